What follows belongs to an exercise in optimizing a design on an open flow for small area, a short achievable clock period and few clock cycles per item; a production flow would make more cautious choices. Where RTL was checked, it was by simulation tests only, not by an equivalence proof against the original. Order is by start time. A run may have started before the one above it ended, and the first run may already hold edits. Not every run is shown, and edits may drop behaviour that the tests do not exercise. No functional check of the RTL was part of runs 5, 6, 19, 20, 35, 42 and 43. The clock port is modelled as an ideal driver; clocking choices that lean on that would not hold on a real chip.

[flow/config.mk]
export PLATFORM = sky130hd
export DESIGN_NAME = skinny_top
export DESIGN_NICKNAME = skinny_top
export VERILOG_FILES = /design/flow/design.v
export SDC_FILE = /design/flow/constraint.sdc
export NUM_CORES = 4
export LEC_CHECK = 0
export CAP_MARGIN = 20
export CORE_MARGIN = 2
export CORE_UTILIZATION = 40
export SLEW_MARGIN = 20
[flow/constraint.sdc]
create_clock -name core_clock -period 10.0 [get_ports {clock}]
set_input_delay 2.0000 -clock core_clock [delete_from_list [all_inputs] [get_ports {clock}]]
set_output_delay 2.0000 -clock core_clock [all_outputs]
set_load 0.01 [all_outputs]
[flow/design.v]
module skinny_top (
    input               clock,
    input               reset,
    input               start,
    input [7:0]         input_plaintext,
    input [23:0]        input_tweakey,
    output              ready,
    output              done,
    output [127:0]      ciphertext
);
    reg [127:0] st;      
    reg [383:0] tk;      
    reg         loading;
    reg [3:0]   lcnt;
    reg         busy;
    reg [5:0]   rc;
    reg         done_r;
    wire last = (rc == 6'h0A);    
    assign ready      = ~loading & ~busy;
    assign done       = done_r;
    assign ciphertext = st;
    always @(posedge clock or posedge reset) begin
        if (reset) begin
            loading <= 1'b0;
            lcnt    <= 4'd0;
            busy    <= 1'b0;
            rc      <= 6'd0;
            done_r  <= 1'b0;
        end else begin
            done_r <= busy & last;
            if (loading) begin
                lcnt <= lcnt + 4'd1;
                if (lcnt == 4'd15) begin
                    loading <= 1'b0;
                    busy    <= 1'b1;
                end
            end else if (busy) begin
                if (last)
                    busy <= 1'b0;
            end else if (start) begin
                loading <= 1'b1;
                lcnt    <= 4'd1;
            end
            rc <= busy ? {rc[4:0], rc[5] ^ rc[4] ^ 1'b1} : 6'h01;
        end
    end
    always @(posedge clock) begin
        if (busy) begin
            st <= round(st, tk, rc);
            tk <= {tk_sched1(tk[383:256]), tk_sched2(tk[255:128]), tk_sched3(tk[127:0])};
        end else begin
            st <= {st[119:0], input_plaintext};
            tk <= {tk[359:0], input_tweakey};
        end
    end
    function [7:0] sbox;
        input [7:0] a;
        reg x0, x1, x2, x3, x4, x5, x6, x7;
        begin
            {x7, x6, x5, x4, x3, x2, x1, x0} = a;
            x0 = x0 ^ ~(x2 | x3);
            x4 = x4 ^ ~(x6 | x7);
            x5 = x5 ^ ~(x0 | x4);
            x6 = x6 ^ ~(x1 | x2);
            x7 = x7 ^ ~(x5 | x6);
            x1 = x1 ^ ~(x3 | x0);
            x2 = x2 ^ ~(x7 | x1);
            x3 = x3 ^ ~(x4 | x5);
            sbox = {x5, x4, x0, x3, x1, x6, x7, x2};
        end
    endfunction
    function [127:0] round;
        input [127:0] s;
        input [383:0] k;
        input [5:0]   c;
        reg [7:0] b [0:15];
        reg [7:0] n [0:15];
        integer i;
        begin
            for (i = 0; i < 16; i = i + 1)
                b[i] = sbox(s[127 - 8*i -: 8]);
            b[0] = b[0] ^ {4'h0, c[3:0]};
            b[4] = b[4] ^ {6'h00, c[5:4]};
            b[8] = b[8] ^ 8'h02;
            for (i = 0; i < 8; i = i + 1)
                b[i] = b[i] ^ k[383 - 8*i -: 8] ^ k[255 - 8*i -: 8] ^ k[127 - 8*i -: 8];
            for (i = 0; i < 4; i = i + 1) begin
                n[i]      = b[i];
                n[4 + i]  = b[4  + ((i + 3) % 4)];
                n[8 + i]  = b[8  + ((i + 2) % 4)];
                n[12 + i] = b[12 + ((i + 1) % 4)];
            end
            for (i = 0; i < 4; i = i + 1) begin
                round[127 - 8*i -: 8]      = n[i] ^ n[8+i] ^ n[12+i];
                round[127 - 8*(4+i) -: 8]  = n[i];
                round[127 - 8*(8+i) -: 8]  = n[4+i] ^ n[8+i];
                round[127 - 8*(12+i) -: 8] = n[i] ^ n[8+i];
            end
        end
    endfunction
    function [127:0] tk_perm;
        input [127:0] t;
        begin
            tk_perm = {t[55:48], t[7:0], t[63:56], t[23:16],
                       t[47:40], t[15:8], t[31:24], t[39:32],
                       t[127:64]};
        end
    endfunction
    function [127:0] tk_sched1;
        input [127:0] t;
        begin
            tk_sched1 = tk_perm(t);
        end
    endfunction
    function [127:0] tk_sched2;
        input [127:0] t;
        reg [127:0] p;
        integer i;
        begin
            p = tk_perm(t);
            for (i = 0; i < 8; i = i + 1)
                p[127 - 8*i -: 8] = {p[126 - 8*i -: 7], p[127 - 8*i] ^ p[125 - 8*i]};
            tk_sched2 = p;
        end
    endfunction
    function [127:0] tk_sched3;
        input [127:0] t;
        reg [127:0] p;
        integer i;
        begin
            p = tk_perm(t);
            for (i = 0; i < 8; i = i + 1)
                p[127 - 8*i -: 8] = {p[120 - 8*i] ^ p[126 - 8*i], p[127 - 8*i -: 7]};
            tk_sched3 = p;
        end
    endfunction
endmodule
[flow/run.sh]
#!/bin/bash
# synth_recipe.tcl (not shown) runs the flow's synth.tcl, then flattens the netlist and writes it again
# the make line also repeats each setting of config.mk as NAME=value (left out here)
make -C /OpenROAD-flow-scripts/flow DESIGN_CONFIG=/design/flow/config.mk WORK_HOME=/design/flow/orfs CLKGATE_MAP_FILE= SYNTH_SCRIPT=/design/flow/synth_recipe.tcl finish
==> metrics.cfg, run 1 <==
[timing]
slew_headroom_pct=26.0
hold_viol=0
tightest_slew_ns=1.11
maxSlewViolCount=0
setup_tns_ns=0
finalSetupViolCount=0
fin_skew_ns=0.0166
fmax_ghz=0.232
fin_crit_ns=4.30
rsz0062_at_grt=no
fin_crit_sh_pct=43.0
fin_ws_ns=5.70

[hold_path]
hold_path.class=reg2reg
min_from=tk[184]

[placed_design]
place_congestion=0.923
detailed_place_hpwl_mm=53.5
portBuffers=164
post_dp_cell_area_um2=24600
pre_cts_ws_ns=5.69

[setup_path]
reg2reg_from=busy
path_class=reg2out
crit_start=busy
worst_path_max_delay_cell=dfrtp_4
crit_path_end_kind=primary output
critPathMaxStageDelay_ns=1.11
arrival_ns=2.30
worstPathMaxFanout=85
worstPathRequired_ns=8.00
start_kind=flip-flop
path_cells=nor2_1, clkdlybuf4s50_1

[logic_synthesis]
synth_edf_count=0
ys_ff_latch=525
synth_fp_nets=1963
syn_area_um2=22300
synth_async_sr_flop_share_pct=2.48
syn_inst=1926
synth_cell_type_count=52
synth_ff_type=dfxtp_1
synth_compound_area_share_pct=3.39
synth_xor_xnor_area_share_pct=16.8
synth-adder-area-share_pct=0.112
synth_simple_gate_area_share_pct=6.06
ys_warn_count=3
synthMuxAreaShare_pct=24.7
synth_top_family_by_area=multiplexers
syn-mean-instance-area_um2=11.6
synth_seq_area_share_pct=47.4

[routing]
drt_first_iter_violations=898
drc=0
dr.pass1.iters=5
vias=14509
wirelength_mm=68.4
post_drt_via_cell_ratio=5.08
antenna_left=0
wl_per_cell_um=24.0

[cells_and_area]
n_antenna_cell=0
fin_area_um2=26500
fin_nets=2100
drive_gt1_share_pct=27.3
layout_commonest_cell=dfxtp_1
area_growth_syn_to_layout_pct=18.7
layout_common_cells=dfxtp_1, mux2_2, xnor2_1

[cts]
clock_latency_ns=0.60
clock_sinks=525
holdBufCountCts=0
htreeDepth=2
cts.clk_slew.worst_paths_ns=0.06
clock_path_buffers=3
cts_root_buffer=clkbuf_16
cts_tree=done
numCtsBuffers=55
postCtsSetupBuffers=0
cts_resized=0

[die]
std_cell_rows=86
dieWidth_um=240
die-area_um2=57700
core_um2=55100
initial_utilization_pct=40.5
die_y_um=240
ioPinCount=165

[grt]
grt_pass1_vias=14421
grt_overflow_total=0
track_usage_pct=23.5
antenna_found_initial=1
grt_max_degree=206
grt_pass1_wl_mm=98.1

[run]
maxCapViolations=0

[status]
status=finished clean

final timing paths:
path | endpoint | slack [ns] | cells past startpoint
setup / recovery | ready | 5.70 | 2
hold / removal | tk[208] | 0.47 | 2
setup reg to reg | tk[96] | 5.70 | 4
hold reg to reg | tk[208] | 0.47 | 2
max in group asynchronous | busy | 7.91 | 2
min in group asynchronous | rc[5] | 1.72 | 2
final cells by class:
| class | instances | area, um2 |
|---|---|---|
| Fill cell | 5025 | 28600 |
| Multi-Input combinational cell | 1309 | 11400 |
| Sequential cell | 525 | 10600 |
| Timing Repair Buffer | 167 | 1690 |
| Clock buffer | 74 | 1530 |
| Tap cell | 748 | 936 |
| Clock inverter | 26 | 353 |
| Inverter | 5 | 18.8 |
registers in the layout (all words and copies together) (netlist names):
signal,cells
tk,384
st,128
rc,6
lcnt,4
busy,1
done_r,1
loading,1
layer usage:
layer  global-route usage [%]  part of all wire [%]  up-vias
met3                     2.95                   4.2      102
met5                        0                     0        -
li1                         -                     -     6898
met2                     40.4                    48      359
met4                     8.58                   3.5        0
met1                     30.3                    44     7150
Yosys cell counts (2+ instances only):
cell	instances	area share, %
a211oi_1	5	0.17
a21oi_1	40	0.90
a221o_1	2	0.090
a221oi_1	2	0.079
a31oi_1	3	0.084
and2_1	20	0.56
buf_1	9	0.15
clkbuf_1	77	1.3
dfrtp_1	13	1.5
dfxtp_1	512	46
ha_1	2	0.11
inv_1	5	0.084
mux2_2	475	24
mux2i_1	15	0.67
nand2_1	57	0.96
nand2b_1	5	0.14
nand3_1	22	0.49
nand3b_1	16	0.54
nand4_1	11	0.31
nor2_1	88	1.5
nor2b_1	2	0.056
nor3_1	10	0.22
nor4_1	3	0.084
o211ai_1	2	0.067
o21a_1	11	0.37
o21ai_0	46	1.0
o22ai_1	5	0.14
or3_1	32	0.90
xnor2_1	334	13
xor2_1	77	3.0
xor3_1	4	0.43
kinds of logic (layout without fill, tap and decap cells):
family,Yosys count,count (layout)
compound gates,127,127
fa+ha+maj,2,2
flops,525,525
mux,490,490
buf+inv,92,272
simple gates,273,273
xor+xnor,417,417
critical path, delay by kind of cell (launching register included):
family                 cells  cell delay (ns)
AND/OR/NAND/NOR            1             0.08
flip-flops                 1             1.11
buffers and inverters      1             0.52
stage by stage:
stage	instances	hold slack [ns]	util [%]
after detailed placement	2754	0.464	44.6
final	2854	0.471	48.1
after global routing	2854	0.491	48.1
after CTS	2854	0.476	48.1
after global placement	2754	0.459	44.6
after floorplan	1926	0.447	-
Testbench counts, summed over its fixed seeds: cycles 27,656, items 384.
Power of run 1 is not shown: default switching activity piles up to over one toggle a cycle in this logic, so the estimate is an artifact.
==> run 2, diff against run 1 <==
--- a/flow/config.mk
+++ b/flow/config.mk
@@ -10,2 +10,3 @@
 export CORE_UTILIZATION = 40
+export SETUP_SLACK_MARGIN = 5
 export SLEW_MARGIN = 20
==> run 2 against run 1 <==
Against the previous run: setup slack stayed put; fmax stayed put; wire length stayed put; sequential share of layout area stayed put; critical endpoint unchanged; largest cell class unchanged.
==> metrics.cfg, run 2 <==
[status]
status=finished clean

[cts]
holdBufCountCts=0  ; unchanged
postCtsSetupBuffers=0  ; unchanged
clock_latency_ns=0.60  ; about the same
cts_tree=done
cts_resized=0  ; unchanged
clock_sinks=525  ; unchanged
clock_path_buffers=3  ; unchanged
htreeDepth=2  ; unchanged
cts_root_buffer=clkbuf_16
cts.clk_slew.worst_paths_ns=0.06  ; about the same
numCtsBuffers=55  ; unchanged

[logic_synthesis]
ys_ff_latch=525  ; unchanged
synth_area_leaders=dfxtp_1, mux2_2, xnor2_1
yosysMostFrequentCell=dfxtp_1
ys_top_cells_by_count=dfxtp_1, mux2_2, xnor2_1
yosysTopAreaCellShare_pct=46.0  ; unchanged
ys_warn_count=3  ; unchanged
syn_area_um2=22300  ; unchanged
syn-mean-instance-area_um2=11.6  ; unchanged
synth_edf_count=0  ; unchanged
synth_async_sr_flop_share_pct=2.48  ; unchanged
synth_top_area_cell=dfxtp_1
synth_fp_nets=1963  ; unchanged
synth_ff_type=dfxtp_1
syn_inst=1926  ; unchanged
synth_cell_type_count=52  ; unchanged
synth_seq_area_share_pct=47.4  ; unchanged

[timing]
rsz0062_at_grt=no
tightest_slew_ns=1.11  ; unchanged
fin_crit_sh_pct=43.0  ; unchanged
setup_tns_ns=0  ; unchanged
fin_skew_ns=0.0166  ; unchanged
fmax_ghz=0.232  ; unchanged
fin_crit_ns=4.30  ; unchanged
hold_viol=0  ; unchanged
slew_headroom_pct=26.0  ; unchanged
finalSetupViolCount=0  ; unchanged
maxSlewViolCount=0  ; unchanged

[die]
initial_utilization_pct=40.5  ; unchanged
die-area_um2=57700  ; unchanged
std_cell_rows=86  ; unchanged
dieWidth_um=240  ; unchanged
core_um2=55100  ; unchanged
ioPinCount=165  ; unchanged
die_y_um=240  ; unchanged

[cells_and_area]
register_area_um2=10600  ; unchanged
n_antenna_cell=0  ; unchanged
area_growth_syn_to_layout_pct=18.7  ; unchanged
multi_input_area_um2=11400  ; unchanged
fin_nets=2100  ; unchanged
layout_common_cells=dfxtp_1, mux2_2, xnor2_1
largest-register=tk
layout_commonest_cell=dfxtp_1
reg_top3=tk (384), st (128), rc (6)
largest_reg_flops=384  ; unchanged
fill_cells=5025  ; unchanged
drive_gt1_share_pct=27.3  ; unchanged

[routing]
antenna_left=0  ; unchanged
dr.pass1.iters=5  ; unchanged
drc=0  ; unchanged
drt_first_iter_violations=898  ; unchanged
vias=14509  ; unchanged
post_drt_via_cell_ratio=5.08  ; unchanged
wirelength_mm=68.4  ; unchanged
wl_per_cell_um=24.0  ; unchanged

[placed_design]
detailed_place_hpwl_mm=53.5  ; unchanged
portBuffers=164  ; unchanged
place_congestion=0.923  ; unchanged

[setup_path]
worstPathRequired_ns=8.00  ; about the same
path_class=reg2out
arrival_ns=2.30  ; about the same
critPathMaxStageDelay_ns=1.11  ; about the same
start_kind=flip-flop
ff2ff_setup_slack_ns=5.70  ; about the same
path_cells=nor2_1, clkdlybuf4s50_1
crit_path_end_kind=primary output
worstPathMaxFanout=85  ; unchanged
worst_path_max_delay_cell=dfrtp_4

[grt]
grt_max_degree=206  ; unchanged
grt_pass1_wl_mm=98.1  ; unchanged
grt_overflow_total=0  ; unchanged
antenna_found_initial=1  ; unchanged
track_usage_pct=23.5  ; unchanged
grt_pass1_vias=14421  ; unchanged

[run]
maxCapViolations=0  ; unchanged

[hold_path]
hold_path.class=reg2reg

run 2: routing by layer:
layer  vias up  global-route usage [%]  part of all wire (%)
met2       359                    40.4                    48
met4         0                    8.58                   3.5
met3       102                    2.95                   4.2
li1       6898                       -                     -
met5         -                       0                     0
met1      7150                    30.3                    44
run 2: path summary, 6_finish.rpt:
check	startpoint	to	cells after the start
worst max-delay path	busy	ready	2
worst min register to register	tk[184]	tk[208]	2
worst max register to register	busy	tk[96]	4
worst min-delay path	tk[184]	tk[208]	2
min in group asynchronous	reset	rc[5]	2
max in group asynchronous	reset	busy	2
run 2: layout make-up:
class	count	share of cell area (%)
Sequential cell	525	40.0
Clock inverter	26	1.33
Clock buffer	74	5.77
Tap cell	748	3.53
Timing Repair Buffer	167	6.38
Multi-Input combinational cell	1309	43.0
Inverter	5	0.0709
run 2: cell families (layout without fill, tap and decap cells):
kind of cell | after synthesis | after routing | synth area share (%)
XOR/XNOR | 417 | 417 | 16.8
multiplexers | 490 | 490 | 24.7
AND/OR/NAND/NOR | 273 | 273 | 6.06
flip-flops | 525 | 525 | 47.4
buffers and inverters | 92 | 272 | 1.58
adder cells (fa/ha/maj) | 2 | 2 | 0.112
AO/OA/AOI/OAI | 127 | 127 | 3.39
run 2: critical path, delay by kind of cell, from the launching register on:
family	cells	cell delay (ns)
flops	1	1.11
buf+inv	1	0.52
simple gates	1	0.08
run 2: stage by stage:
stage          std cells  util, %  hold WS [ns]  instance area, um2  worst slack (ns)
2_1_floorplan       1926        -         0.447               22300              6.76
3_3_place_gp        2754     44.6         0.459               24600              5.74
3_5_place_dp        2754     44.6         0.464               24600              5.69
4_1_cts             2854     48.1         0.476               26500              5.64
5_1_grt             2854     48.1         0.491               26500              5.40
6_report            2854     48.1         0.471               26500              5.70
Power of run 2 is left out for the same reason.
==> run 3, diff against run 2 <==
--- a/flow/config.mk
+++ b/flow/config.mk
@@ -7,2 +7,3 @@
 export LEC_CHECK = 0
+export ABC_CLOCK_PERIOD_IN_PS = 3000
 export CAP_MARGIN = 20
==> run 3 against run 2 <==
Against the previous run: still clean; non-clock buffer count did not move; register-to-register slack barely moved; synthesized cell count did not move; global-route usage did not move; via count did not move; design area did not move; utilization did not move; fmax did not move; flip-flop and latch count did not move; clock-buffer cell count did not move; final cell count did not move; die area did not move.
==> metrics.cfg, run 3 <==
[status]
status=finished clean

[setup_path]
r2r_cells=4  ; unchanged
path_cells=nor2_1, clkdlybuf4s50_1
ff2ff_setup_slack_ns=5.70  ; about the same
r2r_end=tk[96]
arrival_ns=2.30  ; about the same
worstPathRequired_ns=8.00  ; about the same
start_kind=flip-flop
cp_top_family=flip-flops
worstPathMaxFanout=85  ; unchanged
worst_path_max_delay_cell=dfrtp_4
crit_path_end_kind=primary output
critPathMaxStageDelay_ns=1.11  ; about the same
path_class=reg2out
cp_num_buf_inv=1  ; unchanged
reg2reg_from=busy

[timing]
finalSetupViolCount=0  ; unchanged
fin_skew_ns=0.0166  ; unchanged
hold_viol=0  ; unchanged
fmax_ghz=0.232  ; unchanged
fin_crit_sh_pct=43.0  ; unchanged
fin_crit_ns=4.30  ; unchanged
slew_headroom_pct=26.0  ; unchanged
setup_tns_ns=0  ; unchanged
fin_ws_ns=5.70  ; unchanged
maxSlewViolCount=0  ; unchanged
tightest_slew_ns=1.11  ; unchanged
rsz0062_at_grt=no

[logic_synthesis]
synth_cell_type_count=52  ; unchanged
syn-mean-instance-area_um2=11.6  ; unchanged
synth_ff_type=dfxtp_1
yosysTopAreaCellShare_pct=46.0  ; unchanged
synth_top_area_cell=dfxtp_1
synth_seq_area_share_pct=47.4  ; unchanged
ys_top_cells_by_count=dfxtp_1, mux2_2, xnor2_1
yosysMostFrequentCell=dfxtp_1
synth_area_leaders=dfxtp_1, mux2_2, xnor2_1
ys_ff_latch=525  ; unchanged
synth_fp_nets=1963  ; unchanged
syn_area_um2=22300  ; unchanged
synth_edf_count=0  ; unchanged
synth_async_sr_flop_share_pct=2.48  ; unchanged
syn_inst=1926  ; unchanged
ys_warn_count=3  ; unchanged

[cells_and_area]
largest-register=tk
fill_cells=5025  ; unchanged
fin_nets=2100  ; unchanged
layout_commonest_cell=dfxtp_1
layout_common_cells=dfxtp_1, mux2_2, xnor2_1
n_antenna_cell=0  ; unchanged
final-instance-count-excl-fill=2854  ; unchanged
final_core_util_pct=48.1  ; unchanged
area_growth_syn_to_layout_pct=18.7  ; unchanged
reg_top3=tk (384), st (128), rc (6)
largest_reg_flops=384  ; unchanged
drive_gt1_share_pct=27.3  ; unchanged

[hold_path]
hold_path.class=reg2reg
holdPathStages=2  ; unchanged
min_to=tk[208]
min_from=tk[184]

[placed_design]
place_congestion=0.923  ; unchanged
placedCellCount=2754  ; unchanged
detailed_place_hpwl_mm=53.5  ; unchanged
pre_cts_ws_ns=5.69  ; unchanged
portBuffers=164  ; unchanged

[grt]
grt_pass1_vias=14421  ; unchanged
antenna_found_initial=1  ; unchanged
track_usage_pct=23.5  ; unchanged
grt_max_degree=206  ; unchanged
grt_pass1_wl_mm=98.1  ; unchanged
grt_overflow_total=0  ; unchanged

[routing]
drt_first_iter_violations=898  ; unchanged
wl_per_cell_um=24.0  ; unchanged
dr.pass1.iters=5  ; unchanged
wirelength_mm=68.4  ; unchanged
vias=14509  ; unchanged
post_drt_via_cell_ratio=5.08  ; unchanged
drc=0  ; unchanged
antenna_left=0  ; unchanged

[cts]
cts_resized=0  ; unchanged
htreeDepth=2  ; unchanged
cts_root_buffer=clkbuf_16
postCtsSetupBuffers=0  ; unchanged
cts.clk_slew.worst_paths_ns=0.06  ; about the same
clock_path_buffers=3  ; unchanged
cts_tree=done
numCtsBuffers=55  ; unchanged
clock_latency_ns=0.60  ; about the same
holdBufCountCts=0  ; unchanged
clock_sinks=525  ; unchanged

[die]
ioPinCount=165  ; unchanged
die_y_um=240  ; unchanged
std_cell_rows=86  ; unchanged
die-area_um2=57700  ; unchanged
dieWidth_um=240  ; unchanged
initial_utilization_pct=40.5  ; unchanged
core_um2=55100  ; unchanged

[run]
maxCapViolations=0  ; unchanged

-- run 3: cell counts in the layout (fill, tap and decap cells not counted) --
Identical to the previous run, type by type.
-- run 3: worst register-to-register path, delay by kind of cell, from the launching register on --
kind | cells | cell delay (ns)
buffers and inverters | 3 | 2.62
flip-flops | 1 | 1.11
multiplexers | 1 | 0.46
-- run 3: worst max-delay path by stage --
stage | from | cells past startpoint | end
after floorplan | busy | 4 | ready
after global placement | busy | 4 | tk[246]
after detailed placement | busy | 4 | tk[0]
after CTS | busy | 2 | ready
after global routing | busy | 4 | tk[21]
final | busy | 2 | ready
-- run 3: final cells by class --
| type | instances | area (um2) | share of cell area, % |
|---|---|---|---|
| Inverter | 5 | 18.8 | 0.0709 |
| Clock buffer | 74 | 1530 | 5.77 |
| Sequential cell | 525 | 10600 | 40.0 |
| Timing Repair Buffer | 167 | 1690 | 6.38 |
| Multi-Input combinational cell | 1309 | 11400 | 43.0 |
| Clock inverter | 26 | 353 | 1.33 |
| Tap cell | 748 | 936 | 3.53 |
-- run 3: per-layer routing --
| metal | global-route usage [%] | share of wire [%] | wire length [um] |
|---|---|---|---|
| met1 | 30.3 | 44 | 30100 |
| met2 | 40.4 | 48 | 33000 |
| met3 | 2.95 | 4.2 | 2870 |
| met4 | 8.58 | 3.5 | 2420 |
| met5 | 0 | 0 | 0 |
-- run 3: kinds of logic (layout without fill, tap and decap cells) --
logic type | after synthesis | in the layout | synth area share, %
flip-flops | 525 | 525 | 47.4
multiplexers | 490 | 490 | 24.7
XOR/XNOR | 417 | 417 | 16.8
AND/OR/NAND/NOR | 273 | 273 | 6.06
AO/OA/AOI/OAI | 127 | 127 | 3.39
buffers and inverters | 92 | 272 | 1.58
adder cells (fa/ha/maj) | 2 | 2 | 0.112
-- run 3: per-stage QoR --
step	cell area, um2	hold slack [ns]
after floorplan	22300	0.447
after global placement	24600	0.459
after detailed placement	24600	0.464
after CTS	26500	0.476
after global routing	26500	0.491
final	26500	0.471
Power of run 3 is left out for the same reason.
==> run 4, diff against run 3 <==
==> flow/flow/run.sh (new file) <==
#!/bin/bash
set -euo pipefail
MARGIN=${MARGIN:-7}
bash standard.sh SETUP_SLACK_MARGIN=$MARGIN finish > standard_flow.log 2>&1
==> flow/standard.sh (new file) <==
#!/bin/bash
# synth_recipe.tcl (not shown) runs the flow's synth.tcl, then flattens the netlist and writes it again
# the make line also repeats each setting of config.mk as NAME=value (left out here)
make -C /OpenROAD-flow-scripts/flow DESIGN_CONFIG=/design/flow/config.mk WORK_HOME=/design/flow/orfs CLKGATE_MAP_FILE= SYNTH_SCRIPT=/design/flow/synth_recipe.tcl "${@:-finish}"
--- a/flow/config.mk
+++ b/flow/config.mk
@@ -7,3 +7,2 @@
 export LEC_CHECK = 0
-export ABC_CLOCK_PERIOD_IN_PS = 3000
 export CAP_MARGIN = 20
@@ -11,3 +10,2 @@
 export CORE_UTILIZATION = 40
-export SETUP_SLACK_MARGIN = 5
 export SLEW_MARGIN = 20
removed: flow/run.sh
==> run 4 against run 3 <==
Against the previous run: still clean on timing, DRC and antenna; via count increased by 4.8%; setup slack improved by 0.99 ns; die area unchanged; critical endpoint unchanged.
==> metrics.cfg, run 4 <==
[status]
status=finished clean

[cells_and_area]
fin_nets=2244  ; +6.9%
n_antenna_cell=0  ; unchanged
fill_cells=4875  ; -3.0%
drive_gt1_share_pct=44.2  ; +17 points
largest_reg_flops=384  ; unchanged
layout_commonest_cell=mux2_2
reg_top3=tk (384), st (128), rc (6)
register_area_um2=11000  ; +4.4%
largest-register=tk
layout_common_cells=mux2_2, dfxtp_1, xnor2_1
area_growth_syn_to_layout_pct=27.1
multi_input_area_um2=11500  ; +1.5%

[placed_design]
portBuffers=164  ; unchanged
place_congestion=0.958  ; +3.8%
detailed_place_hpwl_mm=54.1  ; +1.2%

[timing]
setup_tns_ns=0  ; unchanged
slew_headroom_pct=27.0  ; +1.0 points
hold_viol=0  ; unchanged
fin_crit_sh_pct=33.1  ; -9.9 points
tightest_slew_ns=1.09  ; -0.0156 ns
fmax_ghz=0.302  ; +30%
fin_skew_ns=0.0285  ; +0.0119 ns
maxSlewViolCount=0  ; unchanged
rsz0062_at_grt=yes
finalSetupViolCount=0  ; unchanged
fin_crit_ns=3.31  ; -0.994 ns

[logic_synthesis]
yosysMostFrequentCell=dfxtp_1
synth_area_leaders=dfxtp_1, mux2_2, xnor2_1
ys_top_cells_by_count=dfxtp_1, mux2_2, xnor2_1
synth_edf_count=0  ; unchanged
synth_cell_type_count=52  ; unchanged
ys_warn_count=3  ; unchanged
synth_top_area_cell=dfxtp_1
synth_ff_type=dfxtp_1
syn_inst=1926  ; unchanged
syn_area_um2=22300  ; unchanged
syn-mean-instance-area_um2=11.6  ; unchanged
synth_seq_area_share_pct=47.4  ; unchanged
synth_fp_nets=1963  ; unchanged
ys_ff_latch=525  ; unchanged
yosysTopAreaCellShare_pct=46.0  ; unchanged
synth_async_sr_flop_share_pct=2.48  ; unchanged

[grt]
track_usage_pct=25.0  ; +1.5 points
grt_max_degree=91  ; -56%
grt_pass1_vias=15480  ; +7.3%
grt_pass1_wl_mm=104  ; +6.1%
grt_overflow_total=0  ; unchanged
antenna_found_initial=2  ; +1

[die]
ioPinCount=165  ; unchanged
die-area_um2=57700  ; unchanged
die_y_um=240  ; unchanged
core_um2=55100  ; unchanged
initial_utilization_pct=40.5  ; unchanged
std_cell_rows=86  ; unchanged
dieWidth_um=240  ; unchanged

[hold_path]
min_from=tk[63]
min_to=tk[87]
holdPathStages=2  ; unchanged
hold_path.class=reg2reg

[setup_path]
path_class=reg2out
start_kind=flip-flop
worstPathRequired_ns=8.00  ; about the same
r2r_end=st[108]
ff2ff_setup_slack_ns=7.06  ; +1.36 ns
r2r_cells=10  ; +6
worstPathMaxFanout=2  ; -98%
crit_path_end_kind=primary output
crit_start=busy
reg2reg_from=st[107]
arrival_ns=1.31  ; -0.99 ns

[routing]
wl_per_cell_um=24.3  ; +1.3%
wirelength_mm=72.9  ; +6.5%
drc=0  ; unchanged
antenna_left=0  ; unchanged
post_drt_via_cell_ratio=5.07  ; -0.26%
vias=15211  ; +4.8%
dr.pass1.iters=5  ; unchanged
drt_first_iter_violations=1035  ; +15%

[cts]
clock_sinks=525  ; unchanged
clock_latency_ns=0.62  ; +0.02 ns
clock_path_buffers=3  ; unchanged
cts.clk_slew.worst_paths_ns=0.06  ; about the same
numCtsBuffers=54  ; -1.8%
cts_root_buffer=clkbuf_16
cts_tree=done
htreeDepth=2  ; unchanged
holdBufCountCts=0  ; unchanged

[run]
maxCapViolations=0  ; unchanged

run 4: cell counts after synthesis:
Identical to the previous run, type by type.
run 4: cell type report:
type,instances,share of cell area [%]
repair buffers,312,10.4
flip-flops and latches,525,39.0
well taps,748,3.30
multi-input cells,1309,40.7
inverters,5,0.0662
clock buffers,83,5.65
clock inverters,18,0.936
run 4: worst max-delay path by stage:
stage	cells past startpoint	endpoint
after global placement	2	ready
after floorplan	4	ready
after detailed placement	2	ready
final	2	ready
after CTS	2	ready
after global routing	2	ready
run 4: logic make-up (layout without fill, tap and decap cells):
| kind of cell | after synthesis | after routing | synth area share [%] |
|---|---|---|---|
| adders and majority gates | 2 | 2 | 0.112 |
| AOI/OAI and AO/OA | 127 | 127 | 3.39 |
| and+or+nand+nor | 273 | 273 | 6.06 |
| DFF | 525 | 525 | 47.4 |
| buffers and inverters | 92 | 418 | 1.58 |
| muxes | 490 | 490 | 24.7 |
| xor gates and xnor gates | 417 | 417 | 16.8 |
run 4: worst max-delay path, stage by stage, from the launching register on:
cell     delay [ns]
dfrtp_4        0.49
nor2_2         0.08
buf_2          0.13
run 4: stage by stage:
step	cells	utilization, %	hold slack (ns)	cell area [um2]	setup slack, ns
6_report	3000	51.4	0.463	28300	6.69
5_1_grt	3000	51.4	0.491	28300	6.64
4_1_cts	2992	51.1	0.466	28200	6.66
3_5_place_dp	2757	44.6	0.463	24600	6.33
3_3_place_gp	2757	44.6	0.457	24600	6.32
2_1_floorplan	1926	-	0.447	22300	7.02
run 4: repair_timing:
item,in CTS,in global routing
endpoints found under the setup margin,283,209
setup buffers,134,8
resized for setup,921,17
pin swaps,1,6
run 4: metal layers:
layer | wire length (um) | vias up | share of wire, % | GRT usage [%]
met4 | 3530 | 0 | 4.8 | 11.2
met1 | 31200 | 7460 | 43 | 31.7
met2 | 34800 | 445 | 48 | 42.5
met3 | 3330 | 124 | 4.6 | 3.31
met5 | 0 | - | 0 | 0
li1 | - | 7182 | - | -
Power of run 4 is left out for the same reason.
==> run 5, diff against run 4 <==
--- a/flow/design.v
+++ b/flow/design.v
@@ -17,6 +17,23 @@
     reg         done_r;
+    reg         ready_r;
     wire last = (rc == 6'h0A);    
-    assign ready      = ~loading & ~busy;
+    assign ready      = ready_r;
     assign done       = done_r;
     assign ciphertext = st;
+    reg loading_n, busy_n;
+    always @(*) begin
+        loading_n = loading;
+        busy_n    = busy;
+        if (loading) begin
+            if (lcnt == 4'd15) begin
+                loading_n = 1'b0;
+                busy_n    = 1'b1;
+            end
+        end else if (busy) begin
+            if (last)
+                busy_n = 1'b0;
+        end else if (start) begin
+            loading_n = 1'b1;
+        end
+    end
     always @(posedge clock or posedge reset) begin
@@ -28,18 +45,10 @@
             done_r  <= 1'b0;
+            ready_r <= 1'b1;
         end else begin
-            done_r <= busy & last;
-            if (loading) begin
-                lcnt <= lcnt + 4'd1;
-                if (lcnt == 4'd15) begin
-                    loading <= 1'b0;
-                    busy    <= 1'b1;
-                end
-            end else if (busy) begin
-                if (last)
-                    busy <= 1'b0;
-            end else if (start) begin
-                loading <= 1'b1;
-                lcnt    <= 4'd1;
-            end
-            rc <= busy ? {rc[4:0], rc[5] ^ rc[4] ^ 1'b1} : 6'h01;
+            done_r  <= busy & last;
+            loading <= loading_n;
+            busy    <= busy_n;
+            ready_r <= ~loading_n & ~busy_n;
+            lcnt    <= loading ? lcnt + 4'd1 : 4'd1;
+            rc      <= busy ? {rc[4:0], rc[5] ^ rc[4] ^ 1'b1} : 6'h01;
         end
--- a/flow/config.mk
+++ b/flow/config.mk
@@ -9,3 +9,4 @@
 export CORE_MARGIN = 2
-export CORE_UTILIZATION = 40
+export CORE_UTILIZATION = 60
+export CTS_BUF_LIST = sky130_fd_sc_hd__clkbuf_4 sky130_fd_sc_hd__clkbuf_8
 export SLEW_MARGIN = 20
==> run 5 against run 4 <==
Against the previous run: wire length is 4.7% lower; design area is 1.6% lower; synthesized cell count is 0.83% lower; clock skew is 0.0018 ns higher; first-iteration DRC count down 15%; flip-flop and latch count increased by 1; global-route usage up 10 points; non-clock buffer count decreased by 3; setup slack improved by 0.0012 ns; via count grew 3.2%; critical endpoint unchanged; largest cell class unchanged.
==> metrics.cfg, run 5 <==
[routing]
wl_per_cell_um=25.2  ; +3.8%
antenna_left=0  ; unchanged
drt_first_iter_violations=878  ; -15%
vias=15695  ; +3.2%
dr.pass1.iters=6  ; +1
wirelength_mm=69.5  ; -4.7%
post_drt_via_cell_ratio=5.70  ; +12%
drc=0  ; unchanged

[cells_and_area]
fin_area_um2=27900  ; -1.6%
drive_gt1_share_pct=46.1  ; +1.9 points
fin_nets=2263  ; +0.85%
area_growth_syn_to_layout_pct=25.2
largest_reg_flops=384  ; unchanged
n_antenna_cell=0  ; unchanged
largest-register=tk
layout_common_cells=mux2_2, dfxtp_1, xnor2_1
final_core_util_pct=76.2  ; +25 points
layout_commonest_cell=mux2_2
reg_top3=tk (384), st (128), rc (6)

[timing]
finalSetupViolCount=0  ; unchanged
fin_crit_sh_pct=33.1  ; about the same
fin_crit_ns=3.31  ; -0.00122 ns
setup_tns_ns=0  ; unchanged
fin_ws_ns=6.69  ; +0.00122 ns
hold_viol=0  ; unchanged
slew_headroom_pct=28.5  ; +1.4 points
fin_skew_ns=0.0303  ; +0.00178 ns
fmax_ghz=0.302  ; about the same
rsz0062_at_grt=yes
maxSlewViolCount=0  ; unchanged
tightest_slew_ns=1.07  ; -0.0289 ns

[logic_synthesis]
synth_area_leaders=dfxtp_1, mux2_2, xnor2_1
syn_inst=1910  ; -0.83%
synth_top_area_cell=dfxtp_1
yosysMostFrequentCell=dfxtp_1
synth_cell_type_count=54  ; +3.8%
synth_ff_type=dfxtp_1
synth_fp_nets=1947  ; -0.82%
synth_async_sr_flop_share_pct=2.66  ; +0.19 points
synth_seq_area_share_pct=47.6  ; +0.16 points
yosysTopAreaCellShare_pct=46.0  ; about the same
synth_edf_count=0  ; unchanged
ys_top_cells_by_count=dfxtp_1, mux2_2, xnor2_1
syn_area_um2=22300  ; about the same
syn-mean-instance-area_um2=11.7  ; +0.76%
ys_ff_latch=526  ; +0.19%
ys_warn_count=3  ; unchanged

[setup_path]
crit_start=ready_r
cp_top_family=flip-flops
worstPathRequired_ns=8.00  ; about the same
path_class=reg2out
worst_path_max_delay_cell=dfstp_2
start_kind=flip-flop
cp_num_buf_inv=1  ; unchanged
path_cells=buf_6
critPathMaxStageDelay_ns=0.56  ; +0.07 ns
arrival_ns=1.31  ; about the same
worstPathMaxFanout=1  ; -1
crit_path_end_kind=primary output
reg2reg_from=st[115]

[placed_design]
portBuffers=164  ; unchanged
place_congestion=0.953  ; -0.50%
detailed_place_hpwl_mm=51.1  ; -5.5%
pre_cts_ws_ns=6.70  ; +0.370 ns
post_dp_cell_area_um2=24300  ; -1.4%

[grt]
grt_pass1_vias=15692  ; +1.4%
grt_pass1_wl_mm=99.6  ; -4.3%
antenna_found_initial=0  ; -2
grt_max_degree=182  ; +100%
grt_overflow_total=0  ; unchanged
track_usage_pct=35.4  ; +10 points

[die]
ioPinCount=165  ; unchanged
initial_utilization_pct=60.9  ; +20 points
dieWidth_um=197  ; -18%
core_um2=36600  ; -34%
die-area_um2=38700  ; -33%
std_cell_rows=70  ; -19%
die_y_um=197  ; -18%

[cts]
clock_sinks=526  ; +0.19%
cts.clk_slew.worst_paths_ns=0.06  ; about the same
htreeDepth=3  ; +1
clock_path_buffers=3  ; unchanged
holdBufCountCts=0  ; unchanged
clock_latency_ns=0.65  ; +0.03 ns
cts_tree=done
cts_root_buffer=clkbuf_8
numCtsBuffers=83  ; +54%

[hold_path]
hold_path.class=reg2reg
min_from=tk[287]

[status]
status=finished clean

[run]
maxCapViolations=0  ; unchanged

## run 5: cell count changes after synthesis, moves of 4 or more
cell	previous run	this run
nand2_1	57	53
and2_1	20	24
o21ai_0	46	39
clkbuf_1	77	67
## run 5: area by class of cell
type,instances,area [um2]
Clock buffer,127,1610
Clock inverter,18,220
Fill cell,2458,8720
Inverter,7,26.3
Multi-Input combinational cell,1299,11500
Sequential cell,526,11100
Tap cell,468,586
Timing Repair Buffer,309,2940
## run 5: timing repair
item	4_1_cts	5_1_grt
buffers inserted	131	9
gates cloned	0	0
resized for setup	902	20
endpoints found under the setup margin	441	363
pin swaps	0	3
## run 5: metal layers
metal / wire length, um / GRT usage [%]
met1: 28800 / 45.0
met2: 32200 / 57.7
met3: 4530 / 6.37
met4: 3990 / 19.1
met5: 0 / 0
## run 5: logic make-up (layout without fill, tap and decap cells)
| group | count (synthesis) | count (layout) | synth area share, % |
|---|---|---|---|
| adder cells (fa/ha/maj) | 2 | 2 | 0.112 |
| AO/OA/AOI/OAI | 121 | 121 | 3.27 |
| multiplexers | 489 | 489 | 24.6 |
| buffers and inverters | 85 | 461 | 1.48 |
| AND/OR/NAND/NOR | 271 | 271 | 6.24 |
| flip-flops | 526 | 526 | 47.6 |
| XOR/XNOR | 416 | 416 | 16.7 |
## run 5: worst reg2reg max path: stages (launching register included)
cell and delay [ns]:
dfxtp_4 0.35, buf_4 0.17, or3_1 0.39, nand4_1 0.15, xor2_1 0.49, nand2_1 0.14, xnor2_1 0.42, xnor2_1 0.29
xnor2_1 0.21, mux2_2 0.28
## run 5: worst paths after layout
path / slack (ns) / end / depth (start not counted)
hold reg to reg: 0.46 / tk[311] / 1
setup reg to reg: 7.01 / st[116] / 9
hold / removal: 0.46 / tk[311] / 1
min in group asynchronous: 1.83 / rc[2] / 2
setup / recovery: 6.69 / ready / 1
max in group asynchronous: 7.80 / busy / 2
## run 5: metrics by stage
stage                     hold WS, ns  std cells
after detailed placement        0.464       2469
after CTS                       0.459       2745
after global routing            0.479       2754
final                           0.464       2754
after global placement          0.454       2469
after floorplan                 0.438       1910
Power of run 5 is left out for the same reason.
==> run 6, diff against run 5 <==
--- a/flow/config.mk
+++ b/flow/config.mk
@@ -9,4 +9,3 @@
 export CORE_MARGIN = 2
-export CORE_UTILIZATION = 60
-export CTS_BUF_LIST = sky130_fd_sc_hd__clkbuf_4 sky130_fd_sc_hd__clkbuf_8
+export CORE_UTILIZATION = 40
 export SLEW_MARGIN = 20
==> run 6 against run 5 <==
Against the previous run: worst hold slack barely moved; final cell count increased by 8.9%; clock skew shrank 0.0065 ns; flip-flop and latch count is the same; non-clock buffer count up 7; via count decreased by 2.6%; design area is 1.9% higher; highest routed layer unchanged.
==> metrics.cfg, run 6 <==
[status]
status=finished clean

[cts]
numCtsBuffers=55  ; -34%
holdBufCountCts=0  ; unchanged
cts_tree=done
clock_path_buffers=3  ; unchanged
cts.clk_slew.worst_paths_ns=0.06  ; about the same
clock_sinks=526  ; unchanged
htreeDepth=2  ; -1
cts_root_buffer=clkbuf_16
clock_latency_ns=0.63  ; -0.02 ns

[die]
dieWidth_um=240  ; +22%
die_y_um=240  ; +22%
die-area_um2=57600  ; +49%
initial_utilization_pct=40.4  ; -20 points
core_um2=55100  ; +50%
ioPinCount=165  ; unchanged
std_cell_rows=86  ; +23%

[cells_and_area]
layout_common_cells=mux2_2, dfxtp_1, xnor2_1
fin_nets=2242  ; -0.93%
n_antenna_cell=0  ; unchanged
drive_gt1_share_pct=44.7  ; -1.3 points
largest-register=tk
largest_reg_flops=384  ; unchanged
final_core_util_pct=51.6  ; -25 points
reg_top3=tk (384), st (128), rc (6)
layout_commonest_cell=mux2_2
area_growth_syn_to_layout_pct=27.5

[timing]
fin_crit_sh_pct=32.3  ; -0.72 points
rsz0062_at_grt=yes
hold_viol=0  ; unchanged
tightest_slew_ns=1.10  ; +0.0353 ns
maxSlewViolCount=0  ; unchanged
fmax_ghz=0.309  ; +2.2%
fin_skew_ns=0.0238  ; -0.00650 ns
slew_headroom_pct=26.6  ; -1.8 points
finalSetupViolCount=0  ; unchanged
setup_tns_ns=0  ; unchanged
hold_slack_ns=0.464  ; +0.0000210 ns
fin_crit_ns=3.23  ; -0.0724 ns

[grt]
grt_pass1_vias=15476  ; -1.4%
track_usage_pct=24.9  ; -11 points
antenna_found_initial=0  ; unchanged
grt_max_degree=201  ; +10%
grt_pass1_wl_mm=104  ; +4.2%
grt_overflow_total=0  ; unchanged

[setup_path]
crit_path_end_kind=primary output
worstPathMaxFanout=1  ; unchanged
start_kind=flip-flop
arrival_ns=1.23  ; -0.08 ns
r2r_end=st[120]
worstPathRequired_ns=8.00  ; about the same
r2r_cells=11  ; +2
path_cells=buf_6
ff2ff_setup_slack_ns=6.99  ; -0.02 ns
cp_num_buf_inv=1  ; unchanged
critPathMaxStageDelay_ns=0.52  ; -0.04 ns
worst_path_max_delay_cell=dfstp_2
cp_top_family=flip-flops
reg2reg_from=st[43]
path_class=reg2out

[hold_path]
hold_path.class=reg2reg
min_to=lcnt[0]
min_from=lcnt[0]
holdPathStages=1  ; unchanged

[routing]
post_drt_via_cell_ratio=5.10  ; -11%
antenna_left=0  ; unchanged
dr.pass1.iters=5  ; -1
wirelength_mm=72.2  ; +3.9%
drc=0  ; unchanged
wl_per_cell_um=24.1  ; -4.6%
vias=15293  ; -2.6%
drt_first_iter_violations=932  ; +6.2%

[logic_synthesis]
ys_ff_latch=526  ; unchanged
yosysTopAreaCellShare_pct=46.0  ; unchanged
ys_warn_count=3  ; unchanged
syn_area_um2=22300  ; unchanged
synth_seq_area_share_pct=47.6  ; unchanged
synth_fp_nets=1947  ; unchanged
synth_async_sr_flop_share_pct=2.66  ; unchanged
synth_ff_type=dfxtp_1
synth_area_leaders=dfxtp_1, mux2_2, xnor2_1
synth_edf_count=0  ; unchanged
syn_inst=1910  ; unchanged
syn-mean-instance-area_um2=11.7  ; unchanged
synth_top_area_cell=dfxtp_1
yosysMostFrequentCell=dfxtp_1
synth_cell_type_count=54  ; unchanged
ys_top_cells_by_count=dfxtp_1, mux2_2, xnor2_1

[placed_design]
place_congestion=0.901  ; -5.5%
portBuffers=164  ; unchanged
detailed_place_hpwl_mm=53.2  ; +4.1%

[run]
maxCapViolations=0  ; unchanged

==> run 6: cell families after synthesis <==
kind of cell | after synthesis | synth area share, %
compound gates | 121 | 3.27
mux | 489 | 24.6
buf+inv | 85 | 1.48
flops | 526 | 47.6
xor+xnor | 416 | 16.7
simple gates | 271 | 6.24
fa+ha+maj | 2 | 0.112
==> run 6: how the worst max path moves through the flow <==
| stage | startpoint | to | slack (ns) | cells past startpoint |
|---|---|---|---|---|
| floorplan | st[42] | st[120] | 7.30 | 9 |
| detailed placement | st[64] | ciphertext[64] | 6.75 | 1 |
| global route | ready_r | ready | 6.74 | 1 |
| CTS | ready_r | ready | 6.74 | 1 |
| finish | ready_r | ready | 6.77 | 1 |
| global placement | st[64] | ciphertext[64] | 6.72 | 1 |
==> run 6: final cells by class <==
| cell class | count | area, um2 |
|---|---|---|
| Inverter | 7 | 26.3 |
| Tap cell | 748 | 936 |
| Timing Repair Buffer | 316 | 2980 |
| Clock inverter | 25 | 347 |
| Fill cell | 4839 | 26700 |
| Clock buffer | 78 | 1590 |
| Multi-Input combinational cell | 1299 | 11500 |
| Sequential cell | 526 | 11100 |
==> run 6: repair_timing <==
item                                   4_1_cts  5_1_grt
pin swaps                                    0        2
setup endpoints to repair                  134      139
setup buffers                              140        9
resized for setup                          916       18
endpoints found under the hold margin        0        0
==> run 6: per-layer routing <==
| metal | share of wire [%] | wire length (um) | track usage (%) |
|---|---|---|---|
| met1 | 42 | 30600 | 30.9 |
| met4 | 5.5 | 3970 | 13.4 |
| met2 | 48 | 34500 | 42.1 |
| met3 | 4.4 | 3160 | 3.10 |
| met5 | 0 | 0 | 0 |
==> run 6: stage by stage <==
step | setup slack, ns | instances | instance area, um2
after floorplan | 7.30 | 1910 | 22300
after global placement | 6.72 | 2747 | 24600
after detailed placement | 6.75 | 2747 | 24600
after CTS | 6.74 | 2990 | 28300
after global routing | 6.74 | 2999 | 28400
final | 6.77 | 2999 | 28400
Power of run 6 is left out for the same reason.
==> run 7, diff against run 6 <==
--- a/flow/design.v
+++ b/flow/design.v
@@ -18,2 +18,3 @@
     reg         ready_r;
+    reg         idle_n;      
     wire last = (rc == 6'h0A);    
@@ -45,3 +46,4 @@
             done_r  <= 1'b0;
-            ready_r <= 1'b1;
+            ready_r <= 1'b0;
+            idle_n  <= 1'b1;
         end else begin
@@ -50,2 +52,3 @@
             busy    <= busy_n;
+            idle_n  <= ~busy_n;
             ready_r <= ~loading_n & ~busy_n;
@@ -55,10 +58,7 @@
     end
+    wire [127:0] st_rnd = round(st, tk, rc);
+    wire [383:0] tk_rnd = {tk_sched1(tk[383:256]), tk_sched2(tk[255:128]), tk_sched3(tk[127:0])};
     always @(posedge clock) begin
-        if (busy) begin
-            st <= round(st, tk, rc);
-            tk <= {tk_sched1(tk[383:256]), tk_sched2(tk[255:128]), tk_sched3(tk[127:0])};
-        end else begin
-            st <= {st[119:0], input_plaintext};
-            tk <= {tk[359:0], input_tweakey};
-        end
+        st <= ({128{busy}} & st_rnd) | ({128{idle_n}} & {st[119:0], input_plaintext});
+        tk <= ({384{busy}} & tk_rnd) | ({384{idle_n}} & {tk[359:0], input_tweakey});
     end
==> flow/flow/run.sh (replaced) <==
#!/bin/bash
# Standard ORFS layout (standard.sh), with the resizer asked to aim for
# a setup slack margin of 7 ns, so it works the critical paths harder.
set -euo pipefail
bash standard.sh SETUP_SLACK_MARGIN=7 finish > standard_flow.log 2>&1
==> run 7 against run 6 <==
Against the previous run: clock-buffer cell count unchanged; setup slack improved by 0.091 ns; clock skew down 0.0052 ns; fmax up 2.9%; sequential share of layout area is 2.7 points higher; utilization rose by 0.21 points; non-clock buffer count shrank 5; wire length rose by 3.8%; critical path depth unchanged; still clean; critical path type unchanged; design area is 6.1% lower; global-route usage up 2.1 points.
==> metrics.cfg, run 7 <==
[status]
status=finished clean

[logic_synthesis]
synth_seq_area_share_pct=50.7  ; +3.1 points
synth_cell_type_count=34  ; -37%
syn_inst=1931  ; +1.1%
synth_area_leaders=dfxtp_1, a22o_1, xnor2_1
syn-mean-instance-area_um2=10.8  ; -7.0%
yosysMostFrequentCell=dfxtp_1
synth_ff_type=dfxtp_1
synth_async_sr_flop_share_pct=2.85  ; +0.18 points
yosysTopAreaCellShare_pct=48.9  ; +2.9 points
ys_top_cells_by_count=dfxtp_1, a22o_1, xnor2_1
ys_warn_count=3  ; unchanged
synth_fp_nets=1968  ; +1.1%
synth_top_area_cell=dfxtp_1
ys_ff_latch=527  ; +0.19%
syn_area_um2=21000  ; -6.0%
synth_edf_count=0  ; unchanged

[cells_and_area]
multi_input_area_um2=9900  ; -14%
final-instance-count-excl-fill=2898  ; -3.4%
layout_commonest_cell=a22o_1
largest-register=tk
reg_top3=tk (384), st (128), rc (6)
n_antenna_cell=0  ; unchanged
fin_nets=2213  ; -1.3%
register_area_um2=11100  ; +0.31%
area_growth_syn_to_layout_pct=27.3
largest_reg_flops=384  ; unchanged
fill_cells=4691  ; -3.1%
layout_common_cells=a22o_1, dfxtp_1, xnor2_1
drive_gt1_share_pct=23.2  ; -22 points
fin_area_um2=26700  ; -6.1%

[timing]
fmax_ghz=0.318  ; +2.9%
setup_tns_ns=0  ; unchanged
finalSetupViolCount=0  ; unchanged
hold_viol=0  ; unchanged
rsz0062_at_grt=yes
slew_headroom_pct=34.1  ; +7.5 points
fin_crit_sh_pct=31.4  ; -0.91 points
fin_skew_ns=0.0186  ; -0.00520 ns
tightest_slew_ns=0.989  ; -0.112 ns
fin_crit_ns=3.14  ; -0.0910 ns
maxSlewViolCount=0  ; unchanged
hold_slack_ns=0.456  ; -0.00808 ns

[setup_path]
worstPathMaxFanout=6  ; +5
r2r_cells=9  ; -2
cp_num_buf_inv=1  ; unchanged
worst_path_max_delay_cell=dfxtp_4
path_cells=buf_6
ff2ff_setup_slack_ns=7.06  ; +0.07 ns
critPathMaxStageDelay_ns=0.40  ; -0.12 ns
worstPathRequired_ns=8.00  ; about the same
reg2reg_from=st[58]
start_kind=flip-flop
path_class=reg2out
crit_path_end_kind=primary output
arrival_ns=1.14  ; -0.09 ns
cp_top_family=flip-flops
r2r_end=st[104]

[routing]
post_drt_via_cell_ratio=5.64  ; +11%
vias=16357  ; +7.0%
wl_per_cell_um=25.9  ; +7.4%
antenna_left=0  ; unchanged
drc=0  ; unchanged
dr.pass1.iters=5  ; unchanged
drt_first_iter_violations=1481  ; +59%
wirelength_mm=74.9  ; +3.8%

[die]
dieWidth_um=233  ; -3.0%
ioPinCount=165  ; unchanged
die-area_um2=54200  ; -5.9%
core_um2=51500  ; -6.5%
initial_utilization_pct=40.7  ; +0.23 points
die_y_um=233  ; -3.0%
std_cell_rows=83  ; -3.5%

[cts]
holdBufCountCts=0  ; unchanged
clock_latency_ns=0.62  ; about the same
numCtsBuffers=53  ; -3.6%
cts_tree=done
clock_path_buffers=3  ; unchanged
htreeDepth=2  ; unchanged
cts_root_buffer=clkbuf_16
clock_sinks=527  ; +0.19%
cts.clk_slew.worst_paths_ns=0.06  ; about the same

[grt]
grt_max_degree=227  ; +13%
antenna_found_initial=0  ; unchanged
grt_pass1_vias=15674  ; +1.3%
grt_overflow_total=0  ; unchanged
grt_pass1_wl_mm=107  ; +2.6%
track_usage_pct=27.0  ; +2.1 points

[placed_design]
detailed_place_hpwl_mm=52.4  ; -1.5%
placedCellCount=2662  ; -3.1%
post_dp_cell_area_um2=23000  ; -6.5%
portBuffers=164  ; unchanged
place_congestion=0.953  ; +5.8%

[hold_path]
min_from=tk[270]
min_to=tk[342]
holdPathStages=1  ; unchanged
hold_path.class=reg2reg

[run]
maxCapViolations=0  ; unchanged

[run 7: timing repair]
action,CTS,global route
cloned,0,0
resized for setup,924,14
setup buffers,128,10
setup endpoints to repair,341,138
pin swaps,3,3
[run 7: how the worst max path moves through the flow]
stage          slack (ns)  cells past startpoint             end    from
2_1_floorplan        7.42                      9         st[120]  st[42]
3_3_place_gp         6.56                      3         tk[316]  idle_n
3_5_place_dp         6.49                      3         tk[316]  idle_n
5_1_grt              6.84                      1  ciphertext[37]  st[37]
4_1_cts              6.79                      1  ciphertext[66]  st[66]
6_report             6.86                      1  ciphertext[37]  st[37]
[run 7: through the flow]
step	setup WS [ns]	util, %
floorplan	7.42	-
detailed placement	6.49	44.7
finish	6.86	51.8
global route	6.84	51.8
CTS	6.79	51.5
global placement	6.56	44.7
[run 7: kinds of logic (layout without fill, tap and decap cells)]
logic type / Yosys count / count (layout) / share of synthesized area, %
fa+ha+maj: 2 / 2 / 0.119
buf+inv: 127 / 414 / 2.56
flops: 527 / 527 / 50.7
compound gates: 561 / 561 / 21.3
mux: 15 / 15 / 0.717
xor+xnor: 413 / 413 / 17.9
simple gates: 286 / 286 / 6.68
[run 7: metal layers]
layer  global-route usage (%)  part of all wire, %  vias up
li1                         -                    -     7406
met2                     44.2                   46      613
met4                     9.06                  3.2        0
met3                     3.47                  6.3      112
met5                        0                    0        -
met1                     36.7                   44     8226
[run 7: final cells by class]
cell class	instances	area share (%)
clock buffer	78	5.89
clock inverter	19	0.994
inverter	6	0.0844
multi-input combinational	1277	37.1
sequential	527	41.6
tap	680	3.19
timing repair buffer	311	11.1
Testbench counts for the RTL of run 7, summed over its fixed seeds: cycles 27,656, items 384.
Power of run 7 is left out for the same reason.
==> run 8, diff against run 7 <==
--- a/flow/config.mk
+++ b/flow/config.mk
@@ -9,3 +9,5 @@
 export CORE_MARGIN = 2
-export CORE_UTILIZATION = 40
+export CORE_UTILIZATION = 55
+export CTS_CLUSTER_DIAMETER = 100
+export CTS_CLUSTER_SIZE = 20
 export SLEW_MARGIN = 20
==> run 8 against run 7 <==
Against the previous run: fmax grew 1.2%; first-iteration DRC count shrank 13%; synthesized area is the same; register-to-register slack lost 0.02 ns; clock-buffer cell count shrank 45.
==> metrics.cfg, run 8 <==
[placed_design]
place_congestion=0.962  ; +0.90%
portBuffers=164  ; unchanged
detailed_place_hpwl_mm=51.9  ; -1.0%

[die]
core_um2=37600  ; -27%
dieWidth_um=199  ; -14%
ioPinCount=165  ; unchanged
initial_utilization_pct=55.8  ; +15 points
die_y_um=199  ; -14%
die-area_um2=39700  ; -27%
std_cell_rows=71  ; -14%

[hold_path]
hold_path.class=reg2reg

[cts]
cts_root_buffer=clkbuf_16
clock_latency_ns=0.60  ; -0.02 ns
cts_tree=done
htreeDepth=1  ; -1
cts.clk_slew.worst_paths_ns=0.09  ; +0.03 ns
clock_path_buffers=3  ; unchanged
numCtsBuffers=30  ; -43%
clock_sinks=527  ; unchanged

[logic_synthesis]
ys_warn_count=3  ; unchanged
synth_ff_type=dfxtp_1
syn_area_um2=21000  ; unchanged
synth_async_sr_flop_share_pct=2.85  ; unchanged
synth_edf_count=0  ; unchanged
synth_area_leaders=dfxtp_1, a22o_1, xnor2_1
synth_seq_area_share_pct=50.7  ; unchanged
syn_inst=1931  ; unchanged
synth_top_area_cell=dfxtp_1
yosysTopAreaCellShare_pct=48.9  ; unchanged
syn-mean-instance-area_um2=10.8  ; unchanged
ys_top_cells_by_count=dfxtp_1, a22o_1, xnor2_1
ys_ff_latch=527  ; unchanged
synth_cell_type_count=34  ; unchanged
synth_fp_nets=1968  ; unchanged
yosysMostFrequentCell=dfxtp_1

[timing]
rsz0062_at_grt=yes
fmax_ghz=0.322  ; +1.2%
slew_headroom_pct=31.5  ; -2.5 points
fin_crit_ns=3.11  ; -0.0372 ns
finalSetupViolCount=0  ; unchanged
fin_skew_ns=0.0177  ; -0.000860 ns
tightest_slew_ns=1.03  ; +0.0382 ns
fin_crit_sh_pct=31.1  ; -0.37 points
setup_tns_ns=0  ; unchanged
maxSlewViolCount=0  ; unchanged
hold_viol=0  ; unchanged

[grt]
grt_pass1_wl_mm=102  ; -4.6%
grt_overflow_total=0  ; unchanged
grt_max_degree=221  ; -2.6%
track_usage_pct=35.5  ; +8.5 points
grt_pass1_vias=15252  ; -2.7%
antenna_found_initial=0  ; unchanged

[setup_path]
worstPathRequired_ns=8.00  ; about the same
crit_path_end_kind=primary output
path_class=reg2out
arrival_ns=1.11  ; -0.03 ns
start_kind=flip-flop
cp_top_family=flip-flops
worstPathMaxFanout=2  ; -4
critPathMaxStageDelay_ns=0.40  ; about the same
cp_num_buf_inv=1  ; unchanged
worst_path_max_delay_cell=dfxtp_4
path_cells=buf_6

[cells_and_area]
largest-register=tk
fill_cells=3019  ; -36%
area_growth_syn_to_layout_pct=21.2
reg_top3=tk (384), st (128), rc (6)
drive_gt1_share_pct=21.4  ; -1.8 points
largest_reg_flops=384  ; unchanged
fin_nets=2188  ; -1.1%
layout_common_cells=a22o_1, dfxtp_1, xnor2_1
n_antenna_cell=0  ; unchanged
layout_commonest_cell=a22o_1

[routing]
antenna_left=0  ; unchanged
dr.pass1.iters=7  ; +2
wl_per_cell_um=26.8  ; +3.6%
vias=16172  ; -1.1%
post_drt_via_cell_ratio=6.07  ; +7.6%
wirelength_mm=71.3  ; -4.8%
drc=0  ; unchanged
drt_first_iter_violations=1291  ; -13%

[status]
status=finished clean

[run]
maxCapViolations=0  ; unchanged

-- run 8: logic make-up after synthesis --
logic type	share of synthesized area, %
AO/OA/AOI/OAI	21.3
XOR/XNOR	17.9
adder cells (fa/ha/maj)	0.119
buffers and inverters	2.56
flip-flops	50.7
multiplexers	0.717
AND/OR/NAND/NOR	6.68
-- run 8: area by class of cell --
class / count / area, um2 / area share, %
multi-input combinational: 1277 / 9900 / 39.0
timing repair buffer: 309 / 2940 / 11.6
inverter: 6 / 22.5 / 0.0887
clock buffer: 33 / 783 / 3.08
sequential: 527 / 11100 / 43.7
tap: 511 / 639 / 2.52
clock inverter: 1 / 16.3 / 0.0641
-- run 8: metal layers --
layer  routed length, um  global-route usage [%]  vias to the layer above
met5                   0                       0                        -
met4                4430                    19.4                        0
met3                4210                    3.86                      158
met2               32700                    57.3                      663
met1               30000                    46.9                     8014
li1                    -                       -                     7337
-- run 8: worst paths after layout --
kind	start	end	slack (ns)	cells after the start
worst min register to register	tk[9]	tk[80]	0.45	1
worst max register to register	st[58]	st[104]	7.04	9
worst min-delay path	tk[9]	tk[80]	0.45	1
min in group asynchronous	reset	loading	1.80	2
max in group asynchronous	reset	busy	7.72	2
worst max-delay path	st[81]	ciphertext[81]	6.89	1
-- run 8: repair_timing --
action | 4_1_cts | 5_1_grt
setup buffers | 125 | 9
pin swaps | 1 | 1
hold buffers | 0 | 0
endpoints found under the setup margin | 225 | 229
resized for setup | 912 | 16
endpoints found under the hold margin | 0 | 0
-- run 8: through the flow --
stage               setup slack [ns]  cells  area (um2)  hold WS [ns]  util, %
floorplan                       7.42   1931       21000         0.429        -
global placement                6.71   2495       22800         0.446     60.7
detailed placement              6.67   2495       22800         0.453     60.7
CTS                             6.88   2654       25200         0.459     67.1
global route                    6.85   2664       25400         0.479     67.6
finish                          6.89   2664       25400         0.453     67.6
Power of run 8 is left out for the same reason.
==> run 9, diff against run 8 <==
--- a/flow/config.mk
+++ b/flow/config.mk
@@ -10,4 +10,4 @@
 export CORE_UTILIZATION = 55
-export CTS_CLUSTER_DIAMETER = 100
-export CTS_CLUSTER_SIZE = 20
+export CTS_CLUSTER_DIAMETER = 120
+export CTS_CLUSTER_SIZE = 24
 export SLEW_MARGIN = 20
==> run 9 against run 8 <==
Against the previous run: via count decreased by 0.62%; first-iteration DRC count increased by 3.6%; setup slack improved by 0.012 ns; final cell count decreased by 0.38%; clock skew increased by 0.012 ns; design area decreased by 0.79%; fmax increased by 0.38%; sequential share of layout area increased by 0.35 points.
==> metrics.cfg, run 9 <==
[grt]
grt_max_degree=221  ; unchanged
grt_overflow_total=0  ; unchanged
grt_pass1_wl_mm=102  ; about the same
antenna_found_initial=0  ; unchanged
grt_pass1_vias=15210  ; -0.28%
track_usage_pct=35.4  ; -0.11 points

[logic_synthesis]
ys_warn_count=3  ; unchanged
synth_ff_type=dfxtp_1
synth_seq_area_share_pct=50.7  ; unchanged
synth_fp_nets=1968  ; unchanged
synth_area_leaders=dfxtp_1, a22o_1, xnor2_1
syn_inst=1931  ; unchanged
synth_cell_type_count=34  ; unchanged
yosysTopAreaCellShare_pct=48.9  ; unchanged
synth_async_sr_flop_share_pct=2.85  ; unchanged
ys_ff_latch=527  ; unchanged
synth_edf_count=0  ; unchanged
syn_area_um2=21000  ; unchanged
ys_top_cells_by_count=dfxtp_1, a22o_1, xnor2_1
yosysMostFrequentCell=dfxtp_1
syn-mean-instance-area_um2=10.8  ; unchanged
synth_top_area_cell=dfxtp_1

[cells_and_area]
fill_cells=3045  ; +0.86%
largest-register=tk
n_antenna_cell=0  ; unchanged
area_growth_syn_to_layout_pct=20.2
fin_nets=2179  ; -0.41%
reg_top3=tk (384), st (128), rc (6)
drive_gt1_share_pct=20.9  ; -0.46 points
layout_common_cells=a22o_1, dfxtp_1, xnor2_1
largest_reg_flops=384  ; unchanged
layout_commonest_cell=a22o_1

[setup_path]
r2r_cells=9  ; unchanged
cp_num_buf_inv=1  ; unchanged
critPathMaxStageDelay_ns=0.48  ; +0.08 ns
ff2ff_setup_slack_ns=6.91  ; -0.13 ns
path_cells=buf_4, or3_1, nand4_1, mux2i_2, xor2_1, xnor2_1, xor2_1, xor2_1, o21ai_0
crit_path_end_kind=flip-flop
worstPathMaxFanout=6  ; +4
cp_top_family=XOR/XNOR gates
arrival_ns=3.53  ; +2.42 ns
cp.depth=9  ; +8
start_kind=flip-flop
path_common_cell=xor2_1
worst_path_max_delay_cell=xor2_1
worstPathRequired_ns=10.43  ; +2.43 ns
path_class=reg2reg

[die]
ioPinCount=165  ; unchanged
die_y_um=199  ; unchanged
std_cell_rows=71  ; unchanged
initial_utilization_pct=55.8  ; unchanged
dieWidth_um=199  ; unchanged
die-area_um2=39700  ; unchanged
core_um2=37600  ; unchanged

[routing]
wirelength_mm=71.1  ; -0.34%
dr.pass1.iters=7  ; unchanged
wl_per_cell_um=26.8  ; about the same
antenna_left=0  ; unchanged
drt_first_iter_violations=1338  ; +3.6%
vias=16072  ; -0.62%
drc=0  ; unchanged
post_drt_via_cell_ratio=6.06  ; -0.24%

[timing]
fin_crit_sh_pct=30.9  ; -0.12 points
slew_headroom_pct=32.6  ; +1.0 points
rsz0062_at_grt=yes
fmax_ghz=0.323  ; +0.38%
fin_skew_ns=0.0296  ; +0.0119 ns
hold_viol=0  ; unchanged
fin_crit_ns=3.09  ; -0.0117 ns
maxSlewViolCount=0  ; unchanged
tightest_slew_ns=1.01  ; -0.0154 ns
setup_tns_ns=0  ; unchanged
finalSetupViolCount=0  ; unchanged

[placed_design]
place_congestion=0.962  ; unchanged
portBuffers=164  ; unchanged
detailed_place_hpwl_mm=51.9  ; unchanged

[cts]
cts_root_buffer=clkbuf_16
cts.clk_slew.worst_paths_ns=0.11  ; +0.02 ns
numCtsBuffers=25  ; -17%
htreeDepth=1  ; unchanged
holdBufCountCts=0  ; unchanged
clock_latency_ns=0.58  ; -0.02 ns
cts_tree=done
clock_sinks=527  ; unchanged
clock_path_buffers=3  ; unchanged

[run]
maxCapViolations=0  ; unchanged

[hold_path]
holdPathStages=1  ; unchanged
hold_path.class=reg2reg

[status]
status=finished clean

==> run 9: cell count changes in the layout (fill, tap and decap cells not counted) <==
cell       change
clkbuf_16      -6
buf_4          -4
nor4_2         -2
nor4_4         +2
xor2_1         +2
xor2_2         -2
buf_2          +1
buf_6          -1
inv_12         -1
inv_6          +1
mux2i_2        +1
mux2i_4        -1
==> run 9: metal layers <==
| layer | up-vias | global-route usage, % | routed length (um) |
|---|---|---|---|
| met2 | 591 | 58.2 | 33000 |
| li1 | 7310 | - | - |
| met4 | 0 | 18.3 | 4140 |
| met5 | - | 0 | 0 |
| met1 | 8009 | 46.2 | 29700 |
| met3 | 162 | 4.02 | 4290 |
==> run 9: final timing paths <==
check | start | end
setup reg to reg | st[107] | st[105]
setup / recovery | st[107] | st[105]
hold / removal | lcnt[0] | lcnt[0]
max in group asynchronous | reset | busy
min in group asynchronous | reset | ready_r
hold reg to reg | lcnt[0] | lcnt[0]
==> run 9: stage by stage <==
step / setup slack (ns) / hold slack (ns) / area [um2] / utilization, % / cells
after floorplan: 7.42 / 0.429 / 21000 / - / 1931
after CTS: 6.90 / 0.473 / 25000 / 66.6 / 2648
after global routing: 6.88 / 0.487 / 25200 / 67.0 / 2654
after detailed placement: 6.67 / 0.453 / 22800 / 60.7 / 2495
final: 6.91 / 0.470 / 25200 / 67.0 / 2654
after global placement: 6.71 / 0.446 / 22800 / 60.7 / 2495
==> run 9: timing repair <==
item                                    4_1_cts  5_1_grt
endpoints found under the setup margin      224      231
pin swaps                                     1        1
setup buffers                               125        5
gates resized for setup                     910       16
endpoints found under the hold margin         0        0
==> run 9: cell type report <==
class | count | area, um2 | area share [%]
clock buffers | 27 | 633 | 2.51
clock inverters | 1 | 8.76 | 0.0348
multi-input cells | 1277 | 9890 | 39.3
inverters | 6 | 22.5 | 0.0894
repair buffers | 305 | 2900 | 11.5
flip-flops and latches | 527 | 11100 | 44.0
well taps | 511 | 639 | 2.54
==> run 9: cell families (layout without fill, tap and decap cells) <==
family / count (synthesis) / in the layout / share of synthesized area [%]
AO/OA/AOI/OAI: 561 / 561 / 21.3
flip-flops: 527 / 527 / 50.7
XOR/XNOR: 413 / 413 / 17.9
AND/OR/NAND/NOR: 286 / 286 / 6.68
buffers and inverters: 127 / 339 / 2.56
multiplexers: 15 / 15 / 0.717
adder cells (fa/ha/maj): 2 / 2 / 0.119
Power of run 9 is left out for the same reason.
==> run 10, diff against run 9 <==
--- a/flow/design.v
+++ b/flow/design.v
@@ -84,24 +84,38 @@
         input [5:0]   c;
-        reg [7:0] b [0:15];
-        reg [7:0] n [0:15];
+        reg [7:0] e [0:15];    
+        reg [7:0] l [0:15];    
+        reg [7:0] ne [0:15];
+        reg [7:0] nl [0:15];
+        reg x0, x1, x2, x3, x4, x5, x6, x7, y0, y1, y2;
         integer i;
         begin
-            for (i = 0; i < 16; i = i + 1)
-                b[i] = sbox(s[127 - 8*i -: 8]);
-            b[0] = b[0] ^ {4'h0, c[3:0]};
-            b[4] = b[4] ^ {6'h00, c[5:4]};
-            b[8] = b[8] ^ 8'h02;
+            for (i = 0; i < 16; i = i + 1) begin
+                {x7, x6, x5, x4, x3, x2, x1, x0} = s[127 - 8*i -: 8];
+                x0 = x0 ^ ~(x2 | x3);
+                x4 = x4 ^ ~(x6 | x7);
+                x5 = x5 ^ ~(x0 | x4);
+                x6 = x6 ^ ~(x1 | x2);
+                y0 = ~(x5 | x6);           
+                x1 = x1 ^ ~(x3 | x0);
+                y1 = ~((x7 ^ y0) | x1);    
+                y2 = ~(x4 | x5);           
+                e[i] = {x5, x4, x0, x3, x1, x6, x7, x2};
+                l[i] = {3'b0, y2, 2'b0, y0, y1};
+            end
+            e[0] = e[0] ^ {4'h0, c[3:0]};
+            e[4] = e[4] ^ {6'h00, c[5:4]};
+            e[8] = e[8] ^ 8'h02;
             for (i = 0; i < 8; i = i + 1)
-                b[i] = b[i] ^ k[383 - 8*i -: 8] ^ k[255 - 8*i -: 8] ^ k[127 - 8*i -: 8];
+                e[i] = e[i] ^ k[383 - 8*i -: 8] ^ k[255 - 8*i -: 8] ^ k[127 - 8*i -: 8];
             for (i = 0; i < 4; i = i + 1) begin
-                n[i]      = b[i];
-                n[4 + i]  = b[4  + ((i + 3) % 4)];
-                n[8 + i]  = b[8  + ((i + 2) % 4)];
-                n[12 + i] = b[12 + ((i + 1) % 4)];
+                ne[i]      = e[i];                   nl[i]      = l[i];
+                ne[4 + i]  = e[4  + ((i + 3) % 4)];  nl[4 + i]  = l[4  + ((i + 3) % 4)];
+                ne[8 + i]  = e[8  + ((i + 2) % 4)];  nl[8 + i]  = l[8  + ((i + 2) % 4)];
+                ne[12 + i] = e[12 + ((i + 1) % 4)];  nl[12 + i] = l[12 + ((i + 1) % 4)];
             end
             for (i = 0; i < 4; i = i + 1) begin
-                round[127 - 8*i -: 8]      = n[i] ^ n[8+i] ^ n[12+i];
-                round[127 - 8*(4+i) -: 8]  = n[i];
-                round[127 - 8*(8+i) -: 8]  = n[4+i] ^ n[8+i];
-                round[127 - 8*(12+i) -: 8] = n[i] ^ n[8+i];
+                round[127 - 8*i -: 8]      = (nl[i] ^ nl[8+i]) ^ (nl[12+i] ^ (ne[i] ^ ne[8+i] ^ ne[12+i]));
+                round[127 - 8*(4+i) -: 8]  = nl[i] ^ ne[i];
+                round[127 - 8*(8+i) -: 8]  = (nl[4+i] ^ nl[8+i]) ^ (ne[4+i] ^ ne[8+i]);
+                round[127 - 8*(12+i) -: 8] = (nl[i] ^ nl[8+i]) ^ (ne[i] ^ ne[8+i]);
             end
==> run 10 against run 9 <==
Against the previous run: setup slack worse by 0.0090 ns; wire length down 0.19%; synthesized area is essentially flat; register-to-register slack better by 0.16 ns; clock skew down 0.0059 ns; synthesized cell count about the same; via count up 0.41%; first-iteration DRC count up 21%; final cell count up 0.26%; utilization is 0.057 points higher; die area about the same; critical endpoint is now ready; largest cell class unchanged.
==> metrics.cfg, run 10 <==
[status]
status=finished clean

[logic_synthesis]
ys_warn_count=5  ; +2
synth_async_sr_flop_share_pct=2.85  ; unchanged
synth-adder-area-share_pct=0.119  ; about the same
yosysTopAreaCellShare_pct=48.9  ; about the same
synth_top_area_cell=dfxtp_1
synth_xor_xnor_area_share_pct=17.9  ; about the same
synth_top_family_by_area=compound AO/OA/AOI/OAI gates
synth_edf_count=0  ; unchanged
syn-mean-instance-area_um2=10.8  ; about the same
ys_ff_latch=527  ; unchanged
ys_top_cells_by_count=dfxtp_1, a22o_1, xnor2_1
syn_inst=1932  ; +0.052%
syn_area_um2=20900  ; about the same
synth_fp_nets=1969  ; +0.051%
synth_compound_area_share_pct=21.3  ; about the same
synth_simple_gate_area_share_pct=6.72  ; +0.033 points
synthMuxAreaShare_pct=0.717  ; about the same
synth_cell_type_count=35  ; +2.9%
synth_area_leaders=dfxtp_1, a22o_1, xnor2_1
synth_seq_area_share_pct=50.7  ; about the same
synth_ff_type=dfxtp_1
yosysMostFrequentCell=dfxtp_1

[timing]
fin_skew_ns=0.0237  ; -0.00588 ns
fin_crit_ns=3.10  ; +0.00899 ns
tightest_slew_ns=1.01  ; +0.00114 ns
hold_viol=0  ; unchanged
fmax_ghz=0.322  ; -0.29%
setup_tns_ns=0  ; unchanged
slew_headroom_pct=32.5  ; -0.076 points
maxSlewViolCount=0  ; unchanged
fin_crit_sh_pct=31.0  ; +0.090 points
finalSetupViolCount=0  ; unchanged
rsz0062_at_grt=yes

[die]
core_um2=37600  ; unchanged
dieWidth_um=199  ; about the same
die_y_um=199  ; about the same
std_cell_rows=71  ; unchanged
ioPinCount=165  ; unchanged
initial_utilization_pct=55.7  ; about the same
die-area_um2=39700  ; about the same

[routing]
wl_per_cell_um=26.7  ; -0.46%
antenna_left=0  ; unchanged
drt_first_iter_violations=1618  ; +21%
drc=0  ; unchanged
vias=16138  ; +0.41%
wirelength_mm=71.0  ; -0.19%
post_drt_via_cell_ratio=6.06  ; +0.15%
dr.pass1.iters=7  ; unchanged

[grt]
grt_pass1_vias=15229  ; +0.12%
antenna_found_initial=0  ; unchanged
grt_max_degree=235  ; +6.3%
grt_pass1_wl_mm=102  ; about the same
grt_overflow_total=0  ; unchanged
track_usage_pct=35.4  ; about the same

[hold_path]
min_to=tk[328]
holdPathStages=1  ; unchanged
min_from=tk[280]
hold_path.class=reg2reg

[setup_path]
worstPathRequired_ns=8.00  ; -2.43 ns
worstPathMaxFanout=1  ; -5
critPathMaxStageDelay_ns=0.40  ; -0.08 ns
cp_top_family=flip-flops
path_cells=buf_6
r2r_end=st[100]
reg2reg_from=st[99]
start_kind=flip-flop
crit_path_end_kind=primary output
path_class=reg2out
r2r_cells=9  ; unchanged
ff2ff_setup_slack_ns=7.07  ; +0.16 ns
cp_num_buf_inv=1  ; unchanged
arrival_ns=1.10  ; -2.43 ns
worst_path_max_delay_cell=dfrtp_1

[cells_and_area]
largest-register=tk
multi_input_area_um2=9880  ; -0.11%
reg_top3=tk (384), st (128), rc (6)
n_antenna_cell=0  ; unchanged
layout_commonest_cell=a22o_1
register_area_um2=11100  ; about the same
final_core_util_pct=67.1  ; about the same
fill_cells=2995  ; -1.6%
area_growth_syn_to_layout_pct=20.4
drive_gt1_share_pct=21.1  ; +0.16 points
layout_common_cells=a22o_1, dfxtp_1, xnor2_1
largest_reg_flops=384  ; unchanged
fin_nets=2186  ; +0.32%

[placed_design]
detailed_place_hpwl_mm=51.9  ; about the same
place_congestion=0.992  ; +3.2%
portBuffers=164  ; unchanged

[cts]
clock_sinks=527  ; unchanged
cts.clk_slew.worst_paths_ns=0.11  ; about the same
clock_latency_ns=0.58  ; about the same
htreeDepth=1  ; unchanged
clock_path_buffers=3  ; unchanged
cts_root_buffer=clkbuf_16
numCtsBuffers=25  ; unchanged
holdBufCountCts=0  ; unchanged
cts_tree=done

[run]
maxCapViolations=0  ; unchanged

## run 10: layout make-up
| cell class | instances | share of cell area (%) |
|---|---|---|
| Sequential cell | 527 | 44.0 |
| Multi-Input combinational cell | 1278 | 39.2 |
| Timing Repair Buffer | 311 | 11.7 |
| Tap cell | 511 | 2.54 |
| Clock buffer | 27 | 2.51 |
| Inverter | 6 | 0.0893 |
| Clock inverter | 1 | 0.0347 |
## run 10: logic make-up after synthesis
family          Yosys count
simple gates            287
compound gates          561
buf+inv                 127
mux                      15
flops                   527
xor+xnor                413
fa+ha+maj                 2
## run 10: per-stage QoR
| stage | area, um2 | std cells | setup WS, ns | hold slack, ns |
|---|---|---|---|---|
| after floorplan | 20900 | 1932 | 7.42 | 0.429 |
| after global placement | 22800 | 2495 | 6.82 | 0.440 |
| after detailed placement | 22800 | 2495 | 6.84 | 0.449 |
| after CTS | 25100 | 2652 | 6.84 | 0.453 |
| after global routing | 25200 | 2661 | 6.87 | 0.479 |
| final | 25200 | 2661 | 6.90 | 0.452 |
## run 10: how the worst max path moves through the flow
stage	start	endpoint	cells past startpoint
floorplan	st[42]	st[120]	9
global placement	idle_n	st[46]	4
detailed placement	idle_n	tk[209]	3
CTS	idle_n	tk[209]	3
global route	ready_r	ready	1
finish	ready_r	ready	1
## run 10: layer usage
layer | up-vias | global-route usage (%) | routed length, um
li1 | 7315 | - | -
met1 | 7987 | 48.8 | 30100
met2 | 695 | 56.7 | 32100
met3 | 141 | 3.38 | 5010
met4 | 0 | 15.7 | 3740
met5 | - | 0 | 0
## run 10: what timing repair did
action,in CTS,in global routing
pin swaps,1,0
setup buffers,129,9
setup endpoints to repair,335,358
resized for setup,917,16
Testbench counts for the RTL of run 10, summed over its fixed seeds: cycles 27,656, items 384.
Power of run 10 is left out for the same reason.
==> run 11, diff against run 10 <==
--- a/flow/config.mk
+++ b/flow/config.mk
@@ -9,4 +9,4 @@
 export CORE_MARGIN = 2
-export CORE_UTILIZATION = 55
-export CTS_CLUSTER_DIAMETER = 120
+export CORE_UTILIZATION = 70
+export CTS_CLUSTER_DIAMETER = 100
 export CTS_CLUSTER_SIZE = 24
==> run 11 against run 10 <==
Against the previous run: fmax fell by 0.13%; highest routed layer unchanged; worst hold slack improved by 0.012 ns; largest cell class unchanged; register-to-register slack got worse by 0.10 ns; global-route usage rose by 8.6 points; design area fell by 0.74%; setup slack got worse by 0.0041 ns; die area fell by 21%; via count rose by 5.8%.
==> metrics.cfg, run 11 <==
[logic_synthesis]
ys_warn_count=5  ; unchanged
synth_ff_type=dfxtp_1
synth_edf_count=0  ; unchanged
synth_simple_gate_area_share_pct=6.72  ; unchanged
yosysTopAreaCellShare_pct=48.9  ; unchanged
synth_fp_nets=1969  ; unchanged
synth_top_family_by_area=compound AO/OA/AOI/OAI gates
synth_xor_xnor_area_share_pct=17.9  ; unchanged
syn_inst=1932  ; unchanged
synth_async_sr_flop_share_pct=2.85  ; unchanged
synth_compound_area_share_pct=21.3  ; unchanged
syn_area_um2=20900  ; unchanged
synth-adder-area-share_pct=0.119  ; unchanged
synth_area_leaders=dfxtp_1, a22o_1, xnor2_1
ys_ff_latch=527  ; unchanged
synthMuxAreaShare_pct=0.717  ; unchanged
ys_top_cells_by_count=dfxtp_1, a22o_1, xnor2_1
synth_top_area_cell=dfxtp_1
synth_cell_type_count=35  ; unchanged
yosysMostFrequentCell=dfxtp_1
synth_seq_area_share_pct=50.7  ; unchanged
syn-mean-instance-area_um2=10.8  ; unchanged

[cells_and_area]
area_growth_syn_to_layout_pct=19.5
layout_commonest_cell=a22o_1
reg_top3=tk (384), st (128), rc (6)
layout_common_cells=a22o_1, dfxtp_1, xnor2_1
drive_gt1_share_pct=20.8  ; -0.25 points
n_antenna_cell=0  ; unchanged
largest_reg_flops=384  ; unchanged
fin_nets=2178  ; -0.37%
largest-register=tk

[timing]
fin_crit_ns=3.11  ; +0.00408 ns
hold_viol=0  ; unchanged
maxSlewViolCount=0  ; unchanged
fin_crit_sh_pct=31.1  ; +0.041 points
fmax_ghz=0.322  ; -0.13%
tightest_slew_ns=1.20  ; +0.190 ns
rsz0062_at_grt=yes
finalSetupViolCount=0  ; unchanged
fin_skew_ns=0.0196  ; -0.00413 ns
slew_headroom_pct=19.8  ; -13 points
setup_tns_ns=0  ; unchanged

[die]
initial_utilization_pct=70.8  ; +15 points
std_cell_rows=63  ; -11%
core_um2=29600  ; -21%
dieWidth_um=177  ; -11%
die-area_um2=31300  ; -21%
ioPinCount=165  ; unchanged
die_y_um=177  ; -11%

[setup_path]
start_kind=flip-flop
worstPathMaxFanout=2  ; +1
cp_top_family=flip-flops
worst_path_max_delay_cell=dfxtp_4
critPathMaxStageDelay_ns=0.41  ; about the same
crit_path_end_kind=primary output
path_class=reg2out
worstPathRequired_ns=8.00  ; about the same
cp_num_buf_inv=1  ; unchanged
arrival_ns=1.11  ; about the same
path_cells=buf_6

[routing]
wl_per_cell_um=27.7  ; +4.0%
vias=17070  ; +5.8%
antenna_left=0  ; unchanged
drt_first_iter_violations=2502  ; +55%
dr.pass1.iters=6  ; -1
post_drt_via_cell_ratio=6.74  ; +11%
drc=0  ; unchanged
wirelength_mm=70.2  ; -1.1%

[cts]
numCtsBuffers=25  ; unchanged
htreeDepth=1  ; unchanged
cts_tree=done
holdBufCountCts=0  ; unchanged
cts.clk_slew.worst_paths_ns=0.11  ; about the same
clock_sinks=527  ; unchanged
clock_latency_ns=0.59  ; about the same
clock_path_buffers=3  ; unchanged
cts_root_buffer=clkbuf_16

[grt]
track_usage_pct=44.0  ; +8.6 points
grt_max_degree=247  ; +5.1%
grt_pass1_wl_mm=102  ; -0.14%
grt_overflow_total=0  ; unchanged
antenna_found_initial=0  ; unchanged
grt_pass1_vias=16041  ; +5.3%

[status]
status=finished clean

[run]
maxCapViolations=0  ; unchanged

[placed_design]
detailed_place_hpwl_mm=47.7  ; -8.1%
portBuffers=164  ; unchanged
place_congestion=1.01  ; +1.7%

[hold_path]
hold_path.class=reg2reg

-- run 11: cell counts after synthesis --
Identical to the previous run, type by type.
-- run 11: cells by family after synthesis --
family,count (synthesis)
AO/OA/AOI/OAI,561
flip-flops,527
XOR/XNOR,413
AND/OR/NAND/NOR,287
buffers and inverters,127
multiplexers,15
adder cells (fa/ha/maj),2
-- run 11: final cells by class --
class / instances / area [um2]
clock inverters: 1 / 20.0
inverters: 6 / 22.5
clock buffers: 27 / 633
repair buffers: 303 / 2900
fillers: 1629 / 4540
well taps: 390 / 488
multi-input cells: 1278 / 9880
flip-flops and latches: 527 / 11100
-- run 11: routing by layer --
layer | vias up | global-route usage [%] | share of wire, %
li1 | 7304 | - | -
met3 | 300 | 8.87 | 11
met5 | - | 0 | 0
met2 | 1187 | 68.5 | 44
met1 | 8279 | 55.5 | 36
met4 | 0 | 29.6 | 8.3
-- run 11: worst paths after layout --
kind                               from              end  slack (ns)  depth (start not counted)
worst max-delay path            st[123]  ciphertext[123]        6.89                          1
worst min-delay path            tk[280]          tk[328]        0.46                          1
worst max register to register   st[38]          st[112]        6.97                          9
min in group asynchronous         reset            rc[0]        1.76                          2
worst min register to register  tk[280]          tk[328]        0.46                          1
max in group asynchronous         reset             busy        7.82                          2
-- run 11: per-stage QoR --
step	instance area, um2	utilization (%)	hold slack, ns	setup slack, ns	cells
final	25000	84.7	0.464	6.89	2532
after global routing	25000	84.7	0.484	6.85	2532
after floorplan	20900	-	0.429	7.42	1932
after CTS	24900	84.1	0.464	6.89	2525
after global placement	22600	76.6	0.444	6.59	2371
after detailed placement	22600	76.6	0.454	6.54	2371
-- run 11: repair_timing --
| item | CTS | global route |
|---|---|---|
| cloned | 0 | 1 |
| endpoints found under the setup margin | 244 | 154 |
| setup buffers | 126 | 6 |
| hold endpoints to repair | 0 | 0 |
| gates resized for setup | 905 | 15 |
Power of run 11 is left out for the same reason.
==> run 12, diff against run 11 <==
==> flow/flow/run.sh (replaced) <==
#!/bin/bash
# Standard ORFS layout (standard.sh), with the resizer asked to aim for
# a setup slack margin of 6.6 ns, so it works the critical paths harder.
set -euo pipefail
bash standard.sh SETUP_SLACK_MARGIN=6.6 finish > standard_flow.log 2>&1
--- a/flow/config.mk
+++ b/flow/config.mk
@@ -9,4 +9,4 @@
 export CORE_MARGIN = 2
-export CORE_UTILIZATION = 70
-export CTS_CLUSTER_DIAMETER = 100
+export CORE_UTILIZATION = 55
+export CTS_CLUSTER_DIAMETER = 120
 export CTS_CLUSTER_SIZE = 24
==> run 12 against run 11 <==
Against the previous run: still clean; non-clock buffer count shrank 129; critical path depth is the same; clock-buffer cell count is the same; global-route usage shrank 10 points; utilization shrank 22 points; highest routed layer unchanged.
==> metrics.cfg, run 12 <==
[timing]
finalSetupViolCount=0  ; unchanged
tightest_slew_ns=1.16  ; -0.0451 ns
setup_tns_ns=0  ; unchanged
fin_skew_ns=0.0228  ; +0.00326 ns
rsz0062_at_grt=yes
hold_viol=0  ; unchanged
fmax_ghz=0.296  ; -7.9%
maxSlewViolCount=0  ; unchanged
slew_headroom_pct=22.8  ; +3.0 points
fin_crit_ns=3.37  ; +0.266 ns
fin_crit_sh_pct=33.7  ; +2.7 points

[cells_and_area]
area_growth_syn_to_layout_pct=12.5
n_antenna_cell=0  ; unchanged
drive_gt1_share_pct=8.05  ; -13 points
layout_commonest_cell=a22o_1
fin_area_um2=23600  ; -5.8%
register_area_um2=10900  ; -1.7%
largest_reg_flops=384  ; unchanged
largest-register=tk
final-instance-count-excl-fill=2524  ; -0.32%
layout_common_cells=a22o_1, dfxtp_1, xnor2_1
multi_input_area_um2=9790  ; -0.86%
fin_nets=2049  ; -5.9%
fill_cells=3202  ; +97%
reg_top3=tk (384), st (128), rc (6)

[logic_synthesis]
synth_ff_type=dfxtp_1
synth_async_sr_flop_share_pct=2.85  ; unchanged
ys_ff_latch=527  ; unchanged
ys_warn_count=5  ; unchanged
syn_inst=1932  ; unchanged
synth_top_area_cell=dfxtp_1
syn-mean-instance-area_um2=10.8  ; unchanged
ys_top_cells_by_count=dfxtp_1, a22o_1, xnor2_1
synth_fp_nets=1969  ; unchanged
synth_edf_count=0  ; unchanged
synth_seq_area_share_pct=50.7  ; unchanged
yosysTopAreaCellShare_pct=48.9  ; unchanged
yosysMostFrequentCell=dfxtp_1
syn_area_um2=20900  ; unchanged
synth_cell_type_count=35  ; unchanged
synth_area_leaders=dfxtp_1, a22o_1, xnor2_1

[routing]
drt_first_iter_violations=1436  ; -43%
vias=15307  ; -10%
wirelength_mm=67.8  ; -3.4%
antenna_left=0  ; unchanged
dr.pass1.iters=6  ; unchanged
wl_per_cell_um=26.9  ; -3.1%
drc=0  ; unchanged
post_drt_via_cell_ratio=6.06  ; -10%

[grt]
grt_pass1_vias=14459  ; -9.9%
grt_overflow_total=0  ; unchanged
grt_max_degree=235  ; -4.9%
antenna_found_initial=0  ; unchanged
grt_pass1_wl_mm=97.0  ; -4.5%
track_usage_pct=33.9  ; -10 points

[cts]
numCtsBuffers=25  ; unchanged
clock_sinks=527  ; unchanged
clock_latency_ns=0.58  ; about the same
holdBufCountCts=0  ; unchanged
clock_path_buffers=3  ; unchanged
cts_root_buffer=clkbuf_16
cts.clk_slew.worst_paths_ns=0.11  ; about the same
htreeDepth=1  ; unchanged
cts_tree=done

[die]
core_um2=37600  ; +27%
die_y_um=199  ; +13%
std_cell_rows=71  ; +13%
initial_utilization_pct=55.7  ; -15 points
die-area_um2=39700  ; +27%
ioPinCount=165  ; unchanged
dieWidth_um=199  ; +13%

[setup_path]
ff2ff_setup_slack_ns=6.89  ; -0.08 ns
crit_path_end_kind=primary output
reg2reg_from=st[62]
start_kind=flip-flop
critPathMaxStageDelay_ns=0.44  ; +0.03 ns
r2r_end=st[104]
worstPathMaxFanout=6  ; +4
worstPathRequired_ns=8.00  ; about the same
r2r_cells=8  ; -1
path_cells=dlygate4sd2_1
path_class=reg2out
cp_num_buf_inv=1  ; unchanged
worst_path_max_delay_cell=dfxtp_1
crit_start=st[46]
arrival_ns=1.37  ; +0.26 ns
cp_top_family=flip-flops

[run]
maxCapViolations=0  ; unchanged

[placed_design]
placedCellCount=2495  ; +5.2%
detailed_place_hpwl_mm=51.9  ; +8.8%
portBuffers=164  ; unchanged
place_congestion=0.992  ; -1.7%
post_dp_cell_area_um2=22800  ; +0.71%

[hold_path]
holdPathStages=1  ; unchanged
hold_path.class=reg2reg
min_from=tk[280]
min_to=tk[328]

[status]
status=finished clean

-- run 12: changes by cell type in the layout (fill, tap and decap cells not counted), sizes merged --
| cell | before | now |
|---|---|---|
| buf | 268 | 10 |
| dlygate4sd2 | 0 | 126 |
| clkdlybuf4s15 | 0 | 3 |
| clkbuf | 28 | 27 |
| dlymetal6s2s | 0 | 1 |
-- run 12: logic make-up after synthesis --
kind of cell	after synthesis	synth area share, %
adders and majority gates	2	0.119
AOI/OAI and AO/OA	561	21.3
and+or+nand+nor	287	6.72
DFF	527	50.7
xor gates and xnor gates	413	17.9
muxes	15	0.717
buffers and inverters	127	2.50
-- run 12: worst max path at each step --
stage	endpoint	slack, ns	cells past startpoint
3_3_place_gp	st[46]	6.82	4
2_1_floorplan	st[120]	7.42	9
5_1_grt	ciphertext[46]	6.58	1
3_5_place_dp	tk[209]	6.84	3
4_1_cts	ciphertext[90]	6.35	1
6_report	ciphertext[46]	6.63	1
-- run 12: routing by layer --
layer	vias up	track usage [%]	routed length (um)
met1	7580	46.4	29200
met3	131	3.90	4530
li1	7031	-	-
met5	-	0	0
met2	565	53.5	30300
met4	0	16.9	3790
-- run 12: cell type report --
class,instances,area share [%]
Clock buffer,27,2.69
Clock inverter,1,0.0372
Timing Repair Buffer,174,6.71
Multi-Input combinational cell,1278,41.5
Sequential cell,527,46.2
Tap cell,511,2.71
Inverter,6,0.0956
-- run 12: worst register-to-register path, cell delays in order (launching register included) --
cell     delay [ns]
dfxtp_1        0.37
o21a_1         0.22
nor4_2         0.43
mux2i_1        0.39
mux2i_1        0.14
xnor2_1        0.62
xnor2_1        0.24
xor3_1         0.39
a22o_1         0.20
-- run 12: per-stage QoR --
step / setup WS, ns / hold slack [ns] / utilization (%)
after CTS: 6.35 / 0.453 / 62.7
after detailed placement: 6.84 / 0.449 / 60.7
after global placement: 6.82 / 0.440 / 60.7
after global routing: 6.58 / 0.477 / 62.7
after floorplan: 7.42 / 0.429 / -
final: 6.63 / 0.453 / 62.7
-- run 12: repair_timing --
action                     4_1_cts  5_1_grt
resized for setup              288        7
setup endpoints to repair      130       39
buffers inserted                 1        0
Power of run 12 is left out for the same reason.
==> run 13, diff against run 12 <==
==> flow/flow/run.sh (replaced) <==
#!/bin/bash
# Standard ORFS layout (standard.sh), with the resizer asked to aim for
# a setup slack margin of 7 ns, so it works the critical paths harder.
set -euo pipefail
bash standard.sh SETUP_SLACK_MARGIN=7 'CTS_ARGS=-sink_clustering_enable -repair_clock_nets -sink_clustering_size 24 -sink_clustering_max_diameter 120 -sink_clustering_levels 1' finish > standard_flow.log 2>&1
--- a/flow/config.mk
+++ b/flow/config.mk
@@ -10,4 +10,2 @@
 export CORE_UTILIZATION = 55
-export CTS_CLUSTER_DIAMETER = 120
-export CTS_CLUSTER_SIZE = 24
 export SLEW_MARGIN = 20
==> run 13 against run 12 <==
Against the previous run: still clean on timing, DRC and antenna; sequential share of layout area shrank 2.3 points; non-clock buffer count is 137 higher; global-route usage rose by 1.5 points; worst hold slack worse by 0.00070 ns; via count is 5.4% higher; critical path type unchanged; largest cell class unchanged; highest routed layer unchanged.
==> metrics.cfg, run 13 <==
[routing]
drt_first_iter_violations=1618  ; +13%
wl_per_cell_um=26.7  ; -0.72%
drc=0  ; unchanged
wirelength_mm=71.0  ; +4.7%
antenna_left=0  ; unchanged
post_drt_via_cell_ratio=6.06  ; about the same
vias=16138  ; +5.4%
dr.pass1.iters=7  ; +1

[cts]
numCtsBuffers=25  ; unchanged
cts_root_buffer=clkbuf_16
cts.clk_slew.worst_paths_ns=0.11  ; about the same
htreeDepth=1  ; unchanged
clock_sinks=527  ; unchanged
cts_tree=done
holdBufCountCts=0  ; unchanged
clock_latency_ns=0.58  ; about the same
clock_path_buffers=3  ; unchanged

[timing]
slew_headroom_pct=32.5  ; +9.7 points
fin_skew_ns=0.0237  ; +0.000868 ns
finalSetupViolCount=0  ; unchanged
fin_crit_ns=3.10  ; -0.270 ns
rsz0062_at_grt=yes
maxSlewViolCount=0  ; unchanged
tightest_slew_ns=1.01  ; -0.145 ns
fmax_ghz=0.322  ; +8.7%
fin_crit_sh_pct=31.0  ; -2.7 points
setup_tns_ns=0  ; unchanged
hold_viol=0  ; unchanged

[run]
maxCapViolations=0  ; unchanged

[setup_path]
worstPathMaxFanout=1  ; -5
crit_path_end_kind=primary output
cp_top_family=flip-flops
path_class=reg2out
critPathMaxStageDelay_ns=0.40  ; -0.04 ns
cp_num_buf_inv=1  ; unchanged
worst_path_max_delay_cell=dfrtp_1
arrival_ns=1.10  ; -0.27 ns
path_cells=buf_6
start_kind=flip-flop
worstPathRequired_ns=8.00  ; about the same

[cells_and_area]
n_antenna_cell=0  ; unchanged
final-instance-count-excl-fill=2661  ; +5.4%
fin_nets=2186  ; +6.7%
largest_reg_flops=384  ; unchanged
largest-register=tk
fill_cells=2995  ; -6.5%
layout_common_cells=a22o_1, dfxtp_1, xnor2_1
layout_commonest_cell=a22o_1
area_growth_syn_to_layout_pct=20.4
drive_gt1_share_pct=21.1  ; +13 points
reg_top3=tk (384), st (128), rc (6)

[logic_synthesis]
syn-mean-instance-area_um2=10.8  ; unchanged
ys_ff_latch=527  ; unchanged
synth_async_sr_flop_share_pct=2.85  ; unchanged
synth_area_leaders=dfxtp_1, a22o_1, xnor2_1
yosysTopAreaCellShare_pct=48.9  ; unchanged
synth_fp_nets=1969  ; unchanged
synth_seq_area_share_pct=50.7  ; unchanged
synth_cell_type_count=35  ; unchanged
syn_area_um2=20900  ; unchanged
ys_warn_count=5  ; unchanged
ys_top_cells_by_count=dfxtp_1, a22o_1, xnor2_1
synth_edf_count=0  ; unchanged
yosysMostFrequentCell=dfxtp_1
syn_inst=1932  ; unchanged
synth_top_area_cell=dfxtp_1
synth_ff_type=dfxtp_1

[grt]
grt_pass1_vias=15229  ; +5.3%
track_usage_pct=35.4  ; +1.5 points
grt_max_degree=235  ; unchanged
antenna_found_initial=0  ; unchanged
grt_pass1_wl_mm=102  ; +4.9%
grt_overflow_total=0  ; unchanged

[hold_path]
hold_path.class=reg2reg

[die]
die-area_um2=39700  ; unchanged
die_y_um=199  ; unchanged
std_cell_rows=71  ; unchanged
ioPinCount=165  ; unchanged
core_um2=37600  ; unchanged
initial_utilization_pct=55.7  ; unchanged
dieWidth_um=199  ; unchanged

[placed_design]
portBuffers=164  ; unchanged
detailed_place_hpwl_mm=51.9  ; unchanged
placedCellCount=2495  ; unchanged
place_congestion=0.992  ; unchanged

[status]
status=finished clean

[run 13: cell counts after synthesis]
No cell type changed its count.
[run 13: final timing paths]
path,startpoint,to,slack (ns),depth (start not counted)
max in group asynchronous,reset,busy,7.83,2
min,tk[280],tk[328],0.45,1
max,ready_r,ready,6.90,1
min in group asynchronous,reset,ready_r,1.77,2
max reg2reg,st[99],st[100],7.07,9
min reg2reg,tk[280],tk[328],0.45,1
[run 13: logic make-up after synthesis]
group                    after synthesis  share of synthesized area, %
XOR/XNOR                             413                          17.9
buffers and inverters                127                          2.50
adder cells (fa/ha/maj)                2                         0.119
flip-flops                           527                          50.7
AO/OA/AOI/OAI                        561                          21.3
AND/OR/NAND/NOR                      287                          6.72
multiplexers                          15                         0.717
[run 13: layer usage]
metal	wire length (um)	GRT usage [%]	share of wire, %
met1	30100	48.8	42
met2	32100	56.7	45
met3	5010	3.38	7.1
met4	3740	15.7	5.3
met5	0	0	0
[run 13: cell type report]
type	count	area [um2]	area share (%)
inverters	6	22.5	0.0893
flip-flops and latches	527	11100	44.0
clock buffers	27	633	2.51
well taps	511	639	2.54
clock inverters	1	8.76	0.0347
multi-input cells	1278	9880	39.2
repair buffers	311	2940	11.7
[run 13: timing repair]
action	CTS	global route
pin swaps	1	0
gates resized for setup	917	16
setup endpoints to repair	335	358
buffers inserted	129	9
[run 13: through the flow]
stage          hold slack (ns)  instance area, um2  setup slack (ns)  utilization [%]
6_report                 0.452               25200              6.90             67.1
5_1_grt                  0.479               25200              6.87             67.1
4_1_cts                  0.453               25100              6.84             66.7
3_5_place_dp             0.449               22800              6.84             60.7
3_3_place_gp             0.440               22800              6.82             60.7
2_1_floorplan            0.429               20900              7.42                -
Power of run 13 is left out for the same reason.
==> run 14, diff against run 13 <==
==> flow/flow/run.sh (replaced) <==
#!/bin/bash
# Standard ORFS layout (standard.sh), with the resizer asked to aim for
# a setup slack margin of 6.8 ns, so it works the critical paths harder.
set -euo pipefail
bash standard.sh SETUP_SLACK_MARGIN=6.8  finish > standard_flow.log 2>&1
--- a/flow/config.mk
+++ b/flow/config.mk
@@ -10,2 +10,4 @@
 export CORE_UTILIZATION = 55
+export CTS_CLUSTER_DIAMETER = 120
+export CTS_CLUSTER_SIZE = 24
 export SLEW_MARGIN = 20
==> run 14 against run 13 <==
Against the previous run: final cell count shrank 1.1%; fmax shrank 2.5%; die area unchanged; clock skew rose by 0.0031 ns; worst hold slack got worse by 0.0021 ns; setup slack worse by 0.079 ns; critical path type unchanged; still clean.
==> metrics.cfg, run 14 <==
[status]
status=finished clean

[routing]
dr.pass1.iters=6  ; -1
drc=0  ; unchanged
met2RoutedLength_mm=31.9  ; -0.62%
wirelength_mm=70.2  ; -1.1%
wl_per_cell_um=26.7  ; about the same
post_drt_via_cell_ratio=6.06  ; -0.11%
top_layer=met4
m1WireLength_mm=29.4  ; -2.2%
antenna_left=0  ; unchanged
met3WireLength_mm=5.28  ; +5.5%
drt_first_iter_violations=1529  ; -5.5%
vias=15938  ; -1.2%

[cells_and_area]
reg_top3=tk (384), st (128), rc (6)
layout_commonest_cell=a22o_1
largest_reg_flops=384  ; unchanged
fin_nets=2156  ; -1.4%
largest-register=tk
layout_common_cells=a22o_1, dfxtp_1, xnor2_1
n_antenna_cell=0  ; unchanged
drive_gt1_share_pct=19.3  ; -1.7 points
area_growth_syn_to_layout_pct=17.6
final-instance-count-excl-fill=2631  ; -1.1%

[setup_path]
r2r_cells=9  ; unchanged
arrival_ns=1.18  ; +0.08 ns
path_cells=clkdlybuf4s15_2
cp_num_buf_inv=1  ; unchanged
worstPathMaxFanout=5  ; +4
critPathMaxStageDelay_ns=0.39  ; about the same
path_class=reg2out
worstPathRequired_ns=8.00  ; about the same
start_kind=flip-flop
cp_top_family=flip-flops
crit_path_end_kind=primary output
worst_path_max_delay_cell=dfxtp_4
cp.depth=1  ; unchanged

[die]
dieWidth_um=199  ; unchanged
initial_utilization_pct=55.7  ; unchanged
die_y_um=199  ; unchanged
ioPinCount=165  ; unchanged
std_cell_rows=71  ; unchanged
core_um2=37600  ; unchanged
die-area_um2=39700  ; unchanged

[grt]
grt_overflow_total=0  ; unchanged
antenna_found_initial=0  ; unchanged
grt_pass1_vias=14954  ; -1.8%
grt_pass1_wl_mm=100  ; -1.5%
grt_max_degree=235  ; unchanged
track_usage_pct=35.0  ; -0.36 points

[logic_synthesis]
synth_area_leaders=dfxtp_1, a22o_1, xnor2_1
synth_fp_nets=1969  ; unchanged
yosysTopAreaCellShare_pct=48.9  ; unchanged
syn-mean-instance-area_um2=10.8  ; unchanged
ys_ff_latch=527  ; unchanged
synth_cell_type_count=35  ; unchanged
synth_seq_area_share_pct=50.7  ; unchanged
ys_top_cells_by_count=dfxtp_1, a22o_1, xnor2_1
synth_async_sr_flop_share_pct=2.85  ; unchanged
syn_area_um2=20900  ; unchanged
ys_warn_count=5  ; unchanged
syn_inst=1932  ; unchanged
synth_top_area_cell=dfxtp_1
yosysMostFrequentCell=dfxtp_1
synth_ff_type=dfxtp_1
synth_edf_count=0  ; unchanged

[cts]
htreeDepth=1  ; unchanged
clock_path_buffers=3  ; unchanged
cts_tree=done
clock_sinks=527  ; unchanged
holdBufCountCts=0  ; unchanged
cts.clk_slew.worst_paths_ns=0.11  ; about the same
numCtsBuffers=25  ; unchanged
clock_latency_ns=0.59  ; about the same
cts_root_buffer=clkbuf_16

[hold_path]
holdPathStages=1  ; unchanged
hold_path.class=reg2reg

[placed_design]
placedCellCount=2495  ; unchanged
portBuffers=164  ; unchanged
pre_cts_ws_ns=6.84  ; unchanged
place_congestion=0.992  ; unchanged
detailed_place_hpwl_mm=51.9  ; unchanged

[timing]
fin_crit_sh_pct=31.8  ; +0.79 points
tightest_slew_ns=1.05  ; +0.0346 ns
rsz0062_at_grt=no
fin_ws_ns=6.82  ; -0.0792 ns
hold_slack_ns=0.450  ; -0.00208 ns
maxSlewViolCount=0  ; unchanged
slew_headroom_pct=30.2  ; -2.3 points
hold_viol=0  ; unchanged
fin_crit_ns=3.18  ; +0.0792 ns
fmax_ghz=0.314  ; -2.5%
finalSetupViolCount=0  ; unchanged
fin_skew_ns=0.0269  ; +0.00314 ns
setup_tns_ns=0  ; unchanged

[run]
maxCapViolations=0  ; unchanged

## run 14: cell counts after synthesis
Identical to the previous run, type by type.
## run 14: worst paths after layout
kind,start,end,slack [ns]
worst max-delay path,st[79],ciphertext[79],6.82
worst min-delay path,tk[280],tk[328],0.45
worst max register to register,st[39],st[112],6.90
worst min register to register,tk[280],tk[328],0.45
max in group asynchronous,reset,busy,7.81
min in group asynchronous,reset,ready_r,1.78
## run 14: layer usage
layer / up-vias / GRT usage, %
met5: - / 0
li1: 7257 / -
met3: 122 / 3.32
met2: 666 / 56.3
met4: 0 / 15.4
met1: 7893 / 48.2
## run 14: through the flow
stage | util, % | cell area, um2
after detailed placement | 60.7 | 22800
after CTS | 65.4 | 24600
after global placement | 60.7 | 22800
final | 65.5 | 24600
after global routing | 65.5 | 24600
after floorplan | - | 20900
## run 14: repair_timing
item,4_1_cts,5_1_grt
gates resized for setup,628,38
buffers inserted,87,21
endpoints found under the setup margin,130,251
## run 14: kinds of logic (layout without fill, tap and decap cells)
| logic type | after synthesis | after routing | share of synthesized area (%) |
|---|---|---|---|
| simple gates | 287 | 287 | 6.72 |
| buf+inv | 127 | 315 | 2.50 |
| mux | 15 | 15 | 0.717 |
| flops | 527 | 527 | 50.7 |
| compound gates | 561 | 561 | 21.3 |
| xor+xnor | 413 | 413 | 17.9 |
| fa+ha+maj | 2 | 2 | 0.119 |
## run 14: layout make-up
cell class                 instances  area [um2]
fill                            3091       13000
sequential                       527       11100
multi-input combinational       1278        9810
timing repair buffer             281        2430
tap                              511         639
clock buffer                      27         633
inverter                           6        22.5
clock inverter                     1        8.76
## run 14: worst register-to-register path, cell delays in order (launching register included)
cell and delay [ns]:
dfxtp_4 0.36, buf_4 0.16, o21a_1 0.19, nor4_2 0.42, mux2i_1 0.43, mux2i_1 0.29
xnor2_1 0.19, xnor2_1 0.37, xor3_1 0.38, a22o_1 0.20
Power of run 14 is left out for the same reason.
==> run 15, diff against run 14 <==
==> flow/flow/run.sh (replaced) <==
#!/bin/bash
# Standard ORFS layout (standard.sh), with the resizer asked to aim for
# a setup slack margin of 6.9 ns, so it works the critical paths harder.
set -euo pipefail
bash standard.sh SETUP_SLACK_MARGIN=6.9 'BUFFER_PORTS_ARGS=-buffer_cell sky130_fd_sc_hd__buf_2' finish > standard_flow.log 2>&1
==> run 15 against run 14 <==
Against the previous run: critical path depth is the same; global-route usage up 0.084 points; via count is 0.51% higher; worst hold slack better by 0.021 ns; sequential share of layout area is essentially flat; first-iteration DRC count increased by 0.85%; register-to-register slack improved by 0.04 ns; wire length grew 0.41%.
==> metrics.cfg, run 15 <==
[logic_synthesis]
synth_compound_area_share_pct=21.3  ; unchanged
syn_area_um2=20900  ; unchanged
synth_fp_nets=1969  ; unchanged
ys_top_cells_by_count=dfxtp_1, a22o_1, xnor2_1
synth-adder-area-share_pct=0.119  ; unchanged
synth_cell_type_count=35  ; unchanged
syn-mean-instance-area_um2=10.8  ; unchanged
synth_async_sr_flop_share_pct=2.85  ; unchanged
synth_seq_area_share_pct=50.7  ; unchanged
synth_edf_count=0  ; unchanged
yosysTopAreaCellShare_pct=48.9  ; unchanged
synth_top_area_cell=dfxtp_1
ys_warn_count=5  ; unchanged
synth_simple_gate_area_share_pct=6.72  ; unchanged
yosysMostFrequentCell=dfxtp_1
synth_top_family_by_area=compound AO/OA/AOI/OAI gates
synth_xor_xnor_area_share_pct=17.9  ; unchanged
synth_area_leaders=dfxtp_1, a22o_1, xnor2_1
syn_inst=1932  ; unchanged
synth_ff_type=dfxtp_1
synthMuxAreaShare_pct=0.717  ; unchanged
ys_ff_latch=527  ; unchanged

[timing]
fmax_ghz=0.321  ; +2.0%
setup_tns_ns=0  ; unchanged
rsz0062_at_grt=yes
slew_headroom_pct=36.1  ; +5.9 points
tightest_slew_ns=0.959  ; -0.0880 ns
fin_crit_sh_pct=31.2  ; -0.64 points
hold_viol=0  ; unchanged
fin_crit_ns=3.12  ; -0.0636 ns
fin_ws_ns=6.88  ; +0.0636 ns
fin_skew_ns=0.0121  ; -0.0148 ns
maxSlewViolCount=0  ; unchanged
finalSetupViolCount=0  ; unchanged
hold_slack_ns=0.471  ; +0.0212 ns

[placed_design]
detailed_place_hpwl_mm=50.7  ; -2.3%
pre_cts_ws_ns=6.72  ; -0.127 ns
place_congestion=1.01  ; +1.5%
post_dp_cell_area_um2=22000  ; -3.6%
portBuffers=164  ; unchanged

[routing]
wl_per_cell_um=26.5  ; -0.57%
drt_first_iter_violations=1542  ; +0.85%
drc=0  ; unchanged
m1WireLength_mm=30.2  ; +2.6%
post_drt_via_cell_ratio=6.03  ; -0.47%
vias=16020  ; +0.51%
met2RoutedLength_mm=32.9  ; +3.2%
wirelength_mm=70.5  ; +0.41%
antenna_left=0  ; unchanged
dr.pass1.iters=6  ; unchanged
met3WireLength_mm=4.31  ; -18%
top_layer=met4

[cts]
holdBufCountCts=0  ; unchanged
cts.clk_slew.worst_paths_ns=0.10  ; about the same
cts_root_buffer=clkbuf_16
numCtsBuffers=25  ; unchanged
clock_path_buffers=3  ; unchanged
cts_tree=done
htreeDepth=1  ; unchanged
clock_sinks=527  ; unchanged
clock_latency_ns=0.59  ; about the same

[setup_path]
arrival_ns=1.12  ; -0.06 ns
critPathMaxStageDelay_ns=0.41  ; +0.02 ns
path_class=reg2out
start_kind=flip-flop
worstPathRequired_ns=8.00  ; about the same
worst_path_max_delay_cell=dfxtp_4
path_cells=buf_6
cp_top_family=flip-flops
worstPathMaxFanout=3  ; -2
crit_path_end_kind=primary output
cp_num_buf_inv=1  ; unchanged

[run]
maxCapViolations=0  ; unchanged

[cells_and_area]
fin_nets=2181  ; +1.2%
reg_top3=tk (384), st (128), rc (6)
largest_reg_flops=384  ; unchanged
largest-register=tk
drive_gt1_share_pct=22.2  ; +2.8 points
n_antenna_cell=0  ; unchanged
fin_area_um2=24700  ; +0.11%
area_growth_syn_to_layout_pct=17.7
layout_common_cells=a22o_1, dfxtp_1, xnor2_1
layout_commonest_cell=a22o_1

[die]
ioPinCount=165  ; unchanged
initial_utilization_pct=55.7  ; unchanged
core_um2=37600  ; unchanged
die_y_um=199  ; unchanged
dieWidth_um=199  ; unchanged
std_cell_rows=71  ; unchanged
die-area_um2=39700  ; unchanged

[grt]
grt_pass1_wl_mm=101  ; +0.51%
grt_overflow_total=0  ; unchanged
antenna_found_initial=0  ; unchanged
grt_pass1_vias=15188  ; +1.6%
track_usage_pct=35.1  ; +0.084 points
grt_max_degree=243  ; +3.4%

[hold_path]
hold_path.class=reg2reg

[status]
status=finished clean

-- run 15: cell counts after synthesis --
No cell type changed its count.
-- run 15: per-stage QoR --
stage                     cells  util, %
after floorplan            1932        -
after global placement     2494     58.5
after detailed placement   2494     58.5
after CTS                  2650     64.7
after global routing       2657     65.6
final                      2657     65.6
-- run 15: cell type report --
class	count	area [um2]
fillers	3053	12900
flip-flops and latches	527	11100
multi-input cells	1278	9830
repair buffers	306	2430
well taps	511	639
clock buffers	28	637
inverters	6	22.5
clock inverters	1	8.76
-- run 15: cell families after synthesis --
logic type | Yosys count
flops | 527
fa+ha+maj | 2
buf+inv | 127
mux | 15
compound gates | 561
simple gates | 287
xor+xnor | 413
-- run 15: metal layers --
layer | vias to the layer above | track usage, %
met5 | - | 0
met4 | 0 | 13.4
met3 | 122 | 3.98
met2 | 587 | 58.2
met1 | 8006 | 47.3
li1 | 7305 | -
-- run 15: final timing paths --
| check | from | end | slack, ns | cells after the start |
|---|---|---|---|---|
| worst max-delay path | st[56] | ciphertext[56] | 6.88 | 1 |
| worst min-delay path | lcnt[0] | lcnt[0] | 0.47 | 1 |
| worst max register to register | st[46] | st[120] | 6.94 | 9 |
| worst min register to register | lcnt[0] | lcnt[0] | 0.47 | 1 |
| max in group asynchronous | reset | busy | 8.13 | 2 |
| min in group asynchronous | reset | rc[1] | 1.45 | 2 |
-- run 15: repair_timing --
action                                  in CTS  in global routing
buffers inserted                           127                  7
endpoints found under the setup margin     341                286
gates resized for setup                    298                 53
Power of run 15 is left out for the same reason.
==> run 16, diff against run 15 <==
==> flow/flow/run.sh (replaced) <==
#!/bin/bash
# Standard ORFS layout (standard.sh), with the resizer asked to aim for
# a setup slack margin of 6.9 ns, so it works the critical paths harder.
set -euo pipefail
bash standard.sh SETUP_SLACK_MARGIN=6.9 'BUFFER_PORTS_ARGS=-buffer_cell sky130_fd_sc_hd__buf_4' finish > standard_flow.log 2>&1
==> run 16 against run 15 <==
Against the previous run: global-route usage is 0.35 points lower; sequential share of layout area is 0.62 points lower; first-iteration DRC count is 9.5% higher; clock skew is 0.011 ns higher; register-to-register slack worse by 0.02 ns; non-clock buffer count is 2 lower; clock-buffer cell count is 1 lower; synthesized cell count stayed put; still clean; die area stayed put; worst hold slack worse by 0.0059 ns; via count is 0.42% higher; wire length is 0.79% lower.
==> metrics.cfg, run 16 <==
[status]
status=finished clean

[routing]
dr.pass1.iters=6  ; unchanged
post_drt_via_cell_ratio=6.06  ; +0.54%
drc=0  ; unchanged
wl_per_cell_um=26.3  ; -0.67%
wirelength_mm=69.9  ; -0.79%
vias=16088  ; +0.42%
drt_first_iter_violations=1688  ; +9.5%
antenna_left=0  ; unchanged

[logic_synthesis]
synth_area_leaders=dfxtp_1, a22o_1, xnor2_1
synth_fp_nets=1969  ; unchanged
ys_ff_latch=527  ; unchanged
synth_edf_count=0  ; unchanged
syn-mean-instance-area_um2=10.8  ; unchanged
ys_top_cells_by_count=dfxtp_1, a22o_1, xnor2_1
yosysMostFrequentCell=dfxtp_1
synth_ff_type=dfxtp_1
yosysTopAreaCellShare_pct=48.9  ; unchanged
synth_cell_type_count=35  ; unchanged
syn_inst=1932  ; unchanged
synth_async_sr_flop_share_pct=2.85  ; unchanged
syn_area_um2=20900  ; unchanged
ys_warn_count=5  ; unchanged
synth_seq_area_share_pct=50.7  ; unchanged
synth_top_area_cell=dfxtp_1

[cells_and_area]
fill_cells=2999  ; -1.8%
layout_commonest_cell=a22o_1
area_growth_syn_to_layout_pct=19.4
fin_nets=2179  ; -0.092%
drive_gt1_share_pct=22.0  ; -0.20 points
largest-register=tk
reg_top3=tk (384), st (128), rc (6)
n_antenna_cell=0  ; unchanged
layout_common_cells=a22o_1, dfxtp_1, xnor2_1
largest_reg_flops=384  ; unchanged

[setup_path]
r2r_cells=10  ; +1
r2r_end=st[116]
arrival_ns=1.13  ; about the same
cp_num_buf_inv=1  ; unchanged
path_cells=buf_6
worstPathRequired_ns=8.00  ; about the same
critPathMaxStageDelay_ns=0.41  ; about the same
cp_top_family=flip-flops
worstPathMaxFanout=6  ; +3
reg2reg_from=st[115]
start_kind=flip-flop
crit_path_end_kind=primary output
worst_path_max_delay_cell=dfxtp_4
ff2ff_setup_slack_ns=6.92  ; -0.02 ns
path_class=reg2out

[run]
maxCapViolations=0  ; unchanged

[placed_design]
portBuffers=164  ; unchanged
detailed_place_hpwl_mm=49.7  ; -1.8%
place_congestion=0.959  ; -4.7%

[cts]
cts_tree=done
clock_sinks=527  ; unchanged
numCtsBuffers=25  ; unchanged
cts.clk_slew.worst_paths_ns=0.11  ; about the same
clock_path_buffers=3  ; unchanged
holdBufCountCts=0  ; unchanged
cts_root_buffer=clkbuf_16
clock_latency_ns=0.61  ; +0.02 ns
htreeDepth=1  ; unchanged

[die]
initial_utilization_pct=55.7  ; unchanged
std_cell_rows=71  ; unchanged
ioPinCount=165  ; unchanged
die_y_um=199  ; unchanged
dieWidth_um=199  ; unchanged
die-area_um2=39700  ; unchanged
core_um2=37600  ; unchanged

[grt]
grt_overflow_total=0  ; unchanged
grt_pass1_vias=15241  ; +0.35%
track_usage_pct=34.8  ; -0.35 points
grt_pass1_wl_mm=100  ; -0.27%
grt_max_degree=203  ; -16%
antenna_found_initial=0  ; unchanged

[hold_path]
holdPathStages=1  ; unchanged
min_to=tk[174]
hold_path.class=reg2reg
min_from=tk[150]

[timing]
fmax_ghz=0.319  ; -0.40%
finalSetupViolCount=0  ; unchanged
fin_crit_ns=3.13  ; +0.0124 ns
fin_skew_ns=0.0230  ; +0.0109 ns
tightest_slew_ns=1.07  ; +0.110 ns
hold_viol=0  ; unchanged
maxSlewViolCount=0  ; unchanged
setup_tns_ns=0  ; unchanged
rsz0062_at_grt=yes
slew_headroom_pct=28.7  ; -7.4 points
fin_crit_sh_pct=31.3  ; +0.12 points

## run 16: metrics by stage
stage	std cells	cell area [um2]	hold slack, ns	setup slack, ns	utilization, %
floorplan	1932	20900	0.429	7.42	-
global placement	2494	22400	0.444	6.71	59.6
detailed placement	2494	22400	0.451	6.68	59.6
CTS	2646	24900	0.472	6.71	66.1
global route	2654	25000	0.487	6.83	66.5
finish	2654	25000	0.465	6.87	66.5
## run 16: routing by layer
metal / vias up / share of wire, % / global-route usage [%]
met5: - / 0 / 0
met4: 0 / 5.2 / 15.6
met3: 138 / 6.6 / 3.56
met2: 649 / 46 / 56.3
met1: 7998 / 42 / 47.3
li1: 7303 / - / -
## run 16: area by class of cell
cell class	count	area [um2]	area share [%]
Inverter	6	22.5	0.0901
Tap cell	511	639	2.56
Clock inverter	1	20.0	0.0801
Multi-Input combinational cell	1278	9800	39.2
Sequential cell	527	11100	44.4
Timing Repair Buffer	304	2800	11.2
Clock buffer	27	633	2.53
## run 16: kinds of logic after synthesis
family                   count (synthesis)  share of synthesized area, %
adder cells (fa/ha/maj)                  2                         0.119
XOR/XNOR                               413                          17.9
multiplexers                            15                         0.717
AND/OR/NAND/NOR                        287                          6.72
flip-flops                             527                          50.7
AO/OA/AOI/OAI                          561                          21.3
buffers and inverters                  127                          2.50
## run 16: worst max path at each step
stage                 start         endpoint  slack [ns]  depth (start not counted)
floorplan            st[42]          st[120]        7.42                          9
global placement     idle_n          tk[286]        6.71                          3
detailed placement   idle_n          tk[310]        6.68                          3
CTS                 st[106]  ciphertext[106]        6.71                          1
global route         st[49]   ciphertext[49]        6.83                          1
finish               st[49]   ciphertext[49]        6.87                          1
## run 16: what timing repair did
| action | CTS | global route |
|---|---|---|
| setup buffers | 124 | 8 |
| endpoints found under the setup margin | 235 | 281 |
| resized for setup | 358 | 20 |
Power of run 16 is left out for the same reason.
==> run 17, diff against run 16 <==
==> flow/flow/run.sh (replaced) <==
#!/bin/bash
# Standard ORFS layout (standard.sh), with the resizer asked to aim for
# a setup slack margin of 6.9 ns, so it works the critical paths harder.
set -euo pipefail
bash standard.sh SETUP_SLACK_MARGIN=6.9  finish > standard_flow.log 2>&1
==> run 17 against run 16 <==
Against the previous run: still clean on timing, DRC and antenna; utilization down 1.3 points; design area shrank 2.0%; sequential share of layout area is 0.82 points higher; worst hold slack got worse by 0.012 ns; largest cell class unchanged; highest routed layer unchanged.
==> metrics.cfg, run 17 <==
[die]
core_um2=37600  ; unchanged
die-area_um2=39700  ; unchanged
die_y_um=199  ; unchanged
std_cell_rows=71  ; unchanged
ioPinCount=165  ; unchanged
dieWidth_um=199  ; unchanged
initial_utilization_pct=55.7  ; unchanged

[timing]
rsz0062_at_grt=yes
fin_skew_ns=0.0209  ; -0.00215 ns
setup_tns_ns=0  ; unchanged
fmax_ghz=0.321  ; +0.62%
slew_headroom_pct=26.3  ; -2.4 points
fin_crit_sh_pct=31.1  ; -0.19 points
finalSetupViolCount=0  ; unchanged
tightest_slew_ns=1.10  ; +0.0356 ns
maxSlewViolCount=0  ; unchanged
fin_crit_ns=3.11  ; -0.0193 ns
hold_viol=0  ; unchanged

[logic_synthesis]
syn-mean-instance-area_um2=10.8  ; unchanged
yosysTopAreaCellShare_pct=48.9  ; unchanged
synth_cell_type_count=35  ; unchanged
synth_top_area_cell=dfxtp_1
ys_warn_count=5  ; unchanged
ys_ff_latch=527  ; unchanged
synth_fp_nets=1969  ; unchanged
synth_ff_type=dfxtp_1
synth_async_sr_flop_share_pct=2.85  ; unchanged
synth_edf_count=0  ; unchanged
syn_area_um2=20900  ; unchanged
synth_area_leaders=dfxtp_1, a22o_1, xnor2_1
synth_seq_area_share_pct=50.7  ; unchanged
syn_inst=1932  ; unchanged
yosysMostFrequentCell=dfxtp_1
ys_top_cells_by_count=dfxtp_1, a22o_1, xnor2_1

[setup_path]
worstPathMaxFanout=6  ; unchanged
path_cells=buf_6
worstPathRequired_ns=8.00  ; about the same
arrival_ns=1.11  ; -0.02 ns
cp_num_buf_inv=1  ; unchanged
worst_path_max_delay_cell=dfxtp_4
critPathMaxStageDelay_ns=0.41  ; about the same
crit_path_end_kind=primary output
start_kind=flip-flop
path_class=reg2out
cp_top_family=flip-flops

[cells_and_area]
layout_commonest_cell=a22o_1
layout_common_cells=a22o_1, dfxtp_1, xnor2_1
fin_area_um2=24500  ; -2.0%
largest_reg_flops=384  ; unchanged
largest-register=tk
reg_top3=tk (384), st (128), rc (6)
drive_gt1_share_pct=20.7  ; -1.2 points
fin_nets=2182  ; +0.14%
area_growth_syn_to_layout_pct=17.0
n_antenna_cell=0  ; unchanged

[grt]
antenna_found_initial=0  ; unchanged
track_usage_pct=35.5  ; +0.68 points
grt_max_degree=235  ; +16%
grt_pass1_vias=15256  ; +0.098%
grt_pass1_wl_mm=102  ; +1.4%
grt_overflow_total=0  ; unchanged

[cts]
htreeDepth=1  ; unchanged
clock_path_buffers=3  ; unchanged
clock_sinks=527  ; unchanged
cts_root_buffer=clkbuf_16
cts_tree=done
numCtsBuffers=25  ; unchanged
clock_latency_ns=0.58  ; -0.03 ns
holdBufCountCts=0  ; unchanged
cts.clk_slew.worst_paths_ns=0.11  ; about the same

[status]
status=finished clean

[routing]
post_drt_via_cell_ratio=6.08  ; +0.28%
antenna_left=0  ; unchanged
drt_first_iter_violations=1575  ; -6.7%
wl_per_cell_um=26.7  ; +1.4%
vias=16151  ; +0.39%
drc=0  ; unchanged
wirelength_mm=71.0  ; +1.5%
dr.pass1.iters=5  ; -1

[placed_design]
portBuffers=164  ; unchanged
post_dp_cell_area_um2=22800  ; +1.9%
detailed_place_hpwl_mm=51.9  ; +4.3%
place_congestion=0.992  ; +3.4%

[run]
maxCapViolations=0  ; unchanged

[hold_path]
hold_path.class=reg2reg

-- run 17: cell type report --
class	count	area, um2
clock inverters	1	8.76
clock buffers	27	633
repair buffers	307	2290
multi-input cells	1278	9840
fillers	3101	13100
well taps	511	639
flip-flops and latches	527	11100
inverters	6	22.5
-- run 17: path summary, 6_finish.rpt --
check,depth (start not counted),slack (ns),to,start
min reg2reg,1,0.45,tk[328],tk[280]
min,1,0.45,tk[328],tk[280]
max,1,6.89,ciphertext[41],st[41]
max in group asynchronous,2,7.82,busy,reset
max reg2reg,9,6.98,st[104],st[63]
min in group asynchronous,2,1.77,ready_r,reset
-- run 17: timing repair --
action | 4_1_cts | 5_1_grt
buffers inserted | 129 | 5
resized for setup | 787 | 34
endpoints found under the setup margin | 214 | 76
-- run 17: cell families (layout without fill, tap and decap cells) --
kind of cell | count (synthesis) | after routing | share of synthesized area, %
XOR/XNOR | 413 | 413 | 17.9
buffers and inverters | 127 | 341 | 2.50
multiplexers | 15 | 15 | 0.717
AND/OR/NAND/NOR | 287 | 287 | 6.72
AO/OA/AOI/OAI | 561 | 561 | 21.3
adder cells (fa/ha/maj) | 2 | 2 | 0.119
flip-flops | 527 | 527 | 50.7
-- run 17: per-layer routing --
| layer | part of all wire, % | track usage [%] | vias to the layer above |
|---|---|---|---|
| li1 | - | - | 7308 |
| met1 | 43 | 48.9 | 8004 |
| met2 | 45 | 56.5 | 693 |
| met3 | 6.5 | 3.32 | 146 |
| met4 | 5.4 | 16.4 | 0 |
| met5 | 0 | 0 | - |
-- run 17: metrics by stage --
step / hold slack (ns) / worst slack, ns / instances / util (%)
after floorplan: 0.429 / 7.42 / 1932 / -
after global placement: 0.440 / 6.82 / 2495 / 60.7
after detailed placement: 0.449 / 6.84 / 2495 / 60.7
after CTS: 0.453 / 6.83 / 2652 / 64.7
after global routing: 0.477 / 6.84 / 2657 / 65.2
final: 0.453 / 6.89 / 2657 / 65.2
Power of run 17 is left out for the same reason.
==> run 18, diff against run 17 <==
==> flow/flow/run.sh (replaced) <==
#!/bin/bash
# Standard ORFS layout (standard.sh), with the resizer asked to aim for
# a setup slack margin of 7.05 ns, so it works the critical paths harder.
set -euo pipefail
bash standard.sh SETUP_SLACK_MARGIN=7.05 POST_CTS_TCL=$PWD/flow/rm_root.tcl finish > standard_flow.log 2>&1
==> flow/flow/rm_root.tcl (new file) <==
# After CTS: take out the root clock buffer, so the clock port drives the
# first level of the clock tree (2 buffers) directly. Every register's clock
# passes the same number of buffers as before.
set block [ord::get_db_block]
set root [$block findInst clkbuf_0_clock]
if { $root != "NULL" } {
  set in_net [[$root findITerm A] getNet]
  set out_net [[$root findITerm X] getNet]
  set loads {}
  foreach it [$out_net getITerms] {
    if { [$it getInst] != $root } { lappend loads $it }
  }
  if { [llength $loads] <= 4 } {
    foreach it $loads {
      $it disconnect
      $it connect $in_net
    }
    odb::dbInst_destroy $root
    odb::dbNet_destroy $out_net
    puts "rm_root: clock port now drives [llength $loads] clock buffers directly"
  } else {
    puts "rm_root: root buffer drives [llength $loads] cells, left in place"
  }
}
==> run 18 against run 17 <==
Against the previous run: flip-flop and latch count unchanged; utilization up 1.8 points; register-to-register slack better by 0.13 ns; synthesized cell count unchanged; design area up 2.8%; synthesized area unchanged; fmax up 4.3%; non-clock buffer count up 1; die area unchanged; global-route usage down 0.14 points; highest routed layer unchanged; critical path type unchanged; critical endpoint unchanged; wire length about the same.
==> metrics.cfg, run 18 <==
[status]
status=finished clean

[logic_synthesis]
syn-mean-instance-area_um2=10.8  ; unchanged
ys_top_cells_by_count=dfxtp_1, a22o_1, xnor2_1
yosysMostFrequentCell=dfxtp_1
synth_seq_area_share_pct=50.7  ; unchanged
ys_ff_latch=527  ; unchanged
yosysTopAreaCellShare_pct=48.9  ; unchanged
synth_top_area_cell=dfxtp_1
synth_cell_type_count=35  ; unchanged
synth_async_sr_flop_share_pct=2.85  ; unchanged
synth_area_leaders=dfxtp_1, a22o_1, xnor2_1
synth_edf_count=0  ; unchanged
synth_ff_type=dfxtp_1
ys_warn_count=5  ; unchanged
syn_area_um2=20900  ; unchanged
synth_fp_nets=1969  ; unchanged
syn_inst=1932  ; unchanged

[grt]
grt_overflow_total=0  ; unchanged
grt_pass1_vias=15292  ; +0.24%
track_usage_pct=35.3  ; -0.14 points
grt_max_degree=235  ; unchanged
antenna_found_initial=0  ; unchanged
grt_pass1_wl_mm=102  ; -0.20%

[routing]
wirelength_mm=70.9  ; about the same
post_drt_via_cell_ratio=6.08  ; about the same
wl_per_cell_um=26.7  ; about the same
drc=0  ; unchanged
antenna_left=0  ; unchanged
dr.pass1.iters=7  ; +2
vias=16149  ; -0.012%
drt_first_iter_violations=1440  ; -8.6%

[setup_path]
cp_num_buf_inv=1  ; unchanged
crit_start=st[41]
start_kind=flip-flop
crit_path_end_kind=primary output
r2r_end=st[40]
arrival_ns=0.98  ; -0.13 ns
path_cells=buf_6
r2r_cells=8  ; -1
reg2reg_from=st[62]
cp_top_family=flip-flops
path_class=reg2out
worstPathMaxFanout=6  ; unchanged
worst_path_max_delay_cell=dfxtp_4
critPathMaxStageDelay_ns=0.41  ; about the same
ff2ff_setup_slack_ns=7.11  ; +0.13 ns
worstPathRequired_ns=8.00  ; about the same

[die]
die-area_um2=39700  ; unchanged
dieWidth_um=199  ; unchanged
ioPinCount=165  ; unchanged
initial_utilization_pct=55.7  ; unchanged
core_um2=37600  ; unchanged
std_cell_rows=71  ; unchanged
die_y_um=199  ; unchanged

[cts]
cts.clk_slew.worst_paths_ns=0.11  ; about the same
clock_latency_ns=0.45  ; -0.13 ns
clock_sinks=527  ; unchanged
cts_tree=done

[cells_and_area]
area_growth_syn_to_layout_pct=20.3
layout_commonest_cell=a22o_1
drive_gt1_share_pct=21.1  ; +0.33 points
fill_cells=2991  ; -3.5%
fin_nets=2182  ; unchanged
layout_common_cells=a22o_1, dfxtp_1, xnor2_1
final-instance-count-excl-fill=2657  ; unchanged
fin_area_um2=25200  ; +2.8%
largest_reg_flops=384  ; unchanged
n_antenna_cell=0  ; unchanged
register_area_um2=11100  ; about the same
reg_top3=tk (384), st (128), rc (6)
largest-register=tk
multi_input_area_um2=9910  ; +0.72%

[timing]
hold_viol=0  ; unchanged
fmax_ghz=0.335  ; +4.3%
fin_crit_ns=2.98  ; -0.128 ns
slew_headroom_pct=35.9  ; +9.6 points
maxSlewViolCount=0  ; unchanged
finalSetupViolCount=0  ; unchanged
rsz0062_at_grt=yes
fin_crit_sh_pct=29.8  ; -1.3 points
fin_skew_ns=0.0250  ; +0.00415 ns
setup_tns_ns=0  ; unchanged
fin_ws_ns=7.02  ; +0.128 ns
tightest_slew_ns=0.961  ; -0.144 ns

[run]
maxCapViolations=0  ; unchanged

[placed_design]
place_congestion=0.992  ; unchanged
placedCellCount=2495  ; unchanged
post_dp_cell_area_um2=22800  ; unchanged
detailed_place_hpwl_mm=51.9  ; unchanged
pre_cts_ws_ns=6.84  ; unchanged
portBuffers=164  ; unchanged

[hold_path]
hold_path.class=reg2reg
holdPathStages=1  ; unchanged
min_from=tk[280]
min_to=tk[328]

-- run 18: cell counts after synthesis --
No cell type changed its count.
-- run 18: layer usage --
metal | track usage, % | routed length [um] | vias up
li1 | - | - | 7310
met1 | 48.3 | 30000 | 7998
met3 | 3.81 | 5160 | 138
met5 | 0 | 0 | -
met2 | 56.1 | 31900 | 703
met4 | 16.8 | 3880 | 0
-- run 18: kinds of logic (layout without fill, tap and decap cells) --
family          Yosys count  in the layout  share of synthesized area (%)
flops                   527            527                           50.7
xor+xnor                413            413                           17.9
mux                      15             15                          0.717
fa+ha+maj                 2              2                          0.119
buf+inv                 127            341                           2.50
simple gates            287            287                           6.72
compound gates          561            561                           21.3
-- run 18: area by class of cell --
class | instances | area share [%]
Timing Repair Buffer | 308 | 11.6
Clock buffer | 26 | 2.41
Inverter | 6 | 0.0894
Sequential cell | 527 | 44.0
Multi-Input combinational cell | 1278 | 39.3
Clock inverter | 1 | 0.0348
Tap cell | 511 | 2.54
-- run 18: worst max path at each step --
| stage | to | slack (ns) | depth (start not counted) |
|---|---|---|---|
| finish | ciphertext[41] | 7.02 | 1 |
| detailed placement | tk[209] | 6.84 | 3 |
| global route | ciphertext[41] | 7.00 | 1 |
| global placement | st[46] | 6.82 | 4 |
| floorplan | st[120] | 7.42 | 9 |
-- run 18: per-stage QoR --
| stage | hold WS [ns] | utilization, % |
|---|---|---|
| after global placement | 0.440 | 60.7 |
| final | 0.448 | 67.0 |
| after global routing | 0.477 | 67.0 |
| after detailed placement | 0.449 | 60.7 |
| after floorplan | 0.429 | - |
Power of run 18 is left out for the same reason.
==> run 19, diff against run 18 <==
--- a/flow/design.v
+++ b/flow/design.v
@@ -19,2 +19,4 @@
     reg         idle_n;      
+    reg  [3:0]  bsel, isel;
+    wire        go = loading & (lcnt == 4'd15);
     wire last = (rc == 6'h0A);    
@@ -48,2 +50,4 @@
             idle_n  <= 1'b1;
+            bsel    <= 4'b0000;
+            isel    <= 4'b1111;
         end else begin
@@ -53,2 +57,4 @@
             idle_n  <= ~busy_n;
+            bsel    <= {4{go}} | (bsel & {4{~last}});
+            isel    <= ~({4{go}} | (~isel & {4{~last}}));
             ready_r <= ~loading_n & ~busy_n;
@@ -61,4 +67,6 @@
     always @(posedge clock) begin
-        st <= ({128{busy}} & st_rnd) | ({128{idle_n}} & {st[119:0], input_plaintext});
-        tk <= ({384{busy}} & tk_rnd) | ({384{idle_n}} & {tk[359:0], input_tweakey});
+        st <= ({128{bsel[0]}} & st_rnd) | ({128{isel[0]}} & {st[119:0], input_plaintext});
+        tk[383:256] <= ({128{bsel[1]}} & tk_rnd[383:256]) | ({128{isel[1]}} & tk[359:232]);
+        tk[255:128] <= ({128{bsel[2]}} & tk_rnd[255:128]) | ({128{isel[2]}} & tk[231:104]);
+        tk[127:0]   <= ({128{bsel[3]}} & tk_rnd[127:0])   | ({128{isel[3]}} & {tk[103:0], input_tweakey});
     end
==> run 19 against run 18 <==
Against the previous run: design area is 1.0% higher; first-iteration DRC count is 5.4% lower; wire length is 0.59% lower.
==> metrics.cfg, run 19 <==
[placed_design]
portBuffers=164  ; unchanged
placedCellCount=2498  ; +0.12%
post_dp_cell_area_um2=23100  ; +1.1%
place_congestion=0.978  ; -1.4%
detailed_place_hpwl_mm=51.3  ; -0.98%

[die]
ioPinCount=165  ; unchanged
die-area_um2=40100  ; +1.1%
core_um2=37800  ; +0.47%
die_y_um=200  ; +0.54%
initial_utilization_pct=56.1  ; +0.35 points
std_cell_rows=71  ; unchanged
dieWidth_um=200  ; +0.54%

[timing]
fmax_ghz=0.333  ; -0.76%
tightest_slew_ns=1.02  ; +0.0554 ns
hold_viol=0  ; unchanged
slew_headroom_pct=32.2  ; -3.7 points
setup_tns_ns=0  ; unchanged
fin_crit_sh_pct=30.1  ; +0.23 points
finalSetupViolCount=0  ; unchanged
maxSlewViolCount=0  ; unchanged
rsz0062_at_grt=yes
fin_crit_ns=3.01  ; +0.0228 ns
hold_slack_ns=0.473  ; +0.0257 ns
fin_skew_ns=0.0203  ; -0.00473 ns

[logic_synthesis]
ys_ff_latch=534  ; +1.3%
ys_warn_count=5  ; unchanged
synth_top_area_cell=dfxtp_1
synth_ff_type=dfxtp_1
yosysTopAreaCellShare_pct=48.4  ; -0.53 points
syn-mean-instance-area_um2=11.0  ; +1.0%
synth_cell_type_count=37  ; +5.7%
synth_fp_nets=1970  ; +0.051%
synth_area_leaders=dfxtp_1, a22o_1, xnor2_1
syn_area_um2=21200  ; +1.1%
synth_async_sr_flop_share_pct=4.12  ; +1.3 points
yosysMostFrequentCell=dfxtp_1
synth_seq_area_share_pct=51.0  ; +0.29 points
ys_top_cells_by_count=dfxtp_1, a22o_1, xnor2_1
synth_edf_count=0  ; unchanged
syn_inst=1933  ; +0.052%

[routing]
antenna_left=0  ; unchanged
wl_per_cell_um=26.5  ; -0.78%
drt_first_iter_violations=1362  ; -5.4%
wirelength_mm=70.5  ; -0.59%
post_drt_via_cell_ratio=6.03  ; -0.76%
drc=0  ; unchanged
vias=16057  ; -0.57%
dr.pass1.iters=5  ; -2

[grt]
grt_overflow_total=0  ; unchanged
antenna_found_initial=1  ; +1
grt_max_degree=99  ; -58%
track_usage_pct=33.9  ; -1.5 points
grt_pass1_wl_mm=101  ; -0.20%
grt_pass1_vias=15547  ; +1.7%

[cts]
clock_sinks=534  ; +1.3%
cts.clk_slew.worst_paths_ns=0.10  ; about the same
clock_latency_ns=0.47  ; +0.02 ns
cts_tree=done

[setup_path]
arrival_ns=1.01  ; +0.03 ns
crit_path_end_kind=primary output
worst_path_max_delay_cell=dfrtp_1
worstPathRequired_ns=8.00  ; about the same
critPathMaxStageDelay_ns=0.40  ; about the same
worstPathMaxFanout=1  ; -5
start_kind=flip-flop
cp_top_family=flip-flops
path_class=reg2out
cp_num_buf_inv=1  ; unchanged
path_cells=buf_2

[cells_and_area]
fin_nets=2184  ; +0.092%
reg_top3=tk (384), st (128), rc (6)
layout_commonest_cell=a22o_1
drive_gt1_share_pct=21.3  ; +0.19 points
layout_common_cells=a22o_1, dfxtp_1, xnor2_1
final-instance-count-excl-fill=2662  ; +0.19%
fin_area_um2=25500  ; +1.0%
largest-register=tk
area_growth_syn_to_layout_pct=20.2  ; about the same
largest_reg_flops=384  ; unchanged

[hold_path]
hold_path.class=reg2reg

[run]
maxCapViolations=0  ; unchanged

[status]
status=finished clean

-- run 19: cell types whose count changed in the layout (fill, tap and decap cells not counted), sizes merged, moves of 3 or more --
| cell | before | now |
|---|---|---|
| nand2 | 124 | 114 |
| dfrtp | 14 | 18 |
| xor2 | 114 | 130 |
| a22o | 434 | 449 |
| xnor2 | 290 | 274 |
| o21a | 8 | 12 |
| o21ai | 118 | 103 |
| dfstp | 1 | 4 |
-- run 19: cells by family (layout without fill, tap and decap cells) --
kind of cell    Yosys count  count (layout)  synth area share [%]
mux                      15              15                 0.709
flops                   534             534                  51.0
simple gates            278             278                  6.49
other cells               0               1                     0
buf+inv                 124             341                  2.41
compound gates          567             567                  21.5
fa+ha+maj                 2               2                 0.118
xor+xnor                413             413                  17.7
-- run 19: path summary, 6_finish.rpt --
kind                              start  endpoint  slack, ns  cells past startpoint
worst min-delay path            tk[281]   tk[329]       0.47                      1
min in group asynchronous         reset   ready_r       2.03                      2
worst max-delay path            ready_r     ready       6.99                      1
worst max register to register   st[54]    st[32]       7.07                      8
worst min register to register  tk[281]   tk[329]       0.47                      1
max in group asynchronous         reset   bsel[2]       7.37                      2
-- run 19: cell type report --
| type | count | area [um2] |
|---|---|---|
| Clock inverter | 2 | 50.0 |
| Timing Repair Buffer | 306 | 2860 |
| Tap cell | 511 | 639 |
| Fill cell | 2969 | 12300 |
| Clock buffer | 28 | 637 |
| Antenna cell | 1 | 2.50 |
| Sequential cell | 534 | 11300 |
| Inverter | 5 | 18.8 |
| Multi-Input combinational cell | 1275 | 9970 |
-- run 19: layer usage --
metal | up-vias | track usage (%) | wire length, um
met4 | 0 | 16.1 | 3870
li1 | 7339 | - | -
met5 | - | 0 | 0
met1 | 7957 | 44.6 | 29500
met3 | 139 | 3.81 | 4570
met2 | 622 | 55.8 | 32600
-- run 19: through the flow --
stage	setup WS, ns	util [%]
detailed placement	6.81	61.1
floorplan	7.42	-
global placement	6.81	61.1
finish	6.99	67.4
global route	6.96	67.4
Power of run 19 is not shown: the default activity estimate is doubtful for this run.
==> run 20, diff against run 19 <==
==> flow/flow/run.sh (replaced) <==
#!/bin/bash
# Standard ORFS layout (standard.sh), with the resizer asked to aim for
# a setup slack margin of 6.9 ns, so it works the critical paths harder.
set -euo pipefail
bash standard.sh SETUP_SLACK_MARGIN=6.9 POST_CTS_TCL=$PWD/flow/rm_root.tcl finish > standard_flow.log 2>&1
==> run 20 against run 19 <==
Against the previous run: wire length is 0.44% lower; critical endpoint unchanged; fmax barely moved; sequential share of layout area grew 0.42 points; utilization fell by 0.63 points; via count down 0.45%; non-clock buffer count shrank 6; critical path depth stayed put; global-route usage decreased by 0.053 points; design area is 0.94% lower; first-iteration DRC count fell by 3.9%; setup slack worse by 0.00088 ns.
==> metrics.cfg, run 20 <==
[timing]
hold_viol=0  ; unchanged
fin_crit_ns=3.01  ; +0.000880 ns
fin_ws_ns=6.99  ; -0.000880 ns
rsz0062_at_grt=yes
maxSlewViolCount=0  ; unchanged
finalSetupViolCount=0  ; unchanged
fmax_ghz=0.332  ; about the same
hold_slack_ns=0.475  ; +0.00147 ns
slew_headroom_pct=32.7  ; +0.46 points
fin_crit_sh_pct=30.1  ; about the same
tightest_slew_ns=1.01  ; -0.00683 ns
fin_skew_ns=0.0210  ; +0.000720 ns
setup_tns_ns=0  ; unchanged

[cells_and_area]
fin_area_um2=25200  ; -0.94%
fin_nets=2178  ; -0.27%
layout_common_cells=a22o_1, dfxtp_1, xnor2_1
drive_gt1_share_pct=20.5  ; -0.73 points
multi_input_area_um2=9890  ; -0.85%
area_growth_syn_to_layout_pct=19.1
fill_cells=2993  ; +0.81%
largest_reg_flops=384  ; unchanged
n_antenna_cell=0  ; -1
reg_top3=tk (384), st (128), rc (6)
register_area_um2=11300  ; unchanged
largest-register=tk
layout_commonest_cell=a22o_1

[run]
maxCapViolations=0  ; unchanged

[grt]
grt_pass1_wl_mm=101  ; -0.16%
track_usage_pct=33.8  ; -0.053 points
antenna_found_initial=0  ; -1
grt_overflow_total=0  ; unchanged
grt_pass1_vias=15503  ; -0.28%
grt_max_degree=99  ; unchanged

[routing]
wirelength_mm=70.2  ; -0.44%
drt_first_iter_violations=1309  ; -3.9%
wl_per_cell_um=26.4  ; -0.18%
post_drt_via_cell_ratio=6.02  ; -0.19%
drc=0  ; unchanged
antenna_left=0  ; unchanged
dr.pass1.iters=5  ; unchanged
vias=15985  ; -0.45%

[setup_path]
arrival_ns=1.01  ; about the same
crit_path_end_kind=primary output
cp_top_family=flip-flops
worstPathRequired_ns=8.00  ; about the same
cp_num_buf_inv=1  ; unchanged
critPathMaxStageDelay_ns=0.40  ; about the same
worstPathMaxFanout=1  ; unchanged
path_cells=buf_2
path_class=reg2out
start_kind=flip-flop
worst_path_max_delay_cell=dfrtp_1

[cts]
cts_tree=done
clock_latency_ns=0.47  ; about the same
clock_sinks=534  ; unchanged
cts.clk_slew.worst_paths_ns=0.10  ; about the same

[logic_synthesis]
synth_seq_area_share_pct=51.0  ; unchanged
ys_top_cells_by_count=dfxtp_1, a22o_1, xnor2_1
syn_area_um2=21200  ; unchanged
synth_async_sr_flop_share_pct=4.12  ; unchanged
yosysMostFrequentCell=dfxtp_1
synth_fp_nets=1970  ; unchanged
ys_warn_count=5  ; unchanged
synth_edf_count=0  ; unchanged
synth_top_area_cell=dfxtp_1
ys_ff_latch=534  ; unchanged
synth_ff_type=dfxtp_1
syn_inst=1933  ; unchanged
yosysTopAreaCellShare_pct=48.4  ; unchanged
syn-mean-instance-area_um2=11.0  ; unchanged
synth_area_leaders=dfxtp_1, a22o_1, xnor2_1
synth_cell_type_count=37  ; unchanged

[die]
die-area_um2=40100  ; unchanged
die_y_um=200  ; unchanged
initial_utilization_pct=56.1  ; unchanged
ioPinCount=165  ; unchanged
core_um2=37800  ; unchanged
dieWidth_um=200  ; unchanged
std_cell_rows=71  ; unchanged

[placed_design]
detailed_place_hpwl_mm=51.3  ; unchanged
portBuffers=164  ; unchanged
pre_cts_ws_ns=6.81  ; unchanged
post_dp_cell_area_um2=23100  ; unchanged
place_congestion=0.978  ; unchanged

[hold_path]
hold_path.class=reg2reg

[status]
status=finished clean

[run 20: cell types whose count changed in the layout (fill, tap and decap cells not counted), moves of 3 or more]
| cell | delta |
|---|---|
| buf_2 | +17 |
| buf_6 | -17 |
| buf_4 | -6 |
| xnor2_1 | +4 |
| xnor2_2 | -4 |
| mux2i_1 | +3 |
| mux2i_2 | -3 |
| nor4_2 | +3 |
| nor4_4 | -3 |
[run 20: metal layers]
layer / GRT usage (%) / up-vias / share of wire (%)
met3: 3.30 / 127 / 6.1
met2: 56.2 / 596 / 46
met1: 44.8 / 7947 / 42
li1: - / 7315 / -
met4: 15.1 / 0 / 5.2
met5: 0 / - / 0
[run 20: logic make-up (layout without fill, tap and decap cells)]
kind of cell / count (synthesis) / in the layout / synth area share (%)
multiplexers: 15 / 15 / 0.709
AO/OA/AOI/OAI: 567 / 567 / 21.5
XOR/XNOR: 413 / 413 / 17.7
flip-flops: 534 / 534 / 51.0
buffers and inverters: 124 / 335 / 2.41
AND/OR/NAND/NOR: 278 / 278 / 6.49
adder cells (fa/ha/maj): 2 / 2 / 0.118
[run 20: path summary, 6_finish.rpt]
path / start / cells after the start / slack [ns] / endpoint
worst min-delay path: tk[160] / 1 / 0.47 / tk[193]
min in group asynchronous: reset / 2 / 2.02 / done_r
worst max-delay path: ready_r / 1 / 6.99 / ready
worst max register to register: st[54] / 8 / 7.02 / st[32]
max in group asynchronous: reset / 2 / 7.38 / bsel[2]
worst min register to register: tk[160] / 1 / 0.47 / tk[193]
[run 20: final cells by class]
type,instances,share of cell area [%]
repair buffers,300,10.7
multi-input cells,1275,39.2
well taps,511,2.54
inverters,5,0.0744
flip-flops and latches,534,44.7
clock inverters,2,0.198
clock buffers,28,2.53
[run 20: per-stage QoR]
| step | cells | util, % |
|---|---|---|
| final | 2655 | 66.8 |
| after global routing | 2655 | 66.8 |
| after detailed placement | 2498 | 61.1 |
| after global placement | 2498 | 61.1 |
| after floorplan | 1933 | - |
Power of run 20 is not shown: the default activity estimate is doubtful for this run.
==> run 21, diff against run 20 <==
--- a/flow/design.v
+++ b/flow/design.v
@@ -19,4 +19,2 @@
     reg         idle_n;      
-    reg  [3:0]  bsel, isel;
-    wire        go = loading & (lcnt == 4'd15);
     wire last = (rc == 6'h0A);    
@@ -50,4 +48,2 @@
             idle_n  <= 1'b1;
-            bsel    <= 4'b0000;
-            isel    <= 4'b1111;
         end else begin
@@ -57,4 +53,2 @@
             idle_n  <= ~busy_n;
-            bsel    <= {4{go}} | (bsel & {4{~last}});
-            isel    <= ~({4{go}} | (~isel & {4{~last}}));
             ready_r <= ~loading_n & ~busy_n;
@@ -67,6 +61,4 @@
     always @(posedge clock) begin
-        st <= ({128{bsel[0]}} & st_rnd) | ({128{isel[0]}} & {st[119:0], input_plaintext});
-        tk[383:256] <= ({128{bsel[1]}} & tk_rnd[383:256]) | ({128{isel[1]}} & tk[359:232]);
-        tk[255:128] <= ({128{bsel[2]}} & tk_rnd[255:128]) | ({128{isel[2]}} & tk[231:104]);
-        tk[127:0]   <= ({128{bsel[3]}} & tk_rnd[127:0])   | ({128{isel[3]}} & {tk[103:0], input_tweakey});
+        st <= ({128{busy}} & st_rnd) | ({128{idle_n}} & {st[119:0], input_plaintext});
+        tk <= ({384{busy}} & tk_rnd) | ({384{idle_n}} & {tk[359:0], input_tweakey});
     end
==> run 21 against run 20 <==
Against the previous run: utilization decreased by 2.1 points; largest cell class unchanged; critical path type is now reg2reg; final cell count fell by 0.15%; clock-buffer cell count shrank 2; synthesized cell count is essentially flat; die area fell by 1.1%; clock skew hardly changed; global-route usage up 1.6 points; synthesized area shrank 1.1%; still clean on timing, DRC and antenna; register-to-register slack got worse by 0.06 ns; design area down 3.6%; worst hold slack got worse by 0.020 ns.
==> metrics.cfg, run 21 <==
[routing]
drc=0  ; unchanged
wl_per_cell_um=26.7  ; +0.99%
wirelength_mm=70.8  ; +0.83%
dr.pass1.iters=6  ; +1
drt_first_iter_violations=1521  ; +16%
vias=16068  ; +0.52%
post_drt_via_cell_ratio=6.06  ; +0.67%
antenna_left=0  ; unchanged

[setup_path]
critPathMaxStageDelay_ns=0.62  ; +0.22 ns
start_kind=flip-flop
cp.depth=9  ; +8
crit_path_end_kind=flip-flop
worst_path_max_delay_cell=xnor2_1
worstPathMaxFanout=6  ; +5
arrival_ns=3.33  ; +2.32 ns
path_cells=buf_4, or3_1, nand4_1, xor2_1, nand2_1, xnor2_1, xnor2_1, xnor2_1, o21ai_0
r2r_cells=9  ; +1
path_class=reg2reg
cp_num_buf_inv=1  ; unchanged
cp_top_family=XOR/XNOR gates
worstPathRequired_ns=10.30  ; +2.30 ns
path_common_cell=xnor2_1

[die]
std_cell_rows=71  ; unchanged
dieWidth_um=199  ; -0.53%
die_y_um=199  ; -0.53%
initial_utilization_pct=55.7  ; -0.35 points
ioPinCount=165  ; unchanged
die-area_um2=39700  ; -1.1%
core_um2=37600  ; -0.47%

[logic_synthesis]
ys_top_cells_by_count=dfxtp_1, a22o_1, xnor2_1
synth_top_area_cell=dfxtp_1
syn_inst=1932  ; -0.052%
synth_edf_count=0  ; unchanged
yosysTopAreaCellShare_pct=48.9  ; +0.53 points
syn_area_um2=20900  ; -1.1%
synth_fp_nets=1969  ; -0.051%
synth_area_leaders=dfxtp_1, a22o_1, xnor2_1
synth_cell_type_count=35  ; -5.4%
synth_seq_area_share_pct=50.7  ; -0.29 points
yosysMostFrequentCell=dfxtp_1
ys_warn_count=5  ; unchanged
ys_ff_latch=527  ; -1.3%
synth_ff_type=dfxtp_1
syn-mean-instance-area_um2=10.8  ; -1.0%
synth_async_sr_flop_share_pct=2.85  ; -1.3 points

[grt]
grtUsageMet1_pct=48.8  ; +3.9 points
met2_usage_pct=56.3  ; +0.15 points
met3_usage_pct=3.59  ; +0.29 points
grt_pass1_wl_mm=102  ; +0.52%
busiest_layer=met2
antenna_found_initial=0  ; unchanged
grt_max_degree=235  ; +140%
grt_overflow_total=0  ; unchanged
grt_pass1_vias=15288  ; -1.4%
track_usage_pct=35.4  ; +1.6 points

[cts]
clock_latency_ns=0.45  ; -0.02 ns
clock_sinks=527  ; -1.3%
cts.clk_slew.worst_paths_ns=0.11  ; about the same
cts_tree=done

[timing]
finalSetupViolCount=0  ; unchanged
hold_viol=0  ; unchanged
maxSlewViolCount=0  ; unchanged
slew_headroom_pct=26.2  ; -6.5 points
tightest_slew_ns=1.11  ; +0.0968 ns
fin_crit_ns=3.04  ; +0.0308 ns
fin_crit_sh_pct=30.4  ; +0.31 points
rsz0062_at_grt=yes
fin_skew_ns=0.0205  ; -0.000496 ns
fmax_ghz=0.329  ; -1.0%
setup_tns_ns=0  ; unchanged

[cells_and_area]
layout_common_cells=a22o_1, dfxtp_1, xnor2_1
fin_nets=2176  ; -0.092%
reg_top3=tk (384), st (128), rc (6)
largest-register=tk
fin_area_um2=24300  ; -3.6%
largest_reg_flops=384  ; unchanged
drive_gt1_share_pct=20.5  ; -0.055 points
n_antenna_cell=0  ; unchanged
layout_commonest_cell=a22o_1
area_growth_syn_to_layout_pct=16.1

[placed_design]
detailed_place_hpwl_mm=51.9  ; +0.99%
place_congestion=0.992  ; +1.4%
portBuffers=164  ; unchanged
post_dp_cell_area_um2=22800  ; -1.1%

[hold_path]
holdPathStages=1  ; unchanged
hold_path.class=reg2reg

[status]
status=finished clean

[run]
maxCapViolations=0  ; unchanged

## run 21: path summary, 6_finish.rpt
path | startpoint | end | slack [ns]
max | st[99] | st[100] | 6.96
min | tk[280] | tk[328] | 0.46
max reg2reg | st[99] | st[100] | 6.96
min reg2reg | tk[280] | tk[328] | 0.46
max in group asynchronous | reset | busy | 7.69
min in group asynchronous | reset | ready_r | 1.90
## run 21: kinds of logic after synthesis
logic type	Yosys count	synth area share, %
compound gates	561	21.3
flops	527	50.7
xor+xnor	413	17.9
simple gates	287	6.72
buf+inv	127	2.50
mux	15	0.717
fa+ha+maj	2	0.119
## run 21: layout make-up
cell class,count,area [um2]
clock buffer,26,608
clock inverter,1,8.76
fill,3133,13300
inverter,6,22.5
multi-input combinational,1278,9830
sequential,527,11100
tap,511,639
timing repair buffer,302,2130
## run 21: layer usage
metal / vias up / wire (um)
met5: - / 0
met4: 0 / 3670
met3: 142 / 5070
met2: 689 / 31800
met1: 7955 / 30200
li1: 7282 / -
## run 21: stage by stage
step	util (%)	setup WS [ns]	hold slack, ns	instances
2_1_floorplan	-	7.42	0.429	1932
3_3_place_gp	60.7	6.82	0.440	2495
3_5_place_dp	60.7	6.84	0.449	2495
5_1_grt	64.7	6.83	0.478	2651
6_report	64.7	6.96	0.455	2651
Testbench counts for the RTL of run 21, summed over its fixed seeds: cycles 27,656, items 384.
Power of run 21 is left out: the tool's default activity adds up to more than one toggle a clock period on the data nets, which glitch-free logic cannot reach.
==> run 22, diff against run 21 <==
==> flow/flow/run.sh (replaced) <==
#!/bin/bash
# Standard ORFS layout (standard.sh), with the resizer asked to aim for
# a setup slack margin of 6.95 ns, so it works the critical paths harder.
set -euo pipefail
bash standard.sh SETUP_SLACK_MARGIN=6.95 POST_CTS_TCL=$PWD/flow/rm_root.tcl 'BUFFER_PORTS_ARGS=-buffer_cell sky130_fd_sc_hd__buf_2' finish > standard_flow.log 2>&1
--- a/flow/config.mk
+++ b/flow/config.mk
@@ -9,3 +9,3 @@
 export CORE_MARGIN = 2
-export CORE_UTILIZATION = 55
+export CORE_UTILIZATION = 60
 export CTS_CLUSTER_DIAMETER = 120
==> run 22 against run 21 <==
Against the previous run: first-iteration DRC count grew 7.7%; non-clock buffer count is the same; highest routed layer is now met5; global-route usage grew 2.3 points; die area shrank 8.2%; still clean on timing, DRC and antenna; fmax grew 1.9%.
==> metrics.cfg, run 22 <==
[status]
status=finished clean

[timing]
fin_crit_sh_pct=29.8  ; -0.56 points
hold_viol=0  ; unchanged
fin_ws_ns=7.02  ; +0.0556 ns
rsz0062_at_grt=yes
tightest_slew_ns=1.12  ; +0.0111 ns
setup_tns_ns=0  ; unchanged
slew_headroom_pct=25.5  ; -0.74 points
finalSetupViolCount=0  ; unchanged
maxSlewViolCount=0  ; unchanged
fmax_ghz=0.335  ; +1.9%
fin_crit_ns=2.98  ; -0.0556 ns
fin_skew_ns=0.0146  ; -0.00593 ns

[routing]
wl_per_cell_um=26.9  ; +0.55%
dr.pass1.iters=7  ; +1
drt_first_iter_violations=1638  ; +7.7%
vias=16286  ; +1.4%
drc=0  ; unchanged
wirelength_mm=69.7  ; -1.6%
antenna_left=0  ; unchanged
post_drt_via_cell_ratio=6.28  ; +3.5%

[logic_synthesis]
ys_warn_count=5  ; unchanged
syn_area_um2=20900  ; unchanged
synth_fp_nets=1969  ; unchanged
syn-mean-instance-area_um2=10.8  ; unchanged
synth_seq_area_share_pct=50.7  ; unchanged
ys_top_cells_by_count=dfxtp_1, a22o_1, xnor2_1
synth_area_leaders=dfxtp_1, a22o_1, xnor2_1
ys_ff_latch=527  ; unchanged
synth_edf_count=0  ; unchanged
synth_async_sr_flop_share_pct=2.85  ; unchanged
yosysTopAreaCellShare_pct=48.9  ; unchanged
synth_ff_type=dfxtp_1
syn_inst=1932  ; unchanged
synth_top_area_cell=dfxtp_1
synth_cell_type_count=35  ; unchanged
yosysMostFrequentCell=dfxtp_1

[setup_path]
crit_path_end_kind=primary output
worstPathRequired_ns=8.00  ; -2.30 ns
arrival_ns=0.98  ; -2.35 ns
cp_top_family=flip-flops
worstPathMaxFanout=1  ; -5
path_class=reg2out
worst_path_max_delay_cell=dfrtp_1
cp_num_buf_inv=1  ; unchanged
critPathMaxStageDelay_ns=0.40  ; -0.22 ns
start_kind=flip-flop
path_cells=buf_6

[cts]
clock_sinks=527  ; unchanged
cts_tree=done
clock_latency_ns=0.46  ; about the same
cts.clk_slew.worst_paths_ns=0.09  ; -0.02 ns

[die]
die-area_um2=36400  ; -8.2%
core_um2=34500  ; -8.3%
ioPinCount=165  ; unchanged
initial_utilization_pct=60.8  ; +5.0 points
dieWidth_um=191  ; -4.2%
std_cell_rows=68  ; -4.2%
die_y_um=191  ; -4.2%

[placed_design]
detailed_place_hpwl_mm=48.8  ; -5.9%
portBuffers=164  ; unchanged
place_congestion=0.959  ; -3.4%
pre_cts_ws_ns=6.64  ; -0.200 ns

[grt]
track_usage_pct=37.7  ; +2.3 points
grt_pass1_vias=15464  ; +1.2%
grt_pass1_wl_mm=100  ; -1.3%
grt_overflow_total=0  ; unchanged
antenna_found_initial=1  ; +1
grt_max_degree=250  ; +6.4%

[hold_path]
hold_path.class=reg2reg

[cells_and_area]
n_antenna_cell=0  ; unchanged
largest-register=tk
area_growth_syn_to_layout_pct=18.6
largest_reg_flops=384  ; unchanged
layout_commonest_cell=a22o_1
fin_nets=2176  ; unchanged
reg_top3=tk (384), st (128), rc (6)
drive_gt1_share_pct=22.2  ; +1.7 points
layout_common_cells=a22o_1, dfxtp_1, xnor2_1

[run]
maxCapViolations=0  ; unchanged

-- run 22: cell counts after synthesis --
No cell type changed its count.
-- run 22: per-layer routing --
metal | GRT usage [%] | wire length (um) | up-vias | share of wire [%]
met4 | 18.1 | 4120 | 2 | 5.9
met1 | 49.0 | 27900 | 7958 | 40
met2 | 62.6 | 32600 | 833 | 47
li1 | - | - | 7290 | -
met5 | 0 | 12 | - | 0.017
met3 | 4.49 | 5050 | 203 | 7.2
-- run 22: cell type report --
type                            count  area, um2
Sequential cell                   527      11100
Timing Repair Buffer              302       2690
Inverter                            6       22.5
Multi-Input combinational cell   1278       9860
Fill cell                        2513       9610
Clock buffer                       26        608
Tap cell                          455        569
Clock inverter                      1       20.0
-- run 22: final timing paths --
check | start | end | slack, ns | depth (start not counted)
max | done_r | done | 7.02 | 1
min | lcnt[0] | lcnt[0] | 0.47 | 1
max reg2reg | st[54] | st[96] | 7.03 | 9
min reg2reg | lcnt[0] | lcnt[0] | 0.47 | 1
max in group asynchronous | reset | busy | 8.02 | 2
min in group asynchronous | reset | loading | 1.57 | 2
-- run 22: per-stage QoR --
step           utilization, %  area [um2]  cells  hold WS, ns
2_1_floorplan               -       20900   1932        0.429
3_3_place_gp             63.6       21900   2438        0.443
3_5_place_dp             63.6       21900   2438        0.451
5_1_grt                  72.1       24800   2595        0.488
6_report                 72.1       24800   2595        0.466
-- run 22: cells by family after synthesis --
family / after synthesis / share of synthesized area (%)
AO/OA/AOI/OAI: 561 / 21.3
XOR/XNOR: 413 / 17.9
adder cells (fa/ha/maj): 2 / 0.119
buffers and inverters: 127 / 2.50
flip-flops: 527 / 50.7
multiplexers: 15 / 0.717
AND/OR/NAND/NOR: 287 / 6.72
-- run 22: worst reg2reg max path, cell delays in order, from the launching register on --
cell and delay, ns:
dfxtp_4 0.37, buf_4 0.16, o21a_1 0.21, nor4_2 0.44
mux2i_2 0.38, mux2i_1 0.34, xnor2_2 0.18, xnor2_2 0.28
xor3_1 0.35, a22o_1 0.18
Power of run 22 is left out for the same reason.
==> run 23, diff against run 22 <==
==> flow/flow/run.sh (replaced) <==
#!/bin/bash
# Standard ORFS layout (standard.sh), with the resizer asked to aim for
# a setup slack margin of 6.95 ns, so it works the critical paths harder.
set -euo pipefail
bash standard.sh SETUP_SLACK_MARGIN=6.95 POST_CTS_TCL=$PWD/flow/rm_root.tcl finish > standard_flow.log 2>&1
--- a/flow/config.mk
+++ b/flow/config.mk
@@ -7,5 +7,6 @@
 export LEC_CHECK = 0
+export ABC_AREA = 1
 export CAP_MARGIN = 20
 export CORE_MARGIN = 2
-export CORE_UTILIZATION = 60
+export CORE_UTILIZATION = 55
 export CTS_CLUSTER_DIAMETER = 120
==> run 23 against run 22 <==
Against the previous run: register-to-register slack better by 0.08 ns; synthesized area is 9.1% higher; critical path depth stayed put; critical path type unchanged; largest cell class unchanged; highest routed layer unchanged.
==> metrics.cfg, run 23 <==
[placed_design]
portBuffers=164  ; unchanged
place_congestion=1.01  ; +5.4%
detailed_place_hpwl_mm=63.8  ; +31%

[logic_synthesis]
synth_fp_nets=2918  ; +48%
synth_async_sr_flop_share_pct=2.85  ; unchanged
synth_area_leaders=dfxtp_1, o22ai_1, nand2_1
synth_xor_xnor_area_share_pct=12.9  ; -5.0 points
syn_inst=2881  ; +49%
ys_top_cells_by_count=nand2_1, inv_1, dfxtp_1
synth_edf_count=0  ; unchanged
synth_seq_area_share_pct=46.5  ; -4.3 points
synth_ff_type=dfxtp_1
synthMuxAreaShare_pct=0  ; -0.72 points
synth_cell_type_count=29  ; -17%
syn_area_um2=22900  ; +9.1%
synth-adder-area-share_pct=0.109  ; -0.010 points
yosysMostFrequentCell=nand2_1
synth_simple_gate_area_share_pct=16.2  ; +9.5 points
ys_ff_latch=527  ; unchanged
ys_warn_count=5  ; unchanged
syn-mean-instance-area_um2=7.93  ; -27%
synth_top_area_cell=dfxtp_1
synth_compound_area_share_pct=13.7  ; -7.6 points
synth_top_family_by_area=simple AND/OR/NAND/NOR gates
yosysTopAreaCellShare_pct=44.8  ; -4.1 points

[cts]
clock_sinks=527  ; unchanged
clock_latency_ns=0.47  ; about the same
cts.clk_slew.worst_paths_ns=0.11  ; +0.02 ns
cts_tree=done

[setup_path]
path_class=reg2out
worstPathMaxFanout=2  ; +1
cp_num_buf_inv=1  ; unchanged
path_cells=buf_6
critPathMaxStageDelay_ns=0.40  ; about the same
crit_path_end_kind=primary output
start_kind=flip-flop
worst_path_max_delay_cell=dfxtp_4
arrival_ns=0.98  ; about the same
cp_top_family=flip-flops
worstPathRequired_ns=8.00  ; about the same

[routing]
drc=0  ; unchanged
drt_first_iter_violations=2013  ; +23%
wl_per_cell_um=23.0  ; -14%
wirelength_mm=83.1  ; +19%
dr.pass1.iters=6  ; -1
post_drt_via_cell_ratio=5.63  ; -10%
vias=20356  ; +25%
antenna_left=0  ; unchanged

[timing]
fin_crit_ns=2.98  ; -0.00454 ns
slew_headroom_pct=19.9  ; -5.6 points
fin_crit_sh_pct=29.8  ; -0.045 points
hold_viol=0  ; unchanged
fin_skew_ns=0.0166  ; +0.00198 ns
setup_tns_ns=0  ; unchanged
tightest_slew_ns=1.19  ; +0.0752 ns
rsz0062_at_grt=no
fmax_ghz=0.336  ; +0.15%
maxSlewViolCount=0  ; unchanged
finalSetupViolCount=0  ; unchanged

[cells_and_area]
layout_common_cells=nand2_1, inv_1, dfxtp_1
drive_gt1_share_pct=15.9  ; -6.3 points
largest-register=tk
n_antenna_cell=0  ; unchanged
layout_commonest_cell=nand2_1
fin_nets=3117  ; +43%
reg_top3=tk (384), st (128), rc (6)
area_growth_syn_to_layout_pct=17.1
largest_reg_flops=384  ; unchanged

[die]
initial_utilization_pct=55.9  ; -4.9 points
ioPinCount=165  ; unchanged
die-area_um2=43200  ; +19%
die_y_um=208  ; +8.9%
core_um2=40900  ; +19%
dieWidth_um=208  ; +8.9%
std_cell_rows=74  ; +8.8%

[status]
status=finished clean

[grt]
grtUsageMet1_pct=46.4  ; -2.6 points
grt_overflow_total=0  ; unchanged
busiest_layer=met2
grt_pass1_vias=19382  ; +25%
track_usage_pct=37.1  ; -0.60 points
grt_max_degree=162  ; -35%
antenna_found_initial=1  ; unchanged
grt_pass1_wl_mm=120  ; +20%
met3_usage_pct=6.10  ; +1.6 points
met2_usage_pct=60.4  ; -2.2 points

[hold_path]
hold_path.class=reg2reg

[run]
maxCapViolations=0  ; unchanged

==> run 23: final timing paths <==
| path | startpoint | to | slack [ns] | cells past startpoint |
|---|---|---|---|---|
| worst max-delay path | st[40] | ciphertext[40] | 7.02 | 1 |
| worst min-delay path | tk[273] | tk[353] | 0.45 | 2 |
| worst max register to register | idle_n | st[54] | 7.11 | 3 |
| worst min register to register | tk[273] | tk[353] | 0.45 | 2 |
| max in group asynchronous | reset | busy | 7.61 | 2 |
| min in group asynchronous | reset | rc[2] | 1.91 | 2 |
==> run 23: cell families after synthesis <==
kind of cell | Yosys count
AO/OA/AOI/OAI | 531
flip-flops | 527
adder cells (fa/ha/maj) | 2
buffers and inverters | 643
AND/OR/NAND/NOR | 855
XOR/XNOR | 323
==> run 23: metal layers <==
layer,routed length [um],up-vias
met5,8,-
met4,5770,2
met3,6930,212
met2,38200,927
met1,32200,9632
li1,-,9583
==> run 23: cell type report <==
cell class | count | area, um2
clock inverters | 1 | 20.0
fillers | 3571 | 14200
clock buffers | 28 | 616
flip-flops and latches | 527 | 10900
inverters | 530 | 2000
well taps | 532 | 666
repair buffers | 286 | 2710
multi-input cells | 1711 | 9810
==> run 23: metrics by stage <==
stage / instances / cell area (um2) / setup slack, ns / hold WS, ns / utilization [%]
6_report: 3615 / 26800 / 7.02 / 0.454 / 65.4
5_1_grt: 3615 / 26800 / 7.00 / 0.477 / 65.4
3_5_place_dp: 3472 / 24800 / 6.82 / 0.449 / 60.6
3_3_place_gp: 3472 / 24800 / 6.82 / 0.439 / 60.6
2_1_floorplan: 2881 / 22900 / 7.55 / 0.430 / -
Power of run 23 is not shown: the default activity estimate is doubtful for this run.
==> run 24, diff against run 23 <==
==> flow/flow/run.sh (replaced) <==
#!/bin/bash
# Standard ORFS layout (standard.sh), with the resizer asked to aim for
# a setup slack margin of 6.95 ns, so it works the critical paths harder.
set -euo pipefail
bash standard.sh SETUP_SLACK_MARGIN=6.95 POST_CTS_TCL=$PWD/flow/post_cts.tcl RECOVER_MARGIN=7.0 finish > standard_flow.log 2>&1
==> flow/flow/post_cts.tcl (new file) <==
set block [ord::get_db_block]
set root [$block findInst clkbuf_0_clock]
if { $root != "NULL" } {
  set in_net [[$root findITerm A] getNet]
  set out_net [[$root findITerm X] getNet]
  set loads {}
  foreach it [$out_net getITerms] {
    if { [$it getInst] != $root } { lappend loads $it }
  }
  if { [llength $loads] <= 4 } {
    foreach it $loads {
      $it disconnect
      $it connect $in_net
    }
    odb::dbInst_destroy $root
    odb::dbNet_destroy $out_net
    puts "post_cts: clock port now drives [llength $loads] clock buffers directly"
  } else {
    puts "post_cts: root buffer drives [llength $loads] cells, left in place"
  }
}
if { [info exists ::env(RECOVER_MARGIN)] } {
  estimate_parasitics -placement
  set_clock_uncertainty -setup $::env(RECOVER_MARGIN) [all_clocks]
  report_worst_slack -max
  report_design_area
  repair_timing -recover_power 100
  report_worst_slack -max
  report_design_area
  set_clock_uncertainty -setup 0 [all_clocks]
  detailed_placement
  check_placement -verbose
}
--- a/flow/config.mk
+++ b/flow/config.mk
@@ -7,3 +7,2 @@
 export LEC_CHECK = 0
-export ABC_AREA = 1
 export CAP_MARGIN = 20
removed: flow/flow/rm_root.tcl
==> run 24 against run 23 <==
Against the previous run: critical path depth is the same; synthesized area shrank 8.4%; worst hold slack lost 0.0083 ns; clock-buffer cell count shrank 2; final cell count shrank 27%; synthesized cell count shrank 33%; fmax shrank 0.81%; clock skew grew 0.012 ns.
==> metrics.cfg, run 24 <==
[setup_path]
path_cells=clkbuf_2
worstPathMaxFanout=2  ; unchanged
crit_path_end_kind=primary output
worst_path_max_delay_cell=dfxtp_1
cp_num_buf_inv=1  ; unchanged
worstPathRequired_ns=8.00  ; about the same
critPathMaxStageDelay_ns=0.39  ; about the same
start_kind=flip-flop
arrival_ns=1.00  ; +0.02 ns
cp_top_family=flip-flops
path_class=reg2out

[routing]
dr.pass1.iters=5  ; -1
drt_first_iter_violations=1522  ; -24%
wl_per_cell_um=26.7  ; +16%
drc=0  ; unchanged
antenna_left=0  ; unchanged
vias=16065  ; -21%
wirelength_mm=70.9  ; -15%
post_drt_via_cell_ratio=6.06  ; +7.6%

[cells_and_area]
reg_top3=tk (384), st (128), rc (6)
drive_gt1_share_pct=15.8  ; -0.14 points
largest-register=tk
fin_nets=2177  ; -30%
layout_commonest_cell=dfxtp_1
layout_common_cells=dfxtp_1, a22o_1, xnor2_1
n_antenna_cell=0  ; unchanged
area_growth_syn_to_layout_pct=17.5
largest_reg_flops=384  ; unchanged

[grt]
grtUsageMet1_pct=48.5  ; +2.0 points
met2_usage_pct=56.1  ; -4.3 points
grt_pass1_vias=15275  ; -21%
grt_overflow_total=0  ; unchanged
met3_usage_pct=3.68  ; -2.4 points
grt_pass1_wl_mm=102  ; -16%
antenna_found_initial=1  ; unchanged
busiest_layer=met2
track_usage_pct=35.3  ; -1.8 points
grt_max_degree=235  ; +45%

[timing]
slew_headroom_pct=32.4  ; +12 points
fin_crit_ns=3.00  ; +0.0245 ns
fin_skew_ns=0.0289  ; +0.0123 ns
maxSlewViolCount=0  ; unchanged
hold_viol=0  ; unchanged
setup_tns_ns=0  ; unchanged
rsz0062_at_grt=no
finalSetupViolCount=0  ; unchanged
fin_crit_sh_pct=30.0  ; +0.24 points
tightest_slew_ns=1.01  ; -0.178 ns
fmax_ghz=0.333  ; -0.81%

[die]
dieWidth_um=199  ; -4.2%
initial_utilization_pct=55.7  ; -0.12 points
core_um2=37600  ; -8.2%
std_cell_rows=71  ; -4.1%
ioPinCount=165  ; unchanged
die-area_um2=39700  ; -8.2%
die_y_um=199  ; -4.2%

[cts]
clock_latency_ns=0.45  ; -0.02 ns
clock_sinks=527  ; unchanged
cts_tree=done
cts.clk_slew.worst_paths_ns=0.11  ; about the same

[logic_synthesis]
synth_async_sr_flop_share_pct=2.85  ; unchanged
syn-mean-instance-area_um2=10.8  ; +37%
syn_inst=1932  ; -33%
synth_seq_area_share_pct=50.7  ; +4.3 points
ys_top_cells_by_count=dfxtp_1, a22o_1, xnor2_1
ys_ff_latch=527  ; unchanged
synth_edf_count=0  ; unchanged
synth_ff_type=dfxtp_1
synth_fp_nets=1969  ; -33%
synth_cell_type_count=35  ; +21%
syn_area_um2=20900  ; -8.4%
synth_area_leaders=dfxtp_1, a22o_1, xnor2_1
yosysTopAreaCellShare_pct=48.9  ; +4.1 points
yosysMostFrequentCell=dfxtp_1
ys_warn_count=5  ; unchanged
synth_top_area_cell=dfxtp_1

[placed_design]
detailed_place_hpwl_mm=51.9  ; -19%
place_congestion=0.992  ; -1.8%
portBuffers=164  ; unchanged

[run]
maxCapViolations=0  ; unchanged

[hold_path]
hold_path.class=reg2reg

[status]
status=finished clean

[run 24: worst paths after layout]
path / start / end / slack, ns / cells after the start
min in group asynchronous: reset / ready_r / 2.04 / 2
max in group asynchronous: reset / busy / 7.54 / 2
worst max register to register: st[103] / st[103] / 7.01 / 8
worst min register to register: tk[280] / tk[328] / 0.45 / 1
worst max-delay path: st[42] / ciphertext[42] / 7.00 / 1
worst min-delay path: tk[280] / tk[328] / 0.45 / 1
[run 24: worst reg2reg max path: stages, from the launching register on]
cell      delay [ns]
dfxtp_1         0.36
clkbuf_1        0.19
or3_1           0.41
nand4_1         0.16
xor2_1          0.57
xnor2_1         0.21
xnor2_1         0.67
xor2_1          0.19
o21ai_0         0.08
[run 24: per-layer routing]
metal	routed length [um]	part of all wire, %
met1	30300	43
met2	32000	45
met3	4760	6.7
met4	3880	5.5
met5	13	0.018
[run 24: layout make-up]
class	instances	area, um2
tap	511	639
clock inverter	1	8.76
clock buffer	26	608
fill	3135	13000
sequential	527	10700
timing repair buffer	303	2720
multi-input combinational	1278	9870
inverter	6	22.5
[run 24: cell families after synthesis]
logic type	share of synthesized area (%)
fa+ha+maj	0.119
flops	50.7
simple gates	6.72
buf+inv	2.50
xor+xnor	17.9
compound gates	21.3
mux	0.717
[run 24: through the flow]
stage | hold slack, ns | setup slack, ns | cell area, um2 | cells | utilization, %
floorplan | 0.429 | 7.42 | 20900 | 1932 | -
global placement | 0.440 | 6.82 | 22800 | 2495 | 60.7
detailed placement | 0.449 | 6.84 | 22800 | 2495 | 60.7
global route | 0.478 | 6.95 | 24600 | 2652 | 65.5
finish | 0.445 | 7.00 | 24600 | 2652 | 65.5
Power of run 24 is not shown: default switching activity piles up to over one toggle a cycle in this logic, so the estimate is an artifact.
==> run 25, diff against run 24 <==
--- a/flow/design.v
+++ b/flow/design.v
@@ -11,3 +11,4 @@
     reg [127:0] st;      
-    reg [383:0] tk;      
+    reg  [383:0] tkv;
+    wire [383:0] tk = tkv ^ 384'hb678464987a92670c949b0b67846c987a927708bf8897426564b13a9257a8bf8cb7426348fd99b70b26ae1cb7436648f;
     reg         loading;
@@ -62,3 +63,389 @@
         st <= ({128{busy}} & st_rnd) | ({128{idle_n}} & {st[119:0], input_plaintext});
-        tk <= ({384{busy}} & tk_rnd) | ({384{idle_n}} & {tk[359:0], input_tweakey});
+    end
+    wire [383:0] tk_ld = {tk[359:0], input_tweakey};
+    always @(posedge clock) begin
+        tkv[376] <= ~(((tk_rnd[376] ^ 1'b1) | idle_n) & ((tk_ld[376] ^ 1'b1) | busy));
+        tkv[377] <= ~(((tk_rnd[377] ^ 1'b0) | idle_n) & ((tk_ld[377] ^ 1'b0) | busy));
+        tkv[378] <= ~(((tk_rnd[378] ^ 1'b0) | idle_n) & ((tk_ld[378] ^ 1'b0) | busy));
+        tkv[379] <= ~(((tk_rnd[379] ^ 1'b1) | idle_n) & ((tk_ld[379] ^ 1'b1) | busy));
+        tkv[380] <= ~(((tk_rnd[380] ^ 1'b0) | idle_n) & ((tk_ld[380] ^ 1'b0) | busy));
+        tkv[381] <= ~(((tk_rnd[381] ^ 1'b0) | idle_n) & ((tk_ld[381] ^ 1'b0) | busy));
+        tkv[382] <= ~(((tk_rnd[382] ^ 1'b1) | idle_n) & ((tk_ld[382] ^ 1'b1) | busy));
+        tkv[383] <= ~(((tk_rnd[383] ^ 1'b0) | idle_n) & ((tk_ld[383] ^ 1'b0) | busy));
+        tkv[368] <= ~(((tk_rnd[368] ^ 1'b1) | idle_n) & ((tk_ld[368] ^ 1'b1) | busy));
+        tkv[369] <= ~(((tk_rnd[369] ^ 1'b1) | idle_n) & ((tk_ld[369] ^ 1'b1) | busy));
+        tkv[370] <= ~(((tk_rnd[370] ^ 1'b1) | idle_n) & ((tk_ld[370] ^ 1'b1) | busy));
+        tkv[371] <= ~(((tk_rnd[371] ^ 1'b0) | idle_n) & ((tk_ld[371] ^ 1'b0) | busy));
+        tkv[372] <= ~(((tk_rnd[372] ^ 1'b0) | idle_n) & ((tk_ld[372] ^ 1'b0) | busy));
+        tkv[373] <= ~(((tk_rnd[373] ^ 1'b0) | idle_n) & ((tk_ld[373] ^ 1'b0) | busy));
+        tkv[374] <= ~(((tk_rnd[374] ^ 1'b0) | idle_n) & ((tk_ld[374] ^ 1'b0) | busy));
+        tkv[375] <= ~(((tk_rnd[375] ^ 1'b1) | idle_n) & ((tk_ld[375] ^ 1'b1) | busy));
+        tkv[360] <= ~(((tk_rnd[360] ^ 1'b1) | idle_n) & ((tk_ld[360] ^ 1'b1) | busy));
+        tkv[361] <= ~(((tk_rnd[361] ^ 1'b0) | idle_n) & ((tk_ld[361] ^ 1'b0) | busy));
+        tkv[362] <= ~(((tk_rnd[362] ^ 1'b0) | idle_n) & ((tk_ld[362] ^ 1'b0) | busy));
+        tkv[363] <= ~(((tk_rnd[363] ^ 1'b1) | idle_n) & ((tk_ld[363] ^ 1'b1) | busy));
+        tkv[364] <= ((tk_rnd[364] ^ 1'b0) & busy) | ((tk_ld[364] ^ 1'b0) & idle_n);
+        tkv[365] <= ((tk_rnd[365] ^ 1'b0) & busy) | ((tk_ld[365] ^ 1'b0) & idle_n);
+        tkv[366] <= ((tk_rnd[366] ^ 1'b1) & busy) | ((tk_ld[366] ^ 1'b1) & idle_n);
+        tkv[367] <= ~(((tk_rnd[367] ^ 1'b1) | idle_n) & ((tk_ld[367] ^ 1'b1) | busy));
+        tkv[352] <= ~(((tk_rnd[352] ^ 1'b0) | idle_n) & ((tk_ld[352] ^ 1'b0) | busy));
+        tkv[353] <= ~(((tk_rnd[353] ^ 1'b1) | idle_n) & ((tk_ld[353] ^ 1'b1) | busy));
+        tkv[354] <= ~(((tk_rnd[354] ^ 1'b1) | idle_n) & ((tk_ld[354] ^ 1'b1) | busy));
+        tkv[355] <= ~(((tk_rnd[355] ^ 1'b0) | idle_n) & ((tk_ld[355] ^ 1'b0) | busy));
+        tkv[356] <= ((tk_rnd[356] ^ 1'b0) & busy) | ((tk_ld[356] ^ 1'b0) & idle_n);
+        tkv[357] <= ((tk_rnd[357] ^ 1'b0) & busy) | ((tk_ld[357] ^ 1'b0) & idle_n);
+        tkv[358] <= ((tk_rnd[358] ^ 1'b1) & busy) | ((tk_ld[358] ^ 1'b1) & idle_n);
+        tkv[359] <= ((tk_rnd[359] ^ 1'b0) & busy) | ((tk_ld[359] ^ 1'b0) & idle_n);
+        tkv[344] <= ~(((tk_rnd[344] ^ 1'b0) | idle_n) & ((tk_ld[344] ^ 1'b0) | busy));
+        tkv[345] <= ~(((tk_rnd[345] ^ 1'b0) | idle_n) & ((tk_ld[345] ^ 1'b0) | busy));
+        tkv[346] <= ~(((tk_rnd[346] ^ 1'b0) | idle_n) & ((tk_ld[346] ^ 1'b0) | busy));
+        tkv[347] <= ((tk_rnd[347] ^ 1'b0) & busy) | ((tk_ld[347] ^ 1'b0) & idle_n);
+        tkv[348] <= ~(((tk_rnd[348] ^ 1'b1) | idle_n) & ((tk_ld[348] ^ 1'b1) | busy));
+        tkv[349] <= ~(((tk_rnd[349] ^ 1'b1) | idle_n) & ((tk_ld[349] ^ 1'b1) | busy));
+        tkv[350] <= ((tk_rnd[350] ^ 1'b0) & busy) | ((tk_ld[350] ^ 1'b0) & idle_n);
+        tkv[351] <= ((tk_rnd[351] ^ 1'b1) & busy) | ((tk_ld[351] ^ 1'b1) & idle_n);
+        tkv[336] <= ((tk_rnd[336] ^ 1'b1) & busy) | ((tk_ld[336] ^ 1'b1) & idle_n);
+        tkv[337] <= ((tk_rnd[337] ^ 1'b0) & busy) | ((tk_ld[337] ^ 1'b0) & idle_n);
+        tkv[338] <= ((tk_rnd[338] ^ 1'b0) & busy) | ((tk_ld[338] ^ 1'b0) & idle_n);
+        tkv[339] <= ((tk_rnd[339] ^ 1'b1) & busy) | ((tk_ld[339] ^ 1'b1) & idle_n);
+        tkv[340] <= ((tk_rnd[340] ^ 1'b0) & busy) | ((tk_ld[340] ^ 1'b0) & idle_n);
+        tkv[341] <= ~(((tk_rnd[341] ^ 1'b0) | idle_n) & ((tk_ld[341] ^ 1'b0) | busy));
+        tkv[342] <= ~(((tk_rnd[342] ^ 1'b1) | idle_n) & ((tk_ld[342] ^ 1'b1) | busy));
+        tkv[343] <= ((tk_rnd[343] ^ 1'b1) & busy) | ((tk_ld[343] ^ 1'b1) & idle_n);
+        tkv[328] <= ((tk_rnd[328] ^ 1'b0) & busy) | ((tk_ld[328] ^ 1'b0) & idle_n);
+        tkv[329] <= ~(((tk_rnd[329] ^ 1'b0) | idle_n) & ((tk_ld[329] ^ 1'b0) | busy));
+        tkv[330] <= ~(((tk_rnd[330] ^ 1'b0) | idle_n) & ((tk_ld[330] ^ 1'b0) | busy));
+        tkv[331] <= ~(((tk_rnd[331] ^ 1'b1) | idle_n) & ((tk_ld[331] ^ 1'b1) | busy));
+        tkv[332] <= ((tk_rnd[332] ^ 1'b0) & busy) | ((tk_ld[332] ^ 1'b0) & idle_n);
+        tkv[333] <= ((tk_rnd[333] ^ 1'b1) & busy) | ((tk_ld[333] ^ 1'b1) & idle_n);
+        tkv[334] <= ~(((tk_rnd[334] ^ 1'b1) | idle_n) & ((tk_ld[334] ^ 1'b1) | busy));
+        tkv[335] <= ((tk_rnd[335] ^ 1'b0) & busy) | ((tk_ld[335] ^ 1'b0) & idle_n);
+        tkv[320] <= ((tk_rnd[320] ^ 1'b0) & busy) | ((tk_ld[320] ^ 1'b0) & idle_n);
+        tkv[321] <= ((tk_rnd[321] ^ 1'b0) & busy) | ((tk_ld[321] ^ 1'b0) & idle_n);
+        tkv[322] <= ((tk_rnd[322] ^ 1'b0) & busy) | ((tk_ld[322] ^ 1'b0) & idle_n);
+        tkv[323] <= ((tk_rnd[323] ^ 1'b0) & busy) | ((tk_ld[323] ^ 1'b0) & idle_n);
+        tkv[324] <= ((tk_rnd[324] ^ 1'b1) & busy) | ((tk_ld[324] ^ 1'b1) & idle_n);
+        tkv[325] <= ((tk_rnd[325] ^ 1'b1) & busy) | ((tk_ld[325] ^ 1'b1) & idle_n);
+        tkv[326] <= ~(((tk_rnd[326] ^ 1'b0) | idle_n) & ((tk_ld[326] ^ 1'b0) | busy));
+        tkv[327] <= ~(((tk_rnd[327] ^ 1'b1) | idle_n) & ((tk_ld[327] ^ 1'b1) | busy));
+        tkv[312] <= ~(((tk_rnd[312] ^ 1'b0) | idle_n) & ((tk_ld[312] ^ 1'b0) | busy));
+        tkv[313] <= ~(((tk_rnd[313] ^ 1'b1) | idle_n) & ((tk_ld[313] ^ 1'b1) | busy));
+        tkv[314] <= ~(((tk_rnd[314] ^ 1'b1) | idle_n) & ((tk_ld[314] ^ 1'b1) | busy));
+        tkv[315] <= ~(((tk_rnd[315] ^ 1'b0) | idle_n) & ((tk_ld[315] ^ 1'b0) | busy));
+        tkv[316] <= ~(((tk_rnd[316] ^ 1'b1) | idle_n) & ((tk_ld[316] ^ 1'b1) | busy));
+        tkv[317] <= ~(((tk_rnd[317] ^ 1'b1) | idle_n) & ((tk_ld[317] ^ 1'b1) | busy));
+        tkv[318] <= ~(((tk_rnd[318] ^ 1'b0) | idle_n) & ((tk_ld[318] ^ 1'b0) | busy));
+        tkv[319] <= ((tk_rnd[319] ^ 1'b1) & busy) | ((tk_ld[319] ^ 1'b1) & idle_n);
+        tkv[304] <= ~(((tk_rnd[304] ^ 1'b0) | idle_n) & ((tk_ld[304] ^ 1'b0) | busy));
+        tkv[305] <= ((tk_rnd[305] ^ 1'b0) & busy) | ((tk_ld[305] ^ 1'b0) & idle_n);
+        tkv[306] <= ((tk_rnd[306] ^ 1'b0) & busy) | ((tk_ld[306] ^ 1'b0) & idle_n);
+        tkv[307] <= ((tk_rnd[307] ^ 1'b1) & busy) | ((tk_ld[307] ^ 1'b1) & idle_n);
+        tkv[308] <= ~(((tk_rnd[308] ^ 1'b1) | idle_n) & ((tk_ld[308] ^ 1'b1) | busy));
+        tkv[309] <= ~(((tk_rnd[309] ^ 1'b1) | idle_n) & ((tk_ld[309] ^ 1'b1) | busy));
+        tkv[310] <= ((tk_rnd[310] ^ 1'b1) & busy) | ((tk_ld[310] ^ 1'b1) & idle_n);
+        tkv[311] <= ((tk_rnd[311] ^ 1'b0) & busy) | ((tk_ld[311] ^ 1'b0) & idle_n);
+        tkv[296] <= ((tk_rnd[296] ^ 1'b0) & busy) | ((tk_ld[296] ^ 1'b0) & idle_n);
+        tkv[297] <= ~(((tk_rnd[297] ^ 1'b1) | idle_n) & ((tk_ld[297] ^ 1'b1) | busy));
+        tkv[298] <= ~(((tk_rnd[298] ^ 1'b1) | idle_n) & ((tk_ld[298] ^ 1'b1) | busy));
+        tkv[299] <= ((tk_rnd[299] ^ 1'b0) & busy) | ((tk_ld[299] ^ 1'b0) & idle_n);
+        tkv[300] <= ~(((tk_rnd[300] ^ 1'b0) | idle_n) & ((tk_ld[300] ^ 1'b0) | busy));
+        tkv[301] <= ~(((tk_rnd[301] ^ 1'b0) | idle_n) & ((tk_ld[301] ^ 1'b0) | busy));
+        tkv[302] <= ~(((tk_rnd[302] ^ 1'b1) | idle_n) & ((tk_ld[302] ^ 1'b1) | busy));
+        tkv[303] <= ~(((tk_rnd[303] ^ 1'b0) | idle_n) & ((tk_ld[303] ^ 1'b0) | busy));
+        tkv[288] <= ~(((tk_rnd[288] ^ 1'b1) | idle_n) & ((tk_ld[288] ^ 1'b1) | busy));
+        tkv[289] <= ~(((tk_rnd[289] ^ 1'b0) | idle_n) & ((tk_ld[289] ^ 1'b0) | busy));
+        tkv[290] <= ~(((tk_rnd[290] ^ 1'b0) | idle_n) & ((tk_ld[290] ^ 1'b0) | busy));
+        tkv[291] <= ~(((tk_rnd[291] ^ 1'b1) | idle_n) & ((tk_ld[291] ^ 1'b1) | busy));
+        tkv[292] <= ~(((tk_rnd[292] ^ 1'b0) | idle_n) & ((tk_ld[292] ^ 1'b0) | busy));
+        tkv[293] <= ~(((tk_rnd[293] ^ 1'b0) | idle_n) & ((tk_ld[293] ^ 1'b0) | busy));
+        tkv[294] <= ~(((tk_rnd[294] ^ 1'b1) | idle_n) & ((tk_ld[294] ^ 1'b1) | busy));
+        tkv[295] <= ((tk_rnd[295] ^ 1'b1) & busy) | ((tk_ld[295] ^ 1'b1) & idle_n);
+        tkv[280] <= ~(((tk_rnd[280] ^ 1'b1) | idle_n) & ((tk_ld[280] ^ 1'b1) | busy));
+        tkv[281] <= ~(((tk_rnd[281] ^ 1'b1) | idle_n) & ((tk_ld[281] ^ 1'b1) | busy));
+        tkv[282] <= ~(((tk_rnd[282] ^ 1'b1) | idle_n) & ((tk_ld[282] ^ 1'b1) | busy));
+        tkv[283] <= ~(((tk_rnd[283] ^ 1'b0) | idle_n) & ((tk_ld[283] ^ 1'b0) | busy));
+        tkv[284] <= ~(((tk_rnd[284] ^ 1'b0) | idle_n) & ((tk_ld[284] ^ 1'b0) | busy));
+        tkv[285] <= ~(((tk_rnd[285] ^ 1'b0) | idle_n) & ((tk_ld[285] ^ 1'b0) | busy));
+        tkv[286] <= ~(((tk_rnd[286] ^ 1'b0) | idle_n) & ((tk_ld[286] ^ 1'b0) | busy));
+        tkv[287] <= ~(((tk_rnd[287] ^ 1'b1) | idle_n) & ((tk_ld[287] ^ 1'b1) | busy));
+        tkv[272] <= ~(((tk_rnd[272] ^ 1'b1) | idle_n) & ((tk_ld[272] ^ 1'b1) | busy));
+        tkv[273] <= ~(((tk_rnd[273] ^ 1'b0) | idle_n) & ((tk_ld[273] ^ 1'b0) | busy));
+        tkv[274] <= ~(((tk_rnd[274] ^ 1'b0) | idle_n) & ((tk_ld[274] ^ 1'b0) | busy));
+        tkv[275] <= ~(((tk_rnd[275] ^ 1'b1) | idle_n) & ((tk_ld[275] ^ 1'b1) | busy));
+        tkv[276] <= ((tk_rnd[276] ^ 1'b0) & busy) | ((tk_ld[276] ^ 1'b0) & idle_n);
+        tkv[277] <= ~(((tk_rnd[277] ^ 1'b1) | idle_n) & ((tk_ld[277] ^ 1'b1) | busy));
+        tkv[278] <= ~(((tk_rnd[278] ^ 1'b0) | idle_n) & ((tk_ld[278] ^ 1'b0) | busy));
+        tkv[279] <= ~(((tk_rnd[279] ^ 1'b1) | idle_n) & ((tk_ld[279] ^ 1'b1) | busy));
+        tkv[264] <= ((tk_rnd[264] ^ 1'b1) & busy) | ((tk_ld[264] ^ 1'b1) & idle_n);
+        tkv[265] <= ~(((tk_rnd[265] ^ 1'b1) | idle_n) & ((tk_ld[265] ^ 1'b1) | busy));
+        tkv[266] <= ~(((tk_rnd[266] ^ 1'b1) | idle_n) & ((tk_ld[266] ^ 1'b1) | busy));
+        tkv[267] <= ~(((tk_rnd[267] ^ 1'b0) | idle_n) & ((tk_ld[267] ^ 1'b0) | busy));
+        tkv[268] <= ((tk_rnd[268] ^ 1'b0) & busy) | ((tk_ld[268] ^ 1'b0) & idle_n);
+        tkv[269] <= ~(((tk_rnd[269] ^ 1'b1) | idle_n) & ((tk_ld[269] ^ 1'b1) | busy));
+        tkv[270] <= ~(((tk_rnd[270] ^ 1'b0) | idle_n) & ((tk_ld[270] ^ 1'b0) | busy));
+        tkv[271] <= ~(((tk_rnd[271] ^ 1'b0) | idle_n) & ((tk_ld[271] ^ 1'b0) | busy));
+        tkv[256] <= ~(((tk_rnd[256] ^ 1'b0) | idle_n) & ((tk_ld[256] ^ 1'b0) | busy));
+        tkv[257] <= ~(((tk_rnd[257] ^ 1'b0) | idle_n) & ((tk_ld[257] ^ 1'b0) | busy));
+        tkv[258] <= ~(((tk_rnd[258] ^ 1'b0) | idle_n) & ((tk_ld[258] ^ 1'b0) | busy));
+        tkv[259] <= ((tk_rnd[259] ^ 1'b0) & busy) | ((tk_ld[259] ^ 1'b0) & idle_n);
+        tkv[260] <= ~(((tk_rnd[260] ^ 1'b1) | idle_n) & ((tk_ld[260] ^ 1'b1) | busy));
+        tkv[261] <= ~(((tk_rnd[261] ^ 1'b1) | idle_n) & ((tk_ld[261] ^ 1'b1) | busy));
+        tkv[262] <= ~(((tk_rnd[262] ^ 1'b1) | idle_n) & ((tk_ld[262] ^ 1'b1) | busy));
+        tkv[263] <= ~(((tk_rnd[263] ^ 1'b0) | idle_n) & ((tk_ld[263] ^ 1'b0) | busy));
+        tkv[248] <= ((tk_rnd[248] ^ 1'b1) & busy) | ((tk_ld[248] ^ 1'b1) & idle_n);
+        tkv[249] <= ~(((tk_rnd[249] ^ 1'b1) | idle_n) & ((tk_ld[249] ^ 1'b1) | busy));
+        tkv[250] <= ((tk_rnd[250] ^ 1'b0) & busy) | ((tk_ld[250] ^ 1'b0) & idle_n);
+        tkv[251] <= ((tk_rnd[251] ^ 1'b1) & busy) | ((tk_ld[251] ^ 1'b1) & idle_n);
+        tkv[252] <= ((tk_rnd[252] ^ 1'b0) & busy) | ((tk_ld[252] ^ 1'b0) & idle_n);
+        tkv[253] <= ~(((tk_rnd[253] ^ 1'b0) | idle_n) & ((tk_ld[253] ^ 1'b0) | busy));
+        tkv[254] <= ((tk_rnd[254] ^ 1'b0) & busy) | ((tk_ld[254] ^ 1'b0) & idle_n);
+        tkv[255] <= ((tk_rnd[255] ^ 1'b1) & busy) | ((tk_ld[255] ^ 1'b1) & idle_n);
+        tkv[240] <= ~(((tk_rnd[240] ^ 1'b0) | idle_n) & ((tk_ld[240] ^ 1'b0) | busy));
+        tkv[241] <= ~(((tk_rnd[241] ^ 1'b0) | idle_n) & ((tk_ld[241] ^ 1'b0) | busy));
+        tkv[242] <= ~(((tk_rnd[242] ^ 1'b0) | idle_n) & ((tk_ld[242] ^ 1'b0) | busy));
+        tkv[243] <= ((tk_rnd[243] ^ 1'b0) & busy) | ((tk_ld[243] ^ 1'b0) & idle_n);
+        tkv[244] <= ~(((tk_rnd[244] ^ 1'b1) | idle_n) & ((tk_ld[244] ^ 1'b1) | busy));
+        tkv[245] <= ((tk_rnd[245] ^ 1'b1) & busy) | ((tk_ld[245] ^ 1'b1) & idle_n);
+        tkv[246] <= ~(((tk_rnd[246] ^ 1'b1) | idle_n) & ((tk_ld[246] ^ 1'b1) | busy));
+        tkv[247] <= ~(((tk_rnd[247] ^ 1'b1) | idle_n) & ((tk_ld[247] ^ 1'b1) | busy));
+        tkv[232] <= ~(((tk_rnd[232] ^ 1'b1) | idle_n) & ((tk_ld[232] ^ 1'b1) | busy));
+        tkv[233] <= ((tk_rnd[233] ^ 1'b0) & busy) | ((tk_ld[233] ^ 1'b0) & idle_n);
+        tkv[234] <= ((tk_rnd[234] ^ 1'b0) & busy) | ((tk_ld[234] ^ 1'b0) & idle_n);
+        tkv[235] <= ~(((tk_rnd[235] ^ 1'b1) | idle_n) & ((tk_ld[235] ^ 1'b1) | busy));
+        tkv[236] <= ~(((tk_rnd[236] ^ 1'b0) | idle_n) & ((tk_ld[236] ^ 1'b0) | busy));
+        tkv[237] <= ((tk_rnd[237] ^ 1'b1) & busy) | ((tk_ld[237] ^ 1'b1) & idle_n);
+        tkv[238] <= ~(((tk_rnd[238] ^ 1'b0) | idle_n) & ((tk_ld[238] ^ 1'b0) | busy));
+        tkv[239] <= ~(((tk_rnd[239] ^ 1'b1) | idle_n) & ((tk_ld[239] ^ 1'b1) | busy));
+        tkv[224] <= ~(((tk_rnd[224] ^ 1'b0) | idle_n) & ((tk_ld[224] ^ 1'b0) | busy));
+        tkv[225] <= ~(((tk_rnd[225] ^ 1'b0) | idle_n) & ((tk_ld[225] ^ 1'b0) | busy));
+        tkv[226] <= ~(((tk_rnd[226] ^ 1'b1) | idle_n) & ((tk_ld[226] ^ 1'b1) | busy));
+        tkv[227] <= ~(((tk_rnd[227] ^ 1'b0) | idle_n) & ((tk_ld[227] ^ 1'b0) | busy));
+        tkv[228] <= ~(((tk_rnd[228] ^ 1'b1) | idle_n) & ((tk_ld[228] ^ 1'b1) | busy));
+        tkv[229] <= ~(((tk_rnd[229] ^ 1'b1) | idle_n) & ((tk_ld[229] ^ 1'b1) | busy));
+        tkv[230] <= ~(((tk_rnd[230] ^ 1'b1) | idle_n) & ((tk_ld[230] ^ 1'b1) | busy));
+        tkv[231] <= ((tk_rnd[231] ^ 1'b1) & busy) | ((tk_ld[231] ^ 1'b1) & idle_n);
+        tkv[216] <= ((tk_rnd[216] ^ 1'b0) & busy) | ((tk_ld[216] ^ 1'b0) & idle_n);
+        tkv[217] <= ~(((tk_rnd[217] ^ 1'b1) | idle_n) & ((tk_ld[217] ^ 1'b1) | busy));
+        tkv[218] <= ~(((tk_rnd[218] ^ 1'b1) | idle_n) & ((tk_ld[218] ^ 1'b1) | busy));
+        tkv[219] <= ~(((tk_rnd[219] ^ 1'b0) | idle_n) & ((tk_ld[219] ^ 1'b0) | busy));
+        tkv[220] <= ~(((tk_rnd[220] ^ 1'b0) | idle_n) & ((tk_ld[220] ^ 1'b0) | busy));
+        tkv[221] <= ((tk_rnd[221] ^ 1'b1) & busy) | ((tk_ld[221] ^ 1'b1) & idle_n);
+        tkv[222] <= ~(((tk_rnd[222] ^ 1'b0) | idle_n) & ((tk_ld[222] ^ 1'b0) | busy));
+        tkv[223] <= ~(((tk_rnd[223] ^ 1'b0) | idle_n) & ((tk_ld[223] ^ 1'b0) | busy));
+        tkv[208] <= ~(((tk_rnd[208] ^ 1'b0) | idle_n) & ((tk_ld[208] ^ 1'b0) | busy));
+        tkv[209] <= ~(((tk_rnd[209] ^ 1'b1) | idle_n) & ((tk_ld[209] ^ 1'b1) | busy));
+        tkv[210] <= ~(((tk_rnd[210] ^ 1'b1) | idle_n) & ((tk_ld[210] ^ 1'b1) | busy));
+        tkv[211] <= ~(((tk_rnd[211] ^ 1'b0) | idle_n) & ((tk_ld[211] ^ 1'b0) | busy));
+        tkv[212] <= ~(((tk_rnd[212] ^ 1'b1) | idle_n) & ((tk_ld[212] ^ 1'b1) | busy));
+        tkv[213] <= ((tk_rnd[213] ^ 1'b0) & busy) | ((tk_ld[213] ^ 1'b0) & idle_n);
+        tkv[214] <= ((tk_rnd[214] ^ 1'b0) & busy) | ((tk_ld[214] ^ 1'b0) & idle_n);
+        tkv[215] <= ~(((tk_rnd[215] ^ 1'b0) | idle_n) & ((tk_ld[215] ^ 1'b0) | busy));
+        tkv[200] <= ~(((tk_rnd[200] ^ 1'b1) | idle_n) & ((tk_ld[200] ^ 1'b1) | busy));
+        tkv[201] <= ~(((tk_rnd[201] ^ 1'b1) | idle_n) & ((tk_ld[201] ^ 1'b1) | busy));
+        tkv[202] <= ~(((tk_rnd[202] ^ 1'b0) | idle_n) & ((tk_ld[202] ^ 1'b0) | busy));
+        tkv[203] <= ~(((tk_rnd[203] ^ 1'b1) | idle_n) & ((tk_ld[203] ^ 1'b1) | busy));
+        tkv[204] <= ~(((tk_rnd[204] ^ 1'b0) | idle_n) & ((tk_ld[204] ^ 1'b0) | busy));
+        tkv[205] <= ~(((tk_rnd[205] ^ 1'b0) | idle_n) & ((tk_ld[205] ^ 1'b0) | busy));
+        tkv[206] <= ((tk_rnd[206] ^ 1'b1) & busy) | ((tk_ld[206] ^ 1'b1) & idle_n);
+        tkv[207] <= ((tk_rnd[207] ^ 1'b0) & busy) | ((tk_ld[207] ^ 1'b0) & idle_n);
+        tkv[192] <= ~(((tk_rnd[192] ^ 1'b1) | idle_n) & ((tk_ld[192] ^ 1'b1) | busy));
+        tkv[193] <= ((tk_rnd[193] ^ 1'b1) & busy) | ((tk_ld[193] ^ 1'b1) & idle_n);
+        tkv[194] <= ~(((tk_rnd[194] ^ 1'b0) | idle_n) & ((tk_ld[194] ^ 1'b0) | busy));
+        tkv[195] <= ((tk_rnd[195] ^ 1'b0) & busy) | ((tk_ld[195] ^ 1'b0) & idle_n);
+        tkv[196] <= ~(((tk_rnd[196] ^ 1'b1) | idle_n) & ((tk_ld[196] ^ 1'b1) | busy));
+        tkv[197] <= ~(((tk_rnd[197] ^ 1'b0) | idle_n) & ((tk_ld[197] ^ 1'b0) | busy));
+        tkv[198] <= ((tk_rnd[198] ^ 1'b0) & busy) | ((tk_ld[198] ^ 1'b0) & idle_n);
+        tkv[199] <= ((tk_rnd[199] ^ 1'b0) & busy) | ((tk_ld[199] ^ 1'b0) & idle_n);
+        tkv[184] <= ~(((tk_rnd[184] ^ 1'b1) | idle_n) & ((tk_ld[184] ^ 1'b1) | busy));
+        tkv[185] <= ~(((tk_rnd[185] ^ 1'b0) | idle_n) & ((tk_ld[185] ^ 1'b0) | busy));
+        tkv[186] <= ~(((tk_rnd[186] ^ 1'b0) | idle_n) & ((tk_ld[186] ^ 1'b0) | busy));
+        tkv[187] <= ~(((tk_rnd[187] ^ 1'b1) | idle_n) & ((tk_ld[187] ^ 1'b1) | busy));
+        tkv[188] <= ~(((tk_rnd[188] ^ 1'b0) | idle_n) & ((tk_ld[188] ^ 1'b0) | busy));
+        tkv[189] <= ~(((tk_rnd[189] ^ 1'b1) | idle_n) & ((tk_ld[189] ^ 1'b1) | busy));
+        tkv[190] <= ~(((tk_rnd[190] ^ 1'b0) | idle_n) & ((tk_ld[190] ^ 1'b0) | busy));
+        tkv[191] <= ~(((tk_rnd[191] ^ 1'b1) | idle_n) & ((tk_ld[191] ^ 1'b1) | busy));
+        tkv[176] <= ((tk_rnd[176] ^ 1'b1) & busy) | ((tk_ld[176] ^ 1'b1) & idle_n);
+        tkv[177] <= ((tk_rnd[177] ^ 1'b1) & busy) | ((tk_ld[177] ^ 1'b1) & idle_n);
+        tkv[178] <= ~(((tk_rnd[178] ^ 1'b1) | idle_n) & ((tk_ld[178] ^ 1'b1) | busy));
+        tkv[179] <= ~(((tk_rnd[179] ^ 1'b0) | idle_n) & ((tk_ld[179] ^ 1'b0) | busy));
+        tkv[180] <= ((tk_rnd[180] ^ 1'b0) & busy) | ((tk_ld[180] ^ 1'b0) & idle_n);
+        tkv[181] <= ~(((tk_rnd[181] ^ 1'b1) | idle_n) & ((tk_ld[181] ^ 1'b1) | busy));
+        tkv[182] <= ~(((tk_rnd[182] ^ 1'b0) | idle_n) & ((tk_ld[182] ^ 1'b0) | busy));
+        tkv[183] <= ((tk_rnd[183] ^ 1'b0) & busy) | ((tk_ld[183] ^ 1'b0) & idle_n);
+        tkv[168] <= ~(((tk_rnd[168] ^ 1'b0) | idle_n) & ((tk_ld[168] ^ 1'b0) | busy));
+        tkv[169] <= ((tk_rnd[169] ^ 1'b1) & busy) | ((tk_ld[169] ^ 1'b1) & idle_n);
+        tkv[170] <= ((tk_rnd[170] ^ 1'b0) & busy) | ((tk_ld[170] ^ 1'b0) & idle_n);
+        tkv[171] <= ((tk_rnd[171] ^ 1'b0) & busy) | ((tk_ld[171] ^ 1'b0) & idle_n);
+        tkv[172] <= ((tk_rnd[172] ^ 1'b1) & busy) | ((tk_ld[172] ^ 1'b1) & idle_n);
+        tkv[173] <= ~(((tk_rnd[173] ^ 1'b1) | idle_n) & ((tk_ld[173] ^ 1'b1) | busy));
+        tkv[174] <= ~(((tk_rnd[174] ^ 1'b1) | idle_n) & ((tk_ld[174] ^ 1'b1) | busy));
+        tkv[175] <= ((tk_rnd[175] ^ 1'b0) & busy) | ((tk_ld[175] ^ 1'b0) & idle_n);
+        tkv[160] <= ((tk_rnd[160] ^ 1'b1) & busy) | ((tk_ld[160] ^ 1'b1) & idle_n);
+        tkv[161] <= ~(((tk_rnd[161] ^ 1'b1) | idle_n) & ((tk_ld[161] ^ 1'b1) | busy));
+        tkv[162] <= ((tk_rnd[162] ^ 1'b0) & busy) | ((tk_ld[162] ^ 1'b0) & idle_n);
+        tkv[163] <= ((tk_rnd[163] ^ 1'b1) & busy) | ((tk_ld[163] ^ 1'b1) & idle_n);
+        tkv[164] <= ((tk_rnd[164] ^ 1'b0) & busy) | ((tk_ld[164] ^ 1'b0) & idle_n);
+        tkv[165] <= ~(((tk_rnd[165] ^ 1'b0) | idle_n) & ((tk_ld[165] ^ 1'b0) | busy));
+        tkv[166] <= ((tk_rnd[166] ^ 1'b0) & busy) | ((tk_ld[166] ^ 1'b0) & idle_n);
+        tkv[167] <= ((tk_rnd[167] ^ 1'b1) & busy) | ((tk_ld[167] ^ 1'b1) & idle_n);
+        tkv[152] <= ~(((tk_rnd[152] ^ 1'b0) | idle_n) & ((tk_ld[152] ^ 1'b0) | busy));
+        tkv[153] <= ((tk_rnd[153] ^ 1'b0) & busy) | ((tk_ld[153] ^ 1'b0) & idle_n);
+        tkv[154] <= ~(((tk_rnd[154] ^ 1'b0) | idle_n) & ((tk_ld[154] ^ 1'b0) | busy));
+        tkv[155] <= ~(((tk_rnd[155] ^ 1'b1) | idle_n) & ((tk_ld[155] ^ 1'b1) | busy));
+        tkv[156] <= ~(((tk_rnd[156] ^ 1'b1) | idle_n) & ((tk_ld[156] ^ 1'b1) | busy));
+        tkv[157] <= ((tk_rnd[157] ^ 1'b1) & busy) | ((tk_ld[157] ^ 1'b1) & idle_n);
+        tkv[158] <= ~(((tk_rnd[158] ^ 1'b1) | idle_n) & ((tk_ld[158] ^ 1'b1) | busy));
+        tkv[159] <= ~(((tk_rnd[159] ^ 1'b1) | idle_n) & ((tk_ld[159] ^ 1'b1) | busy));
+        tkv[144] <= ~(((tk_rnd[144] ^ 1'b1) | idle_n) & ((tk_ld[144] ^ 1'b1) | busy));
+        tkv[145] <= ((tk_rnd[145] ^ 1'b1) & busy) | ((tk_ld[145] ^ 1'b1) & idle_n);
+        tkv[146] <= ((tk_rnd[146] ^ 1'b0) & busy) | ((tk_ld[146] ^ 1'b0) & idle_n);
+        tkv[147] <= ((tk_rnd[147] ^ 1'b1) & busy) | ((tk_ld[147] ^ 1'b1) & idle_n);
+        tkv[148] <= ~(((tk_rnd[148] ^ 1'b0) | idle_n) & ((tk_ld[148] ^ 1'b0) | busy));
+        tkv[149] <= ~(((tk_rnd[149] ^ 1'b0) | idle_n) & ((tk_ld[149] ^ 1'b0) | busy));
+        tkv[150] <= ((tk_rnd[150] ^ 1'b1) & busy) | ((tk_ld[150] ^ 1'b1) & idle_n);
+        tkv[151] <= ~(((tk_rnd[151] ^ 1'b1) | idle_n) & ((tk_ld[151] ^ 1'b1) | busy));
+        tkv[136] <= ~(((tk_rnd[136] ^ 1'b0) | idle_n) & ((tk_ld[136] ^ 1'b0) | busy));
+        tkv[137] <= ~(((tk_rnd[137] ^ 1'b0) | idle_n) & ((tk_ld[137] ^ 1'b0) | busy));
+        tkv[138] <= ~(((tk_rnd[138] ^ 1'b1) | idle_n) & ((tk_ld[138] ^ 1'b1) | busy));
+        tkv[139] <= ~(((tk_rnd[139] ^ 1'b0) | idle_n) & ((tk_ld[139] ^ 1'b0) | busy));
+        tkv[140] <= ~(((tk_rnd[140] ^ 1'b1) | idle_n) & ((tk_ld[140] ^ 1'b1) | busy));
+        tkv[141] <= ~(((tk_rnd[141] ^ 1'b1) | idle_n) & ((tk_ld[141] ^ 1'b1) | busy));
+        tkv[142] <= ~(((tk_rnd[142] ^ 1'b1) | idle_n) & ((tk_ld[142] ^ 1'b1) | busy));
+        tkv[143] <= ~(((tk_rnd[143] ^ 1'b0) | idle_n) & ((tk_ld[143] ^ 1'b0) | busy));
+        tkv[128] <= ((tk_rnd[128] ^ 1'b0) & busy) | ((tk_ld[128] ^ 1'b0) & idle_n);
+        tkv[129] <= ~(((tk_rnd[129] ^ 1'b1) | idle_n) & ((tk_ld[129] ^ 1'b1) | busy));
+        tkv[130] <= ~(((tk_rnd[130] ^ 1'b1) | idle_n) & ((tk_ld[130] ^ 1'b1) | busy));
+        tkv[131] <= ~(((tk_rnd[131] ^ 1'b0) | idle_n) & ((tk_ld[131] ^ 1'b0) | busy));
+        tkv[132] <= ~(((tk_rnd[132] ^ 1'b0) | idle_n) & ((tk_ld[132] ^ 1'b0) | busy));
+        tkv[133] <= ((tk_rnd[133] ^ 1'b1) & busy) | ((tk_ld[133] ^ 1'b1) & idle_n);
+        tkv[134] <= ~(((tk_rnd[134] ^ 1'b0) | idle_n) & ((tk_ld[134] ^ 1'b0) | busy));
+        tkv[135] <= ~(((tk_rnd[135] ^ 1'b0) | idle_n) & ((tk_ld[135] ^ 1'b0) | busy));
+        tkv[120] <= ((tk_rnd[120] ^ 1'b1) & busy) | ((tk_ld[120] ^ 1'b1) & idle_n);
+        tkv[121] <= ~(((tk_rnd[121] ^ 1'b0) | idle_n) & ((tk_ld[121] ^ 1'b0) | busy));
+        tkv[122] <= ~(((tk_rnd[122] ^ 1'b1) | idle_n) & ((tk_ld[122] ^ 1'b1) | busy));
+        tkv[123] <= ~(((tk_rnd[123] ^ 1'b0) | idle_n) & ((tk_ld[123] ^ 1'b0) | busy));
+        tkv[124] <= ~(((tk_rnd[124] ^ 1'b1) | idle_n) & ((tk_ld[124] ^ 1'b1) | busy));
+        tkv[125] <= ~(((tk_rnd[125] ^ 1'b1) | idle_n) & ((tk_ld[125] ^ 1'b1) | busy));
+        tkv[126] <= ~(((tk_rnd[126] ^ 1'b0) | idle_n) & ((tk_ld[126] ^ 1'b0) | busy));
+        tkv[127] <= ~(((tk_rnd[127] ^ 1'b0) | idle_n) & ((tk_ld[127] ^ 1'b0) | busy));
+        tkv[112] <= ~(((tk_rnd[112] ^ 1'b1) | idle_n) & ((tk_ld[112] ^ 1'b1) | busy));
+        tkv[113] <= ~(((tk_rnd[113] ^ 1'b1) | idle_n) & ((tk_ld[113] ^ 1'b1) | busy));
+        tkv[114] <= ((tk_rnd[114] ^ 1'b1) & busy) | ((tk_ld[114] ^ 1'b1) & idle_n);
+        tkv[115] <= ((tk_rnd[115] ^ 1'b0) & busy) | ((tk_ld[115] ^ 1'b0) & idle_n);
+        tkv[116] <= ~(((tk_rnd[116] ^ 1'b0) | idle_n) & ((tk_ld[116] ^ 1'b0) | busy));
+        tkv[117] <= ~(((tk_rnd[117] ^ 1'b0) | idle_n) & ((tk_ld[117] ^ 1'b0) | busy));
+        tkv[118] <= ((tk_rnd[118] ^ 1'b1) & busy) | ((tk_ld[118] ^ 1'b1) & idle_n);
+        tkv[119] <= ~(((tk_rnd[119] ^ 1'b1) | idle_n) & ((tk_ld[119] ^ 1'b1) | busy));
+        tkv[104] <= ~(((tk_rnd[104] ^ 1'b1) | idle_n) & ((tk_ld[104] ^ 1'b1) | busy));
+        tkv[105] <= ~(((tk_rnd[105] ^ 1'b0) | idle_n) & ((tk_ld[105] ^ 1'b0) | busy));
+        tkv[106] <= ~(((tk_rnd[106] ^ 1'b0) | idle_n) & ((tk_ld[106] ^ 1'b0) | busy));
+        tkv[107] <= ~(((tk_rnd[107] ^ 1'b1) | idle_n) & ((tk_ld[107] ^ 1'b1) | busy));
+        tkv[108] <= ~(((tk_rnd[108] ^ 1'b1) | idle_n) & ((tk_ld[108] ^ 1'b1) | busy));
+        tkv[109] <= ~(((tk_rnd[109] ^ 1'b0) | idle_n) & ((tk_ld[109] ^ 1'b0) | busy));
+        tkv[110] <= ~(((tk_rnd[110] ^ 1'b1) | idle_n) & ((tk_ld[110] ^ 1'b1) | busy));
+        tkv[111] <= ~(((tk_rnd[111] ^ 1'b1) | idle_n) & ((tk_ld[111] ^ 1'b1) | busy));
+        tkv[96] <= ~(((tk_rnd[96] ^ 1'b1) | idle_n) & ((tk_ld[96] ^ 1'b1) | busy));
+        tkv[97] <= ~(((tk_rnd[97] ^ 1'b1) | idle_n) & ((tk_ld[97] ^ 1'b1) | busy));
+        tkv[98] <= ~(((tk_rnd[98] ^ 1'b0) | idle_n) & ((tk_ld[98] ^ 1'b0) | busy));
+        tkv[99] <= ~(((tk_rnd[99] ^ 1'b1) | idle_n) & ((tk_ld[99] ^ 1'b1) | busy));
+        tkv[100] <= ((tk_rnd[100] ^ 1'b1) & busy) | ((tk_ld[100] ^ 1'b1) & idle_n);
+        tkv[101] <= ~(((tk_rnd[101] ^ 1'b0) | idle_n) & ((tk_ld[101] ^ 1'b0) | busy));
+        tkv[102] <= ((tk_rnd[102] ^ 1'b0) & busy) | ((tk_ld[102] ^ 1'b0) & idle_n);
+        tkv[103] <= ~(((tk_rnd[103] ^ 1'b1) | idle_n) & ((tk_ld[103] ^ 1'b1) | busy));
+        tkv[88] <= ~(((tk_rnd[88] ^ 1'b0) | idle_n) & ((tk_ld[88] ^ 1'b0) | busy));
+        tkv[89] <= ~(((tk_rnd[89] ^ 1'b0) | idle_n) & ((tk_ld[89] ^ 1'b0) | busy));
+        tkv[90] <= ~(((tk_rnd[90] ^ 1'b0) | idle_n) & ((tk_ld[90] ^ 1'b0) | busy));
+        tkv[91] <= ~(((tk_rnd[91] ^ 1'b0) | idle_n) & ((tk_ld[91] ^ 1'b0) | busy));
+        tkv[92] <= ~(((tk_rnd[92] ^ 1'b1) | idle_n) & ((tk_ld[92] ^ 1'b1) | busy));
+        tkv[93] <= ~(((tk_rnd[93] ^ 1'b1) | idle_n) & ((tk_ld[93] ^ 1'b1) | busy));
+        tkv[94] <= ~(((tk_rnd[94] ^ 1'b1) | idle_n) & ((tk_ld[94] ^ 1'b1) | busy));
+        tkv[95] <= ~(((tk_rnd[95] ^ 1'b0) | idle_n) & ((tk_ld[95] ^ 1'b0) | busy));
+        tkv[80] <= ~(((tk_rnd[80] ^ 1'b0) | idle_n) & ((tk_ld[80] ^ 1'b0) | busy));
+        tkv[81] <= ~(((tk_rnd[81] ^ 1'b1) | idle_n) & ((tk_ld[81] ^ 1'b1) | busy));
+        tkv[82] <= ((tk_rnd[82] ^ 1'b0) & busy) | ((tk_ld[82] ^ 1'b0) & idle_n);
+        tkv[83] <= ~(((tk_rnd[83] ^ 1'b0) | idle_n) & ((tk_ld[83] ^ 1'b0) | busy));
+        tkv[84] <= ((tk_rnd[84] ^ 1'b1) & busy) | ((tk_ld[84] ^ 1'b1) & idle_n);
+        tkv[85] <= ~(((tk_rnd[85] ^ 1'b1) | idle_n) & ((tk_ld[85] ^ 1'b1) | busy));
+        tkv[86] <= ~(((tk_rnd[86] ^ 1'b0) | idle_n) & ((tk_ld[86] ^ 1'b0) | busy));
+        tkv[87] <= ((tk_rnd[87] ^ 1'b1) & busy) | ((tk_ld[87] ^ 1'b1) & idle_n);
+        tkv[72] <= ~(((tk_rnd[72] ^ 1'b0) | idle_n) & ((tk_ld[72] ^ 1'b0) | busy));
+        tkv[73] <= ((tk_rnd[73] ^ 1'b1) & busy) | ((tk_ld[73] ^ 1'b1) & idle_n);
+        tkv[74] <= ((tk_rnd[74] ^ 1'b0) & busy) | ((tk_ld[74] ^ 1'b0) & idle_n);
+        tkv[75] <= ((tk_rnd[75] ^ 1'b1) & busy) | ((tk_ld[75] ^ 1'b1) & idle_n);
+        tkv[76] <= ((tk_rnd[76] ^ 1'b1) & busy) | ((tk_ld[76] ^ 1'b1) & idle_n);
+        tkv[77] <= ~(((tk_rnd[77] ^ 1'b1) | idle_n) & ((tk_ld[77] ^ 1'b1) | busy));
+        tkv[78] <= ((tk_rnd[78] ^ 1'b0) & busy) | ((tk_ld[78] ^ 1'b0) & idle_n);
+        tkv[79] <= ~(((tk_rnd[79] ^ 1'b0) | idle_n) & ((tk_ld[79] ^ 1'b0) | busy));
+        tkv[64] <= ~(((tk_rnd[64] ^ 1'b1) | idle_n) & ((tk_ld[64] ^ 1'b1) | busy));
+        tkv[65] <= ((tk_rnd[65] ^ 1'b0) & busy) | ((tk_ld[65] ^ 1'b0) & idle_n);
+        tkv[66] <= ((tk_rnd[66] ^ 1'b0) & busy) | ((tk_ld[66] ^ 1'b0) & idle_n);
+        tkv[67] <= ((tk_rnd[67] ^ 1'b0) & busy) | ((tk_ld[67] ^ 1'b0) & idle_n);
+        tkv[68] <= ~(((tk_rnd[68] ^ 1'b0) | idle_n) & ((tk_ld[68] ^ 1'b0) | busy));
+        tkv[69] <= ((tk_rnd[69] ^ 1'b1) & busy) | ((tk_ld[69] ^ 1'b1) & idle_n);
+        tkv[70] <= ((tk_rnd[70] ^ 1'b1) & busy) | ((tk_ld[70] ^ 1'b1) & idle_n);
+        tkv[71] <= ~(((tk_rnd[71] ^ 1'b1) | idle_n) & ((tk_ld[71] ^ 1'b1) | busy));
+        tkv[56] <= ~(((tk_rnd[56] ^ 1'b1) | idle_n) & ((tk_ld[56] ^ 1'b1) | busy));
+        tkv[57] <= ((tk_rnd[57] ^ 1'b1) & busy) | ((tk_ld[57] ^ 1'b1) & idle_n);
+        tkv[58] <= ((tk_rnd[58] ^ 1'b0) & busy) | ((tk_ld[58] ^ 1'b0) & idle_n);
+        tkv[59] <= ~(((tk_rnd[59] ^ 1'b1) | idle_n) & ((tk_ld[59] ^ 1'b1) | busy));
+        tkv[60] <= ~(((tk_rnd[60] ^ 1'b0) | idle_n) & ((tk_ld[60] ^ 1'b0) | busy));
+        tkv[61] <= ~(((tk_rnd[61] ^ 1'b0) | idle_n) & ((tk_ld[61] ^ 1'b0) | busy));
+        tkv[62] <= ~(((tk_rnd[62] ^ 1'b1) | idle_n) & ((tk_ld[62] ^ 1'b1) | busy));
+        tkv[63] <= ((tk_rnd[63] ^ 1'b1) & busy) | ((tk_ld[63] ^ 1'b1) & idle_n);
+        tkv[48] <= ((tk_rnd[48] ^ 1'b0) & busy) | ((tk_ld[48] ^ 1'b0) & idle_n);
+        tkv[49] <= ~(((tk_rnd[49] ^ 1'b0) | idle_n) & ((tk_ld[49] ^ 1'b0) | busy));
+        tkv[50] <= ~(((tk_rnd[50] ^ 1'b1) | idle_n) & ((tk_ld[50] ^ 1'b1) | busy));
+        tkv[51] <= ~(((tk_rnd[51] ^ 1'b0) | idle_n) & ((tk_ld[51] ^ 1'b0) | busy));
+        tkv[52] <= ~(((tk_rnd[52] ^ 1'b1) | idle_n) & ((tk_ld[52] ^ 1'b1) | busy));
+        tkv[53] <= ((tk_rnd[53] ^ 1'b1) & busy) | ((tk_ld[53] ^ 1'b1) & idle_n);
+        tkv[54] <= ((tk_rnd[54] ^ 1'b1) & busy) | ((tk_ld[54] ^ 1'b1) & idle_n);
+        tkv[55] <= ((tk_rnd[55] ^ 1'b0) & busy) | ((tk_ld[55] ^ 1'b0) & idle_n);
+        tkv[40] <= ~(((tk_rnd[40] ^ 1'b0) | idle_n) & ((tk_ld[40] ^ 1'b0) | busy));
+        tkv[41] <= ~(((tk_rnd[41] ^ 1'b1) | idle_n) & ((tk_ld[41] ^ 1'b1) | busy));
+        tkv[42] <= ~(((tk_rnd[42] ^ 1'b1) | idle_n) & ((tk_ld[42] ^ 1'b1) | busy));
+        tkv[43] <= ((tk_rnd[43] ^ 1'b0) & busy) | ((tk_ld[43] ^ 1'b0) & idle_n);
+        tkv[44] <= ((tk_rnd[44] ^ 1'b0) & busy) | ((tk_ld[44] ^ 1'b0) & idle_n);
+        tkv[45] <= ((tk_rnd[45] ^ 1'b1) & busy) | ((tk_ld[45] ^ 1'b1) & idle_n);
+        tkv[46] <= ~(((tk_rnd[46] ^ 1'b0) | idle_n) & ((tk_ld[46] ^ 1'b0) | busy));
+        tkv[47] <= ~(((tk_rnd[47] ^ 1'b0) | idle_n) & ((tk_ld[47] ^ 1'b0) | busy));
+        tkv[32] <= ~(((tk_rnd[32] ^ 1'b0) | idle_n) & ((tk_ld[32] ^ 1'b0) | busy));
+        tkv[33] <= ~(((tk_rnd[33] ^ 1'b0) | idle_n) & ((tk_ld[33] ^ 1'b0) | busy));
+        tkv[34] <= ~(((tk_rnd[34] ^ 1'b1) | idle_n) & ((tk_ld[34] ^ 1'b1) | busy));
+        tkv[35] <= ~(((tk_rnd[35] ^ 1'b0) | idle_n) & ((tk_ld[35] ^ 1'b0) | busy));
+        tkv[36] <= ((tk_rnd[36] ^ 1'b0) & busy) | ((tk_ld[36] ^ 1'b0) & idle_n);
+        tkv[37] <= ~(((tk_rnd[37] ^ 1'b1) | idle_n) & ((tk_ld[37] ^ 1'b1) | busy));
+        tkv[38] <= ((tk_rnd[38] ^ 1'b1) & busy) | ((tk_ld[38] ^ 1'b1) & idle_n);
+        tkv[39] <= ~(((tk_rnd[39] ^ 1'b0) | idle_n) & ((tk_ld[39] ^ 1'b0) | busy));
+        tkv[24] <= ~(((tk_rnd[24] ^ 1'b1) | idle_n) & ((tk_ld[24] ^ 1'b1) | busy));
+        tkv[25] <= ~(((tk_rnd[25] ^ 1'b1) | idle_n) & ((tk_ld[25] ^ 1'b1) | busy));
+        tkv[26] <= ((tk_rnd[26] ^ 1'b1) & busy) | ((tk_ld[26] ^ 1'b1) & idle_n);
+        tkv[27] <= ~(((tk_rnd[27] ^ 1'b1) | idle_n) & ((tk_ld[27] ^ 1'b1) | busy));
+        tkv[28] <= ~(((tk_rnd[28] ^ 1'b0) | idle_n) & ((tk_ld[28] ^ 1'b0) | busy));
+        tkv[29] <= ~(((tk_rnd[29] ^ 1'b0) | idle_n) & ((tk_ld[29] ^ 1'b0) | busy));
+        tkv[30] <= ~(((tk_rnd[30] ^ 1'b0) | idle_n) & ((tk_ld[30] ^ 1'b0) | busy));
+        tkv[31] <= ~(((tk_rnd[31] ^ 1'b1) | idle_n) & ((tk_ld[31] ^ 1'b1) | busy));
+        tkv[16] <= ~(((tk_rnd[16] ^ 1'b1) | idle_n) & ((tk_ld[16] ^ 1'b1) | busy));
+        tkv[17] <= ~(((tk_rnd[17] ^ 1'b0) | idle_n) & ((tk_ld[17] ^ 1'b0) | busy));
+        tkv[18] <= ~(((tk_rnd[18] ^ 1'b0) | idle_n) & ((tk_ld[18] ^ 1'b0) | busy));
+        tkv[19] <= ~(((tk_rnd[19] ^ 1'b1) | idle_n) & ((tk_ld[19] ^ 1'b1) | busy));
+        tkv[20] <= ((tk_rnd[20] ^ 1'b1) & busy) | ((tk_ld[20] ^ 1'b1) & idle_n);
+        tkv[21] <= ~(((tk_rnd[21] ^ 1'b0) | idle_n) & ((tk_ld[21] ^ 1'b0) | busy));
+        tkv[22] <= ~(((tk_rnd[22] ^ 1'b1) | idle_n) & ((tk_ld[22] ^ 1'b1) | busy));
+        tkv[23] <= ~(((tk_rnd[23] ^ 1'b1) | idle_n) & ((tk_ld[23] ^ 1'b1) | busy));
+        tkv[8] <= ~(((tk_rnd[8] ^ 1'b1) | idle_n) & ((tk_ld[8] ^ 1'b1) | busy));
+        tkv[9] <= ~(((tk_rnd[9] ^ 1'b1) | idle_n) & ((tk_ld[9] ^ 1'b1) | busy));
+        tkv[10] <= ~(((tk_rnd[10] ^ 1'b0) | idle_n) & ((tk_ld[10] ^ 1'b0) | busy));
+        tkv[11] <= ~(((tk_rnd[11] ^ 1'b1) | idle_n) & ((tk_ld[11] ^ 1'b1) | busy));
+        tkv[12] <= ~(((tk_rnd[12] ^ 1'b1) | idle_n) & ((tk_ld[12] ^ 1'b1) | busy));
+        tkv[13] <= ~(((tk_rnd[13] ^ 1'b0) | idle_n) & ((tk_ld[13] ^ 1'b0) | busy));
+        tkv[14] <= ~(((tk_rnd[14] ^ 1'b0) | idle_n) & ((tk_ld[14] ^ 1'b0) | busy));
+        tkv[15] <= ~(((tk_rnd[15] ^ 1'b1) | idle_n) & ((tk_ld[15] ^ 1'b1) | busy));
+        tkv[0] <= ~(((tk_rnd[0] ^ 1'b0) | idle_n) & ((tk_ld[0] ^ 1'b0) | busy));
+        tkv[1] <= ~(((tk_rnd[1] ^ 1'b0) | idle_n) & ((tk_ld[1] ^ 1'b0) | busy));
+        tkv[2] <= ~(((tk_rnd[2] ^ 1'b0) | idle_n) & ((tk_ld[2] ^ 1'b0) | busy));
+        tkv[3] <= ~(((tk_rnd[3] ^ 1'b0) | idle_n) & ((tk_ld[3] ^ 1'b0) | busy));
+        tkv[4] <= ~(((tk_rnd[4] ^ 1'b1) | idle_n) & ((tk_ld[4] ^ 1'b1) | busy));
+        tkv[5] <= ~(((tk_rnd[5] ^ 1'b1) | idle_n) & ((tk_ld[5] ^ 1'b1) | busy));
+        tkv[6] <= ~(((tk_rnd[6] ^ 1'b1) | idle_n) & ((tk_ld[6] ^ 1'b1) | busy));
+        tkv[7] <= ~(((tk_rnd[7] ^ 1'b0) | idle_n) & ((tk_ld[7] ^ 1'b0) | busy));
     end
==> flow/flow/run.sh (replaced) <==
#!/bin/bash
# Standard ORFS layout (standard.sh), with the resizer asked to aim for
# a setup slack margin of 6.9 ns, so it works the critical paths harder.
set -euo pipefail
bash standard.sh SETUP_SLACK_MARGIN=6.9 POST_CTS_TCL=$PWD/flow/post_cts.tcl finish > standard_flow.log 2>&1
==> run 25 against run 24 <==
Against the previous run: non-clock buffer count down 1; flip-flop and latch count is the same; clock-buffer cell count rose by 1; largest cell class unchanged; via count is 0.75% lower; design area is 4.1% lower; still clean.
==> metrics.cfg, run 25 <==
[logic_synthesis]
yosysTopAreaCellShare_pct=50.5  ; +1.6 points
synth_top_area_cell=dfxtp_1
syn_area_um2=20300  ; -3.1%
synth-adder-area-share_pct=0.123  ; +0.0038 points
synth_seq_area_share_pct=52.4  ; +1.6 points
synth_edf_count=0  ; unchanged
synth_simple_gate_area_share_pct=7.56  ; +0.85 points
synth_async_sr_flop_share_pct=2.85  ; unchanged
synth_xor_xnor_area_share_pct=18.4  ; +0.45 points
syn_inst=1965  ; +1.7%
yosysMostFrequentCell=dfxtp_1
synth_cell_type_count=34  ; -2.9%
synth_top_family_by_area=XOR/XNOR gates
synth_compound_area_share_pct=18.3  ; -3.0 points
synth_ff_type=dfxtp_1
ys_top_cells_by_count=dfxtp_1, xnor2_1, o22ai_1
synth_fp_nets=2002  ; +1.7%
synth_area_leaders=dfxtp_1, xnor2_1, o22ai_1
syn-mean-instance-area_um2=10.3  ; -4.7%
ys_warn_count=5  ; unchanged
synthMuxAreaShare_pct=0.789  ; +0.072 points
ys_ff_latch=527  ; unchanged

[cts]
cts_tree=done
cts.clk_slew.worst_paths_ns=0.11  ; about the same
clock_latency_ns=0.44  ; about the same
clock_sinks=527  ; unchanged

[routing]
top_layer=met4
met3WireLength_mm=4.17  ; -12%
post_drt_via_cell_ratio=6.04  ; -0.34%
wl_per_cell_um=24.9  ; -7.0%
antenna_left=0  ; unchanged
dr.pass1.iters=6  ; +1
drc=0  ; unchanged
m1WireLength_mm=28.4  ; -6.3%
vias=15944  ; -0.75%
drt_first_iter_violations=1381  ; -9.3%
met2RoutedLength_mm=30.4  ; -5.0%
wirelength_mm=65.7  ; -7.4%

[timing]
rsz0062_at_grt=yes
hold_viol=0  ; unchanged
fin_crit_ns=3.08  ; +0.0773 ns
tightest_slew_ns=1.08  ; +0.0677 ns
slew_headroom_pct=27.8  ; -4.6 points
fmax_ghz=0.325  ; -2.5%
maxSlewViolCount=0  ; unchanged
hold_slack_ns=0.426  ; -0.0193 ns
fin_skew_ns=0.0219  ; -0.00697 ns
setup_tns_ns=0  ; unchanged
finalSetupViolCount=0  ; unchanged
fin_crit_sh_pct=30.8  ; +0.77 points

[placed_design]
portBuffers=164  ; unchanged
place_congestion=0.932  ; -6.0%
detailed_place_hpwl_mm=47.7  ; -8.1%
placedCellCount=2486  ; -0.36%

[cells_and_area]
largest-register=tkv
drive_gt1_share_pct=20.0  ; +4.2 points
fin_nets=2209  ; +1.5%
largest_reg_flops=384  ; unchanged
area_growth_syn_to_layout_pct=16.2
reg_top3=tkv (384), st (128), rc (6)
layout_commonest_cell=dfxtp_1
final-instance-count-excl-fill=2641  ; -0.41%
n_antenna_cell=0  ; unchanged
layout_common_cells=dfxtp_1, xnor2_1, o22ai_1

[die]
die_y_um=196  ; -1.5%
ioPinCount=165  ; unchanged
std_cell_rows=70  ; -1.4%
initial_utilization_pct=55.7  ; about the same
dieWidth_um=196  ; -1.5%
core_um2=36400  ; -3.0%
die-area_um2=38400  ; -3.1%

[grt]
grt_max_degree=102  ; -57%
antenna_found_initial=0  ; -1
grt_overflow_total=0  ; unchanged
grt_pass1_wl_mm=95.6  ; -5.9%
grt_pass1_vias=15037  ; -1.6%
track_usage_pct=33.4  ; -1.9 points

[setup_path]
path_class=reg2reg
worstPathMaxFanout=5  ; +3
crit_start=st[62]
path_common_cell=mux2i_1
path_cells=buf_4, o21a_1, nor4_2, mux2i_1, mux2i_1, xnor2_2, xnor2_1, xor3_1, a22o_1
worstPathRequired_ns=10.32  ; +2.32 ns
critPathMaxStageDelay_ns=0.44  ; +0.05 ns
worst_path_max_delay_cell=nor4_2
cp_num_buf_inv=1  ; unchanged
start_kind=flip-flop
arrival_ns=3.40  ; +2.40 ns
cp_top_family=XOR/XNOR gates
crit_path_end_kind=flip-flop
reg2reg_from=st[62]

[hold_path]
hold_path.class=reg2reg
min_from=tkv[283]

[status]
status=finished clean

[run]
maxCapViolations=0  ; unchanged

## run 25: metal layers
metal  up-vias  global-route usage (%)
li1       7382                       -
met3       115                    2.77
met4         0                    12.7
met2       631                    55.0
met5         -                       0
met1      7816                    46.1
## run 25: cells by family after synthesis
| logic type | count (synthesis) |
|---|---|
| flops | 527 |
| simple gates | 317 |
| compound gates | 562 |
| buf+inv | 129 |
| fa+ha+maj | 2 |
| xor+xnor | 412 |
| mux | 16 |
## run 25: cell type report
type	instances	area (um2)
Timing Repair Buffer	302	2060
Sequential cell	527	11100
Inverter	8	30.0
Fill cell	3074	12900
Clock buffer	27	612
Multi-Input combinational cell	1309	9220
Tap cell	468	586
## run 25: path summary, 6_finish.rpt
kind	slack (ns)	endpoint	cells after the start
worst max-delay path	6.92	st[104]	9
worst min-delay path	0.43	tkv[331]	1
worst max register to register	6.92	st[104]	9
worst min register to register	0.43	tkv[331]	1
max in group asynchronous	7.64	busy	2
min in group asynchronous	1.93	rc[2]	2
## run 25: per-stage QoR
| step | worst slack, ns | util, % | area, um2 |
|---|---|---|---|
| 6_report | 6.92 | 64.7 | 23600 |
| 3_5_place_dp | 6.83 | 60.7 | 22100 |
| 3_3_place_gp | 6.83 | 60.7 | 22100 |
| 5_1_grt | 6.78 | 64.7 | 23600 |
| 2_1_floorplan | 7.47 | - | 20300 |
Testbench counts for the RTL of run 25, summed over its fixed seeds: cycles 27,656, items 384.
Power of run 25 is left out for the same reason.
==> run 26, diff against run 25 <==
==> flow/flow/run.sh (replaced) <==
#!/bin/bash
# Standard ORFS layout (standard.sh), with the resizer asked to aim for
# a setup slack margin of 7.0 ns, so it works the critical paths harder.
set -euo pipefail
bash standard.sh SETUP_SLACK_MARGIN=7.0 POST_CTS_TCL=$PWD/flow/post_cts.tcl finish > standard_flow.log 2>&1
==> run 26 against run 25 <==
Against the previous run: highest routed layer unchanged; sequential share of layout area shrank 1.6 points; largest cell class unchanged; fmax up 3.4%; critical path depth increased by 1; synthesized area is the same; worst hold slack got worse by 0.0019 ns; first-iteration DRC count up 4.3%.
==> metrics.cfg, run 26 <==
[routing]
wirelength_mm=65.6  ; -0.16%
drt_first_iter_violations=1441  ; +4.3%
post_drt_via_cell_ratio=6.05  ; +0.24%
antenna_left=0  ; unchanged
vias=15995  ; +0.32%
dr.pass1.iters=7  ; +1
drc=0  ; unchanged
wl_per_cell_um=24.8  ; -0.24%

[logic_synthesis]
synth_edf_count=0  ; unchanged
syn_inst=1965  ; unchanged
syn_area_um2=20300  ; unchanged
syn-mean-instance-area_um2=10.3  ; unchanged
ys_top_cells_by_count=dfxtp_1, xnor2_1, o22ai_1
synth_top_area_cell=dfxtp_1
synth_seq_area_share_pct=52.4  ; unchanged
yosysTopAreaCellShare_pct=50.5  ; unchanged
ys_ff_latch=527  ; unchanged
synth_async_sr_flop_share_pct=2.85  ; unchanged
synth_ff_type=dfxtp_1
ys_warn_count=5  ; unchanged
yosysMostFrequentCell=dfxtp_1
synth_cell_type_count=34  ; unchanged
synth_area_leaders=dfxtp_1, xnor2_1, o22ai_1
synth_fp_nets=2002  ; unchanged

[timing]
fin_crit_sh_pct=29.8  ; -1.0 points
fin_skew_ns=0.0203  ; -0.00161 ns
maxSlewViolCount=0  ; unchanged
finalSetupViolCount=0  ; unchanged
fin_crit_ns=2.98  ; -0.101 ns
setup_tns_ns=0  ; unchanged
fmax_ghz=0.336  ; +3.4%
tightest_slew_ns=1.07  ; -0.00878 ns
rsz0062_at_grt=no
hold_viol=0  ; unchanged
slew_headroom_pct=28.3  ; +0.59 points

[cells_and_area]
n_antenna_cell=0  ; unchanged
layout_commonest_cell=dfxtp_1
fill_cells=2955  ; -3.9%
layout_common_cells=dfxtp_1, xnor2_1, o22ai_1
fin_nets=2211  ; +0.091%
final_core_util_pct=67.0  ; +2.3 points
final-instance-count-excl-fill=2643  ; +0.076%
area_growth_syn_to_layout_pct=20.4
largest-register=tkv
largest_reg_flops=384  ; unchanged
fin_area_um2=24400  ; +3.6%
drive_gt1_share_pct=20.4  ; +0.40 points
reg_top3=tkv (384), st (128), rc (6)

[grt]
track_usage_pct=33.3  ; -0.072 points
grt_pass1_vias=15012  ; -0.17%
grt_overflow_total=0  ; unchanged
grt_max_degree=102  ; unchanged
grt_pass1_wl_mm=95.4  ; -0.21%
antenna_found_initial=0  ; unchanged

[placed_design]
placedCellCount=2486  ; unchanged
place_congestion=0.932  ; unchanged
portBuffers=164  ; unchanged
post_dp_cell_area_um2=22100  ; unchanged
detailed_place_hpwl_mm=47.7  ; unchanged

[hold_path]
hold_path.class=reg2reg
holdPathStages=1  ; unchanged
min_from=tkv[283]
min_to=tkv[331]

[setup_path]
start_kind=flip-flop
ff2ff_setup_slack_ns=7.02  ; +0.10 ns
crit_path_end_kind=flip-flop
worstPathRequired_ns=10.27  ; -0.05 ns
reg2reg_from=st[123]
worstPathMaxFanout=4  ; -1
r2r_cells=10  ; +1
path_class=reg2reg
arrival_ns=3.25  ; -0.15 ns
r2r_end=st[121]

[die]
die-area_um2=38400  ; unchanged
initial_utilization_pct=55.7  ; unchanged
core_um2=36400  ; unchanged
ioPinCount=165  ; unchanged
dieWidth_um=196  ; unchanged
die_y_um=196  ; unchanged
std_cell_rows=70  ; unchanged

[cts]
cts.clk_slew.worst_paths_ns=0.11  ; about the same
clock_latency_ns=0.44  ; about the same
clock_sinks=527  ; unchanged
cts_tree=done

[status]
status=finished clean

[run]
maxCapViolations=0  ; unchanged

==> run 26: final cells by class <==
| type | instances | area [um2] | area share [%] |
|---|---|---|---|
| Sequential cell | 527 | 11100 | 45.4 |
| Multi-Input combinational cell | 1309 | 9270 | 37.9 |
| Timing Repair Buffer | 304 | 2850 | 11.7 |
| Clock buffer | 27 | 612 | 2.50 |
| Tap cell | 468 | 586 | 2.40 |
| Inverter | 8 | 30.0 | 0.123 |
==> run 26: how the worst max path moves through the flow <==
| stage | start | endpoint | slack, ns | cells after the start |
|---|---|---|---|---|
| after floorplan | st[58] | st[104] | 7.47 | 9 |
| after global placement | st[66] | ciphertext[66] | 6.83 | 1 |
| after detailed placement | st[66] | ciphertext[66] | 6.83 | 1 |
| after global routing | st[123] | st[121] | 6.99 | 10 |
| final | st[123] | st[121] | 7.02 | 10 |
==> run 26: cells by family after synthesis <==
group	count (synthesis)	share of synthesized area (%)
AOI/OAI and AO/OA	562	18.3
xor gates and xnor gates	412	18.4
adders and majority gates	2	0.123
buffers and inverters	129	2.46
DFF	527	52.4
muxes	16	0.789
and+or+nand+nor	317	7.56
==> run 26: routing by layer <==
layer  global-route usage [%]  share of wire (%)  vias to the layer above
met5                        0                  0                        -
met4                     12.1                3.9                        0
met2                     55.3                 47                      610
met3                     2.89                6.3                      101
met1                     45.8                 43                     7895
li1                         -                  -                     7389
==> run 26: critical path, cell delays in order, from the launching register on <==
cell	delay, ns
dfxtp_4	0.36
buf_4	0.13
buf_4	0.15
or3_1	0.36
nand4_1	0.17
mux2i_2	0.32
xor2_1	0.13
xnor2_1	0.57
xnor2_1	0.25
xor2_1	0.26
o21ai_0	0.12
==> run 26: metrics by stage <==
step / setup WS, ns / hold WS, ns
final: 7.02 / 0.424
after global routing: 6.99 / 0.442
after detailed placement: 6.83 / 0.428
after global placement: 6.83 / 0.422
after floorplan: 7.47 / 0.412
Power of run 26 is left out for the same reason.
==> run 27, diff against run 26 <==
==> flow/flow/run.sh (replaced) <==
#!/bin/bash
# Standard ORFS layout (standard.sh), with the resizer asked to aim for
# a setup slack margin of 6.9 ns, so it works the critical paths harder.
set -euo pipefail
bash standard.sh SETUP_SLACK_MARGIN=6.9 POST_CTS_TCL=$PWD/flow/post_cts.tcl 'BUFFER_PORTS_ARGS=-buffer_cell sky130_fd_sc_hd__buf_1' finish > standard_flow.log 2>&1
==> run 27 against run 26 <==
Against the previous run: setup slack is essentially flat; first-iteration DRC count grew 7.2%; global-route usage shrank 0.13 points; critical path depth shrank 1; utilization shrank 3.5 points; die area is the same; flip-flop and latch count is the same; critical path type unchanged; largest cell class unchanged.
==> metrics.cfg, run 27 <==
[logic_synthesis]
syn-mean-instance-area_um2=10.3  ; unchanged
yosysTopAreaCellShare_pct=50.5  ; unchanged
synth_seq_area_share_pct=52.4  ; unchanged
synth_cell_type_count=34  ; unchanged
syn_area_um2=20300  ; unchanged
synth_top_area_cell=dfxtp_1
synth_edf_count=0  ; unchanged
yosysMostFrequentCell=dfxtp_1
synth_ff_type=dfxtp_1
ys_ff_latch=527  ; unchanged
synth_area_leaders=dfxtp_1, xnor2_1, o22ai_1
ys_warn_count=5  ; unchanged
synth_async_sr_flop_share_pct=2.85  ; unchanged
synth_fp_nets=2002  ; unchanged
syn_inst=1965  ; unchanged
ys_top_cells_by_count=dfxtp_1, xnor2_1, o22ai_1

[placed_design]
detailed_place_hpwl_mm=47.1  ; -1.3%
placedCellCount=2483  ; -0.12%
portBuffers=164  ; unchanged
place_congestion=0.971  ; +4.1%

[setup_path]
reg2reg_from=st[39]
path_cells=buf_4, o21a_1, nor4_2, mux2i_1, mux2i_1, xnor2_1, xnor2_1, xnor3_1, a22o_1
crit_path_end_kind=flip-flop
critPathMaxStageDelay_ns=0.41  ; -0.16 ns
ff2ff_setup_slack_ns=7.02  ; about the same
worstPathMaxFanout=5  ; +1
crit_start=st[39]
arrival_ns=3.31  ; +0.06 ns
path_class=reg2reg
worstPathRequired_ns=10.33  ; +0.06 ns
worst_path_max_delay_cell=xnor3_1
start_kind=flip-flop

[grt]
antenna_found_initial=0  ; unchanged
grt_pass1_vias=15196  ; +1.2%
busiest_layer=met2
grt_overflow_total=0  ; unchanged
grt_pass1_wl_mm=95.0  ; -0.38%
grt_max_degree=243  ; +140%
met3_usage_pct=3.42  ; +0.53 points
grtUsageMet1_pct=45.3  ; -0.42 points
track_usage_pct=33.2  ; -0.13 points
met2_usage_pct=52.8  ; -2.5 points

[timing]
slew_headroom_pct=24.8  ; -3.5 points
rsz0062_at_grt=no
tightest_slew_ns=1.13  ; +0.0541 ns
hold_viol=0  ; unchanged
setup_tns_ns=0  ; unchanged
fin_crit_ns=2.98  ; +0.000290 ns
maxSlewViolCount=0  ; unchanged
fmax_ghz=0.336  ; about the same
fin_crit_sh_pct=29.8  ; about the same
fin_skew_ns=0.0195  ; -0.000743 ns
finalSetupViolCount=0  ; unchanged

[cells_and_area]
layout_common_cells=dfxtp_1, xnor2_1, o22ai_1
fill_cells=3121  ; +5.6%
fin_nets=2184  ; -1.2%
area_growth_syn_to_layout_pct=14.1
largest-register=tkv
multi_input_area_um2=9170  ; -1.1%
layout_commonest_cell=dfxtp_1
reg_top3=tkv (384), st (128), rc (6)
register_area_um2=11100  ; about the same
final-instance-count-excl-fill=2617  ; -0.98%
drive_gt1_share_pct=18.7  ; -1.7 points
n_antenna_cell=0  ; unchanged
largest_reg_flops=384  ; unchanged

[routing]
drt_first_iter_violations=1545  ; +7.2%
post_drt_via_cell_ratio=6.05  ; about the same
drc=0  ; unchanged
wirelength_mm=65.6  ; about the same
vias=15828  ; -1.0%
dr.pass1.iters=5  ; -2
wl_per_cell_um=25.1  ; +1.0%
antenna_left=0  ; unchanged

[cts]
cts_tree=done
clock_latency_ns=0.43  ; about the same
clock_sinks=527  ; unchanged
cts.clk_slew.worst_paths_ns=0.10  ; about the same

[die]
die_y_um=196  ; unchanged
ioPinCount=165  ; unchanged
initial_utilization_pct=55.7  ; unchanged
core_um2=36400  ; unchanged
std_cell_rows=70  ; unchanged
die-area_um2=38400  ; unchanged
dieWidth_um=196  ; unchanged

[hold_path]
min_from=tkv[284]
hold_path.class=reg2reg

[run]
maxCapViolations=0  ; unchanged

[status]
status=finished clean

[run 27: cell counts after synthesis]
No cell type changed its count.
[run 27: final timing paths]
kind	cells past startpoint	to
worst max register to register	9	st[112]
worst min register to register	1	tkv[332]
worst max-delay path	9	st[112]
worst min-delay path	1	tkv[332]
min in group asynchronous	2	rc[5]
max in group asynchronous	2	busy
[run 27: layout make-up]
cell class                      count  area share [%]
Sequential cell                   527            47.8
Multi-Input combinational cell   1309            39.6
Timing Repair Buffer              277            7.20
Clock buffer                       28            2.66
Tap cell                          468            2.53
Inverter                            8           0.130
[run 27: per-stage QoR]
step / cell area, um2 / setup slack, ns / utilization [%] / hold slack, ns
finish: 23100 / 7.02 / 63.5 / 0.442
global route: 23100 / 6.93 / 63.5 / 0.452
global placement: 21100 / 7.07 / 57.9 / 0.427
detailed placement: 21100 / 7.05 / 57.9 / 0.425
floorplan: 20300 / 7.47 / - / 0.412
[run 27: worst max-delay path: cells and delay by family, from the launching register on]
kind	cells	cell delay (ns)
XOR/XNOR	3	0.98
AND/OR/NAND/NOR	1	0.40
AO/OA/AOI/OAI	2	0.36
flip-flops	1	0.36
multiplexers	2	0.61
buffers and inverters	1	0.15
[run 27: routing by layer]
| metal | routed length (um) | up-vias |
|---|---|---|
| met1 | 28100 | 7747 |
| met5 | 0 | - |
| met4 | 3680 | 0 |
| met3 | 4280 | 127 |
| met2 | 29500 | 615 |
| li1 | - | 7339 |
[run 27: logic make-up (layout without fill, tap and decap cells)]
logic type / after synthesis / after routing / share of synthesized area, %
AOI/OAI and AO/OA: 562 / 562 / 18.3
xor gates and xnor gates: 412 / 412 / 18.4
adders and majority gates: 2 / 2 / 0.123
buffers and inverters: 129 / 313 / 2.46
DFF: 527 / 527 / 52.4
muxes: 16 / 16 / 0.789
and+or+nand+nor: 317 / 317 / 7.56
Power of run 27 is left out for the same reason.
==> run 28, diff against run 27 <==
==> flow/flow/run.sh (replaced) <==
#!/bin/bash
# Standard ORFS layout (standard.sh), with the resizer asked to aim for
# a setup slack margin of 6.9 ns, so it works the critical paths harder.
set -euo pipefail
bash standard.sh SETUP_SLACK_MARGIN=6.9 POST_CTS_TCL=$PWD/flow/post_cts.tcl RECOVER_MARGIN=7.0 'BUFFER_PORTS_ARGS=-buffer_cell sky130_fd_sc_hd__buf_1' finish > standard_flow.log 2>&1
==> run 28 against run 27 <==
Against the previous run: register-to-register slack about the same; first-iteration DRC count down 12%; die area stayed put; synthesized cell count stayed put.
==> metrics.cfg, run 28 <==
[status]
status=finished clean

[hold_path]
holdPathStages=1  ; unchanged
hold_path.class=reg2reg
min_from=tkv[284]
min_to=tkv[332]

[timing]
maxSlewViolCount=0  ; unchanged
finalSetupViolCount=0  ; unchanged
fin_crit_sh_pct=30.4  ; +0.61 points
fin_skew_ns=0.0235  ; +0.00393 ns
hold_viol=0  ; unchanged
setup_tns_ns=0  ; unchanged
tightest_slew_ns=1.14  ; +0.0171 ns
fin_crit_ns=3.04  ; +0.0615 ns
fmax_ghz=0.329  ; -2.0%
slew_headroom_pct=23.7  ; -1.1 points
rsz0062_at_grt=no

[logic_synthesis]
synth_async_sr_flop_share_pct=2.85  ; unchanged
synth_top_area_cell=dfxtp_1
syn_area_um2=20300  ; unchanged
synth_cell_type_count=34  ; unchanged
syn_inst=1965  ; unchanged
synth_ff_type=dfxtp_1
ys_top_cells_by_count=dfxtp_1, xnor2_1, o22ai_1
yosysMostFrequentCell=dfxtp_1
synth_fp_nets=2002  ; unchanged
synth_area_leaders=dfxtp_1, xnor2_1, o22ai_1
ys_ff_latch=527  ; unchanged
syn-mean-instance-area_um2=10.3  ; unchanged
synth_seq_area_share_pct=52.4  ; unchanged
ys_warn_count=5  ; unchanged
yosysTopAreaCellShare_pct=50.5  ; unchanged
synth_edf_count=0  ; unchanged

[cts]
clock_sinks=527  ; unchanged
cts.clk_slew.worst_paths_ns=0.11  ; about the same
cts_tree=done
clock_latency_ns=0.44  ; about the same

[die]
initial_utilization_pct=55.7  ; unchanged
ioPinCount=165  ; unchanged
std_cell_rows=70  ; unchanged
die-area_um2=38400  ; unchanged
core_um2=36400  ; unchanged
die_y_um=196  ; unchanged
dieWidth_um=196  ; unchanged

[cells_and_area]
register_area_um2=10900  ; -1.6%
drive_gt1_share_pct=14.4  ; -4.2 points
final_core_util_pct=62.9  ; -0.59 points
fill_cells=3195  ; +2.4%
layout_commonest_cell=dfxtp_1
multi_input_area_um2=9170  ; unchanged
largest-register=tkv
fin_area_um2=22900  ; -0.92%
largest_reg_flops=384  ; unchanged
area_growth_syn_to_layout_pct=13.0
fin_nets=2185  ; +0.046%
layout_common_cells=dfxtp_1, xnor2_1, o22ai_1
final-instance-count-excl-fill=2618  ; +0.038%
reg_top3=tkv (384), st (128), rc (6)
n_antenna_cell=0  ; unchanged

[setup_path]
critPathMaxStageDelay_ns=0.43  ; +0.02 ns
cp_top_family=flip-flops
cp_num_buf_inv=1  ; unchanged
path_class=reg2out
path_cells=buf_2
r2r_end=st[112]
crit_path_end_kind=primary output
reg2reg_from=st[115]
arrival_ns=1.04  ; -2.27 ns
start_kind=flip-flop
r2r_cells=9  ; unchanged
worstPathMaxFanout=2  ; -3
worst_path_max_delay_cell=dfxtp_1
worstPathRequired_ns=8.00  ; -2.33 ns
ff2ff_setup_slack_ns=7.03  ; about the same

[placed_design]
detailed_place_hpwl_mm=47.1  ; unchanged
portBuffers=164  ; unchanged
post_dp_cell_area_um2=21100  ; unchanged
placedCellCount=2483  ; unchanged
place_congestion=0.971  ; unchanged

[grt]
grt_max_degree=243  ; unchanged
grt_overflow_total=0  ; unchanged
grt_pass1_wl_mm=95.1  ; about the same
grt_pass1_vias=15169  ; -0.18%
track_usage_pct=33.2  ; about the same
antenna_found_initial=0  ; unchanged

[routing]
post_drt_via_cell_ratio=6.06  ; +0.18%
drc=0  ; unchanged
drt_first_iter_violations=1360  ; -12%
antenna_left=0  ; unchanged
wl_per_cell_um=25.1  ; +0.28%
vias=15863  ; +0.22%
dr.pass1.iters=6  ; +1
wirelength_mm=65.8  ; +0.32%

[run]
maxCapViolations=0  ; unchanged

-- run 28: cell counts after synthesis --
No cell type changed its count.
-- run 28: final cells by class --
class	count	area share, %
flip-flops and latches	527	47.5
multi-input cells	1309	40.0
repair buffers	278	7.09
clock buffers	28	2.69
well taps	468	2.55
inverters	8	0.131
-- run 28: logic make-up after synthesis --
| group | after synthesis | synth area share (%) |
|---|---|---|
| AO/OA/AOI/OAI | 562 | 18.3 |
| XOR/XNOR | 412 | 18.4 |
| adder cells (fa/ha/maj) | 2 | 0.123 |
| buffers and inverters | 129 | 2.46 |
| flip-flops | 527 | 52.4 |
| multiplexers | 16 | 0.789 |
| AND/OR/NAND/NOR | 317 | 7.56 |
-- run 28: worst max path at each step --
stage / start / depth (start not counted) / to / slack (ns)
final: st[73] / 1 / ciphertext[73] / 6.96
after global routing: st[54] / 9 / st[96] / 6.91
after detailed placement: st[47] / 8 / st[120] / 7.05
after global placement: st[107] / 8 / st[104] / 7.07
after floorplan: st[58] / 9 / st[104] / 7.47
-- run 28: routing by layer --
| metal | GRT usage [%] | up-vias | wire length (um) |
|---|---|---|---|
| met5 | 0 | - | 0 |
| met4 | 16.7 | 0 | 3690 |
| met3 | 3.28 | 131 | 3970 |
| met2 | 52.7 | 616 | 29600 |
| met1 | 45.5 | 7783 | 28600 |
| li1 | - | 7333 | - |
-- run 28: metrics by stage --
stage | hold WS, ns | setup slack (ns)
3_5_place_dp | 0.425 | 7.05
2_1_floorplan | 0.412 | 7.47
5_1_grt | 0.451 | 6.91
3_3_place_gp | 0.427 | 7.07
6_report | 0.430 | 6.96
Power of run 28 is left out for the same reason.
==> run 29, diff against run 28 <==
==> flow/flow/run.sh (replaced) <==
#!/bin/bash
# Standard ORFS layout (standard.sh), with the resizer asked to aim for
# a setup slack margin of 6.9 ns, so it works the critical paths harder.
set -euo pipefail
bash standard.sh SETUP_SLACK_MARGIN=6.9 POST_CTS_TCL=$PWD/flow/post_cts.tcl SETUP_MOVE_SEQUENCE=unbuffer,sizeup,swap 'BUFFER_PORTS_ARGS=-buffer_cell sky130_fd_sc_hd__buf_1' finish > standard_flow.log 2>&1
==> run 29 against run 28 <==
Against the previous run: via count shrank 4.1%; critical path depth is the same; clock-buffer cell count is the same; setup slack gained 0.032 ns; utilization grew 0.15 points; still clean on timing, DRC and antenna.
==> metrics.cfg, run 29 <==
[cells_and_area]
fin_nets=2078  ; -4.9%
multi_input_area_um2=9160  ; about the same
largest-register=tkv
register_area_um2=11100  ; +1.6%
layout_common_cells=dfxtp_1, xnor2_1, o22ai_1
n_antenna_cell=0  ; unchanged
layout_commonest_cell=dfxtp_1
reg_top3=tkv (384), st (128), rc (6)
fill_cells=3106  ; -2.8%
area_growth_syn_to_layout_pct=13.3
largest_reg_flops=384  ; unchanged
final_core_util_pct=63.1  ; +0.15 points
drive_gt1_share_pct=14.4  ; +0.021 points

[setup_path]
start_kind=flip-flop
cp_num_buf_inv=1  ; unchanged
ff2ff_setup_slack_ns=7.07  ; +0.04 ns
r2r_end=st[120]
worstPathMaxFanout=7  ; +5
critPathMaxStageDelay_ns=0.44  ; about the same
arrival_ns=1.01  ; -0.03 ns
reg2reg_from=st[47]
cp_top_family=flip-flops
r2r_cells=8  ; -1
worstPathRequired_ns=8.00  ; about the same
worst_path_max_delay_cell=dfxtp_4
path_cells=buf_6
path_class=reg2out
crit_path_end_kind=primary output

[cts]
clock_latency_ns=0.43  ; about the same
clock_sinks=527  ; unchanged
cts.clk_slew.worst_paths_ns=0.10  ; about the same
cts_tree=done

[timing]
rsz0062_at_grt=no
fin_skew_ns=0.0212  ; -0.00231 ns
tightest_slew_ns=1.06  ; -0.0812 ns
slew_headroom_pct=29.1  ; +5.4 points
hold_slack_ns=0.435  ; +0.00533 ns
fin_crit_sh_pct=30.1  ; -0.32 points
setup_tns_ns=0  ; unchanged
maxSlewViolCount=0  ; unchanged
fmax_ghz=0.332  ; +1.1%
hold_viol=0  ; unchanged
fin_crit_ns=3.01  ; -0.0320 ns
finalSetupViolCount=0  ; unchanged

[grt]
grt_pass1_wl_mm=91.9  ; -3.3%
antenna_found_initial=0  ; unchanged
grtUsageMet1_pct=43.9  ; -1.6 points
track_usage_pct=32.0  ; -1.2 points
grt_pass1_vias=14697  ; -3.1%
met2_usage_pct=50.9  ; -1.8 points
busiest_layer=met2
met3_usage_pct=3.16  ; -0.12 points
grt_overflow_total=0  ; unchanged
grt_max_degree=243  ; unchanged

[logic_synthesis]
synth_ff_type=dfxtp_1
synth_xor_xnor_area_share_pct=18.4  ; unchanged
syn_inst=1965  ; unchanged
yosysTopAreaCellShare_pct=50.5  ; unchanged
synth_edf_count=0  ; unchanged
synth_compound_area_share_pct=18.3  ; unchanged
synth_top_area_cell=dfxtp_1
synth_top_family_by_area=XOR/XNOR gates
synth_area_leaders=dfxtp_1, xnor2_1, o22ai_1
synth_seq_area_share_pct=52.4  ; unchanged
syn_area_um2=20300  ; unchanged
ys_ff_latch=527  ; unchanged
synth-adder-area-share_pct=0.123  ; unchanged
synthMuxAreaShare_pct=0.789  ; unchanged
synth_fp_nets=2002  ; unchanged
syn-mean-instance-area_um2=10.3  ; unchanged
ys_top_cells_by_count=dfxtp_1, xnor2_1, o22ai_1
ys_warn_count=5  ; unchanged
synth_cell_type_count=34  ; unchanged
synth_simple_gate_area_share_pct=7.56  ; unchanged
synth_async_sr_flop_share_pct=2.85  ; unchanged
yosysMostFrequentCell=dfxtp_1

[routing]
drt_first_iter_violations=1198  ; -12%
post_drt_via_cell_ratio=6.06  ; about the same
dr.pass1.iters=5  ; -1
wirelength_mm=63.1  ; -4.1%
antenna_left=0  ; unchanged
vias=15217  ; -4.1%
drc=0  ; unchanged
wl_per_cell_um=25.1  ; about the same

[die]
core_um2=36400  ; unchanged
std_cell_rows=70  ; unchanged
ioPinCount=165  ; unchanged
die-area_um2=38400  ; unchanged
initial_utilization_pct=55.7  ; unchanged
die_y_um=196  ; unchanged
dieWidth_um=196  ; unchanged

[hold_path]
holdPathStages=1  ; unchanged
min_from=tkv[284]
hold_path.class=reg2reg
min_to=tkv[332]

[run]
maxCapViolations=0  ; unchanged

[status]
status=finished clean

[placed_design]
place_congestion=0.971  ; unchanged
portBuffers=164  ; unchanged
detailed_place_hpwl_mm=47.1  ; unchanged

[run 29: cell families (layout without fill, tap and decap cells)]
group                    Yosys count  in the layout
AND/OR/NAND/NOR                  317            317
multiplexers                      16             16
buffers and inverters            129            207
adder cells (fa/ha/maj)            2              2
flip-flops                       527            527
XOR/XNOR                         412            412
AO/OA/AOI/OAI                    562            562
[run 29: worst reg2reg max path, delay by kind of cell, from the launching register on]
kind             cells  cell delay (ns)
XOR/XNOR             3             1.16
multiplexers         2             0.51
AND/OR/NAND/NOR      1             0.40
flip-flops           1             0.39
AO/OA/AOI/OAI        2             0.38
[run 29: final cells by class]
| class | count | area share (%) |
|---|---|---|
| Sequential cell | 527 | 48.2 |
| Timing Repair Buffer | 171 | 6.59 |
| Tap cell | 468 | 2.55 |
| Clock buffer | 28 | 2.68 |
| Multi-Input combinational cell | 1309 | 39.9 |
| Inverter | 8 | 0.131 |
[run 29: layer usage]
| layer | up-vias | routed length (um) | part of all wire [%] |
|---|---|---|---|
| met5 | - | 0 | 0 |
| met2 | 492 | 28500 | 45 |
| met1 | 7480 | 28000 | 44 |
| met4 | 0 | 3460 | 5.5 |
| met3 | 124 | 3110 | 4.9 |
| li1 | 7121 | - | - |
[run 29: per-stage QoR]
stage / cell area (um2) / worst slack [ns] / instances
floorplan: 20300 / 7.47 / 1965
global placement: 21100 / 7.07 / 2483
detailed placement: 21100 / 7.05 / 2483
global route: 23000 / 6.95 / 2511
finish: 23000 / 6.99 / 2511
[run 29: worst max-delay path by stage]
| stage | from | end | slack (ns) | cells after the start |
|---|---|---|---|---|
| final | st[107] | ciphertext[107] | 6.99 | 1 |
| after floorplan | st[58] | st[104] | 7.47 | 9 |
| after global placement | st[107] | st[104] | 7.07 | 8 |
| after global routing | st[47] | st[120] | 6.95 | 8 |
| after detailed placement | st[47] | st[120] | 7.05 | 8 |
Power of run 29 is left out for the same reason.
==> run 30, diff against run 29 <==
==> flow/flow/run.sh (replaced) <==
#!/bin/bash
# Standard ORFS layout (standard.sh), with the resizer asked to aim for
# a setup slack margin of 7.0 ns, so it works the critical paths harder.
set -euo pipefail
bash standard.sh SETUP_SLACK_MARGIN=7.0 POST_CTS_TCL=$PWD/flow/post_cts.tcl SETUP_MOVE_SEQUENCE=unbuffer,sizeup,swap 'BUFFER_PORTS_ARGS=-buffer_cell sky130_fd_sc_hd__buf_1' finish > standard_flow.log 2>&1
==> run 30 against run 29 <==
Against the previous run: synthesized cell count stayed put; final cell count stayed put; clock-buffer cell count did not move.
==> metrics.cfg, run 30 <==
[cells_and_area]
layout_commonest_cell=dfxtp_1
reg_top3=tkv (384), st (128), rc (6)
largest_reg_flops=384  ; unchanged
layout_common_cells=dfxtp_1, xnor2_1, o22ai_1
fin_nets=2078  ; unchanged
drive_gt1_share_pct=14.5  ; +0.098 points
largest-register=tkv
area_growth_syn_to_layout_pct=14.2
n_antenna_cell=0  ; unchanged

[logic_synthesis]
synth_compound_area_share_pct=18.3  ; unchanged
synth_fp_nets=2002  ; unchanged
ys_warn_count=5  ; unchanged
synth_top_area_cell=dfxtp_1
syn_inst=1965  ; unchanged
ys_top_cells_by_count=dfxtp_1, xnor2_1, o22ai_1
synth-adder-area-share_pct=0.123  ; unchanged
synth_ff_type=dfxtp_1
synth_async_sr_flop_share_pct=2.85  ; unchanged
synth_area_leaders=dfxtp_1, xnor2_1, o22ai_1
syn_area_um2=20300  ; unchanged
synth_edf_count=0  ; unchanged
synthMuxAreaShare_pct=0.789  ; unchanged
ys_ff_latch=527  ; unchanged
synth_simple_gate_area_share_pct=7.56  ; unchanged
yosysTopAreaCellShare_pct=50.5  ; unchanged
synth_top_family_by_area=XOR/XNOR gates
synth_seq_area_share_pct=52.4  ; unchanged
yosysMostFrequentCell=dfxtp_1
synth_cell_type_count=34  ; unchanged
syn-mean-instance-area_um2=10.3  ; unchanged
synth_xor_xnor_area_share_pct=18.4  ; unchanged

[setup_path]
arrival_ns=1.00  ; about the same
worst_path_max_delay_cell=dfxtp_4
cp_num_buf_inv=1  ; unchanged
start_kind=flip-flop
cp_top_family=flip-flops
worstPathRequired_ns=8.00  ; about the same
path_cells=buf_6
worstPathMaxFanout=7  ; unchanged
path_class=reg2out
critPathMaxStageDelay_ns=0.44  ; about the same
crit_path_end_kind=primary output

[grt]
grt_pass1_vias=14770  ; +0.50%
track_usage_pct=32.1  ; +0.12 points
grt_pass1_wl_mm=92.4  ; +0.59%
antenna_found_initial=0  ; unchanged
grt_max_degree=243  ; unchanged
grt_overflow_total=0  ; unchanged

[cts]
clock_sinks=527  ; unchanged
cts.clk_slew.worst_paths_ns=0.10  ; about the same
clock_latency_ns=0.43  ; about the same
cts_tree=done

[routing]
antenna_left=0  ; unchanged
wl_per_cell_um=25.2  ; +0.17%
wirelength_mm=63.2  ; +0.17%
vias=15214  ; -0.020%
post_drt_via_cell_ratio=6.06  ; about the same
drt_first_iter_violations=1213  ; +1.3%
drc=0  ; unchanged
dr.pass1.iters=5  ; unchanged

[timing]
hold_slack_ns=0.427  ; -0.00808 ns
finalSetupViolCount=0  ; unchanged
fmax_ghz=0.333  ; +0.16%
rsz0062_at_grt=yes
fin_skew_ns=0.0204  ; -0.000723 ns
fin_crit_sh_pct=30.0  ; -0.049 points
tightest_slew_ns=1.08  ; +0.0138 ns
setup_tns_ns=0  ; unchanged
fin_crit_ns=3.00  ; -0.00488 ns
slew_headroom_pct=28.2  ; -0.92 points
hold_viol=0  ; unchanged
maxSlewViolCount=0  ; unchanged

[die]
dieWidth_um=196  ; unchanged
die-area_um2=38400  ; unchanged
initial_utilization_pct=55.7  ; unchanged
core_um2=36400  ; unchanged
die_y_um=196  ; unchanged
std_cell_rows=70  ; unchanged
ioPinCount=165  ; unchanged

[run]
maxCapViolations=0  ; unchanged

[placed_design]
portBuffers=164  ; unchanged
detailed_place_hpwl_mm=47.1  ; unchanged
place_congestion=0.971  ; unchanged

[status]
status=finished clean

[hold_path]
hold_path.class=reg2reg

run 30: changes by cell type in the layout (fill, tap and decap cells not counted), moves of 13 or more:
cell	change
dfxtp_2	-13
buf_2	-21
dfxtp_4	+13
buf_6	+23
run 30: cell type report:
type | count | area (um2)
fillers | 3085 | 13300
clock buffers | 28 | 616
well taps | 468 | 586
repair buffers | 171 | 1670
flip-flops and latches | 527 | 11100
inverters | 8 | 30.0
multi-input cells | 1309 | 9170
run 30: per-layer routing:
| layer | vias up | track usage (%) | wire length, um | share of wire, % |
|---|---|---|---|---|
| met2 | 497 | 51.2 | 28500 | 45 |
| met4 | 0 | 15.7 | 3420 | 5.4 |
| met3 | 124 | 3.47 | 3310 | 5.2 |
| met1 | 7471 | 43.7 | 27900 | 44 |
| li1 | 7122 | - | - | - |
| met5 | - | 0 | 0 | 0 |
run 30: worst paths after layout:
check	start	end	slack, ns	cells past startpoint
worst min register to register	tkv[284]	tkv[332]	0.43	1
worst max-delay path	st[107]	ciphertext[107]	7.00	1
max in group asynchronous	reset	busy	7.91	2
worst min-delay path	tkv[284]	tkv[332]	0.43	1
min in group asynchronous	reset	rc[3]	1.61	2
worst max register to register	idle_n	tkv[302]	7.14	3
run 30: logic make-up after synthesis:
kind of cell	after synthesis
compound gates	562
xor+xnor	412
fa+ha+maj	2
buf+inv	129
flops	527
mux	16
simple gates	317
run 30: through the flow:
step | utilization [%] | area [um2] | worst slack, ns | instances
after floorplan | - | 20300 | 7.47 | 1965
after global placement | 57.9 | 21100 | 7.07 | 2483
after detailed placement | 57.9 | 21100 | 7.05 | 2483
after global routing | 63.6 | 23200 | 6.97 | 2511
final | 63.6 | 23200 | 7.00 | 2511
Power of run 30 is left out for the same reason.
==> run 31, diff against run 30 <==
==> flow/flow/run.sh (replaced) <==
#!/bin/bash
# Standard ORFS layout (standard.sh), with the resizer asked to aim for
# a setup slack margin of 6.9 ns, so it works the critical paths harder.
set -euo pipefail
bash standard.sh SETUP_SLACK_MARGIN=6.9 POST_CTS_TCL=$PWD/flow/post_cts.tcl RECOVER_MARGIN=7.0 SETUP_MOVE_SEQUENCE=unbuffer,sizeup,swap 'BUFFER_PORTS_ARGS=-buffer_cell sky130_fd_sc_hd__buf_1' finish > standard_flow.log 2>&1
==> run 31 against run 30 <==
Against the previous run: still clean; synthesized cell count did not move; design area fell by 2.0%; clock skew fell by 0.0029 ns; critical endpoint is now ciphertext[41]; largest cell class unchanged; highest routed layer unchanged.
==> metrics.cfg, run 31 <==
[setup_path]
path_class=reg2out
worst_path_max_delay_cell=dfxtp_2
worstPathRequired_ns=8.00  ; about the same
worstPathMaxFanout=6  ; -1
start_kind=flip-flop
arrival_ns=1.01  ; about the same
critPathMaxStageDelay_ns=0.44  ; about the same
cp_num_buf_inv=1  ; unchanged
path_cells=buf_6
cp_top_family=flip-flops
crit_path_end_kind=primary output

[logic_synthesis]
ys_top_cells_by_count=dfxtp_1, xnor2_1, o22ai_1
syn-mean-instance-area_um2=10.3  ; unchanged
synth_edf_count=0  ; unchanged
ys_ff_latch=527  ; unchanged
yosysTopAreaCellShare_pct=50.5  ; unchanged
yosysMostFrequentCell=dfxtp_1
synth_async_sr_flop_share_pct=2.85  ; unchanged
syn_inst=1965  ; unchanged
syn_area_um2=20300  ; unchanged
synth_seq_area_share_pct=52.4  ; unchanged
synth_fp_nets=2002  ; unchanged
synth_ff_type=dfxtp_1
synth_cell_type_count=34  ; unchanged
synth_area_leaders=dfxtp_1, xnor2_1, o22ai_1
ys_warn_count=5  ; unchanged
synth_top_area_cell=dfxtp_1

[timing]
rsz0062_at_grt=no
fin_crit_ns=3.01  ; +0.00719 ns
hold_viol=0  ; unchanged
fmax_ghz=0.332  ; -0.24%
setup_tns_ns=0  ; unchanged
maxSlewViolCount=0  ; unchanged
fin_skew_ns=0.0176  ; -0.00287 ns
slew_headroom_pct=29.6  ; +1.4 points
finalSetupViolCount=0  ; unchanged
tightest_slew_ns=1.06  ; -0.0211 ns
fin_crit_sh_pct=30.1  ; +0.072 points

[cells_and_area]
fill_cells=3168  ; +2.7%
multi_input_area_um2=9160  ; about the same
area_growth_syn_to_layout_pct=11.9
largest-register=tkv
drive_gt1_share_pct=14.0  ; -0.55 points
fin_nets=2079  ; +0.048%
fin_area_um2=22700  ; -2.0%
register_area_um2=10900  ; -1.7%
largest_reg_flops=384  ; unchanged
n_antenna_cell=0  ; unchanged
layout_common_cells=dfxtp_1, xnor2_1, o22ai_1
reg_top3=tkv (384), st (128), rc (6)
layout_commonest_cell=dfxtp_1

[die]
initial_utilization_pct=55.7  ; unchanged
dieWidth_um=196  ; unchanged
die-area_um2=38400  ; unchanged
core_um2=36400  ; unchanged
ioPinCount=165  ; unchanged
std_cell_rows=70  ; unchanged
die_y_um=196  ; unchanged

[cts]
cts.clk_slew.worst_paths_ns=0.11  ; about the same
clock_latency_ns=0.43  ; about the same
clock_sinks=527  ; unchanged
cts_tree=done

[placed_design]
detailed_place_hpwl_mm=47.1  ; unchanged
post_dp_cell_area_um2=21100  ; unchanged
place_congestion=0.971  ; unchanged
portBuffers=164  ; unchanged

[status]
status=finished clean

[hold_path]
hold_path.class=reg2reg

[routing]
wirelength_mm=63.0  ; -0.29%
drt_first_iter_violations=1147  ; -5.4%
vias=15156  ; -0.38%
drc=0  ; unchanged
wl_per_cell_um=25.1  ; -0.33%
dr.pass1.iters=5  ; unchanged
antenna_left=0  ; unchanged
post_drt_via_cell_ratio=6.03  ; -0.42%

[grt]
antenna_found_initial=0  ; unchanged
grt_overflow_total=0  ; unchanged
grt_pass1_vias=14683  ; -0.59%
track_usage_pct=32.0  ; -0.11 points
grt_max_degree=243  ; unchanged
grt_pass1_wl_mm=91.9  ; -0.59%

[run]
maxCapViolations=0  ; unchanged

## run 31: cell counts after synthesis
Identical to the previous run, type by type.
## run 31: cells by family (layout without fill, tap and decap cells)
group / count (synthesis) / count (layout) / share of synthesized area (%)
fa+ha+maj: 2 / 2 / 0.123
mux: 16 / 16 / 0.789
buf+inv: 129 / 208 / 2.46
simple gates: 317 / 317 / 7.56
xor+xnor: 412 / 412 / 18.4
compound gates: 562 / 562 / 18.3
flops: 527 / 527 / 52.4
## run 31: area by class of cell
| cell class | count | share of cell area (%) |
|---|---|---|
| Clock buffer | 28 | 2.71 |
| Inverter | 8 | 0.132 |
| Multi-Input combinational cell | 1309 | 40.4 |
| Sequential cell | 527 | 48.1 |
| Tap cell | 468 | 2.58 |
| Timing Repair Buffer | 172 | 6.12 |
## run 31: stage by stage
step	std cells	hold slack [ns]	utilization (%)	setup WS (ns)
after detailed placement	2483	0.425	57.9	7.05
after floorplan	1965	0.412	-	7.47
after global routing	2512	0.449	62.3	6.95
final	2512	0.424	62.3	6.99
after global placement	2483	0.427	57.9	7.07
## run 31: final timing paths
path / start / end / slack (ns) / cells past startpoint
worst max-delay path: st[41] / ciphertext[41] / 6.99 / 1
worst max register to register: st[47] / st[120] / 7.08 / 8
worst min register to register: tkv[284] / tkv[332] / 0.42 / 1
max in group asynchronous: reset / busy / 7.89 / 2
worst min-delay path: tkv[284] / tkv[332] / 0.42 / 1
min in group asynchronous: reset / rc[3] / 1.62 / 2
## run 31: routing by layer
metal	vias to the layer above	global-route usage [%]	share of wire (%)
li1	7112	-	-
met1	7436	43.9	44
met3	118	3.16	5.0
met4	0	15.7	5.5
met2	490	50.9	45
met5	-	0	0
Power of run 31 is left out for the same reason.
==> run 32, diff against run 31 <==
--- a/flow/config.mk
+++ b/flow/config.mk
@@ -9,3 +9,3 @@
 export CORE_MARGIN = 2
-export CORE_UTILIZATION = 55
+export CORE_UTILIZATION = 65
 export CTS_CLUSTER_DIAMETER = 120
==> run 32 against run 31 <==
Against the previous run: highest routed layer unchanged; sequential share of layout area grew 0.36 points; via count rose by 3.6%; synthesized cell count unchanged; wire length rose by 0.38%; design area decreased by 1.3%; clock-buffer cell count decreased by 2; largest cell class unchanged; critical path type unchanged; register-to-register slack got worse by 0.09 ns; fmax decreased by 1.2%; setup slack got worse by 0.038 ns; non-clock buffer count shrank 1.
==> metrics.cfg, run 32 <==
[status]
status=finished clean

[grt]
antenna_found_initial=0  ; unchanged
grt_max_degree=246  ; +1.2%
grt_overflow_total=0  ; unchanged
track_usage_pct=37.8  ; +5.8 points
grt_pass1_vias=14787  ; +0.71%
grt_pass1_wl_mm=93.4  ; +1.7%

[setup_path]
critPathMaxStageDelay_ns=0.47  ; +0.03 ns
worstPathMaxFanout=7  ; +1
path_cells=buf_6
worst_path_max_delay_cell=dfxtp_1
crit_path_end_kind=primary output
cp_top_family=flip-flops
start_kind=flip-flop
reg2reg_from=st[54]
ff2ff_setup_slack_ns=6.99  ; -0.09 ns
cp.depth=1  ; unchanged
cp_num_buf_inv=1  ; unchanged
cp-endpoint=ciphertext[122]
arrival_ns=1.05  ; +0.04 ns
r2r_cells=8  ; unchanged
worstPathRequired_ns=8.00  ; about the same
crit_start=st[122]
r2r_end=st[96]
path_class=reg2out

[die]
die_y_um=181  ; -7.8%
ioPinCount=165  ; unchanged
die-area_um2=32600  ; -15%
initial_utilization_pct=66.2  ; +10 points
core_um2=30700  ; -16%
dieWidth_um=181  ; -7.8%
std_cell_rows=64  ; -8.6%

[cells_and_area]
final-instance-count-excl-fill=2439  ; -2.9%
drive_gt1_share_pct=13.4  ; -0.57 points
fin_area_um2=22400  ; -1.3%
layout_commonest_cell=dfxtp_1
reg_top3=tkv (384), st (128), rc (6)
fill_cells=2306  ; -27%
multi_input_area_um2=9160  ; about the same
largest-register=tkv
area_growth_syn_to_layout_pct=10.5
fin_nets=2078  ; -0.048%
layout_common_cells=dfxtp_1, xnor2_1, o22ai_1
register_area_um2=10900  ; -0.52%
largest_reg_flops=384  ; unchanged

[logic_synthesis]
ys_ff_latch=527  ; unchanged
syn-mean-instance-area_um2=10.3  ; unchanged
ys_top_cells_by_count=dfxtp_1, xnor2_1, o22ai_1
yosysTopAreaCellShare_pct=50.5  ; unchanged
synth_seq_area_share_pct=52.4  ; unchanged
yosysMostFrequentCell=dfxtp_1
synth_top_area_cell=dfxtp_1
ys_warn_count=5  ; unchanged
synth_cell_type_count=34  ; unchanged
syn_inst=1965  ; unchanged
synth_area_leaders=dfxtp_1, xnor2_1, o22ai_1
synth_async_sr_flop_share_pct=2.85  ; unchanged
synth_ff_type=dfxtp_1
syn_area_um2=20300  ; unchanged
synth_fp_nets=2002  ; unchanged
synth_edf_count=0  ; unchanged

[timing]
tightest_slew_ns=1.02  ; -0.0389 ns
rsz0062_at_grt=no
fin_crit_sh_pct=30.5  ; +0.38 points
finalSetupViolCount=0  ; unchanged
fin_ws_ns=6.95  ; -0.0377 ns
setup_tns_ns=0  ; unchanged
fin_crit_ns=3.05  ; +0.0377 ns
fin_skew_ns=0.0271  ; +0.00954 ns
fmax_ghz=0.328  ; -1.2%
maxSlewViolCount=0  ; unchanged
slew_headroom_pct=32.2  ; +2.6 points
hold_viol=0  ; unchanged

[routing]
drt_first_iter_violations=1712  ; +49%
wirelength_mm=63.3  ; +0.38%
dr.pass1.iters=6  ; +1
post_drt_via_cell_ratio=6.44  ; +6.7%
vias=15703  ; +3.6%
wl_per_cell_um=25.9  ; +3.4%
drc=0  ; unchanged
antenna_left=0  ; unchanged

[cts]
clock_sinks=527  ; unchanged
cts.clk_slew.worst_paths_ns=0.10  ; about the same
cts_tree=done
clock_latency_ns=0.45  ; +0.02 ns

[placed_design]
portBuffers=164  ; unchanged
detailed_place_hpwl_mm=46.7  ; -0.79%
placedCellCount=2411  ; -2.9%
post_dp_cell_area_um2=21000  ; -0.43%
place_congestion=0.978  ; +0.75%
pre_cts_ws_ns=6.90  ; -0.156 ns

[hold_path]
hold_path.class=reg2reg

[run]
maxCapViolations=0  ; unchanged

==> run 32: final cells by class <==
type | instances | area share (%)
clock buffer | 26 | 2.71
clock inverter | 1 | 0.0391
sequential | 527 | 48.5
tap | 396 | 2.21
timing repair buffer | 171 | 5.59
multi-input combinational | 1309 | 40.8
inverter | 8 | 0.134
antenna | 1 | 0.0112
==> run 32: logic make-up after synthesis <==
kind of cell	after synthesis	synth area share [%]
muxes	16	0.789
and+or+nand+nor	317	7.56
AOI/OAI and AO/OA	562	18.3
adders and majority gates	2	0.123
buffers and inverters	129	2.46
DFF	527	52.4
xor gates and xnor gates	412	18.4
==> run 32: how the worst min path moves through the flow <==
| stage | from | to | cells after the start |
|---|---|---|---|
| 2_1_floorplan | tkv[153] | tkv[177] | 1 |
| 3_3_place_gp | tkv[147] | tkv[171] | 1 |
| 3_5_place_dp | tkv[147] | tkv[171] | 1 |
| 5_1_grt | tkv[284] | tkv[332] | 1 |
| 6_report | tkv[284] | tkv[332] | 1 |
==> run 32: per-stage QoR <==
stage	hold slack, ns	utilization [%]
global placement	0.423	68.5
floorplan	0.412	-
global route	0.455	73.1
finish	0.444	73.1
detailed placement	0.423	68.5
==> run 32: metal layers <==
layer,track usage (%),vias to the layer above,share of wire [%]
li1,-,7102,-
met1,50.3,7712,40
met2,61.3,731,46
met3,4.63,158,7.5
met4,18.4,0,5.8
met5,0,-,0
Power of run 32 is left out for the same reason.
==> run 33, diff against run 32 <==
==> flow/flow/run.sh (replaced) <==
#!/bin/bash
# Standard ORFS layout (standard.sh), with the resizer asked to aim for
# a setup slack margin of 6.9 ns, so it works the critical paths harder.
set -euo pipefail
bash standard.sh SETUP_SLACK_MARGIN=6.9 POST_CTS_TCL=$PWD/flow/post_cts.tcl PRE_GLOBAL_ROUTE_TCL=$PWD/flow/pre_grt.tcl POST_GLOBAL_ROUTE_TCL=$PWD/flow/post_grt.tcl GRT_MARGIN=6.9 RECOVER_MARGIN=7.0 SETUP_MOVE_SEQUENCE=unbuffer,sizeup,swap 'BUFFER_PORTS_ARGS=-buffer_cell sky130_fd_sc_hd__buf_1' finish > standard_flow.log 2>&1
==> flow/flow/post_grt.tcl (new file) <==
# Take away the temporary setup uncertainty set by pre_grt.tcl.
if { [info exists ::env(GRT_MARGIN)] } {
  set_clock_uncertainty -setup 0 [all_clocks]
  report_worst_slack -max
  report_design_area
}
==> flow/flow/pre_grt.tcl (new file) <==
# Before global route: express the resizer's setup margin as a temporary
# clock uncertainty, so that the power-recovery step that follows the timing
# repair (RECOVER_POWER) keeps the same margin.  post_grt.tcl removes it.
if { [info exists ::env(GRT_MARGIN)] } {
  set ::env(SETUP_SLACK_MARGIN) 0
  set ::env(RECOVER_POWER) 100
  set_clock_uncertainty -setup $::env(GRT_MARGIN) [all_clocks]
  puts "pre_grt: setup uncertainty $::env(GRT_MARGIN) while repairing"
}
--- a/flow/config.mk
+++ b/flow/config.mk
@@ -9,3 +9,3 @@
 export CORE_MARGIN = 2
-export CORE_UTILIZATION = 65
+export CORE_UTILIZATION = 55
 export CTS_CLUSTER_DIAMETER = 120
==> run 33 against run 32 <==
Against the previous run: register-to-register slack improved by 0.06 ns; non-clock buffer count grew 1; still clean; clock skew is 0.0079 ns lower; setup slack got worse by 0.012 ns; sequential share of layout area is 0.15 points lower; synthesized cell count is the same; first-iteration DRC count down 34%; global-route usage down 5.8 points; die area up 18%; utilization is 12 points lower; via count is 3.1% lower; largest cell class unchanged; fmax decreased by 0.40%.
==> metrics.cfg, run 33 <==
[cells_and_area]
layout_commonest_cell=dfxtp_1
drive_gt1_share_pct=11.2  ; -2.2 points
multi_input_area_um2=9160  ; about the same
register_area_um2=10800  ; -0.73%
largest_reg_flops=384  ; unchanged
layout_common_cells=dfxtp_1, xnor2_1, o22ai_1
fin_nets=2079  ; +0.048%
area_growth_syn_to_layout_pct=10.0
largest-register=tkv
fill_cells=3240  ; +41%
reg_top3=tkv (384), st (128), rc (6)
n_antenna_cell=0  ; -1

[die]
die-area_um2=38400  ; +18%
ioPinCount=165  ; unchanged
dieWidth_um=196  ; +8.5%
core_um2=36400  ; +19%
die_y_um=196  ; +8.5%
initial_utilization_pct=55.7  ; -10 points
std_cell_rows=70  ; +9.4%

[grt]
grt_max_degree=243  ; -1.2%
grt_pass1_vias=14683  ; -0.70%
grt_overflow_total=0  ; unchanged
grt_pass1_wl_mm=91.9  ; -1.6%
antenna_found_initial=0  ; unchanged
track_usage_pct=32.0  ; -5.8 points

[run]
maxCapViolations=0  ; unchanged

[logic_synthesis]
syn_area_um2=20300  ; unchanged
syn_inst=1965  ; unchanged
synth_async_sr_flop_share_pct=2.85  ; unchanged
synth_cell_type_count=34  ; unchanged
ys_ff_latch=527  ; unchanged
ys_warn_count=5  ; unchanged
synth_edf_count=0  ; unchanged
synth_ff_type=dfxtp_1
yosysTopAreaCellShare_pct=50.5  ; unchanged
synth_seq_area_share_pct=52.4  ; unchanged
ys_top_cells_by_count=dfxtp_1, xnor2_1, o22ai_1
synth_top_area_cell=dfxtp_1
syn-mean-instance-area_um2=10.3  ; unchanged
synth_fp_nets=2002  ; unchanged
yosysMostFrequentCell=dfxtp_1
synth_area_leaders=dfxtp_1, xnor2_1, o22ai_1

[timing]
hold_viol=0  ; unchanged
fin_crit_sh_pct=30.6  ; +0.12 points
setup_tns_ns=0  ; unchanged
slew_headroom_pct=22.1  ; -10 points
fin_skew_ns=0.0192  ; -0.00788 ns
tightest_slew_ns=1.17  ; +0.152 ns
fmax_ghz=0.327  ; -0.40%
fin_crit_ns=3.06  ; +0.0124 ns
hold_slack_ns=0.420  ; -0.0242 ns
finalSetupViolCount=0  ; unchanged
maxSlewViolCount=0  ; unchanged

[setup_path]
arrival_ns=1.06  ; about the same
crit_start=st[90]
cp_num_buf_inv=1  ; unchanged
start_kind=flip-flop
path_class=reg2out
path_cells=buf_6
worstPathMaxFanout=7  ; unchanged
cp_top_family=flip-flops
worst_path_max_delay_cell=dfxtp_2
critPathMaxStageDelay_ns=0.48  ; about the same
crit_path_end_kind=primary output
r2r_end=st[120]
worstPathRequired_ns=8.00  ; about the same
ff2ff_setup_slack_ns=7.05  ; +0.06 ns
reg2reg_from=st[46]
r2r_cells=8  ; unchanged

[routing]
dr.pass1.iters=5  ; -1
wirelength_mm=63.2  ; -0.14%
drc=0  ; unchanged
wl_per_cell_um=25.1  ; -3.0%
vias=15216  ; -3.1%
post_drt_via_cell_ratio=6.06  ; -5.9%
drt_first_iter_violations=1137  ; -34%
antenna_left=0  ; unchanged

[hold_path]
min_to=tkv[332]
min_from=tkv[284]
hold_path.class=reg2reg
holdPathStages=1  ; unchanged

[cts]
clock_latency_ns=0.43  ; -0.02 ns
cts_tree=done
clock_sinks=527  ; unchanged
cts.clk_slew.worst_paths_ns=0.11  ; about the same

[placed_design]
detailed_place_hpwl_mm=47.1  ; +0.80%
portBuffers=164  ; unchanged
place_congestion=0.971  ; -0.75%

[status]
status=finished clean

==> run 33: final cells by class <==
class	instances	area share, %
clock buffers	28	2.76
inverters	8	0.135
flip-flops and latches	527	48.3
repair buffers	172	5.13
multi-input cells	1309	41.0
well taps	468	2.62
==> run 33: worst max-delay path by stage <==
stage                     endpoint  slack (ns)  cells past startpoint
floorplan                  st[104]        7.47                      9
global placement           st[104]        7.07                      8
detailed placement         st[120]        7.05                      8
finish              ciphertext[90]        6.94                      1
==> run 33: through the flow <==
step / area (um2) / std cells / utilization, % / worst slack, ns
3_5_place_dp: 21100 / 2483 / 57.9 / 7.05
6_report: 22300 / 2512 / 61.3 / 6.94
2_1_floorplan: 20300 / 1965 / - / 7.47
3_3_place_gp: 21100 / 2483 / 57.9 / 7.07
==> run 33: cells by family (layout without fill, tap and decap cells) <==
family | Yosys count | count (layout) | synth area share, %
xor+xnor | 412 | 412 | 18.4
flops | 527 | 527 | 52.4
mux | 16 | 16 | 0.789
compound gates | 562 | 562 | 18.3
simple gates | 317 | 317 | 7.56
buf+inv | 129 | 208 | 2.46
fa+ha+maj | 2 | 2 | 0.123
==> run 33: per-layer routing <==
layer	vias to the layer above	wire [um]	global-route usage, %
met4	0	3400	15.7
met2	543	28400	50.9
met3	115	3230	3.16
li1	7106	-	-
met1	7452	28100	43.9
met5	-	0	0
Power of run 33 is left out for the same reason.
==> run 34, diff against run 33 <==
--- a/flow/design.v
+++ b/flow/design.v
@@ -14,5 +14,4 @@
     reg         loading;
-    reg [3:0]   lcnt;
     reg         busy;
-    reg [5:0]   rc;
+    reg [5:0]   rc;      
     reg         done_r;
@@ -21,2 +20,3 @@
     wire last = (rc == 6'h0A);    
+    wire beat15 = (rc == 6'h00);
     assign ready      = ready_r;
@@ -29,3 +29,3 @@
         if (loading) begin
-            if (lcnt == 4'd15) begin
+            if (beat15) begin
                 loading_n = 1'b0;
@@ -43,3 +43,2 @@
             loading <= 1'b0;
-            lcnt    <= 4'd0;
             busy    <= 1'b0;
@@ -55,4 +54,3 @@
             ready_r <= ~loading_n & ~busy_n;
-            lcnt    <= loading ? lcnt + 4'd1 : 4'd1;
-            rc      <= busy ? {rc[4:0], rc[5] ^ rc[4] ^ 1'b1} : 6'h01;
+            rc      <= (loading | busy) ? {rc[4:0], rc[5] ^ rc[4] ^ 1'b1} : 6'h09;
         end
==> flow/flow/run.sh (replaced) <==
#!/bin/bash
# Standard ORFS layout (standard.sh), with the resizer asked to aim for
# a setup slack margin of 6.9 ns, so it works the critical paths harder.
set -euo pipefail
bash standard.sh SETUP_SLACK_MARGIN=6.9 POST_CTS_TCL=$PWD/flow/post_cts.tcl RECOVER_MARGIN=7.0 SETUP_MOVE_SEQUENCE=unbuffer,sizeup,swap 'BUFFER_PORTS_ARGS=-buffer_cell sky130_fd_sc_hd__buf_1' finish > standard_flow.log 2>&1
removed: flow/flow/post_grt.tcl
removed: flow/flow/pre_grt.tcl
==> run 34 against run 33 <==
Against the previous run: still clean; critical path depth did not move; first-iteration DRC count rose by 8.4%; clock-buffer cell count fell by 2; flip-flop and latch count fell by 4.
==> metrics.cfg, run 34 <==
[routing]
drt_first_iter_violations=1233  ; +8.4%
post_drt_via_cell_ratio=6.10  ; +0.75%
dr.pass1.iters=6  ; +1
wirelength_mm=65.5  ; +3.7%
wl_per_cell_um=26.2  ; +4.1%
drc=0  ; unchanged
antenna_left=0  ; unchanged
vias=15282  ; +0.43%

[setup_path]
path_cells=buf_6
arrival_ns=1.00  ; -0.06 ns
start_kind=flip-flop
crit_path_end_kind=primary output
path_class=reg2out
ff2ff_setup_slack_ns=7.04  ; about the same
worstPathMaxFanout=4  ; -3
worstPathRequired_ns=8.00  ; about the same
critPathMaxStageDelay_ns=0.43  ; -0.05 ns
cp_num_buf_inv=1  ; unchanged
worst_path_max_delay_cell=dfxtp_2
cp_top_family=flip-flops

[logic_synthesis]
ys_top_cells_by_count=dfxtp_1, xnor2_1, o22ai_1
syn_area_um2=20100  ; -0.73%
yosysMostFrequentCell=dfxtp_1
yosysTopAreaCellShare_pct=50.9  ; +0.37 points
synth_seq_area_share_pct=52.3  ; -0.11 points
synth_top_area_cell=dfxtp_1
synth_edf_count=0  ; unchanged
ys_ff_latch=523  ; -0.76%
syn_inst=1957  ; -0.41%
synth_fp_nets=1993  ; -0.45%
synth_ff_type=dfxtp_1
syn-mean-instance-area_um2=10.3  ; -0.32%
synth_area_leaders=dfxtp_1, xnor2_1, o22ai_1
synth_async_sr_flop_share_pct=2.10  ; -0.74 points
synth_cell_type_count=34  ; unchanged
ys_warn_count=5  ; unchanged

[timing]
tightest_slew_ns=1.15  ; -0.0170 ns
fin_crit_sh_pct=30.0  ; -0.58 points
fmax_ghz=0.333  ; +1.9%
slew_headroom_pct=23.2  ; +1.1 points
maxSlewViolCount=0  ; unchanged
fin_crit_ns=3.00  ; -0.0576 ns
fin_skew_ns=0.0208  ; +0.00156 ns
setup_tns_ns=0  ; unchanged
finalSetupViolCount=0  ; unchanged
hold_viol=0  ; unchanged
hold_slack_ns=0.434  ; +0.0146 ns
rsz0062_at_grt=no

[cts]
cts.clk_slew.worst_paths_ns=0.10  ; about the same
cts_tree=done
clock_sinks=523  ; -0.76%
clock_latency_ns=0.44  ; about the same

[placed_design]
portBuffers=164  ; unchanged
detailed_place_hpwl_mm=49.2  ; +4.6%
placedCellCount=2474  ; -0.36%
place_congestion=0.944  ; -2.7%
post_dp_cell_area_um2=21000  ; -0.73%

[cells_and_area]
register_area_um2=10800  ; unchanged
largest-register=tkv
layout_common_cells=dfxtp_1, xnor2_1, o22ai_1
fill_cells=3124  ; -3.6%
fin_area_um2=22600  ; +1.1%
largest_reg_flops=384  ; unchanged
area_growth_syn_to_layout_pct=12.1
drive_gt1_share_pct=14.1  ; +2.9 points
fin_nets=2071  ; -0.38%
multi_input_area_um2=9110  ; -0.61%
layout_commonest_cell=dfxtp_1
reg_top3=tkv (384), st (128), rc (6)
n_antenna_cell=0  ; unchanged
final-instance-count-excl-fill=2504  ; -0.32%

[die]
die-area_um2=38200  ; -0.71%
ioPinCount=165  ; unchanged
std_cell_rows=70  ; unchanged
die_y_um=195  ; -0.36%
dieWidth_um=195  ; -0.36%
core_um2=36300  ; -0.24%
initial_utilization_pct=55.4  ; -0.27 points

[grt]
track_usage_pct=33.7  ; +1.7 points
grt_max_degree=242  ; -0.41%
antenna_found_initial=0  ; unchanged
grt_pass1_vias=14585  ; -0.67%
grt_overflow_total=0  ; unchanged
grt_pass1_wl_mm=95.4  ; +3.8%

[status]
status=finished clean

[hold_path]
hold_path.class=reg2reg

[run]
maxCapViolations=0  ; unchanged

run 34: cell types whose count changed after synthesis, moves of 2 or more:
cell	previous run	this run
o21ai_0	147	150
clkbuf_1	114	104
dfrtp_1	14	10
nand3_1	20	18
buf_1	5	15
nor2b_1	0	3
and2_1	30	25
a21oi_1	0	3
run 34: metrics by stage:
stage,worst slack [ns],utilization (%)
after detailed placement,7.05,57.6
after floorplan,7.47,-
after global placement,7.12,57.6
final,7.00,62.1
after global routing,6.92,62.1
run 34: cell families after synthesis:
family	count (synthesis)	synth area share (%)
simple gates	313	7.48
mux	16	0.795
compound gates	566	18.5
xor+xnor	410	18.4
fa+ha+maj	1	0.0621
flops	523	52.3
buf+inv	128	2.46
run 34: worst paths after layout:
path / startpoint / end / depth (start not counted)
worst min-delay path: tkv[304] / tkv[328] / 1
worst max register to register: st[47] / st[120] / 8
worst max-delay path: st[77] / ciphertext[77] / 1
max in group asynchronous: reset / busy / 2
min in group asynchronous: reset / loading / 2
worst min register to register: tkv[304] / tkv[328] / 1
run 34: layer usage:
layer  vias to the layer above  global-route usage (%)  share of wire (%)
met5                         -                       0                  0
met4                         0                    14.8                4.9
met3                       105                    3.01                4.8
met2                       507                    55.8                 47
met1                      7583                    45.2                 43
li1                       7087                       -                  -
run 34: cell type report:
class	instances	share of cell area (%)
Sequential cell	523	47.8
Multi-Input combinational cell	1306	40.3
Timing Repair Buffer	173	6.34
Clock buffer	26	2.69
Tap cell	468	2.59
Clock inverter	1	0.133
Inverter	7	0.116
Testbench counts for the RTL of run 34, summed over its fixed seeds: cycles 27,656, items 384.
Power of run 34 is left out for the same reason.
--- run 35: outline of the changes from run 34 ---
flow/design.v: 545 -> 548 lines; modules unchanged: 0
  skinny_top: edited, 545 -> 548 lines, shown in part
==> module skinny_top, changes in run 35, first 35 of 794 lines <==
@@ -18,3 +18,4 @@
     reg         ready_r;
-    reg         idle_n;      
+    reg  [3:0]  bsel, isel;
+    wire        go = loading & beat15;
     wire last = (rc == 6'h0A);    
@@ -47,3 +48,4 @@
             ready_r <= 1'b0;
-            idle_n  <= 1'b1;
+            bsel    <= 4'b0000;
+            isel    <= 4'b1111;
         end else begin
@@ -52,3 +54,4 @@
             busy    <= busy_n;
-            idle_n  <= ~busy_n;
+            bsel    <= {4{go}} | (bsel & {4{~last}});
+            isel    <= {4{~go}} & (isel | {4{last}});
             ready_r <= ~loading_n & ~busy_n;
@@ -60,3 +63,3 @@
     always @(posedge clock) begin
-        st <= ({128{busy}} & st_rnd) | ({128{idle_n}} & {st[119:0], input_plaintext});
+        st <= ({128{bsel[0]}} & st_rnd) | ({128{isel[0]}} & {st[119:0], input_plaintext});
     end
@@ -64,386 +67,386 @@
     always @(posedge clock) begin
-        tkv[376] <= ~(((tk_rnd[376] ^ 1'b1) | idle_n) & ((tk_ld[376] ^ 1'b1) | busy));
-        tkv[377] <= ~(((tk_rnd[377] ^ 1'b0) | idle_n) & ((tk_ld[377] ^ 1'b0) | busy));
-        tkv[378] <= ~(((tk_rnd[378] ^ 1'b0) | idle_n) & ((tk_ld[378] ^ 1'b0) | busy));
-        tkv[379] <= ~(((tk_rnd[379] ^ 1'b1) | idle_n) & ((tk_ld[379] ^ 1'b1) | busy));
-        tkv[380] <= ~(((tk_rnd[380] ^ 1'b0) | idle_n) & ((tk_ld[380] ^ 1'b0) | busy));
-        tkv[381] <= ~(((tk_rnd[381] ^ 1'b0) | idle_n) & ((tk_ld[381] ^ 1'b0) | busy));
-        tkv[382] <= ~(((tk_rnd[382] ^ 1'b1) | idle_n) & ((tk_ld[382] ^ 1'b1) | busy));
-        tkv[383] <= ~(((tk_rnd[383] ^ 1'b0) | idle_n) & ((tk_ld[383] ^ 1'b0) | busy));
-        tkv[368] <= ~(((tk_rnd[368] ^ 1'b1) | idle_n) & ((tk_ld[368] ^ 1'b1) | busy));
-        tkv[369] <= ~(((tk_rnd[369] ^ 1'b1) | idle_n) & ((tk_ld[369] ^ 1'b1) | busy));
==> run 35 against run 34 <==
Against the previous run: die area up 1.2%; flip-flop and latch count up 7; non-clock buffer count up 3; clock-buffer cell count up 1; setup slack worse by 0.042 ns; final cell count up 0.92%; utilization up 1.5 points; first-iteration DRC count up 6.7%; register-to-register slack worse by 0.09 ns.
==> metrics.cfg, run 35 <==
[setup_path]
worstPathMaxFanout=6  ; +2
start_kind=flip-flop
worstPathRequired_ns=10.36  ; +2.36 ns
r2r_cells=8  ; unchanged
crit_path_end_kind=flip-flop
path_class=reg2reg
arrival_ns=3.41  ; +2.41 ns

[grt]
grtUsageMet1_pct=45.6  ; +0.33 points
grt_pass1_wl_mm=97.3  ; +2.0%
grt_overflow_total=0  ; unchanged
antenna_found_initial=0  ; unchanged
met2_usage_pct=56.3  ; +0.47 points
busiest_layer=met2
grt_max_degree=122  ; -50%
met3_usage_pct=3.87  ; +0.86 points
track_usage_pct=34.2  ; +0.48 points
grt_pass1_vias=14650  ; +0.45%

[cells_and_area]
fin_nets=2092  ; +1.0%
drive_gt1_share_pct=14.6  ; +0.47 points
layout_commonest_cell=dfxtp_1
reg_top3=tkv (384), st (128), rc (6)
area_growth_syn_to_layout_pct=13.9
largest-register=tkv
layout_common_cells=dfxtp_1, xnor2_1, o22ai_1
final_core_util_pct=63.6  ; +1.5 points
fill_cells=3043  ; -2.6%
n_antenna_cell=0  ; unchanged
largest_reg_flops=384  ; unchanged

[routing]
antenna_left=0  ; unchanged
vias=15490  ; +1.4%
dr.pass1.iters=5  ; -1
post_drt_via_cell_ratio=6.13  ; +0.44%
wirelength_mm=67.2  ; +2.5%
drc=0  ; unchanged
wl_per_cell_um=26.6  ; +1.6%
drt_first_iter_violations=1316  ; +6.7%

[logic_synthesis]
synth_area_leaders=dfxtp_1, xnor2_1, o22ai_1
ys_top_cells_by_count=dfxtp_1, xnor2_1, o22ai_1
synth_cell_type_count=35  ; +2.9%
ys_warn_count=5  ; unchanged
synth_ff_type=dfxtp_1
synth_top_area_cell=dfxtp_1
syn_inst=1971  ; +0.72%
syn-mean-instance-area_um2=10.3  ; +0.46%
yosysTopAreaCellShare_pct=50.3  ; -0.59 points
yosysMostFrequentCell=dfxtp_1
ys_ff_latch=530  ; +1.3%
syn_area_um2=20400  ; +1.2%
synth_async_sr_flop_share_pct=3.40  ; +1.3 points
synth_seq_area_share_pct=52.5  ; +0.27 points
synth_edf_count=0  ; unchanged
synth_fp_nets=2007  ; +0.70%

[hold_path]
hold_path.class=reg2reg
holdPathStages=1  ; unchanged

[placed_design]
portBuffers=164  ; unchanged
place_congestion=0.980  ; +3.8%
detailed_place_hpwl_mm=51.3  ; +4.3%

[die]
dieWidth_um=196  ; +0.58%
ioPinCount=165  ; unchanged
core_um2=36500  ; +0.48%
initial_utilization_pct=55.8  ; +0.39 points
die-area_um2=38600  ; +1.2%
die_y_um=196  ; +0.58%
std_cell_rows=70  ; unchanged

[timing]
finalSetupViolCount=0  ; unchanged
hold_viol=0  ; unchanged
fin_crit_ns=3.05  ; +0.0417 ns
fmax_ghz=0.328  ; -1.4%
fin_skew_ns=0.0233  ; +0.00253 ns
maxSlewViolCount=0  ; unchanged
fin_crit_sh_pct=30.5  ; +0.42 points
setup_tns_ns=0  ; unchanged
slew_headroom_pct=28.6  ; +5.4 points
hold_slack_ns=0.420  ; -0.0146 ns
rsz0062_at_grt=no
tightest_slew_ns=1.07  ; -0.0806 ns

[run]
maxCapViolations=0  ; unchanged

[cts]
cts_tree=done
clock_latency_ns=0.46  ; +0.02 ns
cts.clk_slew.worst_paths_ns=0.10  ; about the same
clock_sinks=530  ; +1.3%

[status]
status=finished clean

run 35: cell count changes in the layout (fill, tap and decap cells not counted), sizes merged, moves of 2 or more:
| cell | change |
|---|---|
| a21boi | +3 |
| a21oi | -3 |
| buf | +3 |
| dfrtp | +4 |
| dfstp | +3 |
| inv | +5 |
| nor2 | -3 |
| o21a | +2 |
| o21ai | +4 |
run 35: final timing paths:
path                       slack [ns]  endpoint      from
min in group asynchronous        1.62      busy     reset
max in group asynchronous        7.89   bsel[0]     reset
setup reg to reg                 6.95   st[120]    st[46]
hold / removal                   0.42  tkv[282]  tkv[258]
hold reg to reg                  0.42  tkv[282]  tkv[258]
setup / recovery                 6.95   st[120]    st[46]
run 35: through the flow:
step / cell area (um2) / setup WS (ns) / std cells
floorplan: 20400 / 7.47 / 1971
global placement: 21200 / 7.09 / 2493
detailed placement: 21200 / 7.05 / 2493
global route: 23200 / 6.93 / 2527
finish: 23200 / 6.95 / 2527
run 35: cell type report:
| cell class | count | area (um2) | area share (%) |
|---|---|---|---|
| Clock inverter | 3 | 57.6 | 0.248 |
| Clock buffer | 27 | 633 | 2.73 |
| Inverter | 10 | 37.5 | 0.162 |
| Timing Repair Buffer | 176 | 1650 | 7.11 |
| Tap cell | 468 | 586 | 2.52 |
| Multi-Input combinational cell | 1313 | 9170 | 39.5 |
| Sequential cell | 530 | 11100 | 47.7 |
run 35: layer usage:
metal  vias up  share of wire [%]
met5         -                  0
met4         0                5.1
met3       118                5.4
met2       562                 47
met1      7638                 43
li1       7172                  -
run 35: kinds of logic after synthesis:
| kind of cell | share of synthesized area, % |
|---|---|
| DFF | 52.5 |
| and+or+nand+nor | 7.50 |
| AOI/OAI and AO/OA | 18.5 |
| muxes | 0.786 |
| buffers and inverters | 2.43 |
| xor gates and xnor gates | 18.2 |
| adders and majority gates | 0.0614 |
run 35: worst max-delay path, cell delays in order (launching register included):
cell and delay [ns]:
dfxtp_4 0.37, o21a_1 0.21, nor4_2 0.43, mux2i_1 0.34
mux2i_1 0.13, xnor2_1 0.69, xnor2_1 0.24, xnor3_1 0.35
a22o_1 0.18
Power of run 35 is left out for the same reason.
==> run 36, diff against run 35 <==
==> flow/design.v: back to that of run 34 <==
==> flow/flow/run.sh (replaced) <==
#!/bin/bash
# Standard ORFS layout (standard.sh), with the resizer asked to aim for
# a setup slack margin of 6.9 ns, so it works the critical paths harder.
set -euo pipefail
bash standard.sh SETUP_SLACK_MARGIN=6.9 POST_CTS_TCL=$PWD/flow/post_cts.tcl PRE_GLOBAL_ROUTE_TCL=$PWD/flow/pre_grt.tcl POST_GLOBAL_ROUTE_TCL=$PWD/flow/post_grt.tcl GRT_MARGIN=6.95 RECOVER_MARGIN=7.0 SETUP_MOVE_SEQUENCE=unbuffer,sizeup,swap 'BUFFER_PORTS_ARGS=-buffer_cell sky130_fd_sc_hd__buf_1' finish > standard_flow.log 2>&1
==> flow/flow/post_grt.tcl (new file) <==
# Take away the temporary setup uncertainty set by pre_grt.tcl.
if { [info exists ::env(GRT_MARGIN)] } {
  set_clock_uncertainty -setup 0 [all_clocks]
  report_worst_slack -max
  report_design_area
}
==> flow/flow/pre_grt.tcl (new file) <==
# Before global route: express the resizer's setup margin as a temporary
# clock uncertainty, so that the power-recovery step that follows the timing
# repair (RECOVER_POWER) keeps the same margin.  post_grt.tcl removes it.
if { [info exists ::env(GRT_MARGIN)] } {
  set ::env(SETUP_SLACK_MARGIN) 0
  set ::env(RECOVER_POWER) 100
  set_clock_uncertainty -setup $::env(GRT_MARGIN) [all_clocks]
  puts "pre_grt: setup uncertainty $::env(GRT_MARGIN) while repairing"
}
==> run 36 against run 35 <==
Against the previous run: global-route usage fell by 0.48 points; register-to-register slack improved by 0.09 ns; clock skew barely moved; clock-buffer cell count fell by 1; critical path depth fell by 7; via count fell by 1.7%; wire length fell by 2.4%; setup slack improved by 0.019 ns; design area fell by 4.8%; fmax rose by 0.64%; non-clock buffer count fell by 3; critical path type is now reg2out.
==> metrics.cfg, run 36 <==
[status]
status=finished clean

[hold_path]
holdPathStages=1  ; unchanged
hold_path.class=reg2reg
min_to=tkv[328]
min_from=tkv[304]

[cts]
cts_tree=done
cts.clk_slew.worst_paths_ns=0.11  ; about the same
clock_latency_ns=0.44  ; -0.02 ns
clock_sinks=523  ; -1.3%

[routing]
dr.pass1.iters=5  ; unchanged
drt_first_iter_violations=1178  ; -10%
antenna_left=0  ; unchanged
wirelength_mm=65.6  ; -2.4%
post_drt_via_cell_ratio=6.08  ; -0.83%
drc=0  ; unchanged
vias=15222  ; -1.7%
wl_per_cell_um=26.2  ; -1.5%

[timing]
setup_tns_ns=0  ; unchanged
hold_viol=0  ; unchanged
fin_crit_sh_pct=30.3  ; -0.19 points
fin_ws_ns=6.97  ; +0.0193 ns
fmax_ghz=0.330  ; +0.64%
hold_slack_ns=0.438  ; +0.0186 ns
maxSlewViolCount=0  ; unchanged
finalSetupViolCount=0  ; unchanged
slew_headroom_pct=20.0  ; -8.5 points
fin_crit_ns=3.03  ; -0.0193 ns
tightest_slew_ns=1.20  ; +0.128 ns
fin_skew_ns=0.0232  ; -0.0000844 ns

[logic_synthesis]
syn_area_um2=20100  ; -1.2%
synth_cell_type_count=34  ; -2.9%
synth_top_area_cell=dfxtp_1
syn_inst=1957  ; -0.71%
synth_area_leaders=dfxtp_1, xnor2_1, o22ai_1
synth_ff_type=dfxtp_1
ys_ff_latch=523  ; -1.3%
synth_async_sr_flop_share_pct=2.10  ; -1.3 points
syn-mean-instance-area_um2=10.3  ; -0.46%
ys_warn_count=5  ; unchanged
yosysMostFrequentCell=dfxtp_1
synth_fp_nets=1993  ; -0.70%
ys_top_cells_by_count=dfxtp_1, xnor2_1, o22ai_1
synth_seq_area_share_pct=52.3  ; -0.27 points
synth_edf_count=0  ; unchanged
yosysTopAreaCellShare_pct=50.9  ; +0.59 points

[die]
die-area_um2=38200  ; -1.1%
initial_utilization_pct=55.4  ; -0.39 points
std_cell_rows=70  ; unchanged
die_y_um=195  ; -0.57%
ioPinCount=165  ; unchanged
dieWidth_um=195  ; -0.57%
core_um2=36300  ; -0.48%

[setup_path]
arrival_ns=1.03  ; -2.38 ns
critPathMaxStageDelay_ns=0.42  ; -0.27 ns
crit_path_end_kind=primary output
r2r_end=st[120]
cp_top_family=flip-flops
path_class=reg2out
ff2ff_setup_slack_ns=7.04  ; +0.09 ns
worst_path_max_delay_cell=dfxtp_2
cp_num_buf_inv=1  ; +1
start_kind=flip-flop
worstPathMaxFanout=6  ; unchanged
r2r_cells=8  ; unchanged
worstPathRequired_ns=8.00  ; -2.36 ns
reg2reg_from=st[47]
path_cells=clkbuf_1

[grt]
track_usage_pct=33.7  ; -0.48 points
antenna_found_initial=0  ; unchanged
grt_pass1_wl_mm=95.4  ; -2.0%
grt_pass1_vias=14585  ; -0.44%
grt_max_degree=242  ; +98%
grt_overflow_total=0  ; unchanged

[run]
maxCapViolations=0  ; unchanged

[cells_and_area]
largest_reg_flops=384  ; unchanged
fill_cells=3215  ; +5.7%
multi_input_area_um2=9120  ; -0.51%
reg_top3=tkv (384), st (128), rc (6)
largest-register=tkv
layout_common_cells=dfxtp_1, xnor2_1, o22ai_1
fin_nets=2071  ; -1.0%
n_antenna_cell=0  ; unchanged
register_area_um2=10700  ; -3.2%
area_growth_syn_to_layout_pct=9.75
drive_gt1_share_pct=12.2  ; -2.4 points
layout_commonest_cell=dfxtp_1

[placed_design]
pre_cts_ws_ns=7.05  ; -0.000880 ns
place_congestion=0.944  ; -3.7%
portBuffers=164  ; unchanged
detailed_place_hpwl_mm=49.2  ; -4.1%

## run 36: cell type report
type	instances	area share, %
flip-flops and latches	523	48.5
well taps	468	2.65
clock buffers	26	2.75
repair buffers	173	4.55
clock inverters	1	0.136
inverters	7	0.119
multi-input cells	1306	41.3
## run 36: worst max-delay path by stage
stage             from              to  slack (ns)  cells past startpoint
3_5_place_dp    st[47]         st[120]        7.05                      8
2_1_floorplan   st[58]         st[104]        7.47                      9
3_3_place_gp   st[107]         st[104]        7.12                      8
6_report        st[49]  ciphertext[49]        6.97                      1
## run 36: kinds of logic after synthesis
| kind of cell | after synthesis | share of synthesized area, % |
|---|---|---|
| and+or+nand+nor | 313 | 7.48 |
| DFF | 523 | 52.3 |
| buffers and inverters | 128 | 2.46 |
| AOI/OAI and AO/OA | 566 | 18.5 |
| xor gates and xnor gates | 410 | 18.4 |
| muxes | 16 | 0.795 |
| adders and majority gates | 1 | 0.0621 |
## run 36: routing by layer
metal	vias to the layer above	track usage (%)	share of wire, %
met3	105	3.01	5.0
met2	460	55.8	47
li1	7089	-	-
met4	0	14.8	4.9
met1	7568	45.2	43
met5	-	0	0
## run 36: stage by stage
stage | area [um2] | instances | utilization (%)
global placement | 21000 | 2474 | 57.6
floorplan | 20100 | 1957 | -
finish | 22100 | 2504 | 60.8
detailed placement | 21000 | 2474 | 57.6
Testbench counts for the RTL of run 36, summed over its fixed seeds: cycles 27,656, items 384.
Power of run 36 is left out for the same reason.
==> run 37, diff against run 36 <==
==> flow/flow/run.sh (replaced) <==
#!/bin/bash
# Standard ORFS layout (standard.sh), with the resizer asked to aim for
# a setup slack margin of 7.0 ns, so it works the critical paths harder.
set -euo pipefail
bash standard.sh SETUP_SLACK_MARGIN=7.0 POST_CTS_TCL=$PWD/flow/post_cts.tcl PRE_GLOBAL_ROUTE_TCL=$PWD/flow/pre_grt.tcl POST_GLOBAL_ROUTE_TCL=$PWD/flow/post_grt.tcl GRT_MARGIN=7.0 RECOVER_MARGIN=7.05 SETUP_MOVE_SEQUENCE=unbuffer,sizeup,swap 'BUFFER_PORTS_ARGS=-buffer_cell sky130_fd_sc_hd__buf_1' finish > standard_flow.log 2>&1
==> run 37 against run 36 <==
Against the previous run: critical path depth unchanged; clock-buffer cell count unchanged; critical endpoint is now ciphertext[78]; non-clock buffer count unchanged; global-route usage increased by 0.066 points; synthesized area unchanged; register-to-register slack improved by 0.10 ns; critical path type unchanged; die area unchanged; first-iteration DRC count increased by 5.1%; utilization increased by 1.6 points; final cell count unchanged; design area increased by 2.7%.
==> metrics.cfg, run 37 <==
[status]
status=finished clean

[timing]
tightest_slew_ns=1.25  ; +0.0467 ns
hold_viol=0  ; unchanged
maxSlewViolCount=0  ; unchanged
fmax_ghz=0.334  ; +1.1%
finalSetupViolCount=0  ; unchanged
fin_ws_ns=7.01  ; +0.0325 ns
fin_crit_ns=2.99  ; -0.0325 ns
fin_skew_ns=0.0289  ; +0.00571 ns
setup_tns_ns=0  ; unchanged
slew_headroom_pct=16.9  ; -3.1 points
fin_crit_sh_pct=29.9  ; -0.33 points

[grt]
antenna_found_initial=0  ; unchanged
grt_pass1_wl_mm=95.5  ; +0.16%
grt_overflow_total=0  ; unchanged
grt_pass1_vias=14635  ; +0.34%
track_usage_pct=33.8  ; +0.066 points
grt_max_degree=242  ; unchanged

[setup_path]
path_cells=clkbuf_2
r2r_cells=3  ; -5
worst_path_max_delay_cell=dfxtp_4
reg2reg_from=busy
worstPathMaxFanout=5  ; -1
cp-endpoint=ciphertext[78]
cp.depth=1  ; unchanged
crit_start=st[78]
cp_top_family=flip-flops
worstPathRequired_ns=8.00  ; about the same
ff2ff_setup_slack_ns=7.14  ; +0.10 ns
cp_num_buf_inv=1  ; unchanged
critPathMaxStageDelay_ns=0.41  ; about the same
arrival_ns=0.99  ; -0.04 ns
r2r_end=st[44]
start_kind=flip-flop
path_class=reg2out
crit_path_end_kind=primary output

[die]
std_cell_rows=70  ; unchanged
dieWidth_um=195  ; unchanged
core_um2=36300  ; unchanged
initial_utilization_pct=55.4  ; unchanged
die-area_um2=38200  ; unchanged
ioPinCount=165  ; unchanged
die_y_um=195  ; unchanged

[cells_and_area]
n_antenna_cell=0  ; unchanged
drive_gt1_share_pct=14.7  ; +2.5 points
fin_nets=2071  ; unchanged
area_growth_syn_to_layout_pct=12.7
reg_top3=tkv (384), st (128), rc (6)
largest-register=tkv
layout_common_cells=dfxtp_1, xnor2_1, o22ai_1
largest_reg_flops=384  ; unchanged
layout_commonest_cell=dfxtp_1

[logic_synthesis]
synth_async_sr_flop_share_pct=2.10  ; unchanged
syn-mean-instance-area_um2=10.3  ; unchanged
yosysTopAreaCellShare_pct=50.9  ; unchanged
synth_edf_count=0  ; unchanged
synth_seq_area_share_pct=52.3  ; unchanged
synth_fp_nets=1993  ; unchanged
yosysMostFrequentCell=dfxtp_1
ys_warn_count=5  ; unchanged
synth_top_area_cell=dfxtp_1
synth_ff_type=dfxtp_1
synth_area_leaders=dfxtp_1, xnor2_1, o22ai_1
syn_inst=1957  ; unchanged
syn_area_um2=20100  ; unchanged
synth_cell_type_count=34  ; unchanged
ys_ff_latch=523  ; unchanged
ys_top_cells_by_count=dfxtp_1, xnor2_1, o22ai_1

[cts]
clock_sinks=523  ; unchanged
cts.clk_slew.worst_paths_ns=0.11  ; about the same
cts_tree=done
clock_latency_ns=0.44  ; about the same

[hold_path]
hold_path.class=reg2reg

[routing]
post_drt_via_cell_ratio=6.08  ; about the same
antenna_left=0  ; unchanged
wirelength_mm=65.5  ; -0.18%
vias=15214  ; -0.053%
dr.pass1.iters=5  ; unchanged
drc=0  ; unchanged
drt_first_iter_violations=1238  ; +5.1%
wl_per_cell_um=26.1  ; -0.18%

[placed_design]
detailed_place_hpwl_mm=49.2  ; unchanged
place_congestion=0.944  ; unchanged
pre_cts_ws_ns=7.05  ; unchanged
portBuffers=164  ; unchanged

[run]
maxCapViolations=0  ; unchanged

[run 37: logic make-up (layout without fill, tap and decap cells)]
family | count (synthesis) | in the layout | synth area share [%]
adder cells (fa/ha/maj) | 1 | 1 | 0.0621
multiplexers | 16 | 16 | 0.795
flip-flops | 523 | 523 | 52.3
AND/OR/NAND/NOR | 313 | 313 | 7.48
AO/OA/AOI/OAI | 566 | 566 | 18.5
buffers and inverters | 128 | 207 | 2.46
XOR/XNOR | 410 | 410 | 18.4
[run 37: how the worst min path moves through the flow]
stage	from	to	slack (ns)	depth (start not counted)
finish	tkv[304]	tkv[328]	0.44	1
detailed placement	tkv[190]	tkv[239]	0.43	1
global placement	tkv[304]	tkv[328]	0.43	1
floorplan	tkv[153]	tkv[177]	0.41	1
[run 37: stage by stage]
step,util (%),cell area (um2),std cells,hold slack (ns)
after global placement,57.6,21000,2474,0.428
final,62.5,22700,2504,0.439
after detailed placement,57.6,21000,2474,0.432
after floorplan,-,20100,1957,0.412
[run 37: final cells by class]
cell class | count | area [um2]
Sequential cell | 523 | 10900
Clock buffer | 26 | 608
Fill cell | 3108 | 13600
Inverter | 7 | 26.3
Multi-Input combinational cell | 1306 | 9130
Tap cell | 468 | 586
Clock inverter | 1 | 30.0
Timing Repair Buffer | 173 | 1470
[run 37: routing by layer]
layer  routed length, um  share of wire, %  vias up  track usage (%)
li1                    -                 -     7083                -
met1               27900                43     7533             45.2
met2               31000                47      493             56.1
met3                3340               5.1      105             2.85
met4                3240               4.9        0             15.1
met5                   0                 0        -                0
Power of run 37 is left out for the same reason.
==> run 38, diff against run 37 <==
==> flow/flow/run.sh (replaced) <==
#!/bin/bash
# Standard ORFS layout (standard.sh), with the resizer asked to aim for
# a setup slack margin of 6.9 ns, so it works the critical paths harder.
set -euo pipefail
bash standard.sh SETUP_SLACK_MARGIN=6.9 POST_CTS_TCL=$PWD/flow/post_cts.tcl PRE_GLOBAL_ROUTE_TCL=$PWD/flow/pre_grt.tcl POST_GLOBAL_ROUTE_TCL=$PWD/flow/post_grt.tcl GRT_MARGIN=6.95 RECOVER_MARGIN=7.0 SETUP_MOVE_SEQUENCE=unbuffer,sizeup,swap 'BUFFER_PORTS_ARGS=-buffer_cell sky130_fd_sc_hd__buf_1' finish > standard_flow.log 2>&1
--- a/flow/config.mk
+++ b/flow/config.mk
@@ -9,3 +9,3 @@
 export CORE_MARGIN = 2
-export CORE_UTILIZATION = 55
+export CORE_UTILIZATION = 62
 export CTS_CLUSTER_DIAMETER = 120
==> run 38 against run 37 <==
Against the previous run: utilization is 7.7 points higher; setup slack worse by 0.045 ns; non-clock buffer count is 2 lower; worst hold slack worse by 0.0020 ns; critical endpoint is now ciphertext[90]; synthesized area stayed put; design area is 1.8% lower; critical path type unchanged; largest cell class unchanged; global-route usage is 3.4 points higher; via count is 2.3% higher; clock skew is 0.0045 ns lower; sequential share of layout area is 0.52 points higher.
==> metrics.cfg, run 38 <==
[status]
status=finished clean

[setup_path]
crit_path_end_kind=primary output
cp_num_buf_inv=1  ; unchanged
worstPathRequired_ns=8.00  ; about the same
critPathMaxStageDelay_ns=0.46  ; +0.05 ns
arrival_ns=1.04  ; +0.05 ns
path_cells=buf_6
worst_path_max_delay_cell=dfxtp_4
path_class=reg2out
cp_top_family=flip-flops
start_kind=flip-flop
worstPathMaxFanout=7  ; +2

[die]
initial_utilization_pct=63.3  ; +7.9 points
dieWidth_um=184  ; -5.7%
die_y_um=184  ; -5.7%
ioPinCount=165  ; unchanged
std_cell_rows=65  ; -7.1%
core_um2=31800  ; -13%
die-area_um2=33900  ; -11%

[cells_and_area]
area_growth_syn_to_layout_pct=10.7
fin_area_um2=22300  ; -1.8%
n_antenna_cell=0  ; unchanged
fin_nets=2069  ; -0.097%
largest-register=tkv
layout_commonest_cell=dfxtp_1
final-instance-count-excl-fill=2471  ; -1.3%
layout_common_cells=dfxtp_1, xnor2_1, o22ai_1
largest_reg_flops=384  ; unchanged
reg_top3=tkv (384), st (128), rc (6)
drive_gt1_share_pct=13.3  ; -1.4 points

[timing]
hold_viol=0  ; unchanged
fin_skew_ns=0.0244  ; -0.00454 ns
fin_crit_ns=3.04  ; +0.0446 ns
fmax_ghz=0.329  ; -1.5%
fin_crit_sh_pct=30.4  ; +0.45 points
tightest_slew_ns=1.13  ; -0.113 ns
maxSlewViolCount=0  ; unchanged
finalSetupViolCount=0  ; unchanged
slew_headroom_pct=24.4  ; +7.5 points
setup_tns_ns=0  ; unchanged
hold_slack_ns=0.437  ; -0.00205 ns

[logic_synthesis]
syn_area_um2=20100  ; unchanged
yosysTopAreaCellShare_pct=50.9  ; unchanged
synth_ff_type=dfxtp_1
synth_cell_type_count=34  ; unchanged
synth_async_sr_flop_share_pct=2.10  ; unchanged
synth_top_area_cell=dfxtp_1
syn-mean-instance-area_um2=10.3  ; unchanged
synth_edf_count=0  ; unchanged
synth_area_leaders=dfxtp_1, xnor2_1, o22ai_1
syn_inst=1957  ; unchanged
synth_seq_area_share_pct=52.3  ; unchanged
yosysMostFrequentCell=dfxtp_1
ys_ff_latch=523  ; unchanged
synth_fp_nets=1993  ; unchanged
ys_warn_count=5  ; unchanged
ys_top_cells_by_count=dfxtp_1, xnor2_1, o22ai_1

[placed_design]
portBuffers=164  ; unchanged
place_congestion=0.957  ; +1.3%
placedCellCount=2442  ; -1.3%
detailed_place_hpwl_mm=46.7  ; -5.1%
post_dp_cell_area_um2=20900  ; -0.22%

[routing]
drc=0  ; unchanged
post_drt_via_cell_ratio=6.30  ; +3.7%
vias=15563  ; +2.3%
antenna_left=0  ; unchanged
wirelength_mm=64.2  ; -2.0%
wl_per_cell_um=26.0  ; -0.67%
dr.pass1.iters=5  ; unchanged
drt_first_iter_violations=1704  ; +38%

[cts]
clock_latency_ns=0.45  ; about the same
cts_tree=done
clock_sinks=523  ; unchanged
cts.clk_slew.worst_paths_ns=0.09  ; -0.02 ns

[grt]
antenna_found_initial=0  ; unchanged
grt_overflow_total=0  ; unchanged
grt_max_degree=208  ; -14%
track_usage_pct=37.2  ; +3.4 points
grt_pass1_vias=14578  ; -0.39%
grt_pass1_wl_mm=93.1  ; -2.5%

[run]
maxCapViolations=0  ; unchanged

[hold_path]
hold_path.class=reg2reg

[run 38: changes by cell type in the layout (fill, tap and decap cells not counted), sizes merged]
| cell | before | now |
|---|---|---|
| buf | 142 | 100 |
| bufinv | 1 | 0 |
| clkbuf | 57 | 98 |
| clkinvlp | 0 | 1 |
| inv | 7 | 8 |
[run 38: final cells by class]
class                   count  area, um2
well taps                 435        544
clock buffers              27        612
flip-flops and latches    523      10800
clock inverters             2       27.5
repair buffers            171       1190
inverters                   7       28.8
fillers                  2598       9510
multi-input cells        1306       9110
[run 38: per-layer routing]
metal	vias to the layer above	GRT usage [%]	part of all wire, %
met5	-	0	0
met4	0	16.4	5.0
met3	129	4.82	7.1
met2	667	61.0	47
met1	7683	49.3	41
li1	7084	-	-
[run 38: cells by family after synthesis]
kind of cell,Yosys count,synth area share [%]
compound gates,566,18.5
xor+xnor,410,18.4
fa+ha+maj,1,0.0621
buf+inv,128,2.46
flops,523,52.3
mux,16,0.795
simple gates,313,7.48
[run 38: stage by stage]
step                      setup WS (ns)  utilization (%)
after floorplan                    7.47                -
after global placement             6.64             65.7
after detailed placement           6.61             65.7
final                              6.96             70.1
[run 38: final timing paths]
| check | startpoint | endpoint | slack [ns] | depth (start not counted) |
|---|---|---|---|---|
| setup / recovery | st[90] | ciphertext[90] | 6.96 | 1 |
| hold / removal | tkv[282] | tkv[330] | 0.44 | 1 |
| setup reg to reg | st[54] | st[96] | 7.05 | 8 |
| hold reg to reg | tkv[282] | tkv[330] | 0.44 | 1 |
| max in group asynchronous | reset | idle_n | 8.19 | 2 |
| min in group asynchronous | reset | rc[1] | 1.48 | 2 |
Power of run 38 is left out for the same reason.
==> run 39, diff against run 38 <==
--- a/flow/config.mk
+++ b/flow/config.mk
@@ -9,5 +9,5 @@
 export CORE_MARGIN = 2
-export CORE_UTILIZATION = 62
-export CTS_CLUSTER_DIAMETER = 120
-export CTS_CLUSTER_SIZE = 24
+export CORE_UTILIZATION = 55
+export CTS_CLUSTER_DIAMETER = 100
+export CTS_CLUSTER_SIZE = 20
 export SLEW_MARGIN = 20
==> run 39 against run 38 <==
Against the previous run: utilization fell by 8.2 points; global-route usage fell by 3.4 points; via count fell by 1.9%; largest cell class unchanged; synthesized area did not move; critical path type unchanged; register-to-register slack improved by 0.06 ns; highest routed layer unchanged; setup slack improved by 0.0088 ns; design area rose by 0.96%; sequential share of layout area fell by 0.43 points; first-iteration DRC count fell by 29%; clock-buffer cell count rose by 5; fmax rose by 0.29%.
==> metrics.cfg, run 39 <==
[timing]
fin_crit_ns=3.03  ; -0.00884 ns
fmax_ghz=0.330  ; +0.29%
fin_skew_ns=0.0222  ; -0.00221 ns
tightest_slew_ns=1.22  ; +0.0842 ns
slew_headroom_pct=18.9  ; -5.5 points
fin_crit_sh_pct=30.3  ; -0.088 points
hold_viol=0  ; unchanged
finalSetupViolCount=0  ; unchanged
maxSlewViolCount=0  ; unchanged
hold_slack_ns=0.437  ; -0.0000930 ns
setup_tns_ns=0  ; unchanged

[status]
status=finished clean

[die]
ioPinCount=165  ; unchanged
std_cell_rows=70  ; +7.7%
die-area_um2=38200  ; +12%
dieWidth_um=195  ; +6.0%
core_um2=36300  ; +14%
initial_utilization_pct=55.4  ; -7.9 points
die_y_um=195  ; +6.0%

[grt]
met3_usage_pct=2.78  ; -2.0 points
busiest_layer=met2
grt_pass1_vias=14639  ; +0.42%
grt_overflow_total=0  ; unchanged
antenna_found_initial=0  ; unchanged
grt_max_degree=242  ; +16%
grt_pass1_wl_mm=95.5  ; +2.5%
track_usage_pct=33.8  ; -3.4 points
grtUsageMet1_pct=45.2  ; -4.1 points
met2_usage_pct=56.6  ; -4.4 points

[hold_path]
hold_path.class=reg2reg

[routing]
vias=15271  ; -1.9%
drc=0  ; unchanged
wirelength_mm=65.9  ; +2.7%
dr.pass1.iters=5  ; unchanged
drt_first_iter_violations=1203  ; -29%
antenna_left=0  ; unchanged
wl_per_cell_um=26.3  ; +1.1%
post_drt_via_cell_ratio=6.09  ; -3.3%

[logic_synthesis]
synth_seq_area_share_pct=52.3  ; unchanged
yosysTopAreaCellShare_pct=50.9  ; unchanged
synth_area_leaders=dfxtp_1, xnor2_1, o22ai_1
ys_warn_count=5  ; unchanged
syn-mean-instance-area_um2=10.3  ; unchanged
synth_fp_nets=1993  ; unchanged
ys_top_cells_by_count=dfxtp_1, xnor2_1, o22ai_1
syn_area_um2=20100  ; unchanged
synth_top_area_cell=dfxtp_1
synth_async_sr_flop_share_pct=2.10  ; unchanged
synth_edf_count=0  ; unchanged
synth_cell_type_count=34  ; unchanged
ys_ff_latch=523  ; unchanged
yosysMostFrequentCell=dfxtp_1
syn_inst=1957  ; unchanged
synth_ff_type=dfxtp_1

[cts]
cts.clk_slew.worst_paths_ns=0.10  ; about the same
clock_sinks=523  ; unchanged
cts_tree=done
clock_latency_ns=0.46  ; about the same

[cells_and_area]
area_growth_syn_to_layout_pct=11.8
drive_gt1_share_pct=13.6  ; +0.37 points
layout_common_cells=dfxtp_1, xnor2_1, o22ai_1
fin_area_um2=22500  ; +0.96%
fin_nets=2074  ; +0.24%
largest_reg_flops=384  ; unchanged
layout_commonest_cell=dfxtp_1
n_antenna_cell=0  ; unchanged
reg_top3=tkv (384), st (128), rc (6)
largest-register=tkv

[run]
maxCapViolations=0  ; unchanged

[placed_design]
portBuffers=164  ; unchanged
detailed_place_hpwl_mm=49.2  ; +5.4%
place_congestion=0.944  ; -1.3%
post_dp_cell_area_um2=21000  ; +0.22%

[setup_path]
arrival_ns=1.03  ; about the same
worstPathRequired_ns=8.00  ; about the same
cp_num_buf_inv=1  ; unchanged
worst_path_max_delay_cell=dfxtp_4
worstPathMaxFanout=7  ; unchanged
cp_top_family=flip-flops
path_class=reg2out
path_cells=clkbuf_2
start_kind=flip-flop
crit_path_end_kind=primary output
critPathMaxStageDelay_ns=0.41  ; -0.05 ns

run 39: through the flow:
step	util [%]	std cells	setup slack [ns]
global placement	57.6	2474	7.12
finish	61.9	2508	6.97
detailed placement	57.6	2474	7.05
floorplan	-	1957	7.47
run 39: worst paths after layout:
path,from,endpoint,slack [ns],cells after the start
max,st[103],ciphertext[103],6.97,1
min,tkv[262],tkv[286],0.44,1
max reg2reg,idle_n,tkv[190],7.11,3
min reg2reg,tkv[262],tkv[286],0.44,1
max in group asynchronous,reset,busy,8.10,2
min in group asynchronous,reset,busy,1.53,2
run 39: kinds of logic after synthesis:
| logic type | synth area share, % |
|---|---|
| adder cells (fa/ha/maj) | 0.0621 |
| AND/OR/NAND/NOR | 7.48 |
| multiplexers | 0.795 |
| XOR/XNOR | 18.4 |
| flip-flops | 52.3 |
| AO/OA/AOI/OAI | 18.5 |
| buffers and inverters | 2.46 |
run 39: routing by layer:
metal | wire length (um) | vias to the layer above
li1 | - | 7094
met1 | 28500 | 7583
met2 | 31200 | 483
met3 | 3090 | 111
met4 | 3020 | 0
met5 | 0 | -
run 39: cell type report:
cell class / count / area [um2]
sequential: 523 / 10800
fill: 3142 / 13800
inverter: 7 / 26.3
clock inverter: 1 / 20.0
clock buffer: 32 / 758
multi-input combinational: 1306 / 9130
tap: 468 / 586
timing repair buffer: 171 / 1210
run 39: worst reg2reg max path, stage by stage, from the launching register on:
cell and delay, ns:
dfstp_4 0.98, clkbuf_4 0.90, buf_16 0.52, o22ai_1 0.30
Power of run 39 is left out for the same reason.
==> run 40, diff against run 39 <==
--- a/flow/config.mk
+++ b/flow/config.mk
@@ -7,2 +7,3 @@
 export LEC_CHECK = 0
+export ABC_AREA = 1
 export CAP_MARGIN = 20
@@ -10,4 +11,4 @@
 export CORE_UTILIZATION = 55
-export CTS_CLUSTER_DIAMETER = 100
-export CTS_CLUSTER_SIZE = 20
+export CTS_CLUSTER_DIAMETER = 120
+export CTS_CLUSTER_SIZE = 24
 export SLEW_MARGIN = 20
==> run 40 against run 39 <==
Against the previous run: still clean; setup slack worse by 0.017 ns; sequential share of layout area down 3.4 points; via count up 23%; fmax down 0.54%; wire length up 19%; non-clock buffer count up 3; register-to-register slack better by 0.12 ns; critical endpoint is now ciphertext[85].
==> metrics.cfg, run 40 <==
[setup_path]
worstPathMaxFanout=3  ; -4
r2r_end=st[26]
reg2reg_from=idle_n
start_kind=flip-flop
worstPathRequired_ns=8.00  ; about the same
crit_path_end_kind=primary output
cp_num_buf_inv=1  ; unchanged
cp_top_family=flip-flops
cp.depth=1  ; unchanged
worst_path_max_delay_cell=dfxtp_1
critPathMaxStageDelay_ns=0.46  ; +0.05 ns
arrival_ns=1.05  ; +0.02 ns
ff2ff_setup_slack_ns=7.23  ; +0.12 ns
r2r_cells=3  ; unchanged
path_class=reg2out
path_cells=buf_6

[hold_path]
hold_path.class=reg2reg
min_to=tkv[360]
min_from=tkv[312]
holdPathStages=1  ; unchanged

[cells_and_area]
drive_gt1_share_pct=13.1  ; -0.52 points
fin_nets=2711  ; +31%
n_antenna_cell=0  ; unchanged
layout_common_cells=nand2_1, dfxtp_1, o22ai_1
layout_commonest_cell=nand2_1
largest_reg_flops=384  ; unchanged
area_growth_syn_to_layout_pct=10.3
reg_top3=tkv (384), st (128), rc (6)
largest-register=tkv

[routing]
antenna_left=0  ; unchanged
drc=0  ; unchanged
dr.pass1.iters=6  ; +1
drt_first_iter_violations=1845  ; +53%
post_drt_via_cell_ratio=5.88  ; -3.5%
wirelength_mm=78.1  ; +19%
wl_per_cell_um=24.4  ; -7.1%
vias=18813  ; +23%

[placed_design]
detailed_place_hpwl_mm=59.7  ; +21%
portBuffers=164  ; unchanged
place_congestion=0.983  ; +4.1%

[logic_synthesis]
syn_area_um2=22000  ; +9.0%
syn_inst=2588  ; +32%
ys_warn_count=5  ; unchanged
synth_fp_nets=2624  ; +32%
synth_top_area_cell=dfxtp_1
yosysMostFrequentCell=nand2_1
synth_async_sr_flop_share_pct=2.10  ; unchanged
synth_ff_type=dfxtp_1
ys_ff_latch=523  ; unchanged
synth_area_leaders=dfxtp_1, nand2_1, o22ai_1
synth_edf_count=0  ; unchanged
synth_seq_area_share_pct=47.9  ; -4.3 points
yosysTopAreaCellShare_pct=46.7  ; -4.2 points
syn-mean-instance-area_um2=8.48  ; -18%
synth_cell_type_count=38  ; +12%
ys_top_cells_by_count=nand2_1, dfxtp_1, o22ai_1

[timing]
setup_tns_ns=0  ; unchanged
fin_crit_sh_pct=30.5  ; +0.17 points
fmax_ghz=0.328  ; -0.54%
tightest_slew_ns=1.18  ; -0.0345 ns
fin_crit_ns=3.05  ; +0.0165 ns
fin_skew_ns=0.0301  ; +0.00793 ns
slew_headroom_pct=21.2  ; +2.3 points
finalSetupViolCount=0  ; unchanged
hold_viol=0  ; unchanged
maxSlewViolCount=0  ; unchanged

[grt]
grt_overflow_total=0  ; unchanged
grt_max_degree=203  ; -16%
track_usage_pct=36.8  ; +3.1 points
grt_pass1_vias=17732  ; +21%
grt_pass1_wl_mm=113  ; +19%
antenna_found_initial=1  ; +1

[status]
status=finished clean

[run]
maxCapViolations=0  ; unchanged

[cts]
clock_latency_ns=0.45  ; about the same
cts.clk_slew.worst_paths_ns=0.11  ; about the same
clock_sinks=523  ; unchanged
cts_tree=done

[die]
dieWidth_um=204  ; +4.3%
die_y_um=204  ; +4.3%
initial_utilization_pct=55.5  ; +0.11 points
std_cell_rows=73  ; +4.3%
core_um2=39500  ; +8.8%
ioPinCount=165  ; unchanged
die-area_um2=41500  ; +8.8%

-- run 40: cell types whose count changed after synthesis, sizes merged, moves of 36 or more --
cell,delta
or3,-40
nand3,+133
nor2,+63
a22o,-106
xnor2,-120
nand2,+428
xor2,+36
inv,+214
o22ai,+62
-- run 40: logic make-up after synthesis --
logic type	share of synthesized area, %
adder cells (fa/ha/maj)	0.0570
AO/OA/AOI/OAI	14.9
XOR/XNOR	13.6
buffers and inverters	5.73
flip-flops	47.9
AND/OR/NAND/NOR	17.8
-- run 40: layout make-up --
class / instances / area [um2]
fillers: 3642 / 15300
flip-flops and latches: 523 / 10800
multi-input cells: 1731 / 10100
repair buffers: 174 / 1160
inverters: 220 / 831
well taps: 525 / 657
clock buffers: 27 / 654
clock inverters: 2 / 31.3
-- run 40: how the worst max path moves through the flow --
stage                  from               to  slack [ns]
floorplan           st[113]  ciphertext[113]        7.51
global placement     idle_n         tkv[284]        6.89
detailed placement   idle_n         tkv[117]        6.83
finish               st[85]   ciphertext[85]        6.95
-- run 40: layer usage --
layer	share of wire (%)	up-vias	wire [um]	GRT usage, %
li1	-	8801	-	-
met1	41	9070	32400	48.1
met2	47	765	36400	60.8
met3	6.6	177	5150	4.77
met4	5.3	0	4160	17.1
met5	0	-	0	0
-- run 40: per-stage QoR --
stage          worst slack [ns]  instance area, um2  hold slack [ns]  std cells  utilization [%]
2_1_floorplan              7.51               22000            0.406       2588                -
3_3_place_gp               6.89               22900            0.415       3172             57.9
3_5_place_dp               6.83               22900            0.423       3172             57.9
6_report                   6.95               24200            0.427       3202             61.2
-- run 40: worst register-to-register path, stage by stage (launching register included) --
cell	delay, ns
dfstp_4	0.66
inv_4	0.45
buf_4	0.89
o22ai_1	0.53
Power of run 40 is left out for the same reason.
==> run 41, diff against run 40 <==
==> flow/flow/run.sh (replaced) <==
#!/bin/bash
# Standard ORFS layout (standard.sh), with the resizer asked to aim for
# a setup slack margin of 6.85 ns, so it works the critical paths harder.
set -euo pipefail
bash standard.sh SETUP_SLACK_MARGIN=6.85 POST_CTS_TCL=$PWD/flow/post_cts.tcl PRE_GLOBAL_ROUTE_TCL=$PWD/flow/pre_grt.tcl POST_GLOBAL_ROUTE_TCL=$PWD/flow/post_grt.tcl GRT_MARGIN=6.85 RECOVER_MARGIN=6.9 SETUP_MOVE_SEQUENCE=unbuffer,sizeup,swap 'BUFFER_PORTS_ARGS=-buffer_cell sky130_fd_sc_hd__buf_1' finish > standard_flow.log 2>&1
--- a/flow/config.mk
+++ b/flow/config.mk
@@ -7,3 +7,2 @@
 export LEC_CHECK = 0
-export ABC_AREA = 1
 export CAP_MARGIN = 20
==> run 41 against run 40 <==
Against the previous run: critical path depth unchanged; global-route usage decreased by 3.3 points; setup slack got worse by 0.052 ns; via count decreased by 19%; final cell count decreased by 22%; clock skew decreased by 0.0087 ns; synthesized cell count decreased by 24%; flip-flop and latch count unchanged.
==> metrics.cfg, run 41 <==
[setup_path]
arrival_ns=1.10  ; +0.05 ns
worstPathRequired_ns=8.00  ; about the same
r2r_cells=8  ; +5
worstPathMaxFanout=4  ; +1
path_cells=buf_2
cp_top_family=flip-flops
cp.depth=1  ; unchanged
path_class=reg2out
crit_path_end_kind=primary output
worst_path_max_delay_cell=dfxtp_1
cp_num_buf_inv=1  ; unchanged
critPathMaxStageDelay_ns=0.48  ; +0.02 ns
start_kind=flip-flop

[logic_synthesis]
yosysTopAreaCellShare_pct=50.9  ; +4.2 points
ys_top_cells_by_count=dfxtp_1, xnor2_1, o22ai_1
ys_warn_count=5  ; unchanged
ys_ff_latch=523  ; unchanged
synth_edf_count=0  ; unchanged
syn-mean-instance-area_um2=10.3  ; +21%
synth_cell_type_count=34  ; -11%
synth_top_area_cell=dfxtp_1
synth_area_leaders=dfxtp_1, xnor2_1, o22ai_1
yosysMostFrequentCell=dfxtp_1
synth_async_sr_flop_share_pct=2.10  ; unchanged
synth_seq_area_share_pct=52.3  ; +4.3 points
syn_inst=1957  ; -24%
synth_fp_nets=1993  ; -24%
syn_area_um2=20100  ; -8.3%
synth_ff_type=dfxtp_1

[timing]
fmax_ghz=0.323  ; -1.7%
fin_crit_sh_pct=31.0  ; +0.52 points
slew_headroom_pct=22.7  ; +1.5 points
hold_slack_ns=0.432  ; +0.00422 ns
fin_skew_ns=0.0215  ; -0.00866 ns
maxSlewViolCount=0  ; unchanged
tightest_slew_ns=1.16  ; -0.0226 ns
fin_crit_ns=3.10  ; +0.0524 ns
setup_tns_ns=0  ; unchanged
finalSetupViolCount=0  ; unchanged
hold_viol=0  ; unchanged

[cells_and_area]
n_antenna_cell=0  ; unchanged
layout_commonest_cell=dfxtp_1
final_core_util_pct=59.6  ; -1.6 points
reg_top3=tkv (384), st (128), rc (6)
layout_common_cells=dfxtp_1, xnor2_1, o22ai_1
drive_gt1_share_pct=5.36  ; -7.8 points
fin_nets=2069  ; -24%
fin_area_um2=21700  ; -11%
fill_cells=3258  ; -11%
largest-register=tkv
largest_reg_flops=384  ; unchanged
area_growth_syn_to_layout_pct=7.63

[placed_design]
portBuffers=164  ; unchanged
detailed_place_hpwl_mm=49.2  ; -18%
place_congestion=0.944  ; -4.0%
post_dp_cell_area_um2=21000  ; -8.5%

[die]
std_cell_rows=70  ; -4.1%
ioPinCount=165  ; unchanged
core_um2=36300  ; -8.1%
die_y_um=195  ; -4.1%
die-area_um2=38200  ; -8.1%
dieWidth_um=195  ; -4.1%
initial_utilization_pct=55.4  ; -0.11 points

[routing]
post_drt_via_cell_ratio=6.08  ; +3.5%
wl_per_cell_um=26.0  ; +6.7%
drc=0  ; unchanged
vias=15208  ; -19%
wirelength_mm=65.1  ; -17%
antenna_left=0  ; unchanged
drt_first_iter_violations=1222  ; -34%
dr.pass1.iters=5  ; -1

[grt]
antenna_found_initial=0  ; -1
grt_overflow_total=0  ; unchanged
track_usage_pct=33.5  ; -3.3 points
grt_max_degree=242  ; +19%
grt_pass1_vias=14488  ; -18%
grt_pass1_wl_mm=94.7  ; -16%

[cts]
clock_sinks=523  ; unchanged
cts.clk_slew.worst_paths_ns=0.10  ; about the same
cts_tree=done
clock_latency_ns=0.44  ; about the same

[run]
maxCapViolations=0  ; unchanged

[hold_path]
holdPathStages=1  ; unchanged
hold_path.class=reg2reg

[status]
status=finished clean

==> run 41: cell count changes in the layout (fill, tap and decap cells not counted), moves of 25 or more <==
| cell | change |
|---|---|
| a22o_1 | +106 |
| nor2_1 | -44 |
| dfxtp_4 | -42 |
| buf_6 | -52 |
| xnor2_1 | +125 |
| nand2_1 | -402 |
| dfxtp_1 | +52 |
| and2_1 | +25 |
| o22ai_1 | -62 |
| inv_1 | -193 |
| buf_1 | +88 |
| or3_1 | +39 |
| clkbuf_2 | -34 |
| nand3_1 | -125 |
==> run 41: path summary, 6_finish.rpt <==
check	endpoint	slack, ns	from
setup / recovery	ciphertext[73]	6.90	st[73]
hold / removal	tkv[328]	0.43	tkv[304]
setup reg to reg	st[112]	7.02	st[38]
hold reg to reg	tkv[328]	0.43	tkv[304]
max in group asynchronous	busy	8.09	reset
min in group asynchronous	loading	1.55	reset
==> run 41: final cells by class <==
type	count	area [um2]	area share, %
clock buffers	26	608	2.81
clock inverters	1	30.0	0.139
inverters	7	26.3	0.121
multi-input cells	1306	9100	42.0
flip-flops and latches	523	10600	48.9
well taps	468	586	2.70
repair buffers	171	723	3.34
==> run 41: cell families (layout without fill, tap and decap cells) <==
kind of cell,after synthesis,in the layout,synth area share (%)
AO/OA/AOI/OAI,566,566,18.5
flip-flops,523,523,52.3
XOR/XNOR,410,410,18.4
AND/OR/NAND/NOR,313,313,7.48
buffers and inverters,128,205,2.46
multiplexers,16,16,0.795
adder cells (fa/ha/maj),1,1,0.0621
==> run 41: per-stage QoR <==
| stage | setup WS (ns) | instances |
|---|---|---|
| 2_1_floorplan | 7.47 | 1957 |
| 3_3_place_gp | 7.12 | 2474 |
| 3_5_place_dp | 7.05 | 2474 |
| 6_report | 6.90 | 2502 |
==> run 41: routing by layer <==
metal	global-route usage (%)	wire length (um)	vias up
met1	45.1	28000	7531
met2	55.6	30800	504
met5	0	0	-
met3	3.02	3240	103
li1	-	-	7070
met4	14.1	3090	0
Power of run 41 is left out for the same reason.
==> run 42: too many edits to list; what changed since run 41 <==
flow/design.v: 545 -> 545 lines; modules unchanged: 0
  skinny_top: edited, 545 -> 545 lines, shown in part
==> module skinny_top, changes in run 42, first 23 of 546 lines <==
@@ -12,3 +12,3 @@
     reg  [383:0] tkv;
-    wire [383:0] tk = tkv ^ 384'hb678464987a92670c949b0b67846c987a927708bf8897426564b13a9257a8bf8cb7426348fd99b70b26ae1cb7436648f;
+    wire [383:0] tk = tkv ^ 384'hbc61bc439e4fbc65434365bc61bc439e4fbc64b2c1cbc93665599b4dbc64b2c1cbd936240fc99bf09268e1cbd136240f;
     reg         loading;
@@ -65,5 +65,5 @@
         tkv[376] <= ~(((tk_rnd[376] ^ 1'b1) | idle_n) & ((tk_ld[376] ^ 1'b1) | busy));
-        tkv[377] <= ~(((tk_rnd[377] ^ 1'b0) | idle_n) & ((tk_ld[377] ^ 1'b0) | busy));
+        tkv[377] <= ~(((tk_rnd[377] ^ 1'b1) | idle_n) & ((tk_ld[377] ^ 1'b1) | busy));
         tkv[378] <= ~(((tk_rnd[378] ^ 1'b0) | idle_n) & ((tk_ld[378] ^ 1'b0) | busy));
-        tkv[379] <= ~(((tk_rnd[379] ^ 1'b1) | idle_n) & ((tk_ld[379] ^ 1'b1) | busy));
+        tkv[379] <= ~(((tk_rnd[379] ^ 1'b0) | idle_n) & ((tk_ld[379] ^ 1'b0) | busy));
         tkv[380] <= ~(((tk_rnd[380] ^ 1'b0) | idle_n) & ((tk_ld[380] ^ 1'b0) | busy));
@@ -72,7 +72,7 @@
         tkv[383] <= ~(((tk_rnd[383] ^ 1'b0) | idle_n) & ((tk_ld[383] ^ 1'b0) | busy));
-        tkv[368] <= ~(((tk_rnd[368] ^ 1'b1) | idle_n) & ((tk_ld[368] ^ 1'b1) | busy));
+        tkv[368] <= ~(((tk_rnd[368] ^ 1'b0) | idle_n) & ((tk_ld[368] ^ 1'b0) | busy));
         tkv[369] <= ~(((tk_rnd[369] ^ 1'b1) | idle_n) & ((tk_ld[369] ^ 1'b1) | busy));
         tkv[370] <= ~(((tk_rnd[370] ^ 1'b1) | idle_n) & ((tk_ld[370] ^ 1'b1) | busy));
-        tkv[371] <= ~(((tk_rnd[371] ^ 1'b0) | idle_n) & ((tk_ld[371] ^ 1'b0) | busy));
-        tkv[372] <= ~(((tk_rnd[372] ^ 1'b0) | idle_n) & ((tk_ld[372] ^ 1'b0) | busy));
+        tkv[371] <= ~(((tk_rnd[371] ^ 1'b1) | idle_n) & ((tk_ld[371] ^ 1'b1) | busy));
+        tkv[372] <= ~(((tk_rnd[372] ^ 1'b1) | idle_n) & ((tk_ld[372] ^ 1'b1) | busy));
==> flow/flow/run.sh (replaced) <==
#!/bin/bash
# Standard ORFS layout (standard.sh), with the resizer asked to aim for
# a setup slack margin of 6.9 ns, so it works the critical paths harder.
set -euo pipefail
bash standard.sh SETUP_SLACK_MARGIN=6.9 POST_CTS_TCL=$PWD/flow/post_cts.tcl PRE_GLOBAL_ROUTE_TCL=$PWD/flow/pre_grt.tcl POST_GLOBAL_ROUTE_TCL=$PWD/flow/post_grt.tcl GRT_MARGIN=6.95 RECOVER_MARGIN=7.0 SETUP_MOVE_SEQUENCE=unbuffer,sizeup,swap 'BUFFER_PORTS_ARGS=-buffer_cell sky130_fd_sc_hd__buf_1' finish > standard_flow.log 2>&1
==> run 42 against run 41 <==
Against the previous run: critical path depth unchanged; synthesized cell count fell by 0.97%; fmax is 2.0% higher; global-route usage about the same; setup slack better by 0.062 ns; utilization is 1.2 points higher; critical path type unchanged; largest cell class unchanged.
==> metrics.cfg, run 42 <==
[logic_synthesis]
synth_fp_nets=1974  ; -0.95%
synth_top_area_cell=dfxtp_1
syn_inst=1938  ; -0.97%
ys_ff_latch=523  ; unchanged
yosysMostFrequentCell=dfxtp_1
ys_top_cells_by_count=dfxtp_1, xnor2_1, o22ai_1
synth_xor_xnor_area_share_pct=18.5  ; +0.13 points
synth_seq_area_share_pct=52.3  ; about the same
synth_area_leaders=dfxtp_1, xnor2_1, o22ai_1
synth_ff_type=dfxtp_1
synth_async_sr_flop_share_pct=2.10  ; unchanged
synth-adder-area-share_pct=0.0622  ; about the same
synth_cell_type_count=36  ; +5.9%
yosysTopAreaCellShare_pct=50.9  ; about the same
syn_area_um2=20100  ; about the same
syn-mean-instance-area_um2=10.4  ; +0.89%
synth_compound_area_share_pct=18.6  ; +0.091 points
synth_edf_count=0  ; unchanged
synth_simple_gate_area_share_pct=7.12  ; -0.36 points
synthMuxAreaShare_pct=0.746  ; -0.049 points
synth_top_family_by_area=compound AO/OA/AOI/OAI gates
ys_warn_count=5  ; unchanged

[setup_path]
worstPathMaxFanout=4  ; unchanged
worstPathRequired_ns=8.00  ; about the same
start_kind=flip-flop
critPathMaxStageDelay_ns=0.41  ; -0.07 ns
cp_top_family=flip-flops
cp_num_buf_inv=1  ; unchanged
r2r_cells=8  ; unchanged
path_cells=clkbuf_1
reg2reg_from=st[62]
worst_path_max_delay_cell=dfxtp_2
cp.depth=1  ; unchanged
cp-endpoint=ciphertext[9]
ff2ff_setup_slack_ns=7.05  ; +0.03 ns
crit_start=st[9]
arrival_ns=1.04  ; -0.06 ns
r2r_end=st[104]
crit_path_end_kind=primary output
path_class=reg2out

[hold_path]
hold_path.class=reg2reg
holdPathStages=1  ; unchanged

[cells_and_area]
largest_reg_flops=384  ; unchanged
area_growth_syn_to_layout_pct=9.95
drive_gt1_share_pct=12.3  ; +6.9 points
largest-register=tkv
n_antenna_cell=0  ; unchanged
layout_common_cells=dfxtp_1, xnor2_1, o22ai_1
reg_top3=tkv (384), st (128), rc (6)
fin_nets=2050  ; -0.92%
layout_commonest_cell=dfxtp_1

[timing]
setup_tns_ns=0  ; unchanged
fin_crit_ns=3.04  ; -0.0618 ns
fin_skew_ns=0.0276  ; +0.00610 ns
slew_headroom_pct=13.0  ; -9.7 points
fin_crit_sh_pct=30.4  ; -0.62 points
hold_viol=0  ; unchanged
fmax_ghz=0.329  ; +2.0%
finalSetupViolCount=0  ; unchanged
maxSlewViolCount=0  ; unchanged
tightest_slew_ns=1.31  ; +0.146 ns

[die]
ioPinCount=165  ; unchanged
initial_utilization_pct=55.4  ; about the same
dieWidth_um=195  ; about the same
std_cell_rows=70  ; unchanged
die-area_um2=38100  ; about the same
die_y_um=195  ; about the same
core_um2=36300  ; unchanged

[status]
status=finished clean

[placed_design]
place_congestion=0.970  ; +2.8%
detailed_place_hpwl_mm=49.4  ; +0.38%
portBuffers=164  ; unchanged

[grt]
antenna_found_initial=1  ; +1
grt_pass1_wl_mm=94.4  ; -0.33%
track_usage_pct=33.5  ; +0.044 points
grt_pass1_vias=14294  ; -1.3%
grt_max_degree=244  ; +0.83%
grt_overflow_total=0  ; unchanged

[routing]
post_drt_via_cell_ratio=6.10  ; +0.30%
wl_per_cell_um=26.5  ; +1.7%
dr.pass1.iters=7  ; +2
antenna_left=0  ; unchanged
drt_first_iter_violations=1289  ; +5.5%
vias=15138  ; -0.46%
wirelength_mm=65.7  ; +0.89%
drc=0  ; unchanged

[run]
maxCapViolations=0  ; unchanged

[cts]
clock_latency_ns=0.44  ; about the same
cts.clk_slew.worst_paths_ns=0.11  ; about the same
cts_tree=done
clock_sinks=523  ; unchanged

run 42: worst min-delay path by stage:
stage	startpoint	endpoint	slack, ns
after detailed placement	tkv[292]	tkv[324]	0.43
final	tkv[296]	tkv[344]	0.44
after floorplan	tkv[4]	tkv[115]	0.41
after global placement	tkv[294]	tkv[326]	0.42
run 42: stage by stage:
step | std cells | hold slack, ns | worst slack, ns | cell area [um2] | util [%]
6_report | 2483 | 0.442 | 6.96 | 22100 | 60.9
3_5_place_dp | 2455 | 0.428 | 6.78 | 20900 | 57.5
3_3_place_gp | 2455 | 0.423 | 6.81 | 20900 | 57.5
2_1_floorplan | 1938 | 0.413 | 7.26 | 20100 | -
run 42: final cells by class:
cell class                 count  area, um2
clock inverter                 1       7.51
sequential                   523      10800
inverter                       7       26.3
timing repair buffer         171       1030
fill                        3190      14200
multi-input combinational   1287       9100
tap                          468        586
clock buffer                  26        608
run 42: routing by layer:
| metal | up-vias | GRT usage (%) | wire, um |
|---|---|---|---|
| met1 | 7482 | 45.6 | 28600 |
| met3 | 101 | 2.80 | 3250 |
| li1 | 7035 | - | - |
| met2 | 518 | 55.4 | 30900 |
| met5 | - | 0 | 10 |
| met4 | 2 | 13.9 | 2980 |
run 42: kinds of logic (layout without fill, tap and decap cells):
kind of cell    Yosys count  after routing
buf+inv                 128            205
flops                   523            523
fa+ha+maj                 1              1
compound gates          565            565
xor+xnor                411            411
simple gates            295            295
mux                      15             15
Power of run 42 is left out for the same reason.
==> run 43, diff against run 42 <==
--- a/flow/config.mk
+++ b/flow/config.mk
@@ -9,3 +9,3 @@
 export CORE_MARGIN = 2
-export CORE_UTILIZATION = 55
+export CORE_UTILIZATION = 60
 export CTS_CLUSTER_DIAMETER = 120
==> run 43 against run 42 <==
Against the previous run: final cell count fell by 0.77%; clock-buffer cell count did not move; synthesized area did not move; worst hold slack got worse by 0.0011 ns; via count rose by 1.0%; flip-flop and latch count did not move; fmax rose by 0.52%; sequential share of layout area fell by 0.094 points; design area rose by 1.6%; global-route usage rose by 1.3 points.
==> metrics.cfg, run 43 <==
[status]
status=finished clean

[logic_synthesis]
yosysTopAreaCellShare_pct=50.9  ; unchanged
synth_ff_type=dfxtp_1
yosysMostFrequentCell=dfxtp_1
syn_inst=1938  ; unchanged
ys_ff_latch=523  ; unchanged
synth_xor_xnor_area_share_pct=18.5  ; unchanged
synth_simple_gate_area_share_pct=7.12  ; unchanged
synthMuxAreaShare_pct=0.746  ; unchanged
synth_fp_nets=1974  ; unchanged
synth_cell_type_count=36  ; unchanged
syn_area_um2=20100  ; unchanged
synth_top_area_cell=dfxtp_1
syn-mean-instance-area_um2=10.4  ; unchanged
synth_async_sr_flop_share_pct=2.10  ; unchanged
synth_top_family_by_area=compound AO/OA/AOI/OAI gates
synth_compound_area_share_pct=18.6  ; unchanged
ys_top_cells_by_count=dfxtp_1, xnor2_1, o22ai_1
ys_warn_count=5  ; unchanged
synth-adder-area-share_pct=0.0622  ; unchanged
synth_edf_count=0  ; unchanged
synth_seq_area_share_pct=52.3  ; unchanged
synth_area_leaders=dfxtp_1, xnor2_1, o22ai_1

[timing]
hold_viol=0  ; unchanged
fin_skew_ns=0.0168  ; -0.0108 ns
hold_slack_ns=0.441  ; -0.00115 ns
slew_headroom_pct=23.1  ; +10 points
setup_tns_ns=0  ; unchanged
fin_crit_ns=3.02  ; -0.0158 ns
fin_crit_sh_pct=30.2  ; -0.16 points
finalSetupViolCount=0  ; unchanged
maxSlewViolCount=0  ; unchanged
fmax_ghz=0.331  ; +0.52%
tightest_slew_ns=1.15  ; -0.151 ns

[cells_and_area]
final_core_util_pct=67.5  ; +6.7 points
reg_top3=tkv (384), st (128), rc (6)
layout_commonest_cell=dfxtp_1
fin_nets=2051  ; +0.049%
largest-register=tkv
layout_common_cells=dfxtp_1, xnor2_1, o22ai_1
n_antenna_cell=0  ; unchanged
final-instance-count-excl-fill=2464  ; -0.77%
area_growth_syn_to_layout_pct=11.7
drive_gt1_share_pct=14.2  ; +2.0 points
largest_reg_flops=384  ; unchanged

[routing]
drt_first_iter_violations=1380  ; +7.1%
drc=0  ; unchanged
antenna_left=0  ; unchanged
wirelength_mm=63.4  ; -3.6%
post_drt_via_cell_ratio=6.21  ; +1.8%
vias=15294  ; +1.0%
wl_per_cell_um=25.7  ; -2.8%
dr.pass1.iters=5  ; -2

[cts]
cts.clk_slew.worst_paths_ns=0.10  ; about the same
clock_sinks=523  ; unchanged
clock_latency_ns=0.43  ; about the same
cts_tree=done

[setup_path]
worst_path_max_delay_cell=xnor2_1
worstPathMaxFanout=6  ; +2
r2r_cells=8  ; unchanged
critPathMaxStageDelay_ns=0.50  ; +0.09 ns
ff2ff_setup_slack_ns=6.98  ; -0.07 ns
worstPathRequired_ns=10.33  ; +2.33 ns
r2r_end=st[96]
path_class=reg2reg
reg2reg_from=st[54]
start_kind=flip-flop
crit_start=st[54]
path_cells=o21a_1, nor4_1, mux2i_1, mux2i_1, xnor2_1, xnor2_1, xnor3_1, a22o_1
crit_path_end_kind=flip-flop
arrival_ns=3.35  ; +2.31 ns

[hold_path]
hold_path.class=reg2reg
holdPathStages=1  ; unchanged
min_to=tkv[66]
min_from=tkv[35]

[run]
maxCapViolations=0  ; unchanged

[placed_design]
place_congestion=0.990  ; +2.1%
detailed_place_hpwl_mm=47.2  ; -4.4%
placedCellCount=2435  ; -0.81%
portBuffers=164  ; unchanged

[die]
initial_utilization_pct=60.5  ; +5.1 points
dieWidth_um=187  ; -4.2%
core_um2=33300  ; -8.4%
std_cell_rows=67  ; -4.3%
ioPinCount=165  ; unchanged
die-area_um2=35000  ; -8.2%
die_y_um=187  ; -4.2%

[grt]
busiest_layer=met2
met2_usage_pct=55.3  ; -0.13 points
grtUsageMet1_pct=47.9  ; +2.3 points
grt_pass1_vias=14324  ; +0.21%
grt_max_degree=246  ; +0.82%
track_usage_pct=34.9  ; +1.3 points
antenna_found_initial=0  ; -1
grt_overflow_total=0  ; unchanged
grt_pass1_wl_mm=91.6  ; -2.9%
met3_usage_pct=3.60  ; +0.80 points

-- run 43: how the worst max path moves through the flow --
stage	end	slack, ns
2_1_floorplan	st[104]	7.26
3_3_place_gp	tkv[122]	6.95
3_5_place_dp	tkv[192]	6.91
6_report	st[96]	6.98
-- run 43: metrics by stage --
stage	worst slack, ns	area [um2]
final	6.98	22500
after detailed placement	6.91	20900
after floorplan	7.26	20100
after global placement	6.95	20900
-- run 43: cell type report --
cell class                 instances  area, um2
multi-input combinational       1287       9090
inverter                           7       26.3
fill                            2743      10800
clock inverter                     1       7.51
clock buffer                      26        608
tap                              448        561
sequential                       523      10900
timing repair buffer             172       1260
-- run 43: logic make-up after synthesis --
family                   Yosys count
AO/OA/AOI/OAI                    565
XOR/XNOR                         411
multiplexers                      15
buffers and inverters            128
AND/OR/NAND/NOR                  295
adder cells (fa/ha/maj)            1
flip-flops                       523
-- run 43: layer usage --
layer	wire (um)	share of wire [%]
met5	0	0
met4	3580	5.7
met3	3530	5.6
met2	28900	46
met1	27300	43
-- run 43: worst max-delay path: cells and delay by family (launching register included) --
kind	cells	cell delay, ns
muxes	2	0.53
AOI/OAI and AO/OA	2	0.38
and+or+nand+nor	1	0.49
xor gates and xnor gates	3	1.15
DFF	1	0.38
Power of run 43 is left out for the same reason.
==> run 44, diff against run 43 <==
==> flow/design.v: back to that of run 34 <==
==> flow/flow/run.sh (replaced) <==
#!/bin/bash
# Standard ORFS layout (standard.sh), with the resizer asked to aim for
# a setup slack margin of 6.9 ns, so it works the critical paths harder.
set -euo pipefail
bash standard.sh SETUP_SLACK_MARGIN=6.9 POST_CTS_TCL=$PWD/flow/post_cts.tcl PRE_GLOBAL_ROUTE_TCL=$PWD/flow/pre_grt.tcl POST_GLOBAL_ROUTE_TCL=$PWD/flow/post_grt.tcl GRT_MARGIN=6.95 RECOVER_MARGIN=7.0 SETUP_MOVE_SEQUENCE=sizeup,swap 'BUFFER_PORTS_ARGS=-buffer_cell sky130_fd_sc_hd__buf_1' finish > standard_flow.log 2>&1
--- a/flow/config.mk
+++ b/flow/config.mk
@@ -9,3 +9,3 @@
 export CORE_MARGIN = 2
-export CORE_UTILIZATION = 60
+export CORE_UTILIZATION = 55
 export CTS_CLUSTER_DIAMETER = 120
==> run 44 against run 43 <==
Against the previous run: clock-buffer cell count did not move; setup slack got worse by 0.0054 ns; wire length rose by 3.5%; first-iteration DRC count fell by 15%; synthesized cell count rose by 0.98%; design area fell by 1.6%; still clean; fmax fell by 0.18%; largest cell class unchanged.
==> metrics.cfg, run 44 <==
[status]
status=finished clean

[cells_and_area]
fin_nets=2071  ; +0.98%
register_area_um2=10700  ; -1.7%
largest_reg_flops=384  ; unchanged
drive_gt1_share_pct=12.2  ; -2.0 points
layout_commonest_cell=dfxtp_1
final-instance-count-excl-fill=2504  ; +1.6%
final_core_util_pct=60.8  ; -6.7 points
fill_cells=3215  ; +17%
area_growth_syn_to_layout_pct=9.75
layout_common_cells=dfxtp_1, xnor2_1, o22ai_1
multi_input_area_um2=9120  ; +0.32%
n_antenna_cell=0  ; unchanged
reg_top3=tkv (384), st (128), rc (6)
largest-register=tkv

[grt]
grtUsageMet1_pct=45.2  ; -2.6 points
met2_usage_pct=55.8  ; +0.49 points
grt_pass1_wl_mm=95.4  ; +4.1%
grt_max_degree=242  ; -1.6%
busiest_layer=met2
grt_overflow_total=0  ; unchanged
grt_pass1_vias=14585  ; +1.8%
antenna_found_initial=0  ; unchanged
met3_usage_pct=3.01  ; -0.60 points
track_usage_pct=33.7  ; -1.2 points

[logic_synthesis]
yosysTopAreaCellShare_pct=50.9  ; about the same
synth_xor_xnor_area_share_pct=18.4  ; -0.13 points
synth_compound_area_share_pct=18.5  ; -0.091 points
synth-adder-area-share_pct=0.0621  ; about the same
synth_area_leaders=dfxtp_1, xnor2_1, o22ai_1
synth_fp_nets=1993  ; +0.96%
syn-mean-instance-area_um2=10.3  ; -0.88%
syn_area_um2=20100  ; about the same
synth_edf_count=0  ; unchanged
synth_top_area_cell=dfxtp_1
synth_cell_type_count=34  ; -5.6%
ys_warn_count=5  ; unchanged
synth_async_sr_flop_share_pct=2.10  ; unchanged
ys_ff_latch=523  ; unchanged
synth_simple_gate_area_share_pct=7.48  ; +0.36 points
synthMuxAreaShare_pct=0.795  ; +0.049 points
synth_ff_type=dfxtp_1
synth_top_family_by_area=compound AO/OA/AOI/OAI gates
syn_inst=1957  ; +0.98%
synth_seq_area_share_pct=52.3  ; about the same
yosysMostFrequentCell=dfxtp_1
ys_top_cells_by_count=dfxtp_1, xnor2_1, o22ai_1

[cts]
clock_latency_ns=0.44  ; about the same
cts_tree=done
cts.clk_slew.worst_paths_ns=0.11  ; about the same
clock_sinks=523  ; unchanged

[routing]
post_drt_via_cell_ratio=6.08  ; -2.1%
drt_first_iter_violations=1178  ; -15%
antenna_left=0  ; unchanged
wirelength_mm=65.6  ; +3.5%
dr.pass1.iters=5  ; unchanged
drc=0  ; unchanged
wl_per_cell_um=26.2  ; +1.8%
vias=15222  ; -0.47%

[setup_path]
worstPathRequired_ns=8.00  ; -2.33 ns
cp_num_buf_inv=1  ; +1
path_class=reg2out
worst_path_max_delay_cell=dfxtp_2
critPathMaxStageDelay_ns=0.42  ; -0.08 ns
crit_path_end_kind=primary output
path_cells=clkbuf_1
worstPathMaxFanout=6  ; unchanged
start_kind=flip-flop
cp_top_family=flip-flops
arrival_ns=1.03  ; -2.32 ns

[placed_design]
detailed_place_hpwl_mm=49.2  ; +4.2%
place_congestion=0.944  ; -4.7%
portBuffers=164  ; unchanged
pre_cts_ws_ns=7.05  ; +0.134 ns
placedCellCount=2474  ; +1.6%

[die]
die-area_um2=38200  ; +9.0%
initial_utilization_pct=55.4  ; -5.1 points
die_y_um=195  ; +4.4%
core_um2=36300  ; +9.2%
dieWidth_um=195  ; +4.4%
ioPinCount=165  ; unchanged
std_cell_rows=70  ; +4.5%

[timing]
maxSlewViolCount=0  ; unchanged
tightest_slew_ns=1.20  ; +0.0454 ns
finalSetupViolCount=0  ; unchanged
fin_crit_sh_pct=30.3  ; +0.054 points
setup_tns_ns=0  ; unchanged
fin_ws_ns=6.97  ; -0.00543 ns
hold_viol=0  ; unchanged
fin_skew_ns=0.0232  ; +0.00643 ns
slew_headroom_pct=20.0  ; -3.0 points
fmax_ghz=0.330  ; -0.18%
fin_crit_ns=3.03  ; +0.00543 ns

[hold_path]
hold_path.class=reg2reg

[run]
maxCapViolations=0  ; unchanged

==> run 44: cell count changes after synthesis, moves of 2 or more <==
cell	change
o21ai_0	+17
xor2_1	-2
buf_1	+14
o22ai_1	-16
xnor2_1	+2
clkbuf_1	-10
nand2_1	+16
clkbuf_8	-2
==> run 44: final timing paths <==
path	cells after the start	from	endpoint	slack (ns)
setup reg to reg	8	st[47]	st[120]	7.04
max in group asynchronous	2	reset	busy	8.09
hold reg to reg	1	tkv[304]	tkv[328]	0.44
setup / recovery	1	st[49]	ciphertext[49]	6.97
min in group asynchronous	2	reset	loading	1.55
hold / removal	1	tkv[304]	tkv[328]	0.44
==> run 44: final cells by class <==
cell class	instances	area share [%]
flip-flops and latches	523	48.5
multi-input cells	1306	41.3
clock buffers	26	2.75
clock inverters	1	0.136
well taps	468	2.65
repair buffers	173	4.55
inverters	7	0.119
==> run 44: through the flow <==
| step | hold slack [ns] | area, um2 |
|---|---|---|
| 6_report | 0.438 | 22100 |
| 3_5_place_dp | 0.432 | 21000 |
| 3_3_place_gp | 0.428 | 21000 |
| 2_1_floorplan | 0.412 | 20100 |
==> run 44: routing by layer <==
layer  share of wire, %  wire [um]  vias up
met4                4.9       3180        0
met1                 43      28200     7568
met2                 47      30900      460
met5                  0          0        -
li1                   -          -     7089
met3                5.0       3280      105
==> run 44: logic make-up (layout without fill, tap and decap cells) <==
logic type,Yosys count,count (layout)
xor+xnor,410,410
buf+inv,128,207
fa+ha+maj,1,1
compound gates,566,566
simple gates,313,313
mux,16,16
flops,523,523
Testbench counts for the RTL of run 44, summed over its fixed seeds: cycles 27,656, items 384.
Power of run 44 is left out for the same reason.
==> run 45, diff against run 44 <==
==> flow/flow/run.sh (replaced) <==
#!/bin/bash
# Standard ORFS layout (standard.sh), with the resizer asked to aim for
# a setup slack margin of 6.9 ns, so it works the critical paths harder.
set -euo pipefail
bash standard.sh SETUP_SLACK_MARGIN=6.9 POST_CTS_TCL=$PWD/flow/post_cts.tcl PRE_GLOBAL_ROUTE_TCL=$PWD/flow/pre_grt.tcl POST_GLOBAL_ROUTE_TCL=$PWD/flow/post_grt.tcl GRT_MARGIN=6.95 RECOVER_MARGIN=7.0 SETUP_MOVE_SEQUENCE=unbuffer,sizeup,swap 'BUFFER_PORTS_ARGS=-buffer_cell sky130_fd_sc_hd__buf_1' finish > standard_flow.log 2>&1
--- a/flow/config.mk
+++ b/flow/config.mk
@@ -10,4 +10,4 @@
 export CORE_UTILIZATION = 55
-export CTS_CLUSTER_DIAMETER = 120
-export CTS_CLUSTER_SIZE = 24
+export CTS_CLUSTER_DIAMETER = 150
+export CTS_CLUSTER_SIZE = 22
 export SLEW_MARGIN = 20
==> run 45 against run 44 <==
Against the previous run: wire length hardly changed; die area stayed put; clock skew is 0.0084 ns lower; flip-flop and latch count stayed put; worst hold slack worse by 0.0049 ns; first-iteration DRC count is 9.3% higher; largest cell class unchanged.
==> metrics.cfg, run 45 <==
[die]
std_cell_rows=70  ; unchanged
ioPinCount=165  ; unchanged
die_y_um=195  ; unchanged
initial_utilization_pct=55.4  ; unchanged
die-area_um2=38200  ; unchanged
core_um2=36300  ; unchanged
dieWidth_um=195  ; unchanged

[timing]
tightest_slew_ns=1.19  ; -0.00649 ns
finalSetupViolCount=0  ; unchanged
fin_crit_ns=3.02  ; -0.00468 ns
maxSlewViolCount=0  ; unchanged
slew_headroom_pct=20.5  ; +0.43 points
fin_skew_ns=0.0149  ; -0.00835 ns
setup_tns_ns=0  ; unchanged
fmax_ghz=0.331  ; +0.15%
fin_crit_sh_pct=30.2  ; -0.047 points
hold_viol=0  ; unchanged

[setup_path]
critPathMaxStageDelay_ns=0.42  ; about the same
r2r_end=st[44]
worstPathRequired_ns=8.00  ; about the same
path_cells=clkbuf_2
start_kind=flip-flop
arrival_ns=1.02  ; about the same
cp.depth=1  ; unchanged
cp_num_buf_inv=1  ; unchanged
worst_path_max_delay_cell=dfxtp_2
ff2ff_setup_slack_ns=7.12  ; +0.08 ns
worstPathMaxFanout=4  ; -2
path_class=reg2out
cp_top_family=flip-flops
crit_start=st[81]
cp-endpoint=ciphertext[81]
crit_path_end_kind=primary output
reg2reg_from=busy
r2r_cells=3  ; -5

[placed_design]
detailed_place_hpwl_mm=49.2  ; unchanged
post_dp_cell_area_um2=21000  ; unchanged
portBuffers=164  ; unchanged
place_congestion=0.944  ; unchanged

[logic_synthesis]
synthMuxAreaShare_pct=0.795  ; unchanged
syn_area_um2=20100  ; unchanged
yosysMostFrequentCell=dfxtp_1
synth_fp_nets=1993  ; unchanged
synth_seq_area_share_pct=52.3  ; unchanged
synth_area_leaders=dfxtp_1, xnor2_1, o22ai_1
synth_top_family_by_area=compound AO/OA/AOI/OAI gates
synth_ff_type=dfxtp_1
syn_inst=1957  ; unchanged
synth_top_area_cell=dfxtp_1
ys_top_cells_by_count=dfxtp_1, xnor2_1, o22ai_1
synth_async_sr_flop_share_pct=2.10  ; unchanged
ys_warn_count=5  ; unchanged
synth_compound_area_share_pct=18.5  ; unchanged
syn-mean-instance-area_um2=10.3  ; unchanged
synth_cell_type_count=34  ; unchanged
ys_ff_latch=523  ; unchanged
synth_edf_count=0  ; unchanged
synth_xor_xnor_area_share_pct=18.4  ; unchanged
yosysTopAreaCellShare_pct=50.9  ; unchanged
synth-adder-area-share_pct=0.0621  ; unchanged
synth_simple_gate_area_share_pct=7.48  ; unchanged

[status]
status=finished clean

[cells_and_area]
fill_cells=3198  ; -0.53%
drive_gt1_share_pct=13.1  ; +0.87 points
largest_reg_flops=384  ; unchanged
layout_commonest_cell=dfxtp_1
n_antenna_cell=0  ; unchanged
layout_common_cells=dfxtp_1, xnor2_1, o22ai_1
fin_area_um2=22200  ; +0.60%
largest-register=tkv
area_growth_syn_to_layout_pct=10.4
reg_top3=tkv (384), st (128), rc (6)
fin_nets=2073  ; +0.097%
final_core_util_pct=61.2  ; +0.36 points

[routing]
antenna_left=0  ; unchanged
vias=15218  ; -0.026%
post_drt_via_cell_ratio=6.07  ; -0.11%
drc=0  ; unchanged
wirelength_mm=65.5  ; about the same
dr.pass1.iters=5  ; unchanged
wl_per_cell_um=26.2  ; -0.15%
drt_first_iter_violations=1288  ; +9.3%

[run]
maxCapViolations=0  ; unchanged

[cts]
cts.clk_slew.worst_paths_ns=0.10  ; about the same
cts_tree=done
clock_latency_ns=0.44  ; about the same
clock_sinks=523  ; unchanged

[hold_path]
min_from=tkv[304]
hold_path.class=reg2reg

[grt]
grt_overflow_total=0  ; unchanged
grt_max_degree=242  ; unchanged
grt_pass1_wl_mm=95.5  ; +0.12%
grt_pass1_vias=14572  ; -0.089%
antenna_found_initial=0  ; unchanged
track_usage_pct=33.8  ; +0.069 points

==> run 45: cell counts after synthesis <==
Identical to the previous run, type by type.
==> run 45: how the worst min path moves through the flow <==
stage / end / slack [ns] / depth (start not counted)
floorplan: tkv[177] / 0.41 / 1
global placement: tkv[328] / 0.43 / 1
finish: tkv[328] / 0.43 / 1
detailed placement: tkv[239] / 0.43 / 1
==> run 45: cell families (layout without fill, tap and decap cells) <==
group,count (synthesis),in the layout
AOI/OAI and AO/OA,566,566
DFF,523,523
xor gates and xnor gates,410,410
and+or+nand+nor,313,313
buffers and inverters,128,209
muxes,16,16
adders and majority gates,1,1
==> run 45: metal layers <==
metal | part of all wire (%) | up-vias | GRT usage, %
li1 | - | 7093 | -
met1 | 43 | 7522 | 45.5
met2 | 47 | 498 | 56.0
met3 | 5.1 | 105 | 2.76
met4 | 4.9 | 0 | 14.5
met5 | 0 | - | 0
==> run 45: cell type report <==
cell class | instances | area, um2 | area share [%]
clock buffer | 28 | 658 | 2.96
sequential | 523 | 10700 | 48.3
multi-input combinational | 1306 | 9130 | 41.0
tap | 468 | 586 | 2.63
clock inverter | 1 | 7.51 | 0.0338
timing repair buffer | 173 | 1080 | 4.88
inverter | 7 | 26.3 | 0.118
==> run 45: per-stage QoR <==
| stage | hold WS (ns) | setup WS (ns) | cells |
|---|---|---|---|
| floorplan | 0.412 | 7.47 | 1957 |
| global placement | 0.428 | 7.12 | 2474 |
| detailed placement | 0.432 | 7.05 | 2474 |
| finish | 0.433 | 6.98 | 2506 |
Power of run 45 is left out for the same reason.
==> run 46, diff against run 45 <==
--- a/flow/config.mk
+++ b/flow/config.mk
@@ -9,5 +9,5 @@
 export CORE_MARGIN = 2
-export CORE_UTILIZATION = 55
-export CTS_CLUSTER_DIAMETER = 150
-export CTS_CLUSTER_SIZE = 22
+export CORE_UTILIZATION = 50
+export CTS_CLUSTER_DIAMETER = 120
+export CTS_CLUSTER_SIZE = 24
 export SLEW_MARGIN = 20
==> run 46 against run 45 <==
Against the previous run: via count is 0.97% higher; synthesized cell count did not move; still clean; clock-buffer cell count is 3 lower; sequential share of layout area is 0.36 points lower.
==> metrics.cfg, run 46 <==
[setup_path]
worstPathMaxFanout=4  ; unchanged
path_cells=buf_2
cp_top_family=flip-flops
cp_num_buf_inv=1  ; unchanged
crit_path_end_kind=primary output
worst_path_max_delay_cell=dfxtp_2
critPathMaxStageDelay_ns=0.42  ; about the same
worstPathRequired_ns=8.00  ; about the same
path_class=reg2out
arrival_ns=1.04  ; +0.02 ns
start_kind=flip-flop

[logic_synthesis]
synth_async_sr_flop_share_pct=2.10  ; unchanged
syn_area_um2=20100  ; unchanged
syn_inst=1957  ; unchanged
synth_seq_area_share_pct=52.3  ; unchanged
synth_top_area_cell=dfxtp_1
synth_cell_type_count=34  ; unchanged
ys_ff_latch=523  ; unchanged
yosysTopAreaCellShare_pct=50.9  ; unchanged
yosysMostFrequentCell=dfxtp_1
synth_area_leaders=dfxtp_1, xnor2_1, o22ai_1
ys_warn_count=5  ; unchanged
syn-mean-instance-area_um2=10.3  ; unchanged
synth_edf_count=0  ; unchanged
synth_fp_nets=1993  ; unchanged
ys_top_cells_by_count=dfxtp_1, xnor2_1, o22ai_1
synth_ff_type=dfxtp_1

[routing]
drt_first_iter_violations=1369  ; +6.3%
wl_per_cell_um=25.6  ; -2.0%
drc=0  ; unchanged
wirelength_mm=65.6  ; +0.12%
antenna_left=0  ; unchanged
dr.pass1.iters=5  ; unchanged
vias=15365  ; +0.97%
post_drt_via_cell_ratio=6.00  ; -1.1%

[cells_and_area]
reg_top3=tkv (384), st (128), rc (6)
register_area_um2=10800  ; +0.48%
layout_common_cells=dfxtp_1, xnor2_1, o22ai_1
largest-register=tkv
fin_nets=2069  ; -0.19%
multi_input_area_um2=9110  ; -0.15%
fill_cells=3633  ; +14%
drive_gt1_share_pct=13.5  ; +0.42 points
largest_reg_flops=384  ; unchanged
n_antenna_cell=0  ; unchanged
layout_commonest_cell=dfxtp_1
area_growth_syn_to_layout_pct=11.8

[timing]
hold_viol=0  ; unchanged
fin_skew_ns=0.0187  ; +0.00386 ns
finalSetupViolCount=0  ; unchanged
setup_tns_ns=0  ; unchanged
tightest_slew_ns=1.07  ; -0.126 ns
fin_crit_sh_pct=30.4  ; +0.15 points
fmax_ghz=0.329  ; -0.50%
fin_crit_ns=3.04  ; +0.0151 ns
slew_headroom_pct=28.9  ; +8.4 points
maxSlewViolCount=0  ; unchanged

[grt]
grt_max_degree=228  ; -5.8%
grt_overflow_total=0  ; unchanged
track_usage_pct=30.6  ; -3.2 points
antenna_found_initial=0  ; unchanged
grt_pass1_vias=14395  ; -1.2%
grt_pass1_wl_mm=94.5  ; -1.0%

[die]
initial_utilization_pct=50.7  ; -4.7 points
dieWidth_um=205  ; +4.8%
die-area_um2=41900  ; +9.8%
ioPinCount=165  ; unchanged
std_cell_rows=73  ; +4.3%
core_um2=39700  ; +9.3%
die_y_um=205  ; +4.8%

[run]
maxCapViolations=0  ; unchanged

[placed_design]
portBuffers=164  ; unchanged
place_congestion=0.925  ; -2.0%
detailed_place_hpwl_mm=48.5  ; -1.4%

[cts]
cts.clk_slew.worst_paths_ns=0.11  ; about the same
cts_tree=done
clock_latency_ns=0.46  ; +0.02 ns
clock_sinks=523  ; unchanged

[status]
status=finished clean

[hold_path]
hold_path.class=reg2reg

-- run 46: cell types whose count changed in the layout (fill, tap and decap cells not counted), sizes merged --
cell,before,now
clkbuf,118,87
inv,7,8
buf,83,109
-- run 46: cell type report --
class	count	share of cell area (%)
multi-input combinational	1306	40.5
timing repair buffer	171	5.70
clock inverter	2	0.122
tap	525	2.92
inverter	7	0.117
clock buffer	25	2.68
sequential	523	48.0
-- run 46: path summary, 6_finish.rpt --
path | from | to | slack [ns] | cells after the start
max reg2reg | st[47] | st[120] | 7.12 | 8
max | st[89] | ciphertext[89] | 6.96 | 1
min reg2reg | tkv[288] | tkv[312] | 0.44 | 1
max in group asynchronous | reset | idle_n | 8.20 | 2
min in group asynchronous | reset | ready_r | 1.49 | 2
min | tkv[288] | tkv[312] | 0.44 | 1
-- run 46: cell families (layout without fill, tap and decap cells) --
group,after synthesis,count (layout),synth area share (%)
AO/OA/AOI/OAI,566,566,18.5
flip-flops,523,523,52.3
XOR/XNOR,410,410,18.4
multiplexers,16,16,0.795
AND/OR/NAND/NOR,313,313,7.48
buffers and inverters,128,205,2.46
adder cells (fa/ha/maj),1,1,0.0621
-- run 46: per-stage QoR --
stage	setup WS (ns)	hold WS, ns	cells	cell area (um2)	utilization [%]
final	6.96	0.440	2559	22500	56.7
after global placement	6.81	0.424	2531	21000	52.9
after detailed placement	6.76	0.430	2531	21000	52.9
after floorplan	7.47	0.412	1957	20100	-
-- run 46: per-layer routing --
| metal | GRT usage, % | wire length, um |
|---|---|---|
| met2 | 49.6 | 30400 |
| met5 | 0 | 0 |
| met3 | 2.97 | 3980 |
| met1 | 42.3 | 28600 |
| met4 | 11.4 | 2620 |
-- run 46: worst reg2reg max path: stages, from the launching register on --
cell and delay [ns]:
dfxtp_2 0.37, o21a_1 0.20, nor4_2 0.39, mux2i_1 0.37, mux2i_1 0.15, xnor2_1 0.50
xnor2_1 0.24, xnor3_1 0.37, a22o_1 0.19
Power of run 46 is left out for the same reason.
==> run 47, diff against run 46 <==
--- a/flow/config.mk
+++ b/flow/config.mk
@@ -9,5 +9,6 @@
 export CORE_MARGIN = 2
-export CORE_UTILIZATION = 50
+export CORE_UTILIZATION = 55
 export CTS_CLUSTER_DIAMETER = 120
 export CTS_CLUSTER_SIZE = 24
+export PLACE_DENSITY = 0.75
 export SLEW_MARGIN = 20
==> run 47 against run 46 <==
Against the previous run: the layout now fails its checks (capacitance limit, slew limit); via count rose by 2.0%; sequential share of layout area decreased by 0.19 points; design area grew 1.1%; final cell count fell by 2.2%; wire length shrank 1.6%; die area shrank 8.9%; critical path type unchanged; critical endpoint is now ciphertext[90]; largest cell class unchanged.
==> metrics.cfg, run 47 <==
[logic_synthesis]
synth_fp_nets=1993  ; unchanged
synth_seq_area_share_pct=52.3  ; unchanged
yosysTopAreaCellShare_pct=50.9  ; unchanged
ys_ff_latch=523  ; unchanged
syn_area_um2=20100  ; unchanged
synth_async_sr_flop_share_pct=2.10  ; unchanged
synth_area_leaders=dfxtp_1, xnor2_1, o22ai_1
syn_inst=1957  ; unchanged
synth_top_area_cell=dfxtp_1
syn-mean-instance-area_um2=10.3  ; unchanged
synth_ff_type=dfxtp_1
yosysMostFrequentCell=dfxtp_1
synth_cell_type_count=34  ; unchanged
ys_warn_count=5  ; unchanged
synth_edf_count=0  ; unchanged
ys_top_cells_by_count=dfxtp_1, xnor2_1, o22ai_1

[cells_and_area]
fin_nets=2069  ; unchanged
fill_cells=2946  ; -19%
largest-register=tkv
layout_common_cells=dfxtp_1, xnor2_1, o22ai_1
reg_top3=tkv (384), st (128), rc (6)
area_growth_syn_to_layout_pct=12.9
drive_gt1_share_pct=14.3  ; +0.83 points
n_antenna_cell=0  ; unchanged
layout_commonest_cell=dfxtp_1
register_area_um2=10900  ; +0.65%
largest_reg_flops=384  ; unchanged
multi_input_area_um2=9120  ; about the same

[grt]
grt_pass1_wl_mm=94.1  ; -0.43%
grt_overflow_total=0  ; unchanged
grt_max_degree=249  ; +9.2%
met2_usage_pct=54.9  ; +5.3 points
met3_usage_pct=3.33  ; +0.36 points
grt_pass1_vias=14923  ; +3.7%
busiest_layer=met2
antenna_found_initial=0  ; unchanged
track_usage_pct=32.9  ; +2.3 points
grtUsageMet1_pct=43.9  ; +1.6 points

[die]
std_cell_rows=70  ; -4.1%
die_y_um=195  ; -4.6%
die-area_um2=38200  ; -8.9%
initial_utilization_pct=55.4  ; +4.7 points
dieWidth_um=195  ; -4.6%
core_um2=36300  ; -8.5%
ioPinCount=165  ; unchanged

[timing]
fin_skew_ns=0.0177  ; -0.00109 ns
maxSlewViolCount=249  ; +249
setup_tns_ns=0  ; unchanged
slew_headroom_pct=-30.5  ; -59 points
tightest_slew_ns=1.96  ; +0.891 ns
fmax_ghz=0.330  ; +0.31%
hold_viol=0  ; unchanged
finalSetupViolCount=0  ; unchanged
fin_crit_sh_pct=30.3  ; -0.095 points
fin_crit_ns=3.03  ; -0.00947 ns

[setup_path]
worstPathRequired_ns=8.00  ; about the same
cp_top_family=flip-flops
worst_path_max_delay_cell=dfxtp_4
worstPathMaxFanout=7  ; +3
cp_num_buf_inv=1  ; unchanged
path_class=reg2out
start_kind=flip-flop
path_cells=buf_6
arrival_ns=1.03  ; about the same
crit_path_end_kind=primary output
critPathMaxStageDelay_ns=0.45  ; +0.03 ns

[status]
status=finished with violations
so.violations=capacitance limit, slew limit

[placed_design]
detailed_place_hpwl_mm=47.2  ; -2.6%
place_congestion=0.982  ; +6.2%
portBuffers=164  ; unchanged

[cts]
clock_latency_ns=0.45  ; about the same
cts_tree=done
cts.clk_slew.worst_paths_ns=0.11  ; about the same
clock_sinks=523  ; unchanged

[routing]
dr.pass1.iters=5  ; unchanged
wirelength_mm=64.6  ; -1.6%
wl_per_cell_um=25.8  ; +0.58%
antenna_left=0  ; unchanged
drc=0  ; unchanged
vias=15671  ; +2.0%
post_drt_via_cell_ratio=6.26  ; +4.3%
drt_first_iter_violations=1787  ; +31%

[hold_path]
hold_path.class=reg2reg

[run]
maxCapViolations=1  ; +1

## run 47: changes by cell type in the layout (fill, tap and decap cells not counted), moves of 2 or more
cell / previous run / this run
and2_0: 0 / 5
and2_1: 25 / 20
buf_2: 2 / 9
buf_6: 66 / 108
clkbuf_1: 16 / 4
clkbuf_2: 45 / 14
dfxtp_1: 392 / 388
dfxtp_2: 74 / 52
dfxtp_4: 46 / 72
xnor2_1: 292 / 290
xnor2_2: 0 / 2
## run 47: metal layers
layer	routed length [um]	vias up	share of wire, %
met5	0	-	0
li1	-	7082	-
met3	4350	139	6.7
met4	3150	0	4.9
met1	26400	7785	41
met2	30600	665	47
## run 47: area by class of cell
class | count | area share (%)
Multi-Input combinational cell | 1306 | 40.1
Sequential cell | 523 | 47.8
Inverter | 7 | 0.116
Clock inverter | 2 | 0.121
Clock buffer | 26 | 2.67
Timing Repair Buffer | 171 | 6.63
Tap cell | 468 | 2.57
## run 47: worst register-to-register path: stages (launching register included)
cell and delay, ns:
dfxtp_4 0.39, o21a_1 0.20, nor4_2 0.44, mux2i_1 0.36, mux2i_1 0.16, xnor2_2 0.57, xnor2_2 0.21, xnor3_1 0.34
a22o_1 0.18
## run 47: path summary, 6_finish.rpt
check	startpoint	end	slack, ns	cells past startpoint
worst max-delay path	st[90]	ciphertext[90]	6.97	1
worst min-delay path	tkv[304]	tkv[328]	0.44	1
worst max register to register	st[47]	st[120]	7.05	8
worst min register to register	tkv[304]	tkv[328]	0.44	1
max in group asynchronous	reset	busy	8.17	2
min in group asynchronous	reset	ready_r	1.50	2
## run 47: cells by family after synthesis
group | count (synthesis) | share of synthesized area, %
buffers and inverters | 128 | 2.46
muxes | 16 | 0.795
xor gates and xnor gates | 410 | 18.4
adders and majority gates | 1 | 0.0621
DFF | 523 | 52.3
and+or+nand+nor | 313 | 7.48
AOI/OAI and AO/OA | 566 | 18.5
## run 47: stage by stage
step	setup slack (ns)	hold WS, ns	area, um2	instances	utilization (%)
floorplan	7.47	0.412	20100	1957	-
finish	6.97	0.444	22700	2503	62.6
detailed placement	6.89	0.435	21000	2474	57.6
global placement	6.93	0.428	21000	2474	57.6
Power of run 47 is left out for the same reason.

[afterwards: timing with drivers on the ports]
In the flow no input, the clock included, has a driving cell. The finished layouts below were timed again as built, in two steps. Step 1 sets driving cells, clkbuf_16 on the clock port and buf_2 on the other inputs (assumed; they add their load-dependent delay and slew). Step 2 moves the port delays by t, midway between the first and last clock arrival at a register: inputs arrive t later, outputs are due t later. That takes back most of the time a late clock gives input paths. Slacks: no drivers / after step 1 / after step 2; pairs: no drivers / after step 1.
run	t (ns)	slack for setup (ns)	worst setup path at the end
run 1	0.657	5.698 / 5.639 / 5.703	register to register
run 2	0.657	5.698 / 5.639 / 5.703	register to register
run 3	0.657	5.698 / 5.639 / 5.703	register to register
run 4	0.670	6.692 / 6.631 / 6.848	input to register
run 5	0.690	6.693 / 6.641 / 7.013	register to register
run 6	0.674	6.766 / 6.708 / 6.988	register to register
run 7	0.665	6.857 / 6.801 / 7.060	register to register
run 8	0.644	6.894 / 6.841 / 7.035	register to register
run 9	0.621	6.906 / 6.856 / 6.906	register to register
run 10	0.628	6.897 / 6.840 / 7.063	input to register
run 11	0.636	6.893 / 6.839 / 6.974	register to register
run 12	0.627	6.627 / 6.569 / 6.889	register to register
run 13	0.628	6.897 / 6.840 / 7.063	input to register
run 14	0.629	6.818 / 6.762 / 6.902	register to register
run 15	0.637	6.881 / 6.825 / 6.941	register to register
run 16	0.655	6.869 / 6.812 / 6.921	register to register
run 17	0.629	6.888 / 6.831 / 6.978	register to register
run 18	0.510	7.016 / 6.946 / 7.078	input to register
run 19	0.528	6.993 / 6.921 / 6.887	input, reset recovery
run 20	0.528	6.992 / 6.920 / 6.896	input, reset recovery
run 21	0.510	6.961 / 6.895 / 6.961	register to register
run 22	0.516	7.017 / 6.949 / 7.029	register to register
run 23	0.540	7.021 / 6.941 / 7.043	input to register
run 24	0.506	6.997 / 6.927 / 7.002	input to register
run 25	0.488	6.920 / 6.918 / 6.920	register to register
run 26	0.489	7.021 / 6.995 / 7.021	register to register
run 27	0.489	7.020 / 6.975 / 7.020	register to register
run 28	0.494	6.959 / 6.892 / 7.026	register to register
run 29	0.490	6.991 / 6.924 / 7.071	register to register
run 30	0.490	6.996 / 6.929 / 7.142	register to register
run 31	0.489	6.989 / 6.922 / 7.081	register to register
run 32	0.499	6.951 / 6.886 / 6.985	register to register
run 33	0.490	6.938 / 6.872 / 7.051	register to register
run 34	0.494	6.996 / 6.928 / 7.043	register to register
run 35	0.529	6.954 / 6.888 / 6.954	register to register
run 36	0.495	6.974 / 6.905 / 7.043	register to register
run 37	0.496	7.006 / 6.938 / 7.141	register to register
run 38	0.517	6.962 / 6.888 / 7.053	register to register
run 39	0.518	6.970 / 6.901 / 7.105	register to register
run 40	0.510	6.954 / 6.880 / 7.231	register to register
run 41	0.494	6.901 / 6.832 / 7.020	register to register
run 42	0.495	6.963 / 6.895 / 7.051	register to register
run 43	0.489	6.979 / 6.929 / 6.979	register to register
run 44	0.495	6.974 / 6.905 / 7.043	register to register
run 45	0.500	6.978 / 6.910 / 7.119	register to register
run 46	0.527	6.963 / 6.888 / 7.120	register to register
run 47	0.512	6.973 / 6.903 / 7.047	register to register
For run 19, which loses most, drivers alone change the setup slack by -0.072 ns; drivers and shift together by -0.106 ns. The worst setup slack also covers recovery checks on asynchronous resets.
